Source: an optimization exercise on an open RTL-to-GDS flow (aim: small area, a short achievable clock period and few clock cycles). Production flows keep margins and buffers that such runs may drop.
RTL that was checked went through simulation tests only; none was proved equivalent to the original.
The runs stand in the order in which they began. Some may have run side by side, so a run need not build on the results above it, and the first need not be the original design.
Some runs may be left out. An edit can pass the tests and still lose a function that they never use.
Function not checked in runs 2 to 4, 7 to 11, 15, 18 and 23 to 26: the RTL went through the layout flow alone.

**flow/constraint.sdc**
```tcl
create_clock -name core_clock -period 12.0 [get_ports {clk}]
set_input_delay 2.4000 -clock core_clock [delete_from_list [all_inputs] [get_ports {clk}]]
set_output_delay 2.4000 -clock core_clock [all_outputs]
set_load 0.01 [all_outputs]
```
**flow/run.sh**
```bash
#!/bin/bash
# synth_recipe.tcl (not shown) runs the flow's synth.tcl, then flattens the netlist and writes it again
# the make line also repeats each setting of config.mk as NAME=value (left out here)
make -C /OpenROAD-flow-scripts/flow DESIGN_CONFIG=/design/flow/config.mk WORK_HOME=/design/flow/orfs CLKGATE_MAP_FILE= SYNTH_SCRIPT=/design/flow/synth_recipe.tcl finish
```
**flow/config.mk**
```make
export PLATFORM = sky130hd
export DESIGN_NAME = CONV
export DESIGN_NICKNAME = CONV
export VERILOG_FILES = /design/flow/design.v
export SDC_FILE = /design/flow/constraint.sdc
export NUM_CORES = 4
export LEC_CHECK = 0
export CAP_MARGIN = 20
export CORE_MARGIN = 2
export CORE_UTILIZATION = 45
export SLEW_MARGIN = 20
```
**flow/design.v**
```verilog
`timescale 1ns/10ps
module  convolution(
	input		clk,
	input		reset,	
    input       start,
    output      finish,
	output		[11:0]iaddr,
	input signed[19:0]idata,	
	output	 	cwr,
	output	signed 	[12:0]caddr_wr,
	output	 	[19:0]cdata_wr
	);
        reg [3:0]addr;
        reg signed [6:0] basex_r,basex_w;
        reg signed [6:0] basey_r,basey_w;
        reg signed [1:0] base_add_x;
        reg signed [1:0] base_add_y;
        reg [3:0]add_r,add_w;
        reg state_r;
        wire signed [12:0] y_ex;
        wire signed [12:0]address;
        reg  addr_valid_r,addr_valid_w;
        reg signed [8:0]x,y;
        reg signed [19:0]mul_r,mul_w;
        reg signed [45:0]acum_r,acum_w;
        reg signed[12:0]w_count_r,w_count_w;
        wire signed[19:0]answer;
        wire signed[29:0]shift_ans;
        wire signed[19:0]in;
        assign in=idata;
        assign answer=$signed(shift_ans[20:0])+acum_r[15];
        assign finish=((caddr_wr==4095)&&(cwr==1))?1:0;
        assign cwr=(add_r==0)?1:0;
        assign shift_ans=acum_r>>>16;
        assign caddr_wr=w_count_r;
        assign cdata_wr=((add_r==0)&&(shift_ans[29]==0))?answer:0;
        assign iaddr=address[11:0];
        assign address=x+y_ex;
        assign y_ex={y,6'b0};
        always @(*) begin
            if(add_r==0)begin
                acum_w=$signed(mul_w)*$signed(in)+$signed(36'h013100000);
            end
            else begin
                acum_w=acum_r+mul_w*in;
            end
        end
        always @(*) begin
            x=basex_r+base_add_x;
            y=basey_r+base_add_y;
            w_count_w=(add_r==1)?w_count_r+1:w_count_r;
        end
        always @(*) begin
            if((x>=0)&&(x<=63)&&(y>=0)&&(y<=63))begin
                addr_valid_w=1;
            end
            else begin
                addr_valid_w=0;
            end
        end
        always @(*)begin
            case(add_r)
            0:begin
                base_add_x=-1;
                base_add_y=-1;
                mul_w=(addr_valid_w)?20'h0A89E:0;
            end
            1:begin
                base_add_x=0;
                base_add_y=-1;
                mul_w=(addr_valid_w)?20'h092D5:0;
            end
            2:begin
                base_add_x=1;
                base_add_y=-1;
                mul_w=(addr_valid_w)?20'h06D43:0;
            end
            3:begin
                base_add_x=-1;
                base_add_y=0;
                mul_w=(addr_valid_w)?20'h01004:0;
            end
            4:begin
                base_add_x=0;
                base_add_y=0;
                mul_w=(addr_valid_w)?20'hF8F71:0;
            end
            5:begin
                base_add_x=1;
                base_add_y=0;
                mul_w=(addr_valid_w)?20'hF6E54:0;
            end
            6:begin
                base_add_x=-1;
                base_add_y=1;
                mul_w=(addr_valid_w)?20'hFA6D7:0;
            end
            7:begin
                base_add_x=0;
                base_add_y=1;
                mul_w=(addr_valid_w)?20'hFC834:0;
            end
            8:begin
                base_add_x=1;
                base_add_y=1;
                mul_w=(addr_valid_w)?20'hFAC19:0;
            end
            default: begin
                base_add_x=0;
                base_add_y=0;
                mul_w=(addr_valid_w)?20'hFAC19:0;
            end
            endcase
        end
        always @(*) begin
            if(state_r)begin
                add_w=(add_r==8)?0:add_r+1;
            end
            else begin
                add_w=add_r;
            end
        end
        always @(*) begin
            if(add_r==8)begin
                basex_w=(basex_r==63)?0:basex_r+1;
                basey_w=(basex_r==63)?basey_r+1:basey_r;
            end
            else begin
                basex_w=basex_r;
                basey_w=basey_r;
            end
        end
    always @(posedge clk or posedge reset) begin
        if(reset)begin
            basex_r<=0;
            basey_r<=0;
            state_r<=0;
            mul_r<=0;
            acum_r<=0;
            w_count_r<=-1;
            addr_valid_r<=0;
            add_r<=0;
        end
        else begin
            acum_r<=acum_w;
            mul_r<=mul_w;
            basex_r<=basex_w;
            basey_r<=basey_w;
            state_r<=(start)?1:0;
            add_r<=add_w;
            w_count_r<=w_count_w;
            addr_valid_r<=addr_valid_w;
        end
    end
endmodule
`timescale 1ns/10ps
module  L1(
	input		  L1_start,   
	output		  L1_finished,   
	input		  clk,
	input		  reset,			
	output	 	  cwr,
	output [11:0] caddr_wr,
	output [19:0] cdata_wr,
	output	 	  crd,
	output [11:0] caddr_rd,
	input signed [19:0] cdata_rd,
	output [ 2:0] csel
	);
localparam S_IDLE  = 0;
localparam S_READ  = 1;
localparam S_WRITE = 2;
reg 	   [ 1:0] L1_state_w, L1_state_r;
reg signed [19:0] peak_w, peak_r;
reg 	   [11:0] counter_w, counter_r;
reg 	   [ 0:0] L1_finished_w, L1_finished_r;
assign L1_finished = L1_finished_r;
assign cwr = (L1_state_r == S_WRITE); 
assign caddr_wr = (counter_r == 0) ? 10'd1023 : counter_r[11:2] - 1;
assign cdata_wr = peak_r;
assign crd = (L1_state_r == S_READ);
assign caddr_rd = {counter_r[11:7], counter_r[1:1], counter_r[6:2], counter_r[0:0]};
assign csel = (L1_state_r == S_WRITE) ? 3'd3 : 3'd1;
always @(*) begin
	case(L1_state_r)
	S_IDLE: begin
		L1_state_w = (L1_start) ? S_READ : S_IDLE;
		counter_w = counter_r;
		L1_finished_w = 0;
		peak_w = -524288;
	end
	S_READ: begin
		L1_state_w = (counter_r[1:0] == 2'd3) ? S_WRITE : S_READ;
		counter_w = counter_r + 1;
		L1_finished_w = 0;
		peak_w = (peak_r > cdata_rd) ? peak_r : cdata_rd;
	end
	S_WRITE: begin
		L1_state_w = (counter_r == 12'd0) ? S_IDLE : S_READ;
		counter_w = counter_r;
		L1_finished_w = (counter_r == 12'd0) ? 1 : 0;
		peak_w = -524288;
	end
	default: begin
		L1_state_w = S_IDLE;
		counter_w = counter_r;
		L1_finished_w = 0;
		peak_w = -524288;
	end
	endcase
end
always @(posedge clk or posedge reset) begin
    if (reset) begin
		L1_state_r <= S_IDLE;
		counter_r <= 0;
		L1_finished_r <= 0;
		peak_r <= -524288;   
    end
    else begin
        L1_state_r <= L1_state_w;
		counter_r <= counter_w;
		L1_finished_r <= L1_finished_w;
		peak_r <= peak_w;
    end
end
endmodule
`timescale 1ns/10ps
module  CONV(
	input		  clk,
	input		  reset,
	output		  busy,	
	input		  ready,	
	output [11:0] iaddr,
	input  [19:0] idata,	
	output	 	  cwr,
	output [11:0] caddr_wr,
	output [19:0] cdata_wr,
	output	 	  crd,
	output [11:0] caddr_rd,
	input  [19:0] cdata_rd,
	output [ 2:0] csel
	);
parameter S_IDLE = 0;
parameter S_LAY0 = 1;
parameter S_LAY1 = 2;
reg [ 1:0] state_w, state_r;
reg [ 0:0] busy_w, busy_r;
assign busy = busy_r;
wire L0_start;
assign L0_start = (state_r == S_LAY0);
wire L0_finish;
wire [11:0] L0_iaddr;
assign iaddr = L0_iaddr;
wire L0_cwr;
wire [12:0] L0_caddr_wr;
wire [19:0] L0_cdata_wr;
wire L1_start;
wire L1_finish;
assign L1_start = (state_r == S_LAY1) && !L1_finish;
wire L1_cwr;
wire [11:0] L1_caddr_wr;
wire [19:0] L1_cdata_wr;
wire L1_crd;
wire [11:0] L1_caddr_rd;
assign crd = L1_crd;
assign caddr_rd = L1_caddr_rd;
assign cwr = (state_r == S_LAY0) ? L0_cwr : L1_cwr;
assign caddr_wr = (state_r == S_LAY0) ? L0_caddr_wr : L1_caddr_wr;
assign cdata_wr = (state_r == S_LAY0) ? L0_cdata_wr : L1_cdata_wr;
wire [2:0] L1_csel;
assign csel = L1_csel;
always @(*) begin
	case(state_r)
	S_IDLE: begin
		state_w = (ready) ? S_LAY0 : S_IDLE;
		busy_w = (ready) ? 1 : 0;
	end
	S_LAY0: begin
		state_w = (L0_finish) ? S_LAY1 : S_LAY0;
		busy_w = 1;
	end
	S_LAY1: begin
		state_w = (L1_finish) ? S_IDLE : S_LAY1;
		busy_w = (L1_finish) ? 0 : 1;
	end
	default: begin
		state_w = S_IDLE;
		busy_w = 0;
	end
	endcase
end
convolution L0 (
	.clk(clk),
	.reset(reset),
	.start(L0_start),
	.finish(L0_finish),
	.iaddr(L0_iaddr),
	.idata(idata),
	.cwr(L0_cwr),
	.caddr_wr(L0_caddr_wr),
	.cdata_wr(L0_cdata_wr)
);
L1 L1 (
	.L1_start(L1_start),
	.L1_finished(L1_finish),
	.clk(clk),
	.reset(reset),			
	.cwr(L1_cwr),
	.caddr_wr(L1_caddr_wr),
	.cdata_wr(L1_cdata_wr),
	.crd(L1_crd),
	.caddr_rd(L1_caddr_rd),
	.cdata_rd(cdata_rd),
	.csel(L1_csel)
);
always @(posedge clk or posedge reset) begin
    if (reset) begin
		state_r <= S_IDLE;
		busy_r <= 0;
    end
    else begin
        state_r <= state_w;
		busy_r <= busy_w;
    end
end
endmodule
```
==> results of run 1 <==
==> routing by layer <==
| metal | share of wire (%) | track usage [%] |
|---|---|---|
| met5 | 0 | 0 |
| met4 | 2.4 | 5.86 |
| met3 | 2.9 | 1.77 |
| met2 | 53 | 42.4 |
| met1 | 42 | 30.5 |
==> critical path, delay by kind of cell, from the launching register on <==
family	cells	cell delay (ns)
AO/OA/AOI/OAI	14	2.48
adder cells (fa/ha/maj)	12	5.18
XOR/XNOR	1	0.16
buffers and inverters	7	0.44
flip-flops	1	0.41
AND/OR/NAND/NOR	10	2.56
==> flip-flops by register name (all words and copies together) (netlist names), 2 cells and up <==
name	count
L0.basey_r	7
L0.add_r	4
L0.basex_r	7
L1.peak_r	20
L0.acum_r	46
state_r	2
L1.counter_r	12
L1.L1_state_r	2
L0.w_count_r	13
==> synthesized netlist by cell type, types with 4 or more instances <==
| cell | number | share of area [%] |
|---|---|---|
| inv_1 | 823 | 10 |
| nand2_1 | 317 | 3.9 |
| dfrtp_1 | 102 | 8.3 |
| xnor2_1 | 108 | 3.1 |
| nand4_1 | 21 | 0.43 |
| mux2i_1 | 25 | 0.82 |
| or3_1 | 12 | 0.24 |
| fa_1 | 616 | 40 |
| or2_2 | 6 | 0.12 |
| a211oi_1 | 18 | 0.44 |
| o211ai_1 | 12 | 0.29 |
| o21ai_0 | 75 | 1.2 |
| nor2b_1 | 12 | 0.24 |
| a31oi_1 | 24 | 0.49 |
| nor4_1 | 6 | 0.12 |
| o21bai_1 | 14 | 0.34 |
| dfstp_2 | 14 | 1.2 |
| o31ai_1 | 9 | 0.22 |
| and3_1 | 21 | 0.43 |
| clkbuf_1 | 101 | 1.2 |
| and2_1 | 183 | 3.7 |
| o21ai_1 | 8 | 0.13 |
| a21o_1 | 65 | 1.6 |
| o22ai_1 | 21 | 0.43 |
| nor2_1 | 122 | 1.5 |
| buf_2 | 6 | 0.098 |
| nor3_1 | 27 | 0.44 |
| a41oi_1 | 4 | 0.11 |
| a211o_1 | 9 | 0.26 |
| nand2b_1 | 12 | 0.24 |
| a21oi_1 | 124 | 2.0 |
| xor2_1 | 53 | 1.5 |
| nand3_1 | 40 | 0.65 |
| o2111ai_1 | 4 | 0.11 |
| buf_1 | 10 | 0.12 |
| a21boi_0 | 5 | 0.12 |
| ha_1 | 269 | 11 |
| o21a_1 | 10 | 0.24 |
==> worst paths after layout <==
kind / start / endpoint / slack [ns] / cells past startpoint
min in group asynchronous: reset / L0.acum_r[2] / 2.40 / 2
setup reg to reg: L0.add_r[0] / L0.acum_r[30] / 0.59 / 44
max in group asynchronous: reset / L0.acum_r[45] / 8.17 / 3
setup / recovery: L0.add_r[0] / L0.acum_r[30] / 0.59 / 44
hold / removal: L0.basey_r[6] / L0.basey_r[6] / 0.48 / 1
hold reg to reg: L0.basey_r[6] / L0.basey_r[6] / 0.48 / 1
==> cells by family (layout without fill, tap and decap cells) <==
group / count (synthesis) / after routing / synth area share [%]
xor gates and xnor gates: 163 / 163 / 4.70
adders and majority gates: 885 / 885 / 51.2
AOI/OAI and AO/OA: 441 / 441 / 9.40
DFF: 116 / 116 / 9.52
buffers and inverters: 943 / 1024 / 11.6
muxes: 28 / 28 / 0.926
and+or+nand+nor: 802 / 802 / 12.7
other: 2 / 3 / 0.0245
==> through the flow <==
step | instance area (um^2) | setup slack [ns] | instances | hold slack [ns] | util [%]
detailed placement | 32900 | 0.387 | 4301 | 0.477 | 48.8
global placement | 32900 | 0.593 | 4301 | 0.469 | 48.8
global route | 33500 | 0.0120 | 4335 | 0.507 | 49.8
floorplan | 30700 | 0.303 | 3380 | 0.448 | -
CTS | 33500 | 0.346 | 4333 | 0.491 | 49.7
finish | 33500 | 0.588 | 4335 | 0.485 | 49.8
==> area by class of cell <==
class / count / area, um^2 / area share, %
clock buffer: 18 / 429 / 1.28
sequential: 116 / 2920 / 8.71
antenna: 1 / 2.50 / 0.00746
inverter: 823 / 3090 / 9.22
multi-input combinational: 2321 / 24300 / 72.4
tap: 873 / 1090 / 3.26
clock inverter: 14 / 176 / 0.526
timing repair buffer: 169 / 1540 / 4.59
==> what timing repair did <==
action                     4_1_cts  5_1_grt
resized for setup                0       13
buffers inserted                 0        1
setup endpoints to repair        0       17
==> impl_metrics.csv, run 1 <==
group,metric,value,unit
detailed_routing,wl_per_cell,18.2,um
detailed_routing,route.antenna.remaining_nets,0,
floorplanning,dieArea,0.0703,mm^2
sta,tns,0,ns
logic_synthesis,synth_fp_nets,4308,
detailed_routing,wl,79100,um
min_path,hold_class,"flop to flop",
logic_synthesis,ys_async_sr_fraction,100,%
status,status,"complete, no violations",
global_route,antenna_found_initial,1,
worst_setup_path,critPathCaptureType,"flop",
clock_tree,clk_latency,0.42,ns
global_route,grt_pass1_wl,128000,um
sta,fmaxAchievable,0.0876,GHz
sta,hold_violations,0,
worst_setup_path,crit_type,"flop to flop",
logic_synthesis,synth.avg_cell_area,9.08,um^2
clock_tree,cts_max_path_buffers,2,
sta,finalCritPeriodShare,95.1,%
clock_tree,htree_levels,4,
final_layout,layout_commonest_cell,"inv_1",
worst_setup_path,cp.required,12.27,ns
clock_tree,numCtsBuffers,17,
global_route,grt_pass1_vias,23800,
placed_design,io_buffer_count,102,
final_layout,mostFrequentLayoutCells,"inv_1 (820), fa_1 (616), nand2_1 (316), ha_1 (267), and2_1 (182)",
logic_synthesis,seq_area_frac_synth,9.52,%
logic_synthesis,synth_top_flop_cell,"dfrtp_1",
sta,layout_min_cycle_time,11.41,ns
final_layout,syn_to_final_growth,9.29,%
clock_tree,cts_tree,"done",
clock_tree,cts-hold-fix-buffers,0,
clock_tree,cts.clk_slew.worst_paths,0.06,ns
flow_run,drv_cap,0,
global_route,track_usage,23.4,%
placed_design,hpwl,68800,um
final_layout,num-nets-final,4376,
logic_synthesis,ys_types,82,
sta,skew,0.0112,ns
floorplanning,coreArea,0.0674,mm^2
worst_setup_path,path_max_fanout,10,
worst_setup_path,cpMostUsedCell,"fa_1",
floorplanning,io_pins,105,
global_route,grt_max_degree,73,
sta,worst_pin_slew,0.945,ns
logic_synthesis,syn_area,0.0307,mm^2
final_layout,drive_above_1_share,4.85,%
floorplanning,start_util,45.5,%
worst_setup_path,slowest_stage,"fa_1",
detailed_routing,drt_pass1_iterations,5,
sta,slew_viol_final,0,
detailed_routing,drc,0,
floorplanning,die_h,265,um
sta,finalSetupViolCount,0,
detailed_routing,vias,22300,
logic_synthesis,ys_warn_count,3,
worst_setup_path,slowest_delay,0.63,ns
placed_design,gp_congestion,0.886,
worst_setup_path,arrival,11.69,ns
worst_setup_path,worstSetupStartpointType,"flop",
floorplanning,dieWidth,265,um
clock_tree,cts.sinks,116,
floorplanning,fp-row-count,95,
detailed_routing,via_per_inst,5.16,
clock_tree,cts_root_buf,"clkbuf_16",
final_layout,final.fill_count,6456,
sta,slew_headroom,37.0,%
logic_synthesis,synth_enable_flop_cells,0,
global_route,overflow,0,
logic_synthesis,syn_inst,3380,
sta,grt_setup_unrepaired,"false",
detailed_routing,first_iter_violations,1202,
logic_synthesis,synth_seq_cells,116,
Testbench counts, summed over its fixed seeds: cycles 503,868.
Power of run 1 is not shown: default switching activity piles up to over one toggle a cycle in this logic, so the estimate is an artifact.
--- run 2: outline of the changes from run 1 ---
flow/design.v: 326 -> 2640 lines; modules unchanged: 0
  convolution: edited, 154 -> 2439 lines, shown in part
  conv_fa: new, 4 lines
  conv_ha: new, 4 lines
  L1: edited, 70 -> 42 lines
  CONV: edited, 99 -> 149 lines
  code outside the modules changed too, not shown
==> module convolution as of run 2, first 106 of 2439 lines <==
module convolution(
  input clk,
  input [19:0] t0,
  input [19:0] t1,
  input [19:0] t2,
  input [19:0] t3,
  input [19:0] t4,
  input [19:0] t5,
  input [19:0] t6,
  input [19:0] t7,
  input [19:0] t8,
  output [19:0] res
);
wire [19:0] nt0 = ~t0;
wire [19:0] nt1 = ~t1;
wire [19:0] nt2 = ~t2;
wire [19:0] nt3 = ~t3;
wire [19:0] nt4 = ~t4;
wire [19:0] nt5 = ~t5;
wire [19:0] nt6 = ~t6;
wire [19:0] nt7 = ~t7;
wire [19:0] nt8 = ~t8;
wire w1, w2;
wire w4, w5;
wire w7, w8;
wire w10, w11;
wire w13, w14;
wire w16, w17;
wire w19, w20;
wire w22, w23;
wire w25, w26;
wire w28, w29;
wire w31, w32;
wire w34, w35;
wire w37, w38;
wire w40, w41;
wire w43, w44;
wire w46, w47;
wire w49, w50;
wire w52, w53;
wire w55, w56;
wire w58, w59;
wire w61, w62;
wire w64, w65;
wire w67, w68;
wire w70, w71;
wire w73, w74;
wire w76, w77;
wire w79, w80;
wire w82, w83;
wire w85, w86;
wire w88, w89;
wire w91, w92;
wire w94, w95;
wire w97, w98;
wire w100, w101;
wire w103, w104;
wire w106, w107;
wire w109, w110;
wire w112, w113;
wire w115, w116;
wire w118, w119;
wire w121, w122;
wire w124, w125;
wire w127, w128;
wire w130, w131;
wire w133, w134;
wire w136, w137;
wire w139, w140;
wire w142, w143;
wire w145, w146;
wire w148, w149;
wire w151, w152;
wire w154, w155;
wire w157, w158;
wire w160, w161;
wire w163, w164;
wire w166, w167;
wire w169, w170;
wire w172, w173;
wire w175, w176;
wire w178, w179;
wire w181, w182;
wire w184, w185;
wire w187, w188;
wire w190, w191;
wire w193, w194;
wire w196, w197;
wire w199, w200;
wire w202, w203;
wire w205, w206;
wire w208, w209;
wire w211, w212;
wire w214, w215;
wire w217, w218;
wire w220, w221;
wire w223, w224;
wire w226, w227;
wire w229, w230;
wire w232, w233;
wire w235, w236;
wire w238, w239;
wire w241, w242;
wire w244, w245;
wire w247, w248;
wire w250, w251;
==> module conv_fa as of run 2 <==
module conv_fa(input a, input b, input c, output s, output co);
assign s = a ^ b ^ c;
assign co = (a & b) | (a & c) | (b & c);
endmodule
==> module conv_ha as of run 2 <==
module conv_ha(input a, input b, output s, output co);
assign s = a ^ b;
assign co = a & b;
endmodule
==> module L1 as of run 2 <==
module  L1(
	input             clk,
	input             reset,
	input             rd_next,    
	input             gap_next,   
	output            crd,
	output     [11:0] caddr_rd,
	input      [19:0] cdata_rd,
	output            wr,         
	output     [19:0] val
	);
reg        crd_r, hv;
reg [11:0] q;           
reg        qdone;
reg signed [19:0] m, h;
wire signed [19:0] d = cdata_rd;
wire signed [19:0] mx = (m > d) ? m : d;
assign crd = crd_r;
assign caddr_rd = {q[11:9], q[3:2], q[0], q[8:4], q[1]};
wire blk_end = crd_r && (q[1:0] == 2'd3);
wire wr_b = blk_end && q[2];               
wire wr_h = gap_next && hv && !wr_b;       
assign wr  = wr_b || wr_h;
assign val = wr_b ? mx : h;
always @(posedge clk or posedge reset) begin
	if (reset) begin
		crd_r <= 1'b0; hv <= 1'b0; q <= 12'd0; qdone <= 1'b0;
	end else begin
		crd_r <= rd_next && !qdone;
		if (crd_r) begin
			q <= q + 12'd1;
			if (q == 12'd4095) qdone <= 1'b1;
		end
		if (blk_end && !q[2]) hv <= 1'b1;
		else if (wr_h) hv <= 1'b0;
	end
end
always @(posedge clk) begin
	if (crd_r) m <= (q[1:0] == 2'd0) ? d : mx;
	if (blk_end && !q[2]) h <= mx;
end
endmodule
==> module CONV as of run 2 <==
module  CONV(
	input		  clk,
	input		  reset,
	output		  busy,
	input		  ready,
	output [11:0] iaddr,
	input  [19:0] idata,
	output	 	  cwr,
	output [11:0] caddr_wr,
	output [19:0] cdata_wr,
	output	 	  crd,
	output [11:0] caddr_rd,
	input  [19:0] cdata_rd,
	output [ 2:0] csel
	);
localparam LAT = 1;    
reg        busy_r, done_r, run_r, started_r;
reg [11:0] ra_r;       
reg [ 3:0] rr_r;       
reg        rv_r;       
wire       l1_last;
assign busy  = busy_r;
assign iaddr = ra_r;
wire rlast = (rr_r == 4'd9);
always @(posedge clk or posedge reset) begin
	if (reset) begin
		busy_r    <= 1'b0;
		run_r     <= 1'b0;
		started_r <= 1'b0;
		ra_r      <= 12'd4032;    
		rr_r      <= 4'd0;
		rv_r      <= 1'b0;
	end else begin
		if (!busy_r && !done_r && ready) begin
			busy_r <= 1'b1;
			run_r  <= 1'b1;
		end
		if (l1_last) begin
			busy_r <= 1'b0;
			run_r  <= 1'b0;
		end
		if (run_r) begin
			if (rlast) begin
				rr_r <= 4'd0;
				ra_r <= (ra_r[5:0] == 6'd63) ? ra_r - 12'd127 : ra_r - 12'd575;
				started_r <= 1'b1;
				rv_r <= (ra_r[5:0] != 6'd63) ? (ra_r[11:6] != 6'd8) : 1'b1;
			end else begin
				rr_r <= rr_r + 4'd1;
				ra_r <= ra_r + 12'd64;
				rv_r <= !(rr_r == 4'd8 && ra_r[11:6] == 6'd63);
			end
		end
	end
end
reg [19:0] px [0:22];
reg        vld1;                   
reg [5:0]  mr1, ml1;               
integer i;
always @(posedge clk) begin
	px[0] <= rv_r ? idata : 20'd0;
	for (i = 1; i < 23; i = i + 1) px[i] <= px[i-1];
end
always @(posedge clk or posedge reset) begin
	if (reset) begin
		vld1 <= 1'b0; mr1 <= 6'd0; ml1 <= 6'd0;
	end else begin
		vld1 <= run_r && started_r && (rr_r >= 4'd2);
		mr1  <= {6{ra_r[5:0] == 6'd0}};    
		ml1  <= {6{ra_r[5:0] == 6'd1}};    
	end
end
wire [19:0] rgt0 = {{10{!mr1[0]}}, {10{!mr1[1]}}} & px[0];
wire [19:0] rgt1 = {{10{!mr1[2]}}, {10{!mr1[3]}}} & px[1];
wire [19:0] rgt2 = {{10{!mr1[4]}}, {10{!mr1[5]}}} & px[2];
wire [19:0] lft0 = {{10{!ml1[0]}}, {10{!ml1[1]}}} & px[20];
wire [19:0] lft1 = {{10{!ml1[2]}}, {10{!ml1[3]}}} & px[21];
wire [19:0] lft2 = {{10{!ml1[4]}}, {10{!ml1[5]}}} & px[22];
wire [19:0] res;
convolution u_conv (
	.clk(clk),
	.t0(rgt0), .t1(rgt1), .t2(rgt2),
	.t3(px[10]), .t4(px[11]), .t5(px[12]),
	.t6(lft0), .t7(lft1), .t8(lft2),
	.res(res)
);
reg [LAT-1:0] vpipe;
always @(posedge clk or posedge reset) begin
	if (reset) vpipe <= {LAT{1'b0}};
	else       vpipe <= {vpipe, vld1};
end
wire bnext   = vpipe[LAT-1];
reg  l0_done;
wire l0_next = bnext && !l0_done;
reg        cwr_r;
reg [ 2:0] csel_r;
reg [11:0] cad_r;
reg [19:0] cdat_r;
reg [11:0] wa_r;         
reg [ 9:0] lc_r;         
wire        l1_wr;       
wire [19:0] l1_val;
assign cwr      = cwr_r;
assign csel     = csel_r;
assign caddr_wr = cad_r;
assign cdata_wr = cdat_r;
assign l1_last  = cwr_r && done_r;
always @(posedge clk or posedge reset) begin
	if (reset) begin
		cwr_r <= 1'b0; csel_r <= 3'd1; cad_r <= 12'd0; cdat_r <= 20'd0;
		wa_r <= 12'd0; l0_done <= 1'b0; lc_r <= 10'd0; done_r <= 1'b0;
	end else begin
		cwr_r <= (l0_next || l1_wr) && !done_r;
		if (l0_next) begin
			csel_r <= 3'd1;
			cad_r  <= wa_r;
			cdat_r <= res;
			if (wa_r[8:6] != 3'd7) wa_r <= wa_r + 12'd64;
			else if (wa_r[5:0] == 6'd63) wa_r <= wa_r + 12'd1;
			else wa_r <= wa_r - 12'd447;
			if (wa_r == 12'd4095) l0_done <= 1'b1;
		end else begin
			csel_r <= l1_wr ? 3'd3 : 3'd1;
			cad_r  <= {2'b00, lc_r[9:7], lc_r[1], !lc_r[0], lc_r[6:2]};
			cdat_r <= l1_val;
			if (l1_wr) begin
				lc_r <= lc_r + 10'd1;
				if (lc_r == 10'd1023) done_r <= 1'b1;
			end
		end
	end
end
reg pool_on;
always @(posedge clk or posedge reset) begin
	if (reset) pool_on <= 1'b0;
	else if (l0_next && wa_r == 12'd449) pool_on <= 1'b1;    
end
L1 u_pool (
	.clk(clk),
	.reset(reset),
	.rd_next(bnext && pool_on),
	.gap_next(!bnext),
	.crd(crd),
	.caddr_rd(caddr_rd),
	.cdata_rd(cdata_rd),
	.wr(l1_wr),
	.val(l1_val)
);
endmodule
removed: flow/run.sh
==> flow/flow/run.sh (new file) <==
#!/bin/bash
set -euo pipefail
bash standard.sh SETUP_SLACK_MARGIN=8 finish > make.log 2>&1
==> flow/standard.sh (new file) <==
#!/bin/bash
# synth_recipe.tcl (not shown) runs the flow's synth.tcl, then flattens the netlist and writes it again
# the make line also repeats each setting of config.mk as NAME=value (left out here)
make -C /OpenROAD-flow-scripts/flow DESIGN_CONFIG=/design/flow/config.mk WORK_HOME=/design/flow/orfs CLKGATE_MAP_FILE= SYNTH_SCRIPT=/design/flow/synth_recipe.tcl "${@:-finish}"
--- a/flow/config.mk
+++ b/flow/config.mk
@@ -11 +11,3 @@
 export SLEW_MARGIN = 20
+export SYNTH_HIERARCHICAL = 1
+export SYNTH_MINIMUM_KEEP_SIZE = 0
==> run 2 against run 1 <==
Still clean on timing, DRC and antenna. Worst setup slack improved by 6.7 ns. Worst hold slack got worse by 0.18 ns. Via count increased by 15%. Critical path type unchanged.
==> impl_metrics.csv, run 2 <==
group,metric,value,unit
status,status,"complete, no violations",
logic_synthesis,ys_async_sr_fraction,12.0,%
logic_synthesis,synth_enable_flop_cells,40,
logic_synthesis,yosys.area.top_type,"fa_1",
sta,finalSetupViolCount,0,
clock_tree,cts_tree,"done",
floorplanning,die_h,317,um
logic_synthesis,synth_top_flop_cell,"dfxtp_1",
final_layout,largest_reg_flops,460,
worst_setup_path,critPathCaptureType,"flop",
sta,finalCritPeriodShare,39.5,%
final_layout,num-nets-final,4624,
logic_synthesis,synthTopCellsByCount,"fa_1 (965), dfxtp_1 (672), inv_1 (288)",
worst_setup_path,worstSetupStartpointType,"flop",
logic_synthesis,syn_area,0.0442,mm^2
floorplanning,io_pins,105,
logic_synthesis,synth_fp_nets,4195,
detailed_routing,wl,145000,um
logic_synthesis,synth_most_common_cell,"fa_1",
final_layout,layout_commonest_cell,"fa_1",
global_route,grt_pass1_wl,204000,um
logic_synthesis,synth_seq_cells,809,
clock_tree,cts.sinks,809,
sta,hold_violations,0,
clock_tree,cts_max_path_buffers,3,
worst_setup_path,cpMostUsedCell,"fa_1",
final_layout,syn_to_final_growth,24.0,%
worst_setup_path,worst-path-buf-inv,2,
flow_run,drv_cap,0,
floorplanning,start_util,45.6,%
placed_design,io_buffer_count,102,
placed_design,hpwl,116000,um
final_layout,drive_above_1_share,29.9,%
logic_synthesis,ys_warn_count,11,
logic_synthesis,synth_area_leaders,"fa_1 (44%), dfxtp_1 (30%), dfrtp_1 (5.1%), ha_1 (3.9%), edfxtp_1 (2.7%)",
clock_tree,cts_root_buf,"clkbuf_16",
sta,layout_min_cycle_time,4.74,ns
logic_synthesis,synth_top_area_share,43.7,%
worst_setup_path,crit_chain,"fa_1, fa_1, fa_1, inv_1, ha_1, inv_1, ha_2, a21oi_4, o21ai_2, nor4_4, a211oi_4, o21ai_4, a21boi_4, or4b_4, a41oi_4, nand2_2, nand2_1",
sta,holdWs,0.309,ns
clock_tree,cts.clk_slew.worst_paths,0.07,ns
worst_setup_path,slowest_stage,"fa_1",
worst_setup_path,path_max_fanout,4,
sta,slew_headroom,26.7,%
global_route,grt_max_degree,81,
worst_setup_path,cp.required,12.61,ns
floorplanning,dieWidth,317,um
min_path,hold_class,"flop to flop",
detailed_routing,drt_pass1_iterations,5,
floorplanning,fp-row-count,114,
logic_synthesis,syn_inst,3049,
sta,skew,0.0347,ns
detailed_routing,wl_per_cell,30.0,um
worst_setup_path,crit_family,"adder cells",
global_route,overflow,0,
sta,tns,0,ns
final_layout,mostFrequentLayoutCells,"fa_1 (706), dfxtp_1 (664), fa_2 (259), inv_1 (198), buf_4 (194)",
logic_synthesis,ys_types,71,
clock_tree,numCtsBuffers,86,
clock_tree,cts-hold-fix-buffers,0,
clock_tree,htree_levels,3,
final_layout,regMostFlops,"px",
detailed_routing,route.antenna.remaining_nets,0,
placed_design,gp_congestion,0.996,
floorplanning,coreArea,0.0970,mm^2
clock_tree,clk_latency,0.68,ns
detailed_routing,first_iter_violations,2225,
sta,worst_pin_slew,1.10,ns
global_route,track_usage,29.2,%
sta,fmaxAchievable,0.211,GHz
detailed_routing,vias,25700,
detailed_routing,via_per_inst,5.32,
logic_synthesis,seq_area_frac_synth,38.6,%
global_route,antenna_found_initial,1,
detailed_routing,drc,0,
worst_setup_path,arrival,5.35,ns
sta,slew_viol_final,0,
logic_synthesis,synth.avg_cell_area,14.5,um^2
worst_setup_path,slowest_delay,0.57,ns
floorplanning,dieArea,0.101,mm^2
sta,grt_setup_unrepaired,"true",
worst_setup_path,crit_type,"flop to flop",
global_route,grt_pass1_vias,28800,
## run 2: kinds of logic (layout without fill, tap and decap cells)
group                    after synthesis  after routing  share of synthesized area (%)
flip-flops                           809            809                           38.6
adder cells (fa/ha/maj)             1103           1103                           47.6
buffers and inverters                339            839                           2.96
AND/OR/NAND/NOR                      511            512                           5.85
other                                  2              3                         0.0170
XOR/XNOR                              54             54                           1.07
AO/OA/AOI/OAI                        206            206                           3.08
multiplexers                          25             25                          0.801
## run 2: stage by stage
step,util [%],area [um^2],instances,setup slack (ns)
2_1_floorplan,-,44800,3049,7.29
3_3_place_gp,48.9,47400,4407,6.08
3_5_place_dp,48.9,47400,4407,6.08
4_1_cts,55.7,54000,4770,7.22
5_1_grt,56.6,54900,4826,7.10
6_report,56.6,54900,4827,7.26
## run 2: layout make-up
| class | count | area, um^2 |
|---|---|---|
| repair buffers | 391 | 3900 |
| inverters | 288 | 1240 |
| well taps | 1276 | 1600 |
| flip-flops and latches | 809 | 17100 |
| diodes | 1 | 2.50 |
| fillers | 7871 | 42100 |
| clock inverters | 40 | 478 |
| clock buffers | 120 | 2570 |
| multi-input cells | 1902 | 28000 |
## run 2: repair_timing
item | in CTS | in global routing
endpoints found under the setup margin | 241 | 171
gates resized for setup | 672 | 101
gates cloned | 14 | 7
setup buffers | 189 | 49
pin swaps | 274 | 97
## run 2: modules after synthesis, one instance, submodules excluded
module,copies in the design,cells inside
CONV,1,1013
conv_fa,965,1
conv_ha,28,1
L1,1,308
convolution,1,735
## run 2: routing by layer
metal / vias to the layer above / part of all wire (%) / track usage [%]
met3: 282 / 7.1 / 6.38
met4: 0 / 5.2 / 13.1
met1: 13900 / 39 / 37.7
met2: 1035 / 48 / 47.5
met5: - / 0 / 0
li1: 10500 / - / -
## run 2: path summary, 6_finish.rpt
kind	end	slack, ns	start	cells after the start
setup reg to reg	cdat_r[19]	7.26	u_conv.s1_c17_0	17
setup / recovery	cdat_r[19]	7.26	u_conv.s1_c17_0	17
hold reg to reg	px[9][18]	0.31	px[8][18]	0
max in group asynchronous	mr1[0]	8.77	reset	3
min in group asynchronous	cdat_r[19]	2.04	reset	2
hold / removal	px[9][18]	0.31	px[8][18]	0
Power of run 2 is left out for the same reason.
==> run 3, diff against run 2 <==
==> flow/flow/run.sh (replaced) <==
#!/bin/bash
set -euo pipefail
bash standard.sh SETUP_SLACK_MARGIN=7 finish > make.log 2>&1
==> run 3 against run 2 <==
Worst setup slack lost 0.21 ns. Clock skew shrank 0.014 ns. Sequential cell count is the same. Die area is the same. Global-route usage shrank 1.1 points. Register-to-register slack lost 0.21 ns. Non-clock buffer count shrank 230. First-iteration DRC count shrank 8.4%. Maximum frequency shrank 4.3%.
==> impl_metrics.csv, run 3 <==
group,metric,value,unit
status,status,"complete, no violations",
global_route,grt_pass1_vias,27700,
logic_synthesis,synth.avg_cell_area,14.5,um^2
final_layout,num-nets-final,4395,
logic_synthesis,seq_area_frac_synth,38.6,%
global_route,overflow,0,
final_layout,mostFrequentLayoutCells,"fa_1 (965), dfxtp_1 (672), inv_1 (287), nand2_1 (177), ha_1 (129)",
detailed_routing,drt_pass1_iterations,5,
placed_design,gp_congestion,0.991,
final_layout,regMostFlops,"px",
sta,hold_violations,0,
floorplanning,start_util,45.6,%
final_layout,largest_reg_flops,460,
detailed_routing,route.antenna.remaining_nets,0,
placed_design,io_buffer_count,102,
placed_design,dpl_cell_area,0.0470,mm^2
sta,finalSetupViolCount,0,
clock_tree,cts.clk_slew.worst_paths,0.06,ns
sta,worst_pin_slew,1.11,ns
floorplanning,die_h,317,um
logic_synthesis,synth_area_leaders,"fa_1 (44%), dfxtp_1 (30%), dfrtp_1 (5.1%), ha_1 (3.9%), edfxtp_1 (2.7%)",
detailed_routing,first_iter_violations,2039,
final_layout,layout_commonest_cell,"fa_1",
sta,tns,0,ns
logic_synthesis,synth_top_flop_cell,"dfxtp_1",
floorplanning,dieWidth,317,um
sta,fmaxAchievable,0.202,GHz
sta,layout_min_cycle_time,4.95,ns
min_path,hold_class,"flop to flop",
clock_tree,cts_max_path_buffers,3,
worst_setup_path,path_max_fanout,60,
global_route,grt_pass1_wl,197000,um
final_layout,syn_to_final_growth,14.3,%
detailed_routing,wl_per_cell,30.0,um
logic_synthesis,synth_top_area_share,43.7,%
worst_setup_path,crit_chain,"buf_8, nor2b_2, inv_1, fa_1, fa_1, fa_1, fa_1, fa_1, fa_1",
sta,slew_headroom,26.2,%
sta,skew,0.0211,ns
final_layout,drive_above_1_share,10.2,%
logic_synthesis,synth_fp_nets,4195,
clock_tree,htree_levels,3,
clock_tree,cts_root_buf,"clkbuf_16",
sta,holdWs,0.321,ns
sta,slew_viol_final,0,
worst_setup_path,cp.required,12.54,ns
detailed_routing,via_per_inst,5.34,
detailed_routing,drc,0,
logic_synthesis,ys_types,71,
global_route,antenna_found_initial,6,
clock_tree,cts.sinks,809,
sta,finalCritPeriodShare,41.3,%
sta,grt_setup_unrepaired,"true",
worst_setup_path,crit_type,"flop to flop",
logic_synthesis,ys_warn_count,11,
final_layout,final_cell_area,0.0505,mm^2
floorplanning,fp-row-count,114,
final_layout,postLayoutCoreUtil,52.1,%
logic_synthesis,synth_seq_cells,809,
worst_setup_path,critPathCaptureType,"flop",
logic_synthesis,syn_area,0.0442,mm^2
clock_tree,cts_tree,"done",
worst_setup_path,slowest_delay,0.70,ns
global_route,grt_max_degree,80,
worst_setup_path,slowest_stage,"fa_1",
logic_synthesis,synth_most_common_cell,"fa_1",
detailed_routing,vias,24500,
logic_synthesis,synth_enable_flop_cells,40,
floorplanning,dieArea,0.101,mm^2
worst_setup_path,arrival,5.49,ns
logic_synthesis,ys_async_sr_fraction,12.0,%
worst_setup_path,worstSetupStartpointType,"flop",
floorplanning,coreArea,0.0970,mm^2
clock_tree,clk_latency,0.68,ns
flow_run,drv_cap,0,
logic_synthesis,syn_inst,3049,
detailed_routing,wl,138000,um
clock_tree,numCtsBuffers,87,
global_route,track_usage,28.1,%
placed_design,hpwl,116000,um
logic_synthesis,yosys.area.top_type,"fa_1",
floorplanning,io_pins,105,
logic_synthesis,synthTopCellsByCount,"fa_1 (965), dfxtp_1 (672), inv_1 (288)",
worst_setup_path,cpMostUsedCell,"fa_1",
==> run 3: cell counts after synthesis <==
No cell type changed its count.
==> run 3: worst paths after layout <==
| kind | from | end | slack (ns) | cells after the start |
|---|---|---|---|---|
| min in group asynchronous | reset | cdat_r[13] | 2.11 | 2 |
| max in group asynchronous | reset | ml1[0] | 8.70 | 3 |
| min | px[13][2] | px[14][2] | 0.32 | 0 |
| max | mr1[0] | u_conv.s1_c14_0 | 7.05 | 9 |
| max reg2reg | mr1[0] | u_conv.s1_c14_0 | 7.05 | 9 |
| min reg2reg | px[13][2] | px[14][2] | 0.32 | 0 |
==> run 3: per-stage QoR <==
| step | instances | setup WS [ns] |
|---|---|---|
| after floorplan | 3049 | 7.06 |
| after global placement | 4420 | 6.20 |
| after detailed placement | 4420 | 6.18 |
| after CTS | 4589 | 6.89 |
| after global routing | 4597 | 6.94 |
| final | 4598 | 7.05 |
==> run 3: what timing repair did <==
action / 4_1_cts / 5_1_grt
hold buffers: 0 / 0
cloned: 1 / 0
resized for setup: 31 / 63
setup endpoints to repair: 77 / 83
pin swaps: 8 / 20
setup buffers: 7 / 8
==> run 3: final cells by class <==
| cell class | instances | area, um^2 |
|---|---|---|
| fillers | 8326 | 46500 |
| multi-input cells | 1902 | 26200 |
| flip-flops and latches | 809 | 17100 |
| clock buffers | 119 | 2580 |
| well taps | 1276 | 1600 |
| repair buffers | 161 | 1520 |
| inverters | 288 | 1080 |
| clock inverters | 42 | 427 |
| diodes | 1 | 2.50 |
==> run 3: Yosys stat by module, one instance, submodules excluded <==
module,cells inside,flip-flops and latches
conv_fa,1,0
L1,308,55
CONV,1013,542
conv_ha,1,0
convolution,735,212
==> run 3: logic make-up (layout without fill, tap and decap cells) <==
group	count (synthesis)	count (layout)	share of synthesized area (%)
compound gates	206	206	3.08
mux	25	25	0.801
simple gates	511	511	5.85
flops	809	809	38.6
other cells	2	3	0.0170
fa+ha+maj	1103	1103	47.6
buf+inv	339	610	2.96
xor+xnor	54	55	1.07
==> run 3: layer usage <==
layer	GRT usage, %	up-vias	wire length, um
met1	36.7	13400	56200
li1	-	10000	-
met3	5.43	292	7620
met2	45.2	861	66000
met5	0	-	13
met4	13.7	2	8130
==> run 3: worst max-delay path: cells and delay by family, from the launching register on <==
family | cells | cell delay (ns)
adder cells (fa/ha/maj) | 6 | 3.36
buffers and inverters | 2 | 0.45
AND/OR/NAND/NOR | 1 | 0.45
flip-flops | 1 | 0.40
Power of run 3 is left out for the same reason.
==> run 4, diff against run 3 <==
--- a/flow/design.v
+++ b/flow/design.v
@@ -1227,2 +1227,77 @@
 reg s1_c35_2;
+reg s2_c0_0;
+reg s2_c0_1;
+reg s2_c1_0;
+reg s2_c1_1;
+reg s2_c2_0;
+reg s2_c2_1;
+reg s2_c3_0;
+reg s2_c3_1;
+reg s2_c4_0;
+reg s2_c4_1;
+reg s2_c5_0;
+reg s2_c5_1;
+reg s2_c6_0;
+reg s2_c6_1;
+reg s2_c7_0;
+reg s2_c7_1;
+reg s2_c8_0;
+reg s2_c8_1;
+reg s2_c9_0;
+reg s2_c9_1;
+reg s2_c10_0;
+reg s2_c10_1;
+reg s2_c11_0;
+reg s2_c11_1;
+reg s2_c12_0;
+reg s2_c12_1;
+reg s2_c13_0;
+reg s2_c13_1;
+reg s2_c14_0;
+reg s2_c14_1;
+reg s2_c15_0;
+reg s2_c15_1;
+reg s2_c16_0;
+reg s2_c16_1;
+reg s2_c17_0;
+reg s2_c17_1;
+reg s2_c18_0;
+reg s2_c18_1;
+reg s2_c19_0;
+reg s2_c19_1;
+reg s2_c20_0;
+reg s2_c20_1;
+reg s2_c21_0;
+reg s2_c21_1;
+reg s2_c22_0;
+reg s2_c22_1;
+reg s2_c23_0;
+reg s2_c23_1;
+reg s2_c24_0;
+reg s2_c24_1;
+reg s2_c25_0;
+reg s2_c25_1;
+reg s2_c26_0;
+reg s2_c26_1;
+reg s2_c27_0;
+reg s2_c27_1;
+reg s2_c28_0;
+reg s2_c28_1;
+reg s2_c29_0;
+reg s2_c29_1;
+reg s2_c30_0;
+reg s2_c30_1;
+reg s2_c31_0;
+reg s2_c31_1;
+reg s2_c32_0;
+reg s2_c32_1;
+reg s2_c33_0;
+reg s2_c33_1;
+reg s2_c34_0;
+reg s2_c34_1;
+reg s2_c35_0;
+reg s2_c35_1;
+reg s2_c36_0;
+reg s2_c36_1;
+reg s2_c37_0;
 conv_fa u3 (t0[13], nt0[10], t0[8], w1, w2);
@@ -2433,5 +2508,80 @@
   s1_c35_2 <= w2549;
+  s2_c0_0 <= w2761;
+  s2_c0_1 <= w2869;
+  s2_c1_0 <= w2872;
+  s2_c1_1 <= w2870;
+  s2_c2_0 <= w2875;
+  s2_c2_1 <= w2873;
+  s2_c3_0 <= w2878;
+  s2_c3_1 <= w2876;
+  s2_c4_0 <= w2881;
+  s2_c4_1 <= w2879;
+  s2_c5_0 <= w2884;
+  s2_c5_1 <= w2882;
+  s2_c6_0 <= w2887;
+  s2_c6_1 <= w2885;
+  s2_c7_0 <= w2890;
+  s2_c7_1 <= w2888;
+  s2_c8_0 <= w2893;
+  s2_c8_1 <= w2891;
+  s2_c9_0 <= w2896;
+  s2_c9_1 <= w2894;
+  s2_c10_0 <= w2899;
+  s2_c10_1 <= w2897;
+  s2_c11_0 <= w2902;
+  s2_c11_1 <= w2900;
+  s2_c12_0 <= w2905;
+  s2_c12_1 <= w2903;
+  s2_c13_0 <= w2908;
+  s2_c13_1 <= w2906;
+  s2_c14_0 <= w2911;
+  s2_c14_1 <= w2909;
+  s2_c15_0 <= w2914;
+  s2_c15_1 <= w2912;
+  s2_c16_0 <= w2917;
+  s2_c16_1 <= w2915;
+  s2_c17_0 <= w2920;
+  s2_c17_1 <= w2918;
+  s2_c18_0 <= w2923;
+  s2_c18_1 <= w2921;
+  s2_c19_0 <= w2926;
+  s2_c19_1 <= w2924;
+  s2_c20_0 <= w2929;
+  s2_c20_1 <= w2927;
+  s2_c21_0 <= w2932;
+  s2_c21_1 <= w2930;
+  s2_c22_0 <= w2935;
+  s2_c22_1 <= w2933;
+  s2_c23_0 <= w2938;
+  s2_c23_1 <= w2936;
+  s2_c24_0 <= w2941;
+  s2_c24_1 <= w2939;
+  s2_c25_0 <= w2944;
+  s2_c25_1 <= w2942;
+  s2_c26_0 <= w2947;
+  s2_c26_1 <= w2945;
+  s2_c27_0 <= w2950;
+  s2_c27_1 <= w2948;
+  s2_c28_0 <= w2953;
+  s2_c28_1 <= w2951;
+  s2_c29_0 <= w2956;
+  s2_c29_1 <= w2954;
+  s2_c30_0 <= w2959;
+  s2_c30_1 <= w2957;
+  s2_c31_0 <= w2962;
+  s2_c31_1 <= w2960;
+  s2_c32_0 <= w2965;
+  s2_c32_1 <= w2963;
+  s2_c33_0 <= w2968;
+  s2_c33_1 <= w2966;
+  s2_c34_0 <= w2971;
+  s2_c34_1 <= w2969;
+  s2_c35_0 <= w2974;
+  s2_c35_1 <= w2972;
+  s2_c36_0 <= w2977;
+  s2_c36_1 <= w2975;
+  s2_c37_0 <= w2978;
 end
-wire [37:0] ra = {w2978, w2977, w2974, w2971, w2968, w2965, w2962, w2959, w2956, w2953, w2950, w2947, w2944, w2941, w2938, w2935, w2932, w2929, w2926, w2923, w2920, w2917, w2914, w2911, w2908, w2905, w2902, w2899, w2896, w2893, w2890, w2887, w2884, w2881, w2878, w2875, w2872, w2761};
-wire [37:0] rb = {1'b0, w2975, w2972, w2969, w2966, w2963, w2960, w2957, w2954, w2951, w2948, w2945, w2942, w2939, w2936, w2933, w2930, w2927, w2924, w2921, w2918, w2915, w2912, w2909, w2906, w2903, w2900, w2897, w2894, w2891, w2888, w2885, w2882, w2879, w2876, w2873, w2870, w2869};
+wire [37:0] ra = {s2_c37_0, s2_c36_0, s2_c35_0, s2_c34_0, s2_c33_0, s2_c32_0, s2_c31_0, s2_c30_0, s2_c29_0, s2_c28_0, s2_c27_0, s2_c26_0, s2_c25_0, s2_c24_0, s2_c23_0, s2_c22_0, s2_c21_0, s2_c20_0, s2_c19_0, s2_c18_0, s2_c17_0, s2_c16_0, s2_c15_0, s2_c14_0, s2_c13_0, s2_c12_0, s2_c11_0, s2_c10_0, s2_c9_0, s2_c8_0, s2_c7_0, s2_c6_0, s2_c5_0, s2_c4_0, s2_c3_0, s2_c2_0, s2_c1_0, s2_c0_0};
+wire [37:0] rb = {1'b0, s2_c36_1, s2_c35_1, s2_c34_1, s2_c33_1, s2_c32_1, s2_c31_1, s2_c30_1, s2_c29_1, s2_c28_1, s2_c27_1, s2_c26_1, s2_c25_1, s2_c24_1, s2_c23_1, s2_c22_1, s2_c21_1, s2_c20_1, s2_c19_1, s2_c18_1, s2_c17_1, s2_c16_1, s2_c15_1, s2_c14_1, s2_c13_1, s2_c12_1, s2_c11_1, s2_c10_1, s2_c9_1, s2_c8_1, s2_c7_1, s2_c6_1, s2_c5_1, s2_c4_1, s2_c3_1, s2_c2_1, s2_c1_1, s2_c0_1};
 wire [37:0] acc = ra + rb + 38'd127586188564;
@@ -2486,3 +2636,3 @@
 always @(posedge clk) begin
-	if (crd_r) m <= (q[1:0] == 2'd0) ? d : mx;
+	m <= (!crd_r || q[1:0] == 2'd0) ? d : mx;    
 	if (blk_end && !q[2]) h <= mx;
@@ -2506,4 +2656,6 @@
 	);
-localparam LAT = 1;    
-reg        busy_r, done_r, run_r, started_r;
+localparam LAT = 2;    
+reg        busy_r, done_r, run_r;
+reg        zc_r;       
+reg        prv_r;      
 reg [11:0] ra_r;       
@@ -2519,3 +2671,4 @@
 		run_r     <= 1'b0;
-		started_r <= 1'b0;
+		zc_r      <= 1'b1;
+		prv_r     <= 1'b0;
 		ra_r      <= 12'd4032;    
@@ -2534,10 +2687,21 @@
 			if (rlast) begin
-				rr_r <= 4'd0;
-				ra_r <= (ra_r[5:0] == 6'd63) ? ra_r - 12'd127 : ra_r - 12'd575;
-				started_r <= 1'b1;
-				rv_r <= (ra_r[5:0] != 6'd63) ? (ra_r[11:6] != 6'd8) : 1'b1;
+				rr_r  <= 4'd0;
+				prv_r <= !zc_r;
+				if (zc_r) begin
+					zc_r <= 1'b0;
+					rv_r <= (ra_r[11:6] != 6'd63);
+				end else if (ra_r[5:0] == 6'd63) begin
+					zc_r <= 1'b1;
+					rv_r <= 1'b0;
+					ra_r <= ra_r - 12'd127;           
+				end else begin
+					ra_r <= ra_r - 12'd575;           
+					rv_r <= (ra_r[11:6] != 6'd8);
+				end
 			end else begin
 				rr_r <= rr_r + 4'd1;
-				ra_r <= ra_r + 12'd64;
-				rv_r <= !(rr_r == 4'd8 && ra_r[11:6] == 6'd63);
+				if (!zc_r) begin
+					ra_r <= ra_r + 12'd64;
+					rv_r <= !(rr_r == 4'd8 && ra_r[11:6] == 6'd63);
+				end
 			end
@@ -2548,3 +2712,2 @@
 reg        vld1;                   
-reg [5:0]  mr1, ml1;               
 integer i;
@@ -2555,16 +2718,5 @@
 always @(posedge clk or posedge reset) begin
-	if (reset) begin
-		vld1 <= 1'b0; mr1 <= 6'd0; ml1 <= 6'd0;
-	end else begin
-		vld1 <= run_r && started_r && (rr_r >= 4'd2);
-		mr1  <= {6{ra_r[5:0] == 6'd0}};    
-		ml1  <= {6{ra_r[5:0] == 6'd1}};    
-	end
+	if (reset) vld1 <= 1'b0;
+	else       vld1 <= run_r && prv_r && (rr_r >= 4'd2);
 end
-wire [19:0] rgt0 = {{10{!mr1[0]}}, {10{!mr1[1]}}} & px[0];
-wire [19:0] rgt1 = {{10{!mr1[2]}}, {10{!mr1[3]}}} & px[1];
-wire [19:0] rgt2 = {{10{!mr1[4]}}, {10{!mr1[5]}}} & px[2];
-wire [19:0] lft0 = {{10{!ml1[0]}}, {10{!ml1[1]}}} & px[20];
-wire [19:0] lft1 = {{10{!ml1[2]}}, {10{!ml1[3]}}} & px[21];
-wire [19:0] lft2 = {{10{!ml1[4]}}, {10{!ml1[5]}}} & px[22];
 wire [19:0] res;
@@ -2572,5 +2724,5 @@
 	.clk(clk),
-	.t0(rgt0), .t1(rgt1), .t2(rgt2),
+	.t0(px[0]),  .t1(px[1]),  .t2(px[2]),
 	.t3(px[10]), .t4(px[11]), .t5(px[12]),
-	.t6(lft0), .t7(lft1), .t8(lft2),
+	.t6(px[20]), .t7(px[21]), .t8(px[22]),
 	.res(res)
@@ -2600,3 +2752,3 @@
 	if (reset) begin
-		cwr_r <= 1'b0; csel_r <= 3'd1; cad_r <= 12'd0; cdat_r <= 20'd0;
+		cwr_r <= 1'b0; csel_r <= 3'd1;
 		wa_r <= 12'd0; l0_done <= 1'b0; lc_r <= 10'd0; done_r <= 1'b0;
@@ -2606,4 +2758,2 @@
 			csel_r <= 3'd1;
-			cad_r  <= wa_r;
-			cdat_r <= res;
 			if (wa_r[8:6] != 3'd7) wa_r <= wa_r + 12'd64;
@@ -2614,4 +2764,2 @@
 			csel_r <= l1_wr ? 3'd3 : 3'd1;
-			cad_r  <= {2'b00, lc_r[9:7], lc_r[1], !lc_r[0], lc_r[6:2]};
-			cdat_r <= l1_val;
 			if (l1_wr) begin
@@ -2622,2 +2770,11 @@
 	end
+end
+always @(posedge clk) begin
+	if (l0_next) begin
+		cad_r  <= wa_r;
+		cdat_r <= res;
+	end else begin
+		cad_r  <= {2'b00, lc_r[9:7], lc_r[1], !lc_r[0], lc_r[6:2]};
+		cdat_r <= l1_val;
+	end
 end
==> flow/flow/run.sh (replaced) <==
#!/bin/bash
set -euo pipefail
bash standard.sh SETUP_SLACK_MARGIN=8 finish > make.log 2>&1
--- a/flow/config.mk
+++ b/flow/config.mk
@@ -9,3 +9,3 @@
 export CORE_MARGIN = 2
-export CORE_UTILIZATION = 45
+export CORE_UTILIZATION = 65
 export SLEW_MARGIN = 20
==> run 4 against run 3 <==
Still clean. Synthesized cell count down 2.0%. Design area grew 1.1%. Critical path depth rose by 5. Clock skew rose by 0.012 ns. Core utilization up 24 points. Non-clock buffer count up 8. Clock-buffer cell count unchanged. Worst hold slack got worse by 0.0073 ns. First-iteration DRC count rose by 50%. Via count up 3.8%.
==> impl_metrics.csv, run 4 <==
group,metric,value,unit
global_route,grt_max_degree,51,
detailed_routing,drt_pass1_iterations,6,
worst_setup_path,ff2ff_path_depth,7,
detailed_routing,wl_per_cell,32.6,um
detailed_routing,route.antenna.remaining_nets,0,
sta,grt_setup_unrepaired,"true",
logic_synthesis,synth_seq_cells,884,
worst_setup_path,crit_chain,"buf_8, inv_4, ha_4, nand4_1, nor3_2, and3_4, a221o_2, mux2_8, buf_6, buf_12, nand3_4, o311ai_4, nand2_1, nand2_1",
logic_synthesis,synthTopCellsByCount,"fa_1 (965), dfxtp_1 (799), inv_1 (290)",
clock_tree,cts.sinks,884,
flow_run,drv_cap,0,
global_route,overflow,0,
logic_synthesis,synth.avg_cell_area,14.9,um^2
floorplanning,start_util,66.0,%
worst_setup_path,path_max_fanout,4,
final_layout,num-nets-final,4365,
logic_synthesis,seq_area_frac_synth,40.9,%
min_path,min_path_cells,0,
logic_synthesis,synth_fp_nets,4131,
final_layout,regMostFlops,"px",
clock_tree,clk_latency,0.66,ns
sta,tns,0,ns
status,status,"complete, no violations",
min_path,min_from,"px[6][13]",
final_layout,layout_commonest_cell,"fa_1",
sta,hold_violations,0,
worst_setup_path,worstSetupStartpointType,"input port",
logic_synthesis,ys_warn_count,11,
final_layout,mostFrequentLayoutCells,"fa_1 (953), dfxtp_1 (732), inv_1 (239), nand2_1 (183), ha_1 (117)",
global_route,grt_pass1_vias,28300,
worst_setup_path,worst-path-buf-inv,4,
worst_setup_path,crit_type,"input port to flop",
min_path,worstHoldEndpoint,"px[7][13]",
placed_design,hpwl,106000,um
clock_tree,cts_tree,"done",
logic_synthesis,yosys.area.top_type,"fa_1",
detailed_routing,via_per_inst,6.11,
logic_synthesis,synth_most_common_cell,"fa_1",
global_route,track_usage,39.6,%
logic_synthesis,synth_top_flop_cell,"dfxtp_1",
worst_setup_path,arrival,4.83,ns
logic_synthesis,synth_area_leaders,"fa_1 (43%), dfxtp_1 (36%), ha_1 (3.8%), dfrtp_1 (3.3%), inv_1 (2.4%)",
floorplanning,dieWidth,266,um
sta,skew,0.0333,ns
clock_tree,cts_max_path_buffers,3,
detailed_routing,drc,0,
clock_tree,cts_root_buf,"clkbuf_16",
worst_setup_path,slowest_delay,0.42,ns
worst_setup_path,slowest_stage,"mux2_8",
clock_tree,numCtsBuffers,87,
final_layout,drive_above_1_share,14.9,%
logic_synthesis,synth_top_area_share,43.4,%
clock_tree,htree_levels,3,
final_layout,largest_reg_flops,460,
placed_design,io_buffer_count,102,
sta,finalCritPeriodShare,35.9,%
logic_synthesis,synth_enable_flop_cells,20,
floorplanning,die_h,266,um
final_layout,final.fill_count,3876,
logic_synthesis,syn_area,0.0446,mm^2
global_route,antenna_found_initial,6,
detailed_routing,first_iter_violations,3067,
sta,slew_viol_final,0,
worst_setup_path,reg2reg_from,"px[0][12]",
final_layout,syn_to_final_growth,14.6,%
worst_setup_path,r2r_slack,7.99,ns
worst_setup_path,cp.required,12.53,ns
floorplanning,io_pins,105,
clock_tree,cts-hold-fix-buffers,0,
min_path,hold_class,"flop to flop",
detailed_routing,wl,136000,um
logic_synthesis,ys_types,86,
sta,layout_min_cycle_time,4.31,ns
worst_setup_path,crit_family,"simple AND/OR/NAND/NOR gates",
detailed_routing,vias,25500,
worst_setup_path,critPathCaptureType,"flop",
global_route,grt_pass1_wl,194000,um
clock_tree,cts.clk_slew.worst_paths,0.07,ns
floorplanning,coreArea,0.0675,mm^2
sta,finalSetupViolCount,0,
worst_setup_path,cpMostUsedCell,"nand2_1",
sta,fmaxAchievable,0.232,GHz
worst_setup_path,timing.rr.end,"u_conv.s1_c15_0",
logic_synthesis,syn_inst,2988,
sta,slew_headroom,32.3,%
floorplanning,dieArea,0.0706,mm^2
logic_synthesis,ys_async_sr_fraction,7.35,%
floorplanning,fp-row-count,95,
sta,worst_pin_slew,1.01,ns
placed_design,gp_congestion,1.09,
## run 4: cell types whose count changed in the layout (fill, tap and decap cells not counted), moves of 20 or more
cell	change
nor2b_1	-75
dfxtp_1	+60
dfxtp_2	+49
inv_1	-48
clkdlybuf4s50_1	-43
nor2b_2	-43
dfrtp_1	-35
inv_2	+29
dlygate4sd2_1	+26
o21ai_0	-26
clkinvlp_4	+20
edfxtp_1	-20
## run 4: layout make-up
class / count / area (um^2) / area share (%)
antenna: 2 / 5.00 / 0.00980
multi-input combinational: 1790 / 25800 / 50.6
tap: 873 / 1090 / 2.14
sequential: 884 / 18400 / 36.0
clock inverter: 40 / 589 / 1.15
timing repair buffer: 169 / 1560 / 3.05
clock buffer: 119 / 2460 / 4.81
inverter: 290 / 1180 / 2.31
## run 4: worst max path at each step
| stage | from | cells after the start | slack (ns) | endpoint |
|---|---|---|---|---|
| finish | cdata_rd[19] | 14 | 7.69 | cdat_r[17] |
| global route | cdata_rd[19] | 14 | 7.71 | cdat_r[17] |
| CTS | cdata_rd[3] | 12 | 7.82 | cdat_r[17] |
| detailed placement | cdata_rd[10] | 9 | 5.82 | u_pool.m[7] |
| global placement | cdata_rd[10] | 10 | 5.91 | u_pool.m[17] |
| floorplan | cdata_rd[10] | 9 | 7.54 | u_pool.m[0] |
## run 4: per-stage QoR
step	util (%)	cell area [um^2]	worst slack [ns]	cells	hold slack [ns]
after floorplan	-	44900	7.54	2988	0.310
after global placement	69.3	46800	5.91	3932	0.310
after detailed placement	69.3	46800	5.82	3932	0.312
after CTS	75.0	50700	7.82	4143	0.316
after global routing	75.6	51100	7.71	4165	0.323
final	75.6	51100	7.69	4167	0.314
## run 4: cells by family (layout without fill, tap and decap cells)
family / count (synthesis) / after routing / share of synthesized area (%)
AOI/OAI and AO/OA: 196 / 196 / 3.00
muxes: 24 / 36 / 0.609
other: 2 / 4 / 0.0169
and+or+nand+nor: 396 / 398 / 4.23
buffers and inverters: 328 / 618 / 2.93
adders and majority gates: 1100 / 1100 / 47.2
xor gates and xnor gates: 58 / 58 / 1.14
DFF: 884 / 884 / 40.9
## run 4: layer usage
layer  up-vias  global-route usage [%]  share of wire [%]
met5         -                       0              0.019
met4         4                    16.1                5.2
met3       423                    14.6                 12
met2      1773                    62.1                 46
met1     13300                    50.6                 36
li1       9914                       -                  -
## run 4: timing repair
item | in CTS | in global routing
setup endpoints to repair | 146 | 93
gates resized for setup | 238 | 82
gates cloned | 15 | 0
pin swaps | 29 | 24
setup buffers | 37 | 22
## run 4: per-module statistics from Yosys (local to each module, per instance)
module       cells  area (um^2)
CONV           882        13100
L1             312         3030
conv_fa          1         20.0
conv_ha          1         12.5
convolution    801         8800
Power of run 4 is not shown: the default activity estimate is doubtful for this run.
--- run 5: outline of the changes from run 4 ---
flow/design.v: 2797 -> 2594 lines; modules unchanged: 2
  convolution: edited, 2589 -> 2381 lines, shown in part
  L1: edited, 42 -> 47 lines
  CONV: edited, 156 -> 156 lines
==> module convolution as of run 5, first 106 of 2381 lines <==
module convolution(
  input clk,
  input [19:0] t0,
  input [19:0] t1,
  input [19:0] t2,
  input [19:0] t3,
  input [19:0] t4,
  input [19:0] t5,
  input [19:0] t6,
  input [19:0] t7,
  input [19:0] t8,
  output [19:0] res
);
wire [19:0] nt0 = ~t0;
wire [19:0] nt1 = ~t1;
wire [19:0] nt2 = ~t2;
wire [19:0] nt3 = ~t3;
wire [19:0] nt4 = ~t4;
wire [19:0] nt5 = ~t5;
wire [19:0] nt6 = ~t6;
wire [19:0] nt7 = ~t7;
wire [19:0] nt8 = ~t8;
wire w1, w2;
wire w4, w5;
wire w7, w8;
wire w10, w11;
wire w13, w14;
wire w16, w17;
wire w19, w20;
wire w22, w23;
wire w25, w26;
wire w28, w29;
wire w31, w32;
wire w34, w35;
wire w37, w38;
wire w40, w41;
wire w43, w44;
wire w46, w47;
wire w49, w50;
wire w52, w53;
wire w55, w56;
wire w58, w59;
wire w61, w62;
wire w64, w65;
wire w67, w68;
wire w70, w71;
wire w73, w74;
wire w76, w77;
wire w79, w80;
wire w82, w83;
wire w85, w86;
wire w88, w89;
wire w91, w92;
wire w94, w95;
wire w97, w98;
wire w100, w101;
wire w103, w104;
wire w106, w107;
wire w109, w110;
wire w112, w113;
wire w115, w116;
wire w118, w119;
wire w121, w122;
wire w124, w125;
wire w127, w128;
wire w130, w131;
wire w133, w134;
wire w136, w137;
wire w139, w140;
wire w142, w143;
wire w145, w146;
wire w148, w149;
wire w151, w152;
wire w154, w155;
wire w157, w158;
wire w160, w161;
wire w163, w164;
wire w166, w167;
wire w169, w170;
wire w172, w173;
wire w175, w176;
wire w178, w179;
wire w181, w182;
wire w184, w185;
wire w187, w188;
wire w190, w191;
wire w193, w194;
wire w196, w197;
wire w199, w200;
wire w202, w203;
wire w205, w206;
wire w208, w209;
wire w211, w212;
wire w214, w215;
wire w217, w218;
wire w220, w221;
wire w223, w224;
wire w226, w227;
wire w229, w230;
wire w232, w233;
wire w235, w236;
wire w238, w239;
wire w241, w242;
wire w244, w245;
wire w247, w248;
wire w250, w251;
==> module L1 as of run 5 <==
module  L1(
	input             clk,
	input             reset,
	input             rd_next,    
	input             gap_next,   
	output            crd,
	output     [11:0] caddr_rd,
	input      [19:0] cdata_rd,
	output            wr,         
	output     [19:0] val
	);
reg        crd_r, hv, rd_d;
reg [ 2:0] qd;          
reg [19:0] rd_q;
reg [11:0] q;           
reg        qdone;
reg signed [19:0] m, h;
wire signed [19:0] d = rd_q;
wire signed [19:0] mx = (m > d) ? m : d;
assign crd = crd_r;
assign caddr_rd = {q[11:9], q[3:2], q[0], q[8:4], q[1]};
wire blk_end = rd_d && (qd[1:0] == 2'd3);
wire wr_b = blk_end && qd[2];              
wire wr_h = gap_next && hv && !wr_b;       
assign wr  = wr_b || wr_h;
assign val = wr_b ? mx : h;
always @(posedge clk or posedge reset) begin
	if (reset) begin
		crd_r <= 1'b0; hv <= 1'b0; q <= 12'd0; qdone <= 1'b0; rd_d <= 1'b0; qd <= 3'd0;
	end else begin
		crd_r <= rd_next && !qdone;
		rd_d  <= crd_r;
		qd    <= q[2:0];
		if (crd_r) begin
			q <= q + 12'd1;
			if (q == 12'd4095) qdone <= 1'b1;
		end
		if (blk_end && !qd[2]) hv <= 1'b1;
		else if (wr_h) hv <= 1'b0;
	end
end
always @(posedge clk) begin
	rd_q <= cdata_rd;    
	m <= (!rd_d || qd[1:0] == 2'd0) ? d : mx;    
	if (blk_end && !qd[2]) h <= mx;
end
endmodule
==> module CONV, changes in run 5 <==
@@ -135,3 +135,3 @@
 	end else begin
-		cad_r  <= {2'b00, lc_r[9:7], lc_r[1], !lc_r[0], lc_r[6:2]};
+		cad_r  <= {2'b00, lc_r[9:7], lc_r[1:0], lc_r[6:2]};
 		cdat_r <= l1_val;
==> run 5 against run 4 <==
Global-route usage grew 0.89 points. Worst setup slack gained 0.27 ns. Wire length shrank 2.8%. Worst hold slack lost 0.0021 ns.
==> impl_metrics.csv, run 5 <==
group,metric,value,unit
logic_synthesis,synth_seq_cells,812,
detailed_routing,drc,0,
worst_setup_path,critPathLaunch,"px[0][11]",
logic_synthesis,synth_enable_flop_cells,20,
logic_synthesis,yosys.area.top_type,"fa_1",
final_layout,num-nets-final,4207,
placed_design,hpwl,106000,um
final_layout,mostFrequentLayoutCells,"fa_1 (918), dfxtp_1 (569), inv_1 (197), nand2_1 (135), buf_4 (124)",
clock_tree,cts.clk_slew.worst_paths,0.07,ns
sta,tns,0,ns
logic_synthesis,ys_warn_count,11,
detailed_routing,vias,24000,
detailed_routing,first_iter_violations,2520,
sta,finalSetupViolCount,0,
worst_setup_path,arrival,4.55,ns
global_route,grt_max_degree,51,
clock_tree,cts_max_path_buffers,3,
final_layout,regMostFlops,"px",
logic_synthesis,ys_types,78,
global_route,antenna_found_initial,4,
global_route,overflow,0,
detailed_routing,wl,132000,um
final_layout,diodes,0,
worst_setup_path,slowest_stage,"fa_1",
global_route,grt_pass1_vias,26800,
logic_synthesis,synth_fp_nets,3928,
worst_setup_path,path_max_fanout,4,
worst_setup_path,crit_family,"adder cells",
logic_synthesis,synth_top_area_share,45.8,%
logic_synthesis,synth_top_flop_cell,"dfxtp_1",
logic_synthesis,ys_async_sr_fraction,8.50,%
final_layout,drive_above_1_share,20.5,%
final_layout,layout_commonest_cell,"fa_1",
sta,fmaxAchievable,0.248,GHz
final_layout,largest_reg_flops,460,
placed_design,io_buffer_count,102,
sta,worst_pin_slew,1.10,ns
detailed_routing,wl_per_cell,32.8,um
floorplanning,io_pins,105,
floorplanning,start_util,65.4,%
final_layout,syn_to_final_growth,15.4,%
final_layout,final_cell_area,0.0493,mm^2
min_path,hold_class,"flop to flop",
sta,slew_headroom,26.8,%
sta,layout_min_cycle_time,4.03,ns
worst_setup_path,worstSetupStartpointType,"flop",
global_route,track_usage,40.5,%
clock_tree,cts_tree,"done",
sta,hold_violations,0,
logic_synthesis,synth_area_leaders,"fa_1 (46%), dfxtp_1 (34%), dfrtp_1 (3.6%), ha_1 (2.7%), inv_1 (2.4%)",
flow_run,drv_cap,0,
clock_tree,numCtsBuffers,80,
logic_synthesis,syn_area,0.0427,mm^2
worst_setup_path,slowest_delay,0.71,ns
min_path,min_from,"px[18][10]",
floorplanning,die_h,260,um
floorplanning,dieWidth,260,um
global_route,grt_pass1_wl,187000,um
clock_tree,clk_latency,0.65,ns
clock_tree,cts.sinks,812,
worst_setup_path,crit_type,"flop to flop",
worst_setup_path,cp.required,12.52,ns
worst_setup_path,crit_chain,"clkinvlp_4, fa_1, fa_1, fa_1, fa_1, fa_1, fa_1",
clock_tree,htree_levels,3,
placed_design,dpl_cell_area,0.0447,mm^2
logic_synthesis,synth_most_common_cell,"fa_1",
sta,grt_setup_unrepaired,"true",
sta,finalCritPeriodShare,33.6,%
placed_design,gp_congestion,1.06,
sta,skew,0.0304,ns
detailed_routing,route.antenna.remaining_nets,0,
worst_setup_path,cpMostUsedCell,"fa_1",
logic_synthesis,synth.avg_cell_area,15.2,um^2
sta,slew_viol_final,0,
worst_setup_path,reg2reg_from,"px[0][11]",
floorplanning,fp-row-count,94,
detailed_routing,via_per_inst,5.95,
detailed_routing,drt_pass1_iterations,8,
status,status,"complete, no violations",
logic_synthesis,seq_area_frac_synth,39.3,%
clock_tree,cts-hold-fix-buffers,0,
worst_setup_path,critPathCaptureType,"flop",
logic_synthesis,synthTopCellsByCount,"fa_1 (977), dfxtp_1 (723), inv_1 (268)",
floorplanning,dieArea,0.0678,mm^2
floorplanning,coreArea,0.0654,mm^2
worst_setup_path,worst-path-buf-inv,1,
logic_synthesis,syn_inst,2815,
clock_tree,cts_root_buf,"clkbuf_16",
==> run 5: cell types whose count changed in the layout (fill, tap and decap cells not counted), moves of 42 or more <==
cell / change
buf_4: +65
dfxtp_1: -163
dfxtp_4: +56
fa_2: +47
inv_1: -42
mux2_2: +56
nand2_1: -48
==> run 5: layout make-up <==
class,instances,area [um^2]
Fill cell,3804,16100
Clock inverter,52,727
Timing Repair Buffer,233,2060
Sequential cell,812,17200
Multi-Input combinational cell,1699,24900
Clock buffer,96,2180
Tap cell,864,1080
Inverter,268,1190
==> run 5: cell families (layout without fill, tap and decap cells) <==
kind of cell               count (synthesis)  in the layout  share of synthesized area, %
adders and majority gates               1070           1070                          48.5
DFF                                      812            812                          39.3
and+or+nand+nor                          331            332                          3.85
buffers and inverters                    305            649                          2.82
AOI/OAI and AO/OA                        175            175                          2.67
muxes                                     62             62                          1.63
xor gates and xnor gates                  58             58                          1.19
other                                      2              2                        0.0176
==> run 5: layer usage <==
| metal | wire, um | up-vias | global-route usage (%) |
|---|---|---|---|
| met1 | 48000 | 12700 | 51.4 |
| li1 | - | 9398 | - |
| met5 | 30 | - | 0 |
| met3 | 17300 | 321 | 17.1 |
| met2 | 60900 | 1545 | 62.6 |
| met4 | 5870 | 4 | 15.4 |
==> run 5: worst paths after layout <==
kind	to	slack [ns]	cells past startpoint
max in group asynchronous	run_r	9.13	2
min in group asynchronous	u_pool.q[9]	2.27	2
worst min-delay path	px[19][10]	0.31	0
worst min register to register	px[19][10]	0.31	0
worst max-delay path	u_conv.s1_c25_2	7.97	7
worst max register to register	u_conv.s1_c25_2	7.97	7
==> run 5: per-module statistics from Yosys (local to each module, per instance) <==
module,times used,cell area (um^2),flip-flops and latches,cells
CONV,1,13000,542,882
convolution,1,6680,191,690
L1,1,3390,79,260
conv_fa,977,20.0,0,1
conv_ha,6,12.5,0,1
==> run 5: repair_timing <==
item,CTS,global route
setup buffers,68,59
setup endpoints to repair,104,61
cloned,0,1
resized for setup,248,129
pin swaps,1,44
==> run 5: stage by stage <==
stage	hold WS, ns	std cells	utilization [%]	worst slack (ns)
after floorplan	0.310	2815	-	8.21
after global placement	0.310	3747	68.3	7.52
after global routing	0.312	4024	75.4	7.97
after detailed placement	0.312	3748	68.3	7.51
after CTS	0.300	3964	74.2	7.94
final	0.312	4024	75.4	7.97
Testbench counts for the RTL of run 5, summed over its fixed seeds: cycles 62,964.
Power of run 5 is not shown: the default activity estimate is doubtful for this run.
==> run 6, diff against run 5 <==
--- a/flow/config.mk
+++ b/flow/config.mk
@@ -10,2 +10,5 @@
 export CORE_UTILIZATION = 65
+export CTS_BUF_LIST = sky130_fd_sc_hd__clkbuf_8
+export CTS_CLUSTER_DIAMETER = 50
+export CTS_CLUSTER_SIZE = 16
 export SLEW_MARGIN = 20
==> run 6 against run 5 <==
Worst setup slack lost 0.044 ns. Core utilization shrank 1.5 points. Worst hold slack lost 0.0030 ns.
==> impl_metrics.csv, run 6 <==
group,metric,value,unit
logic_synthesis,synth_most_common_cell,"fa_1",
worst_setup_path,reg2reg_from,"px[0][11]",
floorplanning,dieArea,0.0678,mm^2
final_layout,largest_reg_flops,460,
final_layout,multi_input_area,0.0249,mm^2
global_route,grt_pass1_vias,26200,
worst_setup_path,slowest_delay,0.62,ns
sta,tns,0,ns
detailed_routing,via_per_inst,5.93,
logic_synthesis,synth_fp_nets,3928,
sta,layout_min_cycle_time,4.08,ns
logic_synthesis,synth_seq_cells,812,
min_path,min_path_cells,0,
clock_tree,cts_tree,"done",
logic_synthesis,synth_enable_flop_cells,20,
sta,slew_viol_final,0,
detailed_routing,vias,24000,
logic_synthesis,synth_top_flop_cell,"dfxtp_1",
worst_setup_path,worstSetupStartpointType,"flop",
final_layout,final_cell_area,0.0483,mm^2
placed_design,gp_congestion,1.06,
placed_design,io_buffer_count,102,
sta,skew,0.0366,ns
logic_synthesis,synth_area_leaders,"fa_1 (46%), dfxtp_1 (34%), dfrtp_1 (3.6%), ha_1 (2.7%), inv_1 (2.4%)",
status,status,"complete, no violations",
placed_design,dpl_cell_area,0.0447,mm^2
logic_synthesis,syn_area,0.0427,mm^2
floorplanning,fp-row-count,94,
min_path,hold_class,"flop to flop",
final_layout,drive_above_1_share,20.5,%
logic_synthesis,seq_area_frac_synth,39.3,%
logic_synthesis,ys_async_sr_fraction,8.50,%
detailed_routing,wl_per_cell,31.8,um
sta,grt_setup_unrepaired,"true",
final_layout,layout_commonest_cell,"fa_1",
logic_synthesis,yosys.area.top_type,"fa_1",
final_layout,final.fill_count,4025,
floorplanning,die_h,260,um
final_layout,num-nets-final,4238,
final_layout,syn_to_final_growth,13.1,%
sta,hold_violations,0,
flow_run,drv_cap,0,
worst_setup_path,r2r_slack,7.92,ns
placed_design,hpwl,106000,um
logic_synthesis,syn_inst,2815,
worst_setup_path,critPathCaptureType,"flop",
global_route,grt_max_degree,51,
sta,finalCritPeriodShare,34.0,%
floorplanning,io_pins,105,
detailed_routing,wl,129000,um
clock_tree,clk_latency,0.71,ns
global_route,overflow,0,
floorplanning,coreArea,0.0654,mm^2
logic_synthesis,ys_warn_count,11,
clock_tree,cts-hold-fix-buffers,0,
worst_setup_path,timing.rr.end,"u_conv.s1_c25_2",
placed_design,place_ws,7.51,ns
detailed_routing,first_iter_violations,2714,
clock_tree,cts.clk_slew.worst_paths,0.10,ns
worst_setup_path,slowest_stage,"fa_2",
final_layout,regMostFlops,"px",
sta,finalSetupViolCount,0,
logic_synthesis,synthTopCellsByCount,"fa_1 (977), dfxtp_1 (723), inv_1 (268)",
sta,setup_ws,7.92,ns
final_layout,postLayoutCoreUtil,73.9,%
worst_setup_path,cp.required,12.57,ns
logic_synthesis,ys_types,78,
logic_synthesis,synth_top_area_share,45.8,%
worst_setup_path,crit_chain,"clkinvlp_4, buf_4, fa_2, fa_1, fa_1, fa_1, fa_1, fa_1",
worst_setup_path,cpMostUsedCell,"fa_1",
floorplanning,start_util,65.4,%
worst_setup_path,crit_type,"flop to flop",
worst_setup_path,path_max_fanout,4,
worst_setup_path,arrival,4.65,ns
clock_tree,numCtsBuffers,82,
clock_tree,cts_root_buf,"clkbuf_8",
clock_tree,cts_max_path_buffers,3,
sta,worst_pin_slew,1.08,ns
global_route,antenna_found_initial,4,
sta,fmaxAchievable,0.245,GHz
sta,slew_headroom,27.9,%
final_layout,mostFrequentLayoutCells,"fa_1 (925), dfxtp_1 (567), inv_1 (209), buf_4 (151), nand2_1 (135)",
worst_setup_path,ff2ff_path_depth,8,
min_path,worstHoldEndpoint,"px[10][16]",
global_route,track_usage,39.1,%
min_path,min_from,"px[9][16]",
global_route,grt_pass1_wl,181000,um
floorplanning,dieWidth,260,um
logic_synthesis,synth.avg_cell_area,15.2,um^2
detailed_routing,drc,0,
clock_tree,htree_levels,3,
detailed_routing,route.antenna.remaining_nets,0,
final_layout,regArea,0.0172,mm^2
clock_tree,cts.sinks,812,
detailed_routing,drt_pass1_iterations,7,
-- run 6: changes by cell type in the layout (fill, tap and decap cells not counted), sizes merged --
| cell | delta |
|---|---|
| buf | +29 |
| bufinv | -12 |
| clkbuf | -8 |
| clkdlybuf4s15 | +2 |
| clkdlybuf4s50 | -39 |
| clkinv | -10 |
| clkinvlp | +1 |
| diode | +5 |
| dlygate4sd2 | +36 |
| dlymetal6s2s | +1 |
| inv | +18 |
-- run 6: modules after synthesis (local to each module, per instance) --
module	times used	flops+latches	cells
convolution	1	191	690
conv_ha	6	0	1
CONV	1	542	882
L1	1	79	260
conv_fa	977	0	1
-- run 6: through the flow --
stage / cells / hold WS (ns)
final: 4047 / 0.309
after detailed placement: 3748 / 0.312
after CTS: 3958 / 0.295
after floorplan: 2815 / 0.310
after global routing: 4046 / 0.311
after global placement: 3747 / 0.310
-- run 6: final cells by class --
class	instances	area share [%]
antenna	5	0.0259
tap	864	2.24
clock inverter	49	1.05
sequential	812	35.6
inverter	268	2.49
multi-input combinational	1699	51.4
timing repair buffer	262	4.67
clock buffer	88	2.51
-- run 6: worst max-delay path: cells and delay by family (launching register included) --
family	cells	cell delay (ns)
adders and majority gates	6	3.07
buffers and inverters	2	0.43
DFF	1	0.43
-- run 6: worst max path at each step --
stage,startpoint,end,cells past startpoint
after floorplan,px[12][7],u_conv.s1_c15_0,7
after global placement,px[12][10],u_conv.s1_c18_2,7
after detailed placement,px[12][8],u_conv.s1_c14_0,7
after CTS,px[20][14],u_conv.s1_c14_0,8
after global routing,px[0][11],u_conv.s1_c25_2,8
final,px[0][11],u_conv.s1_c25_2,8
-- run 6: what timing repair did --
action | CTS | global route
pin swaps | 0 | 26
endpoints found under the setup margin | 130 | 57
gates cloned | 0 | 1
gates resized for setup | 276 | 138
buffers inserted | 73 | 83
hold endpoints to repair | 0 | 0
-- run 6: kinds of logic after synthesis --
group	Yosys count	synth area share, %
compound gates	175	2.67
buf+inv	305	2.82
simple gates	331	3.85
fa+ha+maj	1070	48.5
flops	812	39.3
other cells	2	0.0176
mux	62	1.63
xor+xnor	58	1.19
-- run 6: layer usage --
layer  share of wire [%]  track usage (%)  up-vias
met5                   0                0        -
met4                 4.5             14.1        0
met1                  37             51.3    12600
met2                  45             59.7     1579
met3                  13             15.8      329
li1                    -                -     9450
Power of run 6 is not shown: the default activity estimate is doubtful for this run.
==> run 7, diff against run 6 <==
--- a/flow/design.v
+++ b/flow/design.v
@@ -1005,2 +1005,31 @@
 wire w2947, w2948;
+wire w2950, w2951;
+wire w2952, w2953;
+wire w2954, w2955;
+wire w2956, w2957;
+wire w2958, w2959;
+wire w2960, w2961;
+wire w2962, w2963;
+wire w2964, w2965;
+wire w2966, w2967;
+wire w2968, w2969;
+wire w2970, w2971;
+wire w2972, w2973;
+wire w2974, w2975;
+wire w2976, w2977;
+wire w2978, w2979;
+wire w2980, w2981;
+wire w2982, w2983;
+wire w2984, w2985;
+wire w2986, w2987;
+wire w2988, w2989;
+wire w2990, w2991;
+wire w2992, w2993;
+wire w2994, w2995;
+wire w2996, w2997;
+wire w2998, w2999;
+wire w3000, w3001;
+wire w3002, w3003;
+wire w3004, w3005;
+wire w3006, w3007;
 reg s1_c0_0;
@@ -1135,26 +1164,2 @@
 reg s1_c36_1;
-reg s2_c0_0;
-reg s2_c1_0;
-reg s2_c1_1;
-reg s2_c2_0;
-reg s2_c2_1;
-reg s2_c3_0;
-reg s2_c4_0;
-reg s2_c4_1;
-reg s2_c5_0;
-reg s2_c5_1;
-reg s2_c6_0;
-reg s2_c7_0;
-reg s2_c8_0;
-reg s2_c9_0;
-reg s2_c10_0;
-reg s2_c10_1;
-reg s2_c11_0;
-reg s2_c12_0;
-reg s2_c12_1;
-reg s2_c13_0;
-reg s2_c13_1;
-reg s2_c14_0;
-reg s2_c15_0;
-reg s2_c15_1;
 reg s2_c16_0;
@@ -1164,4 +1169,4 @@
 reg s2_c18_0;
+reg s2_c18_1;
 reg s2_c19_0;
-reg s2_c19_1;
 reg s2_c20_0;
@@ -1187,5 +1192,6 @@
 reg s2_c30_0;
+reg s2_c30_1;
 reg s2_c31_0;
-reg s2_c31_1;
 reg s2_c32_0;
+reg s2_c32_1;
 reg s2_c33_0;
@@ -1195,2 +1201,3 @@
 reg s2_c35_0;
+reg s2_c35_1;
 reg s2_c36_0;
@@ -1198,2 +1205,4 @@
 reg s2_c37_0;
+reg s2_c37_1;
+reg s_cin;
 conv_fa u3 (t0[0], nt2[0], t4[0], w1, w2);
@@ -2181,2 +2190,61 @@
 conv_ha u2949 (s1_c36_0, s1_c36_1, w2947, w2948);
+assign w2950 = s1_c1_0 ^ s1_c1_1 ^ 1'b0;
+assign w2951 = (s1_c1_0 & s1_c1_1) | (s1_c1_0 & 1'b0) | (s1_c1_1 & 1'b0);
+assign w2952 = s1_c2_0 ^ s1_c2_1 ^ 1'b1;
+assign w2953 = (s1_c2_0 & s1_c2_1) | (s1_c2_0 & 1'b1) | (s1_c2_1 & 1'b1);
+assign w2954 = s1_c4_0 ^ s1_c4_1 ^ 1'b1;
+assign w2955 = (s1_c4_0 & s1_c4_1) | (s1_c4_0 & 1'b1) | (s1_c4_1 & 1'b1);
+assign w2956 = s1_c5_0 ^ s1_c5_1 ^ 1'b0;
+assign w2957 = (s1_c5_0 & s1_c5_1) | (s1_c5_0 & 1'b0) | (s1_c5_1 & 1'b0);
+assign w2958 = w2833 ^ 1'b1 ^ 1'b0;
+assign w2959 = (w2833 & 1'b1) | (w2833 & 1'b0) | (1'b1 & 1'b0);
+assign w2960 = w2836 ^ w2894 ^ 1'b1;
+assign w2961 = (w2836 & w2894) | (w2836 & 1'b1) | (w2894 & 1'b1);
+assign w2962 = w2896 ^ 1'b1 ^ 1'b0;
+assign w2963 = (w2896 & 1'b1) | (w2896 & 1'b0) | (1'b1 & 1'b0);
+assign w2964 = w2839 ^ w2897 ^ 1'b1;
+assign w2965 = (w2839 & w2897) | (w2839 & 1'b1) | (w2897 & 1'b1);
+assign w2966 = w2842 ^ w2840 ^ 1'b1;
+assign w2967 = (w2842 & w2840) | (w2842 & 1'b1) | (w2840 & 1'b1);
+assign w2968 = w2845 ^ w2900 ^ 1'b1;
+assign w2969 = (w2845 & w2900) | (w2845 & 1'b1) | (w2900 & 1'b1);
+assign w2970 = w2848 ^ w2846 ^ 1'b0;
+assign w2971 = (w2848 & w2846) | (w2848 & 1'b0) | (w2846 & 1'b0);
+assign w2972 = w2851 ^ w2849 ^ 1'b1;
+assign w2973 = (w2851 & w2849) | (w2851 & 1'b1) | (w2849 & 1'b1);
+assign w2974 = w2905 ^ w2903 ^ 1'b1;
+assign w2975 = (w2905 & w2903) | (w2905 & 1'b1) | (w2903 & 1'b1);
+assign w2976 = w2908 ^ w2906 ^ 1'b1;
+assign w2977 = (w2908 & w2906) | (w2908 & 1'b1) | (w2906 & 1'b1);
+assign w2978 = w2911 ^ w2909 ^ 1'b1;
+assign w2979 = (w2911 & w2909) | (w2911 & 1'b1) | (w2909 & 1'b1);
+assign w2980 = w2914 ^ w2912 ^ 1'b0;
+assign w2981 = (w2914 & w2912) | (w2914 & 1'b0) | (w2912 & 1'b0);
+assign w2982 = w2917 ^ w2915 ^ 1'b1;
+assign w2983 = (w2917 & w2915) | (w2917 & 1'b1) | (w2915 & 1'b1);
+assign w2984 = w2920 ^ w2918 ^ 1'b0;
+assign w2985 = (w2920 & w2918) | (w2920 & 1'b0) | (w2918 & 1'b0);
+assign w2986 = w2923 ^ w2921 ^ 1'b0;
+assign w2987 = (w2923 & w2921) | (w2923 & 1'b0) | (w2921 & 1'b0);
+assign w2988 = w2926 ^ w2924 ^ 1'b1;
+assign w2989 = (w2926 & w2924) | (w2926 & 1'b1) | (w2924 & 1'b1);
+assign w2990 = w2929 ^ w2927 ^ 1'b0;
+assign w2991 = (w2929 & w2927) | (w2929 & 1'b0) | (w2927 & 1'b0);
+assign w2992 = w2932 ^ w2930 ^ 1'b1;
+assign w2993 = (w2932 & w2930) | (w2932 & 1'b1) | (w2930 & 1'b1);
+assign w2994 = w2884 ^ w2933 ^ 1'b1;
+assign w2995 = (w2884 & w2933) | (w2884 & 1'b1) | (w2933 & 1'b1);
+assign w2996 = w2887 ^ w2936 ^ 1'b1;
+assign w2997 = (w2887 & w2936) | (w2887 & 1'b1) | (w2936 & 1'b1);
+assign w2998 = w2938 ^ 1'b1 ^ 1'b0;
+assign w2999 = (w2938 & 1'b1) | (w2938 & 1'b0) | (1'b1 & 1'b0);
+assign w3000 = w2941 ^ w2939 ^ 1'b0;
+assign w3001 = (w2941 & w2939) | (w2941 & 1'b0) | (w2939 & 1'b0);
+assign w3002 = w2890 ^ w2942 ^ 1'b1;
+assign w3003 = (w2890 & w2942) | (w2890 & 1'b1) | (w2942 & 1'b1);
+assign w3004 = w2944 ^ 1'b1 ^ 1'b0;
+assign w3005 = (w2944 & 1'b1) | (w2944 & 1'b0) | (1'b1 & 1'b0);
+assign w3006 = w2947 ^ w2945 ^ 1'b1;
+assign w3007 = (w2947 & w2945) | (w2947 & 1'b1) | (w2945 & 1'b1);
+wire [16:0] lowsum = {1'b0, {w2968, w2967, w2965, w2963, w2961, w2960, w2959, w2958, w2731, w2957, w2955, w2954, w2953, w2951, w2950, s1_c0_0}} + {1'b0, {1'b0, w2899, w2966, w2964, w2962, 1'b0, w2893, 1'b0, 1'b0, s1_c6_0, w2956, 1'b0, s1_c3_0, w2952, 1'b0, 1'b0}};
 always @(posedge clk) begin
@@ -2312,70 +2380,50 @@
   s1_c36_1 <= w2612;
-  s2_c0_0 <= s1_c0_0;
-  s2_c1_0 <= s1_c1_0;
-  s2_c1_1 <= s1_c1_1;
-  s2_c2_0 <= s1_c2_0;
-  s2_c2_1 <= s1_c2_1;
-  s2_c3_0 <= s1_c3_0;
-  s2_c4_0 <= s1_c4_0;
-  s2_c4_1 <= s1_c4_1;
-  s2_c5_0 <= s1_c5_0;
-  s2_c5_1 <= s1_c5_1;
-  s2_c6_0 <= s1_c6_0;
-  s2_c7_0 <= w2731;
-  s2_c8_0 <= w2833;
-  s2_c9_0 <= w2893;
-  s2_c10_0 <= w2836;
-  s2_c10_1 <= w2894;
-  s2_c11_0 <= w2896;
-  s2_c12_0 <= w2839;
-  s2_c12_1 <= w2897;
-  s2_c13_0 <= w2842;
-  s2_c13_1 <= w2840;
-  s2_c14_0 <= w2899;
-  s2_c15_0 <= w2845;
-  s2_c15_1 <= w2900;
-  s2_c16_0 <= w2848;
-  s2_c16_1 <= w2846;
-  s2_c17_0 <= w2851;
-  s2_c17_1 <= w2849;
-  s2_c18_0 <= w2902;
-  s2_c19_0 <= w2905;
-  s2_c19_1 <= w2903;
-  s2_c20_0 <= w2908;
-  s2_c20_1 <= w2906;
-  s2_c21_0 <= w2911;
-  s2_c21_1 <= w2909;
-  s2_c22_0 <= w2914;
-  s2_c22_1 <= w2912;
-  s2_c23_0 <= w2917;
-  s2_c23_1 <= w2915;
-  s2_c24_0 <= w2920;
-  s2_c24_1 <= w2918;
-  s2_c25_0 <= w2923;
-  s2_c25_1 <= w2921;
-  s2_c26_0 <= w2926;
-  s2_c26_1 <= w2924;
-  s2_c27_0 <= w2929;
-  s2_c27_1 <= w2927;
-  s2_c28_0 <= w2932;
-  s2_c28_1 <= w2930;
-  s2_c29_0 <= w2884;
-  s2_c29_1 <= w2933;
-  s2_c30_0 <= w2935;
-  s2_c31_0 <= w2887;
-  s2_c31_1 <= w2936;
-  s2_c32_0 <= w2938;
-  s2_c33_0 <= w2941;
-  s2_c33_1 <= w2939;
-  s2_c34_0 <= w2890;
-  s2_c34_1 <= w2942;
-  s2_c35_0 <= w2944;
-  s2_c36_0 <= w2947;
-  s2_c36_1 <= w2945;
-  s2_c37_0 <= w2948;
+  s2_c16_0 <= w2969;
+  s2_c16_1 <= w2970;
+  s2_c17_0 <= w2971;
+  s2_c17_1 <= w2972;
+  s2_c18_0 <= w2973;
+  s2_c18_1 <= w2902;
+  s2_c19_0 <= w2974;
+  s2_c20_0 <= w2975;
+  s2_c20_1 <= w2976;
+  s2_c21_0 <= w2977;
+  s2_c21_1 <= w2978;
+  s2_c22_0 <= w2979;
+  s2_c22_1 <= w2980;
+  s2_c23_0 <= w2981;
+  s2_c23_1 <= w2982;
+  s2_c24_0 <= w2983;
+  s2_c24_1 <= w2984;
+  s2_c25_0 <= w2985;
+  s2_c25_1 <= w2986;
+  s2_c26_0 <= w2987;
+  s2_c26_1 <= w2988;
+  s2_c27_0 <= w2989;
+  s2_c27_1 <= w2990;
+  s2_c28_0 <= w2991;
+  s2_c28_1 <= w2992;
+  s2_c29_0 <= w2993;
+  s2_c29_1 <= w2994;
+  s2_c30_0 <= w2995;
+  s2_c30_1 <= w2935;
+  s2_c31_0 <= w2996;
+  s2_c32_0 <= w2997;
+  s2_c32_1 <= w2998;
+  s2_c33_0 <= w2999;
+  s2_c33_1 <= w3000;
+  s2_c34_0 <= w3001;
+  s2_c34_1 <= w3002;
+  s2_c35_0 <= w3003;
+  s2_c35_1 <= w3004;
+  s2_c36_0 <= w3005;
+  s2_c36_1 <= w3006;
+  s2_c37_0 <= w3007;
+  s2_c37_1 <= w2948;
+  s_cin <= lowsum[16];
 end
-wire [37:0] ra = {s2_c37_0, s2_c36_0, s2_c35_0, s2_c34_0, s2_c33_0, s2_c32_0, s2_c31_0, s2_c30_0, s2_c29_0, s2_c28_0, s2_c27_0, s2_c26_0, s2_c25_0, s2_c24_0, s2_c23_0, s2_c22_0, s2_c21_0, s2_c20_0, s2_c19_0, s2_c18_0, s2_c17_0, s2_c16_0, s2_c15_0, s2_c14_0, s2_c13_0, s2_c12_0, s2_c11_0, s2_c10_0, s2_c9_0, s2_c8_0, s2_c7_0, s2_c6_0, s2_c5_0, s2_c4_0, s2_c3_0, s2_c2_0, s2_c1_0, s2_c0_0};
-wire [37:0] rb = {1'b0, s2_c36_1, 1'b0, s2_c34_1, s2_c33_1, 1'b0, s2_c31_1, 1'b0, s2_c29_1, s2_c28_1, s2_c27_1, s2_c26_1, s2_c25_1, s2_c24_1, s2_c23_1, s2_c22_1, s2_c21_1, s2_c20_1, s2_c19_1, 1'b0, s2_c17_1, s2_c16_1, s2_c15_1, 1'b0, s2_c13_1, s2_c12_1, 1'b0, s2_c10_1, 1'b0, 1'b0, 1'b0, 1'b0, s2_c5_1, s2_c4_1, 1'b0, s2_c2_1, s2_c1_1, 1'b0};
-wire [37:0] acc = ra + rb + 38'd127586188564;
-assign res = acc[37] ? 20'd0 : acc[35:16];
+wire [21:0] ra = {s2_c37_0, s2_c36_0, s2_c35_0, s2_c34_0, s2_c33_0, s2_c32_0, s2_c31_0, s2_c30_0, s2_c29_0, s2_c28_0, s2_c27_0, s2_c26_0, s2_c25_0, s2_c24_0, s2_c23_0, s2_c22_0, s2_c21_0, s2_c20_0, s2_c19_0, s2_c18_0, s2_c17_0, s2_c16_0};
+wire [21:0] rb = {s2_c37_1, s2_c36_1, s2_c35_1, s2_c34_1, s2_c33_1, s2_c32_1, 1'b0, s2_c30_1, s2_c29_1, s2_c28_1, s2_c27_1, s2_c26_1, s2_c25_1, s2_c24_1, s2_c23_1, s2_c22_1, s2_c21_1, s2_c20_1, 1'b0, s2_c18_1, s2_c17_1, s2_c16_1};
+wire [21:0] acc = ra + rb + s_cin;
+assign res = acc[21] ? 20'd0 : acc[19:0];
 endmodule
==> flow/flow/run.sh (replaced) <==
#!/bin/bash
# The standard layout (standard.sh), with two changes to how it is made; the
# constraints are unchanged:
#  - repair_timing aims for 8 ns of setup slack at the design's clock period;
#  - the port buffers that buffer_ports inserts on every input and output are buf_4 cells.
# Each tool's output is in orfs/logs/; make's own output is in make.log.
set -euo pipefail
bash standard.sh SETUP_SLACK_MARGIN=8 "BUFFER_PORTS_ARGS=-buffer_cell sky130_fd_sc_hd__buf_4" finish > make.log 2>&1
--- a/flow/config.mk
+++ b/flow/config.mk
@@ -11,4 +11,4 @@
 export CTS_BUF_LIST = sky130_fd_sc_hd__clkbuf_8
-export CTS_CLUSTER_DIAMETER = 50
-export CTS_CLUSTER_SIZE = 16
+export CTS_CLUSTER_DIAMETER = 55
+export CTS_CLUSTER_SIZE = 18
 export SLEW_MARGIN = 20
==> run 7 against run 6 <==
Largest cell class unchanged. Highest routed layer is now met5. Sequential cell count is 19 lower. Area after synthesis is 1.7% lower. Still clean. Die area is 1.7% lower.
==> impl_metrics.csv, run 7 <==
group,metric,value,unit
clock_tree,htree_levels,3,
worst_setup_path,cp.required,12.56,ns
sta,hold_violations,0,
flow_run,drv_cap,0,
global_route,grt_pass1_vias,25200,
clock_tree,numCtsBuffers,67,
logic_synthesis,yosys.area.top_type,"fa_1",
sta,layout_min_cycle_time,4.04,ns
detailed_routing,vias,22900,
final_layout,drive_above_1_share,22.8,%
global_route,track_usage,38.6,%
detailed_routing,wl_per_cell,31.9,um
placed_design,io_buffer_count,102,
logic_synthesis,synth_enable_flop_cells,20,
floorplanning,die_h,258,um
min_path,min_path_cells,0,
sta,fmaxAchievable,0.248,GHz
floorplanning,io_pins,105,
sta,finalCritPeriodShare,33.7,%
sta,tns,0,ns
floorplanning,dieArea,0.0667,mm^2
floorplanning,coreArea,0.0641,mm^2
final_layout,final_cell_area,0.0469,mm^2
final_layout,mostFrequentLayoutCells,"fa_1 (927), dfxtp_1 (549), inv_1 (218), buf_4 (212), nand2_1 (132)",
final_layout,num-nets-final,4101,
logic_synthesis,ys_warn_count,11,
floorplanning,fp-row-count,93,
clock_tree,cts_tree,"done",
detailed_routing,drt_pass1_iterations,5,
sta,worst_pin_slew,0.929,ns
worst_setup_path,crit_type,"flop to flop",
logic_synthesis,synth_area_leaders,"fa_1 (47%), dfxtp_1 (34%), dfrtp_1 (3.7%), ha_1 (2.7%), inv_1 (2.4%)",
detailed_routing,via_per_inst,5.88,
clock_tree,cts_root_buf,"clkbuf_8",
sta,grt_setup_unrepaired,"true",
logic_synthesis,synth_top_flop_cell,"dfxtp_1",
floorplanning,start_util,65.5,%
logic_synthesis,seq_area_frac_synth,39.1,%
final_layout,regMostFlops,"px",
clock_tree,cts.clk_slew.worst_paths,0.11,ns
min_path,worstHoldEndpoint,"px[10][0]",
status,status,"complete, no violations",
clock_tree,cts-hold-fix-buffers,0,
worst_setup_path,reg2reg_from,"px[2][14]",
sta,holdWs,0.314,ns
logic_synthesis,synth_most_common_cell,"fa_1",
logic_synthesis,synth_fp_nets,3838,
sta,slew_viol_final,0,
min_path,hold_class,"flop to flop",
placed_design,dpl_cell_area,0.0437,mm^2
global_route,antenna_found_initial,6,
detailed_routing,first_iter_violations,2465,
worst_setup_path,path_max_fanout,6,
worst_setup_path,r2r_slack,7.96,ns
global_route,grt_pass1_wl,176000,um
floorplanning,dieWidth,258,um
final_layout,postLayoutCoreUtil,73.2,%
min_path,min_from,"px[9][0]",
logic_synthesis,ys_async_sr_fraction,8.70,%
clock_tree,cts.sinks,793,
placed_design,gp_congestion,1.06,
logic_synthesis,ys_types,72,
logic_synthesis,synthTopCellsByCount,"fa_1 (979), dfxtp_1 (704), inv_1 (271)",
sta,slew_headroom,38.1,%
sta,finalSetupViolCount,0,
worst_setup_path,ff2ff_path_depth,7,
logic_synthesis,synth_top_area_share,46.7,%
logic_synthesis,synth_seq_cells,793,
detailed_routing,drc,0,
detailed_routing,wl,124000,um
logic_synthesis,syn_inst,2726,
detailed_routing,route.antenna.remaining_nets,0,
global_route,grt_max_degree,51,
final_layout,syn_to_final_growth,11.8,%
logic_synthesis,synth.avg_cell_area,15.4,um^2
logic_synthesis,syn_area,0.0420,mm^2
worst_setup_path,worstSetupStartpointType,"flop",
placed_design,hpwl,104000,um
worst_setup_path,arrival,4.60,ns
worst_setup_path,critPathCaptureType,"flop",
sta,skew,0.0448,ns
final_layout,largest_reg_flops,460,
clock_tree,cts_max_path_buffers,3,
worst_setup_path,timing.rr.end,"u_conv.s1_c26_1",
global_route,overflow,0,
clock_tree,clk_latency,0.69,ns
final_layout,layout_commonest_cell,"fa_1",
## run 7: modules after synthesis (local to each module, per instance)
module / copies in the design / area [um^2] / cells inside / flip-flops and latches
CONV: 1 / 13000 / 882 / 542
convolution: 1 / 5940 / 601 / 172
L1: 1 / 3390 / 260 / 79
conv_fa: 977 / 20.0 / 1 / 0
conv_ha: 6 / 12.5 / 1 / 0
## run 7: cells by family (layout without fill, tap and decap cells)
| kind of cell | after synthesis | count (layout) | share of synthesized area [%] |
|---|---|---|---|
| AOI/OAI and AO/OA | 130 | 130 | 2.11 |
| xor gates and xnor gates | 57 | 57 | 1.19 |
| adders and majority gates | 1069 | 1069 | 49.3 |
| buffers and inverters | 301 | 607 | 2.81 |
| DFF | 793 | 793 | 39.1 |
| muxes | 62 | 62 | 1.66 |
| other | 2 | 5 | 0.0179 |
| and+or+nand+nor | 312 | 312 | 3.74 |
## run 7: critical path, stage by stage (launching register included)
cell and delay (ns):
dfxtp_4 0.42, inv_1 0.26, fa_1 0.51, fa_1 0.57, fa_1 0.60, fa_1 0.46
fa_1 0.60, fa_1 0.48
## run 7: worst max-delay path by stage
stage | cells past startpoint | slack, ns | endpoint | start
after CTS | 8 | 7.97 | u_conv.s1_c16_0 | px[20][16]
after global placement | 7 | 7.48 | u_conv.s1_c16_0 | px[12][8]
after global routing | 7 | 7.97 | u_conv.s1_c26_1 | px[0][14]
final | 7 | 7.96 | u_conv.s1_c26_1 | px[2][14]
after floorplan | 7 | 8.21 | u_conv.s1_c15_0 | px[12][7]
after detailed placement | 7 | 7.46 | u_conv.s1_c16_0 | px[12][8]
## run 7: per-layer routing
layer	up-vias	GRT usage, %	share of wire [%]
met5	-	0.783	0.058
li1	9006	-	-
met3	241	16.7	14
met2	1514	57.6	45
met4	4	13.3	3.7
met1	12100	51.5	38
## run 7: what timing repair did
action	CTS	global route
endpoints found under the setup margin	78	59
pin swaps	2	47
setup buffers	42	74
gates resized for setup	215	140
endpoints found under the hold margin	0	0
## run 7: stage by stage
step | cells | worst slack, ns
floorplan | 2726 | 8.21
global placement | 3657 | 7.48
detailed placement | 3658 | 7.46
CTS | 3812 | 7.97
global route | 3888 | 7.97
finish | 3890 | 7.96
## run 7: layout make-up
cell class | instances | area [um^2]
clock buffer | 71 | 977
tap | 855 | 1070
timing repair buffer | 224 | 1820
antenna | 3 | 7.51
clock inverter | 41 | 490
inverter | 271 | 1200
sequential | 793 | 16800
fill | 3904 | 17200
multi-input combinational | 1632 | 24500
Power of run 7 is not shown: the default activity estimate is doubtful for this run.
==> run 8, diff against run 7 <==
--- a/flow/design.v
+++ b/flow/design.v
@@ -2442,3 +2442,2 @@
 	input             rd_next,    
-	input             gap_next,   
 	output            crd,
@@ -2449,3 +2448,3 @@
 	);
-reg        crd_r, hv, rd_d;
+reg        crd_r, rd_d;
 reg [ 2:0] qd;          
@@ -2454,15 +2453,12 @@
 reg        qdone;
-reg signed [19:0] m, h;
+reg signed [19:0] r1, r2;
 wire signed [19:0] d = rd_q;
-wire signed [19:0] mx = (m > d) ? m : d;
+wire signed [19:0] mx = (r2 > d) ? r2 : d;
 assign crd = crd_r;
-assign caddr_rd = {q[11:9], q[3:2], q[0], q[8:4], q[1]};
-wire blk_end = rd_d && (qd[1:0] == 2'd3);
-wire wr_b = blk_end && qd[2];              
-wire wr_h = gap_next && hv && !wr_b;       
-assign wr  = wr_b || wr_h;
-assign val = wr_b ? mx : h;
+assign caddr_rd = {q[11:9], q[3], q[0], q[1], q[8:4], q[2]};
+assign wr  = rd_d && (qd[2:1] == 2'd3);    
+assign val = mx;
 always @(posedge clk or posedge reset) begin
 	if (reset) begin
-		crd_r <= 1'b0; hv <= 1'b0; q <= 12'd0; qdone <= 1'b0; rd_d <= 1'b0; qd <= 3'd0;
+		crd_r <= 1'b0; q <= 12'd0; qdone <= 1'b0; rd_d <= 1'b0; qd <= 3'd0;
 	end else begin
@@ -2475,4 +2471,2 @@
 		end
-		if (blk_end && !qd[2]) hv <= 1'b1;
-		else if (wr_h) hv <= 1'b0;
 	end
@@ -2481,4 +2475,4 @@
 	rd_q <= cdata_rd;    
-	m <= (!rd_d || qd[1:0] == 2'd0) ? d : mx;    
-	if (blk_end && !qd[2]) h <= mx;
+	r1 <= (qd[2:1] == 2'd0) ? d : mx;    
+	r2 <= r1;
 end
@@ -2634,3 +2628,2 @@
 	.rd_next(bnext && pool_on),
-	.gap_next(!bnext),
 	.crd(crd),
==> run 8 against run 7 <==
Clock-buffer cell count is 4 higher. Critical path depth stayed put. Highest routed layer unchanged. Cell count is 1.3% lower.
==> impl_metrics.csv, run 8 <==
group,metric,value,unit
detailed_routing,vias,22900,
final_layout,num-nets-final,4060,
sta,fmaxAchievable,0.249,GHz
final_layout,regMostFlops,"px",
min_path,hold_class,"flop to flop",
global_route,grt_max_degree,51,
sta,layout_min_cycle_time,4.01,ns
detailed_routing,routed.top_layer,"met5",
worst_setup_path,cp.required,12.56,ns
logic_synthesis,synth.mux.area_fraction,1.21,%
clock_tree,cts_max_path_buffers,3,
detailed_routing,drt_pass1_iterations,6,
detailed_routing,wl,126000,um
logic_synthesis,synth_top_area_share,47.2,%
clock_tree,cts.sinks,791,
clock_tree,cts.clk_slew.worst_paths,0.10,ns
global_route,track_usage,39.8,%
final_layout,postLayoutCoreUtil,73.5,%
status,status,"complete, no violations",
logic_synthesis,ys_warn_count,11,
sta,worst_pin_slew,0.871,ns
logic_synthesis,synth_seq_cells,791,
sta,finalCritPeriodShare,33.4,%
global_route,grt_pass1_wl,180000,um
final_layout,mostFrequentLayoutCells,"fa_1 (927), dfxtp_1 (568), inv_1 (215), buf_4 (210), nand2_1 (131)",
sta,grt_setup_unrepaired,"true",
logic_synthesis,ys_async_sr_fraction,8.47,%
logic_synthesis,synth_compound_area_share,2.10,%
final_layout,syn_to_final_growth,11.8,%
floorplanning,coreArea,0.0631,mm^2
logic_synthesis,syn_area,0.0415,mm^2
floorplanning,start_util,65.8,%
worst_setup_path,cpMostUsedCell,"fa_1",
logic_synthesis,yosys.area.top_type,"fa_1",
worst_setup_path,crit_type,"flop to flop",
logic_synthesis,syn_inst,2689,
logic_synthesis,synth_top_flop_cell,"dfxtp_1",
clock_tree,clk_latency,0.70,ns
placed_design,hpwl,106000,um
sta,skew,0.0248,ns
logic_synthesis,synth_most_common_cell,"fa_1",
floorplanning,die_h,257,um
detailed_routing,met2_wirelength,56200,um
final_layout,drive_above_1_share,22.5,%
sta,tns,0,ns
floorplanning,io_pins,105,
detailed_routing,route.antenna.remaining_nets,0,
worst_setup_path,critPathCaptureType,"flop",
global_route,antenna_found_initial,8,
sta,hold_violations,0,
logic_synthesis,synthTopCellsByCount,"fa_1 (979), dfxtp_1 (724), inv_1 (269)",
clock_tree,cts_root_buf,"clkbuf_8",
detailed_routing,wl_met3,16800,um
logic_synthesis,synth_fa_ha_area_share,49.9,%
detailed_routing,via_per_inst,5.96,
global_route,overflow,0,
detailed_routing,wl_per_cell,32.8,um
logic_synthesis,synth_fp_nets,3801,
sta,slew_headroom,41.9,%
logic_synthesis,synthXorXnorAreaFrac,1.20,%
sta,finalSetupViolCount,0,
clock_tree,htree_levels,3,
global_route,grt_pass1_vias,25600,
sta,slew_viol_final,0,
logic_synthesis,synth.avg_cell_area,15.4,um^2
worst_setup_path,crit_chain,"clkinvlp_4, fa_2, fa_2, fa_1, fa_1, fa_1, fa_1",
placed_design,gp_congestion,1.05,
final_layout,layout_commonest_cell,"fa_1",
floorplanning,fp-row-count,92,
logic_synthesis,synthSimpleGateAreaFrac,3.70,%
floorplanning,dieArea,0.0659,mm^2
flow_run,drv_cap,0,
detailed_routing,wl_met1,47700,um
final_layout,largest_reg_flops,460,
logic_synthesis,synth_enable_flop_cells,0,
detailed_routing,drc,0,
detailed_routing,first_iter_violations,2522,
clock_tree,cts_tree,"done",
worst_setup_path,path_max_fanout,4,
logic_synthesis,ys_types,72,
worst_setup_path,worstSetupStartpointType,"flop",
worst_setup_path,slowest_stage,"fa_2",
worst_setup_path,arrival,4.57,ns
placed_design,io_buffer_count,102,
logic_synthesis,synth_top_family_by_area,"adder cells",
floorplanning,dieWidth,257,um
worst_setup_path,slowest_delay,0.69,ns
logic_synthesis,seq_area_frac_synth,39.0,%
logic_synthesis,synth_area_leaders,"fa_1 (47%), dfxtp_1 (35%), dfrtp_1 (3.6%), ha_1 (2.7%), inv_1 (2.4%)",
clock_tree,numCtsBuffers,68,
run 8: cell count changes after synthesis, sizes merged, moves of 5 or more:
cell,delta
nor3,-5
mux2,-20
edfxtp,-20
nand2b,-5
dfxtp,+20
nand3,-8
a31oi,-6
run 8: per-module statistics from Yosys, one instance, submodules excluded:
module,area [um^2],copies in the design,cells,flops+latches
convolution,5940,1,601,172
conv_ha,12.5,6,1,0
CONV,13000,1,876,542
conv_fa,20.0,977,1,0
L1,2900,1,229,77
run 8: cell families after synthesis:
kind of cell,count (synthesis)
flops,791
buf+inv,300
fa+ha+maj,1069
compound gates,124
mux,44
xor+xnor,57
simple gates,302
other cells,2
run 8: final timing paths:
path                       depth (start not counted)  slack [ns]     startpoint               to
min                                                0        0.32  u_pool.r1[18]    u_pool.r2[18]
min reg2reg                                        0        0.32  u_pool.r1[18]    u_pool.r2[18]
min in group asynchronous                          2        1.79          reset      u_pool.q[5]
max reg2reg                                        7        7.99       px[0][6]  u_conv.s1_c16_0
max                                                7        7.99       px[0][6]  u_conv.s1_c16_0
max in group asynchronous                          2        9.60          reset          rr_r[1]
run 8: cell type report:
type                            instances  area (um^2)
Clock inverter                         38          427
Antenna cell                            3         7.51
Fill cell                            3800        16700
Sequential cell                       791        16600
Inverter                              269         1190
Tap cell                              846         1060
Multi-Input combinational cell       1598        24300
Clock buffer                           75         1030
Timing Repair Buffer                  220         1780
run 8: repair_timing:
item	CTS	global route
gates resized for setup	252	101
hold endpoints to repair	0	0
hold buffers	0	0
pin swaps	6	37
setup buffers	51	64
setup endpoints to repair	78	61
run 8: layer usage:
| layer | vias to the layer above | GRT usage [%] |
|---|---|---|
| met5 | - | 0 |
| met4 | 4 | 13.6 |
| met3 | 278 | 16.9 |
| met2 | 1435 | 59.3 |
| met1 | 12300 | 53.1 |
| li1 | 8846 | - |
run 8: metrics by stage:
stage	hold slack [ns]	cell area (um^2)	worst slack, ns	instances
2_1_floorplan	0.310	41500	8.21	2689
3_3_place_gp	0.310	43200	7.47	3609
3_5_place_dp	0.312	43200	7.48	3609
4_1_cts	0.316	45600	7.99	3773
5_1_grt	0.327	46400	7.96	3838
6_report	0.320	46400	7.99	3840
run 8: critical path: cells and delay by family, from the launching register on:
| kind | cells | cell delay (ns) |
|---|---|---|
| buffers and inverters | 1 | 0.24 |
| DFF | 1 | 0.39 |
| adders and majority gates | 6 | 3.25 |
Power of run 8 is not shown: default switching activity piles up to over one toggle a cycle in this logic, so the estimate is an artifact.
==> run 9, diff against run 8 <==
--- a/flow/design.v
+++ b/flow/design.v
@@ -1045,2 +1045,4 @@
 reg s1_c6_0;
+reg s1_c6_1;
+reg s1_c6_2;
 reg s1_c7_0;
@@ -1048,4 +1050,6 @@
 reg s1_c7_2;
+reg s1_c7_3;
 reg s1_c8_0;
 reg s1_c8_1;
+reg s1_c8_2;
 reg s1_c9_0;
@@ -1054,4 +1058,6 @@
 reg s1_c9_3;
+reg s1_c9_4;
 reg s1_c10_0;
 reg s1_c10_1;
+reg s1_c10_2;
 reg s1_c11_0;
@@ -1060,2 +1066,3 @@
 reg s1_c11_3;
+reg s1_c11_4;
 reg s1_c12_0;
@@ -1064,2 +1071,3 @@
 reg s1_c12_3;
+reg s1_c12_4;
 reg s1_c13_0;
@@ -1068,2 +1076,3 @@
 reg s1_c13_3;
+reg s1_c13_4;
 reg s1_c14_0;
@@ -1071,2 +1080,5 @@
 reg s1_c14_2;
+reg s1_c14_3;
+reg s1_c14_4;
+reg s1_c14_5;
 reg s1_c15_0;
@@ -1075,2 +1087,4 @@
 reg s1_c15_3;
+reg s1_c15_4;
+reg s1_c15_5;
 reg s1_c16_0;
@@ -1079,2 +1093,4 @@
 reg s1_c16_3;
+reg s1_c16_4;
+reg s1_c16_5;
 reg s1_c17_0;
@@ -1085,2 +1101,4 @@
 reg s1_c17_5;
+reg s1_c17_6;
+reg s1_c17_7;
 reg s1_c18_0;
@@ -1091,2 +1109,4 @@
 reg s1_c18_5;
+reg s1_c18_6;
+reg s1_c18_7;
 reg s1_c19_0;
@@ -1097,2 +1117,4 @@
 reg s1_c19_5;
+reg s1_c19_6;
+reg s1_c19_7;
 reg s1_c20_0;
@@ -1102,2 +1124,4 @@
 reg s1_c20_4;
+reg s1_c20_5;
+reg s1_c20_6;
 reg s1_c21_0;
@@ -1108,2 +1132,4 @@
 reg s1_c21_5;
+reg s1_c21_6;
+reg s1_c21_7;
 reg s1_c22_0;
@@ -1113,2 +1139,4 @@
 reg s1_c22_4;
+reg s1_c22_5;
+reg s1_c22_6;
 reg s1_c23_0;
@@ -1119,2 +1147,4 @@
 reg s1_c23_5;
+reg s1_c23_6;
+reg s1_c23_7;
 reg s1_c24_0;
@@ -1124,2 +1154,4 @@
 reg s1_c24_4;
+reg s1_c24_5;
+reg s1_c24_6;
 reg s1_c25_0;
@@ -1133,2 +1165,5 @@
 reg s1_c26_3;
+reg s1_c26_4;
+reg s1_c26_5;
+reg s1_c26_6;
 reg s1_c27_0;
@@ -1141,2 +1176,3 @@
 reg s1_c28_2;
+reg s1_c28_3;
 reg s1_c29_0;
@@ -1145,2 +1181,3 @@
 reg s1_c29_3;
+reg s1_c29_4;
 reg s1_c30_0;
@@ -1148,2 +1185,3 @@
 reg s1_c30_2;
+reg s1_c30_3;
 reg s1_c31_0;
@@ -1152,2 +1190,3 @@
 reg s1_c31_3;
+reg s1_c31_4;
 reg s1_c32_0;
@@ -1155,5 +1194,5 @@
 reg s1_c32_2;
+reg s1_c32_3;
 reg s1_c33_0;
 reg s1_c33_1;
-reg s1_c33_2;
 reg s1_c34_0;
@@ -1164,2 +1203,9 @@
 reg s1_c36_1;
+reg s2_c12_0;
+reg s2_c12_1;
+reg s2_c13_0;
+reg s2_c13_1;
+reg s2_c14_0;
+reg s2_c14_1;
+reg s2_c15_0;
 reg s2_c16_0;
@@ -2078,81 +2124,81 @@
 conv_fa u2613 (w2113, w2111, w2411, w2611, w2612);
-conv_fa u2616 (w2126, w2419, w2417, w2614, w2615);
-conv_fa u2619 (w2129, w2132, w2422, w2617, w2618);
-conv_fa u2622 (w2425, w2428, w2423, w2620, w2621);
-conv_fa u2625 (w2141, w2144, w2431, w2623, w2624);
-conv_fa u2628 (w2434, w2437, w2432, w2626, w2627);
-conv_fa u2631 (w2162, w2440, w2443, w2629, w2630);
-conv_fa u2634 (w2171, w2446, w2449, w2632, w2633);
-conv_fa u2637 (w2452, w2455, w2458, w2635, w2636);
-conv_fa u2640 (w2461, w2464, w2467, w2638, w2639);
-conv_fa u2643 (w2453, w2456, w2459, w2641, w2642);
-conv_fa u2646 (w2470, w2473, w2476, w2644, w2645);
-conv_fa u2649 (w2462, w2465, w2468, w2647, w2648);
-conv_fa u2652 (w2479, w2482, w2485, w2650, w2651);
-conv_fa u2655 (w2471, w2474, w2477, w2653, w2654);
-conv_fa u2658 (w2228, w2231, w2488, w2656, w2657);
-conv_fa u2661 (w2491, w2494, w2480, w2659, w2660);
-conv_fa u2664 (w2243, w2246, w2497, w2662, w2663);
-conv_fa u2667 (w2500, w2503, w2489, w2665, w2666);
-conv_fa u2670 (w2258, w2261, w2506, w2668, w2669);
-conv_fa u2673 (w2509, w2512, w2498, w2671, w2672);
-conv_fa u2676 (w2515, w2518, w2521, w2674, w2675);
-conv_fa u2679 (w2524, w2507, w2510, w2677, w2678);
-conv_fa u2682 (w2291, w2527, w2530, w2680, w2681);
-conv_fa u2685 (w2533, w2516, w2519, w2683, w2684);
-conv_fa u2688 (w2306, w2536, w2539, w2686, w2687);
-conv_fa u2691 (w2542, w2528, w2531, w2689, w2690);
-conv_fa u2694 (w2318, w2321, w2545, w2692, w2693);
-conv_fa u2697 (w2548, w2551, w2537, w2695, w2696);
-conv_fa u2700 (w2330, w2333, w2554, w2698, w2699);
-conv_fa u2703 (w2557, w2546, w2549, w2701, w2702);
-conv_fa u2706 (w2560, w2563, w2566, w2704, w2705);
-conv_fa u2709 (w2354, w2357, w2569, w2707, w2708);
-conv_fa u2712 (w2572, w2561, w2564, w2710, w2711);
-conv_fa u2715 (w2366, w2575, w2578, w2713, w2714);
-conv_fa u2718 (w2581, w2584, w2576, w2716, w2717);
-conv_fa u2721 (w2384, w2587, w2590, w2719, w2720);
-conv_fa u2724 (w2593, w2596, w2588, w2722, w2723);
-conv_fa u2727 (w2393, w2396, w2599, w2725, w2726);
-conv_fa u2730 (w2399, w2402, w2602, w2728, w2729);
-conv_fa u2733 (s1_c7_0, s1_c7_1, s1_c7_2, w2731, w2732);
-conv_fa u2736 (s1_c9_0, s1_c9_1, s1_c9_2, w2734, w2735);
-conv_fa u2739 (s1_c11_0, s1_c11_1, s1_c11_2, w2737, w2738);
-conv_fa u2742 (s1_c12_0, s1_c12_1, s1_c12_2, w2740, w2741);
-conv_fa u2745 (s1_c13_0, s1_c13_1, s1_c13_2, w2743, w2744);
-conv_fa u2748 (s1_c14_0, s1_c14_1, s1_c14_2, w2746, w2747);
-conv_fa u2751 (s1_c15_0, s1_c15_1, s1_c15_2, w2749, w2750);
-conv_fa u2754 (s1_c16_0, s1_c16_1, s1_c16_2, w2752, w2753);
-conv_fa u2757 (s1_c17_0, s1_c17_1, s1_c17_2, w2755, w2756);
-conv_fa u2760 (s1_c17_3, s1_c17_4, s1_c17_5, w2758, w2759);
-conv_fa u2763 (s1_c18_0, s1_c18_1, s1_c18_2, w2761, w2762);
-conv_fa u2766 (s1_c18_3, s1_c18_4, s1_c18_5, w2764, w2765);
-conv_fa u2769 (s1_c19_0, s1_c19_1, s1_c19_2, w2767, w2768);
-conv_fa u2772 (s1_c19_3, s1_c19_4, s1_c19_5, w2770, w2771);
-conv_fa u2775 (s1_c20_0, s1_c20_1, s1_c20_2, w2773, w2774);
-conv_ha u2778 (s1_c20_3, s1_c20_4, w2776, w2777);
-conv_fa u2781 (s1_c21_0, s1_c21_1, s1_c21_2, w2779, w2780);
-conv_fa u2784 (s1_c21_3, s1_c21_4, s1_c21_5, w2782, w2783);
-conv_fa u2787 (s1_c22_0, s1_c22_1, s1_c22_2, w2785, w2786);
-conv_ha u2790 (s1_c22_3, s1_c22_4, w2788, w2789);
-conv_fa u2793 (s1_c23_0, s1_c23_1, s1_c23_2, w2791, w2792);
-conv_fa u2796 (s1_c23_3, s1_c23_4, s1_c23_5, w2794, w2795);
-conv_fa u2799 (s1_c24_0, s1_c24_1, s1_c24_2, w2797, w2798);
-conv_ha u2802 (s1_c24_3, s1_c24_4, w2800, w2801);
-conv_fa u2805 (s1_c25_0, s1_c25_1, s1_c25_2, w2803, w2804);
-conv_ha u2808 (s1_c25_3, s1_c25_4, w2806, w2807);
-conv_fa u2811 (s1_c26_0, s1_c26_1, s1_c26_2, w2809, w2810);
-conv_fa u2814 (s1_c27_0, s1_c27_1, s1_c27_2, w2812, w2813);
-conv_fa u2817 (s1_c28_0, s1_c28_1, s1_c28_2, w2815, w2816);
-conv_fa u2820 (s1_c29_0, s1_c29_1, s1_c29_2, w2818, w2819);
-conv_fa u2823 (s1_c30_0, s1_c30_1, s1_c30_2, w2821, w2822);
-conv_fa u2826 (s1_c31_0, s1_c31_1, s1_c31_2, w2824, w2825);
-conv_fa u2829 (s1_c32_0, s1_c32_1, s1_c32_2, w2827, w2828);
-conv_fa u2832 (s1_c33_0, s1_c33_1, s1_c33_2, w2830, w2831);
-conv_fa u2835 (s1_c8_0, s1_c8_1, w2732, w2833, w2834);
-conv_fa u2838 (s1_c10_0, s1_c10_1, w2735, w2836, w2837);
-conv_fa u2841 (s1_c12_3, w2740, w2738, w2839, w2840);
-conv_fa u2844 (s1_c13_3, w2743, w2741, w2842, w2843);
-conv_fa u2847 (s1_c15_3, w2749, w2747, w2845, w2846);
-conv_fa u2850 (s1_c16_3, w2752, w2750, w2848, w2849);
+conv_fa u2616 (s1_c6_0, s1_c6_1, s1_c6_2, w2614, w2615);
+conv_fa u2619 (s1_c7_0, s1_c7_1, s1_c7_2, w2617, w2618);
+conv_fa u2622 (s1_c8_0, s1_c8_1, s1_c8_2, w2620, w2621);
+conv_fa u2625 (s1_c9_0, s1_c9_1, s1_c9_2, w2623, w2624);
+conv_fa u2628 (s1_c10_0, s1_c10_1, s1_c10_2, w2626, w2627);
+conv_fa u2631 (s1_c11_0, s1_c11_1, s1_c11_2, w2629, w2630);
+conv_fa u2634 (s1_c12_0, s1_c12_1, s1_c12_2, w2632, w2633);
+conv_fa u2637 (s1_c13_0, s1_c13_1, s1_c13_2, w2635, w2636);
+conv_fa u2640 (s1_c14_0, s1_c14_1, s1_c14_2, w2638, w2639);
+conv_fa u2643 (s1_c14_3, s1_c14_4, s1_c14_5, w2641, w2642);
+conv_fa u2646 (s1_c15_0, s1_c15_1, s1_c15_2, w2644, w2645);
+conv_fa u2649 (s1_c15_3, s1_c15_4, s1_c15_5, w2647, w2648);
+conv_fa u2652 (s1_c16_0, s1_c16_1, s1_c16_2, w2650, w2651);
+conv_fa u2655 (s1_c16_3, s1_c16_4, s1_c16_5, w2653, w2654);
+conv_fa u2658 (s1_c17_0, s1_c17_1, s1_c17_2, w2656, w2657);
+conv_fa u2661 (s1_c17_3, s1_c17_4, s1_c17_5, w2659, w2660);
+conv_fa u2664 (s1_c18_0, s1_c18_1, s1_c18_2, w2662, w2663);
+conv_fa u2667 (s1_c18_3, s1_c18_4, s1_c18_5, w2665, w2666);
+conv_fa u2670 (s1_c19_0, s1_c19_1, s1_c19_2, w2668, w2669);
+conv_fa u2673 (s1_c19_3, s1_c19_4, s1_c19_5, w2671, w2672);
+conv_fa u2676 (s1_c20_0, s1_c20_1, s1_c20_2, w2674, w2675);
+conv_fa u2679 (s1_c20_3, s1_c20_4, s1_c20_5, w2677, w2678);
+conv_fa u2682 (s1_c21_0, s1_c21_1, s1_c21_2, w2680, w2681);
+conv_fa u2685 (s1_c21_3, s1_c21_4, s1_c21_5, w2683, w2684);
+conv_fa u2688 (s1_c22_0, s1_c22_1, s1_c22_2, w2686, w2687);
+conv_fa u2691 (s1_c22_3, s1_c22_4, s1_c22_5, w2689, w2690);
+conv_fa u2694 (s1_c23_0, s1_c23_1, s1_c23_2, w2692, w2693);
+conv_fa u2697 (s1_c23_3, s1_c23_4, s1_c23_5, w2695, w2696);
+conv_fa u2700 (s1_c24_0, s1_c24_1, s1_c24_2, w2698, w2699);
+conv_fa u2703 (s1_c24_3, s1_c24_4, s1_c24_5, w2701, w2702);
+conv_fa u2706 (s1_c25_0, s1_c25_1, s1_c25_2, w2704, w2705);
+conv_fa u2709 (s1_c26_0, s1_c26_1, s1_c26_2, w2707, w2708);
+conv_fa u2712 (s1_c26_3, s1_c26_4, s1_c26_5, w2710, w2711);
+conv_fa u2715 (s1_c27_0, s1_c27_1, s1_c27_2, w2713, w2714);
+conv_fa u2718 (s1_c28_0, s1_c28_1, s1_c28_2, w2716, w2717);
+conv_fa u2721 (s1_c29_0, s1_c29_1, s1_c29_2, w2719, w2720);
+conv_fa u2724 (s1_c30_0, s1_c30_1, s1_c30_2, w2722, w2723);
+conv_fa u2727 (s1_c31_0, s1_c31_1, s1_c31_2, w2725, w2726);
+conv_fa u2730 (s1_c32_0, s1_c32_1, s1_c32_2, w2728, w2729);
+conv_fa u2733 (s1_c7_3, w2617, w2615, w2731, w2732);
+conv_fa u2736 (s1_c9_3, s1_c9_4, w2623, w2734, w2735);
+conv_fa u2739 (s1_c11_3, s1_c11_4, w2629, w2737, w2738);
+conv_fa u2742 (s1_c12_3, s1_c12_4, w2632, w2740, w2741);
+conv_fa u2745 (s1_c13_3, s1_c13_4, w2635, w2743, w2744);
+conv_fa u2748 (w2638, w2641, w2636, w2746, w2747);
+conv_fa u2751 (w2644, w2647, w2639, w2749, w2750);
+conv_fa u2754 (w2650, w2653, w2645, w2752, w2753);
+conv_fa u2757 (s1_c17_6, s1_c17_7, w2656, w2755, w2756);
+conv_fa u2760 (w2659, w2651, w2654, w2758, w2759);
+conv_fa u2763 (s1_c18_6, s1_c18_7, w2662, w2761, w2762);
+conv_fa u2766 (w2665, w2657, w2660, w2764, w2765);
+conv_fa u2769 (s1_c19_6, s1_c19_7, w2668, w2767, w2768);
+conv_fa u2772 (w2671, w2663, w2666, w2770, w2771);
+conv_fa u2775 (s1_c20_6, w2674, w2677, w2773, w2774);
+conv_ha u2778 (w2669, w2672, w2776, w2777);
+conv_fa u2781 (s1_c21_6, s1_c21_7, w2680, w2779, w2780);
+conv_fa u2784 (w2683, w2675, w2678, w2782, w2783);
+conv_fa u2787 (s1_c22_6, w2686, w2689, w2785, w2786);
+conv_ha u2790 (w2681, w2684, w2788, w2789);
+conv_fa u2793 (s1_c23_6, s1_c23_7, w2692, w2791, w2792);
+conv_fa u2796 (w2695, w2687, w2690, w2794, w2795);
+conv_fa u2799 (s1_c24_6, w2698, w2701, w2797, w2798);
+conv_ha u2802 (w2693, w2696, w2800, w2801);
+conv_fa u2805 (s1_c25_3, s1_c25_4, w2704, w2803, w2804);
+conv_ha u2808 (w2699, w2702, w2806, w2807);
+conv_fa u2811 (s1_c26_6, w2707, w2710, w2809, w2810);
+conv_fa u2814 (s1_c27_3, s1_c27_4, w2713, w2812, w2813);
+conv_fa u2817 (s1_c28_3, w2716, w2714, w2815, w2816);
+conv_fa u2820 (s1_c29_3, s1_c29_4, w2719, w2818, w2819);
+conv_fa u2823 (s1_c30_3, w2722, w2720, w2821, w2822);
+conv_fa u2826 (s1_c31_3, s1_c31_4, w2725, w2824, w2825);
+conv_fa u2829 (s1_c32_3, w2728, w2726, w2827, w2828);
+conv_fa u2832 (s1_c33_0, s1_c33_1, w2729, w2830, w2831);
+conv_fa u2835 (w2620, w2618, w2732, w2833, w2834);
+conv_fa u2838 (w2626, w2624, w2735, w2836, w2837);
+conv_fa u2841 (w2630, w2740, w2738, w2839, w2840);
+conv_fa u2844 (w2633, w2743, w2741, w2842, w2843);
+conv_fa u2847 (w2642, w2749, w2747, w2845, w2846);
+conv_fa u2850 (w2648, w2752, w2750, w2848, w2849);
 conv_fa u2853 (w2755, w2758, w2753, w2851, w2852);
@@ -2166,9 +2212,9 @@
 conv_fa u2877 (w2803, w2806, w2798, w2875, w2876);
-conv_fa u2880 (s1_c26_3, w2809, w2804, w2878, w2879);
-conv_fa u2883 (s1_c27_3, s1_c27_4, w2812, w2881, w2882);
-conv_fa u2886 (s1_c29_3, w2818, w2816, w2884, w2885);
-conv_fa u2889 (s1_c31_3, w2824, w2822, w2887, w2888);
+conv_fa u2880 (w2705, w2809, w2804, w2878, w2879);
+conv_fa u2883 (w2708, w2711, w2812, w2881, w2882);
+conv_fa u2886 (w2717, w2818, w2816, w2884, w2885);
+conv_fa u2889 (w2723, w2824, w2822, w2887, w2888);
 conv_fa u2892 (s1_c34_0, s1_c34_1, w2831, w2890, w2891);
-conv_fa u2895 (s1_c9_3, w2734, w2834, w2893, w2894);
-conv_fa u2898 (s1_c11_3, w2737, w2837, w2896, w2897);
+conv_fa u2895 (w2621, w2734, w2834, w2893, w2894);
+conv_fa u2898 (w2627, w2737, w2837, w2896, w2897);
 conv_fa u2901 (w2746, w2744, w2843, w2899, w2900);
@@ -2248,3 +2294,3 @@
 assign w3007 = (w2947 & w2945) | (w2947 & 1'b1) | (w2945 & 1'b1);
-wire [16:0] lowsum = {1'b0, {w2968, w2967, w2965, w2963, w2961, w2960, w2959, w2958, w2731, w2957, w2955, w2954, w2953, w2951, w2950, s1_c0_0}} + {1'b0, {1'b0, w2899, w2966, w2964, w2962, 1'b0, w2893, 1'b0, 1'b0, s1_c6_0, w2956, 1'b0, s1_c3_0, w2952, 1'b0, 1'b0}};
+wire [12:0] lowsum = {1'b0, {w2961, w2960, w2959, w2958, w2731, w2957, w2955, w2954, w2953, w2951, w2950, s1_c0_0}} + {1'b0, {w2962, 1'b0, w2893, 1'b0, 1'b0, w2614, w2956, 1'b0, s1_c3_0, w2952, 1'b0, 1'b0}};
 always @(posedge clk) begin
@@ -2260,116 +2306,155 @@
   s1_c5_1 <= w2414;
-  s1_c6_0 <= w2614;
-  s1_c7_0 <= w2420;
-  s1_c7_1 <= w2617;
-  s1_c7_2 <= w2615;
-  s1_c8_0 <= w2620;
-  s1_c8_1 <= w2618;
-  s1_c9_0 <= w2426;
-  s1_c9_1 <= w2429;
-  s1_c9_2 <= w2623;
-  s1_c9_3 <= w2621;
-  s1_c10_0 <= w2626;
-  s1_c10_1 <= w2624;
-  s1_c11_0 <= w2435;
-  s1_c11_1 <= w2438;
-  s1_c11_2 <= w2629;
-  s1_c11_3 <= w2627;
-  s1_c12_0 <= w2441;
-  s1_c12_1 <= w2444;
-  s1_c12_2 <= w2632;
-  s1_c12_3 <= w2630;
-  s1_c13_0 <= w2447;
-  s1_c13_1 <= w2450;
-  s1_c13_2 <= w2635;
-  s1_c13_3 <= w2633;
-  s1_c14_0 <= w2638;
-  s1_c14_1 <= w2641;
-  s1_c14_2 <= w2636;
-  s1_c15_0 <= w2644;
-  s1_c15_1 <= w2647;
-  s1_c15_2 <= w2639;
-  s1_c15_3 <= w2642;
-  s1_c16_0 <= w2650;
-  s1_c16_1 <= w2653;
-  s1_c16_2 <= w2645;
-  s1_c16_3 <= w2648;
-  s1_c17_0 <= w2483;
-  s1_c17_1 <= w2486;
-  s1_c17_2 <= w2656;
-  s1_c17_3 <= w2659;
-  s1_c17_4 <= w2651;
-  s1_c17_5 <= w2654;
-  s1_c18_0 <= w2492;
-  s1_c18_1 <= w2495;
-  s1_c18_2 <= w2662;
-  s1_c18_3 <= w2665;
-  s1_c18_4 <= w2657;
-  s1_c18_5 <= w2660;
-  s1_c19_0 <= w2501;
-  s1_c19_1 <= w2504;
-  s1_c19_2 <= w2668;
-  s1_c19_3 <= w2671;
-  s1_c19_4 <= w2663;
-  s1_c19_5 <= w2666;
-  s1_c20_0 <= w2513;
-  s1_c20_1 <= w2674;
-  s1_c20_2 <= w2677;
-  s1_c20_3 <= w2669;
-  s1_c20_4 <= w2672;
-  s1_c21_0 <= w2522;
-  s1_c21_1 <= w2525;
-  s1_c21_2 <= w2680;
-  s1_c21_3 <= w2683;
-  s1_c21_4 <= w2675;
-  s1_c21_5 <= w2678;
-  s1_c22_0 <= w2534;
-  s1_c22_1 <= w2686;
-  s1_c22_2 <= w2689;
-  s1_c22_3 <= w2681;
-  s1_c22_4 <= w2684;
-  s1_c23_0 <= w2540;
-  s1_c23_1 <= w2543;
-  s1_c23_2 <= w2692;
-  s1_c23_3 <= w2695;
-  s1_c23_4 <= w2687;
-  s1_c23_5 <= w2690;
-  s1_c24_0 <= w2552;
-  s1_c24_1 <= w2698;
-  s1_c24_2 <= w2701;
-  s1_c24_3 <= w2693;
-  s1_c24_4 <= w2696;
-  s1_c25_0 <= w2555;
-  s1_c25_1 <= w2558;
-  s1_c25_2 <= w2704;
-  s1_c25_3 <= w2699;
-  s1_c25_4 <= w2702;
-  s1_c26_0 <= w2567;
-  s1_c26_1 <= w2707;
-  s1_c26_2 <= w2710;
-  s1_c26_3 <= w2705;
-  s1_c27_0 <= w2570;
-  s1_c27_1 <= w2573;
-  s1_c27_2 <= w2713;
-  s1_c27_3 <= w2708;
-  s1_c27_4 <= w2711;
-  s1_c28_0 <= w2579;
-  s1_c28_1 <= w2716;
-  s1_c28_2 <= w2714;
-  s1_c29_0 <= w2582;
-  s1_c29_1 <= w2585;
-  s1_c29_2 <= w2719;
-  s1_c29_3 <= w2717;
-  s1_c30_0 <= w2591;
-  s1_c30_1 <= w2722;
-  s1_c30_2 <= w2720;
-  s1_c31_0 <= w2594;
-  s1_c31_1 <= w2597;
-  s1_c31_2 <= w2725;
-  s1_c31_3 <= w2723;
-  s1_c32_0 <= w2600;
-  s1_c32_1 <= w2728;
-  s1_c32_2 <= w2726;
+  s1_c6_0 <= w2126;
+  s1_c6_1 <= w2419;
+  s1_c6_2 <= w2417;
+  s1_c7_0 <= w2129;
+  s1_c7_1 <= w2132;
+  s1_c7_2 <= w2422;
+  s1_c7_3 <= w2420;
+  s1_c8_0 <= w2425;
+  s1_c8_1 <= w2428;
+  s1_c8_2 <= w2423;
+  s1_c9_0 <= w2141;
+  s1_c9_1 <= w2144;
+  s1_c9_2 <= w2431;
+  s1_c9_3 <= w2426;
+  s1_c9_4 <= w2429;
+  s1_c10_0 <= w2434;
+  s1_c10_1 <= w2437;
+  s1_c10_2 <= w2432;
+  s1_c11_0 <= w2162;
+  s1_c11_1 <= w2440;
+  s1_c11_2 <= w2443;
+  s1_c11_3 <= w2435;
+  s1_c11_4 <= w2438;
+  s1_c12_0 <= w2171;
+  s1_c12_1 <= w2446;
+  s1_c12_2 <= w2449;
+  s1_c12_3 <= w2441;
+  s1_c12_4 <= w2444;
+  s1_c13_0 <= w2452;
+  s1_c13_1 <= w2455;
+  s1_c13_2 <= w2458;
+  s1_c13_3 <= w2447;
+  s1_c13_4 <= w2450;
+  s1_c14_0 <= w2461;
+  s1_c14_1 <= w2464;
+  s1_c14_2 <= w2467;
+  s1_c14_3 <= w2453;
+  s1_c14_4 <= w2456;
+  s1_c14_5 <= w2459;
+  s1_c15_0 <= w2470;
+  s1_c15_1 <= w2473;
+  s1_c15_2 <= w2476;
+  s1_c15_3 <= w2462;
+  s1_c15_4 <= w2465;
+  s1_c15_5 <= w2468;
+  s1_c16_0 <= w2479;
+  s1_c16_1 <= w2482;
+  s1_c16_2 <= w2485;
+  s1_c16_3 <= w2471;
+  s1_c16_4 <= w2474;
+  s1_c16_5 <= w2477;
+  s1_c17_0 <= w2228;
+  s1_c17_1 <= w2231;
+  s1_c17_2 <= w2488;
+  s1_c17_3 <= w2491;
+  s1_c17_4 <= w2494;
+  s1_c17_5 <= w2480;
+  s1_c17_6 <= w2483;
+  s1_c17_7 <= w2486;
+  s1_c18_0 <= w2243;
+  s1_c18_1 <= w2246;
+  s1_c18_2 <= w2497;
+  s1_c18_3 <= w2500;
+  s1_c18_4 <= w2503;
+  s1_c18_5 <= w2489;
+  s1_c18_6 <= w2492;
+  s1_c18_7 <= w2495;
+  s1_c19_0 <= w2258;
+  s1_c19_1 <= w2261;
+  s1_c19_2 <= w2506;
+  s1_c19_3 <= w2509;
+  s1_c19_4 <= w2512;
+  s1_c19_5 <= w2498;
+  s1_c19_6 <= w2501;
+  s1_c19_7 <= w2504;
+  s1_c20_0 <= w2515;
+  s1_c20_1 <= w2518;
+  s1_c20_2 <= w2521;
+  s1_c20_3 <= w2524;
+  s1_c20_4 <= w2507;
+  s1_c20_5 <= w2510;
+  s1_c20_6 <= w2513;
+  s1_c21_0 <= w2291;
+  s1_c21_1 <= w2527;
+  s1_c21_2 <= w2530;
+  s1_c21_3 <= w2533;
+  s1_c21_4 <= w2516;
+  s1_c21_5 <= w2519;
+  s1_c21_6 <= w2522;
+  s1_c21_7 <= w2525;
+  s1_c22_0 <= w2306;
+  s1_c22_1 <= w2536;
+  s1_c22_2 <= w2539;
+  s1_c22_3 <= w2542;
+  s1_c22_4 <= w2528;
+  s1_c22_5 <= w2531;
+  s1_c22_6 <= w2534;
+  s1_c23_0 <= w2318;
+  s1_c23_1 <= w2321;
+  s1_c23_2 <= w2545;
+  s1_c23_3 <= w2548;
+  s1_c23_4 <= w2551;
+  s1_c23_5 <= w2537;
+  s1_c23_6 <= w2540;
+  s1_c23_7 <= w2543;
+  s1_c24_0 <= w2330;
+  s1_c24_1 <= w2333;
+  s1_c24_2 <= w2554;
+  s1_c24_3 <= w2557;
+  s1_c24_4 <= w2546;
+  s1_c24_5 <= w2549;
+  s1_c24_6 <= w2552;
+  s1_c25_0 <= w2560;
+  s1_c25_1 <= w2563;
+  s1_c25_2 <= w2566;
+  s1_c25_3 <= w2555;
+  s1_c25_4 <= w2558;
+  s1_c26_0 <= w2354;
+  s1_c26_1 <= w2357;
+  s1_c26_2 <= w2569;
+  s1_c26_3 <= w2572;
+  s1_c26_4 <= w2561;
+  s1_c26_5 <= w2564;
+  s1_c26_6 <= w2567;
+  s1_c27_0 <= w2366;
+  s1_c27_1 <= w2575;
+  s1_c27_2 <= w2578;
+  s1_c27_3 <= w2570;
+  s1_c27_4 <= w2573;
+  s1_c28_0 <= w2581;
+  s1_c28_1 <= w2584;
+  s1_c28_2 <= w2576;
+  s1_c28_3 <= w2579;
+  s1_c29_0 <= w2384;
+  s1_c29_1 <= w2587;
+  s1_c29_2 <= w2590;
+  s1_c29_3 <= w2582;
+  s1_c29_4 <= w2585;
+  s1_c30_0 <= w2593;
+  s1_c30_1 <= w2596;
+  s1_c30_2 <= w2588;
+  s1_c30_3 <= w2591;
+  s1_c31_0 <= w2393;
+  s1_c31_1 <= w2396;
+  s1_c31_2 <= w2599;
+  s1_c31_3 <= w2594;
+  s1_c31_4 <= w2597;
+  s1_c32_0 <= w2399;
+  s1_c32_1 <= w2402;
+  s1_c32_2 <= w2602;
+  s1_c32_3 <= w2600;
   s1_c33_0 <= w2605;
   s1_c33_1 <= w2603;
-  s1_c33_2 <= w2729;
   s1_c34_0 <= w2608;
@@ -2380,2 +2465,9 @@
   s1_c36_1 <= w2612;
+  s2_c12_0 <= w2963;
+  s2_c12_1 <= w2964;
+  s2_c13_0 <= w2965;
+  s2_c13_1 <= w2966;
+  s2_c14_0 <= w2967;
+  s2_c14_1 <= w2899;
+  s2_c15_0 <= w2968;
   s2_c16_0 <= w2969;
@@ -2422,8 +2514,8 @@
   s2_c37_1 <= w2948;
-  s_cin <= lowsum[16];
+  s_cin <= lowsum[12];
 end
-wire [21:0] ra = {s2_c37_0, s2_c36_0, s2_c35_0, s2_c34_0, s2_c33_0, s2_c32_0, s2_c31_0, s2_c30_0, s2_c29_0, s2_c28_0, s2_c27_0, s2_c26_0, s2_c25_0, s2_c24_0, s2_c23_0, s2_c22_0, s2_c21_0, s2_c20_0, s2_c19_0, s2_c18_0, s2_c17_0, s2_c16_0};
-wire [21:0] rb = {s2_c37_1, s2_c36_1, s2_c35_1, s2_c34_1, s2_c33_1, s2_c32_1, 1'b0, s2_c30_1, s2_c29_1, s2_c28_1, s2_c27_1, s2_c26_1, s2_c25_1, s2_c24_1, s2_c23_1, s2_c22_1, s2_c21_1, s2_c20_1, 1'b0, s2_c18_1, s2_c17_1, s2_c16_1};
-wire [21:0] acc = ra + rb + s_cin;
-assign res = acc[21] ? 20'd0 : acc[19:0];
+wire [25:0] ra = {s2_c37_0, s2_c36_0, s2_c35_0, s2_c34_0, s2_c33_0, s2_c32_0, s2_c31_0, s2_c30_0, s2_c29_0, s2_c28_0, s2_c27_0, s2_c26_0, s2_c25_0, s2_c24_0, s2_c23_0, s2_c22_0, s2_c21_0, s2_c20_0, s2_c19_0, s2_c18_0, s2_c17_0, s2_c16_0, s2_c15_0, s2_c14_0, s2_c13_0, s2_c12_0};
+wire [25:0] rb = {s2_c37_1, s2_c36_1, s2_c35_1, s2_c34_1, s2_c33_1, s2_c32_1, 1'b0, s2_c30_1, s2_c29_1, s2_c28_1, s2_c27_1, s2_c26_1, s2_c25_1, s2_c24_1, s2_c23_1, s2_c22_1, s2_c21_1, s2_c20_1, 1'b0, s2_c18_1, s2_c17_1, s2_c16_1, 1'b0, s2_c14_1, s2_c13_1, s2_c12_1};
+wire [25:0] acc = ra + rb + s_cin;
+assign res = acc[25] ? 20'd0 : acc[23:4];
 endmodule
@@ -2499,3 +2591,4 @@
 reg        prv_r;      
-reg [11:0] ra_r;       
+reg [11:0] rx_r;       
+wire [11:0] ra_r = rx_r ^ 12'hfc0;
 reg [ 3:0] rr_r;       
@@ -2512,3 +2605,3 @@
 		prv_r     <= 1'b0;
-		ra_r      <= 12'd4032;    
+		rx_r      <= 12'd0;       
 		rr_r      <= 4'd0;
@@ -2534,5 +2627,5 @@
 					rv_r <= 1'b0;
-					ra_r <= ra_r - 12'd127;           
+					rx_r <= (ra_r - 12'd127) ^ 12'hfc0;    
 				end else begin
-					ra_r <= ra_r - 12'd575;           
+					rx_r <= (ra_r - 12'd575) ^ 12'hfc0;    
 					rv_r <= (ra_r[11:6] != 6'd8);
@@ -2542,3 +2635,3 @@
 				if (!zc_r) begin
-					ra_r <= ra_r + 12'd64;
+					rx_r <= (ra_r + 12'd64) ^ 12'hfc0;
 					rv_r <= !(rr_r == 4'd8 && ra_r[11:6] == 6'd63);
==> run 9 against run 8 <==
Still clean. Clock skew rose by 0.023 ns. Global-route usage shrank 0.068 points. Register-to-register slack improved by 0.05 ns. Non-clock buffer count down 115. First-iteration DRC count up 2.1%. Worst hold slack lost 0.026 ns. Critical path depth down 1. Cell count grew 0.42%. Critical endpoint is now u_conv.s1_c21_1. Largest cell class unchanged.
==> impl_metrics.csv, run 9 <==
group,metric,value,unit
sta,setup_ws,8.04,ns
worst_setup_path,critPathCaptureType,"flop",
worst_setup_path,slowest_stage,"dfxtp_1",
worst_setup_path,cpMostUsedCell,"fa_1",
floorplanning,start_util,65.4,%
logic_synthesis,synth_enable_flop_cells,0,
floorplanning,io_pins,105,
clock_tree,cts.sinks,837,
global_route,grt_pass1_wl,182000,um
floorplanning,fp-row-count,94,
floorplanning,dieWidth,260,um
min_path,hold_class,"flop to flop",
final_layout,final.fill_count,4108,
final_layout,drive_above_1_share,10.3,%
placed_design,gp_congestion,1.07,
sta,hold_violations,0,
floorplanning,die_h,260,um
detailed_routing,wl_per_cell,33.3,um
worst_setup_path,slowest_delay,0.69,ns
sta,tns,0,ns
worst_setup_path,crit_family,"adder cells",
detailed_routing,wl,128000,um
placed_design,io_buffer_count,102,
clock_tree,cts_tree,"done",
clock_tree,cts.clk_slew.worst_paths,0.10,ns
global_route,track_usage,39.7,%
sta,holdWs,0.294,ns
sta,skew,0.0480,ns
global_route,grt_max_degree,51,
final_layout,mostFrequentLayoutCells,"fa_1 (977), dfxtp_1 (764), inv_1 (281), nand2_1 (142), buf_4 (105)",
logic_synthesis,synth_top_area_share,45.7,%
final_layout,layout_commonest_cell,"fa_1",
logic_synthesis,syn_area,0.0428,mm^2
sta,fmaxAchievable,0.253,GHz
detailed_routing,drc,0,
logic_synthesis,ys_warn_count,11,
final_layout,largest_reg_flops,460,
global_route,grt_pass1_vias,25600,
floorplanning,dieArea,0.0679,mm^2
logic_synthesis,ys_types,80,
worst_setup_path,path_max_fanout,6,
sta,slew_viol_final,0,
detailed_routing,via_per_inst,5.98,
sta,layout_min_cycle_time,3.96,ns
worst_setup_path,crit_chain,"inv_1, fa_1, fa_1, fa_1, fa_1, fa_1",
logic_synthesis,synth_area_leaders,"fa_1 (46%), dfxtp_1 (36%), dfrtp_1 (3.9%), ha_1 (2.7%), inv_1 (2.4%)",
clock_tree,cts_root_buf,"clkbuf_8",
detailed_routing,vias,23100,
sta,finalCritPeriodShare,33.0,%
global_route,antenna_found_initial,8,
logic_synthesis,synth_top_flop_cell,"dfxtp_1",
logic_synthesis,syn_inst,2799,
worst_setup_path,worst-path-buf-inv,1,
logic_synthesis,ys_async_sr_fraction,8.00,%
worst_setup_path,crit_type,"flop to flop",
worst_setup_path,worstSetupStartpointType,"flop",
floorplanning,coreArea,0.0654,mm^2
clock_tree,cts-hold-fix-buffers,0,
final_layout,postLayoutCoreUtil,70.3,%
sta,slew_headroom,39.8,%
logic_synthesis,synthTopCellsByCount,"fa_1 (977), dfxtp_1 (770), inv_1 (275)",
clock_tree,clk_latency,0.73,ns
sta,finalSetupViolCount,0,
global_route,overflow,0,
final_layout,num-nets-final,4054,
flow_run,drv_cap,0,
logic_synthesis,synth_fp_nets,3910,
placed_design,hpwl,109000,um
sta,worst_pin_slew,0.902,ns
worst_setup_path,cp.required,12.60,ns
clock_tree,cts_max_path_buffers,3,
logic_synthesis,seq_area_frac_synth,40.0,%
detailed_routing,route.antenna.remaining_nets,0,
logic_synthesis,synth_most_common_cell,"fa_1",
final_layout,regMostFlops,"px",
status,status,"complete, no violations",
logic_synthesis,yosys.area.top_type,"fa_1",
logic_synthesis,synth.avg_cell_area,15.3,um^2
sta,grt_setup_unrepaired,"false",
final_layout,syn_to_final_growth,7.45,%
clock_tree,numCtsBuffers,72,
worst_setup_path,arrival,4.56,ns
logic_synthesis,synth_seq_cells,837,
detailed_routing,first_iter_violations,2574,
clock_tree,htree_levels,3,
placed_design,place_ws,7.93,ns
detailed_routing,drt_pass1_iterations,5,
## run 9: stage by stage
step | area (um^2) | instances
finish | 45900 | 3856
CTS | 45900 | 3853
floorplan | 42800 | 2799
global route | 45900 | 3855
detailed placement | 44400 | 3732
global placement | 44400 | 3732
## run 9: logic make-up (layout without fill, tap and decap cells)
group           Yosys count  after routing  synth area share, %
fa+ha+maj              1068           1068                 48.4
xor+xnor                 58             58                 1.21
compound gates          159            159                 2.53
other cells               2              4               0.0176
mux                      45             45                 1.20
flops                   837            837                 40.0
buf+inv                 311            502                 2.94
simple gates            319            319                 3.73
## run 9: what timing repair did
item                                    CTS  global route
endpoints found under the setup margin   10             9
buffers inserted                          0             1
gates resized for setup                   6             4
## run 9: final cells by class
cell class / count / area, um^2 / area share [%]
inverter: 276 / 1040 / 2.27
antenna: 2 / 5.00 / 0.0109
timing repair buffer: 105 / 788 / 1.72
clock inverter: 45 / 454 / 0.988
multi-input combinational: 1651 / 24400 / 53.2
clock buffer: 76 / 1050 / 2.28
sequential: 837 / 17100 / 37.2
tap: 864 / 1080 / 2.35
## run 9: per-layer routing
layer	global-route usage [%]	routed length (um)
met1	53.8	49400
met2	59.0	56900
met3	15.6	16900
met4	14.2	5260
met5	0	37
## run 9: path summary, 6_finish.rpt
path / from / end / slack (ns) / cells after the start
max: px[2][9] / u_conv.s1_c21_1 / 8.04 / 6
min: px[18][8] / px[19][8] / 0.29 / 0
max reg2reg: px[2][9] / u_conv.s1_c21_1 / 8.04 / 6
min reg2reg: px[18][8] / px[19][8] / 0.29 / 0
max in group asynchronous: reset / rx_r[6] / 9.62 / 2
min in group asynchronous: reset / u_pool.qd[2] / 1.77 / 2
## run 9: modules after synthesis, one instance, submodules excluded
module       cell area [um^2]  flip-flops and latches
CONV                    13200                     542
L1                       2900                      77
conv_fa                  20.0                       0
conv_ha                  12.5                       0
convolution              7060                     218
Power of run 9 is not shown: the default activity estimate is doubtful for this run.
==> run 10, diff against run 9 <==
==> flow/flow/run.sh (replaced) <==
#!/bin/bash
# The standard layout (standard.sh), with two changes to how it is made; the
# constraints are unchanged:
#  - repair_timing aims for 9 ns of setup slack at the design's clock period;
#  - the port buffers that buffer_ports inserts on every input and output are buf_4 cells.
# Each tool's output is in orfs/logs/; make's own output is in make.log.
set -euo pipefail
bash standard.sh SETUP_SLACK_MARGIN=9 "BUFFER_PORTS_ARGS=-buffer_cell sky130_fd_sc_hd__buf_4" finish > make.log 2>&1
==> run 10 against run 9 <==
Worst hold slack improved by 0.028 ns. Area after synthesis stayed put. Synthesized cell count is the same. Clock skew fell by 0.015 ns. Critical path type is now flop to output port. Register-to-register slack better by 0.49 ns. Sequential cell count is the same. Via count is 8.0% higher. Non-clock buffer count rose by 306. Still clean on timing, DRC and antenna.
==> impl_metrics.csv, run 10 <==
group,metric,value,unit
detailed_routing,via_per_inst,5.97,
min_path,hold_class,"flop to flop",
floorplanning,start_util,65.4,%
logic_synthesis,synthTopCellsByCount,"fa_1 (977), dfxtp_1 (770), inv_1 (275)",
final_layout,largest_reg_flops,460,
detailed_routing,drt_pass1_iterations,7,
worst_setup_path,slowest_delay,0.42,ns
final_layout,num-nets-final,4362,
logic_synthesis,yosys.area.top_type,"fa_1",
sta,tns,0,ns
sta,grt_setup_unrepaired,"true",
floorplanning,die_h,260,um
worst_setup_path,worstSetupStartpointType,"flop",
worst_setup_path,worst-path-buf-inv,2,
detailed_routing,first_iter_violations,2946,
worst_setup_path,cp.required,9.60,ns
worst_setup_path,critPathLaunch,"rx_r[10]",
worst_setup_path,crit_family,"flip-flops",
worst_setup_path,crit_chain,"inv_2, buf_6",
global_route,grt_pass1_vias,27100,
floorplanning,dieWidth,260,um
sta,hold_violations,0,
final_layout,drive_above_1_share,40.8,%
sta,worst_pin_slew,0.933,ns
global_route,track_usage,40.5,%
global_route,grt_max_degree,51,
final_layout,final.fill_count,3501,
floorplanning,coreArea,0.0654,mm^2
floorplanning,io_pins,105,
status,status,"complete, no violations",
worst_setup_path,ff2ff_path_depth,24,
logic_synthesis,synth_most_common_cell,"fa_1",
clock_tree,cts_root_buf,"clkbuf_8",
worst_setup_path,slowest_stage,"dfrtp_1",
logic_synthesis,syn_area,0.0428,mm^2
clock_tree,cts.sinks,837,
sta,layout_min_cycle_time,3.76,ns
final_layout,syn_to_final_growth,19.8,%
detailed_routing,vias,24900,
clock_tree,clk_latency,0.73,ns
detailed_routing,wl_per_cell,32.1,um
logic_synthesis,syn_inst,2799,
worst_setup_path,reg2reg_from,"rx_r[10]",
global_route,overflow,0,
detailed_routing,drc,0,
floorplanning,dieArea,0.0679,mm^2
logic_synthesis,ys_types,80,
final_layout,mostFrequentLayoutCells,"fa_1 (595), dfxtp_1 (566), fa_2 (382), buf_4 (244), dfxtp_4 (158)",
clock_tree,cts_tree,"done",
worst_setup_path,r2r_slack,8.53,ns
logic_synthesis,synth_fp_nets,3910,
clock_tree,cts.clk_slew.worst_paths,0.11,ns
global_route,grt_pass1_wl,187000,um
logic_synthesis,synth_top_area_share,45.7,%
worst_setup_path,timing.rr.end,"rv_r",
min_path,min_from,"px[18][18]",
global_route,antenna_found_initial,6,
clock_tree,htree_levels,3,
final_layout,regMostFlops,"px",
placed_design,gp_congestion,1.09,
sta,skew,0.0326,ns
sta,fmaxAchievable,0.266,GHz
worst_setup_path,path_max_fanout,2,
logic_synthesis,synth.avg_cell_area,15.3,um^2
clock_tree,numCtsBuffers,72,
min_path,worstHoldEndpoint,"px[19][18]",
floorplanning,fp-row-count,94,
logic_synthesis,synth_seq_cells,837,
worst_setup_path,critPathCaptureType,"output port",
min_path,min_path_cells,0,
placed_design,io_buffer_count,102,
flow_run,drv_cap,0,
logic_synthesis,synth_enable_flop_cells,0,
detailed_routing,route.antenna.remaining_nets,0,
logic_synthesis,seq_area_frac_synth,40.0,%
final_layout,layout_commonest_cell,"fa_1",
logic_synthesis,synth_area_leaders,"fa_1 (46%), dfxtp_1 (36%), dfrtp_1 (3.9%), ha_1 (2.7%), inv_1 (2.4%)",
sta,slew_viol_final,0,
placed_design,hpwl,106000,um
clock_tree,cts_max_path_buffers,3,
logic_synthesis,synth_top_flop_cell,"dfxtp_1",
detailed_routing,wl,134000,um
sta,finalSetupViolCount,0,
logic_synthesis,ys_async_sr_fraction,8.00,%
worst_setup_path,arrival,1.36,ns
sta,slew_headroom,37.8,%
sta,finalCritPeriodShare,31.3,%
worst_setup_path,crit_type,"flop to output port",
logic_synthesis,ys_warn_count,11,
==> run 10: cell count changes in the layout (fill, tap and decap cells not counted), sizes merged <==
| cell | delta |
|---|---|
| a21oi | +2 |
| buf | +306 |
| inv | -1 |
| clkbuf | +1 |
| bufinv | +1 |
| clkinvlp | +5 |
| diode | -1 |
| clkinv | +1 |
==> run 10: worst max-delay path by stage <==
stage / slack, ns / cells past startpoint / end
after global placement: 8.36 / 6 / u_conv.s1_c15_0
after CTS: 8.22 / 2 / iaddr[6]
final: 8.24 / 2 / iaddr[10]
after global routing: 8.21 / 2 / iaddr[10]
after floorplan: 8.99 / 6 / u_conv.s1_c22_1
after detailed placement: 8.33 / 6 / u_conv.s1_c15_1
==> run 10: cell families (layout without fill, tap and decap cells) <==
family | after synthesis | in the layout | synth area share [%]
AOI/OAI and AO/OA | 159 | 161 | 2.53
and+or+nand+nor | 319 | 319 | 3.73
muxes | 45 | 45 | 1.20
DFF | 837 | 837 | 40.0
other | 2 | 3 | 0.0176
xor gates and xnor gates | 58 | 58 | 1.21
buffers and inverters | 311 | 815 | 2.94
adders and majority gates | 1068 | 1068 | 48.4
==> run 10: worst reg2reg max path: stages (launching register included) <==
cell     delay, ns
dfrtp_1       0.40
inv_2         0.08
buf_6         0.12
buf_6         0.10
buf_6         0.10
buf_6         0.10
buf_6         0.10
buf_6         0.10
buf_6         0.11
buf_6         0.11
buf_6         0.11
buf_6         0.11
buf_6         0.10
buf_6         0.10
buf_6         0.11
buf_6         0.11
buf_6         0.10
buf_6         0.11
buf_6         0.11
buf_6         0.10
buf_6         0.10
buf_6         0.11
or4_1         0.40
a31oi_1       0.24
a31oi_1       0.12
==> run 10: per-layer routing <==
layer  up-vias  global-route usage, %  part of all wire (%)
li1       9634                      -                     -
met1     13100                   53.6                    37
met2      1748                   60.2                    45
met3       418                   16.5                    13
met4        12                   17.0                   5.5
met5         -                  0.926                  0.11
==> run 10: cell type report <==
class	instances	area, um^2	area share (%)
Multi-Input combinational cell	1653	25500	49.7
Clock inverter	51	475	0.928
Sequential cell	837	17800	34.7
Inverter	276	1340	2.61
Tap cell	864	1080	2.11
Antenna cell	1	2.50	0.00488
Timing Repair Buffer	411	4070	7.93
Clock buffer	77	1060	2.07
==> run 10: timing repair <==
| action | CTS | global route |
|---|---|---|
| setup endpoints to repair | 216 | 236 |
| endpoints found under the hold margin | 0 | 0 |
| hold buffers | 0 | 0 |
| pin swaps | 312 | 155 |
| cloned | 1 | 1 |
| resized for setup | 669 | 122 |
| buffers inserted | 255 | 51 |
==> run 10: metrics by stage <==
step / instances / util, % / setup slack [ns] / cell area [um^2] / hold WS (ns)
after floorplan: 2799 / - / 8.99 / 43200 / 0.309
after CTS: 4116 / 77.1 / 8.22 / 50400 / 0.318
after detailed placement: 3732 / 68.6 / 8.33 / 44800 / 0.312
after global routing: 4170 / 78.4 / 8.21 / 51200 / 0.321
final: 4170 / 78.4 / 8.24 / 51200 / 0.322
after global placement: 3732 / 68.5 / 8.36 / 44800 / 0.309
==> run 10: modules after synthesis (local to each module, per instance) <==
module / flops+latches / times used / cells inside
CONV: 542 / 1 / 887
convolution: 218 / 1 / 700
conv_ha: 0 / 6 / 1
conv_fa: 0 / 977 / 1
L1: 77 / 1 / 229
Power of run 10 is not shown: the default activity estimate is doubtful for this run.
==> run 11, diff against run 10 <==
==> flow/flow/run.sh (replaced) <==
#!/bin/bash
# The standard layout (standard.sh), with two changes to how it is made; the
# constraints are unchanged:
#  - repair_timing aims for 8.5 ns of setup slack at the design's clock period;
#  - the port buffers that buffer_ports inserts on every input and output are buf_4 cells.
# Each tool's output is in orfs/logs/; make's own output is in make.log.
set -euo pipefail
bash standard.sh SETUP_SLACK_MARGIN=8.5 "BUFFER_PORTS_ARGS=-buffer_cell sky130_fd_sc_hd__buf_4" finish > make.log 2>&1
==> run 11 against run 10 <==
Core utilization is 4.8 points lower. Still clean on timing, DRC and antenna. Wire length decreased by 3.2%. Sequential share of layout area up 1.8 points. Sequential cell count is the same. First-iteration DRC count shrank 8.1%. Non-clock buffer count down 173. Largest cell class unchanged.
==> impl_metrics.csv, run 11 <==
group,metric,value,unit
global_route,grt_pass1_wl,183000,um
sta,layout_min_cycle_time,3.70,ns
detailed_routing,wl_per_cell,32.4,um
logic_synthesis,synth_fp_nets,3910,
logic_synthesis,ys_types,80,
sta,slew_viol_final,0,
floorplanning,coreArea,0.0654,mm^2
floorplanning,die_h,260,um
worst_setup_path,worstSetupStartpointType,"flop",
worst_setup_path,path_max_fanout,2,
global_route,antenna_found_initial,11,
logic_synthesis,synth_enable_flop_cells,0,
sta,hold_violations,0,
detailed_routing,met2_wirelength,58400,um
detailed_routing,first_iter_violations,2706,
worst_setup_path,worst-path-buf-inv,2,
global_route,grt_max_degree,51,
worst_setup_path,crit_type,"flop to output port",
clock_tree,cts_tree,"done",
logic_synthesis,synthTopCellsByCount,"fa_1 (977), dfxtp_1 (770), inv_1 (275)",
logic_synthesis,synth_top_flop_cell,"dfxtp_1",
clock_tree,cts.clk_slew.worst_paths,0.10,ns
final_layout,drive_above_1_share,23.5,%
clock_tree,cts.sinks,837,
sta,worst_pin_slew,0.861,ns
detailed_routing,route.antenna.remaining_nets,0,
min_path,min_from,"px[9][17]",
sta,grt_setup_unrepaired,"true",
logic_synthesis,synth.avg_cell_area,15.3,um^2
clock_tree,cts_max_path_buffers,3,
detailed_routing,via_per_inst,5.98,
min_path,hold_class,"flop to flop",
final_layout,regArea,0.0175,mm^2
floorplanning,fp-row-count,94,
placed_design,placed_cells,3733,
floorplanning,dieArea,0.0679,mm^2
clock_tree,numCtsBuffers,74,
global_route,grt_pass1_vias,26100,
final_layout,layout_commonest_cell,"fa_1",
worst_setup_path,cp.required,9.60,ns
final_layout,regMostFlops,"px",
placed_design,hpwl,107000,um
global_route,track_usage,39.6,%
sta,finalSetupViolCount,0,
final_layout,syn_to_final_growth,12.4,%
worst_setup_path,critPathLaunch,"rx_r[6]",
status,status,"complete, no violations",
logic_synthesis,synth_top_area_share,45.7,%
sta,skew,0.0432,ns
worst_setup_path,reg2reg_from,"px[0][8]",
logic_synthesis,syn_area,0.0428,mm^2
final_layout,postLayoutCoreUtil,73.5,%
logic_synthesis,synth_most_common_cell,"fa_1",
final_layout,largest_reg_flops,460,
sta,tns,0,ns
logic_synthesis,ys_async_sr_fraction,8.00,%
final_layout,final.fill_count,3860,
final_layout,mostFrequentLayoutCells,"fa_1 (932), dfxtp_1 (587), inv_1 (222), buf_4 (169), nand2_1 (142)",
final_layout,multi_input_area,0.0245,mm^2
worst_setup_path,slowest_delay,0.43,ns
detailed_routing,drt_pass1_iterations,5,
sta,fmaxAchievable,0.271,GHz
final_layout,num-nets-final,4189,
floorplanning,start_util,65.4,%
worst_setup_path,slowest_stage,"dfrtp_2",
detailed_routing,wl_met3,16800,um
placed_design,gp_congestion,1.07,
clock_tree,htree_levels,3,
clock_tree,cts-hold-fix-buffers,0,
flow_run,drv_cap,0,
detailed_routing,wl_met1,49100,um
worst_setup_path,arrival,1.30,ns
clock_tree,clk_latency,0.71,ns
sta,slew_headroom,42.6,%
detailed_routing,wl,130000,um
clock_tree,cts_root_buf,"clkbuf_8",
logic_synthesis,syn_inst,2799,
logic_synthesis,seq_area_frac_synth,40.0,%
worst_setup_path,crit_chain,"inv_2, buf_6",
global_route,overflow,0,
sta,finalCritPeriodShare,30.8,%
worst_setup_path,crit_family,"flip-flops",
placed_design,io_buffer_count,102,
final_layout,fin_cells,3996,
detailed_routing,drc,0,
worst_setup_path,critPathCaptureType,"output port",
logic_synthesis,yosys.area.top_type,"fa_1",
logic_synthesis,synth_area_leaders,"fa_1 (46%), dfxtp_1 (36%), dfrtp_1 (3.9%), ha_1 (2.7%), inv_1 (2.4%)",
logic_synthesis,ys_warn_count,11,
logic_synthesis,synth_seq_cells,837,
detailed_routing,routed.top_layer,"met5",
floorplanning,io_pins,105,
detailed_routing,vias,23900,
floorplanning,dieWidth,260,um
[run 11: cell counts after synthesis]
Identical to the previous run, type by type.
[run 11: per-layer routing]
metal	up-vias	track usage, %
li1	9256	-
met1	12700	53.1
met2	1634	59.6
met3	319	15.6
met4	4	14.0
met5	-	0
[run 11: worst register-to-register path, delay by kind of cell (launching register included)]
family / cells / cell delay (ns)
fa+ha+maj: 5 / 2.66
flops: 1 / 0.42
buf+inv: 2 / 0.28
[run 11: worst paths after layout]
check | to | slack, ns | cells past startpoint
worst max register to register | u_conv.s1_c21_1 | 8.51 | 7
worst min register to register | px[10][17] | 0.32 | 0
min in group asynchronous | wa_r[2] | 1.70 | 2
worst min-delay path | px[10][17] | 0.32 | 0
max in group asynchronous | zc_r | 9.72 | 3
worst max-delay path | iaddr[6] | 8.30 | 2
[run 11: kinds of logic after synthesis]
logic type	synth area share [%]
other	0.0176
and+or+nand+nor	3.73
AOI/OAI and AO/OA	2.53
buffers and inverters	2.94
muxes	1.20
adders and majority gates	48.4
DFF	40.0
xor gates and xnor gates	1.21
[run 11: area by class of cell]
| class | count | area share [%] |
|---|---|---|
| Tap cell | 864 | 2.25 |
| Inverter | 276 | 2.53 |
| Clock inverter | 49 | 1.16 |
| Clock buffer | 76 | 2.18 |
| Timing Repair Buffer | 238 | 4.41 |
| Multi-Input combinational cell | 1651 | 51.0 |
| Sequential cell | 837 | 36.4 |
| Antenna cell | 5 | 0.0260 |
[run 11: Yosys stat by module, one instance, submodules excluded]
module,flip-flops and latches,cells inside
conv_fa,0,1
L1,77,229
convolution,218,700
conv_ha,0,1
CONV,542,887
[run 11: metrics by stage]
| stage | hold slack (ns) | cell area, um^2 | setup slack, ns |
|---|---|---|---|
| after CTS | 0.318 | 47400 | 8.27 |
| final | 0.322 | 48100 | 8.30 |
| after floorplan | 0.310 | 42800 | 8.70 |
| after global placement | 0.309 | 44400 | 7.98 |
| after detailed placement | 0.312 | 44400 | 8.02 |
| after global routing | 0.323 | 48100 | 8.27 |
[run 11: repair_timing]
item,4_1_cts,5_1_grt
pin swaps,2,23
setup buffers,76,56
resized for setup,318,109
endpoints found under the setup margin,192,140
Power of run 11 is not shown: the default activity estimate is doubtful for this run.
==> run 12, diff against run 11 <==
--- a/flow/design.v
+++ b/flow/design.v
@@ -2596,2 +2596,3 @@
 wire       l1_last;
+reg        pool_on;    
 assign busy  = busy_r;
@@ -2620,3 +2621,3 @@
 				rr_r  <= 4'd0;
-				prv_r <= !zc_r;
+				prv_r <= !zc_r || (ra_r[11:6] == 6'd63 && pool_on);
 				if (zc_r) begin
@@ -2712,3 +2713,2 @@
 end
-reg pool_on;
 always @(posedge clk or posedge reset) begin
--- a/flow/config.mk
+++ b/flow/config.mk
@@ -9,3 +9,3 @@
 export CORE_MARGIN = 2
-export CORE_UTILIZATION = 65
+export CORE_UTILIZATION = 75
 export CTS_BUF_LIST = sky130_fd_sc_hd__clkbuf_8
==> run 12 against run 11 <==
Design area down 0.70%. Critical path type unchanged. Worst setup slack worse by 0.032 ns. Maximum frequency down 0.85%. Still clean. Non-clock buffer count up 5. Clock skew up 0.0075 ns. Worst hold slack better by 0.0036 ns. Synthesized cell count about the same. First-iteration DRC count up 26%. Critical path depth unchanged.
==> impl_metrics.csv, run 12 <==
group,metric,value,unit
status,status,"complete, no violations",
logic_synthesis,synth_most_common_cell,"fa_1",
placed_design,placed_cells,3627,
sta,setup_ws,8.27,ns
worst_setup_path,worstSetupStartpointType,"flop",
final_layout,drive_above_1_share,23.1,%
logic_synthesis,ys_types,75,
global_route,grt_pass1_vias,27600,
worst_setup_path,crit_family,"flip-flops",
placed_design,gp_congestion,1.13,
logic_synthesis,yosys.area.top_type,"fa_1",
detailed_routing,wl_per_cell,34.5,um
floorplanning,coreArea,0.0563,mm^2
sta,slew_headroom,37.8,%
global_route,grt_pass1_wl,185000,um
worst_setup_path,critPathLaunch,"rx_r[9]",
sta,tns,0,ns
sta,grt_setup_unrepaired,"true",
worst_setup_path,crit_chain,"inv_4, buf_6",
worst_setup_path,slowest_delay,0.47,ns
final_layout,num-nets-final,4191,
floorplanning,fp-row-count,87,
clock_tree,clk_latency,0.71,ns
worst_setup_path,critPathCaptureType,"output port",
floorplanning,io_pins,105,
logic_synthesis,synthTopCellsByCount,"fa_1 (977), dfxtp_1 (770), inv_1 (278)",
sta,fmaxAchievable,0.268,GHz
logic_synthesis,syn_inst,2800,
detailed_routing,vias,25200,
global_route,overflow,0,
final_layout,postLayoutCoreUtil,84.8,%
clock_tree,cts_tree,"done",
worst_setup_path,worst-path-buf-inv,2,
final_layout,largest_reg_flops,460,
logic_synthesis,syn_area,0.0427,mm^2
placed_design,io_buffer_count,102,
global_route,antenna_found_initial,10,
logic_synthesis,synth_fp_nets,3911,
logic_synthesis,synth_top_flop_cell,"dfxtp_1",
logic_synthesis,ys_warn_count,11,
worst_setup_path,reg2reg_from,"px[11][11]",
floorplanning,dieArea,0.0588,mm^2
detailed_routing,wl,134000,um
sta,slew_viol_final,0,
placed_design,hpwl,101000,um
sta,hold_violations,0,
global_route,track_usage,45.6,%
min_path,min_from,"px[9][16]",
sta,finalSetupViolCount,0,
detailed_routing,drt_pass1_iterations,6,
final_layout,fin_cells,3875,
clock_tree,htree_levels,3,
min_path,hold_class,"flop to flop",
logic_synthesis,synth.avg_cell_area,15.2,um^2
clock_tree,cts_max_path_buffers,3,
clock_tree,numCtsBuffers,68,
detailed_routing,route.antenna.remaining_nets,0,
logic_synthesis,synth_seq_cells,837,
worst_setup_path,path_max_fanout,2,
flow_run,drv_cap,0,
logic_synthesis,synth_top_area_share,45.8,%
sta,layout_min_cycle_time,3.73,ns
detailed_routing,via_per_inst,6.51,
worst_setup_path,arrival,1.33,ns
worst_setup_path,crit_type,"flop to output port",
logic_synthesis,synth_enable_flop_cells,0,
clock_tree,cts-hold-fix-buffers,0,
logic_synthesis,synth_area_leaders,"fa_1 (46%), dfxtp_1 (36%), dfrtp_1 (3.9%), ha_1 (2.7%), inv_1 (2.4%)",
clock_tree,cts.sinks,837,
floorplanning,dieWidth,243,um
final_layout,regMostFlops,"px",
final_layout,layout_commonest_cell,"fa_1",
detailed_routing,drc,0,
floorplanning,die_h,243,um
sta,worst_pin_slew,0.933,ns
final_layout,mostFrequentLayoutCells,"fa_1 (935), dfxtp_1 (580), inv_1 (216), buf_4 (173), nand2_1 (135)",
detailed_routing,first_iter_violations,3411,
clock_tree,cts.clk_slew.worst_paths,0.11,ns
global_route,grt_max_degree,51,
worst_setup_path,slowest_stage,"dfrtp_2",
clock_tree,cts_root_buf,"clkbuf_8",
floorplanning,start_util,75.8,%
worst_setup_path,cp.required,9.60,ns
placed_design,place_ws,8.00,ns
logic_synthesis,seq_area_frac_synth,40.0,%
final_layout,syn_to_final_growth,11.8,%
sta,finalCritPeriodShare,31.1,%
logic_synthesis,ys_async_sr_fraction,8.00,%
sta,skew,0.0506,ns
==> run 12: cell families after synthesis <==
group / count (synthesis) / synth area share [%]
muxes: 45 / 1.20
and+or+nand+nor: 313 / 3.56
buffers and inverters: 312 / 2.92
adders and majority gates: 1068 / 48.5
other: 2 / 0.0176
AOI/OAI and AO/OA: 164 / 2.54
xor gates and xnor gates: 59 / 1.23
DFF: 837 / 40.0
==> run 12: per-module statistics from Yosys (local to each module, per instance) <==
module	times used	area, um^2	flops+latches
L1	1	2900	77
CONV	1	13100	542
convolution	1	7060	218
conv_ha	6	12.5	0
conv_fa	977	20.0	0
==> run 12: timing repair <==
item / in CTS / in global routing
gates resized for setup: 266 / 187
pin swaps: 0 / 20
setup endpoints to repair: 191 / 148
setup buffers: 67 / 71
==> run 12: per-stage QoR <==
stage	hold WS (ns)	instance area, um^2
after floorplan	0.310	42700
after global placement	0.310	44200
after detailed placement	0.312	44200
after CTS	0.328	46700
after global routing	0.333	47700
final	0.326	47700
==> run 12: worst paths after layout <==
kind | end | slack [ns] | cells after the start
max | iaddr[9] | 8.27 | 2
min | px[10][16] | 0.33 | 0
max reg2reg | u_conv.s1_c15_0 | 8.47 | 6
min reg2reg | px[10][16] | 0.33 | 0
max in group asynchronous | u_pool.q[1] | 9.72 | 2
min in group asynchronous | csel_r[1] | 1.67 | 2
==> run 12: final cells by class <==
type,instances,area (um^2)
well taps,756,946
flip-flops and latches,837,17500
diodes,1,2.50
clock buffers,72,991
inverters,279,1250
clock inverters,36,364
multi-input cells,1651,24500
fillers,2443,8540
repair buffers,243,2170
==> run 12: layer usage <==
| layer | up-vias | routed length, um | global-route usage [%] |
|---|---|---|---|
| met5 | - | 62 | 0.408 |
| met4 | 10 | 9340 | 22.3 |
| li1 | 9259 | - | - |
| met2 | 2437 | 59700 | 68.4 |
| met3 | 676 | 20600 | 21.6 |
| met1 | 12900 | 43900 | 56.4 |
Testbench counts for the RTL of run 12, summed over its fixed seeds: cycles 62,844.
Power of run 12 is not shown: the default activity estimate is doubtful for this run.
==> run 13, diff against run 12 <==
--- a/flow/config.mk
+++ b/flow/config.mk
@@ -9,3 +9,3 @@
 export CORE_MARGIN = 2
-export CORE_UTILIZATION = 75
+export CORE_UTILIZATION = 65
 export CTS_BUF_LIST = sky130_fd_sc_hd__clkbuf_8
==> run 13 against run 12 <==
Still clean on timing, DRC and antenna. Via count is 4.4% lower. Register-to-register slack hardly changed. Clock-buffer cell count is 5 higher. Cell count is 2.8% higher. Synthesized cell count stayed put. Sequential share of layout area is 0.25 points lower. Wire length is 0.71% lower. Design area is 0.42% higher. Clock skew is 0.0052 ns lower. Critical path type unchanged. Critical endpoint is now iaddr[7]. Largest cell class unchanged. Highest routed layer unchanged.
==> impl_metrics.csv, run 13 <==
group,metric,value,unit
sta,worst_pin_slew,0.885,ns
sta,fmaxAchievable,0.269,GHz
final_layout,num-nets-final,4188,
clock_tree,cts.clk_slew.worst_paths,0.11,ns
worst_setup_path,slowest_stage,"dfrtp_2",
floorplanning,coreArea,0.0647,mm^2
logic_synthesis,synthTopCellsByCount,"fa_1 (977), dfxtp_1 (770), inv_1 (278)",
worst_setup_path,ff2ff_path_depth,7,
clock_tree,cts.sinks,837,
logic_synthesis,synth_area_leaders,"fa_1 (46%), dfxtp_1 (36%), dfrtp_1 (3.9%), ha_1 (2.7%), inv_1 (2.4%)",
worst_setup_path,crit_chain,"inv_4, buf_6",
global_route,track_usage,40.4,%
floorplanning,start_util,66.0,%
logic_synthesis,synth_fp_nets,3911,
detailed_routing,drc,0,
min_path,min_path_cells,0,
placed_design,hpwl,109000,um
floorplanning,die_h,260,um
logic_synthesis,synth_enable_flop_cells,0,
clock_tree,cts_root_buf,"clkbuf_8",
detailed_routing,wl_per_cell,33.3,um
sta,slew_headroom,41.0,%
clock_tree,htree_levels,3,
floorplanning,dieArea,0.0677,mm^2
global_route,grt_max_degree,51,
worst_setup_path,worstSetupStartpointType,"flop",
clock_tree,cts_max_path_buffers,3,
floorplanning,dieWidth,260,um
logic_synthesis,synth.avg_cell_area,15.2,um^2
detailed_routing,via_per_inst,6.05,
worst_setup_path,critPathCaptureType,"output port",
final_layout,syn_to_final_growth,12.3,%
sta,finalSetupViolCount,0,
final_layout,drive_above_1_share,22.7,%
placed_design,io_buffer_count,102,
floorplanning,fp-row-count,93,
worst_setup_path,crit_type,"flop to output port",
status,status,"complete, no violations",
logic_synthesis,ys_warn_count,11,
detailed_routing,wl,133000,um
logic_synthesis,synth_top_area_share,45.8,%
final_layout,layout_commonest_cell,"fa_1",
global_route,grt_pass1_vias,26500,
min_path,min_from,"px[17][4]",
global_route,overflow,0,
final_layout,mostFrequentLayoutCells,"fa_1 (931), dfxtp_1 (590), inv_1 (229), buf_4 (165), nand2_1 (135)",
sta,hold_violations,0,
floorplanning,io_pins,105,
worst_setup_path,cp.required,9.60,ns
sta,skew,0.0454,ns
global_route,antenna_found_initial,10,
clock_tree,cts-hold-fix-buffers,0,
worst_setup_path,reg2reg_from,"px[0][6]",
placed_design,gp_congestion,1.07,
detailed_routing,route.antenna.remaining_nets,0,
placed_design,place_ws,7.90,ns
sta,setup_ws,8.28,ns
sta,layout_min_cycle_time,3.72,ns
worst_setup_path,path_max_fanout,2,
logic_synthesis,synth_seq_cells,837,
worst_setup_path,worst-path-buf-inv,2,
logic_synthesis,ys_async_sr_fraction,8.00,%
logic_synthesis,seq_area_frac_synth,40.0,%
min_path,hold_class,"flop to flop",
logic_synthesis,ys_types,75,
detailed_routing,vias,24100,
detailed_routing,drt_pass1_iterations,8,
worst_setup_path,arrival,1.32,ns
flow_run,drv_cap,0,
sta,slew_viol_final,0,
final_layout,regMostFlops,"px",
detailed_routing,first_iter_violations,2783,
logic_synthesis,syn_inst,2800,
final_layout,largest_reg_flops,460,
sta,grt_setup_unrepaired,"true",
sta,tns,0,ns
global_route,grt_pass1_wl,186000,um
worst_setup_path,crit_family,"flip-flops",
sta,finalCritPeriodShare,31.0,%
clock_tree,cts_tree,"done",
worst_setup_path,critPathLaunch,"rx_r[7]",
logic_synthesis,yosys.area.top_type,"fa_1",
worst_setup_path,cp.depth,2,
worst_setup_path,slowest_delay,0.44,ns
logic_synthesis,synth_top_flop_cell,"dfxtp_1",
logic_synthesis,synth_most_common_cell,"fa_1",
logic_synthesis,syn_area,0.0427,mm^2
clock_tree,clk_latency,0.72,ns
clock_tree,numCtsBuffers,73,
## run 13: cell counts after synthesis
No cell type changed its count.
## run 13: path summary, 6_finish.rpt
path	endpoint	slack, ns
setup / recovery	iaddr[7]	8.28
hold / removal	px[18][4]	0.31
setup reg to reg	u_conv.s1_c20_0	8.48
hold reg to reg	px[18][4]	0.31
max in group asynchronous	u_pool.q[0]	9.75
min in group asynchronous	wa_r[6]	1.68
## run 13: logic make-up (layout without fill, tap and decap cells)
family / count (synthesis) / in the layout / share of synthesized area [%]
flops: 837 / 837 / 40.0
fa+ha+maj: 1068 / 1068 / 48.5
simple gates: 313 / 313 / 3.56
buf+inv: 312 / 636 / 2.92
other cells: 2 / 8 / 0.0176
compound gates: 164 / 164 / 2.54
xor+xnor: 59 / 59 / 1.23
mux: 45 / 45 / 1.20
## run 13: per-layer routing
metal	vias to the layer above	track usage (%)	wire, um
met5	-	0	45
met4	6	14.3	5630
met3	338	17.0	18300
met2	1703	60.2	58400
met1	12800	54.0	50100
li1	9274	-	-
## run 13: modules after synthesis, one instance, submodules excluded
module / flip-flops and latches / area (um^2)
convolution: 218 / 7060
L1: 77 / 2900
conv_ha: 0 / 12.5
conv_fa: 0 / 20.0
CONV: 542 / 13100
## run 13: what timing repair did
action / CTS / global route
gates resized for setup: 306 / 118
endpoints found under the setup margin: 190 / 144
gates cloned: 0 / 0
hold endpoints to repair: 0 / 0
pin swaps: 1 / 23
buffers inserted: 76 / 53
## run 13: metrics by stage
stage	instance area, um^2	util (%)	hold slack, ns	cells
2_1_floorplan	42700	-	0.310	2800
3_3_place_gp	44400	68.6	0.310	3727
3_5_place_dp	44400	68.6	0.312	3727
4_1_cts	47200	72.9	0.319	3925
5_1_grt	47900	74.1	0.312	3982
6_report	47900	74.1	0.310	3985
## run 13: area by class of cell
type / count / area [um^2]
multi-input cells: 1651 / 24500
flip-flops and latches: 837 / 17500
fillers: 3760 / 16800
repair buffers: 235 / 2110
inverters: 279 / 1220
well taps: 855 / 1070
clock buffers: 77 / 1060
clock inverters: 45 / 470
diodes: 6 / 15.0
Power of run 13 is not shown: the default activity estimate is doubtful for this run.
==> run 14, diff against run 13 <==
--- a/flow/config.mk
+++ b/flow/config.mk
@@ -10,5 +10,5 @@
 export CORE_UTILIZATION = 65
-export CTS_BUF_LIST = sky130_fd_sc_hd__clkbuf_8
-export CTS_CLUSTER_DIAMETER = 55
-export CTS_CLUSTER_SIZE = 18
+export CTS_BUF_LIST = sky130_fd_sc_hd__clkbuf_16
+export CTS_CLUSTER_DIAMETER = 80
+export CTS_CLUSTER_SIZE = 30
 export SLEW_MARGIN = 20
==> run 14 against run 13 <==
Non-clock buffer count rose by 5. Clock-buffer cell count is 34 lower. Wire length increased by 0.45%. Core utilization is 0.093 points higher. Still clean. Die area is the same. Largest cell class unchanged. Cell count shrank 1.2%. Worst setup slack gained 0.076 ns. Critical endpoint unchanged.
==> impl_metrics.csv, run 14 <==
group,metric,value,unit
worst_setup_path,worstSetupStartpointType,"flop",
final_layout,drive_above_1_share,22.0,%
sta,hold_violations,0,
detailed_routing,drc,0,
floorplanning,dieWidth,260,um
min_path,hold_class,"flop to flop",
final_layout,layout_commonest_cell,"fa_1",
detailed_routing,vias,24100,
detailed_routing,drt_pass1_iterations,6,
worst_setup_path,cp.required,9.60,ns
logic_synthesis,ys_types,75,
clock_tree,cts_tree,"done",
logic_synthesis,yosys.area.top_type,"fa_1",
clock_tree,cts_max_path_buffers,3,
worst_setup_path,path_max_fanout,2,
detailed_routing,first_iter_violations,2856,
final_layout,largest_reg_flops,460,
clock_tree,cts_root_buf,"clkbuf_16",
placed_design,io_buffer_count,102,
logic_synthesis,ys_warn_count,11,
detailed_routing,via_per_inst,6.11,
detailed_routing,wl_per_cell,33.8,um
worst_setup_path,critPathCaptureType,"output port",
clock_tree,numCtsBuffers,42,
logic_synthesis,synth_enable_flop_cells,0,
detailed_routing,wl,133000,um
floorplanning,io_pins,105,
sta,slew_viol_final,0,
floorplanning,coreArea,0.0647,mm^2
floorplanning,die_h,260,um
sta,grt_setup_unrepaired,"true",
sta,worst_pin_slew,0.878,ns
placed_design,gp_congestion,1.07,
floorplanning,start_util,66.0,%
global_route,grt_max_degree,51,
worst_setup_path,crit_type,"flop to output port",
placed_design,placed_cells,3727,
final_layout,postLayoutCoreUtil,74.2,%
flow_run,drv_cap,0,
logic_synthesis,synth_seq_cells,837,
worst_setup_path,reg2reg_from,"px[0][9]",
detailed_routing,route.antenna.remaining_nets,0,
logic_synthesis,synth_top_area_share,45.8,%
logic_synthesis,ys_async_sr_fraction,8.00,%
sta,finalCritPeriodShare,30.4,%
clock_tree,htree_levels,2,
final_layout,mostFrequentLayoutCells,"fa_1 (926), dfxtp_1 (585), inv_1 (224), buf_4 (168), nand2_1 (135)",
logic_synthesis,seq_area_frac_synth,40.0,%
logic_synthesis,syn_area,0.0427,mm^2
sta,skew,0.0496,ns
global_route,grt_pass1_wl,187000,um
global_route,antenna_found_initial,5,
global_route,overflow,0,
final_layout,regMostFlops,"px",
sta,layout_min_cycle_time,3.64,ns
final_layout,final.fill_count,3755,
final_layout,fin_cells,3937,
clock_tree,cts.clk_slew.worst_paths,0.11,ns
placed_design,hpwl,109000,um
final_layout,syn_to_final_growth,12.4,%
worst_setup_path,arrival,1.24,ns
logic_synthesis,synth_area_leaders,"fa_1 (46%), dfxtp_1 (36%), dfrtp_1 (3.9%), ha_1 (2.7%), inv_1 (2.4%)",
floorplanning,dieArea,0.0677,mm^2
sta,tns,0,ns
sta,fmaxAchievable,0.274,GHz
logic_synthesis,synthTopCellsByCount,"fa_1 (977), dfxtp_1 (770), inv_1 (278)",
sta,finalSetupViolCount,0,
final_layout,num-nets-final,4162,
worst_setup_path,critPathLaunch,"rx_r[7]",
logic_synthesis,synth_top_flop_cell,"dfxtp_1",
status,status,"complete, no violations",
clock_tree,cts-hold-fix-buffers,0,
global_route,grt_pass1_vias,26400,
logic_synthesis,synth.avg_cell_area,15.2,um^2
global_route,track_usage,40.7,%
logic_synthesis,synth_most_common_cell,"fa_1",
clock_tree,clk_latency,0.65,ns
clock_tree,cts.sinks,837,
floorplanning,fp-row-count,93,
logic_synthesis,syn_inst,2800,
min_path,min_from,"px[15][14]",
sta,slew_headroom,41.4,%
logic_synthesis,synth_fp_nets,3911,
## run 14: kinds of logic after synthesis
group | Yosys count | synth area share [%]
AO/OA/AOI/OAI | 164 | 2.54
XOR/XNOR | 59 | 1.23
adder cells (fa/ha/maj) | 1068 | 48.5
buffers and inverters | 312 | 2.92
flip-flops | 837 | 40.0
multiplexers | 45 | 1.20
other | 2 | 0.0176
AND/OR/NAND/NOR | 313 | 3.56
## run 14: worst max-delay path, cell delays in order, from the launching register on
cell and delay (ns):
dfrtp_2 0.45, inv_4 0.07, buf_6 0.10
## run 14: metrics by stage
step,cell area (um^2),hold WS [ns],setup WS [ns]
after floorplan,42700,0.310,8.70
after global placement,44400,0.310,7.92
after detailed placement,44400,0.312,7.90
after CTS,47200,0.321,8.36
after global routing,48000,0.326,8.33
final,48000,0.313,8.36
## run 14: path summary, 6_finish.rpt
check,slack [ns],depth (start not counted),endpoint
max in group asynchronous,9.65,2,u_pool.q[1]
worst max-delay path,8.36,2,iaddr[7]
worst max register to register,8.43,7,u_conv.s1_c12_1
worst min-delay path,0.31,0,px[16][14]
worst min register to register,0.31,0,px[16][14]
min in group asynchronous,1.79,2,cwr_r
## run 14: layer usage
layer | GRT usage, % | vias up | share of wire [%] | wire (um)
li1 | - | 9199 | - | -
met1 | 54.4 | 12700 | 38 | 50500
met2 | 60.8 | 1756 | 44 | 58900
met3 | 17.0 | 369 | 13 | 17700
met4 | 14.0 | 4 | 4.5 | 6020
met5 | 0 | - | 0.058 | 77
## run 14: repair_timing
action                     in CTS  in global routing
resized for setup             307                137
setup buffers                  82                 52
pin swaps                       4                 38
setup endpoints to repair     182                144
## run 14: cell type report
| type | count | area (um^2) | share of cell area [%] |
|---|---|---|---|
| clock buffers | 43 | 1080 | 2.24 |
| repair buffers | 240 | 2180 | 4.54 |
| flip-flops and latches | 837 | 17500 | 36.5 |
| well taps | 855 | 1070 | 2.23 |
| diodes | 4 | 10.0 | 0.0209 |
| clock inverters | 28 | 404 | 0.842 |
| inverters | 279 | 1240 | 2.58 |
| multi-input cells | 1651 | 24500 | 51.0 |
## run 14: Yosys stat by module (local to each module, per instance)
module	flops+latches	cells inside
CONV	542	888
L1	77	229
conv_fa	0	1
conv_ha	0	1
convolution	218	700
Power of run 14 is not shown: the default activity estimate is doubtful for this run.
==> run 15, diff against run 14 <==
--- a/flow/design.v
+++ b/flow/design.v
@@ -1203,9 +1203,2 @@
 reg s1_c36_1;
-reg s2_c12_0;
-reg s2_c12_1;
-reg s2_c13_0;
-reg s2_c13_1;
-reg s2_c14_0;
-reg s2_c14_1;
-reg s2_c15_0;
 reg s2_c16_0;
@@ -2294,3 +2287,3 @@
 assign w3007 = (w2947 & w2945) | (w2947 & 1'b1) | (w2945 & 1'b1);
-wire [12:0] lowsum = {1'b0, {w2961, w2960, w2959, w2958, w2731, w2957, w2955, w2954, w2953, w2951, w2950, s1_c0_0}} + {1'b0, {w2962, 1'b0, w2893, 1'b0, 1'b0, w2614, w2956, 1'b0, s1_c3_0, w2952, 1'b0, 1'b0}};
+wire [16:0] lowsum = {1'b0, {w2968, w2967, w2965, w2963, w2961, w2960, w2959, w2958, w2731, w2957, w2955, w2954, w2953, w2951, w2950, s1_c0_0}} + {1'b0, {1'b0, w2899, w2966, w2964, w2962, 1'b0, w2893, 1'b0, 1'b0, w2614, w2956, 1'b0, s1_c3_0, w2952, 1'b0, 1'b0}};
 always @(posedge clk) begin
@@ -2465,9 +2458,2 @@
   s1_c36_1 <= w2612;
-  s2_c12_0 <= w2963;
-  s2_c12_1 <= w2964;
-  s2_c13_0 <= w2965;
-  s2_c13_1 <= w2966;
-  s2_c14_0 <= w2967;
-  s2_c14_1 <= w2899;
-  s2_c15_0 <= w2968;
   s2_c16_0 <= w2969;
@@ -2514,8 +2500,8 @@
   s2_c37_1 <= w2948;
-  s_cin <= lowsum[12];
+  s_cin <= lowsum[16];
 end
-wire [25:0] ra = {s2_c37_0, s2_c36_0, s2_c35_0, s2_c34_0, s2_c33_0, s2_c32_0, s2_c31_0, s2_c30_0, s2_c29_0, s2_c28_0, s2_c27_0, s2_c26_0, s2_c25_0, s2_c24_0, s2_c23_0, s2_c22_0, s2_c21_0, s2_c20_0, s2_c19_0, s2_c18_0, s2_c17_0, s2_c16_0, s2_c15_0, s2_c14_0, s2_c13_0, s2_c12_0};
-wire [25:0] rb = {s2_c37_1, s2_c36_1, s2_c35_1, s2_c34_1, s2_c33_1, s2_c32_1, 1'b0, s2_c30_1, s2_c29_1, s2_c28_1, s2_c27_1, s2_c26_1, s2_c25_1, s2_c24_1, s2_c23_1, s2_c22_1, s2_c21_1, s2_c20_1, 1'b0, s2_c18_1, s2_c17_1, s2_c16_1, 1'b0, s2_c14_1, s2_c13_1, s2_c12_1};
-wire [25:0] acc = ra + rb + s_cin;
-assign res = acc[25] ? 20'd0 : acc[23:4];
+wire [21:0] ra = {s2_c37_0, s2_c36_0, s2_c35_0, s2_c34_0, s2_c33_0, s2_c32_0, s2_c31_0, s2_c30_0, s2_c29_0, s2_c28_0, s2_c27_0, s2_c26_0, s2_c25_0, s2_c24_0, s2_c23_0, s2_c22_0, s2_c21_0, s2_c20_0, s2_c19_0, s2_c18_0, s2_c17_0, s2_c16_0};
+wire [21:0] rb = {s2_c37_1, s2_c36_1, s2_c35_1, s2_c34_1, s2_c33_1, s2_c32_1, 1'b0, s2_c30_1, s2_c29_1, s2_c28_1, s2_c27_1, s2_c26_1, s2_c25_1, s2_c24_1, s2_c23_1, s2_c22_1, s2_c21_1, s2_c20_1, 1'b0, s2_c18_1, s2_c17_1, s2_c16_1};
+wire [21:0] acc = ra + rb + s_cin;
+assign res = acc[21] ? 20'd0 : acc[19:0];
 endmodule
==> flow/flow/run.sh (replaced) <==
#!/bin/bash
# The standard layout (standard.sh), with two changes to how it is made; the
# constraints are unchanged:
#  - repair_timing aims for 8.4 ns of setup slack at the design's clock period;
#  - the port buffers that buffer_ports inserts on every input and output are buf_4 cells.
# Each tool's output is in orfs/logs/; make's own output is in make.log.
set -euo pipefail
bash standard.sh SETUP_SLACK_MARGIN=8.4 "BUFFER_PORTS_ARGS=-buffer_cell sky130_fd_sc_hd__buf_4" finish > make.log 2>&1
==> run 15 against run 14 <==
Clock-buffer cell count down 1. Register-to-register slack worse by 0.02 ns. Still clean. Critical path type unchanged. Cell count down 3.1%.
==> impl_metrics.csv, run 15 <==
group,metric,value,unit
logic_synthesis,synth_fp_nets,3850,
logic_synthesis,synth_top_flop_cell,"dfxtp_1",
floorplanning,dieArea,0.0673,mm^2
logic_synthesis,synth_enable_flop_cells,0,
clock_tree,htree_levels,2,
placed_design,place_ws,7.99,ns
status,status,"complete, no violations",
sta,finalSetupViolCount,0,
detailed_routing,wl_per_cell,32.6,um
final_layout,fin_cells,3815,
floorplanning,fp-row-count,93,
final_layout,mostFrequentLayoutCells,"fa_1 (964), dfxtp_1 (650), inv_1 (236), buf_4 (174), nand2_1 (124)",
sta,skew,0.0341,ns
global_route,grt_pass1_wl,177000,um
sta,slew_viol_final,0,
placed_design,dpl_cell_area,0.0440,mm^2
sta,grt_setup_unrepaired,"true",
clock_tree,numCtsBuffers,41,
sta,hold_violations,0,
logic_synthesis,ys_async_sr_fraction,8.07,%
final_layout,drive_above_1_share,17.1,%
sta,finalCritPeriodShare,30.2,%
logic_synthesis,seq_area_frac_synth,40.0,%
worst_setup_path,crit_chain,"inv_2, buf_6",
worst_setup_path,slowest_stage,"dfrtp_1",
placed_design,gp_congestion,1.08,
logic_synthesis,syn_area,0.0424,mm^2
worst_setup_path,slowest_delay,0.41,ns
final_layout,num-nets-final,4050,
sta,tns,0,ns
logic_synthesis,synth_most_common_cell,"fa_1",
logic_synthesis,synth_seq_cells,830,
worst_setup_path,path_max_fanout,2,
logic_synthesis,synthTopCellsByCount,"fa_1 (979), dfxtp_1 (763), inv_1 (273)",
placed_design,placed_cells,3663,
floorplanning,dieWidth,259,um
detailed_routing,drt_pass1_iterations,5,
min_path,hold_class,"flop to flop",
final_layout,largest_reg_flops,460,
logic_synthesis,syn_inst,2738,
logic_synthesis,ys_warn_count,11,
final_layout,layout_commonest_cell,"fa_1",
floorplanning,die_h,259,um
global_route,antenna_found_initial,4,
floorplanning,io_pins,105,
worst_setup_path,crit_family,"flip-flops",
logic_synthesis,ys_types,75,
logic_synthesis,yosys.area.top_type,"fa_1",
clock_tree,clk_latency,0.62,ns
clock_tree,cts.clk_slew.worst_paths,0.11,ns
detailed_routing,wl,125000,um
floorplanning,start_util,65.7,%
worst_setup_path,arrival,1.23,ns
final_layout,final_cell_area,0.0466,mm^2
clock_tree,cts.sinks,830,
detailed_routing,drc,0,
sta,setup_ws,8.37,ns
worst_setup_path,worstSetupStartpointType,"flop",
floorplanning,coreArea,0.0645,mm^2
global_route,track_usage,38.6,%
sta,slew_headroom,40.8,%
clock_tree,cts_tree,"done",
detailed_routing,first_iter_violations,2581,
detailed_routing,via_per_inst,5.90,
final_layout,regMostFlops,"px",
logic_synthesis,synth.avg_cell_area,15.5,um^2
clock_tree,cts_max_path_buffers,3,
worst_setup_path,worst-path-buf-inv,2,
logic_synthesis,synth_area_leaders,"fa_1 (46%), dfxtp_1 (36%), dfrtp_1 (3.9%), ha_1 (2.7%), inv_1 (2.4%)",
global_route,overflow,0,
worst_setup_path,crit_type,"flop to output port",
final_layout,syn_to_final_growth,9.92,%
detailed_routing,route.antenna.remaining_nets,0,
worst_setup_path,cp.required,9.60,ns
placed_design,hpwl,105000,um
logic_synthesis,synth_top_area_share,46.3,%
sta,fmaxAchievable,0.276,GHz
detailed_routing,vias,22500,
sta,worst_pin_slew,0.887,ns
placed_design,io_buffer_count,102,
flow_run,drv_cap,0,
global_route,grt_pass1_vias,25400,
global_route,grt_max_degree,51,
clock_tree,cts_root_buf,"clkbuf_16",
sta,layout_min_cycle_time,3.63,ns
worst_setup_path,critPathCaptureType,"output port",
## run 15: cell types whose count changed after synthesis, sizes merged, moves of 4 or more
cell / change
a21oi: -9
dfxtp: -7
a41oi: -4
o2111ai: -4
nand2: -12
o21ai: -20
inv: -5
nor3: +12
nor2: -21
nor4: +4
or3: -4
## run 15: timing repair
action,in CTS,in global routing
gates resized for setup,126,78
setup buffers,62,25
hold buffers,0,0
endpoints found under the setup margin,146,91
cloned,0,0
## run 15: per-module statistics from Yosys (local to each module, per instance)
module / cell area, um^2 / copies in the design / flip-flops and latches / cells inside
L1: 2900 / 1 / 77 / 229
conv_fa: 20.0 / 977 / 0 / 1
CONV: 13100 / 1 / 542 / 886
convolution: 6720 / 1 / 211 / 640
conv_ha: 12.5 / 6 / 0 / 1
## run 15: logic make-up (layout without fill, tap and decap cells)
kind of cell,Yosys count,count (layout),share of synthesized area (%)
compound gates,128,128,2.10
xor+xnor,56,56,1.16
fa+ha+maj,1069,1069,48.9
buf+inv,308,529,2.94
flops,830,830,40.0
mux,44,44,1.18
other cells,2,3,0.0177
simple gates,301,301,3.69
## run 15: routing by layer
layer,vias to the layer above,share of wire [%],global-route usage [%],wire length [um]
li1,8852,-,-,-
met1,12000,38,51.5,47400
met2,1399,44,57.5,55100
met3,262,14,17.4,17200
met4,4,3.9,12.0,4900
met5,-,0.020,0,25
## run 15: worst paths after layout
| path | from | to | slack (ns) | depth (start not counted) |
|---|---|---|---|---|
| setup / recovery | rx_r[9] | iaddr[9] | 8.37 | 2 |
| hold reg to reg | px[19][19] | px[20][19] | 0.32 | 0 |
| hold / removal | px[19][19] | px[20][19] | 0.32 | 0 |
| setup reg to reg | px[12][9] | u_conv.s1_c17_6 | 8.41 | 6 |
| max in group asynchronous | reset | rx_r[6] | 9.48 | 2 |
| min in group asynchronous | reset | u_pool.qdone | 1.87 | 2 |
## run 15: through the flow
stage               hold slack [ns]  util, %
floorplan                     0.310        -
global placement              0.310     68.3
detailed placement            0.312     68.3
CTS                           0.322     71.6
global route                  0.324     72.3
finish                        0.322     72.3
## run 15: cell type report
type | count | area, um^2
antenna | 1 | 2.50
clock buffer | 42 | 1050
clock inverter | 22 | 378
fill | 3939 | 17900
inverter | 273 | 1140
multi-input combinational | 1600 | 24200
sequential | 830 | 17100
tap | 855 | 1070
timing repair buffer | 192 | 1550
## run 15: worst register-to-register path: cells and delay by family (launching register included)
| family | cells | cell delay (ns) |
|---|---|---|
| adders and majority gates | 5 | 2.59 |
| buffers and inverters | 1 | 0.21 |
| DFF | 1 | 0.66 |
Power of run 15 is not shown: the default activity estimate is doubtful for this run.
==> run 16, diff against run 15 <==
--- a/flow/design.v
+++ b/flow/design.v
@@ -2523,4 +2523,7 @@
 	input      [19:0] cdata_rd,
+	input             stop,       
 	output            wr,         
-	output     [19:0] val
+	output     [19:0] val,
+	output     [ 9:0] addr,
+	output            last        
 	);
@@ -2530,3 +2533,2 @@
 reg [11:0] q;           
-reg        qdone;
 reg signed [19:0] r1, r2;
@@ -2538,13 +2540,13 @@
 assign val = mx;
+assign addr = {q[11:9], q[3], qd[0], q[8:4]};
+assign last = (q[11:3] == 9'h1ff) && qd[0];
 always @(posedge clk or posedge reset) begin
 	if (reset) begin
-		crd_r <= 1'b0; q <= 12'd0; qdone <= 1'b0; rd_d <= 1'b0; qd <= 3'd0;
+		crd_r <= 1'b0; q <= 12'd0; rd_d <= 1'b0; qd <= 3'd0;
 	end else begin
-		crd_r <= rd_next && !qdone;
+		crd_r <= rd_next && !stop;
 		rd_d  <= crd_r;
 		qd    <= q[2:0];
-		if (crd_r) begin
-			q <= q + 12'd1;
-			if (q == 12'd4095) qdone <= 1'b1;
-		end
+		if (crd_r) q[2:0] <= q[2:0] + 3'd1;
+		if (wr && qd[0]) q[11:3] <= q[11:3] + 9'd1;    
 	end
@@ -2661,5 +2663,6 @@
 reg [11:0] wa_r;         
-reg [ 9:0] lc_r;         
 wire        l1_wr;       
 wire [19:0] l1_val;
+wire [ 9:0] l1_addr;
+wire        l1_end;      
 assign cwr      = cwr_r;
@@ -2672,3 +2675,3 @@
 		cwr_r <= 1'b0; csel_r <= 3'd1;
-		wa_r <= 12'd0; l0_done <= 1'b0; lc_r <= 10'd0; done_r <= 1'b0;
+		wa_r <= 12'd0; l0_done <= 1'b0; done_r <= 1'b0;
 	end else begin
@@ -2683,6 +2686,3 @@
 			csel_r <= l1_wr ? 3'd3 : 3'd1;
-			if (l1_wr) begin
-				lc_r <= lc_r + 10'd1;
-				if (lc_r == 10'd1023) done_r <= 1'b1;
-			end
+			if (l1_wr && l1_end) done_r <= 1'b1;
 		end
@@ -2695,3 +2695,3 @@
 	end else begin
-		cad_r  <= {2'b00, lc_r[9:7], lc_r[1:0], lc_r[6:2]};
+		cad_r  <= {2'b00, l1_addr};
 		cdat_r <= l1_val;
@@ -2710,4 +2710,7 @@
 	.cdata_rd(cdata_rd),
+	.stop(done_r),
 	.wr(l1_wr),
-	.val(l1_val)
+	.val(l1_val),
+	.addr(l1_addr),
+	.last(l1_end)
 );
==> run 16 against run 15 <==
Non-clock buffer count fell by 4. Critical path depth did not move. Maximum frequency fell by 0.63%. Worst setup slack worse by 0.023 ns. Critical endpoint is now iaddr[8]. Design area is 0.45% lower. Worst hold slack improved by 0.0060 ns. First-iteration DRC count rose by 10%. Area after synthesis fell by 0.72%. Core utilization is 0.062 points lower. Sequential share of layout area down 0.34 points. Highest routed layer is now met4. Sequential cell count down 10. Via count grew 1.7%.
==> impl_metrics.csv, run 16 <==
group,metric,value,unit
final_layout,fin_cells,3796,
logic_synthesis,synth_seq_cells,820,
logic_synthesis,ys_warn_count,11,
placed_design,hpwl,106000,um
global_route,grt_pass1_vias,25600,
logic_synthesis,synth_top_flop_cell,"dfxtp_1",
floorplanning,fp-row-count,93,
logic_synthesis,syn_inst,2724,
logic_synthesis,synth_fp_nets,3837,
sta,layout_min_cycle_time,3.65,ns
detailed_routing,via_per_inst,6.03,
logic_synthesis,synth_top_family_by_area,"adder cells",
logic_synthesis,yosys.area.top_type,"fa_1",
final_layout,final.fill_count,3853,
final_layout,regMostFlops,"px",
floorplanning,start_util,65.5,%
floorplanning,dieArea,0.0668,mm^2
logic_synthesis,synthXorXnorAreaFrac,0.895,%
min_path,hold_class,"flop to flop",
final_layout,drive_above_1_share,17.7,%
clock_tree,numCtsBuffers,43,
sta,slew_viol_final,0,
worst_setup_path,path_max_fanout,2,
global_route,track_usage,39.6,%
floorplanning,dieWidth,258,um
final_layout,mostFrequentLayoutCells,"fa_1 (959), dfxtp_1 (643), inv_1 (242), buf_4 (157), nand2_1 (133)",
sta,skew,0.0350,ns
final_layout,num-nets-final,4028,
logic_synthesis,synthTopCellsByCount,"fa_1 (979), dfxtp_1 (763), inv_1 (273)",
placed_design,gp_congestion,1.05,
sta,finalCritPeriodShare,30.4,%
detailed_routing,wl_per_cell,33.5,um
detailed_routing,drt_pass1_iterations,6,
placed_design,io_buffer_count,102,
logic_synthesis,synth_fa_ha_area_share,49.3,%
logic_synthesis,ys_async_sr_fraction,6.95,%
worst_setup_path,worstSetupStartpointType,"flop",
floorplanning,coreArea,0.0642,mm^2
clock_tree,htree_levels,2,
sta,fmaxAchievable,0.274,GHz
flow_run,drv_cap,0,
worst_setup_path,arrival,1.25,ns
global_route,grt_pass1_wl,181000,um
logic_synthesis,synth_top_area_share,46.6,%
logic_synthesis,ys_types,81,
placed_design,placed_cells,3643,
sta,slew_headroom,33.9,%
logic_synthesis,synthSimpleGateAreaFrac,3.68,%
worst_setup_path,cp.required,9.60,ns
global_route,grt_max_degree,41,
clock_tree,cts.clk_slew.worst_paths,0.12,ns
logic_synthesis,synth.mux.area_fraction,1.24,%
detailed_routing,drc,0,
logic_synthesis,synth_most_common_cell,"fa_1",
final_layout,layout_commonest_cell,"fa_1",
clock_tree,cts_root_buf,"clkbuf_16",
floorplanning,io_pins,105,
final_layout,syn_to_final_growth,10.2,%
worst_setup_path,critPathCaptureType,"output port",
detailed_routing,route.antenna.remaining_nets,0,
clock_tree,cts_tree,"done",
detailed_routing,first_iter_violations,2841,
logic_synthesis,synth_compound_area_share,2.07,%
logic_synthesis,synth_area_leaders,"fa_1 (47%), dfxtp_1 (36%), dfrtp_1 (3.3%), ha_1 (2.7%), inv_1 (2.4%)",
sta,tns,0,ns
global_route,overflow,0,
logic_synthesis,seq_area_frac_synth,39.7,%
worst_setup_path,ff2ff_path_depth,5,
sta,grt_setup_unrepaired,"true",
detailed_routing,wl,127000,um
detailed_routing,vias,22900,
worst_setup_path,crit_type,"flop to output port",
sta,hold_violations,0,
min_path,min_path_cells,0,
clock_tree,cts.sinks,820,
floorplanning,die_h,258,um
logic_synthesis,synth_enable_flop_cells,0,
logic_synthesis,synth.avg_cell_area,15.4,um^2
sta,finalSetupViolCount,0,
logic_synthesis,syn_area,0.0421,mm^2
clock_tree,clk_latency,0.64,ns
global_route,antenna_found_initial,6,
final_layout,largest_reg_flops,460,
status,status,"complete, no violations",
clock_tree,cts_max_path_buffers,3,
clock_tree,cts-hold-fix-buffers,0,
sta,worst_pin_slew,0.991,ns
run 16: changes by cell type in the layout (fill, tap and decap cells not counted), moves of 8 or more:
cell / change
buf_6: +12
nand2_1: +9
buf_4: -17
xnor2_1: -8
dfxtp_2: +8
dfrtp_1: -16
run 16: final timing paths:
check / startpoint / endpoint / slack, ns
hold / removal: px[19][0] / px[20][0] / 0.33
min in group asynchronous: reset / u_pool.q[1] / 1.85
setup reg to reg: px[22][13] / u_conv.s1_c24_2 / 8.38
setup / recovery: rx_r[8] / iaddr[8] / 8.35
hold reg to reg: px[19][0] / px[20][0] / 0.33
max in group asynchronous: reset / u_pool.q[7] / 9.70
run 16: metrics by stage:
step | setup slack, ns | hold slack [ns] | utilization [%] | cell area, um^2
5_1_grt | 8.33 | 0.334 | 72.2 | 46400
3_3_place_gp | 7.98 | 0.310 | 68.0 | 43700
2_1_floorplan | 8.68 | 0.310 | - | 42100
4_1_cts | 8.36 | 0.330 | 71.6 | 46000
3_5_place_dp | 7.97 | 0.312 | 68.0 | 43700
6_report | 8.35 | 0.328 | 72.2 | 46400
run 16: area by class of cell:
class	count	area, um^2	share of cell area [%]
repair buffers	188	1580	3.41
clock inverters	26	437	0.942
flip-flops and latches	820	16900	36.5
clock buffers	44	1100	2.37
multi-input cells	1589	24200	52.1
well taps	855	1070	2.31
inverters	273	1120	2.41
diodes	1	2.50	0.00540
run 16: metal layers:
metal	vias up	GRT usage [%]	share of wire (%)
li1	8773	-	-
met5	-	0	0
met4	0	12.1	3.8
met3	312	15.9	13
met1	12200	53.8	38
met2	1602	59.6	45
run 16: cell families (layout without fill, tap and decap cells):
group / Yosys count / in the layout
flops: 820 / 820
compound gates: 125 / 125
xor+xnor: 43 / 43
buf+inv: 315 / 531
simple gates: 302 / 302
other cells: 2 / 3
fa+ha+maj: 1071 / 1071
mux: 46 / 46
run 16: modules after synthesis, one instance, submodules excluded:
module | cell area, um^2 | flip-flops and latches | times used | cells inside
convolution | 6720 | 211 | 1 | 640
conv_fa | 20.0 | 0 | 977 | 1
conv_ha | 12.5 | 0 | 6 | 1
L1 | 3000 | 77 | 1 | 246
CONV | 12700 | 532 | 1 | 855
run 16: what timing repair did:
| item | CTS | global route |
|---|---|---|
| endpoints found under the setup margin | 147 | 107 |
| gates cloned | 0 | 0 |
| gates resized for setup | 141 | 89 |
| buffers inserted | 64 | 18 |
| pin swaps | 0 | 1 |
run 16: critical path, stage by stage (launching register included):
cell     delay (ns)
dfrtp_2        0.44
inv_2          0.07
buf_6          0.10
Testbench counts for the RTL of run 16, summed over its fixed seeds: cycles 62,844.
Power of run 16 is not shown: the default activity estimate is doubtful for this run.
==> run 17, diff against run 16 <==
==> flow/flow/run.sh (replaced) <==
#!/bin/bash
# The standard layout (standard.sh), with two changes to how it is made; the
# constraints are unchanged:
#  - repair_timing aims for 8.4 ns of setup slack at the design's clock period;
#  - the port buffers that buffer_ports inserts on every input and output are buf_2 cells (repair_timing may upsize them).
# Each tool's output is in orfs/logs/; make's own output is in make.log.
set -euo pipefail
bash standard.sh SETUP_SLACK_MARGIN=8.4 "BUFFER_PORTS_ARGS=-buffer_cell sky130_fd_sc_hd__buf_2" finish > make.log 2>&1
==> run 17 against run 16 <==
Register-to-register slack worse by 0.02 ns. Synthesized cell count did not move. Die area stayed put. Area after synthesis is the same. Global-route usage decreased by 1.3 points. Wire length shrank 3.4%. Clock-buffer cell count is 3 lower. Maximum frequency grew 0.26%. Critical endpoint is now iaddr[10].
==> impl_metrics.csv, run 17 <==
group,metric,value,unit
global_route,grt_max_degree,41,
logic_synthesis,synth_top_flop_cell,"dfxtp_1",
status,status,"complete, no violations",
clock_tree,cts_max_path_buffers,3,
global_route,overflow,0,
worst_setup_path,crit_family,"flip-flops",
logic_synthesis,ys_async_sr_fraction,6.95,%
logic_synthesis,synthSimpleGateAreaFrac,3.68,%
sta,grt_setup_unrepaired,"true",
logic_synthesis,yosys.area.top_type,"fa_1",
placed_design,hpwl,104000,um
detailed_routing,route.antenna.remaining_nets,0,
logic_synthesis,synth_top_family_by_area,"adder cells",
global_route,grt_pass1_vias,25200,
sta,tns,0,ns
logic_synthesis,ys_types,81,
sta,skew,0.0504,ns
placed_design,gp_congestion,1.11,
worst_setup_path,ff2ff_path_depth,6,
logic_synthesis,synth_enable_flop_cells,0,
global_route,grt_pass1_wl,175000,um
detailed_routing,first_iter_violations,2660,
clock_tree,cts.sinks,820,
logic_synthesis,synth_seq_cells,820,
floorplanning,start_util,65.5,%
clock_tree,htree_levels,2,
final_layout,drive_above_1_share,17.2,%
clock_tree,cts.clk_slew.worst_paths,0.11,ns
floorplanning,dieArea,0.0668,mm^2
logic_synthesis,synth_fp_nets,3837,
worst_setup_path,worst-path-buf-inv,2,
logic_synthesis,synthTopCellsByCount,"fa_1 (979), dfxtp_1 (763), inv_1 (273)",
logic_synthesis,seq_area_frac_synth,39.7,%
sta,finalSetupViolCount,0,
detailed_routing,wl,123000,um
clock_tree,clk_latency,0.64,ns
final_layout,multi_input_area,0.0241,mm^2
logic_synthesis,synth_most_common_cell,"fa_1",
logic_synthesis,synth.mux.area_fraction,1.24,%
placed_design,io_buffer_count,102,
logic_synthesis,synth_top_area_share,46.6,%
floorplanning,dieWidth,258,um
flow_run,drv_cap,0,
floorplanning,coreArea,0.0642,mm^2
logic_synthesis,synth_fa_ha_area_share,49.3,%
final_layout,num-nets-final,4021,
detailed_routing,drc,0,
worst_setup_path,slowest_stage,"dfrtp_1",
sta,layout_min_cycle_time,3.64,ns
global_route,antenna_found_initial,5,
worst_setup_path,critPathCaptureType,"output port",
final_layout,regMostFlops,"px",
floorplanning,io_pins,105,
sta,fmaxAchievable,0.275,GHz
worst_setup_path,cp.depth,2,
detailed_routing,wl_per_cell,32.5,um
floorplanning,die_h,258,um
detailed_routing,drt_pass1_iterations,7,
final_layout,layout_commonest_cell,"fa_1",
logic_synthesis,ys_warn_count,11,
worst_setup_path,crit_chain,"inv_2, buf_6",
final_layout,mostFrequentLayoutCells,"fa_1 (966), dfxtp_1 (641), inv_1 (236), nand2_1 (133), dfxtp_2 (103)",
logic_synthesis,synth_area_leaders,"fa_1 (47%), dfxtp_1 (36%), dfrtp_1 (3.3%), ha_1 (2.7%), inv_1 (2.4%)",
sta,finalCritPeriodShare,30.3,%
final_layout,final.fill_count,4072,
logic_synthesis,synth.avg_cell_area,15.4,um^2
detailed_routing,vias,22500,
sta,worst_pin_slew,0.885,ns
sta,hold_violations,0,
min_path,hold_class,"flop to flop",
worst_setup_path,path_max_fanout,2,
clock_tree,numCtsBuffers,41,
final_layout,largest_reg_flops,460,
worst_setup_path,arrival,1.24,ns
logic_synthesis,synthXorXnorAreaFrac,0.895,%
logic_synthesis,syn_inst,2724,
min_path,min_path_cells,0,
logic_synthesis,syn_area,0.0421,mm^2
worst_setup_path,cp.required,9.60,ns
floorplanning,fp-row-count,93,
detailed_routing,via_per_inst,5.95,
worst_setup_path,worstSetupStartpointType,"flop",
final_layout,regArea,0.0169,mm^2
clock_tree,cts_root_buf,"clkbuf_16",
worst_setup_path,slowest_delay,0.43,ns
sta,slew_viol_final,0,
global_route,track_usage,38.3,%
sta,holdWs,0.318,ns
worst_setup_path,crit_type,"flop to output port",
logic_synthesis,synth_compound_area_share,2.07,%
final_layout,syn_to_final_growth,8.98,%
sta,slew_headroom,41.0,%
clock_tree,cts_tree,"done",
==> run 17: cell counts after synthesis <==
Identical to the previous run, type by type.
==> run 17: logic make-up after synthesis <==
kind of cell               after synthesis
adders and majority gates             1071
DFF                                    820
buffers and inverters                  315
and+or+nand+nor                        302
AOI/OAI and AO/OA                      125
muxes                                   46
xor gates and xnor gates                43
other                                    2
==> run 17: layout make-up <==
type | instances | share of cell area [%]
multi-input cells | 1589 | 52.6
flip-flops and latches | 820 | 36.9
repair buffers | 183 | 2.64
inverters | 273 | 2.46
well taps | 855 | 2.33
clock buffers | 41 | 2.24
clock inverters | 24 | 0.797
diodes | 1 | 0.00546
==> run 17: per-stage QoR <==
stage | setup WS [ns] | utilization [%] | std cells | cell area (um^2)
after floorplan | 8.68 | - | 2724 | 42100
after global placement | 8.07 | 67.6 | 3643 | 43400
after detailed placement | 8.09 | 67.6 | 3643 | 43400
after CTS | 8.34 | 70.9 | 3767 | 45600
after global routing | 8.33 | 71.4 | 3785 | 45800
final | 8.36 | 71.4 | 3786 | 45800
==> run 17: path summary, 6_finish.rpt <==
kind / slack [ns] / end / from
worst max-delay path: 8.36 / iaddr[10] / rx_r[10]
worst min-delay path: 0.32 / px[17][14] / px[16][14]
worst max register to register: 8.36 / u_conv.s1_c17_2 / px[11][13]
worst min register to register: 0.32 / px[17][14] / px[16][14]
max in group asynchronous: 9.68 / rx_r[2] / reset
min in group asynchronous: 1.85 / u_pool.rd_d / reset
==> run 17: metal layers <==
metal,global-route usage [%],vias up,share of wire (%),routed length (um)
li1,-,8766,-,-
met1,50.9,12000,38,46300
met2,58.0,1464,45,55300
met3,16.3,281,13,16600
met4,12.4,4,3.9,4830
met5,0,-,0.021,26
==> run 17: modules after synthesis (local to each module, per instance) <==
module       flip-flops and latches  cell area, um^2  cells inside  copies in the design
L1                               77             3000           246                     1
conv_fa                           0             20.0             1                   977
CONV                            532            12700           855                     1
conv_ha                           0             12.5             1                     6
convolution                     211             6720           640                     1
==> run 17: timing repair <==
item,CTS,global route
resized for setup,131,81
pin swaps,0,0
buffers inserted,59,18
endpoints found under the setup margin,145,77
hold buffers,0,0
==> run 17: worst register-to-register path, delay by kind of cell, from the launching register on <==
kind                       cells  cell delay [ns]
adders and majority gates      5             2.69
buffers and inverters          1             0.25
DFF                            1             0.55
Power of run 17 is not shown: the default activity estimate is doubtful for this run.
==> run 18, diff against run 17 <==
--- a/flow/design.v
+++ b/flow/design.v
@@ -2531,6 +2531,5 @@
 reg [ 2:0] qd;          
-reg [19:0] rd_q;
 reg [11:0] q;           
 reg signed [19:0] r1, r2;
-wire signed [19:0] d = rd_q;
+wire signed [19:0] d = cdata_rd;    
 wire signed [19:0] mx = (r2 > d) ? r2 : d;
@@ -2539,3 +2538,3 @@
 assign wr  = rd_d && (qd[2:1] == 2'd3);    
-assign val = mx;
+assign val = r1;
 assign addr = {q[11:9], q[3], qd[0], q[8:4]};
@@ -2554,4 +2553,3 @@
 always @(posedge clk) begin
-	rd_q <= cdata_rd;    
-	r1 <= (qd[2:1] == 2'd0) ? d : mx;    
+	r1 <= (q[2:1] == 2'd0) ? d : mx;    
 	r2 <= r1;
==> flow/flow/run.sh (replaced) <==
#!/bin/bash
# The standard layout (standard.sh), with two changes to how it is made; the
# constraints are unchanged:
#  - repair_timing aims for 8.4 ns of setup slack at the design's clock period;
#  - the port buffers that buffer_ports inserts on every input and output are buf_1 cells (repair_timing may upsize them).
# Each tool's output is in orfs/logs/; make's own output is in make.log.
set -euo pipefail
bash standard.sh SETUP_SLACK_MARGIN=8.4 "BUFFER_PORTS_ARGS=-buffer_cell sky130_fd_sc_hd__buf_1" finish > make.log 2>&1
--- a/flow/config.mk
+++ b/flow/config.mk
@@ -13,2 +13,3 @@
 export CTS_CLUSTER_SIZE = 30
+export PLACE_DENSITY = 0.75
 export SLEW_MARGIN = 20
==> run 18 against run 17 <==
Still clean. Sequential cell count is 20 lower. Critical path depth is 8 higher. Wire length is 2.4% higher. Design area is 1.4% higher. Area after synthesis is 0.70% lower. Maximum frequency is 8.9% lower. Via count is 1.9% higher. Global-route usage is 1.4 points higher. Worst setup slack worse by 0.35 ns. First-iteration DRC count is 4.3% lower. Largest cell class unchanged. Highest routed layer unchanged.
==> impl_metrics.csv, run 18 <==
group,metric,value,unit
worst_setup_path,r2r_slack,8.36,ns
logic_synthesis,ys_types,86,
global_route,grt_pass1_wl,181000,um
worst_setup_path,timing.rr.end,"u_conv.s1_c12_2",
logic_synthesis,synthTopCellsByCount,"fa_1 (979), dfxtp_1 (743), inv_1 (274)",
sta,slew_headroom,27.3,%
detailed_routing,vias,23000,
global_route,track_usage,39.7,%
global_route,grt_max_degree,41,
final_layout,regMostFlops,"px",
global_route,grt_pass1_vias,25900,
clock_tree,clk_latency,0.62,ns
worst_setup_path,critPathLaunch,"cdata_rd[12]",
clock_tree,cts_max_path_buffers,3,
final_layout,largest_reg_flops,460,
worst_setup_path,crit_chain,"buf_8, inv_6, ha_4, nand3_2, or4_4, a211o_4, buf_6, and4_4, a32oi_4, o221a_4",
logic_synthesis,synth_top_flop_cell,"dfxtp_1",
logic_synthesis,synth_most_common_cell,"fa_1",
final_layout,drive_above_1_share,16.6,%
global_route,overflow,0,
sta,skew,0.0302,ns
detailed_routing,wl,126000,um
sta,slew_viol_final,0,
sta,layout_min_cycle_time,4.00,ns
detailed_routing,via_per_inst,6.02,
floorplanning,dieWidth,258,um
placed_design,io_buffer_count,102,
final_layout,diodes,0,
worst_setup_path,reg2reg_from,"px[20][7]",
worst_setup_path,path_max_fanout,5,
clock_tree,cts_root_buf,"clkbuf_16",
worst_setup_path,arrival,4.56,ns
detailed_routing,route.antenna.remaining_nets,0,
worst_setup_path,worstSetupStartpointType,"input port",
sta,tns,0,ns
worst_setup_path,cp.required,12.57,ns
placed_design,hpwl,102000,um
logic_synthesis,seq_area_frac_synth,39.0,%
placed_design,gp_congestion,1.10,
floorplanning,coreArea,0.0633,mm^2
sta,worst_pin_slew,1.09,ns
final_layout,layout_commonest_cell,"fa_1",
logic_synthesis,ys_async_sr_fraction,7.12,%
min_path,hold_class,"flop to flop",
logic_synthesis,synth.avg_cell_area,15.3,um^2
worst_setup_path,cp-endpoint,"u_pool.r1[17]",
clock_tree,htree_levels,2,
detailed_routing,drt_pass1_iterations,5,
logic_synthesis,yosys.area.top_type,"fa_1",
global_route,antenna_found_initial,7,
sta,hold_violations,0,
placed_design,placed_cells,3642,
placed_design,place_ws,6.32,ns
floorplanning,dieArea,0.0663,mm^2
detailed_routing,drc,0,
sta,grt_setup_unrepaired,"true",
final_layout,num-nets-final,4059,
worst_setup_path,slowest_stage,"or4_4",
floorplanning,start_util,66.0,%
floorplanning,fp-row-count,92,
logic_synthesis,synth_area_leaders,"fa_1 (47%), dfxtp_1 (36%), dfrtp_1 (3.4%), ha_1 (2.7%), inv_1 (2.5%)",
worst_setup_path,slowest_delay,0.59,ns
logic_synthesis,synth_seq_cells,800,
floorplanning,die_h,258,um
worst_setup_path,critPathCaptureType,"flop",
flow_run,drv_cap,0,
final_layout,fin_cells,3816,
detailed_routing,first_iter_violations,2546,
final_layout,mostFrequentLayoutCells,"fa_1 (970), dfxtp_1 (619), inv_1 (227), nand2_1 (134), buf_4 (95)",
worst_setup_path,crit_type,"input port to flop",
clock_tree,numCtsBuffers,41,
logic_synthesis,syn_area,0.0418,mm^2
detailed_routing,wl_per_cell,33.0,um
clock_tree,cts.clk_slew.worst_paths,0.11,ns
sta,finalCritPeriodShare,33.3,%
floorplanning,io_pins,105,
logic_synthesis,synth_enable_flop_cells,0,
clock_tree,cts.sinks,800,
clock_tree,cts_tree,"done",
logic_synthesis,syn_inst,2735,
sta,setup_ws,8.00,ns
logic_synthesis,synth_fp_nets,3848,
logic_synthesis,ys_warn_count,11,
logic_synthesis,synth_top_area_share,46.9,%
sta,fmaxAchievable,0.250,GHz
sta,finalSetupViolCount,0,
worst_setup_path,ff2ff_path_depth,7,
final_layout,syn_to_final_growth,11.3,%
status,status,"complete, no violations",
run 18: how the worst min path moves through the flow:
stage | start | endpoint | cells past startpoint
floorplan | px[9][0] | px[10][0] | 0
global placement | px[14][3] | px[15][3] | 0
detailed placement | px[3][12] | px[4][12] | 0
CTS | px[9][9] | px[10][9] | 0
global route | px[9][2] | px[10][2] | 0
finish | px[9][2] | px[10][2] | 0
run 18: layout make-up:
type	count	area, um^2
timing repair buffer	213	1570
tap	846	1060
clock buffer	43	1080
inverter	274	1180
clock inverter	24	385
fill	3895	16800
multi-input combinational	1616	24600
sequential	800	16600
run 18: kinds of logic (layout without fill, tap and decap cells):
kind of cell	after synthesis	in the layout	share of synthesized area [%]
flops	800	800	39.0
compound gates	162	162	3.01
fa+ha+maj	1071	1071	49.7
buf+inv	322	554	3.18
xor+xnor	43	43	0.902
simple gates	328	331	4.02
mux	7	7	0.180
other cells	2	2	0.0180
run 18: layer usage:
| layer | global-route usage, % | vias to the layer above | routed length [um] |
|---|---|---|---|
| met5 | 0 | - | 62 |
| met4 | 15.4 | 10 | 6120 |
| met3 | 15.3 | 328 | 16400 |
| met2 | 60.4 | 1499 | 57000 |
| met1 | 52.4 | 12200 | 46200 |
| li1 | - | 8946 | - |
run 18: timing repair:
| item | in CTS | in global routing |
|---|---|---|
| gates resized for setup | 214 | 129 |
| endpoints found under the setup margin | 173 | 108 |
| pin swaps | 9 | 19 |
| gates cloned | 4 | 0 |
| hold buffers | 0 | 0 |
| buffers inserted | 84 | 19 |
run 18: worst max-delay path: cells and delay by family:
family                   cells  cell delay [ns]
AO/OA/AOI/OAI                3             0.75
adder cells (fa/ha/maj)      1             0.26
buffers and inverters        3             0.27
AND/OR/NAND/NOR              3             0.88
run 18: Yosys stat by module, one instance, submodules excluded:
module / flops+latches / times used / cell area, um^2 / cells inside
convolution: 211 / 1 / 6710 / 637
CONV: 532 / 1 / 12700 / 855
conv_fa: 0 / 977 / 20.0 / 1
L1: 57 / 1 / 2720 / 260
conv_ha: 0 / 6 / 12.5 / 1
run 18: through the flow:
stage	utilization (%)	hold slack (ns)	area, um^2
3_3_place_gp	68.1	0.310	43100
4_1_cts	72.6	0.327	46000
2_1_floorplan	-	0.310	41900
5_1_grt	73.4	0.326	46500
3_5_place_dp	68.1	0.312	43100
6_report	73.4	0.317	46500
Power of run 18 is not shown: the default activity estimate is doubtful for this run.
==> run 19, diff against run 18 <==
--- a/flow/design.v
+++ b/flow/design.v
@@ -2531,5 +2531,6 @@
 reg [ 2:0] qd;          
+reg [19:0] rd_q;
 reg [11:0] q;           
 reg signed [19:0] r1, r2;
-wire signed [19:0] d = cdata_rd;    
+wire signed [19:0] d = rd_q;
 wire signed [19:0] mx = (r2 > d) ? r2 : d;
@@ -2538,3 +2539,3 @@
 assign wr  = rd_d && (qd[2:1] == 2'd3);    
-assign val = r1;
+assign val = mx;
 assign addr = {q[11:9], q[3], qd[0], q[8:4]};
@@ -2553,3 +2554,4 @@
 always @(posedge clk) begin
-	r1 <= (q[2:1] == 2'd0) ? d : mx;    
+	rd_q <= cdata_rd;    
+	r1 <= (qd[2:1] == 2'd0) ? d : mx;    
 	r2 <= r1;
--- a/flow/config.mk
+++ b/flow/config.mk
@@ -13,2 +13,3 @@
 export CTS_CLUSTER_SIZE = 30
+export GPL_TIMING_DRIVEN = 1
 export PLACE_DENSITY = 0.75
==> run 19 against run 18 <==
Still clean on timing, DRC and antenna. Via count is 0.44% lower. Worst setup slack better by 0.36 ns. Clock-buffer cell count stayed put. Worst hold slack better by 0.0043 ns. Critical path depth is 8 lower.
==> impl_metrics.csv, run 19 <==
group,metric,value,unit
sta,slew_viol_final,0,
final_layout,syn_to_final_growth,9.18,%
status,status,"complete, no violations",
logic_synthesis,synth.avg_cell_area,15.4,um^2
logic_synthesis,synth_seq_cells,820,
final_layout,num-nets-final,4023,
clock_tree,numCtsBuffers,42,
min_path,min_from,"px[19][14]",
placed_design,gp_congestion,1.03,
global_route,overflow,0,
clock_tree,cts.sinks,820,
floorplanning,die_h,258,um
floorplanning,dieWidth,258,um
detailed_routing,drc,0,
logic_synthesis,synth_enable_flop_cells,0,
worst_setup_path,cp.required,9.60,ns
min_path,worstHoldEndpoint,"px[20][14]",
worst_setup_path,crit_type,"flop to output port",
detailed_routing,route.antenna.remaining_nets,0,
global_route,track_usage,40.3,%
clock_tree,cts_tree,"done",
logic_synthesis,synth_top_area_share,46.6,%
clock_tree,cts_max_path_buffers,3,
detailed_routing,wl,130000,um
worst_setup_path,arrival,1.23,ns
sta,worst_pin_slew,0.909,ns
sta,skew,0.0439,ns
final_layout,regMostFlops,"px",
worst_setup_path,critPathCaptureType,"output port",
logic_synthesis,seq_area_frac_synth,39.7,%
sta,layout_min_cycle_time,3.63,ns
logic_synthesis,ys_warn_count,11,
sta,finalSetupViolCount,0,
sta,tns,0,ns
flow_run,drv_cap,0,
worst_setup_path,timing.rr.end,"u_conv.s1_c14_1",
logic_synthesis,ys_types,81,
final_layout,drive_above_1_share,15.0,%
placed_design,hpwl,109000,um
final_layout,mostFrequentLayoutCells,"fa_1 (959), dfxtp_1 (638), inv_1 (239), nand2_1 (133), dfxtp_2 (95)",
logic_synthesis,synthTopCellsByCount,"fa_1 (979), dfxtp_1 (763), inv_1 (273)",
logic_synthesis,synth_fp_nets,3837,
logic_synthesis,synth_area_leaders,"fa_1 (47%), dfxtp_1 (36%), dfrtp_1 (3.3%), ha_1 (2.7%), inv_1 (2.4%)",
global_route,grt_pass1_wl,183000,um
final_layout,final.fill_count,3913,
sta,slew_headroom,39.4,%
clock_tree,cts.clk_slew.worst_paths,0.11,ns
final_layout,largest_reg_flops,460,
detailed_routing,first_iter_violations,2716,
global_route,grt_max_degree,41,
sta,holdWs,0.321,ns
worst_setup_path,worstSetupStartpointType,"flop",
min_path,hold_class,"flop to flop",
logic_synthesis,synth_top_flop_cell,"dfxtp_1",
sta,grt_setup_unrepaired,"true",
logic_synthesis,syn_inst,2724,
worst_setup_path,reg2reg_from,"px[11][9]",
global_route,antenna_found_initial,6,
logic_synthesis,syn_area,0.0421,mm^2
detailed_routing,vias,22900,
floorplanning,coreArea,0.0642,mm^2
sta,fmaxAchievable,0.275,GHz
floorplanning,io_pins,105,
worst_setup_path,ff2ff_path_depth,6,
worst_setup_path,path_max_fanout,2,
clock_tree,clk_latency,0.63,ns
clock_tree,cts_root_buf,"clkbuf_16",
final_layout,layout_commonest_cell,"fa_1",
detailed_routing,via_per_inst,6.03,
logic_synthesis,yosys.area.top_type,"fa_1",
sta,finalCritPeriodShare,30.3,%
placed_design,io_buffer_count,102,
clock_tree,cts-hold-fix-buffers,0,
logic_synthesis,ys_async_sr_fraction,6.95,%
min_path,min_path_cells,0,
worst_setup_path,r2r_slack,8.39,ns
logic_synthesis,synth_most_common_cell,"fa_1",
global_route,grt_pass1_vias,25600,
floorplanning,dieArea,0.0668,mm^2
clock_tree,htree_levels,2,
detailed_routing,drt_pass1_iterations,5,
floorplanning,fp-row-count,93,
floorplanning,start_util,65.5,%
sta,hold_violations,0,
detailed_routing,wl_per_cell,34.2,um
[run 19: cell count changes after synthesis, moves of 4 or more]
cell	before	now
mux2_2	4	42
dfxtp_1	743	763
a32oi_1	19	0
o221a_2	18	0
nor2_1	43	26
nand3_1	21	15
clkbuf_1	17	13
o21ai_0	16	20
[run 19: cell families (layout without fill, tap and decap cells)]
family	after synthesis	in the layout	share of synthesized area (%)
fa+ha+maj	1071	1071	49.3
buf+inv	315	527	3.08
simple gates	302	302	3.68
flops	820	820	39.7
compound gates	125	125	2.07
xor+xnor	43	43	0.895
other cells	2	7	0.0179
mux	46	46	1.24
[run 19: modules after synthesis, one instance, submodules excluded]
module / flops+latches / area, um^2
conv_fa: 0 / 20.0
convolution: 211 / 6720
conv_ha: 0 / 12.5
L1: 77 / 3000
CONV: 532 / 12700
[run 19: worst max-delay path by stage]
stage / to / slack, ns / cells after the start / startpoint
3_5_place_dp: u_conv.s1_c23_3 / 7.95 / 6 / px[12][15]
6_report: iaddr[10] / 8.37 / 2 / rx_r[10]
3_3_place_gp: u_conv.s1_c23_3 / 7.97 / 6 / px[12][15]
4_1_cts: iaddr[9] / 8.34 / 2 / rx_r[9]
2_1_floorplan: csel_r[1] / 8.68 / 1 / reset
5_1_grt: iaddr[9] / 8.33 / 2 / rx_r[9]
[run 19: critical path, stage by stage, from the launching register on]
cell and delay [ns]:
dfrtp_1 0.42, inv_2 0.09, buf_6 0.10
[run 19: area by class of cell]
class / instances / area [um^2] / area share (%)
inverters: 273 / 1130 / 2.45
multi-input cells: 1589 / 24100 / 52.6
well taps: 855 / 1070 / 2.33
clock inverters: 27 / 423 / 0.921
clock buffers: 43 / 1080 / 2.34
diodes: 5 / 12.5 / 0.0272
flip-flops and latches: 820 / 17000 / 36.9
repair buffers: 184 / 1130 / 2.46
[run 19: metal layers]
| layer | GRT usage, % | vias to the layer above | wire length [um] |
|---|---|---|---|
| met4 | 12.3 | 0 | 4870 |
| met2 | 60.3 | 1507 | 57600 |
| li1 | - | 8779 | - |
| met1 | 55.2 | 12300 | 50300 |
| met3 | 16.2 | 270 | 16900 |
| met5 | 0 | - | 0 |
[run 19: through the flow]
stage | std cells | setup slack, ns | util, % | instance area (um^2)
6_report | 3796 | 8.37 | 71.5 | 45900
2_1_floorplan | 2724 | 8.68 | - | 42100
4_1_cts | 3774 | 8.34 | 71.0 | 45600
3_3_place_gp | 3643 | 7.97 | 67.4 | 43300
5_1_grt | 3791 | 8.33 | 71.5 | 45900
3_5_place_dp | 3643 | 7.95 | 67.4 | 43300
[run 19: repair_timing]
action / CTS / global route
setup buffers: 61 / 17
resized for setup: 160 / 98
pin swaps: 0 / 0
setup endpoints to repair: 146 / 90
Testbench counts for the RTL of run 19, summed over its fixed seeds: cycles 62,844.
Power of run 19 is not shown: the default activity estimate is doubtful for this run.
==> run 20, diff against run 19 <==
--- a/flow/config.mk
+++ b/flow/config.mk
@@ -9,3 +9,3 @@
 export CORE_MARGIN = 2
-export CORE_UTILIZATION = 65
+export CORE_UTILIZATION = 80
 export CTS_BUF_LIST = sky130_fd_sc_hd__clkbuf_16
@@ -13,4 +13,3 @@
 export CTS_CLUSTER_SIZE = 30
-export GPL_TIMING_DRIVEN = 1
-export PLACE_DENSITY = 0.75
+export PLACE_DENSITY = 0.85
 export SLEW_MARGIN = 20
==> run 20 against run 19 <==
Synthesized cell count stayed put. The flow now stops in 5_1_grt. Area after synthesis stayed put.
==> impl_metrics.csv, run 20 <==
group,metric,value,unit
logic_synthesis,synthTopCellsByCount,"fa_1 (979), dfxtp_1 (763), inv_1 (273)",
logic_synthesis,syn_inst,2724,
clock_tree,numCtsBuffers,38,
floorplanning,fp-row-count,84,
clock_tree,cts.sinks,820,
sta,endpoint_type,"register input",
global_route,grt_max_degree,41,
logic_synthesis,yosys.area.top_type,"fa_1",
logic_synthesis,synth.avg_cell_area,15.4,um^2
logic_synthesis,synth_top_flop_cell,"dfxtp_1",
status,stop_stage,"5_1_grt",
sta,grt-worst-endpoint,"u_conv.s1_c27_1$_DFF_P_/D",
global_route,antenna_found_initial,24,
logic_synthesis,synth_seq_cells,820,
clock_tree,cts-hold-fix-buffers,0,
logic_synthesis,ys_warn_count,11,
logic_synthesis,synth_most_common_cell,"fa_1",
placed_design,hpwl,101000,um
clock_tree,htree_levels,2,
clock_tree,cts_max_path_buffers,3,
placed_design,place_ws,7.96,ns
placed_design,dpl_cell_area,0.0431,mm^2
logic_synthesis,synth_area_leaders,"fa_1 (47%), dfxtp_1 (36%), dfrtp_1 (3.3%), ha_1 (2.7%), inv_1 (2.4%)",
global_route,overflow,20,
logic_synthesis,syn_area,0.0421,mm^2
logic_synthesis,synth_enable_flop_cells,0,
clock_tree,cts_root_buf,"clkbuf_16",
status,status,"stopped before the end",
floorplanning,dieWidth,233,um
logic_synthesis,synth_fp_nets,3837,
status,stop_error,"[ERROR GRT-0232] Routing congestion too high. Check the congestion heatmap in the GUI.",
logic_synthesis,ys_async_sr_fraction,6.95,%
floorplanning,io_pins,105,
logic_synthesis,seq_area_frac_synth,39.7,%
floorplanning,start_util,80.5,%
global_route,track_usage,75.9,%
logic_synthesis,synth_top_area_share,46.6,%
placed_design,io_buffer_count,102,
placed_design,gp_congestion,1.17,
floorplanning,die_h,233,um
logic_synthesis,ys_types,81,
## run 20: cell counts after synthesis
No cell type changed its count.
## run 20: modules after synthesis, one instance, submodules excluded
module,cells inside,cell area [um^2]
CONV,855,12700
L1,246,3000
conv_fa,1,20.0
conv_ha,1,12.5
convolution,640,6720
## run 20: through the flow
step	cells	hold slack, ns
after detailed placement	3476	0.312
after floorplan	2724	0.310
after CTS	3610	0.325
after global placement	3476	0.310
## run 20: per-layer routing
metal  global-route usage [%]  GRT overflow
met5                     44.1             0
met3                     65.6             1
met1                     72.6             1
met4                     75.9             8
met2                     90.4            10
## run 20: logic make-up after synthesis
family,count (synthesis),share of synthesized area (%)
adder cells (fa/ha/maj),1071,49.3
buffers and inverters,315,3.08
multiplexers,46,1.24
XOR/XNOR,43,0.895
AO/OA/AOI/OAI,125,2.07
AND/OR/NAND/NOR,302,3.68
flip-flops,820,39.7
other,2,0.0179
## run 20: worst max-delay path by stage
stage	startpoint	to	slack, ns	cells after the start
after CTS	px[10][4]	u_conv.s1_c8_0	8.31	6
after detailed placement	px[2][8]	u_conv.s1_c8_0	7.96	6
after floorplan	reset	csel_r[1]	8.68	1
after global placement	px[2][9]	u_conv.s1_c21_1	8.05	6
## run 20: repair_timing
item                                    4_1_cts
cloned                                        0
gates resized for setup                     193
pin swaps                                     2
endpoints found under the setup margin      150
setup buffers                                73
==> run 21, diff against run 20 <==
--- a/flow/config.mk
+++ b/flow/config.mk
@@ -9,3 +9,3 @@
 export CORE_MARGIN = 2
-export CORE_UTILIZATION = 80
+export CORE_UTILIZATION = 65
 export CTS_BUF_LIST = sky130_fd_sc_hd__clkbuf_16
@@ -13,3 +13,3 @@
 export CTS_CLUSTER_SIZE = 30
-export PLACE_DENSITY = 0.85
+export PLACE_DENSITY = 0.75
 export SLEW_MARGIN = 20
==> run 21 against run 20 <==
Now clean on timing, DRC and antenna. Area after synthesis is the same. Synthesized cell count is the same.
==> impl_metrics.csv, run 21 <==
group,metric,value,unit
status,status,"complete, no violations",
logic_synthesis,synth_fa_ha_area_share,49.3,%
clock_tree,cts_root_buf,"clkbuf_16",
global_route,antenna_found_initial,6,
worst_setup_path,slowest_stage,"dfrtp_1",
worst_setup_path,arrival,1.23,ns
clock_tree,clk_latency,0.63,ns
global_route,grt_pass1_vias,25600,
global_route,track_usage,40.3,%
logic_synthesis,synth_enable_flop_cells,0,
logic_synthesis,synth.avg_cell_area,15.4,um^2
logic_synthesis,synthSimpleGateAreaFrac,3.68,%
worst_setup_path,cp-endpoint,"iaddr[10]",
clock_tree,numCtsBuffers,42,
floorplanning,fp-row-count,93,
logic_synthesis,ys_async_sr_fraction,6.95,%
min_path,hold_class,"flop to flop",
detailed_routing,first_iter_violations,2716,
worst_setup_path,cp.required,9.60,ns
logic_synthesis,ys_warn_count,11,
logic_synthesis,synth_top_flop_cell,"dfxtp_1",
floorplanning,dieWidth,258,um
final_layout,fin_cells,3796,
logic_synthesis,synth_most_common_cell,"fa_1",
logic_synthesis,synth_top_family_by_area,"adder cells",
sta,finalSetupViolCount,0,
global_route,overflow,0,
global_route,grt_max_degree,41,
clock_tree,cts.clk_slew.worst_paths,0.11,ns
logic_synthesis,synth.mux.area_fraction,1.24,%
global_route,grt_pass1_wl,183000,um
logic_synthesis,synth_compound_area_share,2.07,%
worst_setup_path,r2r_slack,8.39,ns
floorplanning,dieArea,0.0668,mm^2
logic_synthesis,seq_area_frac_synth,39.7,%
final_layout,num-nets-final,4023,
worst_setup_path,path_max_fanout,2,
sta,slew_viol_final,0,
sta,fmaxAchievable,0.275,GHz
floorplanning,coreArea,0.0642,mm^2
logic_synthesis,synth_top_area_share,46.6,%
worst_setup_path,critPathLaunch,"rx_r[10]",
final_layout,layout_commonest_cell,"fa_1",
sta,hold_violations,0,
worst_setup_path,ff2ff_path_depth,6,
flow_run,drv_cap,0,
logic_synthesis,synth_fp_nets,3837,
sta,holdWs,0.321,ns
detailed_routing,wl_per_cell,34.2,um
logic_synthesis,synthXorXnorAreaFrac,0.895,%
clock_tree,cts.sinks,820,
floorplanning,io_pins,105,
detailed_routing,route.antenna.remaining_nets,0,
floorplanning,die_h,258,um
detailed_routing,drt_pass1_iterations,5,
worst_setup_path,reg2reg_from,"px[11][9]",
worst_setup_path,crit_type,"flop to output port",
detailed_routing,via_per_inst,6.03,
final_layout,mostFrequentLayoutCells,"fa_1 (959), dfxtp_1 (638), inv_1 (239), nand2_1 (133), dfxtp_2 (95)",
worst_setup_path,critPathCaptureType,"output port",
sta,grt_setup_unrepaired,"true",
sta,slew_headroom,39.4,%
worst_setup_path,crit_chain,"inv_2, buf_6",
clock_tree,cts_tree,"done",
floorplanning,start_util,65.5,%
placed_design,gp_congestion,1.03,
final_layout,regMostFlops,"px",
logic_synthesis,ys_types,81,
final_layout,syn_to_final_growth,9.18,%
sta,layout_min_cycle_time,3.63,ns
sta,skew,0.0439,ns
worst_setup_path,slowest_delay,0.42,ns
logic_synthesis,synthTopCellsByCount,"fa_1 (979), dfxtp_1 (763), inv_1 (273)",
placed_design,placed_cells,3643,
final_layout,drive_above_1_share,15.0,%
clock_tree,cts_max_path_buffers,3,
placed_design,io_buffer_count,102,
worst_setup_path,timing.rr.end,"u_conv.s1_c14_1",
clock_tree,htree_levels,2,
placed_design,hpwl,109000,um
logic_synthesis,syn_area,0.0421,mm^2
logic_synthesis,syn_inst,2724,
final_layout,postLayoutCoreUtil,71.5,%
sta,worst_pin_slew,0.909,ns
sta,tns,0,ns
detailed_routing,wl,130000,um
logic_synthesis,yosys.area.top_type,"fa_1",
logic_synthesis,synth_seq_cells,820,
detailed_routing,drc,0,
clock_tree,cts-hold-fix-buffers,0,
sta,finalCritPeriodShare,30.3,%
detailed_routing,vias,22900,
logic_synthesis,synth_area_leaders,"fa_1 (47%), dfxtp_1 (36%), dfrtp_1 (3.3%), ha_1 (2.7%), inv_1 (2.4%)",
worst_setup_path,worstSetupStartpointType,"flop",
final_layout,largest_reg_flops,460,
final_layout,final.fill_count,3913,
-- run 21: modules after synthesis (local to each module, per instance) --
module	copies in the design	area, um^2	cells	flip-flops and latches
convolution	1	6720	640	211
conv_fa	977	20.0	1	0
L1	1	3000	246	77
conv_ha	6	12.5	1	0
CONV	1	12700	855	532
-- run 21: stage by stage --
step / cell area (um^2) / setup WS, ns
6_report: 45900 / 8.37
5_1_grt: 45900 / 8.33
4_1_cts: 45600 / 8.34
3_5_place_dp: 43300 / 7.95
3_3_place_gp: 43300 / 7.97
2_1_floorplan: 42100 / 8.68
-- run 21: timing repair --
action / 4_1_cts / 5_1_grt
setup endpoints to repair: 146 / 90
pin swaps: 0 / 0
endpoints found under the hold margin: 0 / 0
gates resized for setup: 160 / 98
buffers inserted: 61 / 17
-- run 21: worst max-delay path: cells and delay by family, from the launching register on --
kind	cells	cell delay, ns
DFF	1	0.42
buffers and inverters	2	0.19
-- run 21: layer usage --
metal	global-route usage [%]	part of all wire, %	routed length (um)	vias to the layer above
met2	60.3	44	57600	1507
met4	12.3	3.8	4870	0
met1	55.2	39	50300	12300
met3	16.2	13	16900	270
li1	-	-	-	8779
met5	0	0	0	-
-- run 21: worst min path at each step --
stage / startpoint / to / slack (ns) / cells past startpoint
floorplan: px[9][0] / px[10][0] / 0.31 / 0
global placement: px[14][0] / px[15][0] / 0.31 / 0
detailed placement: px[9][11] / px[10][11] / 0.31 / 0
CTS: px[17][17] / px[18][17] / 0.33 / 0
global route: u_pool.r1[8] / u_pool.r2[8] / 0.33 / 0
finish: px[19][14] / px[20][14] / 0.32 / 0
-- run 21: layout make-up --
class                   instances  area [um^2]  share of cell area, %
well taps                     855         1070                   2.33
inverters                     273         1130                   2.45
clock inverters                27          423                  0.921
flip-flops and latches        820        17000                   36.9
clock buffers                  43         1080                   2.34
diodes                          5         12.5                 0.0272
repair buffers                184         1130                   2.46
multi-input cells            1589        24100                   52.6
-- run 21: cell families (layout without fill, tap and decap cells) --
kind of cell             Yosys count  after routing
other                              2              7
flip-flops                       820            820
AND/OR/NAND/NOR                  302            302
AO/OA/AOI/OAI                    125            125
buffers and inverters            315            527
adder cells (fa/ha/maj)         1071           1071
multiplexers                      46             46
XOR/XNOR                          43             43
Power of run 21 is not shown: the default activity estimate is doubtful for this run.
==> run 22, diff against run 21 <==
--- a/flow/design.v
+++ b/flow/design.v
@@ -2701,3 +2701,3 @@
 	if (reset) pool_on <= 1'b0;
-	else if (l0_next && wa_r == 12'd449) pool_on <= 1'b1;    
+	else if (l0_next && wa_r == 12'd448) pool_on <= 1'b1;    
 end
==> run 22 against run 21 <==
Still clean. Sequential share of layout area about the same. Synthesized cell count unchanged. Critical path depth unchanged. Via count decreased by 0.32%. Worst setup slack got worse by 0.0022 ns. Core utilization decreased by 0.076 points. Global-route usage decreased by 0.65 points. Critical endpoint is now iaddr[9].
==> impl_metrics.csv, run 22 <==
group,metric,value,unit
logic_synthesis,synthTopCellsByCount,"fa_1 (979), dfxtp_1 (763), inv_1 (274)",
floorplanning,io_pins,105,
final_layout,mostFrequentLayoutCells,"fa_1 (959), dfxtp_1 (639), inv_1 (238), nand2_1 (133), dfxtp_2 (95)",
logic_synthesis,seq_area_frac_synth,39.7,%
logic_synthesis,synth.avg_cell_area,15.4,um^2
logic_synthesis,synth_fp_nets,3837,
clock_tree,cts.clk_slew.worst_paths,0.11,ns
logic_synthesis,synth_enable_flop_cells,0,
detailed_routing,vias,22800,
clock_tree,cts_max_path_buffers,3,
final_layout,largest_reg_flops,460,
final_layout,regMostFlops,"px",
worst_setup_path,cp.required,9.60,ns
logic_synthesis,synth_seq_cells,820,
worst_setup_path,path_max_fanout,2,
detailed_routing,first_iter_violations,2518,
logic_synthesis,synth_top_area_share,46.6,%
logic_synthesis,synth_top_flop_cell,"dfxtp_1",
sta,finalSetupViolCount,0,
placed_design,gp_congestion,1.08,
sta,hold_violations,0,
global_route,grt_pass1_wl,181000,um
final_layout,syn_to_final_growth,9.11,%
clock_tree,htree_levels,2,
worst_setup_path,worstSetupStartpointType,"flop",
worst_setup_path,critPathCaptureType,"output port",
worst_setup_path,crit_type,"flop to output port",
global_route,grt_pass1_vias,25700,
clock_tree,clk_latency,0.63,ns
clock_tree,cts-hold-fix-buffers,0,
min_path,min_path_cells,0,
detailed_routing,route.antenna.remaining_nets,0,
worst_setup_path,worst-path-buf-inv,2,
sta,layout_min_cycle_time,3.64,ns
detailed_routing,wl,127000,um
logic_synthesis,yosys.area.top_type,"fa_1",
worst_setup_path,crit_chain,"inv_2, buf_6",
sta,holdWs,0.321,ns
clock_tree,cts_tree,"done",
clock_tree,cts.sinks,820,
detailed_routing,drt_pass1_iterations,6,
global_route,grt_max_degree,42,
clock_tree,numCtsBuffers,41,
sta,finalCritPeriodShare,30.3,%
worst_setup_path,ff2ff_path_depth,6,
logic_synthesis,ys_warn_count,11,
sta,fmaxAchievable,0.275,GHz
logic_synthesis,syn_area,0.0421,mm^2
worst_setup_path,slowest_stage,"dfrtp_2",
global_route,use_met2,59.5,%
sta,tns,0,ns
global_route,track_usage,39.7,%
flow_run,drv_cap,0,
sta,slew_viol_final,0,
logic_synthesis,ys_types,75,
placed_design,io_buffer_count,102,
global_route,busiest_layer,"met2",
sta,slew_headroom,38.8,%
sta,grt_setup_unrepaired,"true",
sta,worst_pin_slew,0.918,ns
detailed_routing,via_per_inst,6.01,
sta,skew,0.0414,ns
worst_setup_path,slowest_delay,0.43,ns
global_route,overflow,0,
global_route,grtUsageMet3,16.3,%
worst_setup_path,reg2reg_from,"px[2][9]",
status,status,"complete, no violations",
worst_setup_path,r2r_slack,8.40,ns
detailed_routing,wl_per_cell,33.5,um
logic_synthesis,synth_most_common_cell,"fa_1",
min_path,min_from,"px[15][4]",
floorplanning,dieArea,0.0668,mm^2
floorplanning,start_util,65.5,%
detailed_routing,drc,0,
final_layout,num-nets-final,4031,
worst_setup_path,timing.rr.end,"u_conv.s1_c19_2",
logic_synthesis,synth_area_leaders,"fa_1 (47%), dfxtp_1 (36%), dfrtp_1 (3.3%), ha_1 (2.7%), inv_1 (2.4%)",
final_layout,drive_above_1_share,14.7,%
worst_setup_path,crit_family,"flip-flops",
floorplanning,dieWidth,258,um
logic_synthesis,ys_async_sr_fraction,6.95,%
global_route,gr-usage-met1,54.1,%
global_route,antenna_found_initial,13,
min_path,worstHoldEndpoint,"px[16][4]",
floorplanning,die_h,258,um
floorplanning,coreArea,0.0642,mm^2
min_path,hold_class,"flop to flop",
worst_setup_path,arrival,1.24,ns
final_layout,layout_commonest_cell,"fa_1",
floorplanning,fp-row-count,93,
placed_design,hpwl,107000,um
clock_tree,cts_root_buf,"clkbuf_16",
logic_synthesis,syn_inst,2724,
==> run 22: layout make-up <==
| type | count | area (um^2) |
|---|---|---|
| repair buffers | 194 | 1200 |
| fillers | 3959 | 18300 |
| multi-input cells | 1587 | 24100 |
| inverters | 274 | 1150 |
| flip-flops and latches | 820 | 16900 |
| clock buffers | 42 | 1050 |
| well taps | 855 | 1070 |
| diodes | 2 | 5.00 |
| clock inverters | 22 | 348 |
==> run 22: per-layer routing <==
layer  vias up  share of wire [%]
li1       8778                  -
met1     12300                 39
met2      1448                 44
met3       275                 14
met4        12                3.6
met5         -              0.057
==> run 22: Yosys stat by module (local to each module, per instance) <==
module,flops+latches,times used,cells,cell area (um^2)
L1,77,1,246,3000
conv_fa,0,977,1,20.0
convolution,211,1,640,6720
conv_ha,0,6,1,12.5
CONV,532,1,855,12700
==> run 22: worst max-delay path by stage <==
stage               start  slack (ns)               to  depth (start not counted)
2_1_floorplan       reset        8.68        csel_r[1]                          1
3_3_place_gp   px[12][11]        8.02  u_conv.s1_c19_2                          6
3_5_place_dp    px[12][3]        8.00   u_conv.s1_c9_2                          6
4_1_cts         px[12][1]        8.36   u_conv.s1_c9_2                          6
5_1_grt           rx_r[9]        8.34         iaddr[9]                          2
6_report          rx_r[9]        8.36         iaddr[9]                          2
==> run 22: logic make-up (layout without fill, tap and decap cells) <==
logic type,after synthesis,count (layout),synth area share (%)
AND/OR/NAND/NOR,301,301,3.64
multiplexers,46,46,1.24
adder cells (fa/ha/maj),1071,1071,49.3
buffers and inverters,317,532,3.10
flip-flops,820,820,39.7
other,2,4,0.0179
AO/OA/AOI/OAI,124,124,2.06
XOR/XNOR,43,43,0.896
==> run 22: through the flow <==
stage,cells,util [%],instance area (um^2),setup slack (ns)
global route,3794,71.4,45900,8.34
floorplan,2724,-,42100,8.68
finish,3796,71.4,45900,8.36
detailed placement,3643,67.4,43300,8.00
CTS,3774,70.9,45500,8.36
global placement,3642,67.4,43300,8.02
==> run 22: repair_timing <==
action / in CTS / in global routing
endpoints found under the setup margin: 150 / 83
gates cloned: 0 / 0
gates resized for setup: 156 / 89
setup buffers: 67 / 20
pin swaps: 0 / 1
Testbench counts for the RTL of run 22, summed over its fixed seeds: cycles 62,724.
Power of run 22 is not shown: the default activity estimate is doubtful for this run.
==> run 23, diff against run 22 <==
--- a/flow/design.v
+++ b/flow/design.v
@@ -2579,4 +2579,3 @@
 reg        prv_r;      
-reg [11:0] rx_r;       
-wire [11:0] ra_r = rx_r ^ 12'hfc0;
+reg [11:0] ra_r;       
 reg [ 3:0] rr_r;       
@@ -2594,3 +2593,3 @@
 		prv_r     <= 1'b0;
-		rx_r      <= 12'd0;       
+		ra_r      <= 12'd0;       
 		rr_r      <= 4'd0;
@@ -2609,6 +2608,7 @@
 				rr_r  <= 4'd0;
-				prv_r <= !zc_r || (ra_r[11:6] == 6'd63 && pool_on);
+				prv_r <= !zc_r || (ra_r[11:6] == 6'd0 && pool_on);
 				if (zc_r) begin
 					zc_r <= 1'b0;
-					rv_r <= (ra_r[11:6] != 6'd63);
+					ra_r <= ra_r - 12'd64;            
+					rv_r <= (ra_r[11:6] != 6'd0);
 				end else if (ra_r[5:0] == 6'd63) begin
@@ -2616,5 +2616,5 @@
 					rv_r <= 1'b0;
-					rx_r <= (ra_r - 12'd127) ^ 12'hfc0;    
+					ra_r <= ra_r - 12'd63;            
 				end else begin
-					rx_r <= (ra_r - 12'd575) ^ 12'hfc0;    
+					ra_r <= ra_r - 12'd575;           
 					rv_r <= (ra_r[11:6] != 6'd8);
@@ -2624,3 +2624,3 @@
 				if (!zc_r) begin
-					rx_r <= (ra_r + 12'd64) ^ 12'hfc0;
+					ra_r <= ra_r + 12'd64;
 					rv_r <= !(rr_r == 4'd8 && ra_r[11:6] == 6'd63);
==> run 23 against run 22 <==
Maximum frequency increased by 0.20%. Area after synthesis hardly changed. Synthesized cell count is 0.33% higher. Critical endpoint is now u_conv.s1_c21_1. Highest routed layer unchanged.
==> impl_metrics.csv, run 23 <==
group,metric,value,unit
global_route,overflow,0,
logic_synthesis,ys_async_sr_fraction,6.95,%
floorplanning,io_pins,105,
final_layout,mostFrequentLayoutCells,"fa_1 (960), dfxtp_1 (637), inv_1 (249), nand2_1 (133), dfxtp_2 (104)",
final_layout,largest_reg_flops,460,
logic_synthesis,synth_fp_nets,3846,
sta,slew_viol_final,0,
worst_setup_path,cp.required,12.57,ns
logic_synthesis,synth_top_area_share,46.6,%
logic_synthesis,yosys.area.top_type,"fa_1",
detailed_routing,wl,127000,um
sta,slew_headroom,40.5,%
status,status,"complete, no violations",
logic_synthesis,synth_top_family_by_area,"adder cells",
detailed_routing,via_per_inst,5.93,
detailed_routing,drc,0,
logic_synthesis,synth_top_flop_cell,"dfxtp_1",
logic_synthesis,syn_inst,2733,
floorplanning,dieWidth,258,um
final_layout,regMostFlops,"px",
sta,grt_setup_unrepaired,"true",
final_layout,regArea,0.0169,mm^2
logic_synthesis,synth.avg_cell_area,15.4,um^2
floorplanning,die_h,258,um
global_route,grt_pass1_vias,25300,
logic_synthesis,synth.mux.area_fraction,1.24,%
logic_synthesis,synth_enable_flop_cells,0,
logic_synthesis,synthXorXnorAreaFrac,0.895,%
final_layout,layout_commonest_cell,"fa_1",
detailed_routing,first_iter_violations,2402,
global_route,grt_pass1_wl,181000,um
sta,fmaxAchievable,0.276,GHz
clock_tree,cts.clk_slew.worst_paths,0.11,ns
logic_synthesis,synthTopCellsByCount,"fa_1 (979), dfxtp_1 (763), inv_1 (274)",
clock_tree,cts_tree,"done",
placed_design,io_buffer_count,102,
worst_setup_path,crit_type,"flop to flop",
worst_setup_path,worstSetupStartpointType,"flop",
sta,worst_pin_slew,0.893,ns
flow_run,drv_cap,0,
logic_synthesis,ys_types,76,
final_layout,syn_to_final_growth,8.65,%
placed_design,placed_cells,3655,
logic_synthesis,synth_fa_ha_area_share,49.3,%
final_layout,multi_input_area,0.0242,mm^2
logic_synthesis,synth_compound_area_share,2.22,%
worst_setup_path,arrival,4.20,ns
floorplanning,dieArea,0.0668,mm^2
logic_synthesis,synthSimpleGateAreaFrac,3.66,%
logic_synthesis,synth_most_common_cell,"fa_1",
clock_tree,cts_max_path_buffers,3,
sta,layout_min_cycle_time,3.63,ns
clock_tree,cts-hold-fix-buffers,0,
clock_tree,cts.sinks,820,
logic_synthesis,seq_area_frac_synth,39.7,%
detailed_routing,wl_per_cell,33.5,um
worst_setup_path,critPathCaptureType,"flop",
worst_setup_path,path_max_fanout,4,
detailed_routing,route.antenna.remaining_nets,0,
global_route,antenna_found_initial,9,
floorplanning,start_util,65.5,%
clock_tree,clk_latency,0.63,ns
clock_tree,htree_levels,2,
floorplanning,fp-row-count,93,
placed_design,gp_congestion,1.07,
logic_synthesis,syn_area,0.0421,mm^2
placed_design,hpwl,107000,um
clock_tree,numCtsBuffers,41,
final_layout,drive_above_1_share,13.7,%
sta,skew,0.0448,ns
final_layout,final.fill_count,3993,
logic_synthesis,ys_warn_count,11,
logic_synthesis,synth_seq_cells,820,
logic_synthesis,synth_area_leaders,"fa_1 (47%), dfxtp_1 (36%), dfrtp_1 (3.3%), ha_1 (2.7%), inv_1 (2.4%)",
detailed_routing,vias,22500,
global_route,grt_max_degree,42,
clock_tree,cts_root_buf,"clkbuf_16",
global_route,track_usage,39.7,%
sta,tns,0,ns
sta,finalCritPeriodShare,30.2,%
final_layout,num-nets-final,4026,
final_layout,fin_cells,3793,
sta,hold_violations,0,
floorplanning,coreArea,0.0642,mm^2
sta,finalSetupViolCount,0,
min_path,hold_class,"flop to flop",
detailed_routing,drt_pass1_iterations,5,
==> run 23: per-stage QoR <==
stage | worst slack (ns) | cell area (um^2) | utilization [%] | hold WS (ns)
2_1_floorplan | 8.68 | 42100 | - | 0.310
3_3_place_gp | 7.78 | 43300 | 67.5 | 0.310
3_5_place_dp | 7.79 | 43400 | 67.5 | 0.312
4_1_cts | 8.30 | 45400 | 70.7 | 0.325
5_1_grt | 8.34 | 45700 | 71.2 | 0.327
6_report | 8.37 | 45700 | 71.2 | 0.327
==> run 23: timing repair <==
| item | CTS | global route |
|---|---|---|
| pin swaps | 0 | 0 |
| gates resized for setup | 117 | 102 |
| setup buffers | 57 | 13 |
| endpoints found under the setup margin | 153 | 97 |
==> run 23: area by class of cell <==
type	instances	share of cell area [%]
clock inverters	24	0.788
well taps	855	2.34
diodes	2	0.0109
repair buffers	176	2.19
inverters	274	2.44
multi-input cells	1600	52.9
clock buffers	42	2.30
flip-flops and latches	820	37.0
==> run 23: per-module statistics from Yosys (local to each module, per instance) <==
module,flip-flops and latches,area [um^2],times used,cells
conv_fa,0,20.0,977,1
L1,77,3000,1,246
CONV,532,12700,1,864
conv_ha,0,12.5,6,1
convolution,211,6720,1,640
==> run 23: final timing paths <==
kind / start / end / slack (ns) / depth (start not counted)
max: px[0][7] / u_conv.s1_c21_1 / 8.37 / 7
min in group asynchronous: reset / u_pool.q[2] / 1.84 / 2
min: px[9][9] / px[10][9] / 0.33 / 0
max in group asynchronous: reset / u_pool.q[3] / 9.71 / 2
max reg2reg: px[0][7] / u_conv.s1_c21_1 / 8.37 / 7
min reg2reg: px[9][9] / px[10][9] / 0.33 / 0
==> run 23: cells by family (layout without fill, tap and decap cells) <==
family / Yosys count / in the layout
fa+ha+maj: 1070 / 1070
flops: 820 / 820
buf+inv: 313 / 516
simple gates: 304 / 304
compound gates: 135 / 135
mux: 46 / 46
xor+xnor: 43 / 43
other cells: 2 / 4
==> run 23: routing by layer <==
layer	vias up	track usage, %	wire, um
li1	8790	-	-
met1	12000	54.4	49900
met2	1371	58.7	56100
met3	283	16.5	16400
met4	6	12.0	4690
met5	-	0	32
==> run 23: critical path, stage by stage, from the launching register on <==
cell        delay (ns)
dfxtp_2           0.44
clkinvlp_4        0.13
buf_4             0.18
fa_1              0.72
fa_1              0.52
fa_1              0.51
fa_1              0.51
fa_1              0.54
Power of run 23 is not shown: the default activity estimate is doubtful for this run.
==> run 24, diff against run 23 <==
==> flow/flow/run.sh (replaced) <==
#!/bin/bash
# The standard layout (standard.sh), with two changes to how it is made; the
# constraints are unchanged:
#  - repair_timing aims for 8.5 ns of setup slack at the design's clock period;
#  - the port buffers that buffer_ports inserts on every input and output are buf_1 cells (repair_timing may upsize them).
# Each tool's output is in orfs/logs/; make's own output is in make.log.
set -euo pipefail
bash standard.sh SETUP_SLACK_MARGIN=8.5 "BUFFER_PORTS_ARGS=-buffer_cell sky130_fd_sc_hd__buf_1" finish > make.log 2>&1
==> run 24 against run 23 <==
Clock-buffer cell count did not move. Global-route usage grew 0.37 points. Sequential share of layout area decreased by 0.38 points. Core utilization rose by 1.6 points. Clock skew fell by 0.0025 ns. First-iteration DRC count up 5.5%. Critical path depth fell by 6. Area after synthesis did not move. Via count increased by 2.4%. Maximum frequency up 0.93%.
==> impl_metrics.csv, run 24 <==
group,metric,value,unit
status,status,"complete, no violations",
worst_setup_path,path_max_fanout,2,
sta,grt_setup_unrepaired,"true",
logic_synthesis,synth_seq_cells,820,
floorplanning,dieArea,0.0668,mm^2
logic_synthesis,synth_area_leaders,"fa_1 (47%), dfxtp_1 (36%), dfrtp_1 (3.3%), ha_1 (2.7%), inv_1 (2.4%)",
global_route,grt_max_degree,42,
clock_tree,cts.clk_slew.worst_paths,0.11,ns
detailed_routing,vias,23000,
clock_tree,cts_max_path_buffers,3,
floorplanning,io_pins,105,
sta,layout_min_cycle_time,3.59,ns
sta,skew,0.0423,ns
placed_design,dpl_cell_area,0.0434,mm^2
logic_synthesis,ys_async_sr_fraction,6.95,%
clock_tree,htree_levels,2,
sta,worst_pin_slew,0.896,ns
clock_tree,numCtsBuffers,41,
sta,fmaxAchievable,0.278,GHz
logic_synthesis,ys_types,76,
final_layout,fin_cells,3849,
logic_synthesis,synth_fp_nets,3846,
final_layout,syn_to_final_growth,11.1,%
logic_synthesis,synthTopCellsByCount,"fa_1 (979), dfxtp_1 (763), inv_1 (274)",
worst_setup_path,worst-path-buf-inv,1,
logic_synthesis,syn_area,0.0421,mm^2
detailed_routing,drc,0,
worst_setup_path,crit_family,"flip-flops",
worst_setup_path,reg2reg_from,"px[0][11]",
worst_setup_path,slowest_stage,"dfrtp_2",
sta,finalCritPeriodShare,30.0,%
logic_synthesis,synth_most_common_cell,"fa_1",
worst_setup_path,slowest_delay,0.45,ns
worst_setup_path,timing.rr.end,"u_conv.s1_c14_0",
floorplanning,start_util,65.5,%
worst_setup_path,worstSetupStartpointType,"flop",
detailed_routing,drt_pass1_iterations,7,
clock_tree,cts_tree,"done",
placed_design,io_buffer_count,102,
floorplanning,dieWidth,258,um
global_route,track_usage,40.0,%
logic_synthesis,synth_top_flop_cell,"dfxtp_1",
final_layout,drive_above_1_share,20.6,%
worst_setup_path,arrival,1.19,ns
floorplanning,die_h,258,um
detailed_routing,via_per_inst,5.98,
worst_setup_path,r2r_slack,8.46,ns
worst_setup_path,crit_chain,"buf_6",
final_layout,largest_reg_flops,460,
logic_synthesis,syn_inst,2733,
global_route,overflow,0,
placed_design,gp_congestion,1.07,
worst_setup_path,cp-endpoint,"caddr_rd[8]",
clock_tree,cts.sinks,820,
worst_setup_path,critPathCaptureType,"output port",
logic_synthesis,synth_top_area_share,46.6,%
clock_tree,cts-hold-fix-buffers,0,
floorplanning,fp-row-count,93,
global_route,antenna_found_initial,7,
final_layout,regMostFlops,"px",
logic_synthesis,ys_warn_count,11,
worst_setup_path,cp.depth,1,
logic_synthesis,yosys.area.top_type,"fa_1",
sta,slew_viol_final,0,
placed_design,hpwl,107000,um
sta,hold_violations,0,
logic_synthesis,synth.avg_cell_area,15.4,um^2
floorplanning,coreArea,0.0642,mm^2
detailed_routing,wl_per_cell,33.7,um
final_layout,final_cell_area,0.0467,mm^2
sta,finalSetupViolCount,0,
sta,slew_headroom,40.3,%
global_route,grt_pass1_wl,182000,um
flow_run,drv_cap,0,
detailed_routing,first_iter_violations,2535,
clock_tree,cts_root_buf,"clkbuf_16",
final_layout,mostFrequentLayoutCells,"fa_1 (920), dfxtp_1 (595), inv_1 (223), nand2_1 (133), buf_4 (122)",
detailed_routing,wl,130000,um
detailed_routing,route.antenna.remaining_nets,0,
logic_synthesis,synth_enable_flop_cells,0,
clock_tree,clk_latency,0.63,ns
worst_setup_path,critPathLaunch,"u_pool.q[3]",
worst_setup_path,ff2ff_path_depth,6,
worst_setup_path,crit_type,"flop to output port",
final_layout,layout_commonest_cell,"fa_1",
worst_setup_path,cp.required,9.60,ns
sta,tns,0,ns
min_path,hold_class,"flop to flop",
logic_synthesis,seq_area_frac_synth,39.7,%
global_route,grt_pass1_vias,25500,
final_layout,num-nets-final,4082,
placed_design,placed_cells,3655,
## run 24: layout make-up
cell class                      count  area, um^2
Fill cell                        3850       17500
Multi-Input combinational cell   1600       24300
Antenna cell                        2        5.00
Clock inverter                     24         360
Clock buffer                       42        1050
Timing Repair Buffer              232        1640
Tap cell                          855        1070
Inverter                          274        1200
Sequential cell                   820       17100
## run 24: worst min path at each step
stage / from / end / cells past startpoint
2_1_floorplan: px[9][0] / px[10][0] / 0
3_3_place_gp: px[9][5] / px[10][5] / 0
3_5_place_dp: px[4][13] / px[5][13] / 0
4_1_cts: px[15][7] / px[16][7] / 0
5_1_grt: px[9][9] / px[10][9] / 0
6_report: px[9][9] / px[10][9] / 0
## run 24: timing repair
action                                  in CTS  in global routing
resized for setup                          284                167
buffers inserted                            70                 56
endpoints found under the setup margin     193                137
pin swaps                                    1                 27
## run 24: cells by family (layout without fill, tap and decap cells)
kind of cell | count (synthesis) | after routing | share of synthesized area, %
xor gates and xnor gates | 43 | 43 | 0.895
and+or+nand+nor | 304 | 304 | 3.66
DFF | 820 | 820 | 39.7
other | 2 | 4 | 0.0178
adders and majority gates | 1070 | 1070 | 49.3
AOI/OAI and AO/OA | 135 | 135 | 2.22
buffers and inverters | 313 | 572 | 3.01
muxes | 46 | 46 | 1.24
## run 24: modules after synthesis, one instance, submodules excluded
module / flip-flops and latches / cells inside / area (um^2)
convolution: 211 / 640 / 6720
conv_fa: 0 / 1 / 20.0
CONV: 532 / 864 / 12700
L1: 77 / 246 / 3000
conv_ha: 0 / 1 / 12.5
## run 24: metal layers
| layer | routed length, um | global-route usage, % |
|---|---|---|
| met5 | 23 | 0 |
| met4 | 5600 | 12.8 |
| met3 | 17100 | 17.0 |
| met2 | 56800 | 59.3 |
| met1 | 50100 | 54.4 |
## run 24: metrics by stage
step	setup slack [ns]	utilization (%)	hold slack [ns]
final	8.41	72.8	0.323
after global routing	8.38	72.8	0.329
after CTS	8.39	71.4	0.325
after detailed placement	7.79	67.5	0.312
after global placement	7.78	67.5	0.310
after floorplan	8.68	-	0.310
Power of run 24 is not shown: the default activity estimate is doubtful for this run.
==> run 25, diff against run 24 <==
==> flow/flow/run.sh (replaced) <==
#!/bin/bash
# The standard layout (standard.sh), with two changes to how it is made; the
# constraints are unchanged:
#  - repair_timing aims for 8.4 ns of setup slack at the design's clock period;
#  - the port buffers that buffer_ports inserts on every input and output are buf_1 cells (repair_timing may upsize them).
# Each tool's output is in orfs/logs/; make's own output is in make.log.
set -euo pipefail
bash standard.sh SETUP_SLACK_MARGIN=8.4 "BUFFER_PORTS_ARGS=-buffer_cell sky130_fd_sc_hd__buf_1" finish > make.log 2>&1
--- a/flow/config.mk
+++ b/flow/config.mk
@@ -10,3 +10,3 @@
 export CORE_UTILIZATION = 65
-export CTS_BUF_LIST = sky130_fd_sc_hd__clkbuf_16
+export CTS_BUF_LIST = sky130_fd_sc_hd__clkbuf_8 sky130_fd_sc_hd__clkbuf_16
 export CTS_CLUSTER_DIAMETER = 80
==> run 25 against run 24 <==
Worst setup slack got worse by 0.076 ns. Clock skew increased by 0.011 ns. Design area decreased by 2.1%. Sequential share of layout area increased by 0.37 points. Critical path depth increased by 5. Highest routed layer unchanged. Non-clock buffer count decreased by 55. Maximum frequency decreased by 2.1%. Worst hold slack improved by 0.0041 ns. Sequential cell count unchanged.
==> impl_metrics.csv, run 25 <==
group,metric,value,unit
detailed_routing,wl_met1,49700,um
logic_synthesis,synth_top_flop_cell,"dfxtp_1",
worst_setup_path,critPathCaptureType,"flop",
min_path,hold_class,"flop to flop",
logic_synthesis,ys_warn_count,11,
final_layout,final.fill_count,3979,
worst_setup_path,slowest_delay,0.65,ns
detailed_routing,vias,22700,
detailed_routing,drt_pass1_iterations,7,
clock_tree,htree_levels,2,
placed_design,hpwl,107000,um
logic_synthesis,syn_area,0.0421,mm^2
placed_design,dpl_cell_area,0.0434,mm^2
final_layout,mostFrequentLayoutCells,"fa_1 (959), dfxtp_1 (634), inv_1 (250), nand2_1 (133), dfxtp_2 (107)",
logic_synthesis,synth_most_common_cell,"fa_1",
logic_synthesis,synth_enable_flop_cells,0,
floorplanning,coreArea,0.0642,mm^2
worst_setup_path,worst-path-buf-inv,1,
final_layout,diodes,0,
sta,slew_viol_final,0,
floorplanning,dieArea,0.0668,mm^2
clock_tree,cts_max_path_buffers,3,
worst_setup_path,slowest_stage,"fa_1",
global_route,track_usage,39.9,%
sta,fmaxAchievable,0.272,GHz
logic_synthesis,synthTopCellsByCount,"fa_1 (979), dfxtp_1 (763), inv_1 (274)",
final_layout,regMostFlops,"px",
worst_setup_path,cp.required,12.52,ns
detailed_routing,met2_wirelength,57000,um
floorplanning,io_pins,105,
logic_synthesis,synthXorXnorAreaFrac,0.895,%
sta,hold_violations,0,
global_route,grt_max_degree,42,
logic_synthesis,synth_top_area_share,46.6,%
placed_design,io_buffer_count,102,
worst_setup_path,crit_type,"flop to flop",
detailed_routing,wl,129000,um
sta,slew_headroom,39.4,%
floorplanning,fp-row-count,93,
clock_tree,numCtsBuffers,41,
final_layout,largest_reg_flops,460,
detailed_routing,wl_met3,17100,um
logic_synthesis,synthSimpleGateAreaFrac,3.66,%
sta,holdWs,0.327,ns
final_layout,final_cell_area,0.0458,mm^2
clock_tree,cts_root_buf,"clkbuf_16",
final_layout,regArea,0.0169,mm^2
floorplanning,die_h,258,um
clock_tree,cts-hold-fix-buffers,0,
detailed_routing,first_iter_violations,2701,
final_layout,drive_above_1_share,13.9,%
final_layout,syn_to_final_growth,8.72,%
final_layout,num-nets-final,4027,
worst_setup_path,cpMostUsedCell,"fa_1",
logic_synthesis,synth.avg_cell_area,15.4,um^2
logic_synthesis,yosys.area.top_type,"fa_1",
clock_tree,cts.clk_slew.worst_paths,0.12,ns
sta,grt_setup_unrepaired,"true",
logic_synthesis,synth_seq_cells,820,
logic_synthesis,syn_inst,2733,
sta,finalSetupViolCount,0,
detailed_routing,wl_per_cell,33.9,um
sta,skew,0.0531,ns
clock_tree,cts.sinks,820,
clock_tree,clk_latency,0.64,ns
sta,layout_min_cycle_time,3.67,ns
global_route,grt_pass1_vias,25400,
logic_synthesis,synth.mux.area_fraction,1.24,%
final_layout,layout_commonest_cell,"fa_1",
floorplanning,start_util,65.5,%
detailed_routing,via_per_inst,5.98,
detailed_routing,route.antenna.remaining_nets,0,
worst_setup_path,path_max_fanout,5,
sta,finalCritPeriodShare,30.6,%
detailed_routing,drc,0,
clock_tree,cts_tree,"done",
floorplanning,dieWidth,258,um
worst_setup_path,crit_family,"adder cells",
flow_run,drv_cap,0,
logic_synthesis,synth_fp_nets,3846,
status,status,"complete, no violations",
logic_synthesis,ys_types,76,
final_layout,multi_input_area,0.0242,mm^2
sta,worst_pin_slew,0.910,ns
worst_setup_path,arrival,4.19,ns
global_route,overflow,0,
sta,tns,0,ns
logic_synthesis,synth_top_family_by_area,"adder cells",
global_route,antenna_found_initial,6,
logic_synthesis,synth_fa_ha_area_share,49.3,%
logic_synthesis,seq_area_frac_synth,39.7,%
placed_design,place_ws,7.79,ns
logic_synthesis,synth_area_leaders,"fa_1 (47%), dfxtp_1 (36%), dfrtp_1 (3.3%), ha_1 (2.7%), inv_1 (2.4%)",
detailed_routing,routed.top_layer,"met5",
worst_setup_path,crit_chain,"inv_1, fa_1, fa_1, fa_1, fa_1, fa_1",
placed_design,gp_congestion,1.07,
logic_synthesis,ys_async_sr_fraction,6.95,%
sta,setup_ws,8.33,ns
global_route,grt_pass1_wl,181000,um
worst_setup_path,worstSetupStartpointType,"flop",
logic_synthesis,synth_compound_area_share,2.22,%
[run 25: cell counts after synthesis]
No cell type changed its count.
[run 25: path summary, 6_finish.rpt]
path / startpoint / to / slack, ns / cells past startpoint
min: px[15][7] / px[16][7] / 0.33 / 0
max in group asynchronous: reset / u_pool.q[5] / 9.71 / 2
min in group asynchronous: reset / u_pool.q[11] / 1.84 / 2
max reg2reg: px[20][9] / u_conv.s1_c24_2 / 8.33 / 6
max: px[20][9] / u_conv.s1_c24_2 / 8.33 / 6
min reg2reg: px[15][7] / px[16][7] / 0.33 / 0
[run 25: cell type report]
cell class / instances / share of cell area (%)
Inverter: 274 / 2.44
Sequential cell: 820 / 37.0
Multi-Input combinational cell: 1600 / 52.9
Timing Repair Buffer: 177 / 2.20
Clock buffer: 44 / 2.36
Clock inverter: 22 / 0.771
Tap cell: 855 / 2.34
[run 25: cell families (layout without fill, tap and decap cells)]
kind of cell,Yosys count,in the layout
AO/OA/AOI/OAI,135,135
other,2,2
flip-flops,820,820
XOR/XNOR,43,43
AND/OR/NAND/NOR,304,304
multiplexers,46,46
adder cells (fa/ha/maj),1070,1070
buffers and inverters,313,517
[run 25: routing by layer]
layer,track usage (%),vias to the layer above
li1,-,8796
met1,54.3,12100
met2,59.4,1521
met3,16.5,283
met4,12.4,2
met5,0,-
[run 25: per-module statistics from Yosys (local to each module, per instance)]
module,flip-flops and latches,times used,area (um^2),cells
conv_ha,0,6,12.5,1
CONV,532,1,12700,864
L1,77,1,3000,246
conv_fa,0,977,20.0,1
convolution,211,1,6720,640
[run 25: repair_timing]
action / 4_1_cts / 5_1_grt
endpoints found under the setup margin: 153 / 88
buffers inserted: 60 / 11
resized for setup: 122 / 101
pin swaps: 0 / 0
cloned: 0 / 0
[run 25: stage by stage]
| stage | instances | utilization, % |
|---|---|---|
| 3_3_place_gp | 3655 | 67.5 |
| 6_report | 3792 | 71.2 |
| 3_5_place_dp | 3655 | 67.5 |
| 2_1_floorplan | 2733 | - |
| 4_1_cts | 3781 | 70.8 |
| 5_1_grt | 3792 | 71.2 |
Power of run 25 is not shown: the default activity estimate is doubtful for this run.
==> run 26, diff against run 25 <==
--- a/flow/config.mk
+++ b/flow/config.mk
@@ -10,5 +10,5 @@
 export CORE_UTILIZATION = 65
-export CTS_BUF_LIST = sky130_fd_sc_hd__clkbuf_8 sky130_fd_sc_hd__clkbuf_16
-export CTS_CLUSTER_DIAMETER = 80
-export CTS_CLUSTER_SIZE = 30
+export CTS_BUF_LIST = sky130_fd_sc_hd__clkbuf_16
+export CTS_CLUSTER_DIAMETER = 60
+export CTS_CLUSTER_SIZE = 24
 export PLACE_DENSITY = 0.75
==> run 26 against run 25 <==
Maximum frequency up 1.4%. Area after synthesis unchanged. Clock-buffer cell count up 8. Design area up 0.69%. Cell count up 0.50%. Wire length down 0.39%. Global-route usage up 0.10 points. Sequential share of layout area down 0.23 points. Synthesized cell count unchanged. Die area unchanged. Highest routed layer unchanged.
==> impl_metrics.csv, run 26 <==
group,metric,value,unit
status,status,"complete, no violations",
detailed_routing,drc,0,
placed_design,hpwl,107000,um
final_layout,drive_above_1_share,14.7,%
floorplanning,die_h,258,um
logic_synthesis,ys_warn_count,11,
detailed_routing,wl,128000,um
logic_synthesis,synth.avg_cell_area,15.4,um^2
placed_design,gp_congestion,1.07,
worst_setup_path,critPathLaunch,"px[2][18]",
floorplanning,coreArea,0.0642,mm^2
logic_synthesis,yosys.area.top_type,"fa_1",
logic_synthesis,synth_seq_cells,820,
sta,skew,0.0372,ns
global_route,track_usage,40.0,%
clock_tree,cts.sinks,820,
final_layout,final.fill_count,3915,
worst_setup_path,worstSetupStartpointType,"flop",
detailed_routing,via_per_inst,5.98,
min_path,min_from,"px[8][16]",
logic_synthesis,synth_most_common_cell,"fa_1",
global_route,grt_pass1_vias,25600,
logic_synthesis,ys_types,76,
worst_setup_path,slowest_delay,0.67,ns
logic_synthesis,ys_async_sr_fraction,6.95,%
clock_tree,cts_max_path_buffers,3,
global_route,antenna_found_initial,7,
logic_synthesis,syn_inst,2733,
sta,layout_min_cycle_time,3.62,ns
clock_tree,cts.clk_slew.worst_paths,0.09,ns
final_layout,num-nets-final,4038,
floorplanning,fp-row-count,93,
worst_setup_path,cp.required,12.52,ns
detailed_routing,route.antenna.remaining_nets,0,
sta,slew_viol_final,0,
logic_synthesis,synth_enable_flop_cells,0,
logic_synthesis,synth_top_area_share,46.6,%
sta,grt_setup_unrepaired,"true",
worst_setup_path,path_max_fanout,6,
worst_setup_path,slowest_stage,"fa_1",
clock_tree,cts_tree,"done",
logic_synthesis,synth_top_flop_cell,"dfxtp_1",
sta,finalCritPeriodShare,30.2,%
clock_tree,htree_levels,2,
logic_synthesis,synth_fp_nets,3846,
logic_synthesis,seq_area_frac_synth,39.7,%
final_layout,mostFrequentLayoutCells,"fa_1 (950), dfxtp_1 (634), inv_1 (245), nand2_1 (133), dfxtp_2 (103)",
global_route,grt_pass1_wl,182000,um
final_layout,layout_commonest_cell,"fa_1",
placed_design,io_buffer_count,102,
final_layout,syn_to_final_growth,9.47,%
clock_tree,cts_root_buf,"clkbuf_16",
sta,fmaxAchievable,0.276,GHz
worst_setup_path,reg2reg_from,"px[2][18]",
detailed_routing,first_iter_violations,2754,
sta,tns,0,ns
worst_setup_path,arrival,4.14,ns
floorplanning,dieWidth,258,um
min_path,hold_class,"flop to flop",
worst_setup_path,worst-path-buf-inv,1,
logic_synthesis,syn_area,0.0421,mm^2
logic_synthesis,synthTopCellsByCount,"fa_1 (979), dfxtp_1 (763), inv_1 (274)",
sta,finalSetupViolCount,0,
worst_setup_path,critPathCaptureType,"flop",
clock_tree,numCtsBuffers,51,
floorplanning,io_pins,105,
final_layout,largest_reg_flops,460,
floorplanning,start_util,65.5,%
sta,hold_violations,0,
sta,worst_pin_slew,0.900,ns
worst_setup_path,r2r_slack,8.38,ns
final_layout,regMostFlops,"px",
final_layout,multi_input_area,0.0242,mm^2
global_route,grt_max_degree,42,
final_layout,regArea,0.0169,mm^2
worst_setup_path,cpMostUsedCell,"fa_1",
sta,slew_headroom,40.0,%
clock_tree,clk_latency,0.64,ns
flow_run,drv_cap,0,
worst_setup_path,crit_chain,"inv_1, fa_1, fa_1, fa_1, fa_1, fa_1",
logic_synthesis,synth_area_leaders,"fa_1 (47%), dfxtp_1 (36%), dfrtp_1 (3.3%), ha_1 (2.7%), inv_1 (2.4%)",
worst_setup_path,crit_family,"adder cells",
detailed_routing,wl_per_cell,33.6,um
global_route,overflow,0,
detailed_routing,drt_pass1_iterations,5,
worst_setup_path,crit_type,"flop to flop",
floorplanning,dieArea,0.0668,mm^2
detailed_routing,vias,22800,
## run 26: path summary, 6_finish.rpt
path,depth (start not counted),end
max in group asynchronous,2,u_pool.q[6]
max,6,u_conv.s1_c19_2
min in group asynchronous,2,u_pool.q[0]
min,0,px[9][16]
max reg2reg,6,u_conv.s1_c19_2
min reg2reg,0,px[9][16]
## run 26: layout make-up
class | count | area share [%]
multi-input cells | 1600 | 52.6
flip-flops and latches | 820 | 36.8
clock buffers | 52 | 2.82
inverters | 274 | 2.44
well taps | 855 | 2.32
repair buffers | 178 | 2.16
clock inverters | 30 | 0.885
diodes | 2 | 0.0109
## run 26: cells by family after synthesis
kind of cell               Yosys count  synth area share [%]
xor gates and xnor gates            43                 0.895
AOI/OAI and AO/OA                  135                  2.22
DFF                                820                  39.7
adders and majority gates         1070                  49.3
other                                2                0.0178
buffers and inverters              313                  3.01
muxes                               46                  1.24
and+or+nand+nor                    304                  3.66
## run 26: Yosys stat by module (local to each module, per instance)
module | copies in the design | area (um^2) | cells inside | flops+latches
L1 | 1 | 3000 | 246 | 77
conv_fa | 977 | 20.0 | 1 | 0
convolution | 1 | 6720 | 640 | 211
conv_ha | 6 | 12.5 | 1 | 0
CONV | 1 | 12700 | 864 | 532
## run 26: metal layers
| layer | GRT usage, % | up-vias | part of all wire (%) |
|---|---|---|---|
| li1 | - | 8836 | - |
| met1 | 54.4 | 12100 | 39 |
| met2 | 59.7 | 1486 | 44 |
| met3 | 16.4 | 307 | 13 |
| met4 | 12.6 | 2 | 4.0 |
| met5 | 0 | - | 0.010 |
## run 26: worst reg2reg max path, delay by kind of cell (launching register included)
kind	cells	cell delay [ns]
adders and majority gates	5	2.73
DFF	1	0.53
buffers and inverters	1	0.25
## run 26: stage by stage
step	instance area, um^2	hold slack, ns	std cells	worst slack, ns	utilization (%)
after floorplan	42100	0.310	2733	8.68	-
after global placement	43300	0.310	3655	7.78	67.5
after detailed placement	43400	0.312	3655	7.79	67.5
after CTS	45800	0.324	3795	8.40	71.2
after global routing	46100	0.327	3809	8.34	71.7
final	46100	0.325	3811	8.38	71.7
## run 26: repair_timing
action / 4_1_cts / 5_1_grt
hold buffers: 0 / 0
setup buffers: 58 / 14
endpoints found under the setup margin: 151 / 88
cloned: 0 / 0
pin swaps: 0 / 1
gates resized for setup: 129 / 104
Power of run 26 is not shown: the default activity estimate is doubtful for this run.

==> afterwards: timing with drivers on the ports <==
How much do the figures lean on ideal ports? The routed layouts below were timed once more, with nothing changed but the port constraints. Step 1 (the two cells are an assumption about what drives the block):
set clk [get_ports {clk}]
set_driving_cell -lib_cell sky130_fd_sc_hd__clkbuf_16 $clk
set_driving_cell -lib_cell sky130_fd_sc_hd__buf_2 [delete_from_list [all_inputs] $clk]
Step 2 also shifts input and output timing later by t, the mid clock arrival at the registers, as if the neighbouring blocks saw the same clock. a / b / c = ideal / step 1 / step 2; a / b = the first two.
run | shift t [ns] | setup WS [ns] | hold slack, ns | clock arrival spread, ns | worst slew at a driven data input, ns
run 1 | 0.468 | 0.588 / 0.588 / 0.588 | 0.485 / 0.485 / 0.485 | 0.011 / 0.011 | 0.08
run 2 | 0.734 | 7.260 / 7.260 / 6.930 | 0.309 / 0.309 / 0.309 | 0.036 / 0.035 | 0.06
run 3 | 0.732 | 7.047 / 7.047 / 6.401 | 0.321 / 0.321 / 0.321 | 0.022 / 0.021 | 0.05
run 4 | 0.711 | 7.694 / 7.703 / 6.992 | 0.314 / 0.314 / 0.314 | 0.034 / 0.034 | 0.06
run 5 | 0.701 | 7.968 / 7.966 / 7.968 | 0.312 / 0.312 / 0.312 | 0.030 / 0.030 | 0.06
run 6 | 0.757 | 7.924 / 7.924 / 7.924 | 0.309 / 0.309 / 0.309 | 0.038 / 0.038 | 0.06
run 7 | 0.736 | 7.961 / 7.961 / 7.961 | 0.314 / 0.314 / 0.314 | 0.057 / 0.057 | 0.05
run 8 | 0.739 | 7.988 / 7.988 / 7.988 | 0.320 / 0.320 / 0.320 | 0.030 / 0.030 | 0.05
run 9 | 0.769 | 8.042 / 8.009 / 8.042 | 0.294 / 0.294 / 0.294 | 0.049 / 0.050 | 0.05
run 10 | 0.772 | 8.244 / 8.181 / 8.528 | 0.322 / 0.322 / 0.322 | 0.035 / 0.034 | 0.06
run 11 | 0.747 | 8.305 / 8.245 / 8.513 | 0.322 / 0.322 / 0.322 | 0.046 / 0.046 | 0.05
run 12 | 0.744 | 8.273 / 8.212 / 8.475 | 0.326 / 0.326 / 0.326 | 0.052 / 0.051 | 0.06
run 13 | 0.753 | 8.280 / 8.220 / 8.479 | 0.310 / 0.310 / 0.310 | 0.047 / 0.048 | 0.05
run 14 | 0.686 | 8.356 / 8.292 / 8.427 | 0.313 / 0.313 / 0.313 | 0.049 / 0.050 | 0.05
run 15 | 0.666 | 8.372 / 8.308 / 8.415 | 0.322 / 0.322 / 0.322 | 0.035 / 0.036 | 0.06
run 16 | 0.690 | 8.349 / 8.279 / 8.378 | 0.328 / 0.328 / 0.328 | 0.037 / 0.037 | 0.06
run 17 | 0.684 | 8.358 / 8.292 / 8.359 | 0.318 / 0.318 / 0.318 | 0.050 / 0.050 | 0.04
run 18 | 0.675 | 8.004 / 8.019 / 7.343 | 0.317 / 0.317 / 0.317 | 0.035 / 0.035 | 0.08
run 19 | 0.681 | 8.367 / 8.297 / 8.386 | 0.321 / 0.321 / 0.321 | 0.044 / 0.044 | 0.05
run 21 | 0.681 | 8.367 / 8.297 / 8.386 | 0.321 / 0.321 / 0.321 | 0.044 / 0.044 | 0.05
run 22 | 0.671 | 8.365 / 8.300 / 8.405 | 0.321 / 0.321 / 0.321 | 0.043 / 0.043 | 0.04
run 23 | 0.679 | 8.372 / 8.334 / 8.372 | 0.327 / 0.327 / 0.327 | 0.051 / 0.051 | 0.04
run 24 | 0.678 | 8.405 / 8.340 / 8.465 | 0.323 / 0.323 / 0.323 | 0.050 / 0.050 | 0.05
run 25 | 0.678 | 8.329 / 8.329 / 8.329 | 0.327 / 0.327 / 0.327 | 0.054 / 0.054 | 0.05
run 26 | 0.693 | 8.382 / 8.351 / 8.382 | 0.325 / 0.325 / 0.325 | 0.039 / 0.039 | 0.05
After both steps every run listed still meets setup and hold. The setup slack of run 4, which loses most, moves by +0.009 ns with the drivers and by -0.702 ns with both steps.
